This is an optimization exercise on Yosys and OpenROAD, whose aim is small area and a short achievable clock period, not a production implementation.
Where RTL was checked, it was by simulation tests only, not by an equivalence proof against the original.
The runs stand in the order in which they began. Some may have run side by side, so a run need not build on the results above it, and the first need not be the original design.
The series may have gaps, and a smaller design here may also do less where the tests do not look.
Function not checked in runs 1 to 6, 8, 12 to 15 and 21 to 26: the RTL went through the layout flow alone.

--- flow/design.v ---
`timescale 1ns / 1ps
module eq_streaming #(
	parameter integer C_S_AXI_DATA_WIDTH = 32
)
(
    input aclk,
    input aresetn,
    input [C_S_AXI_DATA_WIDTH-1:0] D_READY,
    input [C_S_AXI_DATA_WIDTH-1:0] FFT_PTNS,
    input [C_S_AXI_DATA_WIDTH-1:0] FFT_BKTS,
    input [C_S_AXI_DATA_WIDTH-1:0] my_reg0,
    input [C_S_AXI_DATA_WIDTH-1:0] my_reg1,
    input [C_S_AXI_DATA_WIDTH-1:0] my_reg2,
    input [C_S_AXI_DATA_WIDTH-1:0] my_reg3,
    input [C_S_AXI_DATA_WIDTH-1:0] my_reg4,
    input [C_S_AXI_DATA_WIDTH-1:0] my_reg5,
    input [C_S_AXI_DATA_WIDTH-1:0] my_reg6,
    input [C_S_AXI_DATA_WIDTH-1:0] my_reg7,
    input [C_S_AXI_DATA_WIDTH-1:0] my_reg8,
    input [C_S_AXI_DATA_WIDTH-1:0] my_reg9,
    input [C_S_AXI_DATA_WIDTH-1:0] my_reg10,
    input [C_S_AXI_DATA_WIDTH-1:0] my_reg11,
    input [C_S_AXI_DATA_WIDTH-1:0] my_reg12,
    input [C_S_AXI_DATA_WIDTH-1:0] s_axis_data,
    output reg s_axis_ready,
    input s_axis_valid,
    output reg [C_S_AXI_DATA_WIDTH-1:0] m_axis_data,
    input m_axis_ready,
    output reg m_axis_valid
);
reg [7:0] j;
reg [31:0] my_bkts;
reg [31:0] bkt_c;
reg [31:0] eq_data;
reg [31:0] count;
reg [31:0] d_count;
reg signed [23:0] my_regA [12:0];
reg r0;
reg v0;
reg r1;
reg v1;
reg signed [47:0] re_result;
reg signed [47:0] img_result;
wire signed [23:0] real_P = {eq_data[15:0],8'd0};
wire signed [23:0] img_P = {eq_data[31:16],8'd0};
always @(posedge aclk )
begin
    if ( aresetn == 1'b0 )
    begin
        my_regA[0] <= 0;
        my_regA[1] <= 0;
        my_regA[2] <= 0;
        my_regA[3] <= 0;
        my_regA[4] <= 0;
        my_regA[5] <= 0;
        my_regA[6] <= 0;
        my_regA[7] <= 0;
        my_regA[8] <= 0;
        my_regA[9] <= 0;
        my_regA[10] <= 0;
        my_regA[11] <= 0;
        my_regA[12] <= 0;
    end
    else begin
        my_regA[0] <= my_reg0[23:0];
        my_regA[1] <= my_reg1[23:0];
        my_regA[2] <= my_reg2[23:0];
        my_regA[3] <= my_reg3[23:0];
        my_regA[4] <= my_reg4[23:0];
        my_regA[5] <= my_reg5[23:0];
        my_regA[6] <= my_reg6[23:0];
        my_regA[7] <= my_reg7[23:0];
        my_regA[8] <= my_reg8[23:0];
        my_regA[9] <= my_reg9[23:0];
        my_regA[10] <= my_reg10[23:0];
        my_regA[11] <= my_reg11[23:0];
        my_regA[12] <= my_reg12[23:0];
    end
end
always @(posedge aclk )
begin
    if ( aresetn == 1'b0 )
    begin
        v0 <= 1'b0;
        v1 <= 1'b0;
        m_axis_valid <= 1'b0;
    end
    else begin
        v0 <= s_axis_valid;
        v1  <= v0;
        m_axis_valid <= v1;
    end
end
always @(posedge aclk )
begin
    if ( aresetn == 1'b0 )
    begin
        r0 <= 1'b0;
        r1 <= 1'b0;
        s_axis_ready <= 1'b0;
    end
    else begin
        r0 <= m_axis_ready;
        r1  <= r0;
        s_axis_ready <= r1;
    end
end
always @(posedge aclk )
begin
    if ( aresetn == 1'b0 )
    begin
        d_count <= 1'b0;
    end
    else begin
        d_count <= count;
    end
end
always @(posedge aclk )
begin
    if ( aresetn == 1'b0 )
    begin
        count <= 32'd0;
        eq_data <= 32'd0;
        m_axis_data <= 32'd0;
        j <= 8'd1;
        my_bkts <= 32'd1;
        bkt_c <= 32'd1;
    end
    else begin
        if(s_axis_valid & m_axis_ready) 
        begin
            if (count == (FFT_PTNS-1))
            begin 
                count <= 32'd0;
            end 
            else begin 
                count <= count + 1'b1;
            end
            eq_data <= s_axis_data;
        end 
		if(v0 & r0)
		begin 
		    if(d_count == 0)
		    begin 
		      re_result <= (real_P*my_regA[0]);
              img_result <= (img_P*my_regA[0]);
		    end 
		    else begin
		      re_result <= (real_P*my_regA[j]);
		      img_result <= (img_P*my_regA[j]);
              if(my_bkts == bkt_c) 
                begin 
                    bkt_c <= 32'd1;
                    if (j == (FFT_BKTS))
                    begin 
                        my_bkts <= 32'd1;
                        j <= 8'd1;
                    end 
                    else begin 
                        j <= j + 8'd1;
                        my_bkts <= (my_bkts) << 1;
                    end 
                end 
                else begin 
                    bkt_c <= bkt_c + 1'b1;
                end
		     end
		end
		if(v1 & r1)
		begin 
		    m_axis_data[15:0] <= re_result[31:16];
            m_axis_data[31:16] <= img_result[31:16];
		end	
    end
end    
endmodule
--- flow/run.sh ---
#!/bin/bash
# synth_recipe.tcl (not shown) runs the flow's synth.tcl, then flattens the netlist and writes it again
# the make line also repeats each setting of config.mk as NAME=value (left out here)
make -C /OpenROAD-flow-scripts/flow DESIGN_CONFIG=/design/flow/config.mk WORK_HOME=/design/flow/orfs CLKGATE_MAP_FILE= SYNTH_SCRIPT=/design/flow/synth_recipe.tcl finish
--- flow/config.mk ---
export PLATFORM = sky130hd
export DESIGN_NAME = eq_streaming
export DESIGN_NICKNAME = eq_streaming
export VERILOG_FILES = /design/flow/design.v
export SDC_FILE = /design/flow/constraint.sdc
export NUM_CORES = 4
export LEC_CHECK = 0
export CAP_MARGIN = 20
export CORE_MARGIN = 2
export CORE_UTILIZATION = 45
export PLACE_DENSITY = 0.6
export SLEW_MARGIN = 20
--- flow/constraint.sdc ---
create_clock -name core_clock -period 10.0 [get_ports {aclk}]
set_input_delay 2.0000 -clock core_clock [delete_from_list [all_inputs] [get_ports {aclk}]]
set_output_delay 2.0000 -clock core_clock [all_outputs]
set_load 0.01 [all_outputs]
==> summary.txt, run 1 <==
Status
  • Status: no timing/DRC/antenna violations

Routing
  • DR WL/cell: 20.5 µm
  • Post-detailed-route count of antenna-violating nets: 0
  • DRC Markers: 0
  • Vias: 39,300
  • Drt via density: 5.12
  • DRT iter0 DRCs: 2,135
  • First-pass iteration count of the detailed router: 5
  • Total routed wirelength: 157,000 µm

Floorplanning
  • Core Footprint: 116,000 µm²
  • Rows: 125
  • Initial Utilization: 45.2%
  • Die Wd: 345 µm
  • Die Ht: 345 µm
  • Die ar.: 119,000 µm²
  • Io pins: 582

Synthesis
  • Syn nets: 7,426
  • Synthesized cell area: 52,400 µm²
  • Synth Register Bits: 550
  • Main synth FF type: dfxtp_1
  • Async set-reset flop share out of synthesis: 0%
  • Post-synth cell types: 78
  • EDFF count, synth: 32
  • Register area share after synthesis: 21.6%
  • Gate Count Post-Synth: 5,815
  • Mapped Avg Cell Area: 9.01 µm²
  • Ys Warns: 2

Worst setup path
  • Worst stage delay on the critical path: 660 ps
  • Setup CP Type: flip-flop to flip-flop
  • FF-to-FF path depth: 27
  • Reg-to-Reg Start: j[0]
  • Crit path DAT: 9450 ps
  • Crit path capture type: flip-flop
  • Slowest CP cell: a211o_1
  • Startpoint type of the worst setup path: flip-flop
  • CP most frequent cell: fa_1
  • WP data required: 10,390 ps
  • CP Max Fanout: 13
  • Flop2flop setup slack: 940 ps
  • RR Endpoint: re_result[31]

Worst hold path
  • Hold Crit Class: flip-flop to flip-flop
  • Hold path start: eq_data[12]
  • Hold path depth: 2
  • Hold Path End: eq_data[12]

Clocking
  • H-tree Lvls: 2
  • # hold bufs at CTS: 0
  • Clock Sinks: 550
  • Root Driver: clkbuf_16
  • CTS tree: built
  • CTS max path bufs: 3
  • Post-CTS sizing: 0
  • Clk latency of the worst-skew pair: 700 ps
  • TritonCTS Buffers: 61
  • Reg clk slew, reported paths: 60 ps
  • Post-CTS Setup Bufs: 0

Global routing
  • Largest net degree at the start of global routing: 125
  • Vias in the first global route: 41,100
  • Grt ovf: 0
  • First-pass GRT wire length: 245,000 µm
  • Initial antenna violation count: 16
  • GRT Total Usage: 26.8%

Placement
  • Post-DP HPWL: 119,000 µm
  • Input/output buffers: 445
  • GP Congestion: 0.867

STA
  • FMAX: 0.110 GHz
  • Actual slew at the worst max-slew pin: 1150 ps
  • Fin Setup TNS: 0 ps
  • Worst rel slew slack: 23.4%
  • Endpoints failing hold: 0
  • Final setup fails: 0
  • Slew Limit Fails: 0
  • Unrepaired setup endpoints after global routing: false
  • Final period util: 90.6%
  • Setup Skew: 49.3 ps
  • Min cycle time layout: 9060 ps

Layout
  • Synth-to-Final Area Change: 15.2%
  • FF/Latch Area: 11,300 µm²
  • Area of the multi-input gates: 36,100 µm²
  • Fill cells: 10,900
  • Final nets: 7,708
  • Ratio of cells with drive above 1 in the final layout: 4.04%

Job
  • Max-Cap Viols: 0
[logic make-up (layout without fill, tap and decap cells)]
family                     Yosys count  count (layout)  synth area share [%]
and+or+nand+nor                   2083            2083                  20.4
buffers and inverters             1337            1663                  9.65
adders and majority gates         1063            1063                  36.3
DFF                                550             550                  21.6
AOI/OAI and AO/OA                  450             450                  6.25
xor gates and xnor gates           306             306                  5.24
muxes                               26              26                 0.525
other                                0               4                     0
[flip-flops by register name (all words and copies together), names as in the netlist]
name          count
v1                1
r0                1
bkt_c            32
j                 8
my_bkts          32
eq_data          32
v0                1
m_axis_data      32
d_count          32
s_axis_ready      1
my_regA         312
r1                1
re_result        16
count            32
img_result       16
m_axis_valid      1
[synth_stat cells (all sizes together) (12+ instances only)]
library cell | count | share of area, %
and2 | 793 | 9.5
nor2 | 136 | 0.98
a21boi | 68 | 0.97
a22o | 61 | 1.0
o21ai | 52 | 0.50
nand4 | 50 | 0.60
a22oi | 52 | 0.74
nor3b | 12 | 0.17
a221oi | 27 | 0.45
or3 | 17 | 0.20
clkbuf | 318 | 2.3
a21oi | 61 | 0.58
nor2b | 36 | 0.43
and3 | 13 | 0.16
xor2 | 92 | 1.5
a21o | 24 | 0.34
mux2 | 12 | 0.26
nand3 | 53 | 0.52
ha | 299 | 7.1
buf | 22 | 0.23
edfxtp | 32 | 1.8
dfxtp | 518 | 20
nand2b | 40 | 0.48
nor3 | 32 | 0.33
fa | 764 | 29
mux2i | 14 | 0.27
nand2 | 821 | 5.9
nor4 | 28 | 0.33
inv | 996 | 7.1
xnor2 | 209 | 3.5
[area by class of cell]
type                            instances  share of cell area (%)
Inverter                              997                    6.20
Tap cell                             1524                    3.16
Antenna cell                            4                  0.0166
Clock buffer                           82                    2.84
Multi-Input combinational cell       3928                    59.7
Clock inverter                         25                   0.423
Timing Repair Buffer                  559                    8.88
Sequential cell                       550                    18.8
[how the worst max path moves through the flow]
stage / from / endpoint / slack (ps) / cells past startpoint
after floorplan: j[0] / re_result[31] / 2310 / 30
after detailed placement: j[0] / re_result[31] / 950 / 27
final: j[0] / re_result[31] / 940 / 27
after global placement: j[0] / re_result[31] / 1080 / 27
after CTS: j[0] / re_result[31] / 900 / 27
after global routing: j[0] / re_result[31] / 650 / 29
[routing by layer]
metal / up-vias / share of wire [%] / track usage, % / wire length, µm
met3: 247 / 6.4 / 4.59 / 10100
met1: 19600 / 43 / 35.3 / 67100
met2: 1161 / 47 / 44.6 / 73600
met4: 24 / 3.9 / 9.00 / 6110
met5: - / 0.097 / 0 / 153
li1: 18300 / - / - / -
[per-stage QoR]
stage | util, % | worst slack, ps | hold slack [ps] | cells | area (µm²)
3_3_place_gp | 50.4 | 1080 | 453 | 7558 | 58400
5_1_grt | 52.1 | 653 | 484 | 7666 | 60400
4_1_cts | 52.1 | 905 | 468 | 7665 | 60400
2_1_floorplan | - | 2310 | 444 | 5815 | 52400
6_report | 52.1 | 940 | 464 | 7669 | 60400
3_5_place_dp | 50.4 | 954 | 457 | 7558 | 58400
[worst max-delay path: cells and delay by family (launching register included)]
kind	cells	cell delay, ps
DFF	1	520
adders and majority gates	7	3270
buffers and inverters	5	840
and+or+nand+nor	4	1150
AOI/OAI and AO/OA	1	660
muxes	1	80
xor gates and xnor gates	9	2190
[cell usage in the layout, fill, tap and decap left out, drive strengths merged, types with 52 or more instances in the layout]
cell type         n
a21boi           68
inv            1002
ha              299
o21ai            52
and2            793
dfxtp           518
nor2            136
xor2             92
xnor2           209
buf             115
a22o             61
fa              764
nand2           821
clkbuf           82
a22oi            52
nand3            53
clkdlybuf4s50   444
a21oi            61
Power of run 1 is not shown: the default activity estimate is doubtful for this run.
==> inputs of run 2 (changes only) <==
==> flow/design.v (replaced) <==
`timescale 1ns / 1ps
module eq_streaming #(
	parameter integer C_S_AXI_DATA_WIDTH = 32
)
(
    input aclk,
    input aresetn,
    input [C_S_AXI_DATA_WIDTH-1:0] D_READY,
    input [C_S_AXI_DATA_WIDTH-1:0] FFT_PTNS,
    input [C_S_AXI_DATA_WIDTH-1:0] FFT_BKTS,
    input [C_S_AXI_DATA_WIDTH-1:0] my_reg0,
    input [C_S_AXI_DATA_WIDTH-1:0] my_reg1,
    input [C_S_AXI_DATA_WIDTH-1:0] my_reg2,
    input [C_S_AXI_DATA_WIDTH-1:0] my_reg3,
    input [C_S_AXI_DATA_WIDTH-1:0] my_reg4,
    input [C_S_AXI_DATA_WIDTH-1:0] my_reg5,
    input [C_S_AXI_DATA_WIDTH-1:0] my_reg6,
    input [C_S_AXI_DATA_WIDTH-1:0] my_reg7,
    input [C_S_AXI_DATA_WIDTH-1:0] my_reg8,
    input [C_S_AXI_DATA_WIDTH-1:0] my_reg9,
    input [C_S_AXI_DATA_WIDTH-1:0] my_reg10,
    input [C_S_AXI_DATA_WIDTH-1:0] my_reg11,
    input [C_S_AXI_DATA_WIDTH-1:0] my_reg12,
    input [C_S_AXI_DATA_WIDTH-1:0] s_axis_data,
    output reg s_axis_ready,
    input s_axis_valid,
    output reg [C_S_AXI_DATA_WIDTH-1:0] m_axis_data,
    input m_axis_ready,
    output reg m_axis_valid
);
wire acc = s_axis_valid & m_axis_ready;
reg v0, v1, r0, r1;
always @(posedge aclk) begin
    if (!aresetn) begin
        v0 <= 1'b0; v1 <= 1'b0; m_axis_valid <= 1'b0;
        r0 <= 1'b0; r1 <= 1'b0; s_axis_ready <= 1'b0;
    end else begin
        v0 <= s_axis_valid; v1 <= v0; m_axis_valid <= v1;
        r0 <= m_axis_ready; r1 <= r0; s_axis_ready <= r1;
    end
end
reg [3:0] nb;
always @(posedge aclk) nb <= FFT_BKTS[3:0];
reg [16:0] rem;
reg z;
reg [11:0] n;
wire [12:0] n1 = {1'b0, n} + 13'd1;
wire wrap = n1[nb];
always @(posedge aclk) begin
    if (!aresetn) begin
        rem <= FFT_PTNS[16:0];
        z <= 1'b1;
        n <= 12'd1;
    end else if (acc) begin
        if (rem == 17'd1) begin
            rem <= FFT_PTNS[16:0];
            z <= 1'b1;
        end else begin
            rem <= rem - 17'd1;
            z <= 1'b0;
        end
        if (!z)
            n <= wrap ? 12'd1 : n1[11:0];
    end
end
wire [11:0] lead;
genvar k;
generate for (k = 0; k < 12; k = k + 1) begin : g_lead
    if (k == 11) begin : g_top
        assign lead[k] = n[k];
    end else begin : g_low
        assign lead[k] = n[k] & ~|n[11:k+1];
    end
end endgenerate
wire [12:0] sel = z ? 13'd1 : {lead, 1'b0};
wire [23:0] gsel =
      ({24{sel[0]}}  & my_reg0[23:0])  | ({24{sel[1]}}  & my_reg1[23:0])
    | ({24{sel[2]}}  & my_reg2[23:0])  | ({24{sel[3]}}  & my_reg3[23:0])
    | ({24{sel[4]}}  & my_reg4[23:0])  | ({24{sel[5]}}  & my_reg5[23:0])
    | ({24{sel[6]}}  & my_reg6[23:0])  | ({24{sel[7]}}  & my_reg7[23:0])
    | ({24{sel[8]}}  & my_reg8[23:0])  | ({24{sel[9]}}  & my_reg9[23:0])
    | ({24{sel[10]}} & my_reg10[23:0]) | ({24{sel[11]}} & my_reg11[23:0])
    | ({24{sel[12]}} & my_reg12[23:0]);
reg [31:0] xd;
reg [23:0] g;
always @(posedge aclk) begin
    xd <= s_axis_data;
    g <= gsel;
end
wire [23:0] pr = {{8{xd[15]}}, xd[15:0]} * g;
wire [23:0] pi = {{8{xd[31]}}, xd[31:16]} * g;
reg [15:0] rr, ri;
always @(posedge aclk) begin
    rr <= pr[23:8];
    ri <= pi[23:8];
end
always @(posedge aclk) begin
    if (!aresetn)
        m_axis_data <= 32'd0;
    else if (v1 & r1)
        m_axis_data <= {ri, rr};
end
endmodule
==> summary.txt, run 2 <==
Status
  • Status: no timing/DRC/antenna violations

Clocking
  • CTS tree: built
  • Reg clk slew, reported paths: 70 ps
  • Post-CTS Setup Bufs: 0
  • Post-CTS sizing: 0
  • TritonCTS Buffers: 17
  • Clock Sinks: 160
  • # hold bufs at CTS: 0
  • CTS max path bufs: 2
  • Root Driver: clkbuf_16
  • Clk latency of the worst-skew pair: 500 ps
  • H-tree Lvls: 4

Layout
  • Final nets: 3,999
  • Ratio of cells with drive above 1 in the final layout: 2.86%
  • Commonest cells after routing, fill and taps aside: inv_1 (523), nand2_1 (475), clkdlybuf4s50_1 (402)
  • Commonest non-fill, non-tap cell in the layout: inv_1
  • Area of the multi-input gates: 16,800 µm²
  • Synth-to-Final Area Change: 22.7%
  • Biggest regs: m_axis_data: 32 flops, xd: 32 flops, g: 24 flops
  • FF/Latch Area: 3380 µm²
  • Fill cells: 4,625

STA
  • Endpoints failing hold: 0
  • Setup Skew: 21.6 ps
  • Final period util: 65.0%
  • Fin Setup TNS: 0 ps
  • Unrepaired setup endpoints after global routing: false
  • Worst rel slew slack: 26.1%
  • Slew Limit Fails: 0
  • Min cycle time layout: 6500 ps
  • Final setup fails: 0
  • FMAX: 0.154 GHz
  • Actual slew at the worst max-slew pin: 1110 ps

Routing
  • Post-Route M1 WL: 31,100 µm
  • Vias: 19,000
  • DR WL/cell: 21.7 µm
  • WL met3: 5780 µm
  • DRC Markers: 0
  • Top layer in use: met5
  • Metal2 WL: 39,300 µm
  • First-pass iteration count of the detailed router: 6
  • Total routed wirelength: 78,300 µm
  • Post-detailed-route count of antenna-violating nets: 0
  • DRT iter0 DRCs: 1,097
  • Drt via density: 5.26

Synthesis
  • Synth top area cells: fa_1 (34%), dfxtp_1 (13%), inv_1 (8.7%)
  • Most frequent cell after synthesis: inv_1
  • EDFF count, synth: 17
  • Post-synth cell types: 68
  • Main synth FF type: dfxtp_1
  • Syn nets: 3,698
  • Gate Count Post-Synth: 2,619
  • Post-synth top area cell: fa_1
  • Synth top area share: 33.7%
  • Register area share after synthesis: 14.9%
  • Synth Register Bits: 160
  • Commonest cells in the synthesized netlist: inv_1 (523), nand2_1 (475), fa_1 (382)
  • Async set-reset flop share out of synthesis: 0%
  • Synthesized cell area: 22,700 µm²
  • Mapped Avg Cell Area: 8.65 µm²
  • Ys Warns: 1

Global routing
  • Initial antenna violation count: 9
  • First-pass GRT wire length: 121,000 µm
  • Grt ovf: 0
  • Vias in the first global route: 20,300
  • GRT Total Usage: 30.9%
  • Largest net degree at the start of global routing: 54

Floorplanning
  • Initial Utilization: 45.4%
  • Rows: 82
  • Core Footprint: 50,000 µm²
  • Die Ht: 228 µm
  • Die ar.: 52,200 µm²
  • Die Wd: 228 µm
  • Io pins: 582

Worst setup path
  • Flop2flop setup slack: 3500 ps
  • WP data required: 10,390 ps
  • CP Max Fanout: 22
  • Startpoint type of the worst setup path: flip-flop
  • Setup CP Type: flip-flop to flip-flop
  • Crit path capture type: flip-flop
  • Crit path DAT: 6890 ps

Placement
  • Input/output buffers: 402
  • Post-DP HPWL: 62,100 µm
  • GP Congestion: 1.05

Worst hold path
  • Hold Crit Class: flip-flop to flip-flop

Job
  • Max-Cap Viols: 0
[run 2: cell type report]
| cell class | instances | area share [%] |
|---|---|---|
| antenna | 6 | 0.0540 |
| multi-input combinational | 1786 | 60.4 |
| clock inverter | 14 | 0.522 |
| inverter | 524 | 7.07 |
| sequential | 160 | 12.2 |
| tap | 672 | 3.02 |
| clock buffer | 18 | 1.54 |
| timing repair buffer | 431 | 15.3 |
[run 2: path summary, 6_finish.rpt]
| kind | startpoint | endpoint | cells past startpoint |
|---|---|---|---|
| max | xd[18] | ri[15] | 19 |
| min | ri[4] | m_axis_data[20] | 2 |
| max reg2reg | xd[18] | ri[15] | 19 |
| min reg2reg | ri[4] | m_axis_data[20] | 2 |
[run 2: stage by stage]
stage	hold WS, ps	setup WS (ps)	instances	util (%)	area, µm²
finish	444	3500	3611	55.6	27800
global route	463	3070	3609	55.6	27800
CTS	449	3450	3605	55.6	27800
detailed placement	434	3490	3573	54.5	27200
global placement	416	3530	3572	54.4	27200
floorplan	412	4330	2619	-	22700
[run 2: per-layer routing]
metal	vias to the layer above	GRT usage, %
met1	9568	37.8
met2	633	54.0
li1	8680	-
met3	97	7.45
met4	4	9.40
met5	-	0
[run 2: cell families after synthesis]
family | after synthesis | synth area share, %
simple gates | 855 | 18.2
compound gates | 294 | 9.52
flops | 160 | 14.9
fa+ha+maj | 531 | 42.0
xor+xnor | 105 | 4.06
mux | 1 | 0.0442
buf+inv | 673 | 11.3
[run 2: worst max-delay path, stage by stage (launching register included)]
cell and delay [ps]:
dfxtp_1 1040, nand2_1 200, fa_1 540, fa_1 480
fa_1 540, inv_1 50, fa_1 490, fa_1 490
inv_1 50, fa_1 470, inv_1 40, ha_1 330
a21o_1 190, a21oi_1 130, nor2b_1 60, a311oi_1 240
nand2_1 180, a41oi_1 380, a21oi_1 220, xnor2_1 260
Power of run 2 is not shown: the default activity estimate is doubtful for this run.
==> inputs of run 3 (changes only) <==
--- a/flow/design.v
+++ b/flow/design.v
@@ -83,15 +83,942 @@
     | ({24{sel[12]}} & my_reg12[23:0]);
-reg [31:0] xd;
 reg [23:0] g;
+always @(posedge aclk) g <= gsel;
+reg [15:0] re_x;
+always @(posedge aclk) re_x <= s_axis_data[15:0];
+wire re_one0 = (re_x[0] ^ 1'b0);
+wire re_two0 = ((re_x[0] & 1'b0 & ~re_x[1]) | (~re_x[0] & ~1'b0 & re_x[1]));
+wire re_neg0 = re_x[1];
+wire re_one1 = (re_x[2] ^ re_x[1]);
+wire re_two1 = ((re_x[2] & re_x[1] & ~re_x[3]) | (~re_x[2] & ~re_x[1] & re_x[3]));
+wire re_neg1 = re_x[3];
+wire re_one2 = (re_x[4] ^ re_x[3]);
+wire re_two2 = ((re_x[4] & re_x[3] & ~re_x[5]) | (~re_x[4] & ~re_x[3] & re_x[5]));
+wire re_neg2 = re_x[5];
+wire re_one3 = (re_x[6] ^ re_x[5]);
+wire re_two3 = ((re_x[6] & re_x[5] & ~re_x[7]) | (~re_x[6] & ~re_x[5] & re_x[7]));
+wire re_neg3 = re_x[7];
+wire re_one4 = (re_x[8] ^ re_x[7]);
+wire re_two4 = ((re_x[8] & re_x[7] & ~re_x[9]) | (~re_x[8] & ~re_x[7] & re_x[9]));
+wire re_neg4 = re_x[9];
+wire re_one5 = (re_x[10] ^ re_x[9]);
+wire re_two5 = ((re_x[10] & re_x[9] & ~re_x[11]) | (~re_x[10] & ~re_x[9] & re_x[11]));
+wire re_neg5 = re_x[11];
+wire re_one6 = (re_x[12] ^ re_x[11]);
+wire re_two6 = ((re_x[12] & re_x[11] & ~re_x[13]) | (~re_x[12] & ~re_x[11] & re_x[13]));
+wire re_neg6 = re_x[13];
+wire re_one7 = (re_x[14] ^ re_x[13]);
+wire re_two7 = ((re_x[14] & re_x[13] & ~re_x[15]) | (~re_x[14] & ~re_x[13] & re_x[15]));
+wire re_neg7 = re_x[15];
+wire re_w0 = ((re_one0 & g[0]) ^ re_neg0);
+wire re_w1 = (((re_one0 & g[1]) | (re_two0 & g[0])) ^ re_neg0);
+wire re_w2 = (((re_one0 & g[2]) | (re_two0 & g[1])) ^ re_neg0);
+wire re_w3 = (((re_one0 & g[3]) | (re_two0 & g[2])) ^ re_neg0);
+wire re_w4 = (((re_one0 & g[4]) | (re_two0 & g[3])) ^ re_neg0);
+wire re_w5 = (((re_one0 & g[5]) | (re_two0 & g[4])) ^ re_neg0);
+wire re_w6 = (((re_one0 & g[6]) | (re_two0 & g[5])) ^ re_neg0);
+wire re_w7 = (((re_one0 & g[7]) | (re_two0 & g[6])) ^ re_neg0);
+wire re_w8 = (((re_one0 & g[8]) | (re_two0 & g[7])) ^ re_neg0);
+wire re_w9 = (((re_one0 & g[9]) | (re_two0 & g[8])) ^ re_neg0);
+wire re_w10 = (((re_one0 & g[10]) | (re_two0 & g[9])) ^ re_neg0);
+wire re_w11 = (((re_one0 & g[11]) | (re_two0 & g[10])) ^ re_neg0);
+wire re_w12 = (((re_one0 & g[12]) | (re_two0 & g[11])) ^ re_neg0);
+wire re_w13 = (((re_one0 & g[13]) | (re_two0 & g[12])) ^ re_neg0);
+wire re_w14 = (((re_one0 & g[14]) | (re_two0 & g[13])) ^ re_neg0);
+wire re_w15 = (((re_one0 & g[15]) | (re_two0 & g[14])) ^ re_neg0);
+wire re_w16 = (((re_one0 & g[16]) | (re_two0 & g[15])) ^ re_neg0);
+wire re_w17 = (((re_one0 & g[17]) | (re_two0 & g[16])) ^ re_neg0);
+wire re_w18 = (((re_one0 & g[18]) | (re_two0 & g[17])) ^ re_neg0);
+wire re_w19 = (((re_one0 & g[19]) | (re_two0 & g[18])) ^ re_neg0);
+wire re_w20 = (((re_one0 & g[20]) | (re_two0 & g[19])) ^ re_neg0);
+wire re_w21 = (((re_one0 & g[21]) | (re_two0 & g[20])) ^ re_neg0);
+wire re_w22 = (((re_one0 & g[22]) | (re_two0 & g[21])) ^ re_neg0);
+wire re_w23 = (((re_one0 & g[23]) | (re_two0 & g[22])) ^ re_neg0);
+wire re_w24 = ((re_one1 & g[0]) ^ re_neg1);
+wire re_w25 = (((re_one1 & g[1]) | (re_two1 & g[0])) ^ re_neg1);
+wire re_w26 = (((re_one1 & g[2]) | (re_two1 & g[1])) ^ re_neg1);
+wire re_w27 = (((re_one1 & g[3]) | (re_two1 & g[2])) ^ re_neg1);
+wire re_w28 = (((re_one1 & g[4]) | (re_two1 & g[3])) ^ re_neg1);
+wire re_w29 = (((re_one1 & g[5]) | (re_two1 & g[4])) ^ re_neg1);
+wire re_w30 = (((re_one1 & g[6]) | (re_two1 & g[5])) ^ re_neg1);
+wire re_w31 = (((re_one1 & g[7]) | (re_two1 & g[6])) ^ re_neg1);
+wire re_w32 = (((re_one1 & g[8]) | (re_two1 & g[7])) ^ re_neg1);
+wire re_w33 = (((re_one1 & g[9]) | (re_two1 & g[8])) ^ re_neg1);
+wire re_w34 = (((re_one1 & g[10]) | (re_two1 & g[9])) ^ re_neg1);
+wire re_w35 = (((re_one1 & g[11]) | (re_two1 & g[10])) ^ re_neg1);
+wire re_w36 = (((re_one1 & g[12]) | (re_two1 & g[11])) ^ re_neg1);
+wire re_w37 = (((re_one1 & g[13]) | (re_two1 & g[12])) ^ re_neg1);
+wire re_w38 = (((re_one1 & g[14]) | (re_two1 & g[13])) ^ re_neg1);
+wire re_w39 = (((re_one1 & g[15]) | (re_two1 & g[14])) ^ re_neg1);
+wire re_w40 = (((re_one1 & g[16]) | (re_two1 & g[15])) ^ re_neg1);
+wire re_w41 = (((re_one1 & g[17]) | (re_two1 & g[16])) ^ re_neg1);
+wire re_w42 = (((re_one1 & g[18]) | (re_two1 & g[17])) ^ re_neg1);
+wire re_w43 = (((re_one1 & g[19]) | (re_two1 & g[18])) ^ re_neg1);
+wire re_w44 = (((re_one1 & g[20]) | (re_two1 & g[19])) ^ re_neg1);
+wire re_w45 = (((re_one1 & g[21]) | (re_two1 & g[20])) ^ re_neg1);
+wire re_w46 = ((re_one2 & g[0]) ^ re_neg2);
+wire re_w47 = (((re_one2 & g[1]) | (re_two2 & g[0])) ^ re_neg2);
+wire re_w48 = (((re_one2 & g[2]) | (re_two2 & g[1])) ^ re_neg2);
+wire re_w49 = (((re_one2 & g[3]) | (re_two2 & g[2])) ^ re_neg2);
+wire re_w50 = (((re_one2 & g[4]) | (re_two2 & g[3])) ^ re_neg2);
+wire re_w51 = (((re_one2 & g[5]) | (re_two2 & g[4])) ^ re_neg2);
+wire re_w52 = (((re_one2 & g[6]) | (re_two2 & g[5])) ^ re_neg2);
+wire re_w53 = (((re_one2 & g[7]) | (re_two2 & g[6])) ^ re_neg2);
+wire re_w54 = (((re_one2 & g[8]) | (re_two2 & g[7])) ^ re_neg2);
+wire re_w55 = (((re_one2 & g[9]) | (re_two2 & g[8])) ^ re_neg2);
+wire re_w56 = (((re_one2 & g[10]) | (re_two2 & g[9])) ^ re_neg2);
+wire re_w57 = (((re_one2 & g[11]) | (re_two2 & g[10])) ^ re_neg2);
+wire re_w58 = (((re_one2 & g[12]) | (re_two2 & g[11])) ^ re_neg2);
+wire re_w59 = (((re_one2 & g[13]) | (re_two2 & g[12])) ^ re_neg2);
+wire re_w60 = (((re_one2 & g[14]) | (re_two2 & g[13])) ^ re_neg2);
+wire re_w61 = (((re_one2 & g[15]) | (re_two2 & g[14])) ^ re_neg2);
+wire re_w62 = (((re_one2 & g[16]) | (re_two2 & g[15])) ^ re_neg2);
+wire re_w63 = (((re_one2 & g[17]) | (re_two2 & g[16])) ^ re_neg2);
+wire re_w64 = (((re_one2 & g[18]) | (re_two2 & g[17])) ^ re_neg2);
+wire re_w65 = (((re_one2 & g[19]) | (re_two2 & g[18])) ^ re_neg2);
+wire re_w66 = ((re_one3 & g[0]) ^ re_neg3);
+wire re_w67 = (((re_one3 & g[1]) | (re_two3 & g[0])) ^ re_neg3);
+wire re_w68 = (((re_one3 & g[2]) | (re_two3 & g[1])) ^ re_neg3);
+wire re_w69 = (((re_one3 & g[3]) | (re_two3 & g[2])) ^ re_neg3);
+wire re_w70 = (((re_one3 & g[4]) | (re_two3 & g[3])) ^ re_neg3);
+wire re_w71 = (((re_one3 & g[5]) | (re_two3 & g[4])) ^ re_neg3);
+wire re_w72 = (((re_one3 & g[6]) | (re_two3 & g[5])) ^ re_neg3);
+wire re_w73 = (((re_one3 & g[7]) | (re_two3 & g[6])) ^ re_neg3);
+wire re_w74 = (((re_one3 & g[8]) | (re_two3 & g[7])) ^ re_neg3);
+wire re_w75 = (((re_one3 & g[9]) | (re_two3 & g[8])) ^ re_neg3);
+wire re_w76 = (((re_one3 & g[10]) | (re_two3 & g[9])) ^ re_neg3);
+wire re_w77 = (((re_one3 & g[11]) | (re_two3 & g[10])) ^ re_neg3);
+wire re_w78 = (((re_one3 & g[12]) | (re_two3 & g[11])) ^ re_neg3);
+wire re_w79 = (((re_one3 & g[13]) | (re_two3 & g[12])) ^ re_neg3);
+wire re_w80 = (((re_one3 & g[14]) | (re_two3 & g[13])) ^ re_neg3);
+wire re_w81 = (((re_one3 & g[15]) | (re_two3 & g[14])) ^ re_neg3);
+wire re_w82 = (((re_one3 & g[16]) | (re_two3 & g[15])) ^ re_neg3);
+wire re_w83 = (((re_one3 & g[17]) | (re_two3 & g[16])) ^ re_neg3);
+wire re_w84 = ((re_one4 & g[0]) ^ re_neg4);
+wire re_w85 = (((re_one4 & g[1]) | (re_two4 & g[0])) ^ re_neg4);
+wire re_w86 = (((re_one4 & g[2]) | (re_two4 & g[1])) ^ re_neg4);
+wire re_w87 = (((re_one4 & g[3]) | (re_two4 & g[2])) ^ re_neg4);
+wire re_w88 = (((re_one4 & g[4]) | (re_two4 & g[3])) ^ re_neg4);
+wire re_w89 = (((re_one4 & g[5]) | (re_two4 & g[4])) ^ re_neg4);
+wire re_w90 = (((re_one4 & g[6]) | (re_two4 & g[5])) ^ re_neg4);
+wire re_w91 = (((re_one4 & g[7]) | (re_two4 & g[6])) ^ re_neg4);
+wire re_w92 = (((re_one4 & g[8]) | (re_two4 & g[7])) ^ re_neg4);
+wire re_w93 = (((re_one4 & g[9]) | (re_two4 & g[8])) ^ re_neg4);
+wire re_w94 = (((re_one4 & g[10]) | (re_two4 & g[9])) ^ re_neg4);
+wire re_w95 = (((re_one4 & g[11]) | (re_two4 & g[10])) ^ re_neg4);
+wire re_w96 = (((re_one4 & g[12]) | (re_two4 & g[11])) ^ re_neg4);
+wire re_w97 = (((re_one4 & g[13]) | (re_two4 & g[12])) ^ re_neg4);
+wire re_w98 = (((re_one4 & g[14]) | (re_two4 & g[13])) ^ re_neg4);
+wire re_w99 = (((re_one4 & g[15]) | (re_two4 & g[14])) ^ re_neg4);
+wire re_w100 = ((re_one5 & g[0]) ^ re_neg5);
+wire re_w101 = (((re_one5 & g[1]) | (re_two5 & g[0])) ^ re_neg5);
+wire re_w102 = (((re_one5 & g[2]) | (re_two5 & g[1])) ^ re_neg5);
+wire re_w103 = (((re_one5 & g[3]) | (re_two5 & g[2])) ^ re_neg5);
+wire re_w104 = (((re_one5 & g[4]) | (re_two5 & g[3])) ^ re_neg5);
+wire re_w105 = (((re_one5 & g[5]) | (re_two5 & g[4])) ^ re_neg5);
+wire re_w106 = (((re_one5 & g[6]) | (re_two5 & g[5])) ^ re_neg5);
+wire re_w107 = (((re_one5 & g[7]) | (re_two5 & g[6])) ^ re_neg5);
+wire re_w108 = (((re_one5 & g[8]) | (re_two5 & g[7])) ^ re_neg5);
+wire re_w109 = (((re_one5 & g[9]) | (re_two5 & g[8])) ^ re_neg5);
+wire re_w110 = (((re_one5 & g[10]) | (re_two5 & g[9])) ^ re_neg5);
+wire re_w111 = (((re_one5 & g[11]) | (re_two5 & g[10])) ^ re_neg5);
+wire re_w112 = (((re_one5 & g[12]) | (re_two5 & g[11])) ^ re_neg5);
+wire re_w113 = (((re_one5 & g[13]) | (re_two5 & g[12])) ^ re_neg5);
+wire re_w114 = ((re_one6 & g[0]) ^ re_neg6);
+wire re_w115 = (((re_one6 & g[1]) | (re_two6 & g[0])) ^ re_neg6);
+wire re_w116 = (((re_one6 & g[2]) | (re_two6 & g[1])) ^ re_neg6);
+wire re_w117 = (((re_one6 & g[3]) | (re_two6 & g[2])) ^ re_neg6);
+wire re_w118 = (((re_one6 & g[4]) | (re_two6 & g[3])) ^ re_neg6);
+wire re_w119 = (((re_one6 & g[5]) | (re_two6 & g[4])) ^ re_neg6);
+wire re_w120 = (((re_one6 & g[6]) | (re_two6 & g[5])) ^ re_neg6);
+wire re_w121 = (((re_one6 & g[7]) | (re_two6 & g[6])) ^ re_neg6);
+wire re_w122 = (((re_one6 & g[8]) | (re_two6 & g[7])) ^ re_neg6);
+wire re_w123 = (((re_one6 & g[9]) | (re_two6 & g[8])) ^ re_neg6);
+wire re_w124 = (((re_one6 & g[10]) | (re_two6 & g[9])) ^ re_neg6);
+wire re_w125 = (((re_one6 & g[11]) | (re_two6 & g[10])) ^ re_neg6);
+wire re_w126 = ((re_one7 & g[0]) ^ re_neg7);
+wire re_w127 = (((re_one7 & g[1]) | (re_two7 & g[0])) ^ re_neg7);
+wire re_w128 = (((re_one7 & g[2]) | (re_two7 & g[1])) ^ re_neg7);
+wire re_w129 = (((re_one7 & g[3]) | (re_two7 & g[2])) ^ re_neg7);
+wire re_w130 = (((re_one7 & g[4]) | (re_two7 & g[3])) ^ re_neg7);
+wire re_w131 = (((re_one7 & g[5]) | (re_two7 & g[4])) ^ re_neg7);
+wire re_w132 = (((re_one7 & g[6]) | (re_two7 & g[5])) ^ re_neg7);
+wire re_w133 = (((re_one7 & g[7]) | (re_two7 & g[6])) ^ re_neg7);
+wire re_w134 = (((re_one7 & g[8]) | (re_two7 & g[7])) ^ re_neg7);
+wire re_w135 = (((re_one7 & g[9]) | (re_two7 & g[8])) ^ re_neg7);
+wire re_w136 = re_neg0 ^ re_w0;
+wire re_w137 = re_neg0 & re_w0;
+wire re_w138 = re_w1 ^ re_w137;
+wire re_w139 = re_w1 & re_w137;
+wire re_w140 = re_neg1 ^ re_w2 ^ re_w24;
+wire re_w141 = (re_neg1 & re_w2) | (re_neg1 & re_w24) | (re_w2 & re_w24);
+wire re_w142 = re_w140 ^ re_w139;
+wire re_w143 = re_w140 & re_w139;
+wire re_w144 = re_w3 ^ re_w25 ^ re_w141;
+wire re_w145 = (re_w3 & re_w25) | (re_w3 & re_w141) | (re_w25 & re_w141);
+wire re_w146 = re_w143 ^ re_w144;
+wire re_w147 = re_w143 & re_w144;
+wire re_w148 = re_neg2 ^ re_w4 ^ re_w26;
+wire re_w149 = (re_neg2 & re_w4) | (re_neg2 & re_w26) | (re_w4 & re_w26);
+wire re_w150 = re_w46 ^ re_w148 ^ re_w145;
+wire re_w151 = (re_w46 & re_w148) | (re_w46 & re_w145) | (re_w148 & re_w145);
+wire re_w152 = re_w147 ^ re_w150;
+wire re_w153 = re_w147 & re_w150;
+wire re_w154 = re_w5 ^ re_w27 ^ re_w47;
+wire re_w155 = (re_w5 & re_w27) | (re_w5 & re_w47) | (re_w27 & re_w47);
+wire re_w156 = re_w149 ^ re_w154 ^ re_w151;
+wire re_w157 = (re_w149 & re_w154) | (re_w149 & re_w151) | (re_w154 & re_w151);
+wire re_w158 = re_w153 ^ re_w156;
+wire re_w159 = re_w153 & re_w156;
+wire re_w160 = re_neg3 ^ re_w6 ^ re_w28;
+wire re_w161 = (re_neg3 & re_w6) | (re_neg3 & re_w28) | (re_w6 & re_w28);
+wire re_w162 = re_w48 ^ re_w66 ^ re_w155;
+wire re_w163 = (re_w48 & re_w66) | (re_w48 & re_w155) | (re_w66 & re_w155);
+wire re_w164 = re_w160 ^ re_w162 ^ re_w157;
+wire re_w165 = (re_w160 & re_w162) | (re_w160 & re_w157) | (re_w162 & re_w157);
+wire re_w166 = re_w159 ^ re_w164;
+wire re_w167 = re_w159 & re_w164;
+wire re_w168 = re_w7 ^ re_w29 ^ re_w49;
+wire re_w169 = (re_w7 & re_w29) | (re_w7 & re_w49) | (re_w29 & re_w49);
+wire re_w170 = re_w67 ^ re_w161 ^ re_w168;
+wire re_w171 = (re_w67 & re_w161) | (re_w67 & re_w168) | (re_w161 & re_w168);
+wire re_w172 = re_w163 ^ re_w170 ^ re_w165;
+wire re_w173 = (re_w163 & re_w170) | (re_w163 & re_w165) | (re_w170 & re_w165);
+wire re_w174 = re_w167 ^ re_w172;
+wire re_w175 = re_w167 & re_w172;
+wire re_w176 = re_neg4 ^ re_w8 ^ re_w30;
+wire re_w177 = (re_neg4 & re_w8) | (re_neg4 & re_w30) | (re_w8 & re_w30);
+wire re_w178 = re_w50 ^ re_w68 ^ re_w84;
+wire re_w179 = (re_w50 & re_w68) | (re_w50 & re_w84) | (re_w68 & re_w84);
+wire re_w180 = re_w169 ^ re_w176 ^ re_w178;
+wire re_w181 = (re_w169 & re_w176) | (re_w169 & re_w178) | (re_w176 & re_w178);
+wire re_w182 = re_w171 ^ re_w180 ^ re_w173;
+wire re_w183 = (re_w171 & re_w180) | (re_w171 & re_w173) | (re_w180 & re_w173);
+wire re_w184 = re_w9 ^ re_w31 ^ re_w51;
+wire re_w185 = (re_w9 & re_w31) | (re_w9 & re_w51) | (re_w31 & re_w51);
+wire re_w186 = re_w69 ^ re_w85 ^ re_w177;
+wire re_w187 = (re_w69 & re_w85) | (re_w69 & re_w177) | (re_w85 & re_w177);
+wire re_w188 = re_w179 ^ re_w184 ^ re_w181;
+wire re_w189 = (re_w179 & re_w184) | (re_w179 & re_w181) | (re_w184 & re_w181);
+wire re_w190 = re_w186 ^ re_w188;
+wire re_w191 = re_w186 & re_w188;
+wire re_w192 = re_neg5 ^ re_w10 ^ re_w32;
+wire re_w193 = (re_neg5 & re_w10) | (re_neg5 & re_w32) | (re_w10 & re_w32);
+wire re_w194 = re_w52 ^ re_w70 ^ re_w86;
+wire re_w195 = (re_w52 & re_w70) | (re_w52 & re_w86) | (re_w70 & re_w86);
+wire re_w196 = re_w100 ^ re_w185 ^ re_w192;
+wire re_w197 = (re_w100 & re_w185) | (re_w100 & re_w192) | (re_w185 & re_w192);
+wire re_w198 = re_w194 ^ re_w187 ^ re_w196;
+wire re_w199 = (re_w194 & re_w187) | (re_w194 & re_w196) | (re_w187 & re_w196);
+wire re_w200 = re_w189 ^ re_w198;
+wire re_w201 = re_w189 & re_w198;
+wire re_w202 = re_w11 ^ re_w33 ^ re_w53;
+wire re_w203 = (re_w11 & re_w33) | (re_w11 & re_w53) | (re_w33 & re_w53);
+wire re_w204 = re_w71 ^ re_w87 ^ re_w101;
+wire re_w205 = (re_w71 & re_w87) | (re_w71 & re_w101) | (re_w87 & re_w101);
+wire re_w206 = re_w193 ^ re_w195 ^ re_w202;
+wire re_w207 = (re_w193 & re_w195) | (re_w193 & re_w202) | (re_w195 & re_w202);
+wire re_w208 = re_w204 ^ re_w197 ^ re_w206;
+wire re_w209 = (re_w204 & re_w197) | (re_w204 & re_w206) | (re_w197 & re_w206);
+wire re_w210 = re_w199 ^ re_w208;
+wire re_w211 = re_w199 & re_w208;
+wire re_w212 = re_neg6 ^ re_w12 ^ re_w34;
+wire re_w213 = (re_neg6 & re_w12) | (re_neg6 & re_w34) | (re_w12 & re_w34);
+wire re_w214 = re_w54 ^ re_w72 ^ re_w88;
+wire re_w215 = (re_w54 & re_w72) | (re_w54 & re_w88) | (re_w72 & re_w88);
+wire re_w216 = re_w102 ^ re_w114 ^ re_w203;
+wire re_w217 = (re_w102 & re_w114) | (re_w102 & re_w203) | (re_w114 & re_w203);
+wire re_w218 = re_w205 ^ re_w212 ^ re_w214;
+wire re_w219 = (re_w205 & re_w212) | (re_w205 & re_w214) | (re_w212 & re_w214);
+wire re_w220 = re_w207 ^ re_w216 ^ re_w218;
+wire re_w221 = (re_w207 & re_w216) | (re_w207 & re_w218) | (re_w216 & re_w218);
+wire re_w222 = re_w209 ^ re_w220;
+wire re_w223 = re_w209 & re_w220;
+wire re_w224 = re_w13 ^ re_w35 ^ re_w55;
+wire re_w225 = (re_w13 & re_w35) | (re_w13 & re_w55) | (re_w35 & re_w55);
+wire re_w226 = re_w73 ^ re_w89 ^ re_w103;
+wire re_w227 = (re_w73 & re_w89) | (re_w73 & re_w103) | (re_w89 & re_w103);
+wire re_w228 = re_w115 ^ re_w213 ^ re_w215;
+wire re_w229 = (re_w115 & re_w213) | (re_w115 & re_w215) | (re_w213 & re_w215);
+wire re_w230 = re_w224 ^ re_w226 ^ re_w217;
+wire re_w231 = (re_w224 & re_w226) | (re_w224 & re_w217) | (re_w226 & re_w217);
+wire re_w232 = re_w219 ^ re_w228 ^ re_w230;
+wire re_w233 = (re_w219 & re_w228) | (re_w219 & re_w230) | (re_w228 & re_w230);
+wire re_w234 = re_w221 ^ re_w223;
+wire re_w235 = re_w221 & re_w223;
+wire re_w236 = re_neg7 ^ re_w14 ^ re_w36;
+wire re_w237 = (re_neg7 & re_w14) | (re_neg7 & re_w36) | (re_w14 & re_w36);
+wire re_w238 = re_w56 ^ re_w74 ^ re_w90;
+wire re_w239 = (re_w56 & re_w74) | (re_w56 & re_w90) | (re_w74 & re_w90);
+wire re_w240 = re_w104 ^ re_w116 ^ re_w126;
+wire re_w241 = (re_w104 & re_w116) | (re_w104 & re_w126) | (re_w116 & re_w126);
+wire re_w242 = re_w225 ^ re_w227 ^ re_w236;
+wire re_w243 = (re_w225 & re_w227) | (re_w225 & re_w236) | (re_w227 & re_w236);
+wire re_w244 = re_w238 ^ re_w240 ^ re_w229;
+wire re_w245 = (re_w238 & re_w240) | (re_w238 & re_w229) | (re_w240 & re_w229);
+wire re_w246 = re_w242 ^ re_w231 ^ re_w244;
+wire re_w247 = (re_w242 & re_w231) | (re_w242 & re_w244) | (re_w231 & re_w244);
+wire re_w248 = re_w233 ^ re_w246;
+wire re_w249 = re_w233 & re_w246;
+wire re_w250 = re_w15 ^ re_w37 ^ re_w57;
+wire re_w251 = (re_w15 & re_w37) | (re_w15 & re_w57) | (re_w37 & re_w57);
+wire re_w252 = re_w75 ^ re_w91 ^ re_w105;
+wire re_w253 = (re_w75 & re_w91) | (re_w75 & re_w105) | (re_w91 & re_w105);
+wire re_w254 = re_w117 ^ re_w127 ^ re_w237;
+wire re_w255 = (re_w117 & re_w127) | (re_w117 & re_w237) | (re_w127 & re_w237);
+wire re_w256 = re_w239 ^ re_w241 ^ re_w250;
+wire re_w257 = (re_w239 & re_w241) | (re_w239 & re_w250) | (re_w241 & re_w250);
+wire re_w258 = re_w252 ^ re_w243 ^ re_w254;
+wire re_w259 = (re_w252 & re_w243) | (re_w252 & re_w254) | (re_w243 & re_w254);
+wire re_w260 = re_w256 ^ re_w245 ^ re_w258;
+wire re_w261 = (re_w256 & re_w245) | (re_w256 & re_w258) | (re_w245 & re_w258);
+wire re_w262 = re_w247 ^ re_w260;
+wire re_w263 = re_w247 & re_w260;
+wire re_w264 = re_w16 ^ re_w38 ^ re_w58;
+wire re_w265 = (re_w16 & re_w38) | (re_w16 & re_w58) | (re_w38 & re_w58);
+wire re_w266 = re_w76 ^ re_w92 ^ re_w106;
+wire re_w267 = (re_w76 & re_w92) | (re_w76 & re_w106) | (re_w92 & re_w106);
+wire re_w268 = re_w118 ^ re_w128 ^ re_w251;
+wire re_w269 = (re_w118 & re_w128) | (re_w118 & re_w251) | (re_w128 & re_w251);
+wire re_w270 = re_w253 ^ re_w264 ^ re_w266;
+wire re_w271 = (re_w253 & re_w264) | (re_w253 & re_w266) | (re_w264 & re_w266);
+wire re_w272 = re_w255 ^ re_w257 ^ re_w268;
+wire re_w273 = (re_w255 & re_w257) | (re_w255 & re_w268) | (re_w257 & re_w268);
+wire re_w274 = re_w270 ^ re_w259 ^ re_w272;
+wire re_w275 = (re_w270 & re_w259) | (re_w270 & re_w272) | (re_w259 & re_w272);
+wire re_w276 = re_w261 ^ re_w274;
+wire re_w277 = re_w261 & re_w274;
+wire re_w278 = re_w17 ^ re_w39 ^ re_w59;
+wire re_w279 = (re_w17 & re_w39) | (re_w17 & re_w59) | (re_w39 & re_w59);
+wire re_w280 = re_w77 ^ re_w93 ^ re_w107;
+wire re_w281 = (re_w77 & re_w93) | (re_w77 & re_w107) | (re_w93 & re_w107);
+wire re_w282 = re_w119 ^ re_w129 ^ re_w265;
+wire re_w283 = (re_w119 & re_w129) | (re_w119 & re_w265) | (re_w129 & re_w265);
+wire re_w284 = re_w267 ^ re_w278 ^ re_w280;
+wire re_w285 = (re_w267 & re_w278) | (re_w267 & re_w280) | (re_w278 & re_w280);
+wire re_w286 = re_w269 ^ re_w271 ^ re_w282;
+wire re_w287 = (re_w269 & re_w271) | (re_w269 & re_w282) | (re_w271 & re_w282);
+wire re_w288 = re_w284 ^ re_w273 ^ re_w286;
+wire re_w289 = (re_w284 & re_w273) | (re_w284 & re_w286) | (re_w273 & re_w286);
+wire re_w290 = re_w275 ^ re_w288;
+wire re_w291 = re_w275 & re_w288;
+wire re_w292 = re_w18 ^ re_w40 ^ re_w60;
+wire re_w293 = (re_w18 & re_w40) | (re_w18 & re_w60) | (re_w40 & re_w60);
+wire re_w294 = re_w78 ^ re_w94 ^ re_w108;
+wire re_w295 = (re_w78 & re_w94) | (re_w78 & re_w108) | (re_w94 & re_w108);
+wire re_w296 = re_w120 ^ re_w130 ^ re_w279;
+wire re_w297 = (re_w120 & re_w130) | (re_w120 & re_w279) | (re_w130 & re_w279);
+wire re_w298 = re_w281 ^ re_w292 ^ re_w294;
+wire re_w299 = (re_w281 & re_w292) | (re_w281 & re_w294) | (re_w292 & re_w294);
+wire re_w300 = re_w283 ^ re_w285 ^ re_w296;
+wire re_w301 = (re_w283 & re_w285) | (re_w283 & re_w296) | (re_w285 & re_w296);
+wire re_w302 = re_w298 ^ re_w287 ^ re_w300;
+wire re_w303 = (re_w298 & re_w287) | (re_w298 & re_w300) | (re_w287 & re_w300);
+wire re_w304 = re_w289 ^ re_w302;
+wire re_w305 = re_w289 & re_w302;
+wire re_w306 = re_w19 ^ re_w41 ^ re_w61;
+wire re_w307 = (re_w19 & re_w41) | (re_w19 & re_w61) | (re_w41 & re_w61);
+wire re_w308 = re_w79 ^ re_w95 ^ re_w109;
+wire re_w309 = (re_w79 & re_w95) | (re_w79 & re_w109) | (re_w95 & re_w109);
+wire re_w310 = re_w121 ^ re_w131 ^ re_w293;
+wire re_w311 = (re_w121 & re_w131) | (re_w121 & re_w293) | (re_w131 & re_w293);
+wire re_w312 = re_w295 ^ re_w306 ^ re_w308;
+wire re_w313 = (re_w295 & re_w306) | (re_w295 & re_w308) | (re_w306 & re_w308);
+wire re_w314 = re_w297 ^ re_w299 ^ re_w310;
+wire re_w315 = (re_w297 & re_w299) | (re_w297 & re_w310) | (re_w299 & re_w310);
+wire re_w316 = re_w312 ^ re_w301 ^ re_w314;
+wire re_w317 = (re_w312 & re_w301) | (re_w312 & re_w314) | (re_w301 & re_w314);
+wire re_w318 = re_w303 ^ re_w316;
+wire re_w319 = re_w303 & re_w316;
+wire re_w320 = re_w20 ^ re_w42 ^ re_w62;
+wire re_w321 = (re_w20 & re_w42) | (re_w20 & re_w62) | (re_w42 & re_w62);
+wire re_w322 = re_w80 ^ re_w96 ^ re_w110;
+wire re_w323 = (re_w80 & re_w96) | (re_w80 & re_w110) | (re_w96 & re_w110);
+wire re_w324 = re_w122 ^ re_w132 ^ re_w307;
+wire re_w325 = (re_w122 & re_w132) | (re_w122 & re_w307) | (re_w132 & re_w307);
+wire re_w326 = re_w309 ^ re_w320 ^ re_w322;
+wire re_w327 = (re_w309 & re_w320) | (re_w309 & re_w322) | (re_w320 & re_w322);
+wire re_w328 = re_w311 ^ re_w313 ^ re_w324;
+wire re_w329 = (re_w311 & re_w313) | (re_w311 & re_w324) | (re_w313 & re_w324);
+wire re_w330 = re_w326 ^ re_w315 ^ re_w328;
+wire re_w331 = (re_w326 & re_w315) | (re_w326 & re_w328) | (re_w315 & re_w328);
+wire re_w332 = re_w317 ^ re_w330;
+wire re_w333 = re_w317 & re_w330;
+wire re_w334 = re_w21 ^ re_w43 ^ re_w63;
+wire re_w335 = (re_w21 & re_w43) | (re_w21 & re_w63) | (re_w43 & re_w63);
+wire re_w336 = re_w81 ^ re_w97 ^ re_w111;
+wire re_w337 = (re_w81 & re_w97) | (re_w81 & re_w111) | (re_w97 & re_w111);
+wire re_w338 = re_w123 ^ re_w133 ^ re_w321;
+wire re_w339 = (re_w123 & re_w133) | (re_w123 & re_w321) | (re_w133 & re_w321);
+wire re_w340 = re_w323 ^ re_w334 ^ re_w336;
+wire re_w341 = (re_w323 & re_w334) | (re_w323 & re_w336) | (re_w334 & re_w336);
+wire re_w342 = re_w325 ^ re_w327 ^ re_w338;
+wire re_w343 = (re_w325 & re_w327) | (re_w325 & re_w338) | (re_w327 & re_w338);
+wire re_w344 = re_w340 ^ re_w329 ^ re_w342;
+wire re_w345 = (re_w340 & re_w329) | (re_w340 & re_w342) | (re_w329 & re_w342);
+wire re_w346 = re_w331 ^ re_w344;
+wire re_w347 = re_w331 & re_w344;
+wire re_w348 = re_w22 ^ re_w44 ^ re_w64;
+wire re_w349 = (re_w22 & re_w44) | (re_w22 & re_w64) | (re_w44 & re_w64);
+wire re_w350 = re_w82 ^ re_w98 ^ re_w112;
+wire re_w351 = (re_w82 & re_w98) | (re_w82 & re_w112) | (re_w98 & re_w112);
+wire re_w352 = re_w124 ^ re_w134 ^ re_w335;
+wire re_w353 = (re_w124 & re_w134) | (re_w124 & re_w335) | (re_w134 & re_w335);
+wire re_w354 = re_w337 ^ re_w348 ^ re_w350;
+wire re_w355 = (re_w337 & re_w348) | (re_w337 & re_w350) | (re_w348 & re_w350);
+wire re_w356 = re_w339 ^ re_w341 ^ re_w352;
+wire re_w357 = (re_w339 & re_w341) | (re_w339 & re_w352) | (re_w341 & re_w352);
+wire re_w358 = re_w354 ^ re_w343 ^ re_w356;
+wire re_w359 = (re_w354 & re_w343) | (re_w354 & re_w356) | (re_w343 & re_w356);
+wire re_w360 = re_w345 ^ re_w358;
+wire re_w361 = re_w345 & re_w358;
+wire re_w362 = re_w23 ^ re_w45 ^ re_w65;
+wire re_w363 = (re_w23 & re_w45) | (re_w23 & re_w65) | (re_w45 & re_w65);
+wire re_w364 = re_w83 ^ re_w99 ^ re_w113;
+wire re_w365 = (re_w83 & re_w99) | (re_w83 & re_w113) | (re_w99 & re_w113);
+wire re_w366 = re_w125 ^ re_w135 ^ re_w349;
+wire re_w367 = (re_w125 & re_w135) | (re_w125 & re_w349) | (re_w135 & re_w349);
+wire re_w368 = re_w351 ^ re_w362 ^ re_w364;
+wire re_w369 = (re_w351 & re_w362) | (re_w351 & re_w364) | (re_w362 & re_w364);
+wire re_w370 = re_w353 ^ re_w355 ^ re_w366;
+wire re_w371 = (re_w353 & re_w355) | (re_w353 & re_w366) | (re_w355 & re_w366);
+wire re_w372 = re_w368 ^ re_w357 ^ re_w370;
+wire re_w373 = (re_w368 & re_w357) | (re_w368 & re_w370) | (re_w357 & re_w370);
+wire re_w374 = re_w359 ^ re_w372;
+wire re_w375 = re_w359 & re_w372;
+reg re_q8_0;
+reg re_q8_1;
+reg re_q9_0;
+reg re_q9_1;
+reg re_q10_0;
+reg re_q10_1;
+reg re_q11_0;
+reg re_q11_1;
+reg re_q12_0;
+reg re_q12_1;
+reg re_q13_0;
+reg re_q13_1;
+reg re_q14_0;
+reg re_q14_1;
+reg re_q15_0;
+reg re_q15_1;
+reg re_q16_0;
+reg re_q16_1;
+reg re_q17_0;
+reg re_q17_1;
+reg re_q18_0;
+reg re_q18_1;
+reg re_q19_0;
+reg re_q19_1;
+reg re_q20_0;
+reg re_q20_1;
+reg re_q21_0;
+reg re_q21_1;
+reg re_q22_0;
+reg re_q22_1;
+reg re_q23_0;
+reg re_q23_1;
 always @(posedge aclk) begin
-    xd <= s_axis_data;
-    g <= gsel;
+    re_q8_0 <= re_w175;
+    re_q8_1 <= re_w182;
+    re_q9_0 <= re_w183;
+    re_q9_1 <= re_w190;
+    re_q10_0 <= re_w191;
+    re_q10_1 <= re_w200;
+    re_q11_0 <= re_w201;
+    re_q11_1 <= re_w210;
+    re_q12_0 <= re_w211;
+    re_q12_1 <= re_w222;
+    re_q13_0 <= re_w232;
+    re_q13_1 <= re_w234;
+    re_q14_0 <= re_w235;
+    re_q14_1 <= re_w248;
+    re_q15_0 <= re_w249;
+    re_q15_1 <= re_w262;
+    re_q16_0 <= re_w263;
+    re_q16_1 <= re_w276;
+    re_q17_0 <= re_w277;
+    re_q17_1 <= re_w290;
+    re_q18_0 <= re_w291;
+    re_q18_1 <= re_w304;
+    re_q19_0 <= re_w305;
+    re_q19_1 <= re_w318;
+    re_q20_0 <= re_w319;
+    re_q20_1 <= re_w332;
+    re_q21_0 <= re_w333;
+    re_q21_1 <= re_w346;
+    re_q22_0 <= re_w347;
+    re_q22_1 <= re_w360;
+    re_q23_0 <= re_w361;
+    re_q23_1 <= re_w374;
 end
-wire [23:0] pr = {{8{xd[15]}}, xd[15:0]} * g;
-wire [23:0] pi = {{8{xd[31]}}, xd[31:16]} * g;
-reg [15:0] rr, ri;
+wire [15:0] re_sum = {re_q23_0, re_q22_0, re_q21_0, re_q20_0, re_q19_0, re_q18_0, re_q17_0, re_q16_0, re_q15_0, re_q14_0, re_q13_0, re_q12_0, re_q11_0, re_q10_0, re_q9_0, re_q8_0} + {re_q23_1, re_q22_1, re_q21_1, re_q20_1, re_q19_1, re_q18_1, re_q17_1, re_q16_1, re_q15_1, re_q14_1, re_q13_1, re_q12_1, re_q11_1, re_q10_1, re_q9_1, re_q8_1};
+reg [15:0] im_x;
+always @(posedge aclk) im_x <= s_axis_data[31:16];
+wire im_one0 = (im_x[0] ^ 1'b0);
+wire im_two0 = ((im_x[0] & 1'b0 & ~im_x[1]) | (~im_x[0] & ~1'b0 & im_x[1]));
+wire im_neg0 = im_x[1];
+wire im_one1 = (im_x[2] ^ im_x[1]);
+wire im_two1 = ((im_x[2] & im_x[1] & ~im_x[3]) | (~im_x[2] & ~im_x[1] & im_x[3]));
+wire im_neg1 = im_x[3];
+wire im_one2 = (im_x[4] ^ im_x[3]);
+wire im_two2 = ((im_x[4] & im_x[3] & ~im_x[5]) | (~im_x[4] & ~im_x[3] & im_x[5]));
+wire im_neg2 = im_x[5];
+wire im_one3 = (im_x[6] ^ im_x[5]);
+wire im_two3 = ((im_x[6] & im_x[5] & ~im_x[7]) | (~im_x[6] & ~im_x[5] & im_x[7]));
+wire im_neg3 = im_x[7];
+wire im_one4 = (im_x[8] ^ im_x[7]);
+wire im_two4 = ((im_x[8] & im_x[7] & ~im_x[9]) | (~im_x[8] & ~im_x[7] & im_x[9]));
+wire im_neg4 = im_x[9];
+wire im_one5 = (im_x[10] ^ im_x[9]);
+wire im_two5 = ((im_x[10] & im_x[9] & ~im_x[11]) | (~im_x[10] & ~im_x[9] & im_x[11]));
+wire im_neg5 = im_x[11];
+wire im_one6 = (im_x[12] ^ im_x[11]);
+wire im_two6 = ((im_x[12] & im_x[11] & ~im_x[13]) | (~im_x[12] & ~im_x[11] & im_x[13]));
+wire im_neg6 = im_x[13];
+wire im_one7 = (im_x[14] ^ im_x[13]);
+wire im_two7 = ((im_x[14] & im_x[13] & ~im_x[15]) | (~im_x[14] & ~im_x[13] & im_x[15]));
+wire im_neg7 = im_x[15];
+wire im_w0 = ((im_one0 & g[0]) ^ im_neg0);
+wire im_w1 = (((im_one0 & g[1]) | (im_two0 & g[0])) ^ im_neg0);
+wire im_w2 = (((im_one0 & g[2]) | (im_two0 & g[1])) ^ im_neg0);
+wire im_w3 = (((im_one0 & g[3]) | (im_two0 & g[2])) ^ im_neg0);
+wire im_w4 = (((im_one0 & g[4]) | (im_two0 & g[3])) ^ im_neg0);
+wire im_w5 = (((im_one0 & g[5]) | (im_two0 & g[4])) ^ im_neg0);
+wire im_w6 = (((im_one0 & g[6]) | (im_two0 & g[5])) ^ im_neg0);
+wire im_w7 = (((im_one0 & g[7]) | (im_two0 & g[6])) ^ im_neg0);
+wire im_w8 = (((im_one0 & g[8]) | (im_two0 & g[7])) ^ im_neg0);
+wire im_w9 = (((im_one0 & g[9]) | (im_two0 & g[8])) ^ im_neg0);
+wire im_w10 = (((im_one0 & g[10]) | (im_two0 & g[9])) ^ im_neg0);
+wire im_w11 = (((im_one0 & g[11]) | (im_two0 & g[10])) ^ im_neg0);
+wire im_w12 = (((im_one0 & g[12]) | (im_two0 & g[11])) ^ im_neg0);
+wire im_w13 = (((im_one0 & g[13]) | (im_two0 & g[12])) ^ im_neg0);
+wire im_w14 = (((im_one0 & g[14]) | (im_two0 & g[13])) ^ im_neg0);
+wire im_w15 = (((im_one0 & g[15]) | (im_two0 & g[14])) ^ im_neg0);
+wire im_w16 = (((im_one0 & g[16]) | (im_two0 & g[15])) ^ im_neg0);
+wire im_w17 = (((im_one0 & g[17]) | (im_two0 & g[16])) ^ im_neg0);
+wire im_w18 = (((im_one0 & g[18]) | (im_two0 & g[17])) ^ im_neg0);
+wire im_w19 = (((im_one0 & g[19]) | (im_two0 & g[18])) ^ im_neg0);
+wire im_w20 = (((im_one0 & g[20]) | (im_two0 & g[19])) ^ im_neg0);
+wire im_w21 = (((im_one0 & g[21]) | (im_two0 & g[20])) ^ im_neg0);
+wire im_w22 = (((im_one0 & g[22]) | (im_two0 & g[21])) ^ im_neg0);
+wire im_w23 = (((im_one0 & g[23]) | (im_two0 & g[22])) ^ im_neg0);
+wire im_w24 = ((im_one1 & g[0]) ^ im_neg1);
+wire im_w25 = (((im_one1 & g[1]) | (im_two1 & g[0])) ^ im_neg1);
+wire im_w26 = (((im_one1 & g[2]) | (im_two1 & g[1])) ^ im_neg1);
+wire im_w27 = (((im_one1 & g[3]) | (im_two1 & g[2])) ^ im_neg1);
+wire im_w28 = (((im_one1 & g[4]) | (im_two1 & g[3])) ^ im_neg1);
+wire im_w29 = (((im_one1 & g[5]) | (im_two1 & g[4])) ^ im_neg1);
+wire im_w30 = (((im_one1 & g[6]) | (im_two1 & g[5])) ^ im_neg1);
+wire im_w31 = (((im_one1 & g[7]) | (im_two1 & g[6])) ^ im_neg1);
+wire im_w32 = (((im_one1 & g[8]) | (im_two1 & g[7])) ^ im_neg1);
+wire im_w33 = (((im_one1 & g[9]) | (im_two1 & g[8])) ^ im_neg1);
+wire im_w34 = (((im_one1 & g[10]) | (im_two1 & g[9])) ^ im_neg1);
+wire im_w35 = (((im_one1 & g[11]) | (im_two1 & g[10])) ^ im_neg1);
+wire im_w36 = (((im_one1 & g[12]) | (im_two1 & g[11])) ^ im_neg1);
+wire im_w37 = (((im_one1 & g[13]) | (im_two1 & g[12])) ^ im_neg1);
+wire im_w38 = (((im_one1 & g[14]) | (im_two1 & g[13])) ^ im_neg1);
+wire im_w39 = (((im_one1 & g[15]) | (im_two1 & g[14])) ^ im_neg1);
+wire im_w40 = (((im_one1 & g[16]) | (im_two1 & g[15])) ^ im_neg1);
+wire im_w41 = (((im_one1 & g[17]) | (im_two1 & g[16])) ^ im_neg1);
+wire im_w42 = (((im_one1 & g[18]) | (im_two1 & g[17])) ^ im_neg1);
+wire im_w43 = (((im_one1 & g[19]) | (im_two1 & g[18])) ^ im_neg1);
+wire im_w44 = (((im_one1 & g[20]) | (im_two1 & g[19])) ^ im_neg1);
+wire im_w45 = (((im_one1 & g[21]) | (im_two1 & g[20])) ^ im_neg1);
+wire im_w46 = ((im_one2 & g[0]) ^ im_neg2);
+wire im_w47 = (((im_one2 & g[1]) | (im_two2 & g[0])) ^ im_neg2);
+wire im_w48 = (((im_one2 & g[2]) | (im_two2 & g[1])) ^ im_neg2);
+wire im_w49 = (((im_one2 & g[3]) | (im_two2 & g[2])) ^ im_neg2);
+wire im_w50 = (((im_one2 & g[4]) | (im_two2 & g[3])) ^ im_neg2);
+wire im_w51 = (((im_one2 & g[5]) | (im_two2 & g[4])) ^ im_neg2);
+wire im_w52 = (((im_one2 & g[6]) | (im_two2 & g[5])) ^ im_neg2);
+wire im_w53 = (((im_one2 & g[7]) | (im_two2 & g[6])) ^ im_neg2);
+wire im_w54 = (((im_one2 & g[8]) | (im_two2 & g[7])) ^ im_neg2);
+wire im_w55 = (((im_one2 & g[9]) | (im_two2 & g[8])) ^ im_neg2);
+wire im_w56 = (((im_one2 & g[10]) | (im_two2 & g[9])) ^ im_neg2);
+wire im_w57 = (((im_one2 & g[11]) | (im_two2 & g[10])) ^ im_neg2);
+wire im_w58 = (((im_one2 & g[12]) | (im_two2 & g[11])) ^ im_neg2);
+wire im_w59 = (((im_one2 & g[13]) | (im_two2 & g[12])) ^ im_neg2);
+wire im_w60 = (((im_one2 & g[14]) | (im_two2 & g[13])) ^ im_neg2);
+wire im_w61 = (((im_one2 & g[15]) | (im_two2 & g[14])) ^ im_neg2);
+wire im_w62 = (((im_one2 & g[16]) | (im_two2 & g[15])) ^ im_neg2);
+wire im_w63 = (((im_one2 & g[17]) | (im_two2 & g[16])) ^ im_neg2);
+wire im_w64 = (((im_one2 & g[18]) | (im_two2 & g[17])) ^ im_neg2);
+wire im_w65 = (((im_one2 & g[19]) | (im_two2 & g[18])) ^ im_neg2);
+wire im_w66 = ((im_one3 & g[0]) ^ im_neg3);
+wire im_w67 = (((im_one3 & g[1]) | (im_two3 & g[0])) ^ im_neg3);
+wire im_w68 = (((im_one3 & g[2]) | (im_two3 & g[1])) ^ im_neg3);
+wire im_w69 = (((im_one3 & g[3]) | (im_two3 & g[2])) ^ im_neg3);
+wire im_w70 = (((im_one3 & g[4]) | (im_two3 & g[3])) ^ im_neg3);
+wire im_w71 = (((im_one3 & g[5]) | (im_two3 & g[4])) ^ im_neg3);
+wire im_w72 = (((im_one3 & g[6]) | (im_two3 & g[5])) ^ im_neg3);
+wire im_w73 = (((im_one3 & g[7]) | (im_two3 & g[6])) ^ im_neg3);
+wire im_w74 = (((im_one3 & g[8]) | (im_two3 & g[7])) ^ im_neg3);
+wire im_w75 = (((im_one3 & g[9]) | (im_two3 & g[8])) ^ im_neg3);
+wire im_w76 = (((im_one3 & g[10]) | (im_two3 & g[9])) ^ im_neg3);
+wire im_w77 = (((im_one3 & g[11]) | (im_two3 & g[10])) ^ im_neg3);
+wire im_w78 = (((im_one3 & g[12]) | (im_two3 & g[11])) ^ im_neg3);
+wire im_w79 = (((im_one3 & g[13]) | (im_two3 & g[12])) ^ im_neg3);
+wire im_w80 = (((im_one3 & g[14]) | (im_two3 & g[13])) ^ im_neg3);
+wire im_w81 = (((im_one3 & g[15]) | (im_two3 & g[14])) ^ im_neg3);
+wire im_w82 = (((im_one3 & g[16]) | (im_two3 & g[15])) ^ im_neg3);
+wire im_w83 = (((im_one3 & g[17]) | (im_two3 & g[16])) ^ im_neg3);
+wire im_w84 = ((im_one4 & g[0]) ^ im_neg4);
+wire im_w85 = (((im_one4 & g[1]) | (im_two4 & g[0])) ^ im_neg4);
+wire im_w86 = (((im_one4 & g[2]) | (im_two4 & g[1])) ^ im_neg4);
+wire im_w87 = (((im_one4 & g[3]) | (im_two4 & g[2])) ^ im_neg4);
+wire im_w88 = (((im_one4 & g[4]) | (im_two4 & g[3])) ^ im_neg4);
+wire im_w89 = (((im_one4 & g[5]) | (im_two4 & g[4])) ^ im_neg4);
+wire im_w90 = (((im_one4 & g[6]) | (im_two4 & g[5])) ^ im_neg4);
+wire im_w91 = (((im_one4 & g[7]) | (im_two4 & g[6])) ^ im_neg4);
+wire im_w92 = (((im_one4 & g[8]) | (im_two4 & g[7])) ^ im_neg4);
+wire im_w93 = (((im_one4 & g[9]) | (im_two4 & g[8])) ^ im_neg4);
+wire im_w94 = (((im_one4 & g[10]) | (im_two4 & g[9])) ^ im_neg4);
+wire im_w95 = (((im_one4 & g[11]) | (im_two4 & g[10])) ^ im_neg4);
+wire im_w96 = (((im_one4 & g[12]) | (im_two4 & g[11])) ^ im_neg4);
+wire im_w97 = (((im_one4 & g[13]) | (im_two4 & g[12])) ^ im_neg4);
+wire im_w98 = (((im_one4 & g[14]) | (im_two4 & g[13])) ^ im_neg4);
+wire im_w99 = (((im_one4 & g[15]) | (im_two4 & g[14])) ^ im_neg4);
+wire im_w100 = ((im_one5 & g[0]) ^ im_neg5);
+wire im_w101 = (((im_one5 & g[1]) | (im_two5 & g[0])) ^ im_neg5);
+wire im_w102 = (((im_one5 & g[2]) | (im_two5 & g[1])) ^ im_neg5);
+wire im_w103 = (((im_one5 & g[3]) | (im_two5 & g[2])) ^ im_neg5);
+wire im_w104 = (((im_one5 & g[4]) | (im_two5 & g[3])) ^ im_neg5);
+wire im_w105 = (((im_one5 & g[5]) | (im_two5 & g[4])) ^ im_neg5);
+wire im_w106 = (((im_one5 & g[6]) | (im_two5 & g[5])) ^ im_neg5);
+wire im_w107 = (((im_one5 & g[7]) | (im_two5 & g[6])) ^ im_neg5);
+wire im_w108 = (((im_one5 & g[8]) | (im_two5 & g[7])) ^ im_neg5);
+wire im_w109 = (((im_one5 & g[9]) | (im_two5 & g[8])) ^ im_neg5);
+wire im_w110 = (((im_one5 & g[10]) | (im_two5 & g[9])) ^ im_neg5);
+wire im_w111 = (((im_one5 & g[11]) | (im_two5 & g[10])) ^ im_neg5);
+wire im_w112 = (((im_one5 & g[12]) | (im_two5 & g[11])) ^ im_neg5);
+wire im_w113 = (((im_one5 & g[13]) | (im_two5 & g[12])) ^ im_neg5);
+wire im_w114 = ((im_one6 & g[0]) ^ im_neg6);
+wire im_w115 = (((im_one6 & g[1]) | (im_two6 & g[0])) ^ im_neg6);
+wire im_w116 = (((im_one6 & g[2]) | (im_two6 & g[1])) ^ im_neg6);
+wire im_w117 = (((im_one6 & g[3]) | (im_two6 & g[2])) ^ im_neg6);
+wire im_w118 = (((im_one6 & g[4]) | (im_two6 & g[3])) ^ im_neg6);
+wire im_w119 = (((im_one6 & g[5]) | (im_two6 & g[4])) ^ im_neg6);
+wire im_w120 = (((im_one6 & g[6]) | (im_two6 & g[5])) ^ im_neg6);
+wire im_w121 = (((im_one6 & g[7]) | (im_two6 & g[6])) ^ im_neg6);
+wire im_w122 = (((im_one6 & g[8]) | (im_two6 & g[7])) ^ im_neg6);
+wire im_w123 = (((im_one6 & g[9]) | (im_two6 & g[8])) ^ im_neg6);
+wire im_w124 = (((im_one6 & g[10]) | (im_two6 & g[9])) ^ im_neg6);
+wire im_w125 = (((im_one6 & g[11]) | (im_two6 & g[10])) ^ im_neg6);
+wire im_w126 = ((im_one7 & g[0]) ^ im_neg7);
+wire im_w127 = (((im_one7 & g[1]) | (im_two7 & g[0])) ^ im_neg7);
+wire im_w128 = (((im_one7 & g[2]) | (im_two7 & g[1])) ^ im_neg7);
+wire im_w129 = (((im_one7 & g[3]) | (im_two7 & g[2])) ^ im_neg7);
+wire im_w130 = (((im_one7 & g[4]) | (im_two7 & g[3])) ^ im_neg7);
+wire im_w131 = (((im_one7 & g[5]) | (im_two7 & g[4])) ^ im_neg7);
+wire im_w132 = (((im_one7 & g[6]) | (im_two7 & g[5])) ^ im_neg7);
+wire im_w133 = (((im_one7 & g[7]) | (im_two7 & g[6])) ^ im_neg7);
+wire im_w134 = (((im_one7 & g[8]) | (im_two7 & g[7])) ^ im_neg7);
+wire im_w135 = (((im_one7 & g[9]) | (im_two7 & g[8])) ^ im_neg7);
+wire im_w136 = im_neg0 ^ im_w0;
+wire im_w137 = im_neg0 & im_w0;
+wire im_w138 = im_w1 ^ im_w137;
+wire im_w139 = im_w1 & im_w137;
+wire im_w140 = im_neg1 ^ im_w2 ^ im_w24;
+wire im_w141 = (im_neg1 & im_w2) | (im_neg1 & im_w24) | (im_w2 & im_w24);
+wire im_w142 = im_w140 ^ im_w139;
+wire im_w143 = im_w140 & im_w139;
+wire im_w144 = im_w3 ^ im_w25 ^ im_w141;
+wire im_w145 = (im_w3 & im_w25) | (im_w3 & im_w141) | (im_w25 & im_w141);
+wire im_w146 = im_w143 ^ im_w144;
+wire im_w147 = im_w143 & im_w144;
+wire im_w148 = im_neg2 ^ im_w4 ^ im_w26;
+wire im_w149 = (im_neg2 & im_w4) | (im_neg2 & im_w26) | (im_w4 & im_w26);
+wire im_w150 = im_w46 ^ im_w148 ^ im_w145;
+wire im_w151 = (im_w46 & im_w148) | (im_w46 & im_w145) | (im_w148 & im_w145);
+wire im_w152 = im_w147 ^ im_w150;
+wire im_w153 = im_w147 & im_w150;
+wire im_w154 = im_w5 ^ im_w27 ^ im_w47;
+wire im_w155 = (im_w5 & im_w27) | (im_w5 & im_w47) | (im_w27 & im_w47);
+wire im_w156 = im_w149 ^ im_w154 ^ im_w151;
+wire im_w157 = (im_w149 & im_w154) | (im_w149 & im_w151) | (im_w154 & im_w151);
+wire im_w158 = im_w153 ^ im_w156;
+wire im_w159 = im_w153 & im_w156;
+wire im_w160 = im_neg3 ^ im_w6 ^ im_w28;
+wire im_w161 = (im_neg3 & im_w6) | (im_neg3 & im_w28) | (im_w6 & im_w28);
+wire im_w162 = im_w48 ^ im_w66 ^ im_w155;
+wire im_w163 = (im_w48 & im_w66) | (im_w48 & im_w155) | (im_w66 & im_w155);
+wire im_w164 = im_w160 ^ im_w162 ^ im_w157;
+wire im_w165 = (im_w160 & im_w162) | (im_w160 & im_w157) | (im_w162 & im_w157);
+wire im_w166 = im_w159 ^ im_w164;
+wire im_w167 = im_w159 & im_w164;
+wire im_w168 = im_w7 ^ im_w29 ^ im_w49;
+wire im_w169 = (im_w7 & im_w29) | (im_w7 & im_w49) | (im_w29 & im_w49);
+wire im_w170 = im_w67 ^ im_w161 ^ im_w168;
+wire im_w171 = (im_w67 & im_w161) | (im_w67 & im_w168) | (im_w161 & im_w168);
+wire im_w172 = im_w163 ^ im_w170 ^ im_w165;
+wire im_w173 = (im_w163 & im_w170) | (im_w163 & im_w165) | (im_w170 & im_w165);
+wire im_w174 = im_w167 ^ im_w172;
+wire im_w175 = im_w167 & im_w172;
+wire im_w176 = im_neg4 ^ im_w8 ^ im_w30;
+wire im_w177 = (im_neg4 & im_w8) | (im_neg4 & im_w30) | (im_w8 & im_w30);
+wire im_w178 = im_w50 ^ im_w68 ^ im_w84;
+wire im_w179 = (im_w50 & im_w68) | (im_w50 & im_w84) | (im_w68 & im_w84);
+wire im_w180 = im_w169 ^ im_w176 ^ im_w178;
+wire im_w181 = (im_w169 & im_w176) | (im_w169 & im_w178) | (im_w176 & im_w178);
+wire im_w182 = im_w171 ^ im_w180 ^ im_w173;
+wire im_w183 = (im_w171 & im_w180) | (im_w171 & im_w173) | (im_w180 & im_w173);
+wire im_w184 = im_w9 ^ im_w31 ^ im_w51;
+wire im_w185 = (im_w9 & im_w31) | (im_w9 & im_w51) | (im_w31 & im_w51);
+wire im_w186 = im_w69 ^ im_w85 ^ im_w177;
+wire im_w187 = (im_w69 & im_w85) | (im_w69 & im_w177) | (im_w85 & im_w177);
+wire im_w188 = im_w179 ^ im_w184 ^ im_w181;
+wire im_w189 = (im_w179 & im_w184) | (im_w179 & im_w181) | (im_w184 & im_w181);
+wire im_w190 = im_w186 ^ im_w188;
+wire im_w191 = im_w186 & im_w188;
+wire im_w192 = im_neg5 ^ im_w10 ^ im_w32;
+wire im_w193 = (im_neg5 & im_w10) | (im_neg5 & im_w32) | (im_w10 & im_w32);
+wire im_w194 = im_w52 ^ im_w70 ^ im_w86;
+wire im_w195 = (im_w52 & im_w70) | (im_w52 & im_w86) | (im_w70 & im_w86);
+wire im_w196 = im_w100 ^ im_w185 ^ im_w192;
+wire im_w197 = (im_w100 & im_w185) | (im_w100 & im_w192) | (im_w185 & im_w192);
+wire im_w198 = im_w194 ^ im_w187 ^ im_w196;
+wire im_w199 = (im_w194 & im_w187) | (im_w194 & im_w196) | (im_w187 & im_w196);
+wire im_w200 = im_w189 ^ im_w198;
+wire im_w201 = im_w189 & im_w198;
+wire im_w202 = im_w11 ^ im_w33 ^ im_w53;
+wire im_w203 = (im_w11 & im_w33) | (im_w11 & im_w53) | (im_w33 & im_w53);
+wire im_w204 = im_w71 ^ im_w87 ^ im_w101;
+wire im_w205 = (im_w71 & im_w87) | (im_w71 & im_w101) | (im_w87 & im_w101);
+wire im_w206 = im_w193 ^ im_w195 ^ im_w202;
+wire im_w207 = (im_w193 & im_w195) | (im_w193 & im_w202) | (im_w195 & im_w202);
+wire im_w208 = im_w204 ^ im_w197 ^ im_w206;
+wire im_w209 = (im_w204 & im_w197) | (im_w204 & im_w206) | (im_w197 & im_w206);
+wire im_w210 = im_w199 ^ im_w208;
+wire im_w211 = im_w199 & im_w208;
+wire im_w212 = im_neg6 ^ im_w12 ^ im_w34;
+wire im_w213 = (im_neg6 & im_w12) | (im_neg6 & im_w34) | (im_w12 & im_w34);
+wire im_w214 = im_w54 ^ im_w72 ^ im_w88;
+wire im_w215 = (im_w54 & im_w72) | (im_w54 & im_w88) | (im_w72 & im_w88);
+wire im_w216 = im_w102 ^ im_w114 ^ im_w203;
+wire im_w217 = (im_w102 & im_w114) | (im_w102 & im_w203) | (im_w114 & im_w203);
+wire im_w218 = im_w205 ^ im_w212 ^ im_w214;
+wire im_w219 = (im_w205 & im_w212) | (im_w205 & im_w214) | (im_w212 & im_w214);
+wire im_w220 = im_w207 ^ im_w216 ^ im_w218;
+wire im_w221 = (im_w207 & im_w216) | (im_w207 & im_w218) | (im_w216 & im_w218);
+wire im_w222 = im_w209 ^ im_w220;
+wire im_w223 = im_w209 & im_w220;
+wire im_w224 = im_w13 ^ im_w35 ^ im_w55;
+wire im_w225 = (im_w13 & im_w35) | (im_w13 & im_w55) | (im_w35 & im_w55);
+wire im_w226 = im_w73 ^ im_w89 ^ im_w103;
+wire im_w227 = (im_w73 & im_w89) | (im_w73 & im_w103) | (im_w89 & im_w103);
+wire im_w228 = im_w115 ^ im_w213 ^ im_w215;
+wire im_w229 = (im_w115 & im_w213) | (im_w115 & im_w215) | (im_w213 & im_w215);
+wire im_w230 = im_w224 ^ im_w226 ^ im_w217;
+wire im_w231 = (im_w224 & im_w226) | (im_w224 & im_w217) | (im_w226 & im_w217);
+wire im_w232 = im_w219 ^ im_w228 ^ im_w230;
+wire im_w233 = (im_w219 & im_w228) | (im_w219 & im_w230) | (im_w228 & im_w230);
+wire im_w234 = im_w221 ^ im_w223;
+wire im_w235 = im_w221 & im_w223;
+wire im_w236 = im_neg7 ^ im_w14 ^ im_w36;
+wire im_w237 = (im_neg7 & im_w14) | (im_neg7 & im_w36) | (im_w14 & im_w36);
+wire im_w238 = im_w56 ^ im_w74 ^ im_w90;
+wire im_w239 = (im_w56 & im_w74) | (im_w56 & im_w90) | (im_w74 & im_w90);
+wire im_w240 = im_w104 ^ im_w116 ^ im_w126;
+wire im_w241 = (im_w104 & im_w116) | (im_w104 & im_w126) | (im_w116 & im_w126);
+wire im_w242 = im_w225 ^ im_w227 ^ im_w236;
+wire im_w243 = (im_w225 & im_w227) | (im_w225 & im_w236) | (im_w227 & im_w236);
+wire im_w244 = im_w238 ^ im_w240 ^ im_w229;
+wire im_w245 = (im_w238 & im_w240) | (im_w238 & im_w229) | (im_w240 & im_w229);
+wire im_w246 = im_w242 ^ im_w231 ^ im_w244;
+wire im_w247 = (im_w242 & im_w231) | (im_w242 & im_w244) | (im_w231 & im_w244);
+wire im_w248 = im_w233 ^ im_w246;
+wire im_w249 = im_w233 & im_w246;
+wire im_w250 = im_w15 ^ im_w37 ^ im_w57;
+wire im_w251 = (im_w15 & im_w37) | (im_w15 & im_w57) | (im_w37 & im_w57);
+wire im_w252 = im_w75 ^ im_w91 ^ im_w105;
+wire im_w253 = (im_w75 & im_w91) | (im_w75 & im_w105) | (im_w91 & im_w105);
+wire im_w254 = im_w117 ^ im_w127 ^ im_w237;
+wire im_w255 = (im_w117 & im_w127) | (im_w117 & im_w237) | (im_w127 & im_w237);
+wire im_w256 = im_w239 ^ im_w241 ^ im_w250;
+wire im_w257 = (im_w239 & im_w241) | (im_w239 & im_w250) | (im_w241 & im_w250);
+wire im_w258 = im_w252 ^ im_w243 ^ im_w254;
+wire im_w259 = (im_w252 & im_w243) | (im_w252 & im_w254) | (im_w243 & im_w254);
+wire im_w260 = im_w256 ^ im_w245 ^ im_w258;
+wire im_w261 = (im_w256 & im_w245) | (im_w256 & im_w258) | (im_w245 & im_w258);
+wire im_w262 = im_w247 ^ im_w260;
+wire im_w263 = im_w247 & im_w260;
+wire im_w264 = im_w16 ^ im_w38 ^ im_w58;
+wire im_w265 = (im_w16 & im_w38) | (im_w16 & im_w58) | (im_w38 & im_w58);
+wire im_w266 = im_w76 ^ im_w92 ^ im_w106;
+wire im_w267 = (im_w76 & im_w92) | (im_w76 & im_w106) | (im_w92 & im_w106);
+wire im_w268 = im_w118 ^ im_w128 ^ im_w251;
+wire im_w269 = (im_w118 & im_w128) | (im_w118 & im_w251) | (im_w128 & im_w251);
+wire im_w270 = im_w253 ^ im_w264 ^ im_w266;
+wire im_w271 = (im_w253 & im_w264) | (im_w253 & im_w266) | (im_w264 & im_w266);
+wire im_w272 = im_w255 ^ im_w257 ^ im_w268;
+wire im_w273 = (im_w255 & im_w257) | (im_w255 & im_w268) | (im_w257 & im_w268);
+wire im_w274 = im_w270 ^ im_w259 ^ im_w272;
+wire im_w275 = (im_w270 & im_w259) | (im_w270 & im_w272) | (im_w259 & im_w272);
+wire im_w276 = im_w261 ^ im_w274;
+wire im_w277 = im_w261 & im_w274;
+wire im_w278 = im_w17 ^ im_w39 ^ im_w59;
+wire im_w279 = (im_w17 & im_w39) | (im_w17 & im_w59) | (im_w39 & im_w59);
+wire im_w280 = im_w77 ^ im_w93 ^ im_w107;
+wire im_w281 = (im_w77 & im_w93) | (im_w77 & im_w107) | (im_w93 & im_w107);
+wire im_w282 = im_w119 ^ im_w129 ^ im_w265;
+wire im_w283 = (im_w119 & im_w129) | (im_w119 & im_w265) | (im_w129 & im_w265);
+wire im_w284 = im_w267 ^ im_w278 ^ im_w280;
+wire im_w285 = (im_w267 & im_w278) | (im_w267 & im_w280) | (im_w278 & im_w280);
+wire im_w286 = im_w269 ^ im_w271 ^ im_w282;
+wire im_w287 = (im_w269 & im_w271) | (im_w269 & im_w282) | (im_w271 & im_w282);
+wire im_w288 = im_w284 ^ im_w273 ^ im_w286;
+wire im_w289 = (im_w284 & im_w273) | (im_w284 & im_w286) | (im_w273 & im_w286);
+wire im_w290 = im_w275 ^ im_w288;
+wire im_w291 = im_w275 & im_w288;
+wire im_w292 = im_w18 ^ im_w40 ^ im_w60;
+wire im_w293 = (im_w18 & im_w40) | (im_w18 & im_w60) | (im_w40 & im_w60);
+wire im_w294 = im_w78 ^ im_w94 ^ im_w108;
+wire im_w295 = (im_w78 & im_w94) | (im_w78 & im_w108) | (im_w94 & im_w108);
+wire im_w296 = im_w120 ^ im_w130 ^ im_w279;
+wire im_w297 = (im_w120 & im_w130) | (im_w120 & im_w279) | (im_w130 & im_w279);
+wire im_w298 = im_w281 ^ im_w292 ^ im_w294;
+wire im_w299 = (im_w281 & im_w292) | (im_w281 & im_w294) | (im_w292 & im_w294);
+wire im_w300 = im_w283 ^ im_w285 ^ im_w296;
+wire im_w301 = (im_w283 & im_w285) | (im_w283 & im_w296) | (im_w285 & im_w296);
+wire im_w302 = im_w298 ^ im_w287 ^ im_w300;
+wire im_w303 = (im_w298 & im_w287) | (im_w298 & im_w300) | (im_w287 & im_w300);
+wire im_w304 = im_w289 ^ im_w302;
+wire im_w305 = im_w289 & im_w302;
+wire im_w306 = im_w19 ^ im_w41 ^ im_w61;
+wire im_w307 = (im_w19 & im_w41) | (im_w19 & im_w61) | (im_w41 & im_w61);
+wire im_w308 = im_w79 ^ im_w95 ^ im_w109;
+wire im_w309 = (im_w79 & im_w95) | (im_w79 & im_w109) | (im_w95 & im_w109);
+wire im_w310 = im_w121 ^ im_w131 ^ im_w293;
+wire im_w311 = (im_w121 & im_w131) | (im_w121 & im_w293) | (im_w131 & im_w293);
+wire im_w312 = im_w295 ^ im_w306 ^ im_w308;
+wire im_w313 = (im_w295 & im_w306) | (im_w295 & im_w308) | (im_w306 & im_w308);
+wire im_w314 = im_w297 ^ im_w299 ^ im_w310;
+wire im_w315 = (im_w297 & im_w299) | (im_w297 & im_w310) | (im_w299 & im_w310);
+wire im_w316 = im_w312 ^ im_w301 ^ im_w314;
+wire im_w317 = (im_w312 & im_w301) | (im_w312 & im_w314) | (im_w301 & im_w314);
+wire im_w318 = im_w303 ^ im_w316;
+wire im_w319 = im_w303 & im_w316;
+wire im_w320 = im_w20 ^ im_w42 ^ im_w62;
+wire im_w321 = (im_w20 & im_w42) | (im_w20 & im_w62) | (im_w42 & im_w62);
+wire im_w322 = im_w80 ^ im_w96 ^ im_w110;
+wire im_w323 = (im_w80 & im_w96) | (im_w80 & im_w110) | (im_w96 & im_w110);
+wire im_w324 = im_w122 ^ im_w132 ^ im_w307;
+wire im_w325 = (im_w122 & im_w132) | (im_w122 & im_w307) | (im_w132 & im_w307);
+wire im_w326 = im_w309 ^ im_w320 ^ im_w322;
+wire im_w327 = (im_w309 & im_w320) | (im_w309 & im_w322) | (im_w320 & im_w322);
+wire im_w328 = im_w311 ^ im_w313 ^ im_w324;
+wire im_w329 = (im_w311 & im_w313) | (im_w311 & im_w324) | (im_w313 & im_w324);
+wire im_w330 = im_w326 ^ im_w315 ^ im_w328;
+wire im_w331 = (im_w326 & im_w315) | (im_w326 & im_w328) | (im_w315 & im_w328);
+wire im_w332 = im_w317 ^ im_w330;
+wire im_w333 = im_w317 & im_w330;
+wire im_w334 = im_w21 ^ im_w43 ^ im_w63;
+wire im_w335 = (im_w21 & im_w43) | (im_w21 & im_w63) | (im_w43 & im_w63);
+wire im_w336 = im_w81 ^ im_w97 ^ im_w111;
+wire im_w337 = (im_w81 & im_w97) | (im_w81 & im_w111) | (im_w97 & im_w111);
+wire im_w338 = im_w123 ^ im_w133 ^ im_w321;
+wire im_w339 = (im_w123 & im_w133) | (im_w123 & im_w321) | (im_w133 & im_w321);
+wire im_w340 = im_w323 ^ im_w334 ^ im_w336;
+wire im_w341 = (im_w323 & im_w334) | (im_w323 & im_w336) | (im_w334 & im_w336);
+wire im_w342 = im_w325 ^ im_w327 ^ im_w338;
+wire im_w343 = (im_w325 & im_w327) | (im_w325 & im_w338) | (im_w327 & im_w338);
+wire im_w344 = im_w340 ^ im_w329 ^ im_w342;
+wire im_w345 = (im_w340 & im_w329) | (im_w340 & im_w342) | (im_w329 & im_w342);
+wire im_w346 = im_w331 ^ im_w344;
+wire im_w347 = im_w331 & im_w344;
+wire im_w348 = im_w22 ^ im_w44 ^ im_w64;
+wire im_w349 = (im_w22 & im_w44) | (im_w22 & im_w64) | (im_w44 & im_w64);
+wire im_w350 = im_w82 ^ im_w98 ^ im_w112;
+wire im_w351 = (im_w82 & im_w98) | (im_w82 & im_w112) | (im_w98 & im_w112);
+wire im_w352 = im_w124 ^ im_w134 ^ im_w335;
+wire im_w353 = (im_w124 & im_w134) | (im_w124 & im_w335) | (im_w134 & im_w335);
+wire im_w354 = im_w337 ^ im_w348 ^ im_w350;
+wire im_w355 = (im_w337 & im_w348) | (im_w337 & im_w350) | (im_w348 & im_w350);
+wire im_w356 = im_w339 ^ im_w341 ^ im_w352;
+wire im_w357 = (im_w339 & im_w341) | (im_w339 & im_w352) | (im_w341 & im_w352);
+wire im_w358 = im_w354 ^ im_w343 ^ im_w356;
+wire im_w359 = (im_w354 & im_w343) | (im_w354 & im_w356) | (im_w343 & im_w356);
+wire im_w360 = im_w345 ^ im_w358;
+wire im_w361 = im_w345 & im_w358;
+wire im_w362 = im_w23 ^ im_w45 ^ im_w65;
+wire im_w363 = (im_w23 & im_w45) | (im_w23 & im_w65) | (im_w45 & im_w65);
+wire im_w364 = im_w83 ^ im_w99 ^ im_w113;
+wire im_w365 = (im_w83 & im_w99) | (im_w83 & im_w113) | (im_w99 & im_w113);
+wire im_w366 = im_w125 ^ im_w135 ^ im_w349;
+wire im_w367 = (im_w125 & im_w135) | (im_w125 & im_w349) | (im_w135 & im_w349);
+wire im_w368 = im_w351 ^ im_w362 ^ im_w364;
+wire im_w369 = (im_w351 & im_w362) | (im_w351 & im_w364) | (im_w362 & im_w364);
+wire im_w370 = im_w353 ^ im_w355 ^ im_w366;
+wire im_w371 = (im_w353 & im_w355) | (im_w353 & im_w366) | (im_w355 & im_w366);
+wire im_w372 = im_w368 ^ im_w357 ^ im_w370;
+wire im_w373 = (im_w368 & im_w357) | (im_w368 & im_w370) | (im_w357 & im_w370);
+wire im_w374 = im_w359 ^ im_w372;
+wire im_w375 = im_w359 & im_w372;
+reg im_q8_0;
+reg im_q8_1;
+reg im_q9_0;
+reg im_q9_1;
+reg im_q10_0;
+reg im_q10_1;
+reg im_q11_0;
+reg im_q11_1;
+reg im_q12_0;
+reg im_q12_1;
+reg im_q13_0;
+reg im_q13_1;
+reg im_q14_0;
+reg im_q14_1;
+reg im_q15_0;
+reg im_q15_1;
+reg im_q16_0;
+reg im_q16_1;
+reg im_q17_0;
+reg im_q17_1;
+reg im_q18_0;
+reg im_q18_1;
+reg im_q19_0;
+reg im_q19_1;
+reg im_q20_0;
+reg im_q20_1;
+reg im_q21_0;
+reg im_q21_1;
+reg im_q22_0;
+reg im_q22_1;
+reg im_q23_0;
+reg im_q23_1;
 always @(posedge aclk) begin
-    rr <= pr[23:8];
-    ri <= pi[23:8];
+    im_q8_0 <= im_w175;
+    im_q8_1 <= im_w182;
+    im_q9_0 <= im_w183;
+    im_q9_1 <= im_w190;
+    im_q10_0 <= im_w191;
+    im_q10_1 <= im_w200;
+    im_q11_0 <= im_w201;
+    im_q11_1 <= im_w210;
+    im_q12_0 <= im_w211;
+    im_q12_1 <= im_w222;
+    im_q13_0 <= im_w232;
+    im_q13_1 <= im_w234;
+    im_q14_0 <= im_w235;
+    im_q14_1 <= im_w248;
+    im_q15_0 <= im_w249;
+    im_q15_1 <= im_w262;
+    im_q16_0 <= im_w263;
+    im_q16_1 <= im_w276;
+    im_q17_0 <= im_w277;
+    im_q17_1 <= im_w290;
+    im_q18_0 <= im_w291;
+    im_q18_1 <= im_w304;
+    im_q19_0 <= im_w305;
+    im_q19_1 <= im_w318;
+    im_q20_0 <= im_w319;
+    im_q20_1 <= im_w332;
+    im_q21_0 <= im_w333;
+    im_q21_1 <= im_w346;
+    im_q22_0 <= im_w347;
+    im_q22_1 <= im_w360;
+    im_q23_0 <= im_w361;
+    im_q23_1 <= im_w374;
 end
+wire [15:0] im_sum = {im_q23_0, im_q22_0, im_q21_0, im_q20_0, im_q19_0, im_q18_0, im_q17_0, im_q16_0, im_q15_0, im_q14_0, im_q13_0, im_q12_0, im_q11_0, im_q10_0, im_q9_0, im_q8_0} + {im_q23_1, im_q22_1, im_q21_1, im_q20_1, im_q19_1, im_q18_1, im_q17_1, im_q16_1, im_q15_1, im_q14_1, im_q13_1, im_q12_1, im_q11_1, im_q10_1, im_q9_1, im_q8_1};
 always @(posedge aclk) begin
@@ -100,3 +1027,3 @@
     else if (v1 & r1)
-        m_axis_data <= {ri, rr};
+        m_axis_data <= {im_sum, re_sum};
 end
==> summary.txt, run 3 <==
Global routing
  • Vias in the first global route: 17,800
  • First-pass GRT wire length: 112,000 µm
  • Grt ovf: 0
  • Initial antenna violation count: 14
  • GRT Total Usage: 33.4%
  • Largest net degree at the start of global routing: 54

Layout
  • Largest register FFs: 32
  • Area of the multi-input gates: 14,100 µm²
  • Reg with most FFs: m_axis_data
  • Biggest regs: m_axis_data: 32 flops, g: 24 flops, rem: 17 flops
  • Ratio of cells with drive above 1 in the final layout: 4.71%
  • FF/Latch Area: 4020 µm²
  • Commonest cells after routing, fill and taps aside: clkdlybuf4s50_1 (401), a22oi_1 (260), xnor2_1 (237)
  • Fill cells: 4,072
  • Final nets: 3,288
  • Synth-to-Final Area Change: 24.3%
  • Commonest non-fill, non-tap cell in the layout: clkdlybuf4s50_1
  • Non-Filler Instances: 3,076
  • Post-layout utilization of the core: 56.7%

Floorplanning
  • Io pins: 582
  • Core Footprint: 43,200 µm²
  • Die ar.: 45,500 µm²
  • Die Ht: 213 µm
  • Rows: 76
  • Initial Utilization: 45.6%
  • Die Wd: 213 µm

Synthesis
  • Most frequent cell after synthesis: a22oi_1
  • Synth top area share: 18.5%
  • Gate Count Post-Synth: 2,213
  • Ys Warns: 1
  • Post-synth cell types: 88
  • Post-synth top area cell: fa_1
  • Synthesized cell area: 19,700 µm²
  • Synth Register Bits: 192
  • Main synth FF type: dfxtp_1
  • Syn nets: 3,032
  • Commonest cells in the synthesized netlist: a22oi_1 (260), xnor2_1 (237), nand2_1 (197)
  • Mapped Avg Cell Area: 8.90 µm²
  • Async set-reset flop share out of synthesis: 0%
  • Synth top area cells: fa_1 (18%), dfxtp_1 (18%), xnor2_1 (11%)
  • Register area share after synthesis: 20.4%
  • EDFF count, synth: 17

Placement
  • GP Congestion: 0.959
  • Placed Cells: 3,034
  • Post-DP HPWL: 58,400 µm
  • Input/output buffers: 402

Clocking
  • H-tree Lvls: 4
  • TritonCTS Buffers: 17
  • Clk latency of the worst-skew pair: 500 ps
  • Post-CTS sizing: 0
  • Reg clk slew, reported paths: 70 ps
  • Root Driver: clkbuf_16
  • CTS tree: built
  • Post-CTS Setup Bufs: 0
  • # hold bufs at CTS: 0
  • Clock Sinks: 192
  • CTS max path bufs: 2

Worst setup path
  • Setup CP Type: flip-flop to flip-flop
  • CP Max Fanout: 20
  • Crit path DAT: 6550 ps
  • Startpoint type of the worst setup path: flip-flop
  • WP data required: 10,390 ps
  • Crit path capture type: flip-flop

STA
  • Min cycle time layout: 6170 ps
  • Worst rel slew slack: 29.0%
  • Endpoints failing hold: 0
  • Final hold slack: 440 ps
  • Fin Setup TNS: 0 ps
  • Final setup fails: 0
  • Slew Limit Fails: 0
  • Final period util: 61.7%
  • Setup Skew: 15.2 ps
  • Unrepaired setup endpoints after global routing: false
  • Actual slew at the worst max-slew pin: 1060 ps
  • FMAX: 0.162 GHz

Routing
  • Drt via density: 5.88
  • First-pass iteration count of the detailed router: 5
  • DRC Markers: 0
  • Vias: 18,100
  • Total routed wirelength: 75,600 µm
  • DRT iter0 DRCs: 1,747
  • DR WL/cell: 24.6 µm
  • Post-detailed-route count of antenna-violating nets: 0

Job
  • Max-Cap Viols: 0

Status
  • Status: no timing/DRC/antenna violations

Worst hold path
  • Hold Crit Class: flip-flop to flip-flop
-- run 3: changes by cell type after synthesis, moves of 60 or more --
cell	before	now
fa_1	382	182
nand2_1	475	197
ha_1	149	89
inv_1	523	196
xnor2_1	77	237
and2_1	226	17
a22oi_1	48	260
-- run 3: through the flow --
step / cell area, µm² / setup slack [ps]
6_report: 24500 / 3830
5_1_grt: 24500 / 3640
4_1_cts: 24400 / 3940
3_5_place_dp: 23900 / 3940
3_3_place_gp: 23900 / 3990
2_1_floorplan: 19700 / 4920
-- run 3: routing by layer --
metal	GRT usage, %	up-vias	wire length [µm]
li1	-	8200	-
met1	43.7	8853	31000
met2	52.3	948	34200
met3	11.4	88	8610
met4	10.1	6	1770
met5	0	-	35
-- run 3: worst max-delay path, stage by stage (launching register included) --
cell      delay [ps]
dfxtp_1          820
clkinv_1         860
ha_1            1060
a22oi_1          240
xnor2_1          190
fa_1             510
inv_1             60
fa_1             370
inv_1             80
fa_1             430
fa_1             390
xor2_1           160
xnor2_1          140
xnor2_1          220
xnor2_1          160
xnor2_1          100
xnor2_1          250
-- run 3: worst paths after layout --
check	from	end	slack [ps]	depth (start not counted)
worst max-delay path	im_x[3]	im_q23_1	3830	16
worst min-delay path	v0	v1	440	1
worst max register to register	im_x[3]	im_q23_1	3830	16
worst min register to register	v0	v1	440	1
-- run 3: kinds of logic (layout without fill, tap and decap cells) --
kind of cell	Yosys count	after routing	synth area share (%)
compound gates	573	573	21.1
xor+xnor	315	315	14.0
fa+ha+maj	271	271	24.1
buf+inv	406	675	8.29
flops	192	192	20.4
mux	18	18	1.00
other cells	0	9	0
simple gates	438	438	11.1
-- run 3: layout make-up --
class / count / share of cell area, %
diodes: 9 / 0.0920
well taps: 585 / 2.99
flip-flops and latches: 192 / 16.4
repair buffers: 435 / 17.5
multi-input cells: 1615 / 57.5
clock inverters: 13 / 0.542
inverters: 208 / 3.19
clock buffers: 19 / 1.85
Power of run 3 is not shown: the default activity estimate is doubtful for this run.
==> inputs of run 4 (changes only) <==
--- a/flow/config.mk
+++ b/flow/config.mk
@@ -11,2 +11,3 @@
 export PLACE_DENSITY = 0.6
+export SETUP_SLACK_MARGIN = 5
 export SLEW_MARGIN = 20
==> summary.txt, run 4 <==
Status
  • Status: no timing/DRC/antenna violations

Global routing
  • Grt ovf: 0
  • First-pass GRT wire length: 110,000 µm
  • GRT Total Usage: 33.1%
  • Largest net degree at the start of global routing: 54
  • Vias in the first global route: 17,600
  • Initial antenna violation count: 9

STA
  • Endpoints failing hold: 0
  • Slew Limit Fails: 0
  • Setup Skew: 11.8 ps
  • Fin Setup TNS: 0 ps
  • Worst rel slew slack: 22.6%
  • Final setup fails: 0
  • Unrepaired setup endpoints after global routing: true
  • Min cycle time layout: 4850 ps
  • Actual slew at the worst max-slew pin: 1160 ps
  • Final period util: 48.5%
  • FMAX: 0.206 GHz

Clocking
  • Root Driver: clkbuf_16
  • Clk latency of the worst-skew pair: 490 ps
  • CTS tree: built
  • Reg clk slew, reported paths: 70 ps
  • # hold bufs at CTS: 0
  • Clock Sinks: 192
  • H-tree Lvls: 4
  • Post-CTS Setup Bufs: 0
  • TritonCTS Buffers: 17
  • CTS max path bufs: 2

Worst setup path
  • Flop2flop setup slack: 5150 ps
  • Worst Path Buf+Inv: 4
  • Startpoint type of the worst setup path: flip-flop
  • Worst-path cell chain: inv_4, ha_1, buf_4, a22oi_1, xnor2_1, fa_1, inv_1, fa_1, inv_1, fa_1, fa_1, xor2_1, xnor2_1, xnor2_1, xnor2_1, xnor2_1, xnor2_1
  • CP Max Fanout: 20
  • Crit path capture type: flip-flop
  • Critical path launch point: re_x[3]
  • WP data required: 10,420 ps
  • Worst stage delay on the critical path: 550 ps
  • Crit path DAT: 5270 ps
  • Setup CP Type: flip-flop to flip-flop
  • Reg-to-Reg Start: re_x[3]
  • Slowest CP cell: fa_1
  • FF-to-FF path depth: 17
  • RR Endpoint: re_q23_1
  • CP delay by family, top: adder cells
  • CP most frequent cell: xnor2_1

Job
  • Max-Cap Viols: 0

Routing
  • First-pass iteration count of the detailed router: 6
  • Drt via density: 5.86
  • DRT iter0 DRCs: 1,774
  • Post-detailed-route count of antenna-violating nets: 0
  • Vias: 18,000
  • Total routed wirelength: 75,700 µm
  • DRC Markers: 0
  • DR WL/cell: 24.6 µm

Worst hold path
  • Hold Path End: v1
  • Hold Crit Class: flip-flop to flip-flop
  • Hold path depth: 1
  • Hold path start: v0

Placement
  • GP Congestion: 0.945
  • Input/output buffers: 402
  • Post-DP HPWL: 58,400 µm

Synthesis
  • Syn nets: 3,032
  • Synth top area share: 18.5%
  • Main synth FF type: dfxtp_1
  • Gate Count Post-Synth: 2,213
  • Post-synth cell types: 88
  • Most frequent cell after synthesis: a22oi_1
  • EDFF count, synth: 17
  • Register area share after synthesis: 20.4%
  • Synth top area cells: fa_1 (18%), dfxtp_1 (18%), xnor2_1 (11%)
  • Async set-reset flop share out of synthesis: 0%
  • Synth Register Bits: 192
  • Post-synth top area cell: fa_1
  • Synthesized cell area: 19,700 µm²
  • Commonest cells in the synthesized netlist: a22oi_1 (260), xnor2_1 (237), nand2_1 (197)
  • Mapped Avg Cell Area: 8.90 µm²
  • Ys Warns: 1

Layout
  • Reg with most FFs: m_axis_data
  • Ratio of cells with drive above 1 in the final layout: 5.27%
  • FF/Latch Area: 4030 µm²
  • Area of the multi-input gates: 14,200 µm²
  • Largest register FFs: 32
  • Biggest regs: m_axis_data: 32 flops, g: 24 flops, rem: 17 flops
  • Fill cells: 4,018
  • Commonest cells after routing, fill and taps aside: clkdlybuf4s50_1 (401), a22oi_1 (259), xnor2_1 (237)
  • Final nets: 3,292
  • Commonest non-fill, non-tap cell in the layout: clkdlybuf4s50_1
  • Synth-to-Final Area Change: 25.1%

Floorplanning
  • Initial Utilization: 45.6%
  • Die Ht: 213 µm
  • Die Wd: 213 µm
  • Core Footprint: 43,200 µm²
  • Die ar.: 45,500 µm²
  • Io pins: 582
  • Rows: 76
==> run 4: cell types whose count changed in the layout (fill, tap and decap cells not counted), sizes merged <==
cell and delta:
clkbuf +7, clkinv -4, diode -3, buf +2
bufinv -1, clkinvlp -1, inv -1
==> run 4: worst max-delay path by stage <==
stage                    end  cells past startpoint
detailed placement  im_q23_1                     16
global placement    im_q23_1                     16
finish              re_q23_1                     17
global route        re_q23_1                     18
CTS                 re_q23_1                     18
floorplan           re_q23_1                     20
==> run 4: area by class of cell <==
type / instances / share of cell area, %
multi-input cells: 1615 / 57.5
clock buffers: 24 / 2.08
well taps: 585 / 2.97
flip-flops and latches: 192 / 16.3
repair buffers: 439 / 17.6
inverters: 208 / 3.23
diodes: 6 / 0.0609
clock inverters: 6 / 0.289
==> run 4: what timing repair did <==
action | 4_1_cts | 5_1_grt
gates cloned | 0 | 0
pin swaps | 0 | 1
resized for setup | 24 | 17
endpoints found under the setup margin | 33 | 4
==> run 4: stage by stage <==
step	setup WS, ps	std cells	instance area (µm²)	hold WS [ps]	util [%]
6_report	5150	3075	24700	434	57.1
5_1_grt	4960	3072	24600	454	57.1
4_1_cts	5020	3067	24600	439	56.9
3_5_place_dp	4010	3037	23900	430	55.3
3_3_place_gp	4050	3037	23900	422	55.3
2_1_floorplan	5030	2213	19700	412	-
==> run 4: cells by family (layout without fill, tap and decap cells) <==
| family | count (synthesis) | count (layout) | synth area share, % |
|---|---|---|---|
| compound gates | 573 | 573 | 21.1 |
| simple gates | 438 | 438 | 11.1 |
| buf+inv | 406 | 677 | 8.29 |
| xor+xnor | 315 | 315 | 14.0 |
| fa+ha+maj | 271 | 271 | 24.1 |
| flops | 192 | 192 | 20.4 |
| mux | 18 | 18 | 1.00 |
| other cells | 0 | 6 | 0 |
==> run 4: per-layer routing <==
metal,up-vias,GRT usage (%),share of wire [%]
met3,104,14.9,13
met4,2,12.0,2.8
met1,8776,41.2,40
met2,959,50.7,45
met5,-,0,0.015
li1,8190,-,-
==> run 4: worst register-to-register path: stages (launching register included) <==
cell and delay, ps:
dfxtp_4 510, inv_4 200, ha_1 330, buf_4 290, a22oi_1 170, xnor2_1 200, fa_1 550, inv_1 70
fa_1 400, inv_1 90, fa_1 450, fa_1 460, xor2_1 170, xnor2_1 200, xnor2_1 170, xnor2_1 120
xnor2_1 270, xnor2_1 150
Power of run 4 is not shown: the default activity estimate is doubtful for this run.
==> run 5: too many edits to list; what changed since run 4 <==
flow/design.v: 1030 -> 1098 lines; modules unchanged: 0
  eq_streaming: edited, 1029 -> 1097 lines, not shown
removed: flow/run.sh
==> flow/flow/run.sh (new file) <==
#!/bin/bash
set -euo pipefail
MARGIN=$(cat flow/margin.txt)
bash standard.sh SETUP_SLACK_MARGIN=$MARGIN finish > make_finish.log 2>&1
==> flow/flow/margin.txt (new file) <==
7
==> flow/standard.sh (new file) <==
#!/bin/bash
# synth_recipe.tcl (not shown) runs the flow's synth.tcl, then flattens the netlist and writes it again
# the make line also repeats each setting of config.mk as NAME=value (left out here)
make -C /OpenROAD-flow-scripts/flow DESIGN_CONFIG=/design/flow/config.mk WORK_HOME=/design/flow/orfs CLKGATE_MAP_FILE= SYNTH_SCRIPT=/design/flow/synth_recipe.tcl "${@:-finish}"
--- a/flow/config.mk
+++ b/flow/config.mk
@@ -11,3 +11,2 @@
 export PLACE_DENSITY = 0.6
-export SETUP_SLACK_MARGIN = 5
 export SLEW_MARGIN = 20
==> summary.txt, run 5 <==
Global routing
  • Grt ovf: 0
  • Grt met1 use: 46.3%
  • GR Util met3: 15.2%
  • Grt peak-use layer: met2
  • GRT Total Usage: 36.7%
  • First-pass GRT wire length: 126,000 µm
  • Met2 usage: 55.8%
  • Largest net degree at the start of global routing: 59
  • Initial antenna violation count: 24
  • Vias in the first global route: 18,900

Floorplanning
  • Initial Utilization: 45.6%
  • Rows: 77
  • Io pins: 582
  • Die ar.: 46,500 µm²
  • Die Ht: 216 µm
  • Die Wd: 216 µm
  • Core Footprint: 44,200 µm²

Placement
  • Cell area after placement: 25,000 µm²
  • GP Congestion: 0.969
  • Post-DP HPWL: 64,700 µm
  • Setup slack after placement: 5180 ps
  • Input/output buffers: 402

Worst setup path
  • Crit path DAT: 4380 ps
  • CP delay by family, top: adder cells
  • Slowest CP cell: fa_1
  • Worst stage delay on the critical path: 530 ps
  • CP most frequent cell: fa_1
  • FF-to-FF path depth: 12
  • Flop2flop setup slack: 6110 ps
  • RR Endpoint: re_q8_1
  • Reg-to-Reg Start: re_x[2]
  • Crit path depth: 12
  • WP data required: 10,490 ps
  • CP Max Fanout: 7
  • Worst-path cell chain: inv_1, ha_4, mux2_4, buf_4, a22oi_1, xnor2_1, fa_1, inv_1, fa_1, fa_1, or4b_4, a2111oi_4
  • Setup CP Type: flip-flop to flip-flop
  • Worst Path Buf+Inv: 3
  • Crit path capture type: flip-flop
  • Startpoint type of the worst setup path: flip-flop

Clocking
  • Clock Sinks: 224
  • Clk latency of the worst-skew pair: 590 ps
  • TritonCTS Buffers: 27
  • Root Driver: clkbuf_16
  • CTS max path bufs: 3
  • # hold bufs at CTS: 0
  • H-tree Lvls: 1
  • Reg clk slew, reported paths: 60 ps
  • CTS tree: built

Synthesis
  • Commonest cells in the synthesized netlist: xnor2_1 (256), a22oi_1 (235), dfxtp_1 (207)
  • Ys Warns: 1
  • Post-synth top area cell: dfxtp_1
  • Register area share after synthesis: 23.1%
  • Main synth FF type: dfxtp_1
  • Post-synth cell types: 66
  • Async set-reset flop share out of synthesis: 0%
  • Syn nets: 3,034
  • Synthesized cell area: 20,100 µm²
  • Synth top area share: 20.6%
  • Most frequent cell after synthesis: xnor2_1
  • Gate Count Post-Synth: 2,213
  • Synth Register Bits: 224
  • EDFF count, synth: 17
  • Synth top area cells: dfxtp_1 (21%), fa_1 (18%), xnor2_1 (11%)
  • Mapped Avg Cell Area: 9.10 µm²

Layout
  • Post-route cell area: 28,500 µm²
  • Area of the multi-input gates: 16,000 µm²
  • Largest register FFs: 32
  • Commonest non-fill, non-tap cell in the layout: clkdlybuf4s50_1
  • FF/Latch Area: 4790 µm²
  • Ratio of cells with drive above 1 in the final layout: 27.8%
  • Commonest cells after routing, fill and taps aside: clkdlybuf4s50_1 (306), xnor2_1 (231), dfxtp_1 (144)
  • Reg with most FFs: m_axis_data
  • Biggest regs: m_axis_data: 32 flops, g: 24 flops, rem: 17 flops
  • Final nets: 3,405
  • Fill cells: 3,655
  • Synth-to-Final Area Change: 41.5%

STA
  • Final period util: 38.9%
  • Endpoints failing hold: 0
  • Min cycle time layout: 3890 ps
  • Unrepaired setup endpoints after global routing: true
  • Setup Skew: 40.9 ps
  • Fin Setup TNS: 0 ps
  • Slack of the critical path: 6110 ps
  • Actual slew at the worst max-slew pin: 1020 ps
  • Slew Limit Fails: 0
  • FMAX: 0.257 GHz
  • Final setup fails: 0
  • Worst rel slew slack: 32.0%

Worst hold path
  • Hold Crit Class: flip-flop to flip-flop
  • Hold Path End: r1
  • Hold path start: r0
  • Hold path depth: 1

Routing
  • First-pass iteration count of the detailed router: 7
  • DRT iter0 DRCs: 1,890
  • Total routed wirelength: 88,500 µm
  • Post-detailed-route count of antenna-violating nets: 0
  • Drt via density: 6.01
  • DRC Markers: 0
  • Vias: 19,300
  • DR WL/cell: 27.6 µm

Status
  • Status: no timing/DRC/antenna violations

Job
  • Max-Cap Viols: 0
## run 5: cell types whose count changed in the layout (fill, tap and decap cells not counted), sizes merged, moves of 25 or more
cell	previous run	this run
a22oi	260	235
a21oi	73	117
nor2b	3	28
nand4	29	4
dlygate4sd2	0	33
nand2	197	108
clkdlybuf4s50	401	306
inv	207	169
a221o	22	48
nor2	54	104
dfxtp	175	207
buf	36	172
## run 5: what timing repair did
| item | 4_1_cts | 5_1_grt |
|---|---|---|
| gates resized for setup | 482 | 149 |
| cloned | 4 | 2 |
| setup buffers | 85 | 27 |
| pin swaps | 171 | 110 |
| setup endpoints to repair | 187 | 145 |
## run 5: layer usage
layer  wire (µm)  vias to the layer above
li1            -                     8493
met1       33200                     9384
met2       37900                     1176
met3       12900                      217
met4        4320                       16
met5         126                        -
## run 5: worst max-delay path by stage
| stage | start | end | slack, ps |
|---|---|---|---|
| after floorplan | re_x[1] | re_q8_1 | 5920 |
| after global placement | im_x[1] | im_q8_1 | 5310 |
| after detailed placement | im_x[1] | im_q8_1 | 5180 |
| after CTS | re_x[1] | re_q8_1 | 6180 |
| after global routing | im_x[1] | im_q8_1 | 6060 |
| final | re_x[2] | re_q8_1 | 6110 |
## run 5: cell families after synthesis
group / synth area share (%)
AOI/OAI and AO/OA: 21.0
xor gates and xnor gates: 14.4
adders and majority gates: 23.7
buffers and inverters: 6.93
DFF: 23.1
muxes: 1.09
and+or+nand+nor: 9.66
## run 5: area by class of cell
| cell class | count | share of cell area (%) |
|---|---|---|
| tap | 592 | 2.60 |
| clock buffer | 36 | 2.63 |
| sequential | 224 | 16.8 |
| antenna | 13 | 0.114 |
| timing repair buffer | 538 | 18.8 |
| multi-input combinational | 1625 | 56.0 |
| inverter | 167 | 2.49 |
| clock inverter | 14 | 0.562 |
| timing repair inverter | 1 | 0.0307 |
## run 5: through the flow
| stage | std cells | hold slack (ps) | util (%) |
|---|---|---|---|
| global placement | 3028 | 421 | 56.4 |
| CTS | 3167 | 440 | 62.6 |
| floorplan | 2213 | 412 | - |
| global route | 3199 | 465 | 64.4 |
| finish | 3210 | 440 | 64.5 |
| detailed placement | 3028 | 419 | 56.4 |
Power of run 5 is not shown: the default activity estimate is doubtful for this run.
--- run 6: outline of the changes from run 5 ---
flow/design.v: 1098 -> 1100 lines; modules unchanged: 0
  eq_streaming: edited, 1097 -> 1099 lines, shown in part
==> module eq_streaming as of run 6, first 56 of 1099 lines <==
module eq_streaming #(
	parameter integer C_S_AXI_DATA_WIDTH = 32
)
(
    input aclk,
    input aresetn,
    input [C_S_AXI_DATA_WIDTH-1:0] D_READY,
    input [C_S_AXI_DATA_WIDTH-1:0] FFT_PTNS,
    input [C_S_AXI_DATA_WIDTH-1:0] FFT_BKTS,
    input [C_S_AXI_DATA_WIDTH-1:0] my_reg0,
    input [C_S_AXI_DATA_WIDTH-1:0] my_reg1,
    input [C_S_AXI_DATA_WIDTH-1:0] my_reg2,
    input [C_S_AXI_DATA_WIDTH-1:0] my_reg3,
    input [C_S_AXI_DATA_WIDTH-1:0] my_reg4,
    input [C_S_AXI_DATA_WIDTH-1:0] my_reg5,
    input [C_S_AXI_DATA_WIDTH-1:0] my_reg6,
    input [C_S_AXI_DATA_WIDTH-1:0] my_reg7,
    input [C_S_AXI_DATA_WIDTH-1:0] my_reg8,
    input [C_S_AXI_DATA_WIDTH-1:0] my_reg9,
    input [C_S_AXI_DATA_WIDTH-1:0] my_reg10,
    input [C_S_AXI_DATA_WIDTH-1:0] my_reg11,
    input [C_S_AXI_DATA_WIDTH-1:0] my_reg12,
    input [C_S_AXI_DATA_WIDTH-1:0] s_axis_data,
    output reg s_axis_ready,
    input s_axis_valid,
    output reg [C_S_AXI_DATA_WIDTH-1:0] m_axis_data,
    input m_axis_ready,
    output reg m_axis_valid
);
wire acc = s_axis_valid & m_axis_ready;
reg v0, v1, r0, r1;
always @(posedge aclk) begin
    if (!aresetn) begin
        v0 <= 1'b0; v1 <= 1'b0; m_axis_valid <= 1'b0;
        r0 <= 1'b0; r1 <= 1'b0; s_axis_ready <= 1'b0;
    end else begin
        v0 <= s_axis_valid; v1 <= v0; m_axis_valid <= v1;
        r0 <= m_axis_ready; r1 <= r0; s_axis_ready <= r1;
    end
end
reg [3:0] nb;
always @(posedge aclk) nb <= FFT_BKTS[3:0];
reg [16:0] rem;
reg z;
reg [11:0] n;
wire [12:0] n1 = {1'b0, n} + 13'd1;
wire wrap = n1[nb];
always @(posedge aclk) begin
    if (!aresetn) begin
        rem <= FFT_PTNS[16:0];
        z <= 1'b1;
        n <= 12'd1;
    end else if (acc) begin
        if (rem == 17'd1) begin
            rem <= FFT_PTNS[16:0];
            z <= 1'b1;
==> summary.txt, run 6 <==
Synthesis
  • Post-synth top area cell: dfxtp_1
  • Main synth FF type: dfxtp_1
  • Most frequent cell after synthesis: a22oi_1
  • Post-synth cell types: 73
  • Async set-reset flop share out of synthesis: 0%
  • Synth Register Bits: 240
  • Syn nets: 2,954
  • Synth top area share: 22.1%
  • Ys Warns: 1
  • Commonest cells in the synthesized netlist: a22oi_1 (294), dfxtp_1 (223), fa_1 (182)
  • Synthesized cell area: 20,200 µm²
  • Mapped Avg Cell Area: 9.47 µm²
  • Register area share after synthesis: 24.6%
  • EDFF count, synth: 17
  • Synth top area cells: dfxtp_1 (22%), fa_1 (18%), a22oi_1 (11%)
  • Gate Count Post-Synth: 2,133

Routing
  • Total routed wirelength: 82,700 µm
  • DRT iter0 DRCs: 1,825
  • DR WL/cell: 26.9 µm
  • Post-detailed-route count of antenna-violating nets: 0
  • DRC Markers: 0
  • First-pass iteration count of the detailed router: 5
  • Drt via density: 5.90
  • Vias: 18,100

Clocking
  • Reg clk slew, reported paths: 60 ps
  • Clock Sinks: 240
  • # hold bufs at CTS: 0
  • TritonCTS Buffers: 29
  • H-tree Lvls: 1
  • CTS max path bufs: 3
  • Root Driver: clkbuf_16
  • Clk latency of the worst-skew pair: 570 ps
  • CTS tree: built

Floorplanning
  • Initial Utilization: 45.7%
  • Io pins: 582
  • Die Wd: 216 µm
  • Rows: 77
  • Core Footprint: 44,200 µm²
  • Die ar.: 46,600 µm²
  • Die Ht: 216 µm

Layout
  • Ratio of cells with drive above 1 in the final layout: 17.0%
  • Largest register FFs: 32
  • Biggest regs: m_axis_data: 32 flops, g: 24 flops, rem: 17 flops
  • Synth-to-Final Area Change: 32.6%
  • Commonest non-fill, non-tap cell in the layout: clkdlybuf4s50_1
  • Final nets: 3,268
  • Reg with most FFs: m_axis_data
  • Commonest cells after routing, fill and taps aside: clkdlybuf4s50_1 (260), a22oi_1 (254), xor2_1 (172)
  • Fill cells: 3,844

Worst hold path
  • Hold path start: v0
  • Hold Crit Class: flip-flop to flip-flop
  • Hold path depth: 1
  • Hold Path End: v1

Worst setup path
  • CP most frequent cell: fa_2
  • Slowest CP cell: fa_2
  • CP delay by family, top: adder cells
  • WP data required: 10,450 ps
  • Startpoint type of the worst setup path: flip-flop
  • Setup CP Type: flip-flop to flip-flop
  • Reg-to-Reg Start: g[2]
  • Flop2flop setup slack: 6610 ps
  • Worst stage delay on the critical path: 410 ps
  • Crit path capture type: flip-flop
  • FF-to-FF path depth: 13
  • CP Max Fanout: 5
  • Worst Path Buf+Inv: 3
  • RR Endpoint: im_q8_1
  • Crit path DAT: 3840 ps
  • Worst-path cell chain: buf_12, buf_4, a22oi_2, xor2_1, fa_2, fa_2, fa_2, fa_2, inv_2, fa_1, nor4b_2, nand2_1, a211oi_2

STA
  • Slew Limit Fails: 0
  • Setup Skew: 13.9 ps
  • Endpoints failing hold: 0
  • Unrepaired setup endpoints after global routing: true
  • Min cycle time layout: 3390 ps
  • Worst rel slew slack: 34.1%
  • FMAX: 0.295 GHz
  • Final setup fails: 0
  • Final period util: 33.9%
  • Actual slew at the worst max-slew pin: 984 ps
  • Fin Setup TNS: 0 ps

Global routing
  • GRT Total Usage: 34.9%
  • Initial antenna violation count: 20
  • Largest net degree at the start of global routing: 54
  • Grt ovf: 0
  • Vias in the first global route: 18,500
  • First-pass GRT wire length: 121,000 µm

Status
  • Status: no timing/DRC/antenna violations

Placement
  • Post-DP HPWL: 61,900 µm
  • GP Congestion: 0.922
  • Input/output buffers: 402

Job
  • Max-Cap Viols: 0
[run 6: cell count changes in the layout (fill, tap and decap cells not counted), moves of 56 or more]
| cell | before | now |
|---|---|---|
| fa_1 | 95 | 171 |
| nor2_1 | 99 | 42 |
| buf_4 | 95 | 39 |
| fa_2 | 87 | 11 |
| inv_1 | 101 | 170 |
| xnor2_1 | 231 | 157 |
| a22oi_2 | 107 | 50 |
| a21oi_1 | 107 | 36 |
| a22oi_1 | 128 | 254 |
| xor2_1 | 75 | 172 |
[run 6: layer usage]
layer	share of wire (%)	track usage [%]
met1	41	46.8
met3	14	14.5
met5	0.028	0
met2	41	50.6
met4	3.5	11.6
[run 6: worst max-delay path by stage]
stage / from / endpoint / slack [ps] / depth (start not counted)
finish: g[2] / im_q8_1 / 6610 / 13
global route: g[2] / im_q8_1 / 6520 / 13
CTS: g[4] / re_q8_1 / 6700 / 13
detailed placement: aresetn / m_axis_data[12] / 5800 / 7
global placement: aresetn / m_axis_data[12] / 5790 / 7
floorplan: g[2] / im_q8_1 / 6750 / 14
[run 6: cell type report]
| type | count | area [µm²] | area share [%] |
|---|---|---|---|
| Antenna cell | 15 | 37.5 | 0.140 |
| Clock buffer | 45 | 866 | 3.23 |
| Clock inverter | 8 | 146 | 0.547 |
| Inverter | 176 | 661 | 2.47 |
| Multi-Input combinational cell | 1528 | 14400 | 53.8 |
| Sequential cell | 240 | 5150 | 19.2 |
| Tap cell | 592 | 741 | 2.77 |
| Timing Repair Buffer | 472 | 4760 | 17.8 |
[run 6: logic make-up (layout without fill, tap and decap cells)]
| logic type | count (synthesis) | count (layout) | share of synthesized area, % |
|---|---|---|---|
| other | 0 | 15 | 0 |
| xor gates and xnor gates | 333 | 333 | 14.4 |
| adders and majority gates | 273 | 273 | 23.7 |
| buffers and inverters | 367 | 701 | 7.08 |
| and+or+nand+nor | 344 | 346 | 8.34 |
| muxes | 24 | 24 | 1.42 |
| AOI/OAI and AO/OA | 552 | 552 | 20.4 |
| DFF | 240 | 240 | 24.6 |
[run 6: repair_timing]
| action | in CTS | in global routing |
|---|---|---|
| cloned | 5 | 3 |
| resized for setup | 431 | 126 |
| setup buffers | 24 | 5 |
| endpoints found under the hold margin | 0 | 0 |
| pin swaps | 93 | 72 |
| setup endpoints to repair | 185 | 90 |
[run 6: stage by stage]
stage	cells	worst slack, ps	cell area, µm²	hold WS (ps)	util, %
floorplan	2133	6750	20600	412	-
global placement	2971	5790	24800	423	56.1
detailed placement	2971	5800	24800	430	56.1
CTS	3053	6700	26300	438	59.5
global route	3076	6520	26800	449	60.5
finish	3076	6610	26800	437	60.5
Power of run 6 is not shown: the default activity estimate is doubtful for this run.
## Run 7: large edit since run 6, in outline
flow/design.v: 1100 -> 1070 lines; modules unchanged: 0
  eq_streaming: edited, 1099 -> 1069 lines, shown in part
==> module eq_streaming as of run 7, first 56 of 1069 lines <==
module eq_streaming #(
	parameter integer C_S_AXI_DATA_WIDTH = 32
)
(
    input aclk,
    input aresetn,
    input [C_S_AXI_DATA_WIDTH-1:0] D_READY,
    input [C_S_AXI_DATA_WIDTH-1:0] FFT_PTNS,
    input [C_S_AXI_DATA_WIDTH-1:0] FFT_BKTS,
    input [C_S_AXI_DATA_WIDTH-1:0] my_reg0,
    input [C_S_AXI_DATA_WIDTH-1:0] my_reg1,
    input [C_S_AXI_DATA_WIDTH-1:0] my_reg2,
    input [C_S_AXI_DATA_WIDTH-1:0] my_reg3,
    input [C_S_AXI_DATA_WIDTH-1:0] my_reg4,
    input [C_S_AXI_DATA_WIDTH-1:0] my_reg5,
    input [C_S_AXI_DATA_WIDTH-1:0] my_reg6,
    input [C_S_AXI_DATA_WIDTH-1:0] my_reg7,
    input [C_S_AXI_DATA_WIDTH-1:0] my_reg8,
    input [C_S_AXI_DATA_WIDTH-1:0] my_reg9,
    input [C_S_AXI_DATA_WIDTH-1:0] my_reg10,
    input [C_S_AXI_DATA_WIDTH-1:0] my_reg11,
    input [C_S_AXI_DATA_WIDTH-1:0] my_reg12,
    input [C_S_AXI_DATA_WIDTH-1:0] s_axis_data,
    output reg s_axis_ready,
    input s_axis_valid,
    output reg [C_S_AXI_DATA_WIDTH-1:0] m_axis_data,
    input m_axis_ready,
    output reg m_axis_valid
);
wire acc = s_axis_valid & m_axis_ready;
reg v0, v1, r0, r1;
always @(posedge aclk) begin
    if (!aresetn) begin
        v0 <= 1'b0; v1 <= 1'b0; m_axis_valid <= 1'b0;
        r0 <= 1'b0; r1 <= 1'b0; s_axis_ready <= 1'b0;
    end else begin
        v0 <= s_axis_valid; v1 <= v0; m_axis_valid <= v1;
        r0 <= m_axis_ready; r1 <= r0; s_axis_ready <= r1;
    end
end
reg [3:0] nb;
always @(posedge aclk) nb <= FFT_BKTS[3:0];
reg [16:0] rem;
reg z;
reg [11:0] n;
wire [12:0] n1 = {1'b0, n} + 13'd1;
wire wrap = n1[nb];
always @(posedge aclk) begin
    if (!aresetn) begin
        rem <= FFT_PTNS[16:0];
        z <= 1'b1;
        n <= 12'd1;
    end else if (acc) begin
        if (rem == 17'd1) begin
            rem <= FFT_PTNS[16:0];
            z <= 1'b1;
==> summary.txt, run 7 <==
STA
  • Final period util: 30.3%
  • Worst rel slew slack: 36.4%
  • Slack of the critical path: 6970 ps
  • FMAX: 0.330 GHz
  • Min cycle time layout: 3030 ps
  • Slew Limit Fails: 0
  • Unrepaired setup endpoints after global routing: true
  • Endpoints failing hold: 0
  • Final hold slack: 446 ps
  • Actual slew at the worst max-slew pin: 953 ps
  • Final setup fails: 0
  • Setup Skew: 17.7 ps
  • Fin Setup TNS: 0 ps

Layout
  • Biggest regs: m_axis_data: 32 flops, g: 24 flops, rem: 17 flops
  • Final nets: 3,348
  • Reg with most FFs: m_axis_data
  • Ratio of cells with drive above 1 in the final layout: 14.0%
  • Commonest cells after routing, fill and taps aside: a22oi_1 (305), clkdlybuf4s50_1 (291), xnor2_1 (171)
  • Synth-to-Final Area Change: 30.5%
  • Largest register FFs: 32
  • Commonest non-fill, non-tap cell in the layout: a22oi_1
  • Post-route cell area: 27,000 µm²

Clocking
  • # hold bufs at CTS: 0
  • Reg clk slew, reported paths: 60 ps
  • Root Driver: clkbuf_16
  • TritonCTS Buffers: 28
  • CTS max path bufs: 3
  • H-tree Lvls: 1
  • Clock Sinks: 242
  • Clk latency of the worst-skew pair: 580 ps
  • CTS tree: built

Global routing
  • GR Util met3: 7.10%
  • Met2 usage: 49.6%
  • Grt peak-use layer: met2
  • Grt met1 use: 43.2%
  • Largest net degree at the start of global routing: 58
  • First-pass GRT wire length: 116,000 µm
  • Initial antenna violation count: 20
  • GRT Total Usage: 32.4%
  • Vias in the first global route: 18,400
  • Grt ovf: 0

Synthesis
  • Synth Register Bits: 242
  • Mapped Avg Cell Area: 9.24 µm²
  • EDFF count, synth: 17
  • Synth top area cells: dfxtp_1 (22%), fa_1 (17%), a22oi_1 (12%)
  • Register area share after synthesis: 24.3%
  • Post-synth cell types: 66
  • Gate Count Post-Synth: 2,238
  • Commonest cells in the synthesized netlist: a22oi_1 (326), dfxtp_1 (225), fa_1 (172)
  • Post-synth top area cell: dfxtp_1
  • Synthesized cell area: 20,700 µm²
  • Async set-reset flop share out of synthesis: 0%
  • Synth top area share: 21.8%
  • Ys Warns: 1
  • Syn nets: 3,071
  • Most frequent cell after synthesis: a22oi_1
  • Main synth FF type: dfxtp_1

Placement
  • Setup slack after placement: 5830 ps
  • Post-DP HPWL: 59,600 µm
  • Cell area after placement: 24,900 µm²
  • GP Congestion: 1.01
  • Input/output buffers: 402

Floorplanning
  • Initial Utilization: 45.6%
  • Rows: 78
  • Io pins: 582
  • Core Footprint: 45,400 µm²
  • Die ar.: 47,700 µm²
  • Die Ht: 218 µm
  • Die Wd: 218 µm

Routing
  • Total routed wirelength: 79,800 µm
  • Vias: 18,600
  • DRT iter0 DRCs: 1,866
  • Post-detailed-route count of antenna-violating nets: 0
  • DR WL/cell: 25.4 µm
  • DRC Markers: 0
  • Drt via density: 5.90
  • First-pass iteration count of the detailed router: 6

Job
  • Max-Cap Viols: 0

Worst setup path
  • Crit path capture type: flip-flop
  • Startpoint type of the worst setup path: input pin
  • FF-to-FF path depth: 7
  • Setup CP Type: input pin to flip-flop
  • Reg-to-Reg Start: g[9]
  • Crit path DAT: 3450 ps
  • CP Max Fanout: 1
  • WP data required: 10,420 ps
  • Flop2flop setup slack: 7120 ps
  • RR Endpoint: re_q18_2

Status
  • Status: no timing/DRC/antenna violations

Worst hold path
  • Hold path start: v0
  • Hold Crit Class: flip-flop to flip-flop
  • Hold path depth: 1
  • Hold Path End: v1
==> run 7: how the worst max path moves through the flow <==
stage                                from               to  depth (start not counted)
final                         my_reg9[11]            g[11]                          5
after global routing      m_axis_data[30]  m_axis_data[30]                          1
after CTS                    my_reg12[14]            g[14]                          7
after detailed placement     my_reg12[18]            g[18]                          7
after global placement       my_reg12[18]            g[18]                          7
after floorplan              s_axis_valid            n[11]                          7
==> run 7: cell type report <==
type	count	area [µm²]
antenna	10	25.0
clock buffer	38	841
clock inverter	14	120
tap	600	751
multi-input combinational	1619	14800
sequential	242	5170
fill	4056	18400
inverter	168	631
timing repair buffer	456	4670
==> run 7: logic make-up after synthesis <==
logic type | after synthesis | share of synthesized area [%]
flip-flops | 242 | 24.3
AND/OR/NAND/NOR | 353 | 8.10
adder cells (fa/ha/maj) | 285 | 23.5
multiplexers | 21 | 1.16
XOR/XNOR | 319 | 13.5
buffers and inverters | 377 | 7.18
AO/OA/AOI/OAI | 641 | 22.3
==> run 7: per-stage QoR <==
stage | std cells | utilization (%)
after floorplan | 2238 | -
after global placement | 3067 | 54.9
after detailed placement | 3067 | 54.9
after CTS | 3123 | 58.1
after global routing | 3137 | 59.4
final | 3147 | 59.4
==> run 7: what timing repair did <==
item,4_1_cts,5_1_grt
endpoints found under the setup margin,149,92
setup buffers,2,13
gates cloned,2,1
hold endpoints to repair,0,0
resized for setup,361,143
pin swaps,40,69
==> run 7: critical path: stages <==
cell	delay, ps
clkdlybuf4s50_1	620
a221oi_2	340
o211ai_1	140
a221oi_2	220
o21ai_1	130
==> run 7: metal layers <==
layer  wire length [µm]  vias to the layer above  part of all wire (%)
met3               8060                      159                    10
met4               4260                       18                   5.3
met1              32100                     9045                    40
li1                   -                     8392                     -
met2              35300                      943                    44
met5                121                        -                  0.15
Power of run 7 is not shown: the default activity estimate is doubtful for this run.
--- run 8: outline of the changes from run 7 ---
flow/design.v: 1070 -> 1070 lines; modules unchanged: 0
  eq_streaming: edited, 1069 -> 1069 lines, shown in part
==> module eq_streaming as of run 8, first 56 of 1069 lines <==
module eq_streaming #(
	parameter integer C_S_AXI_DATA_WIDTH = 32
)
(
    input aclk,
    input aresetn,
    input [C_S_AXI_DATA_WIDTH-1:0] D_READY,
    input [C_S_AXI_DATA_WIDTH-1:0] FFT_PTNS,
    input [C_S_AXI_DATA_WIDTH-1:0] FFT_BKTS,
    input [C_S_AXI_DATA_WIDTH-1:0] my_reg0,
    input [C_S_AXI_DATA_WIDTH-1:0] my_reg1,
    input [C_S_AXI_DATA_WIDTH-1:0] my_reg2,
    input [C_S_AXI_DATA_WIDTH-1:0] my_reg3,
    input [C_S_AXI_DATA_WIDTH-1:0] my_reg4,
    input [C_S_AXI_DATA_WIDTH-1:0] my_reg5,
    input [C_S_AXI_DATA_WIDTH-1:0] my_reg6,
    input [C_S_AXI_DATA_WIDTH-1:0] my_reg7,
    input [C_S_AXI_DATA_WIDTH-1:0] my_reg8,
    input [C_S_AXI_DATA_WIDTH-1:0] my_reg9,
    input [C_S_AXI_DATA_WIDTH-1:0] my_reg10,
    input [C_S_AXI_DATA_WIDTH-1:0] my_reg11,
    input [C_S_AXI_DATA_WIDTH-1:0] my_reg12,
    input [C_S_AXI_DATA_WIDTH-1:0] s_axis_data,
    output reg s_axis_ready,
    input s_axis_valid,
    output reg [C_S_AXI_DATA_WIDTH-1:0] m_axis_data,
    input m_axis_ready,
    output reg m_axis_valid
);
wire acc = s_axis_valid & m_axis_ready;
reg v0, v1, r0, r1;
always @(posedge aclk) begin
    if (!aresetn) begin
        v0 <= 1'b0; v1 <= 1'b0; m_axis_valid <= 1'b0;
        r0 <= 1'b0; r1 <= 1'b0; s_axis_ready <= 1'b0;
    end else begin
        v0 <= s_axis_valid; v1 <= v0; m_axis_valid <= v1;
        r0 <= m_axis_ready; r1 <= r0; s_axis_ready <= r1;
    end
end
reg [3:0] nb;
always @(posedge aclk) nb <= FFT_BKTS[3:0];
reg [16:0] rem;
reg z;
reg [11:0] n;
wire [12:0] n1 = {1'b0, n} + 13'd1;
wire wrap = n1[nb];
always @(posedge aclk) begin
    if (!aresetn) begin
        rem <= FFT_PTNS[16:0];
        z <= 1'b1;
        n <= 12'd1;
    end else if (acc) begin
        if (rem == 17'd1) begin
            rem <= FFT_PTNS[16:0];
            z <= 1'b1;
==> summary.txt, run 8 <==
Clocking
  • H-tree Lvls: 1
  • # hold bufs at CTS: 0
  • Clk latency of the worst-skew pair: 570 ps
  • Clock Sinks: 210
  • Reg clk slew, reported paths: 60 ps
  • CTS tree: built
  • Root Driver: clkbuf_16
  • CTS max path bufs: 3
  • TritonCTS Buffers: 26

Routing
  • DRC Markers: 0
  • First-pass iteration count of the detailed router: 6
  • Total routed wirelength: 86,000 µm
  • DRT iter0 DRCs: 1,720
  • Post-detailed-route count of antenna-violating nets: 0
  • Drt via density: 5.98
  • Vias: 19,200
  • DR WL/cell: 26.8 µm

Synthesis
  • Commonest cells in the synthesized netlist: a22oi_1 (305), inv_1 (196), dfxtp_1 (193)
  • Register area share after synthesis: 21.6%
  • Ys Warns: 1
  • Post-synthesis adder-cell area fraction: 25.8%
  • Synthesized cell area: 20,200 µm²
  • Post-synthesis mux area share: 0.879%
  • Post-synth top area cell: dfxtp_1
  • Synth Register Bits: 210
  • Gate Count Post-Synth: 2,176
  • Most frequent cell after synthesis: a22oi_1
  • Syn nets: 3,039
  • EDFF count, synth: 17
  • Post-synth cell types: 79
  • XOR/XNOR Fraction of Synth Area: 14.4%
  • Synth top area share: 19.1%
  • Post-Synth Simple-Gate Area: 8.74%
  • Async set-reset flop share out of synthesis: 0%
  • Largest family of logic cells by synthesized area: adder cells
  • Synth Area in Compound Gates: 20.7%
  • Synth top area cells: dfxtp_1 (19%), fa_1 (17%), a22oi_1 (11%)
  • Main synth FF type: dfxtp_1
  • Mapped Avg Cell Area: 9.29 µm²

STA
  • Slew Limit Fails: 0
  • Actual slew at the worst max-slew pin: 1100 ps
  • Endpoints failing hold: 0
  • Final period util: 34.6%
  • Unrepaired setup endpoints after global routing: true
  • Setup Skew: 28.6 ps
  • Fin Setup TNS: 0 ps
  • Min cycle time layout: 3460 ps
  • FMAX: 0.289 GHz
  • Worst rel slew slack: 26.9%
  • Final setup fails: 0

Floorplanning
  • Core Footprint: 44,200 µm²
  • Die Wd: 216 µm
  • Die Ht: 216 µm
  • Initial Utilization: 45.7%
  • Io pins: 582
  • Die ar.: 46,600 µm²
  • Rows: 77

Worst setup path
  • Startpoint type of the worst setup path: flip-flop
  • CP Max Fanout: 6
  • WP data required: 10,440 ps
  • Crit path capture type: flip-flop
  • Crit path DAT: 3900 ps
  • Setup CP Type: flip-flop to flip-flop

Global routing
  • Initial antenna violation count: 18
  • Grt ovf: 0
  • GRT Total Usage: 35.5%
  • Largest net degree at the start of global routing: 54
  • Vias in the first global route: 19,300
  • First-pass GRT wire length: 124,000 µm

Placement
  • GP Congestion: 0.931
  • Input/output buffers: 402
  • Post-DP HPWL: 60,100 µm

Job
  • Max-Cap Viols: 0

Layout
  • Commonest non-fill, non-tap cell in the layout: clkdlybuf4s50_1
  • Largest register FFs: 32
  • Final nets: 3,457
  • Reg with most FFs: m_axis_data
  • Commonest cells after routing, fill and taps aside: clkdlybuf4s50_1 (258), a22oi_1 (185), xor2_1 (171)
  • Biggest regs: m_axis_data: 32 flops, g: 24 flops, rem: 17 flops
  • Synth-to-Final Area Change: 42.5%
  • Post-layout utilization of the core: 65.1%
  • Ratio of cells with drive above 1 in the final layout: 29.1%

Status
  • Status: no timing/DRC/antenna violations

Worst hold path
  • Hold Crit Class: flip-flop to flip-flop
run 8: metrics by stage:
| step | area [µm²] | std cells | setup slack [ps] | hold WS, ps |
|---|---|---|---|---|
| floorplan | 21400 | 2176 | 6640 | 412 |
| global placement | 25100 | 3008 | 5860 | 415 |
| detailed placement | 25100 | 3008 | 5810 | 421 |
| CTS | 28000 | 3172 | 6520 | 435 |
| global route | 28800 | 3212 | 6400 | 446 |
| finish | 28800 | 3213 | 6540 | 432 |
run 8: final timing paths:
| kind | startpoint | to | slack [ps] | cells past startpoint |
|---|---|---|---|---|
| worst min-delay path | r0 | r1 | 430 | 1 |
| worst max-delay path | g[12] | re_q15_1 | 6540 | 13 |
| worst min register to register | r0 | r1 | 430 | 1 |
| worst max register to register | g[12] | re_q15_1 | 6540 | 13 |
run 8: metal layers:
metal  GRT usage [%]  vias up  part of all wire, %
met5               0        -               0.0093
met2            52.5     1155                   42
met4            12.2        2                  3.8
met1            47.4     9390                   40
li1                -     8477                    -
met3            13.8      192                   14
run 8: worst max-delay path, cell delays in order, from the launching register on:
cell	delay, ps
dfxtp_4	390
buf_6	130
buf_6	110
buf_6	120
buf_6	100
a22oi_2	170
xnor2_2	100
fa_2	370
inv_2	70
fa_1	440
fa_1	530
fa_1	570
inv_2	50
ha_4	200
run 8: kinds of logic after synthesis:
family / after synthesis
AO/OA/AOI/OAI: 565
buffers and inverters: 394
AND/OR/NAND/NOR: 344
XOR/XNOR: 332
adder cells (fa/ha/maj): 315
flip-flops: 210
multiplexers: 16
run 8: final cells by class:
type	instances	area, µm²
multi-input combinational	1574	15700
fill	3642	15400
tap	592	741
sequential	210	4580
inverter	196	739
timing repair buffer	586	6090
clock buffer	33	728
antenna	8	20.0
clock inverter	14	135
run 8: what timing repair did:
| action | in CTS | in global routing |
|---|---|---|
| pin swaps | 188 | 153 |
| setup endpoints to repair | 174 | 115 |
| cloned | 9 | 3 |
| resized for setup | 608 | 169 |
| buffers inserted | 108 | 30 |
Power of run 8 is not shown: the default activity estimate is doubtful for this run.
==> inputs of run 9 (changes only) <==
==> flow/design.v: back to that of run 7 <==
==> flow/flow/run.sh (replaced) <==
#!/bin/bash
set -euo pipefail
MARGIN=$(cat flow/margin.txt)
bash standard.sh SETUP_SLACK_MARGIN=$MARGIN \
  "BUFFER_PORTS_ARGS=-buffer_cell sky130_fd_sc_hd__buf_1" finish > make_finish.log 2>&1
--- a/flow/config.mk
+++ b/flow/config.mk
@@ -12 +12,2 @@
 export SLEW_MARGIN = 20
+export TNS_END_PERCENT = 10
==> summary.txt, run 9 <==
Worst setup path
  • FF-to-FF path depth: 7
  • CP Max Fanout: 1
  • WP data required: 10,420 ps
  • Crit path capture type: flip-flop
  • Startpoint type of the worst setup path: input pin
  • Crit path DAT: 3590 ps
  • Critical path launch point: my_reg12[8]
  • Setup CP Type: input pin to flip-flop
  • Reg-to-Reg Start: g[5]

Layout
  • Non-Filler Instances: 3,142
  • Commonest non-fill, non-tap cell in the layout: buf_1
  • Reg with most FFs: m_axis_data
  • Ratio of cells with drive above 1 in the final layout: 8.26%
  • Area of the multi-input gates: 14,300 µm²
  • Biggest regs: m_axis_data: 32 flops, g: 24 flops, rem: 17 flops
  • Final nets: 3,340
  • Synth-to-Final Area Change: 15.3%
  • Fill cells: 4,350
  • Commonest cells after routing, fill and taps aside: buf_1 (401), a22oi_1 (326), dfxtp_1 (185)
  • FF/Latch Area: 5120 µm²
  • Largest register FFs: 32

Synthesis
  • Syn nets: 3,071
  • Gate Count Post-Synth: 2,238
  • Async set-reset flop share out of synthesis: 0%
  • EDFF count, synth: 17
  • Mapped Avg Cell Area: 9.24 µm²
  • Synth Register Bits: 242
  • Commonest cells in the synthesized netlist: a22oi_1 (326), dfxtp_1 (225), fa_1 (172)
  • Synthesized cell area: 20,700 µm²
  • Post-synth cell types: 66
  • Register area share after synthesis: 24.3%
  • Post-synth top area cell: dfxtp_1
  • Ys Warns: 1
  • Synth top area share: 21.8%
  • Main synth FF type: dfxtp_1
  • Most frequent cell after synthesis: a22oi_1
  • Synth top area cells: dfxtp_1 (22%), fa_1 (17%), a22oi_1 (12%)

Global routing
  • Grt ovf: 0
  • Initial antenna violation count: 25
  • Vias in the first global route: 18,000
  • GRT Total Usage: 32.0%
  • First-pass GRT wire length: 114,000 µm
  • Largest net degree at the start of global routing: 60

Status
  • Status: no timing/DRC/antenna violations

Floorplanning
  • Die Ht: 218 µm
  • Rows: 78
  • Initial Utilization: 45.6%
  • Die Wd: 218 µm
  • Die ar.: 47,700 µm²
  • Core Footprint: 45,400 µm²
  • Io pins: 582

Clocking
  • CTS max path bufs: 3
  • Root Driver: clkbuf_16
  • Reg clk slew, reported paths: 60 ps
  • H-tree Lvls: 1
  • Clock Sinks: 242
  • TritonCTS Buffers: 28
  • # hold bufs at CTS: 0
  • Clk latency of the worst-skew pair: 570 ps
  • CTS tree: built

Routing
  • Drt via density: 5.87
  • DRT iter0 DRCs: 1,885
  • Total routed wirelength: 78,900 µm
  • Post-detailed-route count of antenna-violating nets: 0
  • Vias: 18,400
  • DR WL/cell: 25.1 µm
  • First-pass iteration count of the detailed router: 6
  • DRC Markers: 0

STA
  • Worst rel slew slack: 37.4%
  • Slew Limit Fails: 0
  • Final setup fails: 0
  • Actual slew at the worst max-slew pin: 937 ps
  • Final period util: 31.7%
  • FMAX: 0.316 GHz
  • Setup Skew: 19.4 ps
  • Min cycle time layout: 3170 ps
  • Unrepaired setup endpoints after global routing: true
  • Endpoints failing hold: 0
  • Fin Setup TNS: 0 ps

Placement
  • Post-DP HPWL: 59,200 µm
  • Input/output buffers: 402
  • Placed Cells: 3,067
  • GP Congestion: 1.06

Worst hold path
  • Hold path start: r0
  • Hold path depth: 1
  • Hold Crit Class: flip-flop to flip-flop

Job
  • Max-Cap Viols: 0
run 9: cell count changes in the layout (fill, tap and decap cells not counted), sizes merged, moves of 35 or more:
cell,delta
o21ai,+37
xor2,-35
a221o,-48
dlygate4sd2,-51
buf,+226
clkdlybuf4s50,-258
run 9: logic make-up (layout without fill, tap and decap cells):
logic type	count (synthesis)	in the layout	synth area share, %
xor+xnor	319	319	13.5
buf+inv	377	668	7.18
fa+ha+maj	285	285	23.5
flops	242	242	24.3
compound gates	641	641	22.3
mux	21	21	1.16
simple gates	353	353	8.10
other cells	0	13	0
run 9: worst max-delay path: stages:
cell	delay (ps)
buf_1	80
a22oi_1	160
o21ai_0	100
a221oi_1	560
o211ai_1	330
a221oi_2	250
o21ai_1	110
run 9: through the flow:
step / util [%] / hold WS [ps] / area (µm²) / setup WS [ps]
after floorplan: - / 412 / 20700 / 6800
after global placement: 49.3 / 415 / 22400 / 6050
after detailed placement: 49.3 / 426 / 22400 / 5990
after CTS: 51.5 / 440 / 23400 / 6720
after global routing: 52.5 / 471 / 23800 / 6830
final: 52.5 / 435 / 23800 / 6830
run 9: layout make-up:
class | count | area share [%]
Timing Repair Buffer | 448 | 8.47
Antenna cell | 13 | 0.136
Multi-Input combinational cell | 1619 | 60.1
Inverter | 168 | 2.65
Clock buffer | 44 | 3.57
Clock inverter | 8 | 0.436
Tap cell | 600 | 3.15
Sequential cell | 242 | 21.5
run 9: layer usage:
layer,part of all wire (%),GRT usage (%),up-vias,wire (µm)
li1,-,-,8374,-
met1,40,41.1,8926,31200
met2,44,49.3,1017,34600
met3,11,9.41,115,8770
met4,5.3,15.4,12,4200
met5,0.098,0,-,77
run 9: timing repair:
item,4_1_cts,5_1_grt
gates cloned,0,4
buffers inserted,0,6
endpoints found under the setup margin,144,161
pin swaps,2,10
gates resized for setup,10,101
run 9: final timing paths:
path / to / slack (ps)
setup / recovery: g[8] / 6830
hold / removal: r1 / 440
setup reg to reg: im_c8 / 6940
hold reg to reg: r1 / 440
Power of run 9 is not shown: the default activity estimate is doubtful for this run.
==> inputs of run 10 (changes only) <==
--- a/flow/config.mk
+++ b/flow/config.mk
@@ -12,2 +12 @@
 export SLEW_MARGIN = 20
-export TNS_END_PERCENT = 10
==> summary.txt, run 10 <==
Clocking
  • # hold bufs at CTS: 0
  • Reg clk slew, reported paths: 60 ps
  • CTS max path bufs: 3
  • Clk latency of the worst-skew pair: 580 ps
  • Root Driver: clkbuf_16
  • Clock Sinks: 242
  • CTS tree: built
  • H-tree Lvls: 1
  • TritonCTS Buffers: 28

Worst setup path
  • Crit path DAT: 3440 ps
  • WP data required: 10,400 ps
  • Startpoint type of the worst setup path: input pin
  • Setup CP Type: input pin to flip-flop
  • Crit path capture type: flip-flop
  • RR Endpoint: im_c8
  • Flop2flop setup slack: 7000 ps
  • FF-to-FF path depth: 10
  • CP Max Fanout: 1
  • Reg-to-Reg Start: g[2]

Routing
  • DRT iter0 DRCs: 1,740
  • Drt via density: 5.87
  • Post-detailed-route count of antenna-violating nets: 0
  • DRC Markers: 0
  • Vias: 18,500
  • DR WL/cell: 24.9 µm
  • Total routed wirelength: 78,300 µm
  • First-pass iteration count of the detailed router: 6

Floorplanning
  • Core Footprint: 45,400 µm²
  • Rows: 78
  • Die Ht: 218 µm
  • Initial Utilization: 45.6%
  • Io pins: 582
  • Die Wd: 218 µm
  • Die ar.: 47,700 µm²

Status
  • Status: no timing/DRC/antenna violations

Layout
  • Commonest non-fill, non-tap cell in the layout: buf_1
  • Ratio of cells with drive above 1 in the final layout: 11.6%
  • Final nets: 3,349
  • Reg with most FFs: m_axis_data
  • Commonest cells after routing, fill and taps aside: buf_1 (366), a22oi_1 (324), xnor2_1 (171)
  • Area of the multi-input gates: 14,400 µm²
  • Biggest regs: m_axis_data: 32 flops, g: 24 flops, rem: 17 flops
  • Post-layout utilization of the core: 53.3%
  • Synth-to-Final Area Change: 17.1%
  • FF/Latch Area: 5140 µm²
  • Largest register FFs: 32
  • Non-Filler Instances: 3,144
  • Fill cells: 4,258

Global routing
  • GRT Total Usage: 32.3%
  • Grt ovf: 0
  • Largest net degree at the start of global routing: 60
  • Initial antenna violation count: 16
  • First-pass GRT wire length: 115,000 µm
  • Vias in the first global route: 18,400

Job
  • Max-Cap Viols: 0

Synthesis
  • Ys Warns: 1
  • Async set-reset flop share out of synthesis: 0%
  • Syn nets: 3,071
  • Most frequent cell after synthesis: a22oi_1
  • Synth Register Bits: 242
  • Synthesized cell area: 20,700 µm²
  • Synth top area cells: dfxtp_1 (22%), fa_1 (17%), a22oi_1 (12%)
  • Commonest cells in the synthesized netlist: a22oi_1 (326), dfxtp_1 (225), fa_1 (172)
  • Main synth FF type: dfxtp_1
  • Post-synth top area cell: dfxtp_1
  • Register area share after synthesis: 24.3%
  • Mapped Avg Cell Area: 9.24 µm²
  • Gate Count Post-Synth: 2,238
  • Post-synth cell types: 66
  • Synth top area share: 21.8%
  • EDFF count, synth: 17

Placement
  • Post-DP HPWL: 59,000 µm
  • Setup slack after placement: 5780 ps
  • GP Congestion: 1.02
  • Input/output buffers: 402
  • Placed Cells: 3,071

STA
  • Slew Limit Fails: 0
  • Fin Setup TNS: 0 ps
  • Setup Skew: 31.8 ps
  • Worst rel slew slack: 35.8%
  • Endpoints failing hold: 0
  • Final period util: 30.4%
  • Min cycle time layout: 3040 ps
  • Actual slew at the worst max-slew pin: 959 ps
  • Final setup fails: 0
  • Unrepaired setup endpoints after global routing: true
  • Slack of the critical path: 6960 ps
  • FMAX: 0.329 GHz

Worst hold path
  • Hold Path End: r1
  • Hold path start: r0
  • Hold Crit Class: flip-flop to flip-flop
  • Hold path depth: 1
-- run 10: cell counts after synthesis --
Identical to the previous run, type by type.
-- run 10: final cells by class --
class | instances | area share (%)
Multi-Input combinational cell | 1619 | 59.5
Sequential cell | 242 | 21.2
Tap cell | 600 | 3.10
Inverter | 168 | 2.60
Timing Repair Buffer | 457 | 9.60
Clock inverter | 14 | 0.599
Antenna cell | 6 | 0.0620
Clock buffer | 38 | 3.30
-- run 10: repair_timing --
item                                   in CTS  in global routing
pin swaps                                   9                 22
resized for setup                         150                 69
gates cloned                                2                  0
setup endpoints to repair                 140                 93
endpoints found under the hold margin       0                  0
setup buffers                               2                 11
-- run 10: worst max-delay path, cell delays in order --
cell and delay (ps):
buf_1 70, a22oi_1 160, o21ai_1 90, a221oi_2 210, o211ai_1 430, a221oi_2 340, o21ai_1 140
-- run 10: logic make-up (layout without fill, tap and decap cells) --
group / Yosys count / in the layout / synth area share (%)
AOI/OAI and AO/OA: 641 / 641 / 22.3
buffers and inverters: 377 / 677 / 7.18
and+or+nand+nor: 353 / 353 / 8.10
xor gates and xnor gates: 319 / 319 / 13.5
adders and majority gates: 285 / 285 / 23.5
DFF: 242 / 242 / 24.3
muxes: 21 / 21 / 1.16
other: 0 / 6 / 0
-- run 10: worst max-delay path by stage --
stage | from | end | slack [ps] | depth (start not counted)
3_5_place_dp | my_reg12[8] | g[8] | 5780 | 7
2_1_floorplan | s_axis_valid | n[11] | 6830 | 7
6_report | my_reg12[1] | g[1] | 6960 | 7
5_1_grt | my_reg12[2] | g[2] | 6930 | 7
3_3_place_gp | my_reg12[8] | g[8] | 5790 | 7
4_1_cts | g[3] | re_c8 | 6750 | 9
-- run 10: per-layer routing --
| layer | vias up | part of all wire [%] | track usage, % |
|---|---|---|---|
| met5 | - | 0.092 | 0 |
| met4 | 12 | 5.9 | 17.3 |
| met3 | 127 | 10 | 8.43 |
| met2 | 1018 | 43 | 48.9 |
| met1 | 8911 | 41 | 42.2 |
| li1 | 8394 | - | - |
-- run 10: through the flow --
stage          area, µm²  hold slack [ps]
2_1_floorplan      20700              412
3_3_place_gp       22400              413
6_report           24200              435
4_1_cts            23900              435
5_1_grt            24200              459
3_5_place_dp       22400              420
Power of run 10 is not shown: the default activity estimate is doubtful for this run.
==> inputs of run 11 (changes only) <==
==> flow/flow/margin.txt (replaced) <==
7.4
==> summary.txt, run 11 <==
Status
  • Status: no timing/DRC/antenna violations

Synthesis
  • Largest family of logic cells by synthesized area: adder cells
  • Post-Synth Simple-Gate Area: 8.10%
  • Synth top area cells: dfxtp_1 (22%), fa_1 (17%), a22oi_1 (12%)
  • Post-synthesis mux area share: 1.16%
  • Synth Register Bits: 242
  • Async set-reset flop share out of synthesis: 0%
  • Mapped Avg Cell Area: 9.24 µm²
  • Main synth FF type: dfxtp_1
  • Synth top area share: 21.8%
  • Post-synth top area cell: dfxtp_1
  • Post-synth cell types: 66
  • Register area share after synthesis: 24.3%
  • Gate Count Post-Synth: 2,238
  • Syn nets: 3,071
  • Synthesized cell area: 20,700 µm²
  • Synth Area in Compound Gates: 22.3%
  • Most frequent cell after synthesis: a22oi_1
  • Post-synthesis adder-cell area fraction: 23.5%
  • Ys Warns: 1
  • Commonest cells in the synthesized netlist: a22oi_1 (326), dfxtp_1 (225), fa_1 (172)
  • XOR/XNOR Fraction of Synth Area: 13.5%
  • EDFF count, synth: 17

Placement
  • Input/output buffers: 402
  • Placed Cells: 3,071
  • Post-DP HPWL: 59,000 µm
  • GP Congestion: 1.03

Layout
  • Ratio of cells with drive above 1 in the final layout: 29.9%
  • Fill cells: 3,747
  • Largest register FFs: 32
  • Reg with most FFs: m_axis_data
  • Commonest non-fill, non-tap cell in the layout: buf_1
  • Post-layout utilization of the core: 62.0%
  • Final nets: 3,502
  • FF/Latch Area: 5250 µm²
  • Non-Filler Instances: 3,296
  • Synth-to-Final Area Change: 36.1%
  • Area of the multi-input gates: 16,200 µm²
  • Biggest regs: m_axis_data: 32 flops, g: 24 flops, rem: 17 flops
  • Commonest cells after routing, fill and taps aside: buf_1 (358), a22oi_1 (203), inv_1 (146)

Global routing
  • Grt ovf: 0
  • Vias in the first global route: 19,700
  • Largest net degree at the start of global routing: 60
  • Initial antenna violation count: 12
  • First-pass GRT wire length: 125,000 µm
  • GRT Total Usage: 35.5%

STA
  • Worst rel slew slack: 55.3%
  • Endpoints failing hold: 0
  • Unrepaired setup endpoints after global routing: true
  • Final period util: 30.3%
  • FMAX: 0.330 GHz
  • Actual slew at the worst max-slew pin: 667 ps
  • Setup Skew: 18.3 ps
  • Fin Setup TNS: 0 ps
  • Final setup fails: 0
  • Slew Limit Fails: 0
  • Min cycle time layout: 3030 ps

Routing
  • Post-detailed-route count of antenna-violating nets: 0
  • First-pass iteration count of the detailed router: 8
  • DR WL/cell: 26.8 µm
  • DRC Markers: 0
  • Vias: 19,900
  • DRT iter0 DRCs: 2,119
  • Drt via density: 6.04
  • Total routed wirelength: 88,200 µm

Clocking
  • Root Driver: clkbuf_16
  • Clock Sinks: 242
  • CTS max path bufs: 3
  • # hold bufs at CTS: 0
  • Clk latency of the worst-skew pair: 580 ps
  • TritonCTS Buffers: 28
  • H-tree Lvls: 1
  • Reg clk slew, reported paths: 60 ps
  • CTS tree: built

Worst setup path
  • WP data required: 10,440 ps
  • Crit path DAT: 3470 ps
  • Setup CP Type: input pin to flip-flop
  • Startpoint type of the worst setup path: input pin
  • Crit path capture type: flip-flop
  • CP Max Fanout: 1

Job
  • Max-Cap Viols: 0

Floorplanning
  • Rows: 78
  • Core Footprint: 45,400 µm²
  • Die Wd: 218 µm
  • Die ar.: 47,700 µm²
  • Die Ht: 218 µm
  • Io pins: 582
  • Initial Utilization: 45.6%

Worst hold path
  • Hold Crit Class: flip-flop to flip-flop
run 11: cell counts after synthesis:
No cell type changed its count.
run 11: timing repair:
| item | CTS | global route |
|---|---|---|
| pin swaps | 120 | 193 |
| cloned | 13 | 3 |
| setup endpoints to repair | 213 | 134 |
| resized for setup | 457 | 227 |
| setup buffers | 104 | 48 |
| hold endpoints to repair | 0 | 0 |
run 11: cell type report:
class	count	share of cell area, %
multi-input cells	1620	57.6
flip-flops and latches	242	18.7
repair buffers	609	15.5
clock buffers	37	2.83
well taps	600	2.67
inverters	168	2.27
clock inverters	12	0.423
diodes	8	0.0712
run 11: critical path: stages:
cell      delay, ps
buf_1           250
a221oi_4        530
o211ai_1        280
a221oi_2        280
o21ai_1         110
run 11: metal layers:
| metal | vias up | track usage [%] | share of wire [%] |
|---|---|---|---|
| met1 | 9595 | 44.1 | 38 |
| met4 | 4 | 19.0 | 6.3 |
| li1 | 8722 | - | - |
| met3 | 253 | 12.2 | 12 |
| met2 | 1324 | 54.3 | 44 |
| met5 | - | 0 | 0.025 |
run 11: stage by stage:
stage                     instance area [µm²]  setup WS, ps  hold WS [ps]
final                                   28100          6970           437
after global routing                    28100          6950           449
after CTS                               26600          6960           435
after detailed placement                22700          5960           420
after global placement                  22700          5920           413
after floorplan                         21400          6830           412
run 11: worst paths after layout:
check / to / from / cells past startpoint / slack, ps
worst min-delay path: r1 / r0 / 1 / 440
worst min register to register: r1 / r0 / 1 / 440
worst max register to register: m_axis_data[28] / im_q8_2 / 11 / 7270
worst max-delay path: g[7] / my_reg9[7] / 5 / 6970
run 11: kinds of logic after synthesis:
kind of cell / after synthesis
simple gates: 353
compound gates: 641
flops: 242
mux: 21
fa+ha+maj: 285
xor+xnor: 319
buf+inv: 377
Power of run 11 is not shown: the default activity estimate is doubtful for this run.
==> inputs of run 12 (changes only) <==
--- a/flow/design.v
+++ b/flow/design.v
@@ -43,3 +43,3 @@
 always @(posedge aclk) nb <= FFT_BKTS[3:0];
-reg [16:0] rem;
+reg [15:0] rem;
 reg z;
@@ -50,3 +50,3 @@
     if (!aresetn) begin
-        rem <= FFT_PTNS[16:0];
+        rem <= FFT_PTNS[15:0];
         z <= 1'b1;
@@ -54,7 +54,7 @@
     end else if (acc) begin
-        if (rem == 17'd1) begin
-            rem <= FFT_PTNS[16:0];
+        if (rem == 16'd1) begin
+            rem <= FFT_PTNS[15:0];
             z <= 1'b1;
         end else begin
-            rem <= rem - 17'd1;
+            rem <= rem - 16'd1;
             z <= 1'b0;
==> flow/flow/margin.txt (replaced) <==
7
--- a/flow/config.mk
+++ b/flow/config.mk
@@ -9,4 +9,6 @@
 export CORE_MARGIN = 2
-export CORE_UTILIZATION = 45
-export PLACE_DENSITY = 0.6
+export CORE_UTILIZATION = 65
+export CTS_CLUSTER_DIAMETER = 120
+export CTS_CLUSTER_SIZE = 30
+export PLACE_DENSITY = 0.75
 export SLEW_MARGIN = 20
==> summary.txt, run 12 <==
Status
  • Status: no timing/DRC/antenna violations

Synthesis
  • Gate Count Post-Synth: 2,146
  • Commonest cells in the synthesized netlist: a22oi_1 (278), dfxtp_1 (225), xnor2_1 (175)
  • Synth top area cells: dfxtp_1 (22%), fa_1 (17%), a22oi_1 (10%)
  • Post-synthesis mux area share: 1.08%
  • Post-synth cell types: 67
  • Mapped Avg Cell Area: 9.45 µm²
  • Synth top area share: 22.2%
  • EDFF count, synth: 16
  • Async set-reset flop share out of synthesis: 0%
  • Post-Synth Simple-Gate Area: 8.67%
  • Most frequent cell after synthesis: a22oi_1
  • Synth Register Bits: 241
  • Register area share after synthesis: 24.6%
  • Main synth FF type: dfxtp_1
  • XOR/XNOR Fraction of Synth Area: 13.9%
  • Ys Warns: 1
  • Post-synth top area cell: dfxtp_1
  • Largest family of logic cells by synthesized area: adder cells
  • Syn nets: 2,979
  • Synth Area in Compound Gates: 21.0%
  • Post-synthesis adder-cell area fraction: 23.9%
  • Synthesized cell area: 20,300 µm²

Routing
  • Vias: 18,700
  • DRC Markers: 0
  • DR WL/cell: 27.5 µm
  • Total routed wirelength: 77,900 µm
  • DRT iter0 DRCs: 2,419
  • Drt via density: 6.62
  • First-pass iteration count of the detailed router: 8
  • Post-detailed-route count of antenna-violating nets: 0

STA
  • Fin Setup TNS: 0 ps
  • Slew Limit Fails: 0
  • Actual slew at the worst max-slew pin: 945 ps
  • Final setup fails: 0
  • Setup Skew: 45.1 ps
  • Final period util: 32.9%
  • Unrepaired setup endpoints after global routing: true
  • FMAX: 0.304 GHz
  • Worst rel slew slack: 37.0%
  • Min cycle time layout: 3290 ps
  • Endpoints failing hold: 0

Global routing
  • Vias in the first global route: 18,100
  • Largest net degree at the start of global routing: 56
  • First-pass GRT wire length: 113,000 µm
  • Initial antenna violation count: 15
  • GRT Total Usage: 46.0%
  • Grt peak-use layer: met2
  • Grt ovf: 0
  • GR Util met3: 13.5%
  • Grt met1 use: 56.3%
  • Met2 usage: 68.5%

Placement
  • GP Congestion: 1.12
  • Placed Cells: 2,782
  • Cell area after placement: 22,000 µm²
  • Post-DP HPWL: 59,500 µm
  • Input/output buffers: 401

Floorplanning
  • Io pins: 582
  • Die Wd: 181 µm
  • Die Ht: 181 µm
  • Rows: 64
  • Initial Utilization: 66.2%
  • Core Footprint: 30,700 µm²
  • Die ar.: 32,600 µm²

Worst hold path
  • Hold Path End: r1
  • Hold path depth: 1
  • Hold path start: r0
  • Hold Crit Class: flip-flop to flip-flop

Worst setup path
  • Setup CP Type: input pin to flip-flop
  • Startpoint type of the worst setup path: input pin
  • CP Max Fanout: 1
  • Worst-path cell chain: buf_1, nand3b_1, a21oi_2, a221o_1, a221o_1, a221o_1, a221oi_2, nand3_1
  • WP data required: 10,380 ps
  • RR Endpoint: im_q23_2
  • Worst stage delay on the critical path: 420 ps
  • FF-to-FF path depth: 9
  • Reg-to-Reg Start: g[19]
  • Crit path capture type: flip-flop
  • Crit path DAT: 3670 ps
  • Flop2flop setup slack: 6920 ps
  • Slowest CP cell: a221o_1
  • CP most frequent cell: a221o_1

Clocking
  • CTS tree: built
  • Clk latency of the worst-skew pair: 510 ps
  • H-tree Lvls: 1
  • Reg clk slew, reported paths: 120 ps
  • CTS max path bufs: 3
  • # hold bufs at CTS: 0
  • Clock Sinks: 241
  • Root Driver: clkbuf_16
  • TritonCTS Buffers: 12

Layout
  • Largest register FFs: 32
  • Fill cells: 2,280
  • Commonest cells after routing, fill and taps aside: buf_1 (367), a22oi_1 (278), xnor2_1 (175)
  • Post-layout utilization of the core: 74.7%
  • Synth-to-Final Area Change: 12.9%
  • Non-Filler Instances: 2,830
  • Commonest non-fill, non-tap cell in the layout: buf_1
  • Biggest regs: m_axis_data: 32 flops, g: 24 flops, rem: 16 flops
  • Post-route cell area: 22,900 µm²
  • Reg with most FFs: m_axis_data
  • Ratio of cells with drive above 1 in the final layout: 9.87%
  • Final nets: 3,251

Job
  • Max-Cap Viols: 0
## run 12: worst max path at each step
stage                 start    end  slack [ps]  cells after the start
3_5_place_dp   s_axis_valid   n[2]        6070                      6
6_report       my_reg11[16]  g[16]        6710                      8
3_3_place_gp   s_axis_valid   n[2]        6030                      6
4_1_cts        my_reg11[16]  g[16]        6760                      8
2_1_floorplan  my_reg11[10]  g[10]        6760                      7
5_1_grt        my_reg11[23]  g[23]        6710                      8
## run 12: logic make-up (layout without fill, tap and decap cells)
family / after synthesis / in the layout
xor gates and xnor gates: 321 / 321
buffers and inverters: 364 / 636
and+or+nand+nor: 341 / 343
DFF: 241 / 241
adders and majority gates: 285 / 285
muxes: 20 / 20
AOI/OAI and AO/OA: 574 / 575
other: 0 / 13
## run 12: worst max-delay path: cells and delay by family
kind / cells / cell delay [ps]
simple gates: 2 / 220
buf+inv: 1 / 80
compound gates: 5 / 1380
## run 12: through the flow
step	worst slack, ps	hold slack, ps
finish	6710	454
global route	6710	468
CTS	6760	456
detailed placement	6070	426
global placement	6030	418
floorplan	6760	412
## run 12: cell type report
type / instances / area (µm²) / area share [%]
Clock buffer: 16 / 337 / 1.47
Timing Repair Buffer: 450 / 2100 / 9.15
Antenna cell: 13 / 32.5 / 0.142
Inverter: 169 / 634 / 2.77
Sequential cell: 241 / 5080 / 22.2
Clock inverter: 1 / 30.0 / 0.131
Tap cell: 396 / 495 / 2.16
Multi-Input combinational cell: 1544 / 14200 / 62.0
## run 12: timing repair
item,4_1_cts,5_1_grt
endpoints found under the setup margin,128,98
gates cloned,3,2
pin swaps,3,9
resized for setup,89,70
setup buffers,5,8
## run 12: layer usage
layer / up-vias / part of all wire, %
met5: - / 0.014
met1: 8976 / 34
met4: 2 / 9.8
li1: 8112 / -
met3: 311 / 13
met2: 1332 / 43
Power of run 12 is not shown: the default activity estimate is doubtful for this run.
==> inputs of run 13 (changes only) <==
--- a/flow/design.v
+++ b/flow/design.v
@@ -30,3 +30,2 @@
 );
-wire acc = s_axis_valid & m_axis_ready;
 reg v0, v1, r0, r1;
@@ -43,4 +42,7 @@
 always @(posedge aclk) nb <= FFT_BKTS[3:0];
+wire a0 = v0 & r0;
 reg [15:0] rem;
 reg z;
+wire last = (rem == 16'd1);
+wire z_e = a0 ? last : z;
 reg [11:0] n;
@@ -48,2 +50,3 @@
 wire wrap = n1[nb];
+wire [11:0] n_e = (a0 & ~z) ? (wrap ? 12'd1 : n1[11:0]) : n;
 always @(posedge aclk) begin
@@ -53,12 +56,7 @@
         n <= 12'd1;
-    end else if (acc) begin
-        if (rem == 16'd1) begin
-            rem <= FFT_PTNS[15:0];
-            z <= 1'b1;
-        end else begin
-            rem <= rem - 16'd1;
-            z <= 1'b0;
-        end
-        if (!z)
-            n <= wrap ? 12'd1 : n1[11:0];
+    end else begin
+        if (a0)
+            rem <= last ? FFT_PTNS[15:0] : rem - 16'd1;
+        z <= z_e;
+        n <= n_e;
     end
@@ -69,8 +67,8 @@
     if (k == 11) begin : g_top
-        assign lead[k] = n[k];
+        assign lead[k] = n_e[k];
     end else begin : g_low
-        assign lead[k] = n[k] & ~|n[11:k+1];
+        assign lead[k] = n_e[k] & ~|n_e[11:k+1];
     end
 end endgenerate
-wire [12:0] sel = z ? 13'd1 : {lead, 1'b0};
+wire [12:0] sel = z_e ? 13'd1 : {lead, 1'b0};
 wire [23:0] gsel =
--- a/flow/config.mk
+++ b/flow/config.mk
@@ -9,6 +9,4 @@
 export CORE_MARGIN = 2
-export CORE_UTILIZATION = 65
-export CTS_CLUSTER_DIAMETER = 120
-export CTS_CLUSTER_SIZE = 30
-export PLACE_DENSITY = 0.75
+export CORE_UTILIZATION = 45
+export PLACE_DENSITY = 0.6
 export SLEW_MARGIN = 20
==> summary.txt, run 13 <==
Clocking
  • Clock Sinks: 241
  • H-tree Lvls: 1
  • Root Driver: clkbuf_16
  • CTS tree: built
  • Clk latency of the worst-skew pair: 590 ps
  • CTS max path bufs: 3
  • TritonCTS Buffers: 30
  • Reg clk slew, reported paths: 60 ps

Routing
  • Total routed wirelength: 83,600 µm
  • DR WL/cell: 25.6 µm
  • Post-detailed-route count of antenna-violating nets: 0
  • DRC Markers: 0
  • First-pass iteration count of the detailed router: 8
  • Drt via density: 5.91
  • Vias: 19,300
  • DRT iter0 DRCs: 1,775

Synthesis
  • Synth top area cells: dfxtp_1 (22%), fa_1 (17%), a22oi_1 (9.5%)
  • Ys Warns: 1
  • EDFF count, synth: 16
  • Most frequent cell after synthesis: a22oi_1
  • Synth Register Bits: 241
  • Synthesized cell area: 20,800 µm²
  • Post-synth top area cell: dfxtp_1
  • Async set-reset flop share out of synthesis: 0%
  • Commonest cells in the synthesized netlist: a22oi_1 (262), dfxtp_1 (225), inv_1 (177)
  • Syn nets: 3,075
  • Mapped Avg Cell Area: 9.26 µm²
  • Main synth FF type: dfxtp_1
  • Post-synth cell types: 75
  • Register area share after synthesis: 24.0%
  • Gate Count Post-Synth: 2,242
  • Synth top area share: 21.7%

Layout
  • Synth-to-Final Area Change: 26.5%
  • Final nets: 3,463
  • Commonest cells after routing, fill and taps aside: buf_1 (366), a22oi_1 (254), inv_1 (175)
  • Commonest non-fill, non-tap cell in the layout: buf_1
  • Post-layout utilization of the core: 57.7%
  • Non-Filler Instances: 3,268
  • Ratio of cells with drive above 1 in the final layout: 18.8%
  • Biggest regs: m_axis_data: 32 flops, g: 24 flops, rem: 16 flops
  • Largest register FFs: 32
  • Reg with most FFs: m_axis_data

Placement
  • Input/output buffers: 401
  • Placed Cells: 3,075
  • Post-DP HPWL: 60,000 µm
  • GP Congestion: 0.996

STA
  • Unrepaired setup endpoints after global routing: true
  • FMAX: 0.279 GHz
  • Setup Skew: 15.9 ps
  • Slew Limit Fails: 0
  • Fin Setup TNS: 0 ps
  • Min cycle time layout: 3590 ps
  • Worst rel slew slack: 29.5%
  • Final setup fails: 0
  • Endpoints failing hold: 0
  • Final period util: 35.9%
  • Actual slew at the worst max-slew pin: 1060 ps

Floorplanning
  • Core Footprint: 45,500 µm²
  • Die Wd: 219 µm
  • Initial Utilization: 45.6%
  • Die Ht: 219 µm
  • Rows: 78
  • Die ar.: 47,900 µm²
  • Io pins: 582

Worst setup path
  • CP delay by family, top: simple AND/OR/NAND/NOR gates
  • Reg-to-Reg Start: n[0]
  • Worst stage delay on the critical path: 630 ps
  • CP Max Fanout: 9
  • Slowest CP cell: or4b_4
  • WP data required: 10,450 ps
  • Critical path launch point: n[0]
  • Worst-path cell chain: ha_4, nand2b_4, nand2_1, mux4_2, o211a_4, or4b_4, o221a_4, and2_2, a22o_1, a211oi_4, nand4_1
  • Startpoint type of the worst setup path: flip-flop
  • Worst Path Buf+Inv: 0
  • Setup CP Type: flip-flop to flip-flop
  • Crit path DAT: 4030 ps
  • Crit path capture type: flip-flop

Global routing
  • Grt met1 use: 43.8%
  • Grt ovf: 0
  • Initial antenna violation count: 19
  • Met2 usage: 52.7%
  • Vias in the first global route: 19,400
  • Largest net degree at the start of global routing: 58
  • Grt peak-use layer: met2
  • GRT Total Usage: 34.4%
  • First-pass GRT wire length: 123,000 µm
  • GR Util met3: 9.98%

Status
  • Status: no timing/DRC/antenna violations

Worst hold path
  • Hold Crit Class: flip-flop to flip-flop
  • Hold path start: m_axis_data[0]

Job
  • Max-Cap Viols: 0
==> run 13: cell count changes after synthesis, moves of 16 or more <==
| cell | change |
|---|---|
| and2_1 | +27 |
| a21oi_1 | -51 |
| o21ai_0 | +29 |
| a22oi_1 | -16 |
| nor2_1 | +43 |
| a221o_1 | -43 |
| a22o_1 | +28 |
| nor3_1 | +26 |
| nand2_1 | +25 |
| nand3_1 | -21 |
| nand3b_1 | -22 |
| nand4_1 | +16 |
==> run 13: what timing repair did <==
action / 4_1_cts / 5_1_grt
gates cloned: 12 / 4
endpoints found under the setup margin: 151 / 87
pin swaps: 98 / 52
hold endpoints to repair: 0 / 0
hold buffers: 0 / 0
buffers inserted: 79 / 28
resized for setup: 323 / 80
==> run 13: final timing paths <==
path | end | slack [ps] | depth (start not counted)
min | m_axis_data[0] | 470 | 2
max | g[5] | 6410 | 11
min reg2reg | m_axis_data[0] | 470 | 2
max reg2reg | g[5] | 6410 | 11
==> run 13: final cells by class <==
class	instances	area (µm²)
inverters	179	672
clock buffers	40	881
clock inverters	16	135
multi-input cells	1638	15600
fillers	4173	19200
diodes	14	35.0
repair buffers	540	3000
flip-flops and latches	241	5160
well taps	600	751
==> run 13: worst reg2reg max path: stages, from the launching register on <==
cell and delay, ps:
dfxtp_4 380, ha_4 210, nand2b_4 140, nand2_1 40, mux4_2 480, o211a_4 280
or4b_4 630, o221a_4 330, and2_2 300, a22o_1 250, a211oi_4 270, nand4_1 130
==> run 13: kinds of logic (layout without fill, tap and decap cells) <==
logic type                 Yosys count  in the layout  synth area share, %
xor gates and xnor gates           334            334                 14.1
AOI/OAI and AO/OA                  547            549                 19.9
and+or+nand+nor                    444            454                 10.4
adders and majority gates          285            285                 23.4
buffers and inverters              375            775                 7.17
DFF                                241            241                 24.0
muxes                               16             16                0.922
other                                0             14                    0
==> run 13: routing by layer <==
| layer | share of wire (%) | up-vias |
|---|---|---|
| met3 | 10 | 227 |
| met5 | 0.24 | - |
| met4 | 6.0 | 14 |
| met2 | 44 | 1039 |
| met1 | 39 | 9399 |
| li1 | - | 8624 |
==> run 13: stage by stage <==
stage,instance area [µm²],worst slack [ps],hold slack [ps]
final,26200,6410,471
after global routing,26200,6390,506
after CTS,25600,6460,471
after detailed placement,22500,5260,458
after global placement,22500,5240,453
after floorplan,20900,6640,448
Power of run 13 is not shown: the default activity estimate is doubtful for this run.
==> inputs of run 14 (changes only) <==
--- a/flow/design.v
+++ b/flow/design.v
@@ -30,2 +30,3 @@
 );
+wire acc = s_axis_valid & m_axis_ready;
 reg v0, v1, r0, r1;
@@ -42,7 +43,4 @@
 always @(posedge aclk) nb <= FFT_BKTS[3:0];
-wire a0 = v0 & r0;
 reg [15:0] rem;
 reg z;
-wire last = (rem == 16'd1);
-wire z_e = a0 ? last : z;
 reg [11:0] n;
@@ -50,3 +48,2 @@
 wire wrap = n1[nb];
-wire [11:0] n_e = (a0 & ~z) ? (wrap ? 12'd1 : n1[11:0]) : n;
 always @(posedge aclk) begin
@@ -56,7 +53,12 @@
         n <= 12'd1;
-    end else begin
-        if (a0)
-            rem <= last ? FFT_PTNS[15:0] : rem - 16'd1;
-        z <= z_e;
-        n <= n_e;
+    end else if (acc) begin
+        if (rem == 16'd1) begin
+            rem <= FFT_PTNS[15:0];
+            z <= 1'b1;
+        end else begin
+            rem <= rem - 16'd1;
+            z <= 1'b0;
+        end
+        if (!z)
+            n <= wrap ? 12'd1 : n1[11:0];
     end
@@ -67,8 +69,8 @@
     if (k == 11) begin : g_top
-        assign lead[k] = n_e[k];
+        assign lead[k] = n[k];
     end else begin : g_low
-        assign lead[k] = n_e[k] & ~|n_e[11:k+1];
+        assign lead[k] = n[k] & ~|n[11:k+1];
     end
 end endgenerate
-wire [12:0] sel = z_e ? 13'd1 : {lead, 1'b0};
+wire [12:0] sel = z ? 13'd1 : {lead, 1'b0};
 wire [23:0] gsel =
--- a/flow/config.mk
+++ b/flow/config.mk
@@ -9,4 +9,4 @@
 export CORE_MARGIN = 2
-export CORE_UTILIZATION = 45
-export PLACE_DENSITY = 0.6
+export CORE_UTILIZATION = 65
+export PLACE_DENSITY = 0.75
 export SLEW_MARGIN = 20
==> summary.txt, run 14 <==
Floorplanning
  • Die Wd: 181 µm
  • Io pins: 582
  • Initial Utilization: 66.2%
  • Die Ht: 181 µm
  • Die ar.: 32,600 µm²
  • Rows: 64
  • Core Footprint: 30,700 µm²

Worst hold path
  • Hold Path End: v1
  • Hold path start: v0
  • Hold Crit Class: flip-flop to flip-flop
  • Hold path depth: 1

Global routing
  • Vias in the first global route: 18,700
  • Initial antenna violation count: 18
  • GRT Total Usage: 47.0%
  • Grt ovf: 0
  • First-pass GRT wire length: 115,000 µm
  • Largest net degree at the start of global routing: 56

Synthesis
  • Synth top area cells: dfxtp_1 (22%), fa_1 (17%), a22oi_1 (10%)
  • Async set-reset flop share out of synthesis: 0%
  • Synthesized cell area: 20,300 µm²
  • Synth Register Bits: 241
  • Post-synth top area cell: dfxtp_1
  • Commonest cells in the synthesized netlist: a22oi_1 (278), dfxtp_1 (225), xnor2_1 (175)
  • Gate Count Post-Synth: 2,146
  • EDFF count, synth: 16
  • Syn nets: 2,979
  • Post-synth cell types: 67
  • Most frequent cell after synthesis: a22oi_1
  • Synth top area share: 22.2%
  • Ys Warns: 1
  • Main synth FF type: dfxtp_1
  • Mapped Avg Cell Area: 9.45 µm²
  • Register area share after synthesis: 24.6%

Clocking
  • Reg clk slew, reported paths: 70 ps
  • CTS max path bufs: 3
  • H-tree Lvls: 1
  • Clk latency of the worst-skew pair: 570 ps
  • Clock Sinks: 241
  • Root Driver: clkbuf_16
  • TritonCTS Buffers: 26
  • CTS tree: built

Layout
  • Synth-to-Final Area Change: 17.2%
  • Final nets: 3,277
  • Commonest non-fill, non-tap cell in the layout: buf_1
  • Biggest regs: m_axis_data: 32 flops, g: 24 flops, rem: 16 flops
  • Ratio of cells with drive above 1 in the final layout: 12.3%
  • Commonest cells after routing, fill and taps aside: buf_1 (366), a22oi_1 (278), xnor2_1 (175)
  • Largest register FFs: 32
  • Reg with most FFs: m_axis_data

STA
  • Slew Limit Fails: 0
  • Endpoints failing hold: 0
  • Min cycle time layout: 3260 ps
  • Unrepaired setup endpoints after global routing: true
  • Final setup fails: 0
  • Actual slew at the worst max-slew pin: 877 ps
  • FMAX: 0.307 GHz
  • Fin Setup TNS: 0 ps
  • Final period util: 32.6%
  • Worst rel slew slack: 41.4%
  • Setup Skew: 27.2 ps

Worst setup path
  • CP Max Fanout: 1
  • Crit path DAT: 3670 ps
  • Startpoint type of the worst setup path: input pin
  • Worst stage delay on the critical path: 420 ps
  • RR Endpoint: im_q23_2
  • Setup CP Type: input pin to flip-flop
  • FF-to-FF path depth: 9
  • Reg-to-Reg Start: im_two[0]
  • Flop2flop setup slack: 6960 ps
  • Worst-path cell chain: buf_1, nand3b_1, a21oi_2, a221o_1, a221o_1, a221o_1, a221oi_2, nand3_1
  • WP data required: 10,420 ps
  • Slowest CP cell: a221o_1
  • Critical path launch point: my_reg11[16]
  • CP most frequent cell: a221o_1
  • Crit path capture type: flip-flop

Routing
  • First-pass iteration count of the detailed router: 7
  • DRC Markers: 0
  • Post-detailed-route count of antenna-violating nets: 0
  • Vias: 19,200
  • DRT iter0 DRCs: 2,495
  • WL met3: 10,800 µm
  • Drt via density: 6.69
  • Metal2 WL: 33,600 µm
  • Post-Route M1 WL: 26,800 µm
  • Top layer in use: met5
  • Total routed wirelength: 80,000 µm
  • DR WL/cell: 27.8 µm

Placement
  • GP Congestion: 1.12
  • Post-DP HPWL: 59,500 µm
  • Input/output buffers: 401

Job
  • Max-Cap Viols: 0

Status
  • Status: no timing/DRC/antenna violations
-- run 14: timing repair --
item / in CTS / in global routing
hold endpoints to repair: 0 / 0
pin swaps: 3 / 9
gates resized for setup: 160 / 56
setup endpoints to repair: 140 / 84
setup buffers: 10 / 15
hold buffers: 0 / 0
cloned: 3 / 2
-- run 14: per-layer routing --
layer  global-route usage [%]  vias up
met5                        0        -
met4                     40.4        8
met3                     16.0      361
met2                     69.1     1419
met1                     54.9     9273
li1                         -     8179
-- run 14: metrics by stage --
step                setup slack, ps  std cells  hold WS (ps)  util (%)  area (µm²)
floorplan                      6760       2146           412         -       20500
global placement               6030       2782           418      71.6       22000
detailed placement             6070       2782           426      71.6       22000
CTS                            6790       2843           443      76.4       23400
global route                   6750       2871           453      77.5       23800
finish                         6740       2875           443      77.6       23800
-- run 14: logic make-up (layout without fill, tap and decap cells) --
logic type      count (synthesis)  count (layout)  share of synthesized area (%)
compound gates                574             575                           21.0
xor+xnor                      321             321                           13.9
fa+ha+maj                     285             285                           23.9
buf+inv                       364             679                           6.92
flops                         241             241                           24.6
mux                            20              20                           1.08
other cells                     0              15                              0
simple gates                  341             343                           8.67
-- run 14: worst max path at each step --
| stage | endpoint | slack (ps) | cells after the start |
|---|---|---|---|
| 5_1_grt | g[18] | 6750 | 8 |
| 6_report | g[16] | 6740 | 8 |
| 4_1_cts | g[16] | 6790 | 8 |
| 3_5_place_dp | n[2] | 6070 | 6 |
| 2_1_floorplan | g[10] | 6760 | 7 |
| 3_3_place_gp | n[2] | 6030 | 6 |
-- run 14: layout make-up --
type                    instances  area, µm²
multi-input cells            1544      14200
fillers                      2100       6880
flip-flops and latches        241       5100
repair buffers                462       2340
clock buffers                  37        793
inverters                     169        634
well taps                     396        495
clock inverters                11        154
diodes                         15       37.5
-- run 14: critical path: cells and delay by family --
kind / cells / cell delay [ps]
AO/OA/AOI/OAI: 5 / 1380
AND/OR/NAND/NOR: 2 / 220
buffers and inverters: 1 / 80
Power of run 14 is not shown: the default activity estimate is doubtful for this run.
==> inputs of run 15 (changes only) <==
--- a/flow/config.mk
+++ b/flow/config.mk
@@ -10,2 +10,4 @@
 export CORE_UTILIZATION = 65
+export CTS_CLUSTER_DIAMETER = 100
+export CTS_CLUSTER_SIZE = 25
 export PLACE_DENSITY = 0.75
==> summary.txt, run 15 <==
Floorplanning
  • Die Wd: 181 µm
  • Rows: 64
  • Initial Utilization: 66.2%
  • Io pins: 582
  • Die ar.: 32,600 µm²
  • Die Ht: 181 µm
  • Core Footprint: 30,700 µm²

Synthesis
  • Ys Warns: 1
  • Syn nets: 2,979
  • Post-synth top area cell: dfxtp_1
  • Synth top area share: 22.2%
  • Gate Count Post-Synth: 2,146
  • Most frequent cell after synthesis: a22oi_1
  • EDFF count, synth: 16
  • Main synth FF type: dfxtp_1
  • Synth Register Bits: 241
  • Commonest cells in the synthesized netlist: a22oi_1 (278), dfxtp_1 (225), xnor2_1 (175)
  • Async set-reset flop share out of synthesis: 0%
  • Mapped Avg Cell Area: 9.45 µm²
  • Register area share after synthesis: 24.6%
  • Synthesized cell area: 20,300 µm²
  • Post-synth cell types: 67
  • Synth top area cells: dfxtp_1 (22%), fa_1 (17%), a22oi_1 (10%)

STA
  • Unrepaired setup endpoints after global routing: true
  • FMAX: 0.302 GHz
  • Setup Skew: 15.3 ps
  • Endpoints failing hold: 0
  • Worst rel slew slack: 37.9%
  • Fin Setup TNS: 0 ps
  • Min cycle time layout: 3310 ps
  • Final period util: 33.1%
  • Final setup fails: 0
  • Slew Limit Fails: 0
  • Actual slew at the worst max-slew pin: 932 ps

Clocking
  • Root Driver: clkbuf_16
  • CTS tree: built
  • # hold bufs at CTS: 0
  • Clock Sinks: 241
  • H-tree Lvls: 1
  • Clk latency of the worst-skew pair: 500 ps
  • TritonCTS Buffers: 13
  • CTS max path bufs: 3
  • Reg clk slew, reported paths: 100 ps

Worst setup path
  • Crit path capture type: flip-flop
  • Setup CP Type: input pin to flip-flop
  • Worst stage delay on the critical path: 410 ps
  • Critical path launch point: my_reg11[16]
  • Crit path DAT: 3670 ps
  • RR Endpoint: im_q23_2
  • WP data required: 10,370 ps
  • FF-to-FF path depth: 9
  • CP Max Fanout: 1
  • Worst Setup EP: g[16]
  • Flop2flop setup slack: 6810 ps
  • Slowest CP cell: a221o_1
  • Worst-path cell chain: buf_1, nand3b_1, a21oi_2, a221o_1, a221o_1, a221o_1, a221oi_2, nand3_1
  • Startpoint type of the worst setup path: input pin
  • CP most frequent cell: a221o_1
  • Reg-to-Reg Start: g[16]

Global routing
  • Largest net degree at the start of global routing: 56
  • Initial antenna violation count: 11
  • First-pass GRT wire length: 112,000 µm
  • Vias in the first global route: 18,200
  • GRT Total Usage: 45.9%
  • Grt ovf: 0

Layout
  • Final nets: 3,249
  • Commonest non-fill, non-tap cell in the layout: buf_1
  • Reg with most FFs: m_axis_data
  • Ratio of cells with drive above 1 in the final layout: 8.81%
  • Synth-to-Final Area Change: 12.1%
  • Non-Filler Instances: 2,824
  • Largest register FFs: 32
  • Commonest cells after routing, fill and taps aside: buf_1 (376), a22oi_1 (278), dfxtp_1 (182)
  • Biggest regs: m_axis_data: 32 flops, g: 24 flops, rem: 16 flops

Placement
  • Input/output buffers: 401
  • Placed Cells: 2,782
  • Post-DP HPWL: 59,500 µm
  • GP Congestion: 1.12

Routing
  • Total routed wirelength: 77,700 µm
  • Drt via density: 6.68
  • DRT iter0 DRCs: 2,611
  • DRC Markers: 0
  • DR WL/cell: 27.5 µm
  • First-pass iteration count of the detailed router: 7
  • Vias: 18,900
  • Post-detailed-route count of antenna-violating nets: 0

Status
  • Status: no timing/DRC/antenna violations

Job
  • Max-Cap Viols: 0

Worst hold path
  • Hold Crit Class: flip-flop to flip-flop
-- run 15: cell count changes in the layout (fill, tap and decap cells not counted), moves of 5 or more --
cell       change
buf_1         +10
buf_2          +7
buf_4         -12
buf_6         -34
clkbuf_16     -14
clkbuf_2      +15
clkbuf_8       -9
dfxtp_1       +29
dfxtp_2       -18
dfxtp_4       -11
diode_2        -5
-- run 15: area by class of cell --
cell class	instances	area, µm²
fillers	2310	7920
well taps	396	495
diodes	10	25.0
inverters	169	634
repair buffers	447	2010
clock inverters	1	8.76
multi-input cells	1544	14200
flip-flops and latches	241	5040
clock buffers	16	337
-- run 15: repair_timing --
action	in CTS	in global routing
gates cloned	3	2
endpoints found under the hold margin	0	0
setup endpoints to repair	109	90
pin swaps	3	7
gates resized for setup	66	50
setup buffers	4	6
-- run 15: how the worst min path moves through the flow --
stage	to	slack, ps	cells after the start	startpoint
finish	r1	450	1	r0
global route	v1	460	1	v0
CTS	r1	450	1	r0
detailed placement	r1	430	1	r0
global placement	v1	420	1	v0
floorplan	r1	410	1	r0
-- run 15: cell families (layout without fill, tap and decap cells) --
| family | Yosys count | count (layout) | share of synthesized area, % |
|---|---|---|---|
| flops | 241 | 241 | 24.6 |
| mux | 20 | 20 | 1.08 |
| simple gates | 341 | 343 | 8.67 |
| other cells | 0 | 10 | 0 |
| buf+inv | 364 | 633 | 6.92 |
| compound gates | 574 | 575 | 21.0 |
| fa+ha+maj | 285 | 285 | 23.9 |
| xor+xnor | 321 | 321 | 13.9 |
-- run 15: critical path, delay by kind of cell --
family | cells | cell delay (ps)
AOI/OAI and AO/OA | 5 | 1380
and+or+nand+nor | 2 | 230
buffers and inverters | 1 | 80
-- run 15: metrics by stage --
step / util, % / instance area [µm²] / hold slack [ps] / setup slack, ps
after CTS: 73.4 / 22500 / 450 / 6740
after global routing: 74.2 / 22700 / 462 / 6700
after detailed placement: 71.6 / 22000 / 426 / 6070
final: 74.2 / 22700 / 446 / 6690
after global placement: 71.6 / 22000 / 418 / 6030
after floorplan: - / 20500 / 412 / 6760
-- run 15: per-layer routing --
layer	routed length [µm]	part of all wire (%)	vias up	global-route usage [%]
li1	-	-	8085	-
met1	26000	33	9037	54.0
met2	32500	42	1426	66.3
met3	10900	14	303	16.0
met4	8290	11	2	40.1
met5	18	0.023	-	0
Power of run 15 is not shown: the default activity estimate is doubtful for this run.
==> inputs of run 16 (changes only) <==
--- a/flow/design.v
+++ b/flow/design.v
@@ -75,10 +75,10 @@
 wire [12:0] sel = z ? 13'd1 : {lead, 1'b0};
-wire [23:0] gsel =
-      ({24{sel[0]}}  & my_reg0[23:0])  | ({24{sel[1]}}  & my_reg1[23:0])
-    | ({24{sel[2]}}  & my_reg2[23:0])  | ({24{sel[3]}}  & my_reg3[23:0])
-    | ({24{sel[4]}}  & my_reg4[23:0])  | ({24{sel[5]}}  & my_reg5[23:0])
-    | ({24{sel[6]}}  & my_reg6[23:0])  | ({24{sel[7]}}  & my_reg7[23:0])
-    | ({24{sel[8]}}  & my_reg8[23:0])  | ({24{sel[9]}}  & my_reg9[23:0])
-    | ({24{sel[10]}} & my_reg10[23:0]) | ({24{sel[11]}} & my_reg11[23:0])
-    | ({24{sel[12]}} & my_reg12[23:0]);
+wire [23:0] gsel;
+eq_gmux13 u_gmux (
+    .sel(sel),
+    .d0(my_reg0[23:0]), .d1(my_reg1[23:0]), .d2(my_reg2[23:0]), .d3(my_reg3[23:0]),
+    .d4(my_reg4[23:0]), .d5(my_reg5[23:0]), .d6(my_reg6[23:0]), .d7(my_reg7[23:0]),
+    .d8(my_reg8[23:0]), .d9(my_reg9[23:0]), .d10(my_reg10[23:0]), .d11(my_reg11[23:0]),
+    .d12(my_reg12[23:0]),
+    .y(gsel));
 reg [23:0] g;
@@ -1070 +1070,13 @@
 endmodule
+module eq_gmux13 (
+    input [12:0] sel,
+    input [23:0] d0, d1, d2, d3, d4, d5, d6, d7, d8, d9, d10, d11, d12,
+    output [23:0] y
+);
+assign y =
+      ({24{sel[0]}}  & d0)  | ({24{sel[1]}}  & d1)  | ({24{sel[2]}}  & d2)
+    | ({24{sel[3]}}  & d3)  | ({24{sel[4]}}  & d4)  | ({24{sel[5]}}  & d5)
+    | ({24{sel[6]}}  & d6)  | ({24{sel[7]}}  & d7)  | ({24{sel[8]}}  & d8)
+    | ({24{sel[9]}}  & d9)  | ({24{sel[10]}} & d10) | ({24{sel[11]}} & d11)
+    | ({24{sel[12]}} & d12);
+endmodule
--- a/flow/config.mk
+++ b/flow/config.mk
@@ -9,6 +9,5 @@
 export CORE_MARGIN = 2
-export CORE_UTILIZATION = 65
-export CTS_CLUSTER_DIAMETER = 100
-export CTS_CLUSTER_SIZE = 25
-export PLACE_DENSITY = 0.75
+export CORE_UTILIZATION = 60
+export PLACE_DENSITY = 0.7
 export SLEW_MARGIN = 20
+export SYNTH_HIERARCHICAL = 1
==> summary.txt, run 16 <==
Synthesis
  • Gate Count Post-Synth: 2,129
  • Commonest cells in the synthesized netlist: a22oi_1 (372), dfxtp_1 (225), xnor2_1 (223)
  • Synth Register Bits: 241
  • Ys Warns: 7
  • Syn nets: 2,962
  • Mapped Avg Cell Area: 9.54 µm²
  • Register area share after synthesis: 24.6%
  • EDFF count, synth: 16
  • Synthesized cell area: 20,300 µm²
  • Synth top area cells: dfxtp_1 (22%), fa_1 (17%), a22oi_1 (14%)
  • Post-synth cell types: 76
  • Most frequent cell after synthesis: a22oi_1
  • Synth top area share: 22.2%
  • Post-synth top area cell: dfxtp_1
  • Main synth FF type: dfxtp_1
  • Async set-reset flop share out of synthesis: 0%

Floorplanning
  • Initial Utilization: 60.7%
  • Rows: 67
  • Die Ht: 188 µm
  • Die Wd: 188 µm
  • Die ar.: 35,300 µm²
  • Io pins: 582
  • Core Footprint: 33,400 µm²

Layout
  • Commonest cells after routing, fill and taps aside: a22oi_1 (372), buf_1 (366), xnor2_1 (223)
  • Post-route cell area: 23,500 µm²
  • Non-Filler Instances: 2,902
  • Ratio of cells with drive above 1 in the final layout: 11.7%
  • Commonest non-fill, non-tap cell in the layout: a22oi_1
  • Final nets: 3,252
  • Reg with most FFs: m_axis_data
  • Biggest regs: m_axis_data: 32 flops, g: 24 flops, rem: 16 flops
  • Synth-to-Final Area Change: 15.7%
  • Largest register FFs: 32

STA
  • Worst rel slew slack: 37.0%
  • FMAX: 0.327 GHz
  • Endpoints failing hold: 0
  • Slew Limit Fails: 0
  • Actual slew at the worst max-slew pin: 936 ps
  • Fin Setup TNS: 0 ps
  • Final period util: 30.6%
  • Final setup fails: 0
  • Final hold slack: 441 ps
  • Min cycle time layout: 3060 ps
  • Unrepaired setup endpoints after global routing: true
  • Setup Skew: 23.5 ps

Job
  • Max-Cap Viols: 0

Worst hold path
  • Hold Crit Class: flip-flop to flip-flop
  • Hold Path End: r1
  • Hold path depth: 1
  • Hold path start: r0

Worst setup path
  • Reg-to-Reg Start: re_two[0]
  • Setup CP Type: flip-flop to flip-flop
  • Flop2flop setup slack: 6940 ps
  • WP data required: 10,480 ps
  • RR Endpoint: re_q23_2
  • Crit path capture type: flip-flop
  • CP Max Fanout: 23
  • Startpoint type of the worst setup path: flip-flop
  • Crit path DAT: 3540 ps
  • FF-to-FF path depth: 10

Clocking
  • Clk latency of the worst-skew pair: 580 ps
  • H-tree Lvls: 1
  • CTS tree: built
  • TritonCTS Buffers: 28
  • # hold bufs at CTS: 0
  • Clock Sinks: 241
  • CTS max path bufs: 3
  • Root Driver: clkbuf_16
  • Reg clk slew, reported paths: 70 ps

Routing
  • First-pass iteration count of the detailed router: 12
  • Vias: 19,300
  • Total routed wirelength: 87,100 µm
  • Post-detailed-route count of antenna-violating nets: 0
  • DR WL/cell: 30.0 µm
  • Drt via density: 6.66
  • DRC Markers: 0
  • DRT iter0 DRCs: 3,180

Global routing
  • Initial antenna violation count: 17
  • Vias in the first global route: 18,400
  • First-pass GRT wire length: 123,000 µm
  • Grt ovf: 0
  • GRT Total Usage: 48.4%
  • Largest net degree at the start of global routing: 42

Placement
  • Post-DP HPWL: 64,900 µm
  • Placed Cells: 2,821
  • Cell area after placement: 21,800 µm²
  • GP Congestion: 1.05
  • Input/output buffers: 401

Status
  • Status: no timing/DRC/antenna violations
-- run 16: final cells by class --
| type | count | area (µm²) |
|---|---|---|
| multi-input combinational | 1511 | 13900 |
| clock inverter | 19 | 240 |
| clock buffer | 33 | 749 |
| timing repair buffer | 448 | 2150 |
| sequential | 241 | 5090 |
| tap | 448 | 561 |
| fill | 2635 | 9960 |
| antenna | 13 | 32.5 |
| inverter | 189 | 719 |
-- run 16: kinds of logic after synthesis --
kind of cell	count (synthesis)	synth area share, %
adders and majority gates	285	23.9
xor gates and xnor gates	322	13.9
DFF	241	24.6
buffers and inverters	380	7.68
muxes	16	0.875
and+or+nand+nor	311	7.96
AOI/OAI and AO/OA	574	21.1
-- run 16: worst max path at each step --
stage | from | slack [ps] | cells past startpoint | endpoint
2_1_floorplan | s_axis_valid | 6960 | 6 | n[10]
3_3_place_gp | aresetn | 5900 | 7 | rem[7]
3_5_place_dp | aresetn | 5860 | 7 | rem[7]
4_1_cts | im_one[4] | 6800 | 9 | im_q23_2
5_1_grt | im_one[5] | 6830 | 9 | im_q23_2
6_report | re_two[0] | 6940 | 10 | re_q23_2
-- run 16: stage by stage --
step           worst slack, ps  util [%]
3_3_place_gp              5900      65.2
3_5_place_dp              5860      65.2
2_1_floorplan             6960         -
4_1_cts                   6800      69.4
5_1_grt                   6830      70.2
6_report                  6940      70.2
-- run 16: worst max-delay path, stage by stage (launching register included) --
cell and delay (ps):
dfxtp_2 630, a22oi_1 190, xnor2_1 180, fa_1 560, inv_1 80, fa_1 420, xnor2_1 160, xnor2_1 210
xnor2_1 170, xnor2_1 120, xnor2_1 250
-- run 16: timing repair --
item,in CTS,in global routing
setup endpoints to repair,161,103
setup buffers,4,9
gates resized for setup,146,46
cloned,0,3
pin swaps,0,6
-- run 16: per-module statistics from Yosys, one instance, submodules excluded --
| module | cells inside | cell area [µm²] | times used |
|---|---|---|---|
| eq_streaming | 1911 | 18700 | 1 |
| eq_gmux13 | 218 | 1600 | 1 |
-- run 16: metal layers --
metal | wire length, µm | up-vias | global-route usage, %
met5 | 122 | - | 0
li1 | - | 8098 | -
met1 | 28300 | 9213 | 55.9
met4 | 9650 | 6 | 41.1
met2 | 35900 | 1633 | 69.8
met3 | 13200 | 385 | 19.7
Power of run 16 is not shown: the default activity estimate is doubtful for this run.
==> inputs of run 17 (changes only) <==
--- a/flow/config.mk
+++ b/flow/config.mk
@@ -9,4 +9,4 @@
 export CORE_MARGIN = 2
-export CORE_UTILIZATION = 60
-export PLACE_DENSITY = 0.7
+export CORE_UTILIZATION = 45
+export PLACE_DENSITY = 0.6
 export SLEW_MARGIN = 20
==> summary.txt, run 17 <==
Clocking
  • Clock Sinks: 241
  • TritonCTS Buffers: 29
  • CTS max path bufs: 3
  • CTS tree: built
  • Reg clk slew, reported paths: 60 ps
  • # hold bufs at CTS: 0
  • H-tree Lvls: 1
  • Clk latency of the worst-skew pair: 580 ps
  • Root Driver: clkbuf_16

Synthesis
  • Post-synth top area cell: dfxtp_1
  • Post-synth cell types: 76
  • Gate Count Post-Synth: 2,129
  • Async set-reset flop share out of synthesis: 0%
  • Synthesized cell area: 20,300 µm²
  • Main synth FF type: dfxtp_1
  • Mapped Avg Cell Area: 9.54 µm²
  • Synth top area cells: dfxtp_1 (22%), fa_1 (17%), a22oi_1 (14%)
  • Syn nets: 2,962
  • Synth Register Bits: 241
  • Ys Warns: 7
  • Commonest cells in the synthesized netlist: a22oi_1 (372), dfxtp_1 (225), xnor2_1 (223)
  • EDFF count, synth: 16
  • Synth top area share: 22.2%
  • Most frequent cell after synthesis: a22oi_1
  • Register area share after synthesis: 24.6%

Global routing
  • GR Util met3: 10.8%
  • Largest net degree at the start of global routing: 42
  • Grt met1 use: 47.0%
  • Grt ovf: 0
  • GRT Total Usage: 36.7%
  • First-pass GRT wire length: 125,000 µm
  • Grt peak-use layer: met2
  • Met2 usage: 53.5%
  • Initial antenna violation count: 14
  • Vias in the first global route: 18,100

Floorplanning
  • Die Ht: 216 µm
  • Io pins: 582
  • Rows: 77
  • Die ar.: 46,800 µm²
  • Core Footprint: 44,400 µm²
  • Die Wd: 216 µm
  • Initial Utilization: 45.7%

STA
  • Slew Limit Fails: 0
  • Fin Setup TNS: 0 ps
  • Min cycle time layout: 3020 ps
  • Endpoints failing hold: 0
  • FMAX: 0.331 GHz
  • Actual slew at the worst max-slew pin: 1200 ps
  • Final setup fails: 0
  • Final period util: 30.2%
  • Unrepaired setup endpoints after global routing: true
  • Setup Skew: 28.8 ps
  • Worst rel slew slack: 19.7%

Routing
  • DRT iter0 DRCs: 2,313
  • DR WL/cell: 28.9 µm
  • Post-detailed-route count of antenna-violating nets: 0
  • First-pass iteration count of the detailed router: 10
  • DRC Markers: 0
  • Total routed wirelength: 87,900 µm
  • Vias: 18,300
  • Drt via density: 6.02

Layout
  • Largest register FFs: 32
  • Biggest regs: m_axis_data: 32 flops, g: 24 flops, rem: 16 flops
  • Post-route cell area: 23,700 µm²
  • Post-layout utilization of the core: 53.3%
  • Commonest non-fill, non-tap cell in the layout: a22oi_1
  • Reg with most FFs: m_axis_data
  • Final nets: 3,252
  • Commonest cells after routing, fill and taps aside: a22oi_1 (372), buf_1 (366), xnor2_1 (223)
  • Synth-to-Final Area Change: 16.7%
  • Ratio of cells with drive above 1 in the final layout: 11.7%

Placement
  • GP Congestion: 1.10
  • Post-DP HPWL: 68,200 µm
  • Cell area after placement: 22,000 µm²
  • Input/output buffers: 401

Worst setup path
  • Worst Path Buf+Inv: 1
  • Startpoint type of the worst setup path: flip-flop
  • Crit path DAT: 1020 ps
  • WP data required: 8000 ps
  • FF-to-FF path depth: 10
  • RR Endpoint: g[8]
  • Flop2flop setup slack: 7050 ps
  • Worst stage delay on the critical path: 330 ps
  • Setup CP Type: flip-flop to primary output
  • Slowest CP cell: dfxtp_2
  • CP Max Fanout: 2
  • CP delay by family, top: flip-flops
  • Worst-path cell chain: buf_6
  • Reg-to-Reg Start: z
  • Crit path capture type: primary output

Job
  • Max-Cap Viols: 0

Worst hold path
  • Hold Crit Class: flip-flop to flip-flop
  • Hold path depth: 1
  • Hold Path End: v1
  • Hold path start: v0

Status
  • Status: no timing/DRC/antenna violations
-- run 17: changes by cell type in the layout (fill, tap and decap cells not counted), sizes merged, moves of 2 or more --
cell	before	now
clkbuf	34	39
diode	13	6
clkinvlp	3	1
bufinv	4	2
and3b	3	1
-- run 17: per-module statistics from Yosys, one instance, submodules excluded --
module / cell area, µm² / cells inside / copies in the design
eq_streaming: 18700 / 1911 / 1
eq_gmux13: 1600 / 218 / 1
-- run 17: area by class of cell --
cell class / instances / area, µm²
antenna: 6 / 15.0
clock buffer: 38 / 841
clock inverter: 15 / 153
fill: 4157 / 20700
inverter: 189 / 719
multi-input combinational: 1509 / 13900
sequential: 241 / 5120
tap: 592 / 741
timing repair buffer: 449 / 2220
-- run 17: routing by layer --
metal / vias to the layer above / share of wire [%] / wire length (µm)
met2: 1062 / 42 / 37000
met1: 8920 / 38 / 33800
met5: - / 0.081 / 71
met3: 204 / 11 / 9960
met4: 10 / 8.0 / 7040
li1: 8091 / - / -
-- run 17: through the flow --
stage / instances / hold WS (ps) / setup slack, ps
after global placement: 2969 / 414 / 5770
after floorplan: 2129 / 412 / 6960
final: 3039 / 440 / 6980
after global routing: 3036 / 472 / 6900
after detailed placement: 2969 / 426 / 5720
after CTS: 3025 / 441 / 6940
-- run 17: worst max-delay path by stage --
stage | start | endpoint | slack, ps | cells past startpoint
2_1_floorplan | s_axis_valid | n[10] | 6960 | 6
3_3_place_gp | aresetn | rem[4] | 5770 | 6
3_5_place_dp | aresetn | rem[4] | 5720 | 6
4_1_cts | im_one[5] | im_q23_2 | 6940 | 9
5_1_grt | im_neg[2] | im_q23_2 | 6900 | 9
6_report | m_axis_data[31] | m_axis_data[31] | 6980 | 1
-- run 17: logic make-up after synthesis --
kind of cell / Yosys count / share of synthesized area [%]
compound gates: 574 / 21.1
xor+xnor: 322 / 13.9
fa+ha+maj: 285 / 23.9
buf+inv: 380 / 7.68
flops: 241 / 24.6
mux: 16 / 0.875
simple gates: 311 / 7.96
-- run 17: timing repair --
action / 4_1_cts / 5_1_grt
endpoints found under the setup margin: 163 / 85
pin swaps: 0 / 7
buffers inserted: 3 / 7
cloned: 0 / 1
gates resized for setup: 157 / 43
Power of run 17 is not shown: the default activity estimate is doubtful for this run.
==> inputs of run 18 (changes only) <==
==> flow/flow/margin.txt (replaced) <==
6.85
==> summary.txt, run 18 <==
Status
  • Status: no timing/DRC/antenna violations

Synthesis
  • Synth Register Bits: 241
  • Main synth FF type: dfxtp_1
  • Syn nets: 2,962
  • Mapped Avg Cell Area: 9.54 µm²
  • Most frequent cell after synthesis: a22oi_1
  • Ys Warns: 7
  • Synthesized cell area: 20,300 µm²
  • Register area share after synthesis: 24.6%
  • Commonest cells in the synthesized netlist: a22oi_1 (372), dfxtp_1 (225), xnor2_1 (223)
  • Async set-reset flop share out of synthesis: 0%
  • EDFF count, synth: 16
  • Post-synth top area cell: dfxtp_1
  • Gate Count Post-Synth: 2,129
  • Synth top area cells: dfxtp_1 (22%), fa_1 (17%), a22oi_1 (14%)
  • Post-synth cell types: 76
  • Synth top area share: 22.2%

STA
  • Final period util: 31.2%
  • Unrepaired setup endpoints after global routing: true
  • Endpoints failing hold: 0
  • Worst rel slew slack: 35.8%
  • Final setup fails: 0
  • Setup Skew: 19.6 ps
  • Slew Limit Fails: 0
  • Fin Setup TNS: 0 ps
  • Actual slew at the worst max-slew pin: 963 ps
  • Min cycle time layout: 3120 ps
  • FMAX: 0.320 GHz

Routing
  • Total routed wirelength: 86,500 µm
  • Post-detailed-route count of antenna-violating nets: 0
  • DRC Markers: 0
  • DRT iter0 DRCs: 1,988
  • Drt via density: 6.05
  • First-pass iteration count of the detailed router: 6
  • Vias: 18,400
  • DR WL/cell: 28.5 µm

Layout
  • Biggest regs: m_axis_data: 32 flops, g: 24 flops, rem: 16 flops
  • Commonest non-fill, non-tap cell in the layout: buf_1
  • Synth-to-Final Area Change: 14.3%
  • Fill cells: 4,284
  • Commonest cells after routing, fill and taps aside: buf_1 (400), a22oi_1 (372), xnor2_1 (223)
  • Largest register FFs: 32
  • Reg with most FFs: m_axis_data
  • Ratio of cells with drive above 1 in the final layout: 8.02%
  • Final nets: 3,242

Worst setup path
  • Crit path DAT: 1120 ps
  • Crit path capture type: primary output
  • Worst Setup EP: m_axis_data[15]
  • Worst-path cell chain: buf_1
  • Flop2flop setup slack: 6930 ps
  • Startpoint type of the worst setup path: flip-flop
  • FF-to-FF path depth: 9
  • Setup CP Type: flip-flop to primary output
  • RR Endpoint: im_c8
  • Critical path launch point: m_axis_data[15]
  • Crit path depth: 1
  • Reg-to-Reg Start: g[5]
  • Worst Path Buf+Inv: 1
  • Worst stage delay on the critical path: 340 ps
  • CP Max Fanout: 2
  • WP data required: 8000 ps
  • Slowest CP cell: dfxtp_1
  • CP delay by family, top: flip-flops

Floorplanning
  • Initial Utilization: 45.7%
  • Io pins: 582
  • Die Ht: 216 µm
  • Die ar.: 46,800 µm²
  • Core Footprint: 44,400 µm²
  • Die Wd: 216 µm
  • Rows: 77

Clocking
  • Clk latency of the worst-skew pair: 580 ps
  • CTS max path bufs: 3
  • Clock Sinks: 241
  • Reg clk slew, reported paths: 60 ps
  • H-tree Lvls: 1
  • TritonCTS Buffers: 28
  • CTS tree: built
  • Root Driver: clkbuf_16

Global routing
  • Largest net degree at the start of global routing: 42
  • First-pass GRT wire length: 124,000 µm
  • Grt ovf: 0
  • GRT Total Usage: 36.3%
  • Initial antenna violation count: 17
  • Vias in the first global route: 18,200

Job
  • Max-Cap Viols: 0

Worst hold path
  • Hold path start: v0
  • Hold Crit Class: flip-flop to flip-flop

Placement
  • GP Congestion: 1.13
  • Input/output buffers: 401
  • Post-DP HPWL: 67,700 µm
[run 18: cell count changes in the layout (fill, tap and decap cells not counted), sizes merged]
cell	previous run	this run
diode	6	11
clkinvlp	1	2
bufinv	2	5
clkinv	11	9
a41o	2	1
clkbuf	39	37
buf	448	439
inv	190	189
[run 18: worst min-delay path by stage]
stage	endpoint	slack [ps]	cells past startpoint
finish	v1	430	1
global placement	v1	420	1
detailed placement	v1	420	1
global route	r1	460	1
floorplan	r1	410	1
CTS	v1	430	1
[run 18: kinds of logic (layout without fill, tap and decap cells)]
logic type | count (synthesis) | count (layout) | share of synthesized area, %
buf+inv | 380 | 681 | 7.68
other cells | 0 | 11 | 0
xor+xnor | 322 | 322 | 13.9
flops | 241 | 241 | 24.6
compound gates | 574 | 574 | 21.1
fa+ha+maj | 285 | 285 | 23.9
simple gates | 311 | 311 | 7.96
mux | 16 | 16 | 0.875
[run 18: layer usage]
layer	track usage, %	routed length [µm]	vias up	part of all wire [%]
li1	-	-	8076	-
met1	45.9	32800	8946	38
met2	52.5	36000	1149	42
met3	11.6	10700	185	12
met4	25.1	7010	6	8.1
met5	0	35	-	0.040
[run 18: per-stage QoR]
stage / cells / cell area, µm² / hold slack (ps) / worst slack, ps / utilization [%]
floorplan: 2129 / 20300 / 412 / 6960 / -
global placement: 2970 / 22000 / 417 / 5780 / 49.6
detailed placement: 2970 / 22000 / 419 / 5770 / 49.6
CTS: 3021 / 23100 / 434 / 6810 / 52.0
global route: 3029 / 23200 / 460 / 6790 / 52.2
finish: 3033 / 23200 / 434 / 6880 / 52.2
[run 18: final cells by class]
type / count / area [µm²] / share of cell area, %
Antenna cell: 11 / 27.5 / 0.119
Clock inverter: 16 / 213 / 0.917
Sequential cell: 241 / 5040 / 21.7
Inverter: 189 / 719 / 3.10
Tap cell: 592 / 741 / 3.19
Clock buffer: 35 / 788 / 3.40
Multi-Input combinational cell: 1508 / 13800 / 59.6
Timing Repair Buffer: 441 / 1850 / 7.98
[run 18: per-module statistics from Yosys, one instance, submodules excluded]
module	cells	cell area (µm²)
eq_gmux13	218	1600
eq_streaming	1911	18700
[run 18: repair_timing]
item / 4_1_cts / 5_1_grt
hold buffers: 0 / 0
endpoints found under the hold margin: 0 / 0
setup buffers: 0 / 1
endpoints found under the setup margin: 84 / 38
resized for setup: 33 / 23
Power of run 18 is not shown: the default activity estimate is doubtful for this run.
==> inputs of run 19 (changes only) <==
==> flow/flow/margin.txt (replaced) <==
7
--- a/flow/config.mk
+++ b/flow/config.mk
@@ -10,2 +10,4 @@
 export CORE_UTILIZATION = 45
+export CTS_CLUSTER_DIAMETER = 80
+export CTS_CLUSTER_SIZE = 20
 export PLACE_DENSITY = 0.6
==> summary.txt, run 19 <==
Worst setup path
  • Crit path DAT: 990 ps
  • CP Max Fanout: 2
  • CP delay by family, top: flip-flops
  • Worst stage delay on the critical path: 340 ps
  • Crit path capture type: primary output
  • Worst-path cell chain: buf_6
  • WP data required: 8000 ps
  • Slowest CP cell: dfxtp_2
  • Worst Path Buf+Inv: 1
  • Setup CP Type: flip-flop to primary output
  • Startpoint type of the worst setup path: flip-flop

Routing
  • DRC Markers: 0
  • Vias: 18,300
  • Drt via density: 6.08
  • DR WL/cell: 29.1 µm
  • Total routed wirelength: 87,600 µm
  • First-pass iteration count of the detailed router: 8
  • DRT iter0 DRCs: 2,329
  • Post-detailed-route count of antenna-violating nets: 0

Layout
  • Biggest regs: m_axis_data: 32 flops, g: 24 flops, rem: 16 flops
  • Post-layout utilization of the core: 52.4%
  • Synth-to-Final Area Change: 14.6%
  • Commonest non-fill, non-tap cell in the layout: a22oi_1
  • Final nets: 3,238
  • Post-route cell area: 23,300 µm²
  • Ratio of cells with drive above 1 in the final layout: 10.8%
  • Largest register FFs: 32
  • Commonest cells after routing, fill and taps aside: a22oi_1 (372), buf_1 (366), xnor2_1 (223)
  • Reg with most FFs: m_axis_data

Synthesis
  • Async set-reset flop share out of synthesis: 0%
  • Synth top area cells: dfxtp_1 (22%), fa_1 (17%), a22oi_1 (14%)
  • Synth Register Bits: 241
  • Ys Warns: 7
  • Main synth FF type: dfxtp_1
  • EDFF count, synth: 16
  • Syn nets: 2,962
  • Post-synth cell types: 76
  • Register area share after synthesis: 24.6%
  • Commonest cells in the synthesized netlist: a22oi_1 (372), dfxtp_1 (225), xnor2_1 (223)
  • Synth top area share: 22.2%
  • Most frequent cell after synthesis: a22oi_1
  • Post-synth top area cell: dfxtp_1
  • Mapped Avg Cell Area: 9.54 µm²
  • Synthesized cell area: 20,300 µm²
  • Gate Count Post-Synth: 2,129

Clocking
  • Clock Sinks: 241
  • Clk latency of the worst-skew pair: 550 ps
  • CTS max path bufs: 3
  • Reg clk slew, reported paths: 80 ps
  • # hold bufs at CTS: 0
  • CTS tree: built
  • TritonCTS Buffers: 18
  • Root Driver: clkbuf_16
  • H-tree Lvls: 1

Floorplanning
  • Die ar.: 46,800 µm²
  • Io pins: 582
  • Rows: 77
  • Core Footprint: 44,400 µm²
  • Initial Utilization: 45.7%
  • Die Wd: 216 µm
  • Die Ht: 216 µm

Worst hold path
  • Hold Crit Class: flip-flop to flip-flop

Placement
  • Post-DP HPWL: 68,200 µm
  • GP Congestion: 1.10
  • Input/output buffers: 401
  • Cell area after placement: 22,000 µm²
  • Setup slack after placement: 5720 ps

Job
  • Max-Cap Viols: 0

STA
  • Slew Limit Fails: 0
  • FMAX: 0.335 GHz
  • Setup Skew: 29.2 ps
  • Fin Setup TNS: 0 ps
  • Worst rel slew slack: 21.7%
  • Min cycle time layout: 2990 ps
  • Final setup fails: 0
  • Endpoints failing hold: 0
  • Slack of the critical path: 7010 ps
  • Actual slew at the worst max-slew pin: 1170 ps
  • Unrepaired setup endpoints after global routing: true
  • Final period util: 29.9%

Global routing
  • Largest net degree at the start of global routing: 42
  • First-pass GRT wire length: 124,000 µm
  • Initial antenna violation count: 13
  • GRT Total Usage: 36.6%
  • Grt ovf: 0
  • Met2 usage: 52.9%
  • Grt met1 use: 47.1%
  • Grt peak-use layer: met2
  • GR Util met3: 10.6%
  • Vias in the first global route: 18,000

Status
  • Status: no timing/DRC/antenna violations
## run 19: cell counts after synthesis
Identical to the previous run, type by type.
## run 19: final cells by class
cell class                 instances  area [µm²]
fill                            4191       21100
multi-input combinational       1509       13900
sequential                       241        5120
timing repair buffer             446        2190
tap                              592         741
inverter                         189         719
clock buffer                      22         475
clock inverter                     9         114
antenna                            5        12.5
## run 19: repair_timing
action	4_1_cts	5_1_grt
endpoints found under the setup margin	162	88
pin swaps	0	8
gates resized for setup	149	55
buffers inserted	2	5
gates cloned	0	1
endpoints found under the hold margin	0	0
## run 19: Yosys stat by module, one instance, submodules excluded
module        times used  area, µm²  flip-flops and latches
eq_gmux13              1       1600                       0
eq_streaming           1      18700                     241
## run 19: worst paths after layout
check	from	to	slack (ps)	cells after the start
worst max register to register	im_neg[2]	im_q23_2	7090	9
worst min-delay path	v0	v1	450	1
worst min register to register	v0	v1	450	1
worst max-delay path	m_axis_data[25]	m_axis_data[25]	7010	1
## run 19: cell families (layout without fill, tap and decap cells)
kind of cell    after synthesis  count (layout)  share of synthesized area [%]
buf+inv                     380             666                           7.68
fa+ha+maj                   285             285                           23.9
flops                       241             241                           24.6
mux                          16              16                          0.875
other cells                   0               5                              0
compound gates              574             575                           21.1
simple gates                311             311                           7.96
xor+xnor                    322             322                           13.9
## run 19: per-layer routing
layer | vias up | part of all wire, %
met5 | - | 0.079
met4 | 10 | 8.1
met3 | 206 | 11
met2 | 1066 | 42
met1 | 8980 | 39
li1 | 8043 | -
## run 19: metrics by stage
stage / std cells / hold WS, ps
floorplan: 2129 / 412
global placement: 2969 / 414
detailed placement: 2969 / 426
CTS: 3002 / 445
global route: 3011 / 478
finish: 3013 / 446
Power of run 19 is not shown: the default activity estimate is doubtful for this run.
==> inputs of run 20 (changes only) <==
--- a/flow/config.mk
+++ b/flow/config.mk
@@ -10,4 +10,4 @@
 export CORE_UTILIZATION = 45
-export CTS_CLUSTER_DIAMETER = 80
-export CTS_CLUSTER_SIZE = 20
+export CTS_CLUSTER_DIAMETER = 100
+export CTS_CLUSTER_SIZE = 30
 export PLACE_DENSITY = 0.6
==> summary.txt, run 20 <==
Floorplanning
  • Die ar.: 46,800 µm²
  • Initial Utilization: 45.7%
  • Rows: 77
  • Io pins: 582
  • Die Ht: 216 µm
  • Die Wd: 216 µm
  • Core Footprint: 44,400 µm²

Status
  • Status: no timing/DRC/antenna violations

Synthesis
  • Most frequent cell after synthesis: a22oi_1
  • Mapped Avg Cell Area: 9.54 µm²
  • Post-synth cell types: 76
  • Register area share after synthesis: 24.6%
  • Synth Register Bits: 241
  • Commonest cells in the synthesized netlist: a22oi_1 (372), dfxtp_1 (225), xnor2_1 (223)
  • EDFF count, synth: 16
  • Gate Count Post-Synth: 2,129
  • Synth top area share: 22.2%
  • Ys Warns: 7
  • Synthesized cell area: 20,300 µm²
  • Async set-reset flop share out of synthesis: 0%
  • Syn nets: 2,962
  • Synth top area cells: dfxtp_1 (22%), fa_1 (17%), a22oi_1 (14%)
  • Main synth FF type: dfxtp_1
  • Post-synth top area cell: dfxtp_1

Worst setup path
  • Crit path capture type: primary output
  • Worst stage delay on the critical path: 350 ps
  • Startpoint type of the worst setup path: flip-flop
  • Worst Path Buf+Inv: 1
  • CP Max Fanout: 1
  • WP data required: 8000 ps
  • Setup CP Type: flip-flop to primary output
  • Crit path DAT: 980 ps
  • Slowest CP cell: dfxtp_2
  • CP delay by family, top: flip-flops
  • Worst-path cell chain: buf_6

Routing
  • Vias: 18,200
  • First-pass iteration count of the detailed router: 7
  • Total routed wirelength: 87,600 µm
  • Post-detailed-route count of antenna-violating nets: 0
  • DR WL/cell: 29.1 µm
  • DRC Markers: 0
  • DRT iter0 DRCs: 2,131
  • Drt via density: 6.05

Global routing
  • GRT Total Usage: 36.5%
  • First-pass GRT wire length: 124,000 µm
  • Grt ovf: 0
  • Initial antenna violation count: 12
  • Vias in the first global route: 18,000
  • Largest net degree at the start of global routing: 43

Clocking
  • Root Driver: clkbuf_16
  • H-tree Lvls: 1
  • Clock Sinks: 241
  • # hold bufs at CTS: 0
  • Reg clk slew, reported paths: 120 ps
  • CTS max path bufs: 3
  • CTS tree: built
  • TritonCTS Buffers: 13
  • Clk latency of the worst-skew pair: 510 ps

STA
  • Worst rel slew slack: 20.0%
  • Fin Setup TNS: 0 ps
  • Endpoints failing hold: 0
  • Final period util: 29.8%
  • Setup Skew: 20.4 ps
  • FMAX: 0.335 GHz
  • Unrepaired setup endpoints after global routing: true
  • Slew Limit Fails: 0
  • Final setup fails: 0
  • Actual slew at the worst max-slew pin: 1200 ps
  • Min cycle time layout: 2980 ps

Layout
  • Synth-to-Final Area Change: 13.7%
  • Final nets: 3,239
  • Largest register FFs: 32
  • Reg with most FFs: m_axis_data
  • Commonest non-fill, non-tap cell in the layout: a22oi_1
  • Post-layout utilization of the core: 52.0%
  • Ratio of cells with drive above 1 in the final layout: 10.6%
  • Biggest regs: m_axis_data: 32 flops, g: 24 flops, rem: 16 flops
  • Commonest cells after routing, fill and taps aside: a22oi_1 (372), buf_1 (366), xnor2_1 (223)

Job
  • Max-Cap Viols: 0

Worst hold path
  • Hold Crit Class: flip-flop to flip-flop

Placement
  • Input/output buffers: 401
  • Post-DP HPWL: 68,200 µm
  • GP Congestion: 1.10
## run 20: cell counts after synthesis
Identical to the previous run, type by type.
## run 20: cell type report
class | count | area [µm²]
Fill cell | 4212 | 21300
Multi-Input combinational cell | 1509 | 13900
Sequential cell | 241 | 5120
Timing Repair Buffer | 452 | 2140
Tap cell | 592 | 741
Inverter | 189 | 719
Clock buffer | 16 | 347
Clock inverter | 5 | 93.8
Antenna cell | 7 | 17.5
## run 20: path summary, 6_finish.rpt
path	cells after the start	start	endpoint	slack, ps
setup reg to reg	9	g[3]	re_c8	7050
hold / removal	1	v0	v1	450
setup / recovery	1	m_axis_valid	m_axis_valid	7020
hold reg to reg	1	v0	v1	450
## run 20: stage by stage
step	std cells	setup slack [ps]	hold slack, ps	instance area, µm²
global route	3008	6870	477	23100
floorplan	2129	6960	412	20300
finish	3011	7020	451	23100
CTS	2993	6970	453	22700
global placement	2969	5770	414	22000
detailed placement	2969	5720	426	22000
## run 20: kinds of logic after synthesis
family	count (synthesis)	synth area share, %
xor gates and xnor gates	322	13.9
AOI/OAI and AO/OA	574	21.1
buffers and inverters	380	7.68
DFF	241	24.6
adders and majority gates	285	23.9
and+or+nand+nor	311	7.96
muxes	16	0.875
## run 20: Yosys stat by module, one instance, submodules excluded
module | times used | area (µm²) | cells inside | flip-flops and latches
eq_streaming | 1 | 18700 | 1911 | 241
eq_gmux13 | 1 | 1600 | 218 | 0
## run 20: timing repair
| action | CTS | global route |
|---|---|---|
| buffers inserted | 2 | 11 |
| cloned | 1 | 0 |
| setup endpoints to repair | 166 | 89 |
| pin swaps | 0 | 8 |
| hold endpoints to repair | 0 | 0 |
| gates resized for setup | 112 | 79 |
## run 20: routing by layer
layer / vias to the layer above / share of wire (%) / track usage (%)
li1: 8038 / - / -
met1: 8933 / 39 / 47.1
met2: 1035 / 42 / 52.7
met3: 202 / 11 / 10.4
met4: 8 / 8.1 / 25.1
met5: - / 0.063 / 0
Power of run 20 is not shown: the default activity estimate is doubtful for this run.
--- run 21: outline of the changes from run 20 ---
flow/design.v: 1082 -> 1092 lines; modules unchanged: 1
  eq_streaming: edited, 1069 -> 1071 lines, not shown
  eq_fa: new, 4 lines
  eq_ha: new, 4 lines
==> module eq_fa as of run 21 <==
module eq_fa (input a, input b, input c, output s, output co);
assign s = a ^ b ^ c;
assign co = (a & b) | (a & c) | (b & c);
endmodule
==> module eq_ha as of run 21 <==
module eq_ha (input a, input b, output s, output co);
assign s = a ^ b;
assign co = a & b;
endmodule
--- a/flow/config.mk
+++ b/flow/config.mk
@@ -10,4 +10,4 @@
 export CORE_UTILIZATION = 45
-export CTS_CLUSTER_DIAMETER = 100
-export CTS_CLUSTER_SIZE = 30
+export CTS_CLUSTER_DIAMETER = 80
+export CTS_CLUSTER_SIZE = 20
 export PLACE_DENSITY = 0.6
==> summary.txt, run 21 <==
Routing
  • Total routed wirelength: 83,300 µm
  • Post-detailed-route count of antenna-violating nets: 0
  • Drt via density: 6.22
  • Vias: 17,800
  • DRT iter0 DRCs: 1,934
  • DRC Markers: 0
  • First-pass iteration count of the detailed router: 8
  • DR WL/cell: 29.1 µm

Layout
  • Largest register FFs: 32
  • Area of the multi-input gates: 13,900 µm²
  • Post-layout utilization of the core: 53.2%
  • Final nets: 3,101
  • Commonest non-fill, non-tap cell in the layout: a22oi_1
  • Synth-to-Final Area Change: 16.6%
  • Fill cells: 3,974
  • FF/Latch Area: 5130 µm²
  • Biggest regs: m_axis_data: 32 flops, g: 24 flops, rem: 16 flops
  • Ratio of cells with drive above 1 in the final layout: 10.4%
  • Commonest cells after routing, fill and taps aside: a22oi_1 (373), buf_1 (365), xnor2_1 (294)
  • Reg with most FFs: m_axis_data
  • Non-Filler Instances: 2,862

Clocking
  • TritonCTS Buffers: 20
  • Clk latency of the worst-skew pair: 540 ps
  • CTS max path bufs: 3
  • # hold bufs at CTS: 0
  • H-tree Lvls: 1
  • Reg clk slew, reported paths: 80 ps
  • Clock Sinks: 241
  • CTS tree: built
  • Root Driver: clkbuf_16

Synthesis
  • Register area share after synthesis: 25.4%
  • Async set-reset flop share out of synthesis: 0%
  • Main synth FF type: dfxtp_1
  • Post-synth top area cell: dfxtp_1
  • Commonest cells in the synthesized netlist: a22oi_1 (373), xnor2_1 (294), dfxtp_1 (225)
  • Post-synth cell types: 66
  • Mapped Avg Cell Area: 9.99 µm²
  • Syn nets: 2,813
  • Synth top area cells: dfxtp_1 (23%), fa_1 (19%), a22oi_1 (14%)
  • Gate Count Post-Synth: 1,968
  • Most frequent cell after synthesis: a22oi_1
  • Synthesized cell area: 19,700 µm²
  • Ys Warns: 7
  • Synth top area share: 22.9%
  • Synth Register Bits: 241
  • EDFF count, synth: 16

Status
  • Status: no timing/DRC/antenna violations

Placement
  • GP Congestion: 0.995
  • Placed Cells: 2,803
  • Post-DP HPWL: 64,600 µm
  • Input/output buffers: 401

Worst setup path
  • Worst stage delay on the critical path: 540 ps
  • Worst-path cell chain: fa_1, ha_2, a21o_1, a2111oi_1, o21ai_1, a41o_1, a2111oi_4, o21ai_0, a31oi_1
  • Crit path DAT: 3470 ps
  • WP data required: 10,460 ps
  • Setup CP Type: flip-flop to flip-flop
  • Slowest CP cell: fa_1
  • Crit path capture type: flip-flop
  • Startpoint type of the worst setup path: flip-flop
  • CP Max Fanout: 6

Floorplanning
  • Core Footprint: 43,100 µm²
  • Io pins: 582
  • Die Ht: 213 µm
  • Initial Utilization: 45.6%
  • Die Wd: 213 µm
  • Rows: 76
  • Die ar.: 45,400 µm²

Global routing
  • First-pass GRT wire length: 119,000 µm
  • Vias in the first global route: 17,400
  • Grt ovf: 0
  • Initial antenna violation count: 13
  • GRT Total Usage: 36.3%
  • Largest net degree at the start of global routing: 48

STA
  • Final setup fails: 0
  • Fin Setup TNS: 0 ps
  • Unrepaired setup endpoints after global routing: true
  • Setup Skew: 15.9 ps
  • FMAX: 0.333 GHz
  • Actual slew at the worst max-slew pin: 926 ps
  • Final period util: 30.1%
  • Endpoints failing hold: 0
  • Slew Limit Fails: 0
  • Worst rel slew slack: 38.3%
  • Min cycle time layout: 3010 ps

Worst hold path
  • Hold Crit Class: flip-flop to flip-flop

Job
  • Max-Cap Viols: 0
==> run 21: what timing repair did <==
| item | 4_1_cts | 5_1_grt |
|---|---|---|
| buffers inserted | 7 | 7 |
| cloned | 0 | 2 |
| endpoints found under the setup margin | 132 | 59 |
| pin swaps | 2 | 6 |
| gates resized for setup | 150 | 51 |
==> run 21: worst max-delay path, delay by kind of cell (launching register included) <==
family	cells	cell delay, ps
flops	1	320
compound gates	7	1760
fa+ha+maj	2	840
==> run 21: worst paths after layout <==
| path | start | to | slack (ps) | cells after the start |
|---|---|---|---|---|
| setup / recovery | re_q14_0 | m_axis_data[15] | 6990 | 9 |
| hold reg to reg | v0 | v1 | 440 | 1 |
| hold / removal | v0 | v1 | 440 | 1 |
| setup reg to reg | re_q14_0 | m_axis_data[15] | 6990 | 9 |
==> run 21: logic make-up after synthesis <==
logic type,after synthesis,synth area share (%)
AO/OA/AOI/OAI,580,21.5
XOR/XNOR,306,13.6
adder cells (fa/ha/maj),297,25.9
buffers and inverters,230,4.83
flip-flops,241,25.4
multiplexers,16,0.904
AND/OR/NAND/NOR,298,7.95
==> run 21: cell type report <==
type,count,share of cell area (%)
multi-input combinational,1497,60.6
clock inverter,11,0.857
timing repair buffer,456,9.93
clock buffer,22,2.31
antenna,10,0.109
sequential,241,22.4
tap,585,3.19
inverter,40,0.655
==> run 21: metrics by stage <==
stage / hold slack (ps) / area (µm²) / setup WS (ps)
after floorplan: 412 / 19700 / 7000
after CTS: 439 / 22600 / 6990
after detailed placement: 421 / 21400 / 6050
after global placement: 419 / 21400 / 6220
final: 441 / 22900 / 6990
after global routing: 447 / 22900 / 6770
==> run 21: Yosys stat by module, one instance, submodules excluded <==
module	cell area, µm²	cells inside	flip-flops and latches
eq_streaming	13900	1526	241
eq_gmux13	1600	218	0
eq_fa	20.0	1	0
eq_ha	12.5	1	0
==> run 21: per-layer routing <==
layer  vias to the layer above  global-route usage, %  part of all wire (%)
li1                       7728                      -                     -
met1                      8806                   45.5                    37
met2                      1063                   53.5                    43
met3                       197                   10.7                    11
met4                         8                   25.9                   8.3
met5                         -                      0                 0.071
Power of run 21 is not shown: the default activity estimate is doubtful for this run.
==> inputs of run 22 (changes only) <==
--- a/flow/config.mk
+++ b/flow/config.mk
@@ -10,4 +10,4 @@
 export CORE_UTILIZATION = 45
-export CTS_CLUSTER_DIAMETER = 80
-export CTS_CLUSTER_SIZE = 20
+export CTS_CLUSTER_DIAMETER = 90
+export CTS_CLUSTER_SIZE = 25
 export PLACE_DENSITY = 0.6
==> summary.txt, run 22 <==
Status
  • Status: no timing/DRC/antenna violations

Global routing
  • Largest net degree at the start of global routing: 37
  • Grt ovf: 0
  • Initial antenna violation count: 13
  • GRT Total Usage: 36.5%
  • Vias in the first global route: 17,500
  • First-pass GRT wire length: 119,000 µm

Routing
  • DR WL/cell: 29.2 µm
  • DRC Markers: 0
  • DRT iter0 DRCs: 1,862
  • Post-detailed-route count of antenna-violating nets: 0
  • Total routed wirelength: 83,300 µm
  • Vias: 17,600
  • First-pass iteration count of the detailed router: 6
  • Drt via density: 6.17

Worst setup path
  • Startpoint type of the worst setup path: flip-flop
  • CP delay by family, top: simple AND/OR/NAND/NOR gates
  • Worst-path cell chain: buf_4, or4_4, nor4_4, and2_1, buf_4, a222oi_1, and3_1, nand4_1
  • Flop2flop setup slack: 6880 ps
  • CP Max Fanout: 32
  • RR Endpoint: g[13]
  • CP most frequent cell: buf_4
  • Crit path DAT: 3480 ps
  • FF-to-FF path depth: 8
  • Crit path capture type: flip-flop
  • Slowest CP cell: a222oi_1
  • WP data required: 10,370 ps
  • Setup CP Type: flip-flop to flip-flop
  • Reg-to-Reg Start: z
  • Worst Path Buf+Inv: 2
  • Worst stage delay on the critical path: 850 ps

Clocking
  • Clk latency of the worst-skew pair: 530 ps
  • H-tree Lvls: 1
  • Root Driver: clkbuf_16
  • TritonCTS Buffers: 16
  • CTS max path bufs: 3
  • Clock Sinks: 241
  • Reg clk slew, reported paths: 110 ps
  • # hold bufs at CTS: 0
  • CTS tree: built

STA
  • Actual slew at the worst max-slew pin: 929 ps
  • Min cycle time layout: 3120 ps
  • Fin Setup TNS: 0 ps
  • Setup Skew: 22.7 ps
  • Endpoints failing hold: 0
  • FMAX: 0.321 GHz
  • Slew Limit Fails: 0
  • Final period util: 31.2%
  • Unrepaired setup endpoints after global routing: true
  • Final setup fails: 0
  • Worst rel slew slack: 38.1%

Synthesis
  • Post-synth cell types: 66
  • Mapped Avg Cell Area: 9.99 µm²
  • Async set-reset flop share out of synthesis: 0%
  • Post-synth top area cell: dfxtp_1
  • Synth top area cells: dfxtp_1 (23%), fa_1 (19%), a22oi_1 (14%)
  • Synth Register Bits: 241
  • Syn nets: 2,813
  • Gate Count Post-Synth: 1,968
  • Synth top area share: 22.9%
  • EDFF count, synth: 16
  • Register area share after synthesis: 25.4%
  • Main synth FF type: dfxtp_1
  • Ys Warns: 7
  • Commonest cells in the synthesized netlist: a22oi_1 (373), xnor2_1 (294), dfxtp_1 (225)
  • Synthesized cell area: 19,700 µm²
  • Most frequent cell after synthesis: a22oi_1

Worst hold path
  • Hold path depth: 1
  • Hold path start: v0
  • Hold Path End: v1
  • Hold Crit Class: flip-flop to flip-flop

Layout
  • Ratio of cells with drive above 1 in the final layout: 9.88%
  • Commonest cells after routing, fill and taps aside: a22oi_1 (373), buf_1 (366), xnor2_1 (294)
  • Largest register FFs: 32
  • Final nets: 3,093
  • Reg with most FFs: m_axis_data
  • Commonest non-fill, non-tap cell in the layout: a22oi_1
  • Biggest regs: m_axis_data: 32 flops, g: 24 flops, rem: 16 flops
  • Synth-to-Final Area Change: 15.6%

Job
  • Max-Cap Viols: 0

Floorplanning
  • Initial Utilization: 45.6%
  • Io pins: 582
  • Die Wd: 213 µm
  • Rows: 76
  • Die ar.: 45,400 µm²
  • Die Ht: 213 µm
  • Core Footprint: 43,100 µm²

Placement
  • Input/output buffers: 401
  • GP Congestion: 0.995
  • Post-DP HPWL: 64,600 µm
run 22: cell families (layout without fill, tap and decap cells):
| logic type | count (synthesis) | in the layout | share of synthesized area, % |
|---|---|---|---|
| xor gates and xnor gates | 306 | 306 | 13.6 |
| buffers and inverters | 230 | 519 | 4.83 |
| other | 0 | 9 | 0 |
| DFF | 241 | 241 | 25.4 |
| AOI/OAI and AO/OA | 580 | 580 | 21.5 |
| adders and majority gates | 297 | 297 | 25.9 |
| and+or+nand+nor | 298 | 298 | 7.95 |
| muxes | 16 | 16 | 0.904 |
run 22: through the flow:
step | setup slack (ps) | hold slack, ps | instances | utilization (%) | cell area (µm²)
floorplan | 7000 | 412 | 1968 | - | 19700
global placement | 6220 | 419 | 2803 | 49.7 | 21400
detailed placement | 6050 | 421 | 2803 | 49.7 | 21400
CTS | 6990 | 432 | 2836 | 51.9 | 22400
global route | 6860 | 444 | 2844 | 52.7 | 22700
finish | 6880 | 423 | 2851 | 52.7 | 22700
run 22: worst max-delay path by stage:
stage | from | end | slack [ps] | depth (start not counted)
after global placement | s_axis_valid | n[3] | 6220 | 7
after global routing | re_q15_0 | m_axis_data[14] | 6860 | 9
after detailed placement | s_axis_valid | n[3] | 6050 | 7
final | z | g[13] | 6880 | 8
after CTS | m_axis_data[31] | m_axis_data[31] | 6990 | 1
after floorplan | aresetn | m_axis_data[10] | 7000 | 5
run 22: layout make-up:
cell class / count / area, µm²
Fill cell: 3997 / 20400
Sequential cell: 241 / 5130
Multi-Input combinational cell: 1497 / 13900
Clock inverter: 8 / 133
Antenna cell: 9 / 22.5
Timing Repair Buffer: 452 / 2230
Inverter: 40 / 150
Clock buffer: 19 / 443
Tap cell: 585 / 732
run 22: metal layers:
| layer | up-vias | wire length [µm] | GRT usage [%] |
|---|---|---|---|
| met5 | - | 63 | 0 |
| met4 | 10 | 6890 | 26.8 |
| met3 | 185 | 8810 | 10.5 |
| met2 | 1030 | 35800 | 54.0 |
| met1 | 8674 | 31700 | 45.4 |
| li1 | 7695 | - | - |
run 22: Yosys stat by module, one instance, submodules excluded:
module / area, µm² / flip-flops and latches / times used / cells
eq_streaming: 13900 / 241 / 1 / 1526
eq_gmux13: 1600 / 0 / 1 / 218
eq_fa: 20.0 / 0 / 182 / 1
eq_ha: 12.5 / 0 / 42 / 1
run 22: repair_timing:
| item | CTS | global route |
|---|---|---|
| endpoints found under the setup margin | 130 | 60 |
| pin swaps | 2 | 3 |
| setup buffers | 4 | 6 |
| gates cloned | 2 | 0 |
| gates resized for setup | 127 | 65 |
Power of run 22 is not shown: the default activity estimate is doubtful for this run.
==> inputs of run 23 (changes only) <==
--- a/flow/design.v
+++ b/flow/design.v
@@ -573,4 +573,149 @@
 eq_fa re_fa360 (.a(re_q23_0), .b(re_q23_1), .c(re_q23_2), .s(re_w358), .co(re_w359));
-wire [16:0] re_sum_x = {re_w357, re_w355, re_w353, re_w351, re_w349, re_w347, re_w345, re_w343, re_w341, re_w339, re_w337, re_w335, re_w333, re_w331, re_w329, re_w328, re_c8} + {re_w358, re_w356, re_w354, re_w352, re_w350, re_w348, re_w346, re_w344, re_w342, re_w340, re_w338, re_w336, re_w334, re_w332, re_w330, 1'b0, re_c8};
-wire [15:0] re_sum = re_sum_x[16:1];
+wire re_w360, re_w361;
+eq_ha re_ha362 (.a(re_w329), .b(re_w330), .s(re_w360), .co(re_w361));
+wire re_w362, re_w363;
+eq_ha re_ha364 (.a(re_w331), .b(re_w332), .s(re_w362), .co(re_w363));
+wire re_w364, re_w365;
+eq_ha re_ha366 (.a(re_w333), .b(re_w334), .s(re_w364), .co(re_w365));
+wire re_w366, re_w367;
+eq_ha re_ha368 (.a(re_w335), .b(re_w336), .s(re_w366), .co(re_w367));
+wire re_w368, re_w369;
+eq_ha re_ha370 (.a(re_w337), .b(re_w338), .s(re_w368), .co(re_w369));
+wire re_w370, re_w371;
+eq_ha re_ha372 (.a(re_w339), .b(re_w340), .s(re_w370), .co(re_w371));
+wire re_w372, re_w373;
+eq_ha re_ha374 (.a(re_w341), .b(re_w342), .s(re_w372), .co(re_w373));
+wire re_w374, re_w375;
+eq_ha re_ha376 (.a(re_w343), .b(re_w344), .s(re_w374), .co(re_w375));
+wire re_w376, re_w377;
+eq_ha re_ha378 (.a(re_w345), .b(re_w346), .s(re_w376), .co(re_w377));
+wire re_w378, re_w379;
+eq_ha re_ha380 (.a(re_w347), .b(re_w348), .s(re_w378), .co(re_w379));
+wire re_w380, re_w381;
+eq_ha re_ha382 (.a(re_w349), .b(re_w350), .s(re_w380), .co(re_w381));
+wire re_w382, re_w383;
+eq_ha re_ha384 (.a(re_w351), .b(re_w352), .s(re_w382), .co(re_w383));
+wire re_w384, re_w385;
+eq_ha re_ha386 (.a(re_w353), .b(re_w354), .s(re_w384), .co(re_w385));
+wire re_w386, re_w387;
+eq_ha re_ha388 (.a(re_w355), .b(re_w356), .s(re_w386), .co(re_w387));
+wire re_w388, re_w389;
+eq_ha re_ha390 (.a(re_w357), .b(re_w358), .s(re_w388), .co(re_w389));
+wire re_w390;
+eq_and re_c391 (.a(re_w328), .b(re_c8), .y(re_w390));
+wire re_w391;
+eq_gc re_gc392 (.gh(re_w363), .ph(re_w362), .gl(re_w361), .g(re_w391));
+wire re_w392;
+eq_and re_c393 (.a(re_w362), .b(re_w360), .y(re_w392));
+wire re_w393;
+eq_gc re_gc394 (.gh(re_w367), .ph(re_w366), .gl(re_w365), .g(re_w393));
+wire re_w394;
+eq_and re_c395 (.a(re_w366), .b(re_w364), .y(re_w394));
+wire re_w395;
+eq_gc re_gc396 (.gh(re_w371), .ph(re_w370), .gl(re_w369), .g(re_w395));
+wire re_w396;
+eq_and re_c397 (.a(re_w370), .b(re_w368), .y(re_w396));
+wire re_w397;
+eq_gc re_gc398 (.gh(re_w375), .ph(re_w374), .gl(re_w373), .g(re_w397));
+wire re_w398;
+eq_and re_c399 (.a(re_w374), .b(re_w372), .y(re_w398));
+wire re_w399;
+eq_gc re_gc400 (.gh(re_w379), .ph(re_w378), .gl(re_w377), .g(re_w399));
+wire re_w400;
+eq_and re_c401 (.a(re_w378), .b(re_w376), .y(re_w400));
+wire re_w401;
+eq_gc re_gc402 (.gh(re_w383), .ph(re_w382), .gl(re_w381), .g(re_w401));
+wire re_w402;
+eq_and re_c403 (.a(re_w382), .b(re_w380), .y(re_w402));
+wire re_w403;
+eq_gc re_gc404 (.gh(re_w387), .ph(re_w386), .gl(re_w385), .g(re_w403));
+wire re_w404;
+eq_and re_c405 (.a(re_w386), .b(re_w384), .y(re_w404));
+wire re_w405;
+eq_gc re_gc406 (.gh(re_w361), .ph(re_w360), .gl(re_w390), .g(re_w405));
+wire re_w406;
+eq_gc re_gc407 (.gh(re_w391), .ph(re_w392), .gl(re_w390), .g(re_w406));
+wire re_w407;
+eq_gc re_gc408 (.gh(re_w369), .ph(re_w368), .gl(re_w393), .g(re_w407));
+wire re_w408;
+eq_and re_c409 (.a(re_w368), .b(re_w394), .y(re_w408));
+wire re_w409;
+eq_gc re_gc410 (.gh(re_w395), .ph(re_w396), .gl(re_w393), .g(re_w409));
+wire re_w410;
+eq_and re_c411 (.a(re_w396), .b(re_w394), .y(re_w410));
+wire re_w411;
+eq_gc re_gc412 (.gh(re_w377), .ph(re_w376), .gl(re_w397), .g(re_w411));
+wire re_w412;
+eq_and re_c413 (.a(re_w376), .b(re_w398), .y(re_w412));
+wire re_w413;
+eq_gc re_gc414 (.gh(re_w399), .ph(re_w400), .gl(re_w397), .g(re_w413));
+wire re_w414;
+eq_and re_c415 (.a(re_w400), .b(re_w398), .y(re_w414));
+wire re_w415;
+eq_gc re_gc416 (.gh(re_w385), .ph(re_w384), .gl(re_w401), .g(re_w415));
+wire re_w416;
+eq_and re_c417 (.a(re_w384), .b(re_w402), .y(re_w416));
+wire re_w417;
+eq_gc re_gc418 (.gh(re_w403), .ph(re_w404), .gl(re_w401), .g(re_w417));
+wire re_w418;
+eq_and re_c419 (.a(re_w404), .b(re_w402), .y(re_w418));
+wire re_w419;
+eq_gc re_gc420 (.gh(re_w365), .ph(re_w364), .gl(re_w406), .g(re_w419));
+wire re_w420;
+eq_gc re_gc421 (.gh(re_w393), .ph(re_w394), .gl(re_w406), .g(re_w420));
+wire re_w421;
+eq_gc re_gc422 (.gh(re_w407), .ph(re_w408), .gl(re_w406), .g(re_w421));
+wire re_w422;
+eq_gc re_gc423 (.gh(re_w409), .ph(re_w410), .gl(re_w406), .g(re_w422));
+wire re_w423;
+eq_gc re_gc424 (.gh(re_w381), .ph(re_w380), .gl(re_w413), .g(re_w423));
+wire re_w424;
+eq_and re_c425 (.a(re_w380), .b(re_w414), .y(re_w424));
+wire re_w425;
+eq_gc re_gc426 (.gh(re_w401), .ph(re_w402), .gl(re_w413), .g(re_w425));
+wire re_w426;
+eq_and re_c427 (.a(re_w402), .b(re_w414), .y(re_w426));
+wire re_w427;
+eq_gc re_gc428 (.gh(re_w415), .ph(re_w416), .gl(re_w413), .g(re_w427));
+wire re_w428;
+eq_and re_c429 (.a(re_w416), .b(re_w414), .y(re_w428));
+wire re_w429;
+eq_gc re_gc430 (.gh(re_w417), .ph(re_w418), .gl(re_w413), .g(re_w429));
+wire re_w430;
+eq_and re_c431 (.a(re_w418), .b(re_w414), .y(re_w430));
+wire re_w431;
+eq_gc re_gc432 (.gh(re_w373), .ph(re_w372), .gl(re_w422), .g(re_w431));
+wire re_w432;
+eq_gc re_gc433 (.gh(re_w397), .ph(re_w398), .gl(re_w422), .g(re_w432));
+wire re_w433;
+eq_gc re_gc434 (.gh(re_w411), .ph(re_w412), .gl(re_w422), .g(re_w433));
+wire re_w434;
+eq_gc re_gc435 (.gh(re_w413), .ph(re_w414), .gl(re_w422), .g(re_w434));
+wire re_w435;
+eq_gc re_gc436 (.gh(re_w423), .ph(re_w424), .gl(re_w422), .g(re_w435));
+wire re_w436;
+eq_gc re_gc437 (.gh(re_w425), .ph(re_w426), .gl(re_w422), .g(re_w436));
+wire re_w437;
+eq_gc re_gc438 (.gh(re_w427), .ph(re_w428), .gl(re_w422), .g(re_w437));
+wire re_w438;
+eq_gc re_gc439 (.gh(re_w429), .ph(re_w430), .gl(re_w422), .g(re_w438));
+wire re_w439;
+eq_gc re_gc440 (.gh(re_w389), .ph(re_w388), .gl(re_w438), .g(re_w439));
+wire re_w440 = re_w328 ^ re_c8;
+wire re_w441 = re_w360 ^ re_w390;
+wire re_w442 = re_w362 ^ re_w405;
+wire re_w443 = re_w364 ^ re_w406;
+wire re_w444 = re_w366 ^ re_w419;
+wire re_w445 = re_w368 ^ re_w420;
+wire re_w446 = re_w370 ^ re_w421;
+wire re_w447 = re_w372 ^ re_w422;
+wire re_w448 = re_w374 ^ re_w431;
+wire re_w449 = re_w376 ^ re_w432;
+wire re_w450 = re_w378 ^ re_w433;
+wire re_w451 = re_w380 ^ re_w434;
+wire re_w452 = re_w382 ^ re_w435;
+wire re_w453 = re_w384 ^ re_w436;
+wire re_w454 = re_w386 ^ re_w437;
+wire re_w455 = re_w388 ^ re_w438;
+wire [15:0] re_sum = {re_w455, re_w454, re_w453, re_w452, re_w451, re_w450, re_w449, re_w448, re_w447, re_w446, re_w445, re_w444, re_w443, re_w442, re_w441, re_w440};
 reg [7:0] im_one, im_two, im_neg;
@@ -1063,4 +1208,149 @@
 eq_fa im_fa360 (.a(im_q23_0), .b(im_q23_1), .c(im_q23_2), .s(im_w358), .co(im_w359));
-wire [16:0] im_sum_x = {im_w357, im_w355, im_w353, im_w351, im_w349, im_w347, im_w345, im_w343, im_w341, im_w339, im_w337, im_w335, im_w333, im_w331, im_w329, im_w328, im_c8} + {im_w358, im_w356, im_w354, im_w352, im_w350, im_w348, im_w346, im_w344, im_w342, im_w340, im_w338, im_w336, im_w334, im_w332, im_w330, 1'b0, im_c8};
-wire [15:0] im_sum = im_sum_x[16:1];
+wire im_w360, im_w361;
+eq_ha im_ha362 (.a(im_w329), .b(im_w330), .s(im_w360), .co(im_w361));
+wire im_w362, im_w363;
+eq_ha im_ha364 (.a(im_w331), .b(im_w332), .s(im_w362), .co(im_w363));
+wire im_w364, im_w365;
+eq_ha im_ha366 (.a(im_w333), .b(im_w334), .s(im_w364), .co(im_w365));
+wire im_w366, im_w367;
+eq_ha im_ha368 (.a(im_w335), .b(im_w336), .s(im_w366), .co(im_w367));
+wire im_w368, im_w369;
+eq_ha im_ha370 (.a(im_w337), .b(im_w338), .s(im_w368), .co(im_w369));
+wire im_w370, im_w371;
+eq_ha im_ha372 (.a(im_w339), .b(im_w340), .s(im_w370), .co(im_w371));
+wire im_w372, im_w373;
+eq_ha im_ha374 (.a(im_w341), .b(im_w342), .s(im_w372), .co(im_w373));
+wire im_w374, im_w375;
+eq_ha im_ha376 (.a(im_w343), .b(im_w344), .s(im_w374), .co(im_w375));
+wire im_w376, im_w377;
+eq_ha im_ha378 (.a(im_w345), .b(im_w346), .s(im_w376), .co(im_w377));
+wire im_w378, im_w379;
+eq_ha im_ha380 (.a(im_w347), .b(im_w348), .s(im_w378), .co(im_w379));
+wire im_w380, im_w381;
+eq_ha im_ha382 (.a(im_w349), .b(im_w350), .s(im_w380), .co(im_w381));
+wire im_w382, im_w383;
+eq_ha im_ha384 (.a(im_w351), .b(im_w352), .s(im_w382), .co(im_w383));
+wire im_w384, im_w385;
+eq_ha im_ha386 (.a(im_w353), .b(im_w354), .s(im_w384), .co(im_w385));
+wire im_w386, im_w387;
+eq_ha im_ha388 (.a(im_w355), .b(im_w356), .s(im_w386), .co(im_w387));
+wire im_w388, im_w389;
+eq_ha im_ha390 (.a(im_w357), .b(im_w358), .s(im_w388), .co(im_w389));
+wire im_w390;
+eq_and im_c391 (.a(im_w328), .b(im_c8), .y(im_w390));
+wire im_w391;
+eq_gc im_gc392 (.gh(im_w363), .ph(im_w362), .gl(im_w361), .g(im_w391));
+wire im_w392;
+eq_and im_c393 (.a(im_w362), .b(im_w360), .y(im_w392));
+wire im_w393;
+eq_gc im_gc394 (.gh(im_w367), .ph(im_w366), .gl(im_w365), .g(im_w393));
+wire im_w394;
+eq_and im_c395 (.a(im_w366), .b(im_w364), .y(im_w394));
+wire im_w395;
+eq_gc im_gc396 (.gh(im_w371), .ph(im_w370), .gl(im_w369), .g(im_w395));
+wire im_w396;
+eq_and im_c397 (.a(im_w370), .b(im_w368), .y(im_w396));
+wire im_w397;
+eq_gc im_gc398 (.gh(im_w375), .ph(im_w374), .gl(im_w373), .g(im_w397));
+wire im_w398;
+eq_and im_c399 (.a(im_w374), .b(im_w372), .y(im_w398));
+wire im_w399;
+eq_gc im_gc400 (.gh(im_w379), .ph(im_w378), .gl(im_w377), .g(im_w399));
+wire im_w400;
+eq_and im_c401 (.a(im_w378), .b(im_w376), .y(im_w400));
+wire im_w401;
+eq_gc im_gc402 (.gh(im_w383), .ph(im_w382), .gl(im_w381), .g(im_w401));
+wire im_w402;
+eq_and im_c403 (.a(im_w382), .b(im_w380), .y(im_w402));
+wire im_w403;
+eq_gc im_gc404 (.gh(im_w387), .ph(im_w386), .gl(im_w385), .g(im_w403));
+wire im_w404;
+eq_and im_c405 (.a(im_w386), .b(im_w384), .y(im_w404));
+wire im_w405;
+eq_gc im_gc406 (.gh(im_w361), .ph(im_w360), .gl(im_w390), .g(im_w405));
+wire im_w406;
+eq_gc im_gc407 (.gh(im_w391), .ph(im_w392), .gl(im_w390), .g(im_w406));
+wire im_w407;
+eq_gc im_gc408 (.gh(im_w369), .ph(im_w368), .gl(im_w393), .g(im_w407));
+wire im_w408;
+eq_and im_c409 (.a(im_w368), .b(im_w394), .y(im_w408));
+wire im_w409;
+eq_gc im_gc410 (.gh(im_w395), .ph(im_w396), .gl(im_w393), .g(im_w409));
+wire im_w410;
+eq_and im_c411 (.a(im_w396), .b(im_w394), .y(im_w410));
+wire im_w411;
+eq_gc im_gc412 (.gh(im_w377), .ph(im_w376), .gl(im_w397), .g(im_w411));
+wire im_w412;
+eq_and im_c413 (.a(im_w376), .b(im_w398), .y(im_w412));
+wire im_w413;
+eq_gc im_gc414 (.gh(im_w399), .ph(im_w400), .gl(im_w397), .g(im_w413));
+wire im_w414;
+eq_and im_c415 (.a(im_w400), .b(im_w398), .y(im_w414));
+wire im_w415;
+eq_gc im_gc416 (.gh(im_w385), .ph(im_w384), .gl(im_w401), .g(im_w415));
+wire im_w416;
+eq_and im_c417 (.a(im_w384), .b(im_w402), .y(im_w416));
+wire im_w417;
+eq_gc im_gc418 (.gh(im_w403), .ph(im_w404), .gl(im_w401), .g(im_w417));
+wire im_w418;
+eq_and im_c419 (.a(im_w404), .b(im_w402), .y(im_w418));
+wire im_w419;
+eq_gc im_gc420 (.gh(im_w365), .ph(im_w364), .gl(im_w406), .g(im_w419));
+wire im_w420;
+eq_gc im_gc421 (.gh(im_w393), .ph(im_w394), .gl(im_w406), .g(im_w420));
+wire im_w421;
+eq_gc im_gc422 (.gh(im_w407), .ph(im_w408), .gl(im_w406), .g(im_w421));
+wire im_w422;
+eq_gc im_gc423 (.gh(im_w409), .ph(im_w410), .gl(im_w406), .g(im_w422));
+wire im_w423;
+eq_gc im_gc424 (.gh(im_w381), .ph(im_w380), .gl(im_w413), .g(im_w423));
+wire im_w424;
+eq_and im_c425 (.a(im_w380), .b(im_w414), .y(im_w424));
+wire im_w425;
+eq_gc im_gc426 (.gh(im_w401), .ph(im_w402), .gl(im_w413), .g(im_w425));
+wire im_w426;
+eq_and im_c427 (.a(im_w402), .b(im_w414), .y(im_w426));
+wire im_w427;
+eq_gc im_gc428 (.gh(im_w415), .ph(im_w416), .gl(im_w413), .g(im_w427));
+wire im_w428;
+eq_and im_c429 (.a(im_w416), .b(im_w414), .y(im_w428));
+wire im_w429;
+eq_gc im_gc430 (.gh(im_w417), .ph(im_w418), .gl(im_w413), .g(im_w429));
+wire im_w430;
+eq_and im_c431 (.a(im_w418), .b(im_w414), .y(im_w430));
+wire im_w431;
+eq_gc im_gc432 (.gh(im_w373), .ph(im_w372), .gl(im_w422), .g(im_w431));
+wire im_w432;
+eq_gc im_gc433 (.gh(im_w397), .ph(im_w398), .gl(im_w422), .g(im_w432));
+wire im_w433;
+eq_gc im_gc434 (.gh(im_w411), .ph(im_w412), .gl(im_w422), .g(im_w433));
+wire im_w434;
+eq_gc im_gc435 (.gh(im_w413), .ph(im_w414), .gl(im_w422), .g(im_w434));
+wire im_w435;
+eq_gc im_gc436 (.gh(im_w423), .ph(im_w424), .gl(im_w422), .g(im_w435));
+wire im_w436;
+eq_gc im_gc437 (.gh(im_w425), .ph(im_w426), .gl(im_w422), .g(im_w436));
+wire im_w437;
+eq_gc im_gc438 (.gh(im_w427), .ph(im_w428), .gl(im_w422), .g(im_w437));
+wire im_w438;
+eq_gc im_gc439 (.gh(im_w429), .ph(im_w430), .gl(im_w422), .g(im_w438));
+wire im_w439;
+eq_gc im_gc440 (.gh(im_w389), .ph(im_w388), .gl(im_w438), .g(im_w439));
+wire im_w440 = im_w328 ^ im_c8;
+wire im_w441 = im_w360 ^ im_w390;
+wire im_w442 = im_w362 ^ im_w405;
+wire im_w443 = im_w364 ^ im_w406;
+wire im_w444 = im_w366 ^ im_w419;
+wire im_w445 = im_w368 ^ im_w420;
+wire im_w446 = im_w370 ^ im_w421;
+wire im_w447 = im_w372 ^ im_w422;
+wire im_w448 = im_w374 ^ im_w431;
+wire im_w449 = im_w376 ^ im_w432;
+wire im_w450 = im_w378 ^ im_w433;
+wire im_w451 = im_w380 ^ im_w434;
+wire im_w452 = im_w382 ^ im_w435;
+wire im_w453 = im_w384 ^ im_w436;
+wire im_w454 = im_w386 ^ im_w437;
+wire im_w455 = im_w388 ^ im_w438;
+wire [15:0] im_sum = {im_w455, im_w454, im_w453, im_w452, im_w451, im_w450, im_w449, im_w448, im_w447, im_w446, im_w445, im_w444, im_w443, im_w442, im_w441, im_w440};
 always @(posedge aclk) begin
@@ -1077,8 +1367,15 @@
 );
-assign y =
-      ({24{sel[0]}}  & d0)  | ({24{sel[1]}}  & d1)  | ({24{sel[2]}}  & d2)
-    | ({24{sel[3]}}  & d3)  | ({24{sel[4]}}  & d4)  | ({24{sel[5]}}  & d5)
-    | ({24{sel[6]}}  & d6)  | ({24{sel[7]}}  & d7)  | ({24{sel[8]}}  & d8)
-    | ({24{sel[9]}}  & d9)  | ({24{sel[10]}} & d10) | ({24{sel[11]}} & d11)
-    | ({24{sel[12]}} & d12);
+genvar i;
+generate for (i = 0; i < 24; i = i + 1) begin : g_bit
+    wire na, nb, nc, nd, ne;
+    eq_aoi222 u_a (.a1(sel[0]), .a2(d0[i]), .b1(sel[1]), .b2(d1[i]), .c1(sel[2]), .c2(d2[i]), .y(na));
+    eq_aoi222 u_b (.a1(sel[3]), .a2(d3[i]), .b1(sel[4]), .b2(d4[i]), .c1(sel[5]), .c2(d5[i]), .y(nb));
+    eq_aoi222 u_c (.a1(sel[6]), .a2(d6[i]), .b1(sel[7]), .b2(d7[i]), .c1(sel[8]), .c2(d8[i]), .y(nc));
+    eq_aoi222 u_d (.a1(sel[9]), .a2(d9[i]), .b1(sel[10]), .b2(d10[i]), .c1(sel[11]), .c2(d11[i]), .y(nd));
+    assign ne = ~(sel[12] & d12[i]);
+    assign y[i] = ~(na & nb & nc & nd & ne);
+end endgenerate
+endmodule
+module eq_aoi222 (input a1, input a2, input b1, input b2, input c1, input c2, output y);
+assign y = ~((a1 & a2) | (b1 & b2) | (c1 & c2));
 endmodule
@@ -1092 +1389,7 @@
 endmodule
+module eq_gc (input gh, input ph, input gl, output g);
+assign g = gh | (ph & gl);
+endmodule
+module eq_and (input a, input b, output y);
+assign y = a & b;
+endmodule
--- a/flow/config.mk
+++ b/flow/config.mk
@@ -10,4 +10,4 @@
 export CORE_UTILIZATION = 45
-export CTS_CLUSTER_DIAMETER = 90
-export CTS_CLUSTER_SIZE = 25
+export CTS_CLUSTER_DIAMETER = 80
+export CTS_CLUSTER_SIZE = 20
 export PLACE_DENSITY = 0.6
==> summary.txt, run 23 <==
Synthesis
  • Register area share after synthesis: 25.7%
  • Synth Register Bits: 241
  • Synth top area share: 23.2%
  • EDFF count, synth: 16
  • Async set-reset flop share out of synthesis: 0%
  • Main synth FF type: dfxtp_1
  • Post-synth cell types: 55
  • Post-synth top area cell: dfxtp_1
  • Synth top area cells: dfxtp_1 (23%), fa_1 (19%), xnor2_1 (14%)
  • Gate Count Post-Synth: 1,838
  • Commonest cells in the synthesized netlist: xnor2_1 (311), a22oi_1 (254), dfxtp_1 (225)
  • Synthesized cell area: 19,400 µm²
  • Most frequent cell after synthesis: xnor2_1
  • Syn nets: 2,683
  • Mapped Avg Cell Area: 10.5 µm²
  • Ys Warns: 7

Job
  • Max-Cap Viols: 0

Global routing
  • GRT Total Usage: 35.3%
  • Vias in the first global route: 17,100
  • Largest net degree at the start of global routing: 65
  • Grt ovf: 0
  • Initial antenna violation count: 10
  • First-pass GRT wire length: 114,000 µm

Routing
  • Post-detailed-route count of antenna-violating nets: 0
  • DRC Markers: 0
  • First-pass iteration count of the detailed router: 9
  • Total routed wirelength: 79,200 µm
  • Drt via density: 6.27
  • DRT iter0 DRCs: 2,299
  • DR WL/cell: 29.2 µm
  • Vias: 17,000

Worst setup path
  • WP data required: 10,440 ps
  • CP Max Fanout: 1
  • Crit path capture type: flip-flop
  • Startpoint type of the worst setup path: input pin
  • Worst-path cell chain: buf_1, a222oi_1, nand4_1, a21o_1
  • Slowest CP cell: a222oi_1
  • Setup CP Type: input pin to flip-flop
  • Worst stage delay on the critical path: 1020 ps
  • Crit path DAT: 3470 ps

Layout
  • Largest register FFs: 32
  • Ratio of cells with drive above 1 in the final layout: 11.7%
  • Commonest cells after routing, fill and taps aside: buf_1 (363), xnor2_1 (311), a22oi_1 (254)
  • Commonest non-fill, non-tap cell in the layout: buf_1
  • Fill cells: 3,924
  • Synth-to-Final Area Change: 16.5%
  • Area of the multi-input gates: 13,800 µm²
  • Biggest regs: m_axis_data: 32 flops, g: 24 flops, rem: 16 flops
  • Reg with most FFs: m_axis_data
  • Final nets: 2,999
  • FF/Latch Area: 5140 µm²

STA
  • Final period util: 30.3%
  • Fin Setup TNS: 0 ps
  • Min cycle time layout: 3030 ps
  • Unrepaired setup endpoints after global routing: true
  • Slew Limit Fails: 0
  • Actual slew at the worst max-slew pin: 1200 ps
  • Endpoints failing hold: 0
  • FMAX: 0.330 GHz
  • Final setup fails: 0
  • Setup Skew: 21.3 ps
  • Worst rel slew slack: 19.9%

Clocking
  • Reg clk slew, reported paths: 80 ps
  • Clock Sinks: 241
  • Root Driver: clkbuf_16
  • CTS tree: built
  • TritonCTS Buffers: 19
  • H-tree Lvls: 1
  • CTS max path bufs: 3
  • Clk latency of the worst-skew pair: 550 ps

Worst hold path
  • Hold Crit Class: flip-flop to flip-flop

Floorplanning
  • Die ar.: 44,700 µm²
  • Rows: 76
  • Die Ht: 212 µm
  • Io pins: 582
  • Die Wd: 212 µm
  • Core Footprint: 42,800 µm²
  • Initial Utilization: 45.3%

Placement
  • Post-DP HPWL: 61,400 µm
  • GP Congestion: 0.986
  • Input/output buffers: 401

Status
  • Status: no timing/DRC/antenna violations
==> run 23: cell count changes after synthesis, moves of 14 or more <==
cell      previous run  this run
o211a_1              1        32
a21oi_1             36         9
a22oi_1            373       254
a21o_1              16        85
a222oi_1            24        96
and3_1              29         4
o21ai_0             59        11
o21ai_2              1        15
and2_1              16        47
nor2_1              35        18
xnor2_1            294       311
nand3_1             23         8
==> run 23: per-module statistics from Yosys, one instance, submodules excluded <==
module / cells / cell area (µm²)
eq_aoi222: 1 / 10.0
eq_streaming: 1340 / 12800
eq_fa: 1 / 20.0
eq_and: 1 / 6.26
eq_ha: 1 / 12.5
eq_gmux13: 50 / 358
eq_gc: 1 / 7.51
==> run 23: worst max-delay path, delay by kind of cell <==
family	cells	cell delay (ps)
compound gates	2	1220
buf+inv	1	80
simple gates	1	160
==> run 23: kinds of logic (layout without fill, tap and decap cells) <==
logic type                 count (synthesis)  in the layout  synth area share, %
muxes                                     14             14                0.813
buffers and inverters                    199            524                 4.10
other                                      0              5                    0
AOI/OAI and AO/OA                        538            538                 22.6
xor gates and xnor gates                 315            315                 14.2
adders and majority gates                297            297                 26.2
DFF                                      241            241                 25.7
and+or+nand+nor                          234            235                 6.26
==> run 23: metrics by stage <==
step | std cells | util, % | setup WS, ps | area, µm² | hold WS, ps
finish | 2715 | 52.8 | 6970 | 22600 | 443
CTS | 2703 | 52.2 | 6960 | 22300 | 442
global placement | 2657 | 49.7 | 6260 | 21300 | 415
floorplan | 1838 | - | 6920 | 19500 | 412
detailed placement | 2657 | 49.7 | 6240 | 21300 | 421
global route | 2713 | 52.7 | 6950 | 22600 | 471
==> run 23: repair_timing <==
item,in CTS,in global routing
hold buffers,0,0
resized for setup,146,43
setup buffers,14,6
cloned,1,1
pin swaps,6,3
endpoints found under the setup margin,130,77
==> run 23: final timing paths <==
| check | start | end | slack, ps | cells past startpoint |
|---|---|---|---|---|
| setup reg to reg | z | g[10] | 7020 | 8 |
| hold / removal | v0 | v1 | 440 | 1 |
| hold reg to reg | v0 | v1 | 440 | 1 |
| setup / recovery | my_reg3[9] | g[9] | 6970 | 4 |
==> run 23: final cells by class <==
| type | count | area share [%] |
|---|---|---|
| Timing Repair Buffer | 457 | 9.95 |
| Inverter | 36 | 0.599 |
| Sequential cell | 241 | 22.8 |
| Multi-Input combinational cell | 1399 | 61.0 |
| Antenna cell | 5 | 0.0554 |
| Tap cell | 546 | 3.03 |
| Clock inverter | 9 | 0.443 |
| Clock buffer | 22 | 2.20 |
==> run 23: metal layers <==
metal / GRT usage (%) / up-vias / part of all wire (%)
li1: - / 7387 / -
met1: 45.8 / 8452 / 38
met2: 52.6 / 1035 / 43
met3: 9.06 / 136 / 12
met4: 21.6 / 0 / 6.9
met5: 0 / - / 0
Power of run 23 is not shown: the default activity estimate is doubtful for this run.
==> inputs of run 24 (changes only) <==
--- a/flow/design.v
+++ b/flow/design.v
@@ -573,149 +573,4 @@
 eq_fa re_fa360 (.a(re_q23_0), .b(re_q23_1), .c(re_q23_2), .s(re_w358), .co(re_w359));
-wire re_w360, re_w361;
-eq_ha re_ha362 (.a(re_w329), .b(re_w330), .s(re_w360), .co(re_w361));
-wire re_w362, re_w363;
-eq_ha re_ha364 (.a(re_w331), .b(re_w332), .s(re_w362), .co(re_w363));
-wire re_w364, re_w365;
-eq_ha re_ha366 (.a(re_w333), .b(re_w334), .s(re_w364), .co(re_w365));
-wire re_w366, re_w367;
-eq_ha re_ha368 (.a(re_w335), .b(re_w336), .s(re_w366), .co(re_w367));
-wire re_w368, re_w369;
-eq_ha re_ha370 (.a(re_w337), .b(re_w338), .s(re_w368), .co(re_w369));
-wire re_w370, re_w371;
-eq_ha re_ha372 (.a(re_w339), .b(re_w340), .s(re_w370), .co(re_w371));
-wire re_w372, re_w373;
-eq_ha re_ha374 (.a(re_w341), .b(re_w342), .s(re_w372), .co(re_w373));
-wire re_w374, re_w375;
-eq_ha re_ha376 (.a(re_w343), .b(re_w344), .s(re_w374), .co(re_w375));
-wire re_w376, re_w377;
-eq_ha re_ha378 (.a(re_w345), .b(re_w346), .s(re_w376), .co(re_w377));
-wire re_w378, re_w379;
-eq_ha re_ha380 (.a(re_w347), .b(re_w348), .s(re_w378), .co(re_w379));
-wire re_w380, re_w381;
-eq_ha re_ha382 (.a(re_w349), .b(re_w350), .s(re_w380), .co(re_w381));
-wire re_w382, re_w383;
-eq_ha re_ha384 (.a(re_w351), .b(re_w352), .s(re_w382), .co(re_w383));
-wire re_w384, re_w385;
-eq_ha re_ha386 (.a(re_w353), .b(re_w354), .s(re_w384), .co(re_w385));
-wire re_w386, re_w387;
-eq_ha re_ha388 (.a(re_w355), .b(re_w356), .s(re_w386), .co(re_w387));
-wire re_w388, re_w389;
-eq_ha re_ha390 (.a(re_w357), .b(re_w358), .s(re_w388), .co(re_w389));
-wire re_w390;
-eq_and re_c391 (.a(re_w328), .b(re_c8), .y(re_w390));
-wire re_w391;
-eq_gc re_gc392 (.gh(re_w363), .ph(re_w362), .gl(re_w361), .g(re_w391));
-wire re_w392;
-eq_and re_c393 (.a(re_w362), .b(re_w360), .y(re_w392));
-wire re_w393;
-eq_gc re_gc394 (.gh(re_w367), .ph(re_w366), .gl(re_w365), .g(re_w393));
-wire re_w394;
-eq_and re_c395 (.a(re_w366), .b(re_w364), .y(re_w394));
-wire re_w395;
-eq_gc re_gc396 (.gh(re_w371), .ph(re_w370), .gl(re_w369), .g(re_w395));
-wire re_w396;
-eq_and re_c397 (.a(re_w370), .b(re_w368), .y(re_w396));
-wire re_w397;
-eq_gc re_gc398 (.gh(re_w375), .ph(re_w374), .gl(re_w373), .g(re_w397));
-wire re_w398;
-eq_and re_c399 (.a(re_w374), .b(re_w372), .y(re_w398));
-wire re_w399;
-eq_gc re_gc400 (.gh(re_w379), .ph(re_w378), .gl(re_w377), .g(re_w399));
-wire re_w400;
-eq_and re_c401 (.a(re_w378), .b(re_w376), .y(re_w400));
-wire re_w401;
-eq_gc re_gc402 (.gh(re_w383), .ph(re_w382), .gl(re_w381), .g(re_w401));
-wire re_w402;
-eq_and re_c403 (.a(re_w382), .b(re_w380), .y(re_w402));
-wire re_w403;
-eq_gc re_gc404 (.gh(re_w387), .ph(re_w386), .gl(re_w385), .g(re_w403));
-wire re_w404;
-eq_and re_c405 (.a(re_w386), .b(re_w384), .y(re_w404));
-wire re_w405;
-eq_gc re_gc406 (.gh(re_w361), .ph(re_w360), .gl(re_w390), .g(re_w405));
-wire re_w406;
-eq_gc re_gc407 (.gh(re_w391), .ph(re_w392), .gl(re_w390), .g(re_w406));
-wire re_w407;
-eq_gc re_gc408 (.gh(re_w369), .ph(re_w368), .gl(re_w393), .g(re_w407));
-wire re_w408;
-eq_and re_c409 (.a(re_w368), .b(re_w394), .y(re_w408));
-wire re_w409;
-eq_gc re_gc410 (.gh(re_w395), .ph(re_w396), .gl(re_w393), .g(re_w409));
-wire re_w410;
-eq_and re_c411 (.a(re_w396), .b(re_w394), .y(re_w410));
-wire re_w411;
-eq_gc re_gc412 (.gh(re_w377), .ph(re_w376), .gl(re_w397), .g(re_w411));
-wire re_w412;
-eq_and re_c413 (.a(re_w376), .b(re_w398), .y(re_w412));
-wire re_w413;
-eq_gc re_gc414 (.gh(re_w399), .ph(re_w400), .gl(re_w397), .g(re_w413));
-wire re_w414;
-eq_and re_c415 (.a(re_w400), .b(re_w398), .y(re_w414));
-wire re_w415;
-eq_gc re_gc416 (.gh(re_w385), .ph(re_w384), .gl(re_w401), .g(re_w415));
-wire re_w416;
-eq_and re_c417 (.a(re_w384), .b(re_w402), .y(re_w416));
-wire re_w417;
-eq_gc re_gc418 (.gh(re_w403), .ph(re_w404), .gl(re_w401), .g(re_w417));
-wire re_w418;
-eq_and re_c419 (.a(re_w404), .b(re_w402), .y(re_w418));
-wire re_w419;
-eq_gc re_gc420 (.gh(re_w365), .ph(re_w364), .gl(re_w406), .g(re_w419));
-wire re_w420;
-eq_gc re_gc421 (.gh(re_w393), .ph(re_w394), .gl(re_w406), .g(re_w420));
-wire re_w421;
-eq_gc re_gc422 (.gh(re_w407), .ph(re_w408), .gl(re_w406), .g(re_w421));
-wire re_w422;
-eq_gc re_gc423 (.gh(re_w409), .ph(re_w410), .gl(re_w406), .g(re_w422));
-wire re_w423;
-eq_gc re_gc424 (.gh(re_w381), .ph(re_w380), .gl(re_w413), .g(re_w423));
-wire re_w424;
-eq_and re_c425 (.a(re_w380), .b(re_w414), .y(re_w424));
-wire re_w425;
-eq_gc re_gc426 (.gh(re_w401), .ph(re_w402), .gl(re_w413), .g(re_w425));
-wire re_w426;
-eq_and re_c427 (.a(re_w402), .b(re_w414), .y(re_w426));
-wire re_w427;
-eq_gc re_gc428 (.gh(re_w415), .ph(re_w416), .gl(re_w413), .g(re_w427));
-wire re_w428;
-eq_and re_c429 (.a(re_w416), .b(re_w414), .y(re_w428));
-wire re_w429;
-eq_gc re_gc430 (.gh(re_w417), .ph(re_w418), .gl(re_w413), .g(re_w429));
-wire re_w430;
-eq_and re_c431 (.a(re_w418), .b(re_w414), .y(re_w430));
-wire re_w431;
-eq_gc re_gc432 (.gh(re_w373), .ph(re_w372), .gl(re_w422), .g(re_w431));
-wire re_w432;
-eq_gc re_gc433 (.gh(re_w397), .ph(re_w398), .gl(re_w422), .g(re_w432));
-wire re_w433;
-eq_gc re_gc434 (.gh(re_w411), .ph(re_w412), .gl(re_w422), .g(re_w433));
-wire re_w434;
-eq_gc re_gc435 (.gh(re_w413), .ph(re_w414), .gl(re_w422), .g(re_w434));
-wire re_w435;
-eq_gc re_gc436 (.gh(re_w423), .ph(re_w424), .gl(re_w422), .g(re_w435));
-wire re_w436;
-eq_gc re_gc437 (.gh(re_w425), .ph(re_w426), .gl(re_w422), .g(re_w436));
-wire re_w437;
-eq_gc re_gc438 (.gh(re_w427), .ph(re_w428), .gl(re_w422), .g(re_w437));
-wire re_w438;
-eq_gc re_gc439 (.gh(re_w429), .ph(re_w430), .gl(re_w422), .g(re_w438));
-wire re_w439;
-eq_gc re_gc440 (.gh(re_w389), .ph(re_w388), .gl(re_w438), .g(re_w439));
-wire re_w440 = re_w328 ^ re_c8;
-wire re_w441 = re_w360 ^ re_w390;
-wire re_w442 = re_w362 ^ re_w405;
-wire re_w443 = re_w364 ^ re_w406;
-wire re_w444 = re_w366 ^ re_w419;
-wire re_w445 = re_w368 ^ re_w420;
-wire re_w446 = re_w370 ^ re_w421;
-wire re_w447 = re_w372 ^ re_w422;
-wire re_w448 = re_w374 ^ re_w431;
-wire re_w449 = re_w376 ^ re_w432;
-wire re_w450 = re_w378 ^ re_w433;
-wire re_w451 = re_w380 ^ re_w434;
-wire re_w452 = re_w382 ^ re_w435;
-wire re_w453 = re_w384 ^ re_w436;
-wire re_w454 = re_w386 ^ re_w437;
-wire re_w455 = re_w388 ^ re_w438;
-wire [15:0] re_sum = {re_w455, re_w454, re_w453, re_w452, re_w451, re_w450, re_w449, re_w448, re_w447, re_w446, re_w445, re_w444, re_w443, re_w442, re_w441, re_w440};
+wire [16:0] re_sum_x = {re_w357, re_w355, re_w353, re_w351, re_w349, re_w347, re_w345, re_w343, re_w341, re_w339, re_w337, re_w335, re_w333, re_w331, re_w329, re_w328, re_c8} + {re_w358, re_w356, re_w354, re_w352, re_w350, re_w348, re_w346, re_w344, re_w342, re_w340, re_w338, re_w336, re_w334, re_w332, re_w330, 1'b0, re_c8};
+wire [15:0] re_sum = re_sum_x[16:1];
 reg [7:0] im_one, im_two, im_neg;
@@ -1208,149 +1063,4 @@
 eq_fa im_fa360 (.a(im_q23_0), .b(im_q23_1), .c(im_q23_2), .s(im_w358), .co(im_w359));
-wire im_w360, im_w361;
-eq_ha im_ha362 (.a(im_w329), .b(im_w330), .s(im_w360), .co(im_w361));
-wire im_w362, im_w363;
-eq_ha im_ha364 (.a(im_w331), .b(im_w332), .s(im_w362), .co(im_w363));
-wire im_w364, im_w365;
-eq_ha im_ha366 (.a(im_w333), .b(im_w334), .s(im_w364), .co(im_w365));
-wire im_w366, im_w367;
-eq_ha im_ha368 (.a(im_w335), .b(im_w336), .s(im_w366), .co(im_w367));
-wire im_w368, im_w369;
-eq_ha im_ha370 (.a(im_w337), .b(im_w338), .s(im_w368), .co(im_w369));
-wire im_w370, im_w371;
-eq_ha im_ha372 (.a(im_w339), .b(im_w340), .s(im_w370), .co(im_w371));
-wire im_w372, im_w373;
-eq_ha im_ha374 (.a(im_w341), .b(im_w342), .s(im_w372), .co(im_w373));
-wire im_w374, im_w375;
-eq_ha im_ha376 (.a(im_w343), .b(im_w344), .s(im_w374), .co(im_w375));
-wire im_w376, im_w377;
-eq_ha im_ha378 (.a(im_w345), .b(im_w346), .s(im_w376), .co(im_w377));
-wire im_w378, im_w379;
-eq_ha im_ha380 (.a(im_w347), .b(im_w348), .s(im_w378), .co(im_w379));
-wire im_w380, im_w381;
-eq_ha im_ha382 (.a(im_w349), .b(im_w350), .s(im_w380), .co(im_w381));
-wire im_w382, im_w383;
-eq_ha im_ha384 (.a(im_w351), .b(im_w352), .s(im_w382), .co(im_w383));
-wire im_w384, im_w385;
-eq_ha im_ha386 (.a(im_w353), .b(im_w354), .s(im_w384), .co(im_w385));
-wire im_w386, im_w387;
-eq_ha im_ha388 (.a(im_w355), .b(im_w356), .s(im_w386), .co(im_w387));
-wire im_w388, im_w389;
-eq_ha im_ha390 (.a(im_w357), .b(im_w358), .s(im_w388), .co(im_w389));
-wire im_w390;
-eq_and im_c391 (.a(im_w328), .b(im_c8), .y(im_w390));
-wire im_w391;
-eq_gc im_gc392 (.gh(im_w363), .ph(im_w362), .gl(im_w361), .g(im_w391));
-wire im_w392;
-eq_and im_c393 (.a(im_w362), .b(im_w360), .y(im_w392));
-wire im_w393;
-eq_gc im_gc394 (.gh(im_w367), .ph(im_w366), .gl(im_w365), .g(im_w393));
-wire im_w394;
-eq_and im_c395 (.a(im_w366), .b(im_w364), .y(im_w394));
-wire im_w395;
-eq_gc im_gc396 (.gh(im_w371), .ph(im_w370), .gl(im_w369), .g(im_w395));
-wire im_w396;
-eq_and im_c397 (.a(im_w370), .b(im_w368), .y(im_w396));
-wire im_w397;
-eq_gc im_gc398 (.gh(im_w375), .ph(im_w374), .gl(im_w373), .g(im_w397));
-wire im_w398;
-eq_and im_c399 (.a(im_w374), .b(im_w372), .y(im_w398));
-wire im_w399;
-eq_gc im_gc400 (.gh(im_w379), .ph(im_w378), .gl(im_w377), .g(im_w399));
-wire im_w400;
-eq_and im_c401 (.a(im_w378), .b(im_w376), .y(im_w400));
-wire im_w401;
-eq_gc im_gc402 (.gh(im_w383), .ph(im_w382), .gl(im_w381), .g(im_w401));
-wire im_w402;
-eq_and im_c403 (.a(im_w382), .b(im_w380), .y(im_w402));
-wire im_w403;
-eq_gc im_gc404 (.gh(im_w387), .ph(im_w386), .gl(im_w385), .g(im_w403));
-wire im_w404;
-eq_and im_c405 (.a(im_w386), .b(im_w384), .y(im_w404));
-wire im_w405;
-eq_gc im_gc406 (.gh(im_w361), .ph(im_w360), .gl(im_w390), .g(im_w405));
-wire im_w406;
-eq_gc im_gc407 (.gh(im_w391), .ph(im_w392), .gl(im_w390), .g(im_w406));
-wire im_w407;
-eq_gc im_gc408 (.gh(im_w369), .ph(im_w368), .gl(im_w393), .g(im_w407));
-wire im_w408;
-eq_and im_c409 (.a(im_w368), .b(im_w394), .y(im_w408));
-wire im_w409;
-eq_gc im_gc410 (.gh(im_w395), .ph(im_w396), .gl(im_w393), .g(im_w409));
-wire im_w410;
-eq_and im_c411 (.a(im_w396), .b(im_w394), .y(im_w410));
-wire im_w411;
-eq_gc im_gc412 (.gh(im_w377), .ph(im_w376), .gl(im_w397), .g(im_w411));
-wire im_w412;
-eq_and im_c413 (.a(im_w376), .b(im_w398), .y(im_w412));
-wire im_w413;
-eq_gc im_gc414 (.gh(im_w399), .ph(im_w400), .gl(im_w397), .g(im_w413));
-wire im_w414;
-eq_and im_c415 (.a(im_w400), .b(im_w398), .y(im_w414));
-wire im_w415;
-eq_gc im_gc416 (.gh(im_w385), .ph(im_w384), .gl(im_w401), .g(im_w415));
-wire im_w416;
-eq_and im_c417 (.a(im_w384), .b(im_w402), .y(im_w416));
-wire im_w417;
-eq_gc im_gc418 (.gh(im_w403), .ph(im_w404), .gl(im_w401), .g(im_w417));
-wire im_w418;
-eq_and im_c419 (.a(im_w404), .b(im_w402), .y(im_w418));
-wire im_w419;
-eq_gc im_gc420 (.gh(im_w365), .ph(im_w364), .gl(im_w406), .g(im_w419));
-wire im_w420;
-eq_gc im_gc421 (.gh(im_w393), .ph(im_w394), .gl(im_w406), .g(im_w420));
-wire im_w421;
-eq_gc im_gc422 (.gh(im_w407), .ph(im_w408), .gl(im_w406), .g(im_w421));
-wire im_w422;
-eq_gc im_gc423 (.gh(im_w409), .ph(im_w410), .gl(im_w406), .g(im_w422));
-wire im_w423;
-eq_gc im_gc424 (.gh(im_w381), .ph(im_w380), .gl(im_w413), .g(im_w423));
-wire im_w424;
-eq_and im_c425 (.a(im_w380), .b(im_w414), .y(im_w424));
-wire im_w425;
-eq_gc im_gc426 (.gh(im_w401), .ph(im_w402), .gl(im_w413), .g(im_w425));
-wire im_w426;
-eq_and im_c427 (.a(im_w402), .b(im_w414), .y(im_w426));
-wire im_w427;
-eq_gc im_gc428 (.gh(im_w415), .ph(im_w416), .gl(im_w413), .g(im_w427));
-wire im_w428;
-eq_and im_c429 (.a(im_w416), .b(im_w414), .y(im_w428));
-wire im_w429;
-eq_gc im_gc430 (.gh(im_w417), .ph(im_w418), .gl(im_w413), .g(im_w429));
-wire im_w430;
-eq_and im_c431 (.a(im_w418), .b(im_w414), .y(im_w430));
-wire im_w431;
-eq_gc im_gc432 (.gh(im_w373), .ph(im_w372), .gl(im_w422), .g(im_w431));
-wire im_w432;
-eq_gc im_gc433 (.gh(im_w397), .ph(im_w398), .gl(im_w422), .g(im_w432));
-wire im_w433;
-eq_gc im_gc434 (.gh(im_w411), .ph(im_w412), .gl(im_w422), .g(im_w433));
-wire im_w434;
-eq_gc im_gc435 (.gh(im_w413), .ph(im_w414), .gl(im_w422), .g(im_w434));
-wire im_w435;
-eq_gc im_gc436 (.gh(im_w423), .ph(im_w424), .gl(im_w422), .g(im_w435));
-wire im_w436;
-eq_gc im_gc437 (.gh(im_w425), .ph(im_w426), .gl(im_w422), .g(im_w436));
-wire im_w437;
-eq_gc im_gc438 (.gh(im_w427), .ph(im_w428), .gl(im_w422), .g(im_w437));
-wire im_w438;
-eq_gc im_gc439 (.gh(im_w429), .ph(im_w430), .gl(im_w422), .g(im_w438));
-wire im_w439;
-eq_gc im_gc440 (.gh(im_w389), .ph(im_w388), .gl(im_w438), .g(im_w439));
-wire im_w440 = im_w328 ^ im_c8;
-wire im_w441 = im_w360 ^ im_w390;
-wire im_w442 = im_w362 ^ im_w405;
-wire im_w443 = im_w364 ^ im_w406;
-wire im_w444 = im_w366 ^ im_w419;
-wire im_w445 = im_w368 ^ im_w420;
-wire im_w446 = im_w370 ^ im_w421;
-wire im_w447 = im_w372 ^ im_w422;
-wire im_w448 = im_w374 ^ im_w431;
-wire im_w449 = im_w376 ^ im_w432;
-wire im_w450 = im_w378 ^ im_w433;
-wire im_w451 = im_w380 ^ im_w434;
-wire im_w452 = im_w382 ^ im_w435;
-wire im_w453 = im_w384 ^ im_w436;
-wire im_w454 = im_w386 ^ im_w437;
-wire im_w455 = im_w388 ^ im_w438;
-wire [15:0] im_sum = {im_w455, im_w454, im_w453, im_w452, im_w451, im_w450, im_w449, im_w448, im_w447, im_w446, im_w445, im_w444, im_w443, im_w442, im_w441, im_w440};
+wire [16:0] im_sum_x = {im_w357, im_w355, im_w353, im_w351, im_w349, im_w347, im_w345, im_w343, im_w341, im_w339, im_w337, im_w335, im_w333, im_w331, im_w329, im_w328, im_c8} + {im_w358, im_w356, im_w354, im_w352, im_w350, im_w348, im_w346, im_w344, im_w342, im_w340, im_w338, im_w336, im_w334, im_w332, im_w330, 1'b0, im_c8};
+wire [15:0] im_sum = im_sum_x[16:1];
 always @(posedge aclk) begin
@@ -1389,7 +1099 @@
 endmodule
-module eq_gc (input gh, input ph, input gl, output g);
-assign g = gh | (ph & gl);
-endmodule
-module eq_and (input a, input b, output y);
-assign y = a & b;
-endmodule
==> summary.txt, run 24 <==
Synthesis
  • Most frequent cell after synthesis: xnor2_1
  • EDFF count, synth: 16
  • Synth top area cells: dfxtp_1 (23%), fa_1 (19%), xnor2_1 (13%)
  • Ys Warns: 7
  • Commonest cells in the synthesized netlist: xnor2_1 (294), a22oi_1 (255), dfxtp_1 (225)
  • Register area share after synthesis: 25.7%
  • Post-synth cell types: 67
  • Synthesized cell area: 19,400 µm²
  • Post-synth top area cell: dfxtp_1
  • Syn nets: 2,741
  • Async set-reset flop share out of synthesis: 0%
  • Synth top area share: 23.3%
  • Mapped Avg Cell Area: 10.2 µm²
  • Main synth FF type: dfxtp_1
  • Gate Count Post-Synth: 1,896
  • Synth Register Bits: 241

Clocking
  • Clk latency of the worst-skew pair: 540 ps
  • H-tree Lvls: 1
  • Clock Sinks: 241
  • CTS max path bufs: 3
  • Reg clk slew, reported paths: 70 ps
  • TritonCTS Buffers: 20
  • CTS tree: built
  • Root Driver: clkbuf_16

Worst setup path
  • RR Endpoint: g[17]
  • Reg-to-Reg Start: z
  • Crit path DAT: 3560 ps
  • Worst stage delay on the critical path: 670 ps
  • Flop2flop setup slack: 6940 ps
  • Startpoint type of the worst setup path: input pin
  • Crit path capture type: flip-flop
  • Slowest CP cell: a222oi_1
  • CP Max Fanout: 1
  • Worst Setup EP: g[3]
  • Critical path launch point: my_reg9[3]
  • WP data required: 10,420 ps
  • FF-to-FF path depth: 8
  • Worst-path cell chain: buf_8, a222oi_1, buf_4, nand4_1, a21o_1
  • Setup CP Type: input pin to flip-flop

Floorplanning
  • Die Wd: 211 µm
  • Die Ht: 211 µm
  • Rows: 76
  • Io pins: 582
  • Initial Utilization: 45.3%
  • Die ar.: 44,700 µm²
  • Core Footprint: 42,800 µm²

Routing
  • DRT iter0 DRCs: 2,096
  • Drt via density: 6.30
  • Post-detailed-route count of antenna-violating nets: 0
  • First-pass iteration count of the detailed router: 9
  • Vias: 17,500
  • Total routed wirelength: 82,000 µm
  • DRC Markers: 0
  • DR WL/cell: 29.5 µm

Layout
  • Largest register FFs: 32
  • Reg with most FFs: m_axis_data
  • Synth-to-Final Area Change: 17.6%
  • Final nets: 3,054
  • Commonest non-fill, non-tap cell in the layout: buf_1
  • Ratio of cells with drive above 1 in the final layout: 11.4%
  • Biggest regs: m_axis_data: 32 flops, g: 24 flops, rem: 16 flops
  • Commonest cells after routing, fill and taps aside: buf_1 (362), xnor2_1 (294), a22oi_1 (255)

Status
  • Status: no timing/DRC/antenna violations

Job
  • Max-Cap Viols: 0

STA
  • Final period util: 31.4%
  • Slack of the critical path: 6860 ps
  • Endpoints failing hold: 0
  • Fin Setup TNS: 0 ps
  • FMAX: 0.318 GHz
  • Worst rel slew slack: 32.0%
  • Slew Limit Fails: 0
  • Unrepaired setup endpoints after global routing: true
  • Actual slew at the worst max-slew pin: 1020 ps
  • Setup Skew: 21.8 ps
  • Min cycle time layout: 3140 ps
  • Final setup fails: 0

Global routing
  • GRT Total Usage: 36.4%
  • First-pass GRT wire length: 118,000 µm
  • Grt ovf: 0
  • Vias in the first global route: 17,200
  • Largest net degree at the start of global routing: 37
  • Initial antenna violation count: 22

Placement
  • Post-DP HPWL: 63,700 µm
  • Setup slack after placement: 5940 ps
  • GP Congestion: 1.07
  • Input/output buffers: 401

Worst hold path
  • Hold Crit Class: flip-flop to flip-flop
## run 24: cell types whose count changed in the layout (fill, tap and decap cells not counted), moves of 9 or more
cell	previous run	this run
a21o_1	85	36
a21oi_1	9	36
and2_1	46	16
diode_2	5	14
nand3_1	8	22
nor2_1	16	33
nor3_1	8	17
o211a_1	32	1
o21ai_0	9	55
o21ai_2	15	3
xnor2_1	311	294
## run 24: cells by family after synthesis
family | after synthesis | synth area share (%)
AO/OA/AOI/OAI | 556 | 21.8
XOR/XNOR | 306 | 13.8
adder cells (fa/ha/maj) | 297 | 26.2
buffers and inverters | 206 | 4.19
flip-flops | 241 | 25.7
multiplexers | 16 | 0.917
AND/OR/NAND/NOR | 274 | 7.29
## run 24: worst max-delay path: cells and delay by family
family	cells	cell delay [ps]
AOI/OAI and AO/OA	2	920
buffers and inverters	2	380
and+or+nand+nor	1	260
## run 24: layer usage
metal | track usage (%) | vias up | routed length (µm)
met4 | 20.5 | 10 | 5350
li1 | - | 7640 | -
met3 | 9.35 | 151 | 8940
met2 | 55.2 | 1033 | 35500
met1 | 47.2 | 8681 | 32100
met5 | 0 | - | 67
## run 24: worst min path at each step
stage	to	slack [ps]	from	depth (start not counted)
floorplan	r1	410	r0	1
global placement	v1	420	v0	1
detailed placement	r1	420	r0	1
CTS	r1	440	r0	1
global route	v1	450	v0	1
finish	v1	440	v0	1
## run 24: Yosys stat by module, one instance, submodules excluded
module	copies in the design	cells inside	flops+latches	cell area, µm²
eq_aoi222	96	1	0	10.0
eq_streaming	1	1526	241	13900
eq_fa	182	1	0	20.0
eq_ha	42	1	0	12.5
eq_gmux13	1	50	0	358
## run 24: repair_timing
action,in CTS,in global routing
buffers inserted,11,2
gates cloned,2,0
pin swaps,11,4
endpoints found under the setup margin,138,73
hold buffers,0,0
gates resized for setup,163,58
## run 24: layout make-up
cell class,count,area [µm²]
Antenna cell,14,35.0
Clock buffer,23,543
Clock inverter,10,111
Fill cell,3893,20000
Inverter,40,154
Multi-Input combinational cell,1449,13800
Sequential cell,241,5120
Tap cell,546,683
Timing Repair Buffer,457,2330
## run 24: metrics by stage
step	instance area (µm²)	hold slack (ps)	util, %	std cells
6_report	22800	440	53.2	2780
5_1_grt	22800	450	53.2	2767
4_1_cts	22500	440	52.6	2764
3_5_place_dp	21300	421	49.7	2718
3_3_place_gp	21300	416	49.7	2718
2_1_floorplan	19400	412	-	1896
Power of run 24 is not shown: the default activity estimate is doubtful for this run.
==> inputs of run 25 (changes only) <==
--- a/flow/design.v
+++ b/flow/design.v
@@ -573,4 +573,149 @@
 eq_fa re_fa360 (.a(re_q23_0), .b(re_q23_1), .c(re_q23_2), .s(re_w358), .co(re_w359));
-wire [16:0] re_sum_x = {re_w357, re_w355, re_w353, re_w351, re_w349, re_w347, re_w345, re_w343, re_w341, re_w339, re_w337, re_w335, re_w333, re_w331, re_w329, re_w328, re_c8} + {re_w358, re_w356, re_w354, re_w352, re_w350, re_w348, re_w346, re_w344, re_w342, re_w340, re_w338, re_w336, re_w334, re_w332, re_w330, 1'b0, re_c8};
-wire [15:0] re_sum = re_sum_x[16:1];
+wire re_w360, re_w361;
+eq_ha re_ha362 (.a(re_w329), .b(re_w330), .s(re_w360), .co(re_w361));
+wire re_w362, re_w363;
+eq_ha re_ha364 (.a(re_w331), .b(re_w332), .s(re_w362), .co(re_w363));
+wire re_w364, re_w365;
+eq_ha re_ha366 (.a(re_w333), .b(re_w334), .s(re_w364), .co(re_w365));
+wire re_w366, re_w367;
+eq_ha re_ha368 (.a(re_w335), .b(re_w336), .s(re_w366), .co(re_w367));
+wire re_w368, re_w369;
+eq_ha re_ha370 (.a(re_w337), .b(re_w338), .s(re_w368), .co(re_w369));
+wire re_w370, re_w371;
+eq_ha re_ha372 (.a(re_w339), .b(re_w340), .s(re_w370), .co(re_w371));
+wire re_w372, re_w373;
+eq_ha re_ha374 (.a(re_w341), .b(re_w342), .s(re_w372), .co(re_w373));
+wire re_w374, re_w375;
+eq_ha re_ha376 (.a(re_w343), .b(re_w344), .s(re_w374), .co(re_w375));
+wire re_w376, re_w377;
+eq_ha re_ha378 (.a(re_w345), .b(re_w346), .s(re_w376), .co(re_w377));
+wire re_w378, re_w379;
+eq_ha re_ha380 (.a(re_w347), .b(re_w348), .s(re_w378), .co(re_w379));
+wire re_w380, re_w381;
+eq_ha re_ha382 (.a(re_w349), .b(re_w350), .s(re_w380), .co(re_w381));
+wire re_w382, re_w383;
+eq_ha re_ha384 (.a(re_w351), .b(re_w352), .s(re_w382), .co(re_w383));
+wire re_w384, re_w385;
+eq_ha re_ha386 (.a(re_w353), .b(re_w354), .s(re_w384), .co(re_w385));
+wire re_w386, re_w387;
+eq_ha re_ha388 (.a(re_w355), .b(re_w356), .s(re_w386), .co(re_w387));
+wire re_w388, re_w389;
+eq_ha re_ha390 (.a(re_w357), .b(re_w358), .s(re_w388), .co(re_w389));
+wire re_w390;
+eq_and re_c391 (.a(re_w328), .b(re_c8), .y(re_w390));
+wire re_w391;
+eq_gc re_gc392 (.gh(re_w363), .ph(re_w362), .gl(re_w361), .g(re_w391));
+wire re_w392;
+eq_and re_c393 (.a(re_w362), .b(re_w360), .y(re_w392));
+wire re_w393;
+eq_gc re_gc394 (.gh(re_w367), .ph(re_w366), .gl(re_w365), .g(re_w393));
+wire re_w394;
+eq_and re_c395 (.a(re_w366), .b(re_w364), .y(re_w394));
+wire re_w395;
+eq_gc re_gc396 (.gh(re_w371), .ph(re_w370), .gl(re_w369), .g(re_w395));
+wire re_w396;
+eq_and re_c397 (.a(re_w370), .b(re_w368), .y(re_w396));
+wire re_w397;
+eq_gc re_gc398 (.gh(re_w375), .ph(re_w374), .gl(re_w373), .g(re_w397));
+wire re_w398;
+eq_and re_c399 (.a(re_w374), .b(re_w372), .y(re_w398));
+wire re_w399;
+eq_gc re_gc400 (.gh(re_w379), .ph(re_w378), .gl(re_w377), .g(re_w399));
+wire re_w400;
+eq_and re_c401 (.a(re_w378), .b(re_w376), .y(re_w400));
+wire re_w401;
+eq_gc re_gc402 (.gh(re_w383), .ph(re_w382), .gl(re_w381), .g(re_w401));
+wire re_w402;
+eq_and re_c403 (.a(re_w382), .b(re_w380), .y(re_w402));
+wire re_w403;
+eq_gc re_gc404 (.gh(re_w387), .ph(re_w386), .gl(re_w385), .g(re_w403));
+wire re_w404;
+eq_and re_c405 (.a(re_w386), .b(re_w384), .y(re_w404));
+wire re_w405;
+eq_gc re_gc406 (.gh(re_w361), .ph(re_w360), .gl(re_w390), .g(re_w405));
+wire re_w406;
+eq_gc re_gc407 (.gh(re_w391), .ph(re_w392), .gl(re_w390), .g(re_w406));
+wire re_w407;
+eq_gc re_gc408 (.gh(re_w369), .ph(re_w368), .gl(re_w393), .g(re_w407));
+wire re_w408;
+eq_and re_c409 (.a(re_w368), .b(re_w394), .y(re_w408));
+wire re_w409;
+eq_gc re_gc410 (.gh(re_w395), .ph(re_w396), .gl(re_w393), .g(re_w409));
+wire re_w410;
+eq_and re_c411 (.a(re_w396), .b(re_w394), .y(re_w410));
+wire re_w411;
+eq_gc re_gc412 (.gh(re_w377), .ph(re_w376), .gl(re_w397), .g(re_w411));
+wire re_w412;
+eq_and re_c413 (.a(re_w376), .b(re_w398), .y(re_w412));
+wire re_w413;
+eq_gc re_gc414 (.gh(re_w399), .ph(re_w400), .gl(re_w397), .g(re_w413));
+wire re_w414;
+eq_and re_c415 (.a(re_w400), .b(re_w398), .y(re_w414));
+wire re_w415;
+eq_gc re_gc416 (.gh(re_w385), .ph(re_w384), .gl(re_w401), .g(re_w415));
+wire re_w416;
+eq_and re_c417 (.a(re_w384), .b(re_w402), .y(re_w416));
+wire re_w417;
+eq_gc re_gc418 (.gh(re_w403), .ph(re_w404), .gl(re_w401), .g(re_w417));
+wire re_w418;
+eq_and re_c419 (.a(re_w404), .b(re_w402), .y(re_w418));
+wire re_w419;
+eq_gc re_gc420 (.gh(re_w365), .ph(re_w364), .gl(re_w406), .g(re_w419));
+wire re_w420;
+eq_gc re_gc421 (.gh(re_w393), .ph(re_w394), .gl(re_w406), .g(re_w420));
+wire re_w421;
+eq_gc re_gc422 (.gh(re_w407), .ph(re_w408), .gl(re_w406), .g(re_w421));
+wire re_w422;
+eq_gc re_gc423 (.gh(re_w409), .ph(re_w410), .gl(re_w406), .g(re_w422));
+wire re_w423;
+eq_gc re_gc424 (.gh(re_w381), .ph(re_w380), .gl(re_w413), .g(re_w423));
+wire re_w424;
+eq_and re_c425 (.a(re_w380), .b(re_w414), .y(re_w424));
+wire re_w425;
+eq_gc re_gc426 (.gh(re_w401), .ph(re_w402), .gl(re_w413), .g(re_w425));
+wire re_w426;
+eq_and re_c427 (.a(re_w402), .b(re_w414), .y(re_w426));
+wire re_w427;
+eq_gc re_gc428 (.gh(re_w415), .ph(re_w416), .gl(re_w413), .g(re_w427));
+wire re_w428;
+eq_and re_c429 (.a(re_w416), .b(re_w414), .y(re_w428));
+wire re_w429;
+eq_gc re_gc430 (.gh(re_w417), .ph(re_w418), .gl(re_w413), .g(re_w429));
+wire re_w430;
+eq_and re_c431 (.a(re_w418), .b(re_w414), .y(re_w430));
+wire re_w431;
+eq_gc re_gc432 (.gh(re_w373), .ph(re_w372), .gl(re_w422), .g(re_w431));
+wire re_w432;
+eq_gc re_gc433 (.gh(re_w397), .ph(re_w398), .gl(re_w422), .g(re_w432));
+wire re_w433;
+eq_gc re_gc434 (.gh(re_w411), .ph(re_w412), .gl(re_w422), .g(re_w433));
+wire re_w434;
+eq_gc re_gc435 (.gh(re_w413), .ph(re_w414), .gl(re_w422), .g(re_w434));
+wire re_w435;
+eq_gc re_gc436 (.gh(re_w423), .ph(re_w424), .gl(re_w422), .g(re_w435));
+wire re_w436;
+eq_gc re_gc437 (.gh(re_w425), .ph(re_w426), .gl(re_w422), .g(re_w436));
+wire re_w437;
+eq_gc re_gc438 (.gh(re_w427), .ph(re_w428), .gl(re_w422), .g(re_w437));
+wire re_w438;
+eq_gc re_gc439 (.gh(re_w429), .ph(re_w430), .gl(re_w422), .g(re_w438));
+wire re_w439;
+eq_gc re_gc440 (.gh(re_w389), .ph(re_w388), .gl(re_w438), .g(re_w439));
+wire re_w440 = re_w328 ^ re_c8;
+wire re_w441 = re_w360 ^ re_w390;
+wire re_w442 = re_w362 ^ re_w405;
+wire re_w443 = re_w364 ^ re_w406;
+wire re_w444 = re_w366 ^ re_w419;
+wire re_w445 = re_w368 ^ re_w420;
+wire re_w446 = re_w370 ^ re_w421;
+wire re_w447 = re_w372 ^ re_w422;
+wire re_w448 = re_w374 ^ re_w431;
+wire re_w449 = re_w376 ^ re_w432;
+wire re_w450 = re_w378 ^ re_w433;
+wire re_w451 = re_w380 ^ re_w434;
+wire re_w452 = re_w382 ^ re_w435;
+wire re_w453 = re_w384 ^ re_w436;
+wire re_w454 = re_w386 ^ re_w437;
+wire re_w455 = re_w388 ^ re_w438;
+wire [15:0] re_sum = {re_w455, re_w454, re_w453, re_w452, re_w451, re_w450, re_w449, re_w448, re_w447, re_w446, re_w445, re_w444, re_w443, re_w442, re_w441, re_w440};
 reg [7:0] im_one, im_two, im_neg;
@@ -1063,4 +1208,149 @@
 eq_fa im_fa360 (.a(im_q23_0), .b(im_q23_1), .c(im_q23_2), .s(im_w358), .co(im_w359));
-wire [16:0] im_sum_x = {im_w357, im_w355, im_w353, im_w351, im_w349, im_w347, im_w345, im_w343, im_w341, im_w339, im_w337, im_w335, im_w333, im_w331, im_w329, im_w328, im_c8} + {im_w358, im_w356, im_w354, im_w352, im_w350, im_w348, im_w346, im_w344, im_w342, im_w340, im_w338, im_w336, im_w334, im_w332, im_w330, 1'b0, im_c8};
-wire [15:0] im_sum = im_sum_x[16:1];
+wire im_w360, im_w361;
+eq_ha im_ha362 (.a(im_w329), .b(im_w330), .s(im_w360), .co(im_w361));
+wire im_w362, im_w363;
+eq_ha im_ha364 (.a(im_w331), .b(im_w332), .s(im_w362), .co(im_w363));
+wire im_w364, im_w365;
+eq_ha im_ha366 (.a(im_w333), .b(im_w334), .s(im_w364), .co(im_w365));
+wire im_w366, im_w367;
+eq_ha im_ha368 (.a(im_w335), .b(im_w336), .s(im_w366), .co(im_w367));
+wire im_w368, im_w369;
+eq_ha im_ha370 (.a(im_w337), .b(im_w338), .s(im_w368), .co(im_w369));
+wire im_w370, im_w371;
+eq_ha im_ha372 (.a(im_w339), .b(im_w340), .s(im_w370), .co(im_w371));
+wire im_w372, im_w373;
+eq_ha im_ha374 (.a(im_w341), .b(im_w342), .s(im_w372), .co(im_w373));
+wire im_w374, im_w375;
+eq_ha im_ha376 (.a(im_w343), .b(im_w344), .s(im_w374), .co(im_w375));
+wire im_w376, im_w377;
+eq_ha im_ha378 (.a(im_w345), .b(im_w346), .s(im_w376), .co(im_w377));
+wire im_w378, im_w379;
+eq_ha im_ha380 (.a(im_w347), .b(im_w348), .s(im_w378), .co(im_w379));
+wire im_w380, im_w381;
+eq_ha im_ha382 (.a(im_w349), .b(im_w350), .s(im_w380), .co(im_w381));
+wire im_w382, im_w383;
+eq_ha im_ha384 (.a(im_w351), .b(im_w352), .s(im_w382), .co(im_w383));
+wire im_w384, im_w385;
+eq_ha im_ha386 (.a(im_w353), .b(im_w354), .s(im_w384), .co(im_w385));
+wire im_w386, im_w387;
+eq_ha im_ha388 (.a(im_w355), .b(im_w356), .s(im_w386), .co(im_w387));
+wire im_w388, im_w389;
+eq_ha im_ha390 (.a(im_w357), .b(im_w358), .s(im_w388), .co(im_w389));
+wire im_w390;
+eq_and im_c391 (.a(im_w328), .b(im_c8), .y(im_w390));
+wire im_w391;
+eq_gc im_gc392 (.gh(im_w363), .ph(im_w362), .gl(im_w361), .g(im_w391));
+wire im_w392;
+eq_and im_c393 (.a(im_w362), .b(im_w360), .y(im_w392));
+wire im_w393;
+eq_gc im_gc394 (.gh(im_w367), .ph(im_w366), .gl(im_w365), .g(im_w393));
+wire im_w394;
+eq_and im_c395 (.a(im_w366), .b(im_w364), .y(im_w394));
+wire im_w395;
+eq_gc im_gc396 (.gh(im_w371), .ph(im_w370), .gl(im_w369), .g(im_w395));
+wire im_w396;
+eq_and im_c397 (.a(im_w370), .b(im_w368), .y(im_w396));
+wire im_w397;
+eq_gc im_gc398 (.gh(im_w375), .ph(im_w374), .gl(im_w373), .g(im_w397));
+wire im_w398;
+eq_and im_c399 (.a(im_w374), .b(im_w372), .y(im_w398));
+wire im_w399;
+eq_gc im_gc400 (.gh(im_w379), .ph(im_w378), .gl(im_w377), .g(im_w399));
+wire im_w400;
+eq_and im_c401 (.a(im_w378), .b(im_w376), .y(im_w400));
+wire im_w401;
+eq_gc im_gc402 (.gh(im_w383), .ph(im_w382), .gl(im_w381), .g(im_w401));
+wire im_w402;
+eq_and im_c403 (.a(im_w382), .b(im_w380), .y(im_w402));
+wire im_w403;
+eq_gc im_gc404 (.gh(im_w387), .ph(im_w386), .gl(im_w385), .g(im_w403));
+wire im_w404;
+eq_and im_c405 (.a(im_w386), .b(im_w384), .y(im_w404));
+wire im_w405;
+eq_gc im_gc406 (.gh(im_w361), .ph(im_w360), .gl(im_w390), .g(im_w405));
+wire im_w406;
+eq_gc im_gc407 (.gh(im_w391), .ph(im_w392), .gl(im_w390), .g(im_w406));
+wire im_w407;
+eq_gc im_gc408 (.gh(im_w369), .ph(im_w368), .gl(im_w393), .g(im_w407));
+wire im_w408;
+eq_and im_c409 (.a(im_w368), .b(im_w394), .y(im_w408));
+wire im_w409;
+eq_gc im_gc410 (.gh(im_w395), .ph(im_w396), .gl(im_w393), .g(im_w409));
+wire im_w410;
+eq_and im_c411 (.a(im_w396), .b(im_w394), .y(im_w410));
+wire im_w411;
+eq_gc im_gc412 (.gh(im_w377), .ph(im_w376), .gl(im_w397), .g(im_w411));
+wire im_w412;
+eq_and im_c413 (.a(im_w376), .b(im_w398), .y(im_w412));
+wire im_w413;
+eq_gc im_gc414 (.gh(im_w399), .ph(im_w400), .gl(im_w397), .g(im_w413));
+wire im_w414;
+eq_and im_c415 (.a(im_w400), .b(im_w398), .y(im_w414));
+wire im_w415;
+eq_gc im_gc416 (.gh(im_w385), .ph(im_w384), .gl(im_w401), .g(im_w415));
+wire im_w416;
+eq_and im_c417 (.a(im_w384), .b(im_w402), .y(im_w416));
+wire im_w417;
+eq_gc im_gc418 (.gh(im_w403), .ph(im_w404), .gl(im_w401), .g(im_w417));
+wire im_w418;
+eq_and im_c419 (.a(im_w404), .b(im_w402), .y(im_w418));
+wire im_w419;
+eq_gc im_gc420 (.gh(im_w365), .ph(im_w364), .gl(im_w406), .g(im_w419));
+wire im_w420;
+eq_gc im_gc421 (.gh(im_w393), .ph(im_w394), .gl(im_w406), .g(im_w420));
+wire im_w421;
+eq_gc im_gc422 (.gh(im_w407), .ph(im_w408), .gl(im_w406), .g(im_w421));
+wire im_w422;
+eq_gc im_gc423 (.gh(im_w409), .ph(im_w410), .gl(im_w406), .g(im_w422));
+wire im_w423;
+eq_gc im_gc424 (.gh(im_w381), .ph(im_w380), .gl(im_w413), .g(im_w423));
+wire im_w424;
+eq_and im_c425 (.a(im_w380), .b(im_w414), .y(im_w424));
+wire im_w425;
+eq_gc im_gc426 (.gh(im_w401), .ph(im_w402), .gl(im_w413), .g(im_w425));
+wire im_w426;
+eq_and im_c427 (.a(im_w402), .b(im_w414), .y(im_w426));
+wire im_w427;
+eq_gc im_gc428 (.gh(im_w415), .ph(im_w416), .gl(im_w413), .g(im_w427));
+wire im_w428;
+eq_and im_c429 (.a(im_w416), .b(im_w414), .y(im_w428));
+wire im_w429;
+eq_gc im_gc430 (.gh(im_w417), .ph(im_w418), .gl(im_w413), .g(im_w429));
+wire im_w430;
+eq_and im_c431 (.a(im_w418), .b(im_w414), .y(im_w430));
+wire im_w431;
+eq_gc im_gc432 (.gh(im_w373), .ph(im_w372), .gl(im_w422), .g(im_w431));
+wire im_w432;
+eq_gc im_gc433 (.gh(im_w397), .ph(im_w398), .gl(im_w422), .g(im_w432));
+wire im_w433;
+eq_gc im_gc434 (.gh(im_w411), .ph(im_w412), .gl(im_w422), .g(im_w433));
+wire im_w434;
+eq_gc im_gc435 (.gh(im_w413), .ph(im_w414), .gl(im_w422), .g(im_w434));
+wire im_w435;
+eq_gc im_gc436 (.gh(im_w423), .ph(im_w424), .gl(im_w422), .g(im_w435));
+wire im_w436;
+eq_gc im_gc437 (.gh(im_w425), .ph(im_w426), .gl(im_w422), .g(im_w436));
+wire im_w437;
+eq_gc im_gc438 (.gh(im_w427), .ph(im_w428), .gl(im_w422), .g(im_w437));
+wire im_w438;
+eq_gc im_gc439 (.gh(im_w429), .ph(im_w430), .gl(im_w422), .g(im_w438));
+wire im_w439;
+eq_gc im_gc440 (.gh(im_w389), .ph(im_w388), .gl(im_w438), .g(im_w439));
+wire im_w440 = im_w328 ^ im_c8;
+wire im_w441 = im_w360 ^ im_w390;
+wire im_w442 = im_w362 ^ im_w405;
+wire im_w443 = im_w364 ^ im_w406;
+wire im_w444 = im_w366 ^ im_w419;
+wire im_w445 = im_w368 ^ im_w420;
+wire im_w446 = im_w370 ^ im_w421;
+wire im_w447 = im_w372 ^ im_w422;
+wire im_w448 = im_w374 ^ im_w431;
+wire im_w449 = im_w376 ^ im_w432;
+wire im_w450 = im_w378 ^ im_w433;
+wire im_w451 = im_w380 ^ im_w434;
+wire im_w452 = im_w382 ^ im_w435;
+wire im_w453 = im_w384 ^ im_w436;
+wire im_w454 = im_w386 ^ im_w437;
+wire im_w455 = im_w388 ^ im_w438;
+wire [15:0] im_sum = {im_w455, im_w454, im_w453, im_w452, im_w451, im_w450, im_w449, im_w448, im_w447, im_w446, im_w445, im_w444, im_w443, im_w442, im_w441, im_w440};
 always @(posedge aclk) begin
@@ -1077,15 +1367,8 @@
 );
-genvar i;
-generate for (i = 0; i < 24; i = i + 1) begin : g_bit
-    wire na, nb, nc, nd, ne;
-    eq_aoi222 u_a (.a1(sel[0]), .a2(d0[i]), .b1(sel[1]), .b2(d1[i]), .c1(sel[2]), .c2(d2[i]), .y(na));
-    eq_aoi222 u_b (.a1(sel[3]), .a2(d3[i]), .b1(sel[4]), .b2(d4[i]), .c1(sel[5]), .c2(d5[i]), .y(nb));
-    eq_aoi222 u_c (.a1(sel[6]), .a2(d6[i]), .b1(sel[7]), .b2(d7[i]), .c1(sel[8]), .c2(d8[i]), .y(nc));
-    eq_aoi222 u_d (.a1(sel[9]), .a2(d9[i]), .b1(sel[10]), .b2(d10[i]), .c1(sel[11]), .c2(d11[i]), .y(nd));
-    assign ne = ~(sel[12] & d12[i]);
-    assign y[i] = ~(na & nb & nc & nd & ne);
-end endgenerate
-endmodule
-module eq_aoi222 (input a1, input a2, input b1, input b2, input c1, input c2, output y);
-assign y = ~((a1 & a2) | (b1 & b2) | (c1 & c2));
+assign y =
+      ({24{sel[0]}}  & d0)  | ({24{sel[1]}}  & d1)  | ({24{sel[2]}}  & d2)
+    | ({24{sel[3]}}  & d3)  | ({24{sel[4]}}  & d4)  | ({24{sel[5]}}  & d5)
+    | ({24{sel[6]}}  & d6)  | ({24{sel[7]}}  & d7)  | ({24{sel[8]}}  & d8)
+    | ({24{sel[9]}}  & d9)  | ({24{sel[10]}} & d10) | ({24{sel[11]}} & d11)
+    | ({24{sel[12]}} & d12);
 endmodule
@@ -1099 +1382,7 @@
 endmodule
+module eq_gc (input gh, input ph, input gl, output g);
+assign g = gh | (ph & gl);
+endmodule
+module eq_and (input a, input b, output y);
+assign y = a & b;
+endmodule
==> summary.txt, run 25 <==
Synthesis
  • Post-synth cell types: 56
  • Synthesized cell area: 19,700 µm²
  • Async set-reset flop share out of synthesis: 0%
  • Register area share after synthesis: 25.3%
  • Ys Warns: 7
  • EDFF count, synth: 16
  • Main synth FF type: dfxtp_1
  • Commonest cells in the synthesized netlist: a22oi_1 (372), xnor2_1 (311), dfxtp_1 (225)
  • Synth top area share: 22.9%
  • Most frequent cell after synthesis: a22oi_1
  • Syn nets: 2,755
  • Post-synth top area cell: dfxtp_1
  • Synth top area cells: dfxtp_1 (23%), fa_1 (19%), a22oi_1 (14%)
  • Gate Count Post-Synth: 1,910
  • Mapped Avg Cell Area: 10.3 µm²
  • Synth Register Bits: 241

Worst setup path
  • FF-to-FF path depth: 6
  • Crit path capture type: flip-flop
  • Flop2flop setup slack: 6990 ps
  • Reg-to-Reg Start: re_two[1]
  • CP Max Fanout: 21
  • Crit path DAT: 3410 ps
  • Startpoint type of the worst setup path: flip-flop
  • WP data required: 10,400 ps
  • RR Endpoint: re_q23_2
  • Setup CP Type: flip-flop to flip-flop

Routing
  • DRC Markers: 0
  • Post-detailed-route count of antenna-violating nets: 0
  • DR WL/cell: 25.8 µm
  • Vias: 17,000
  • DRT iter0 DRCs: 2,046
  • Total routed wirelength: 72,200 µm
  • First-pass iteration count of the detailed router: 7
  • Drt via density: 6.09

STA
  • Actual slew at the worst max-slew pin: 902 ps
  • Final hold slack: 443 ps
  • Setup Skew: 20.0 ps
  • Slew Limit Fails: 0
  • Endpoints failing hold: 0
  • Final period util: 30.1%
  • Unrepaired setup endpoints after global routing: true
  • Worst rel slew slack: 39.8%
  • FMAX: 0.333 GHz
  • Slack of the critical path: 6990 ps
  • Fin Setup TNS: 0 ps
  • Min cycle time layout: 3010 ps
  • Final setup fails: 0

Clocking
  • CTS max path bufs: 3
  • TritonCTS Buffers: 17
  • H-tree Lvls: 1
  • Root Driver: clkbuf_16
  • Reg clk slew, reported paths: 80 ps
  • Clock Sinks: 241
  • CTS tree: built
  • Clk latency of the worst-skew pair: 520 ps
  • # hold bufs at CTS: 0

Layout
  • Reg with most FFs: m_axis_data
  • Largest register FFs: 32
  • Commonest non-fill, non-tap cell in the layout: a22oi_1
  • Ratio of cells with drive above 1 in the final layout: 10.6%
  • Biggest regs: m_axis_data: 32 flops, g: 24 flops, rem: 16 flops
  • Post-route cell area: 22,400 µm²
  • Synth-to-Final Area Change: 14.0%
  • Final nets: 3,033
  • Commonest cells after routing, fill and taps aside: a22oi_1 (372), buf_1 (364), xnor2_1 (311)

Worst hold path
  • Hold Crit Class: flip-flop to flip-flop
  • Hold Path End: r1
  • Hold path start: r0
  • Hold path depth: 1

Global routing
  • GRT Total Usage: 31.4%
  • First-pass GRT wire length: 106,000 µm
  • Initial antenna violation count: 19
  • Grt ovf: 0
  • Largest net degree at the start of global routing: 65
  • Vias in the first global route: 16,800

Floorplanning
  • Die Ht: 213 µm
  • Initial Utilization: 45.6%
  • Rows: 76
  • Io pins: 582
  • Die Wd: 213 µm
  • Core Footprint: 43,100 µm²
  • Die ar.: 45,400 µm²

Status
  • Status: no timing/DRC/antenna violations

Job
  • Max-Cap Viols: 0

Placement
  • Input/output buffers: 401
  • GP Congestion: 0.916
  • Post-DP HPWL: 55,500 µm
  • Setup slack after placement: 6190 ps
  • Cell area after placement: 21,400 µm²
## run 25: kinds of logic after synthesis
group	after synthesis	synth area share (%)
mux	14	0.802
simple gates	258	6.92
fa+ha+maj	297	25.8
compound gates	562	22.3
xor+xnor	315	14.0
flops	241	25.3
buf+inv	223	4.74
## run 25: modules after synthesis, one instance, submodules excluded
module	times used	area (µm²)	cells
eq_and	36	6.26	1
eq_fa	182	20.0	1
eq_gc	62	7.51	1
eq_gmux13	1	1600	218
eq_ha	72	12.5	1
eq_streaming	1	12800	1340
## run 25: final cells by class
class | count | area [µm²]
clock inverter | 5 | 42.5
tap | 585 | 732
multi-input combinational | 1450 | 13900
sequential | 241 | 5120
inverter | 36 | 135
timing repair buffer | 442 | 2020
fill | 4057 | 20700
clock buffer | 20 | 447
antenna | 14 | 35.0
## run 25: what timing repair did
action / in CTS / in global routing
setup buffers: 3 / 7
resized for setup: 110 / 50
cloned: 1 / 3
pin swaps: 3 / 2
hold endpoints to repair: 0 / 0
setup endpoints to repair: 124 / 61
## run 25: worst max-delay path by stage
stage                         start               to  depth (start not counted)  slack, ps
CTS                 m_axis_data[11]  m_axis_data[11]                          1       7000
finish                    re_two[1]         re_q23_2                          6       6990
global route              re_neg[3]         re_q23_2                          5       6950
detailed placement          aresetn           rem[3]                          5       6190
global placement            aresetn           rem[3]                          5       6220
floorplan              s_axis_valid             n[0]                          7       6900
## run 25: routing by layer
| metal | GRT usage (%) | vias up | share of wire, % |
|---|---|---|---|
| li1 | - | 7460 | - |
| met1 | 43.8 | 8450 | 41 |
| met2 | 46.0 | 991 | 43 |
| met3 | 10.1 | 114 | 12 |
| met4 | 10.0 | 2 | 3.4 |
| met5 | 0 | - | 0.018 |
## run 25: worst max-delay path, stage by stage (launching register included)
cell     delay, ps
dfxtp_2        650
a22oi_1        160
xnor2_1        180
fa_1           580
fa_1           470
fa_1           510
ha_1           320
## run 25: through the flow
step	cells	util (%)
2_1_floorplan	1910	-
3_3_place_gp	2739	49.7
3_5_place_dp	2740	49.7
4_1_cts	2769	51.4
5_1_grt	2785	52.0
6_report	2793	52.1
Power of run 25 is not shown: the default activity estimate is doubtful for this run.
## Run 26: large edit since run 25, in outline
flow/design.v: 1388 -> 1364 lines; modules unchanged: 5
  eq_streaming: edited, 1361 -> 1337 lines, shown in part
==> module eq_streaming, changes in run 26, first 30 of 1292 lines <==
@@ -278,163 +278,161 @@
 wire re_w166, re_w167;
-eq_fa re_fa168 (.a(re_w9), .b(re_w31), .c(re_w51), .s(re_w166), .co(re_w167));
+eq_ha re_ha168 (.a(re_w157), .b(re_w164), .s(re_w166), .co(re_w167));
 wire re_w168, re_w169;
-eq_fa re_fa170 (.a(re_w69), .b(re_w85), .c(re_w161), .s(re_w168), .co(re_w169));
+eq_fa re_fa170 (.a(re_w9), .b(re_w31), .c(re_w51), .s(re_w168), .co(re_w169));
 wire re_w170, re_w171;
-eq_ha re_ha172 (.a(re_w163), .b(re_w166), .s(re_w170), .co(re_w171));
+eq_fa re_fa172 (.a(re_w69), .b(re_w85), .c(re_w161), .s(re_w170), .co(re_w171));
 wire re_w172, re_w173;
-eq_fa re_fa174 (.a(re_neg[5]), .b(re_w10), .c(re_w32), .s(re_w172), .co(re_w173));
+eq_fa re_fa174 (.a(re_w163), .b(re_w168), .c(re_w165), .s(re_w172), .co(re_w173));
 wire re_w174, re_w175;
-eq_fa re_fa176 (.a(re_w52), .b(re_w70), .c(re_w86), .s(re_w174), .co(re_w175));
+eq_ha re_ha176 (.a(re_w170), .b(re_w167), .s(re_w174), .co(re_w175));
 wire re_w176, re_w177;
-eq_fa re_fa178 (.a(re_w100), .b(re_w167), .c(re_w172), .s(re_w176), .co(re_w177));
+eq_fa re_fa178 (.a(re_neg[5]), .b(re_w10), .c(re_w32), .s(re_w176), .co(re_w177));
 wire re_w178, re_w179;
-eq_ha re_ha180 (.a(re_w174), .b(re_w171), .s(re_w178), .co(re_w179));
+eq_fa re_fa180 (.a(re_w52), .b(re_w70), .c(re_w86), .s(re_w178), .co(re_w179));
 wire re_w180, re_w181;
-eq_fa re_fa182 (.a(re_w11), .b(re_w33), .c(re_w53), .s(re_w180), .co(re_w181));
+eq_fa re_fa182 (.a(re_w100), .b(re_w169), .c(re_w176), .s(re_w180), .co(re_w181));
 wire re_w182, re_w183;
-eq_fa re_fa184 (.a(re_w71), .b(re_w87), .c(re_w101), .s(re_w182), .co(re_w183));
+eq_fa re_fa184 (.a(re_w178), .b(re_w171), .c(re_w180), .s(re_w182), .co(re_w183));
 wire re_w184, re_w185;
-eq_fa re_fa186 (.a(re_w173), .b(re_w175), .c(re_w180), .s(re_w184), .co(re_w185));
==> summary.txt, run 26 <==
Clocking
  • # hold bufs at CTS: 0
  • TritonCTS Buffers: 18
  • Root Driver: clkbuf_16
  • Clk latency of the worst-skew pair: 520 ps
  • CTS tree: built
  • Reg clk slew, reported paths: 80 ps
  • CTS max path bufs: 3
  • Clock Sinks: 237
  • H-tree Lvls: 1

Floorplanning
  • Io pins: 582
  • Die Wd: 212 µm
  • Initial Utilization: 45.3%
  • Die ar.: 44,900 µm²
  • Rows: 76
  • Core Footprint: 42,900 µm²
  • Die Ht: 212 µm

Global routing
  • Grt ovf: 0
  • Grt peak-use layer: met2
  • Initial antenna violation count: 13
  • Vias in the first global route: 16,500
  • GRT Total Usage: 32.4%
  • Grt met1 use: 45.4%
  • First-pass GRT wire length: 108,000 µm
  • GR Util met3: 5.34%
  • Met2 usage: 51.2%
  • Largest net degree at the start of global routing: 62

Routing
  • DRT iter0 DRCs: 2,165
  • DR WL/cell: 26.5 µm
  • Drt via density: 6.09
  • DRC Markers: 0
  • Vias: 17,000
  • Post-detailed-route count of antenna-violating nets: 0
  • Total routed wirelength: 74,100 µm
  • First-pass iteration count of the detailed router: 9

Layout
  • FF/Latch Area: 5020 µm²
  • Non-Filler Instances: 2,792
  • Reg with most FFs: m_axis_data
  • Ratio of cells with drive above 1 in the final layout: 10.6%
  • Area of the multi-input gates: 13,700 µm²
  • Final nets: 3,021
  • Fill cells: 4,021
  • Largest register FFs: 32
  • Commonest cells after routing, fill and taps aside: a22oi_1 (373), buf_1 (364), xnor2_1 (331)
  • Commonest non-fill, non-tap cell in the layout: a22oi_1
  • Biggest regs: m_axis_data: 32 flops, g: 24 flops, rem: 16 flops
  • Synth-to-Final Area Change: 14.9%

STA
  • Min cycle time layout: 3100 ps
  • Worst rel slew slack: 46.1%
  • Setup Skew: 16.5 ps
  • Endpoints failing hold: 0
  • Actual slew at the worst max-slew pin: 808 ps
  • Fin Setup TNS: 0 ps
  • Unrepaired setup endpoints after global routing: true
  • FMAX: 0.323 GHz
  • Slew Limit Fails: 0
  • Final period util: 31.0%
  • Final setup fails: 0

Synthesis
  • Synth Register Bits: 237
  • Ys Warns: 7
  • Synth top area cells: dfxtp_1 (23%), fa_1 (18%), xnor2_1 (15%)
  • EDFF count, synth: 16
  • Syn nets: 2,745
  • Mapped Avg Cell Area: 10.1 µm²
  • Main synth FF type: dfxtp_1
  • Register area share after synthesis: 25.2%
  • Synth top area share: 22.8%
  • Synthesized cell area: 19,400 µm²
  • Commonest cells in the synthesized netlist: a22oi_1 (373), xnor2_1 (332), dfxtp_1 (221)
  • Gate Count Post-Synth: 1,916
  • Most frequent cell after synthesis: a22oi_1
  • Post-synth top area cell: dfxtp_1
  • Post-synth cell types: 66
  • Async set-reset flop share out of synthesis: 0%

Placement
  • Placed Cells: 2,743
  • GP Congestion: 1.04
  • Post-DP HPWL: 56,800 µm
  • Input/output buffers: 401

Worst hold path
  • Hold Crit Class: flip-flop to flip-flop

Worst setup path
  • Setup CP Type: input pin to flip-flop
  • WP data required: 10,460 ps
  • Crit path DAT: 3560 ps
  • CP Max Fanout: 6
  • Flop2flop setup slack: 6970 ps
  • Startpoint type of the worst setup path: input pin
  • Crit path capture type: flip-flop

Status
  • Status: no timing/DRC/antenna violations

Job
  • Max-Cap Viols: 0
-- run 26: logic make-up after synthesis --
group	count (synthesis)	share of synthesized area, %
buf+inv	223	4.75
compound gates	556	21.7
fa+ha+maj	281	24.6
mux	19	1.07
flops	237	25.2
simple gates	255	7.12
xor+xnor	345	15.5
-- run 26: area by class of cell --
cell class                      instances  share of cell area, %
Clock buffer                           20                   2.19
Clock inverter                          7                  0.442
Inverter                               34                  0.571
Multi-Input combinational cell       1456                   61.5
Antenna cell                            8                 0.0896
Tap cell                              585                   3.27
Sequential cell                       237                   22.5
Timing Repair Buffer                  445                   9.48
-- run 26: worst paths after layout --
kind                startpoint    end  cells after the start
setup / recovery  m_axis_ready  n[10]                     10
setup reg to reg          n[4]  n[10]                     10
hold reg to reg             r0     r1                      1
hold / removal              r0     r1                      1
-- run 26: critical path: stages --
cell and delay, ps:
buf_8 80, nand2_4 40, or2_4 260, a2111oi_4 250, o32ai_4 160, nor3_4 240, buf_4 140, buf_6 110
and3_4 170, a221o_1 90
-- run 26: stage by stage --
| step | utilization (%) | hold slack (ps) | setup WS, ps | area (µm²) |
|---|---|---|---|---|
| floorplan | - | 412 | 6550 | 19500 |
| global placement | 49.4 | 414 | 5930 | 21200 |
| detailed placement | 49.4 | 420 | 5930 | 21200 |
| CTS | 51.4 | 441 | 6980 | 22000 |
| global route | 52.1 | 453 | 6850 | 22400 |
| finish | 52.1 | 439 | 6900 | 22400 |
-- run 26: repair_timing --
item / in CTS / in global routing
pin swaps: 5 / 5
endpoints found under the setup margin: 151 / 68
setup buffers: 8 / 6
gates resized for setup: 106 / 65
hold endpoints to repair: 0 / 0
-- run 26: Yosys stat by module, one instance, submodules excluded --
module        times used  cell area, µm²
eq_and                36            6.26
eq_fa                170            20.0
eq_gc                 62            7.51
eq_gmux13              1            1600
eq_ha                 68            12.5
eq_streaming           1           12900
-- run 26: per-layer routing --
layer | part of all wire (%) | vias to the layer above | wire length, µm
met5 | 0.055 | - | 41
met4 | 3.4 | 6 | 2550
met3 | 9.0 | 124 | 6660
met2 | 46 | 919 | 33900
met1 | 42 | 8480 | 30900
li1 | - | 7476 | -
Power of run 26 is not shown: the default activity estimate is doubtful for this run.
==> inputs of run 27 (changes only) <==
--- a/flow/design.v
+++ b/flow/design.v
@@ -279,161 +279,157 @@
 wire re_w166, re_w167;
-eq_ha re_ha168 (.a(re_w157), .b(re_w164), .s(re_w166), .co(re_w167));
+eq_fa re_fa168 (.a(re_w9), .b(re_w31), .c(re_w51), .s(re_w166), .co(re_w167));
 wire re_w168, re_w169;
-eq_fa re_fa170 (.a(re_w9), .b(re_w31), .c(re_w51), .s(re_w168), .co(re_w169));
+eq_fa re_fa170 (.a(re_w69), .b(re_w85), .c(re_w161), .s(re_w168), .co(re_w169));
 wire re_w170, re_w171;
-eq_fa re_fa172 (.a(re_w69), .b(re_w85), .c(re_w161), .s(re_w170), .co(re_w171));
+eq_ha re_ha172 (.a(re_w163), .b(re_w166), .s(re_w170), .co(re_w171));
 wire re_w172, re_w173;
-eq_fa re_fa174 (.a(re_w163), .b(re_w168), .c(re_w165), .s(re_w172), .co(re_w173));
+eq_fa re_fa174 (.a(re_neg[5]), .b(re_w10), .c(re_w32), .s(re_w172), .co(re_w173));
 wire re_w174, re_w175;
-eq_ha re_ha176 (.a(re_w170), .b(re_w167), .s(re_w174), .co(re_w175));
+eq_fa re_fa176 (.a(re_w52), .b(re_w70), .c(re_w86), .s(re_w174), .co(re_w175));
 wire re_w176, re_w177;
-eq_fa re_fa178 (.a(re_neg[5]), .b(re_w10), .c(re_w32), .s(re_w176), .co(re_w177));
+eq_fa re_fa178 (.a(re_w100), .b(re_w167), .c(re_w172), .s(re_w176), .co(re_w177));
 wire re_w178, re_w179;
-eq_fa re_fa180 (.a(re_w52), .b(re_w70), .c(re_w86), .s(re_w178), .co(re_w179));
+eq_ha re_ha180 (.a(re_w174), .b(re_w171), .s(re_w178), .co(re_w179));
 wire re_w180, re_w181;
-eq_fa re_fa182 (.a(re_w100), .b(re_w169), .c(re_w176), .s(re_w180), .co(re_w181));
+eq_fa re_fa182 (.a(re_w11), .b(re_w33), .c(re_w53), .s(re_w180), .co(re_w181));
 wire re_w182, re_w183;
-eq_fa re_fa184 (.a(re_w178), .b(re_w171), .c(re_w180), .s(re_w182), .co(re_w183));
+eq_fa re_fa184 (.a(re_w71), .b(re_w87), .c(re_w101), .s(re_w182), .co(re_w183));
 wire re_w184, re_w185;
-eq_fa re_fa186 (.a(re_w11), .b(re_w33), .c(re_w53), .s(re_w184), .co(re_w185));
+eq_fa re_fa186 (.a(re_w173), .b(re_w175), .c(re_w180), .s(re_w184), .co(re_w185));
 wire re_w186, re_w187;
-eq_fa re_fa188 (.a(re_w71), .b(re_w87), .c(re_w101), .s(re_w186), .co(re_w187));
+eq_ha re_ha188 (.a(re_w182), .b(re_w177), .s(re_w186), .co(re_w187));
 wire re_w188, re_w189;
-eq_fa re_fa190 (.a(re_w177), .b(re_w179), .c(re_w184), .s(re_w188), .co(re_w189));
+eq_fa re_fa190 (.a(re_neg[6]), .b(re_w12), .c(re_w34), .s(re_w188), .co(re_w189));
 wire re_w190, re_w191;
-eq_ha re_ha192 (.a(re_w186), .b(re_w181), .s(re_w190), .co(re_w191));
+eq_fa re_fa192 (.a(re_w54), .b(re_w72), .c(re_w88), .s(re_w190), .co(re_w191));
 wire re_w192, re_w193;
-eq_fa re_fa194 (.a(re_neg[6]), .b(re_w12), .c(re_w34), .s(re_w192), .co(re_w193));
+eq_fa re_fa194 (.a(re_w102), .b(re_w114), .c(re_w181), .s(re_w192), .co(re_w193));
 wire re_w194, re_w195;
-eq_fa re_fa196 (.a(re_w54), .b(re_w72), .c(re_w88), .s(re_w194), .co(re_w195));
+eq_fa re_fa196 (.a(re_w183), .b(re_w188), .c(re_w190), .s(re_w194), .co(re_w195));
 wire re_w196, re_w197;
-eq_fa re_fa198 (.a(re_w102), .b(re_w114), .c(re_w185), .s(re_w196), .co(re_w197));
+eq_ha re_ha198 (.a(re_w185), .b(re_w192), .s(re_w196), .co(re_w197));
 wire re_w198, re_w199;
-eq_fa re_fa200 (.a(re_w187), .b(re_w192), .c(re_w194), .s(re_w198), .co(re_w199));
+eq_fa re_fa200 (.a(re_w13), .b(re_w35), .c(re_w55), .s(re_w198), .co(re_w199));
 wire re_w200, re_w201;
-eq_ha re_ha202 (.a(re_w189), .b(re_w196), .s(re_w200), .co(re_w201));
+eq_fa re_fa202 (.a(re_w73), .b(re_w89), .c(re_w103), .s(re_w200), .co(re_w201));
 wire re_w202, re_w203;
-eq_fa re_fa204 (.a(re_w13), .b(re_w35), .c(re_w55), .s(re_w202), .co(re_w203));
+eq_fa re_fa204 (.a(re_w115), .b(re_w189), .c(re_w191), .s(re_w202), .co(re_w203));
 wire re_w204, re_w205;
-eq_fa re_fa206 (.a(re_w73), .b(re_w89), .c(re_w103), .s(re_w204), .co(re_w205));
+eq_fa re_fa206 (.a(re_w198), .b(re_w200), .c(re_w193), .s(re_w204), .co(re_w205));
 wire re_w206, re_w207;
-eq_fa re_fa208 (.a(re_w115), .b(re_w193), .c(re_w195), .s(re_w206), .co(re_w207));
+eq_ha re_ha208 (.a(re_w195), .b(re_w202), .s(re_w206), .co(re_w207));
 wire re_w208, re_w209;
-eq_fa re_fa210 (.a(re_w202), .b(re_w204), .c(re_w197), .s(re_w208), .co(re_w209));
+eq_fa re_fa210 (.a(re_neg[7]), .b(re_w14), .c(re_w36), .s(re_w208), .co(re_w209));
 wire re_w210, re_w211;
-eq_ha re_ha212 (.a(re_w199), .b(re_w206), .s(re_w210), .co(re_w211));
+eq_fa re_fa212 (.a(re_w56), .b(re_w74), .c(re_w90), .s(re_w210), .co(re_w211));
 wire re_w212, re_w213;
-eq_fa re_fa214 (.a(re_neg[7]), .b(re_w14), .c(re_w36), .s(re_w212), .co(re_w213));
+eq_fa re_fa214 (.a(re_w104), .b(re_w116), .c(re_w126), .s(re_w212), .co(re_w213));
 wire re_w214, re_w215;
-eq_fa re_fa216 (.a(re_w56), .b(re_w74), .c(re_w90), .s(re_w214), .co(re_w215));
+eq_fa re_fa216 (.a(re_w199), .b(re_w201), .c(re_w208), .s(re_w214), .co(re_w215));
 wire re_w216, re_w217;
-eq_fa re_fa218 (.a(re_w104), .b(re_w116), .c(re_w126), .s(re_w216), .co(re_w217));
+eq_fa re_fa218 (.a(re_w210), .b(re_w212), .c(re_w203), .s(re_w216), .co(re_w217));
 wire re_w218, re_w219;
-eq_fa re_fa220 (.a(re_w203), .b(re_w205), .c(re_w212), .s(re_w218), .co(re_w219));
+eq_ha re_ha220 (.a(re_w214), .b(re_w207), .s(re_w218), .co(re_w219));
 wire re_w220, re_w221;
-eq_fa re_fa222 (.a(re_w214), .b(re_w216), .c(re_w207), .s(re_w220), .co(re_w221));
+eq_fa re_fa222 (.a(re_w15), .b(re_w37), .c(re_w57), .s(re_w220), .co(re_w221));
 wire re_w222, re_w223;
-eq_ha re_ha224 (.a(re_w218), .b(re_w211), .s(re_w222), .co(re_w223));
+eq_fa re_fa224 (.a(re_w75), .b(re_w91), .c(re_w105), .s(re_w222), .co(re_w223));
 wire re_w224, re_w225;
-eq_fa re_fa226 (.a(re_w15), .b(re_w37), .c(re_w57), .s(re_w224), .co(re_w225));
+eq_fa re_fa226 (.a(re_w117), .b(re_w127), .c(re_w209), .s(re_w224), .co(re_w225));
 wire re_w226, re_w227;
-eq_fa re_fa228 (.a(re_w75), .b(re_w91), .c(re_w105), .s(re_w226), .co(re_w227));
+eq_fa re_fa228 (.a(re_w211), .b(re_w213), .c(re_w220), .s(re_w226), .co(re_w227));
 wire re_w228, re_w229;
-eq_fa re_fa230 (.a(re_w117), .b(re_w127), .c(re_w213), .s(re_w228), .co(re_w229));
+eq_fa re_fa230 (.a(re_w222), .b(re_w215), .c(re_w224), .s(re_w228), .co(re_w229));
 wire re_w230, re_w231;
-eq_fa re_fa232 (.a(re_w215), .b(re_w217), .c(re_w224), .s(re_w230), .co(re_w231));
+eq_ha re_ha232 (.a(re_w226), .b(re_w217), .s(re_w230), .co(re_w231));
 wire re_w232, re_w233;
-eq_fa re_fa234 (.a(re_w226), .b(re_w219), .c(re_w228), .s(re_w232), .co(re_w233));
+eq_fa re_fa234 (.a(re_w16), .b(re_w38), .c(re_w58), .s(re_w232), .co(re_w233));
 wire re_w234, re_w235;
-eq_ha re_ha236 (.a(re_w230), .b(re_w221), .s(re_w234), .co(re_w235));
+eq_fa re_fa236 (.a(re_w76), .b(re_w92), .c(re_w106), .s(re_w234), .co(re_w235));
 wire re_w236, re_w237;
-eq_fa re_fa238 (.a(re_w16), .b(re_w38), .c(re_w58), .s(re_w236), .co(re_w237));
+eq_fa re_fa238 (.a(re_w118), .b(re_w128), .c(re_w221), .s(re_w236), .co(re_w237));
 wire re_w238, re_w239;
-eq_fa re_fa240 (.a(re_w76), .b(re_w92), .c(re_w106), .s(re_w238), .co(re_w239));
+eq_fa re_fa240 (.a(re_w223), .b(re_w232), .c(re_w234), .s(re_w238), .co(re_w239));
 wire re_w240, re_w241;
-eq_fa re_fa242 (.a(re_w118), .b(re_w128), .c(re_w225), .s(re_w240), .co(re_w241));
+eq_fa re_fa242 (.a(re_w225), .b(re_w227), .c(re_w236), .s(re_w240), .co(re_w241));
 wire re_w242, re_w243;
-eq_fa re_fa244 (.a(re_w227), .b(re_w236), .c(re_w238), .s(re_w242), .co(re_w243));
+eq_ha re_ha244 (.a(re_w238), .b(re_w229), .s(re_w242), .co(re_w243));
 wire re_w244, re_w245;
-eq_fa re_fa246 (.a(re_w229), .b(re_w231), .c(re_w240), .s(re_w244), .co(re_w245));
+eq_fa re_fa246 (.a(re_w17), .b(re_w39), .c(re_w59), .s(re_w244), .co(re_w245));
 wire re_w246, re_w247;
-eq_ha re_ha248 (.a(re_w242), .b(re_w233), .s(re_w246), .co(re_w247));
+eq_fa re_fa248 (.a(re_w77), .b(re_w93), .c(re_w107), .s(re_w246), .co(re_w247));
 wire re_w248, re_w249;
-eq_fa re_fa250 (.a(re_w17), .b(re_w39), .c(re_w59), .s(re_w248), .co(re_w249));
+eq_fa re_fa250 (.a(re_w119), .b(re_w129), .c(re_w233), .s(re_w248), .co(re_w249));
 wire re_w250, re_w251;
-eq_fa re_fa252 (.a(re_w77), .b(re_w93), .c(re_w107), .s(re_w250), .co(re_w251));
+eq_fa re_fa252 (.a(re_w235), .b(re_w244), .c(re_w246), .s(re_w250), .co(re_w251));
 wire re_w252, re_w253;
-eq_fa re_fa254 (.a(re_w119), .b(re_w129), .c(re_w237), .s(re_w252), .co(re_w253));
+eq_fa re_fa254 (.a(re_w237), .b(re_w239), .c(re_w248), .s(re_w252), .co(re_w253));
 wire re_w254, re_w255;
-eq_fa re_fa256 (.a(re_w239), .b(re_w248), .c(re_w250), .s(re_w254), .co(re_w255));
+eq_ha re_ha256 (.a(re_w250), .b(re_w241), .s(re_w254), .co(re_w255));
 wire re_w256, re_w257;
-eq_fa re_fa258 (.a(re_w241), .b(re_w243), .c(re_w252), .s(re_w256), .co(re_w257));
+eq_fa re_fa258 (.a(re_w18), .b(re_w40), .c(re_w60), .s(re_w256), .co(re_w257));
 wire re_w258, re_w259;
-eq_ha re_ha260 (.a(re_w254), .b(re_w245), .s(re_w258), .co(re_w259));
+eq_fa re_fa260 (.a(re_w78), .b(re_w94), .c(re_w108), .s(re_w258), .co(re_w259));
 wire re_w260, re_w261;
-eq_fa re_fa262 (.a(re_w18), .b(re_w40), .c(re_w60), .s(re_w260), .co(re_w261));
+eq_fa re_fa262 (.a(re_w120), .b(re_w130), .c(re_w245), .s(re_w260), .co(re_w261));
 wire re_w262, re_w263;
-eq_fa re_fa264 (.a(re_w78), .b(re_w94), .c(re_w108), .s(re_w262), .co(re_w263));
+eq_fa re_fa264 (.a(re_w247), .b(re_w256), .c(re_w258), .s(re_w262), .co(re_w263));
 wire re_w264, re_w265;
-eq_fa re_fa266 (.a(re_w120), .b(re_w130), .c(re_w249), .s(re_w264), .co(re_w265));
+eq_fa re_fa266 (.a(re_w249), .b(re_w251), .c(re_w260), .s(re_w264), .co(re_w265));
 wire re_w266, re_w267;
-eq_fa re_fa268 (.a(re_w251), .b(re_w260), .c(re_w262), .s(re_w266), .co(re_w267));
+eq_ha re_ha268 (.a(re_w262), .b(re_w253), .s(re_w266), .co(re_w267));
 wire re_w268, re_w269;
-eq_fa re_fa270 (.a(re_w253), .b(re_w255), .c(re_w264), .s(re_w268), .co(re_w269));
+eq_fa re_fa270 (.a(re_w19), .b(re_w41), .c(re_w61), .s(re_w268), .co(re_w269));
 wire re_w270, re_w271;
-eq_ha re_ha272 (.a(re_w266), .b(re_w257), .s(re_w270), .co(re_w271));
+eq_fa re_fa272 (.a(re_w79), .b(re_w95), .c(re_w109), .s(re_w270), .co(re_w271));
 wire re_w272, re_w273;
-eq_fa re_fa274 (.a(re_w19), .b(re_w41), .c(re_w61), .s(re_w272), .co(re_w273));
+eq_fa re_fa274 (.a(re_w121), .b(re_w131), .c(re_w257), .s(re_w272), .co(re_w273));
 wire re_w274, re_w275;
-eq_fa re_fa276 (.a(re_w79), .b(re_w95), .c(re_w109), .s(re_w274), .co(re_w275));
+eq_fa re_fa276 (.a(re_w259), .b(re_w268), .c(re_w270), .s(re_w274), .co(re_w275));
 wire re_w276, re_w277;
-eq_fa re_fa278 (.a(re_w121), .b(re_w131), .c(re_w261), .s(re_w276), .co(re_w277));
+eq_fa re_fa278 (.a(re_w261), .b(re_w263), .c(re_w272), .s(re_w276), .co(re_w277));
 wire re_w278, re_w279;
-eq_fa re_fa280 (.a(re_w263), .b(re_w272), .c(re_w274), .s(re_w278), .co(re_w279));
+eq_ha re_ha280 (.a(re_w274), .b(re_w265), .s(re_w278), .co(re_w279));
 wire re_w280, re_w281;
-eq_fa re_fa282 (.a(re_w265), .b(re_w267), .c(re_w276), .s(re_w280), .co(re_w281));
+eq_fa re_fa282 (.a(re_w20), .b(re_w42), .c(re_w62), .s(re_w280), .co(re_w281));
 wire re_w282, re_w283;
-eq_ha re_ha284 (.a(re_w278), .b(re_w269), .s(re_w282), .co(re_w283));
+eq_fa re_fa284 (.a(re_w80), .b(re_w96), .c(re_w110), .s(re_w282), .co(re_w283));
 wire re_w284, re_w285;
-eq_fa re_fa286 (.a(re_w20), .b(re_w42), .c(re_w62), .s(re_w284), .co(re_w285));
+eq_fa re_fa286 (.a(re_w122), .b(re_w132), .c(re_w269), .s(re_w284), .co(re_w285));
 wire re_w286, re_w287;
-eq_fa re_fa288 (.a(re_w80), .b(re_w96), .c(re_w110), .s(re_w286), .co(re_w287));
+eq_fa re_fa288 (.a(re_w271), .b(re_w280), .c(re_w282), .s(re_w286), .co(re_w287));
 wire re_w288, re_w289;
-eq_fa re_fa290 (.a(re_w122), .b(re_w132), .c(re_w273), .s(re_w288), .co(re_w289));
+eq_fa re_fa290 (.a(re_w273), .b(re_w275), .c(re_w284), .s(re_w288), .co(re_w289));
 wire re_w290, re_w291;
-eq_fa re_fa292 (.a(re_w275), .b(re_w284), .c(re_w286), .s(re_w290), .co(re_w291));
+eq_ha re_ha292 (.a(re_w286), .b(re_w277), .s(re_w290), .co(re_w291));
 wire re_w292, re_w293;
-eq_fa re_fa294 (.a(re_w277), .b(re_w279), .c(re_w288), .s(re_w292), .co(re_w293));
+eq_fa re_fa294 (.a(re_w21), .b(re_w43), .c(re_w63), .s(re_w292), .co(re_w293));
 wire re_w294, re_w295;
-eq_ha re_ha296 (.a(re_w290), .b(re_w281), .s(re_w294), .co(re_w295));
+eq_fa re_fa296 (.a(re_w81), .b(re_w97), .c(re_w111), .s(re_w294), .co(re_w295));
 wire re_w296, re_w297;
-eq_fa re_fa298 (.a(re_w21), .b(re_w43), .c(re_w63), .s(re_w296), .co(re_w297));
+eq_fa re_fa298 (.a(re_w123), .b(re_w133), .c(re_w281), .s(re_w296), .co(re_w297));
 wire re_w298, re_w299;
-eq_fa re_fa300 (.a(re_w81), .b(re_w97), .c(re_w111), .s(re_w298), .co(re_w299));
+eq_fa re_fa300 (.a(re_w283), .b(re_w292), .c(re_w294), .s(re_w298), .co(re_w299));
 wire re_w300, re_w301;
-eq_fa re_fa302 (.a(re_w123), .b(re_w133), .c(re_w285), .s(re_w300), .co(re_w301));
+eq_fa re_fa302 (.a(re_w285), .b(re_w287), .c(re_w296), .s(re_w300), .co(re_w301));
 wire re_w302, re_w303;
-eq_fa re_fa304 (.a(re_w287), .b(re_w296), .c(re_w298), .s(re_w302), .co(re_w303));
+eq_ha re_ha304 (.a(re_w298), .b(re_w289), .s(re_w302), .co(re_w303));
 wire re_w304, re_w305;
-eq_fa re_fa306 (.a(re_w289), .b(re_w291), .c(re_w300), .s(re_w304), .co(re_w305));
+eq_fa re_fa306 (.a(re_w22), .b(re_w44), .c(re_w64), .s(re_w304), .co(re_w305));
 wire re_w306, re_w307;
-eq_ha re_ha308 (.a(re_w302), .b(re_w293), .s(re_w306), .co(re_w307));
+eq_fa re_fa308 (.a(re_w82), .b(re_w98), .c(re_w112), .s(re_w306), .co(re_w307));
 wire re_w308, re_w309;
-eq_fa re_fa310 (.a(re_w22), .b(re_w44), .c(re_w64), .s(re_w308), .co(re_w309));
+eq_fa re_fa310 (.a(re_w124), .b(re_w134), .c(re_w293), .s(re_w308), .co(re_w309));
 wire re_w310, re_w311;
-eq_fa re_fa312 (.a(re_w82), .b(re_w98), .c(re_w112), .s(re_w310), .co(re_w311));
+eq_fa re_fa312 (.a(re_w295), .b(re_w304), .c(re_w306), .s(re_w310), .co(re_w311));
 wire re_w312, re_w313;
-eq_fa re_fa314 (.a(re_w124), .b(re_w134), .c(re_w297), .s(re_w312), .co(re_w313));
+eq_fa re_fa314 (.a(re_w297), .b(re_w299), .c(re_w308), .s(re_w312), .co(re_w313));
 wire re_w314, re_w315;
-eq_fa re_fa316 (.a(re_w299), .b(re_w308), .c(re_w310), .s(re_w314), .co(re_w315));
-wire re_w316, re_w317;
-eq_fa re_fa318 (.a(re_w301), .b(re_w303), .c(re_w312), .s(re_w316), .co(re_w317));
-wire re_w318, re_w319;
-eq_ha re_ha320 (.a(re_w314), .b(re_w305), .s(re_w318), .co(re_w319));
-wire re_w320 = re_w23 ^ re_w45 ^ re_w65;
-wire re_w321 = re_w83 ^ re_w99 ^ re_w113;
-wire re_w322 = re_w125 ^ re_w135 ^ re_w320;
-wire re_w323 = re_w321 ^ re_w309 ^ re_w311;
-wire re_w324 = re_w322 ^ re_w323 ^ re_w313;
-wire re_w325 = re_w315 ^ re_w324;
+eq_ha re_ha316 (.a(re_w310), .b(re_w301), .s(re_w314), .co(re_w315));
+wire re_w316 = re_w23 ^ re_w45 ^ re_w65;
+wire re_w317 = re_w83 ^ re_w99 ^ re_w113;
+wire re_w318 = re_w125 ^ re_w135 ^ re_w316;
+wire re_w319 = re_w317 ^ re_w305 ^ re_w307;
+wire re_w320 = re_w318 ^ re_w319 ^ re_w309;
+wire re_w321 = re_w311 ^ re_w320;
 wire [8:0] re_lo = {1'b0, re_w156, re_w150, re_w144, re_w140, re_w137, re_w24, re_w1, re_w0} + {1'b0, re_w158, re_w152, re_w146, re_w142, re_w138, re_w136, 1'b0, re_neg[0]};
@@ -442,4 +438,6 @@
 reg re_q8_1;
+reg re_q8_2;
 reg re_q9_0;
 reg re_q9_1;
+reg re_q9_2;
 reg re_q10_0;
@@ -488,49 +486,55 @@
     re_c8 <= re_lo[8];
-    re_q8_0 <= re_w159;
-    re_q8_1 <= re_w166;
-    re_q9_0 <= re_w172;
-    re_q9_1 <= re_w174;
-    re_q10_0 <= re_w173;
-    re_q10_1 <= re_w175;
-    re_q10_2 <= re_w182;
-    re_q11_0 <= re_w188;
-    re_q11_1 <= re_w183;
-    re_q11_2 <= re_w190;
-    re_q12_0 <= re_w198;
-    re_q12_1 <= re_w191;
-    re_q12_2 <= re_w200;
-    re_q13_0 <= re_w201;
-    re_q13_1 <= re_w208;
-    re_q13_2 <= re_w210;
-    re_q14_0 <= re_w209;
-    re_q14_1 <= re_w220;
-    re_q14_2 <= re_w222;
-    re_q15_0 <= re_w223;
-    re_q15_1 <= re_w232;
-    re_q15_2 <= re_w234;
-    re_q16_0 <= re_w244;
-    re_q16_1 <= re_w235;
-    re_q16_2 <= re_w246;
-    re_q17_0 <= re_w256;
-    re_q17_1 <= re_w247;
-    re_q17_2 <= re_w258;
-    re_q18_0 <= re_w268;
-    re_q18_1 <= re_w259;
-    re_q18_2 <= re_w270;
-    re_q19_0 <= re_w280;
-    re_q19_1 <= re_w271;
-    re_q19_2 <= re_w282;
-    re_q20_0 <= re_w292;
-    re_q20_1 <= re_w283;
-    re_q20_2 <= re_w294;
-    re_q21_0 <= re_w304;
-    re_q21_1 <= re_w295;
-    re_q21_2 <= re_w306;
-    re_q22_0 <= re_w316;
-    re_q22_1 <= re_w307;
-    re_q22_2 <= re_w318;
-    re_q23_0 <= re_w317;
-    re_q23_1 <= re_w319;
-    re_q23_2 <= re_w325;
+    re_q8_0 <= re_w157;
+    re_q8_1 <= re_w159;
+    re_q8_2 <= re_w164;
+    re_q9_0 <= re_w165;
+    re_q9_1 <= re_w168;
+    re_q9_2 <= re_w170;
+    re_q10_0 <= re_w169;
+    re_q10_1 <= re_w176;
+    re_q10_2 <= re_w178;
+    re_q11_0 <= re_w179;
+    re_q11_1 <= re_w184;
+    re_q11_2 <= re_w186;
+    re_q12_0 <= re_w194;
+    re_q12_1 <= re_w187;
+    re_q12_2 <= re_w196;
+    re_q13_0 <= re_w197;
+    re_q13_1 <= re_w204;
+    re_q13_2 <= re_w206;
+    re_q14_0 <= re_w205;
+    re_q14_1 <= re_w216;
+    re_q14_2 <= re_w218;
+    re_q15_0 <= re_w219;
+    re_q15_1 <= re_w228;
+    re_q15_2 <= re_w230;
+    re_q16_0 <= re_w240;
+    re_q16_1 <= re_w231;
+    re_q16_2 <= re_w242;
+    re_q17_0 <= re_w252;
+    re_q17_1 <= re_w243;
+    re_q17_2 <= re_w254;
+    re_q18_0 <= re_w264;
+    re_q18_1 <= re_w255;
+    re_q18_2 <= re_w266;
+    re_q19_0 <= re_w276;
+    re_q19_1 <= re_w267;
+    re_q19_2 <= re_w278;
+    re_q20_0 <= re_w288;
+    re_q20_1 <= re_w279;
+    re_q20_2 <= re_w290;
+    re_q21_0 <= re_w300;
+    re_q21_1 <= re_w291;
+    re_q21_2 <= re_w302;
+    re_q22_0 <= re_w312;
+    re_q22_1 <= re_w303;
+    re_q22_2 <= re_w314;
+    re_q23_0 <= re_w313;
+    re_q23_1 <= re_w315;
+    re_q23_2 <= re_w321;
 end
+wire re_w322, re_w323;
+eq_fa re_fa324 (.a(re_q8_0), .b(re_q8_1), .c(re_q8_2), .s(re_w322), .co(re_w323));
+wire re_w324, re_w325;
+eq_fa re_fa326 (.a(re_q9_0), .b(re_q9_1), .c(re_q9_2), .s(re_w324), .co(re_w325));
 wire re_w326, re_w327;
@@ -563,5 +567,5 @@
 wire re_w353, re_w354;
-eq_ha re_ha355 (.a(re_q8_0), .b(re_q8_1), .s(re_w353), .co(re_w354));
+eq_ha re_ha355 (.a(re_w323), .b(re_w324), .s(re_w353), .co(re_w354));
 wire re_w355, re_w356;
-eq_ha re_ha357 (.a(re_q9_0), .b(re_q9_1), .s(re_w355), .co(re_w356));
+eq_ha re_ha357 (.a(re_w325), .b(re_w326), .s(re_w355), .co(re_w356));
 wire re_w357, re_w358;
@@ -592,7 +596,7 @@
 wire re_w382;
-eq_gc re_gc383 (.gh(re_w354), .ph(re_w353), .gl(re_c8), .g(re_w382));
+eq_and re_c383 (.a(re_w322), .b(re_c8), .y(re_w382));
 wire re_w383;
-eq_and re_c384 (.a(re_w326), .b(re_w356), .y(re_w383));
+eq_gc re_gc384 (.gh(re_w356), .ph(re_w355), .gl(re_w354), .g(re_w383));
 wire re_w384;
-eq_and re_c385 (.a(re_w326), .b(re_w355), .y(re_w384));
+eq_and re_c385 (.a(re_w355), .b(re_w353), .y(re_w384));
 wire re_w385;
@@ -622,3 +626,3 @@
 wire re_w397;
-eq_gc re_gc398 (.gh(re_w356), .ph(re_w355), .gl(re_w382), .g(re_w397));
+eq_gc re_gc398 (.gh(re_w354), .ph(re_w353), .gl(re_w382), .g(re_w397));
 wire re_w398;
@@ -691,5 +695,5 @@
 eq_and re_c432 (.a(re_w381), .b(re_w430), .y(re_w431));
-wire re_w432 = re_w353 ^ re_c8;
-wire re_w433 = re_w355 ^ re_w382;
-wire re_w434 = re_w326 ^ re_w397;
+wire re_w432 = re_w322 ^ re_c8;
+wire re_w433 = re_w353 ^ re_w382;
+wire re_w434 = re_w355 ^ re_w397;
 wire re_w435 = re_w357 ^ re_w398;
@@ -902,161 +906,157 @@
 wire im_w166, im_w167;
-eq_ha im_ha168 (.a(im_w157), .b(im_w164), .s(im_w166), .co(im_w167));
+eq_fa im_fa168 (.a(im_w9), .b(im_w31), .c(im_w51), .s(im_w166), .co(im_w167));
 wire im_w168, im_w169;
-eq_fa im_fa170 (.a(im_w9), .b(im_w31), .c(im_w51), .s(im_w168), .co(im_w169));
+eq_fa im_fa170 (.a(im_w69), .b(im_w85), .c(im_w161), .s(im_w168), .co(im_w169));
 wire im_w170, im_w171;
-eq_fa im_fa172 (.a(im_w69), .b(im_w85), .c(im_w161), .s(im_w170), .co(im_w171));
+eq_ha im_ha172 (.a(im_w163), .b(im_w166), .s(im_w170), .co(im_w171));
 wire im_w172, im_w173;
-eq_fa im_fa174 (.a(im_w163), .b(im_w168), .c(im_w165), .s(im_w172), .co(im_w173));
+eq_fa im_fa174 (.a(im_neg[5]), .b(im_w10), .c(im_w32), .s(im_w172), .co(im_w173));
 wire im_w174, im_w175;
-eq_ha im_ha176 (.a(im_w170), .b(im_w167), .s(im_w174), .co(im_w175));
+eq_fa im_fa176 (.a(im_w52), .b(im_w70), .c(im_w86), .s(im_w174), .co(im_w175));
 wire im_w176, im_w177;
-eq_fa im_fa178 (.a(im_neg[5]), .b(im_w10), .c(im_w32), .s(im_w176), .co(im_w177));
+eq_fa im_fa178 (.a(im_w100), .b(im_w167), .c(im_w172), .s(im_w176), .co(im_w177));
 wire im_w178, im_w179;
-eq_fa im_fa180 (.a(im_w52), .b(im_w70), .c(im_w86), .s(im_w178), .co(im_w179));
+eq_ha im_ha180 (.a(im_w174), .b(im_w171), .s(im_w178), .co(im_w179));
 wire im_w180, im_w181;
-eq_fa im_fa182 (.a(im_w100), .b(im_w169), .c(im_w176), .s(im_w180), .co(im_w181));
+eq_fa im_fa182 (.a(im_w11), .b(im_w33), .c(im_w53), .s(im_w180), .co(im_w181));
 wire im_w182, im_w183;
-eq_fa im_fa184 (.a(im_w178), .b(im_w171), .c(im_w180), .s(im_w182), .co(im_w183));
+eq_fa im_fa184 (.a(im_w71), .b(im_w87), .c(im_w101), .s(im_w182), .co(im_w183));
 wire im_w184, im_w185;
-eq_fa im_fa186 (.a(im_w11), .b(im_w33), .c(im_w53), .s(im_w184), .co(im_w185));
+eq_fa im_fa186 (.a(im_w173), .b(im_w175), .c(im_w180), .s(im_w184), .co(im_w185));
 wire im_w186, im_w187;
-eq_fa im_fa188 (.a(im_w71), .b(im_w87), .c(im_w101), .s(im_w186), .co(im_w187));
+eq_ha im_ha188 (.a(im_w182), .b(im_w177), .s(im_w186), .co(im_w187));
 wire im_w188, im_w189;
-eq_fa im_fa190 (.a(im_w177), .b(im_w179), .c(im_w184), .s(im_w188), .co(im_w189));
+eq_fa im_fa190 (.a(im_neg[6]), .b(im_w12), .c(im_w34), .s(im_w188), .co(im_w189));
 wire im_w190, im_w191;
-eq_ha im_ha192 (.a(im_w186), .b(im_w181), .s(im_w190), .co(im_w191));
+eq_fa im_fa192 (.a(im_w54), .b(im_w72), .c(im_w88), .s(im_w190), .co(im_w191));
 wire im_w192, im_w193;
-eq_fa im_fa194 (.a(im_neg[6]), .b(im_w12), .c(im_w34), .s(im_w192), .co(im_w193));
+eq_fa im_fa194 (.a(im_w102), .b(im_w114), .c(im_w181), .s(im_w192), .co(im_w193));
 wire im_w194, im_w195;
-eq_fa im_fa196 (.a(im_w54), .b(im_w72), .c(im_w88), .s(im_w194), .co(im_w195));
+eq_fa im_fa196 (.a(im_w183), .b(im_w188), .c(im_w190), .s(im_w194), .co(im_w195));
 wire im_w196, im_w197;
-eq_fa im_fa198 (.a(im_w102), .b(im_w114), .c(im_w185), .s(im_w196), .co(im_w197));
+eq_ha im_ha198 (.a(im_w185), .b(im_w192), .s(im_w196), .co(im_w197));
 wire im_w198, im_w199;
-eq_fa im_fa200 (.a(im_w187), .b(im_w192), .c(im_w194), .s(im_w198), .co(im_w199));
+eq_fa im_fa200 (.a(im_w13), .b(im_w35), .c(im_w55), .s(im_w198), .co(im_w199));
 wire im_w200, im_w201;
-eq_ha im_ha202 (.a(im_w189), .b(im_w196), .s(im_w200), .co(im_w201));
+eq_fa im_fa202 (.a(im_w73), .b(im_w89), .c(im_w103), .s(im_w200), .co(im_w201));
 wire im_w202, im_w203;
-eq_fa im_fa204 (.a(im_w13), .b(im_w35), .c(im_w55), .s(im_w202), .co(im_w203));
+eq_fa im_fa204 (.a(im_w115), .b(im_w189), .c(im_w191), .s(im_w202), .co(im_w203));
 wire im_w204, im_w205;
-eq_fa im_fa206 (.a(im_w73), .b(im_w89), .c(im_w103), .s(im_w204), .co(im_w205));
+eq_fa im_fa206 (.a(im_w198), .b(im_w200), .c(im_w193), .s(im_w204), .co(im_w205));
 wire im_w206, im_w207;
-eq_fa im_fa208 (.a(im_w115), .b(im_w193), .c(im_w195), .s(im_w206), .co(im_w207));
+eq_ha im_ha208 (.a(im_w195), .b(im_w202), .s(im_w206), .co(im_w207));
 wire im_w208, im_w209;
-eq_fa im_fa210 (.a(im_w202), .b(im_w204), .c(im_w197), .s(im_w208), .co(im_w209));
+eq_fa im_fa210 (.a(im_neg[7]), .b(im_w14), .c(im_w36), .s(im_w208), .co(im_w209));
 wire im_w210, im_w211;
-eq_ha im_ha212 (.a(im_w199), .b(im_w206), .s(im_w210), .co(im_w211));
+eq_fa im_fa212 (.a(im_w56), .b(im_w74), .c(im_w90), .s(im_w210), .co(im_w211));
 wire im_w212, im_w213;
-eq_fa im_fa214 (.a(im_neg[7]), .b(im_w14), .c(im_w36), .s(im_w212), .co(im_w213));
+eq_fa im_fa214 (.a(im_w104), .b(im_w116), .c(im_w126), .s(im_w212), .co(im_w213));
 wire im_w214, im_w215;
-eq_fa im_fa216 (.a(im_w56), .b(im_w74), .c(im_w90), .s(im_w214), .co(im_w215));
+eq_fa im_fa216 (.a(im_w199), .b(im_w201), .c(im_w208), .s(im_w214), .co(im_w215));
 wire im_w216, im_w217;
-eq_fa im_fa218 (.a(im_w104), .b(im_w116), .c(im_w126), .s(im_w216), .co(im_w217));
+eq_fa im_fa218 (.a(im_w210), .b(im_w212), .c(im_w203), .s(im_w216), .co(im_w217));
 wire im_w218, im_w219;
-eq_fa im_fa220 (.a(im_w203), .b(im_w205), .c(im_w212), .s(im_w218), .co(im_w219));
+eq_ha im_ha220 (.a(im_w214), .b(im_w207), .s(im_w218), .co(im_w219));
 wire im_w220, im_w221;
-eq_fa im_fa222 (.a(im_w214), .b(im_w216), .c(im_w207), .s(im_w220), .co(im_w221));
+eq_fa im_fa222 (.a(im_w15), .b(im_w37), .c(im_w57), .s(im_w220), .co(im_w221));
 wire im_w222, im_w223;
-eq_ha im_ha224 (.a(im_w218), .b(im_w211), .s(im_w222), .co(im_w223));
+eq_fa im_fa224 (.a(im_w75), .b(im_w91), .c(im_w105), .s(im_w222), .co(im_w223));
 wire im_w224, im_w225;
-eq_fa im_fa226 (.a(im_w15), .b(im_w37), .c(im_w57), .s(im_w224), .co(im_w225));
+eq_fa im_fa226 (.a(im_w117), .b(im_w127), .c(im_w209), .s(im_w224), .co(im_w225));
 wire im_w226, im_w227;
-eq_fa im_fa228 (.a(im_w75), .b(im_w91), .c(im_w105), .s(im_w226), .co(im_w227));
+eq_fa im_fa228 (.a(im_w211), .b(im_w213), .c(im_w220), .s(im_w226), .co(im_w227));
 wire im_w228, im_w229;
-eq_fa im_fa230 (.a(im_w117), .b(im_w127), .c(im_w213), .s(im_w228), .co(im_w229));
+eq_fa im_fa230 (.a(im_w222), .b(im_w215), .c(im_w224), .s(im_w228), .co(im_w229));
 wire im_w230, im_w231;
-eq_fa im_fa232 (.a(im_w215), .b(im_w217), .c(im_w224), .s(im_w230), .co(im_w231));
+eq_ha im_ha232 (.a(im_w226), .b(im_w217), .s(im_w230), .co(im_w231));
 wire im_w232, im_w233;
-eq_fa im_fa234 (.a(im_w226), .b(im_w219), .c(im_w228), .s(im_w232), .co(im_w233));
+eq_fa im_fa234 (.a(im_w16), .b(im_w38), .c(im_w58), .s(im_w232), .co(im_w233));
 wire im_w234, im_w235;
-eq_ha im_ha236 (.a(im_w230), .b(im_w221), .s(im_w234), .co(im_w235));
+eq_fa im_fa236 (.a(im_w76), .b(im_w92), .c(im_w106), .s(im_w234), .co(im_w235));
 wire im_w236, im_w237;
-eq_fa im_fa238 (.a(im_w16), .b(im_w38), .c(im_w58), .s(im_w236), .co(im_w237));
+eq_fa im_fa238 (.a(im_w118), .b(im_w128), .c(im_w221), .s(im_w236), .co(im_w237));
 wire im_w238, im_w239;
-eq_fa im_fa240 (.a(im_w76), .b(im_w92), .c(im_w106), .s(im_w238), .co(im_w239));
+eq_fa im_fa240 (.a(im_w223), .b(im_w232), .c(im_w234), .s(im_w238), .co(im_w239));
 wire im_w240, im_w241;
-eq_fa im_fa242 (.a(im_w118), .b(im_w128), .c(im_w225), .s(im_w240), .co(im_w241));
+eq_fa im_fa242 (.a(im_w225), .b(im_w227), .c(im_w236), .s(im_w240), .co(im_w241));
 wire im_w242, im_w243;
-eq_fa im_fa244 (.a(im_w227), .b(im_w236), .c(im_w238), .s(im_w242), .co(im_w243));
+eq_ha im_ha244 (.a(im_w238), .b(im_w229), .s(im_w242), .co(im_w243));
 wire im_w244, im_w245;
-eq_fa im_fa246 (.a(im_w229), .b(im_w231), .c(im_w240), .s(im_w244), .co(im_w245));
+eq_fa im_fa246 (.a(im_w17), .b(im_w39), .c(im_w59), .s(im_w244), .co(im_w245));
 wire im_w246, im_w247;
-eq_ha im_ha248 (.a(im_w242), .b(im_w233), .s(im_w246), .co(im_w247));
+eq_fa im_fa248 (.a(im_w77), .b(im_w93), .c(im_w107), .s(im_w246), .co(im_w247));
 wire im_w248, im_w249;
-eq_fa im_fa250 (.a(im_w17), .b(im_w39), .c(im_w59), .s(im_w248), .co(im_w249));
+eq_fa im_fa250 (.a(im_w119), .b(im_w129), .c(im_w233), .s(im_w248), .co(im_w249));
 wire im_w250, im_w251;
-eq_fa im_fa252 (.a(im_w77), .b(im_w93), .c(im_w107), .s(im_w250), .co(im_w251));
+eq_fa im_fa252 (.a(im_w235), .b(im_w244), .c(im_w246), .s(im_w250), .co(im_w251));
 wire im_w252, im_w253;
-eq_fa im_fa254 (.a(im_w119), .b(im_w129), .c(im_w237), .s(im_w252), .co(im_w253));
+eq_fa im_fa254 (.a(im_w237), .b(im_w239), .c(im_w248), .s(im_w252), .co(im_w253));
 wire im_w254, im_w255;
-eq_fa im_fa256 (.a(im_w239), .b(im_w248), .c(im_w250), .s(im_w254), .co(im_w255));
+eq_ha im_ha256 (.a(im_w250), .b(im_w241), .s(im_w254), .co(im_w255));
 wire im_w256, im_w257;
-eq_fa im_fa258 (.a(im_w241), .b(im_w243), .c(im_w252), .s(im_w256), .co(im_w257));
+eq_fa im_fa258 (.a(im_w18), .b(im_w40), .c(im_w60), .s(im_w256), .co(im_w257));
 wire im_w258, im_w259;
-eq_ha im_ha260 (.a(im_w254), .b(im_w245), .s(im_w258), .co(im_w259));
+eq_fa im_fa260 (.a(im_w78), .b(im_w94), .c(im_w108), .s(im_w258), .co(im_w259));
 wire im_w260, im_w261;
-eq_fa im_fa262 (.a(im_w18), .b(im_w40), .c(im_w60), .s(im_w260), .co(im_w261));
+eq_fa im_fa262 (.a(im_w120), .b(im_w130), .c(im_w245), .s(im_w260), .co(im_w261));
 wire im_w262, im_w263;
-eq_fa im_fa264 (.a(im_w78), .b(im_w94), .c(im_w108), .s(im_w262), .co(im_w263));
+eq_fa im_fa264 (.a(im_w247), .b(im_w256), .c(im_w258), .s(im_w262), .co(im_w263));
 wire im_w264, im_w265;
-eq_fa im_fa266 (.a(im_w120), .b(im_w130), .c(im_w249), .s(im_w264), .co(im_w265));
+eq_fa im_fa266 (.a(im_w249), .b(im_w251), .c(im_w260), .s(im_w264), .co(im_w265));
 wire im_w266, im_w267;
-eq_fa im_fa268 (.a(im_w251), .b(im_w260), .c(im_w262), .s(im_w266), .co(im_w267));
+eq_ha im_ha268 (.a(im_w262), .b(im_w253), .s(im_w266), .co(im_w267));
 wire im_w268, im_w269;
-eq_fa im_fa270 (.a(im_w253), .b(im_w255), .c(im_w264), .s(im_w268), .co(im_w269));
+eq_fa im_fa270 (.a(im_w19), .b(im_w41), .c(im_w61), .s(im_w268), .co(im_w269));
 wire im_w270, im_w271;
-eq_ha im_ha272 (.a(im_w266), .b(im_w257), .s(im_w270), .co(im_w271));
+eq_fa im_fa272 (.a(im_w79), .b(im_w95), .c(im_w109), .s(im_w270), .co(im_w271));
 wire im_w272, im_w273;
-eq_fa im_fa274 (.a(im_w19), .b(im_w41), .c(im_w61), .s(im_w272), .co(im_w273));
+eq_fa im_fa274 (.a(im_w121), .b(im_w131), .c(im_w257), .s(im_w272), .co(im_w273));
 wire im_w274, im_w275;
-eq_fa im_fa276 (.a(im_w79), .b(im_w95), .c(im_w109), .s(im_w274), .co(im_w275));
+eq_fa im_fa276 (.a(im_w259), .b(im_w268), .c(im_w270), .s(im_w274), .co(im_w275));
 wire im_w276, im_w277;
-eq_fa im_fa278 (.a(im_w121), .b(im_w131), .c(im_w261), .s(im_w276), .co(im_w277));
+eq_fa im_fa278 (.a(im_w261), .b(im_w263), .c(im_w272), .s(im_w276), .co(im_w277));
 wire im_w278, im_w279;
-eq_fa im_fa280 (.a(im_w263), .b(im_w272), .c(im_w274), .s(im_w278), .co(im_w279));
+eq_ha im_ha280 (.a(im_w274), .b(im_w265), .s(im_w278), .co(im_w279));
 wire im_w280, im_w281;
-eq_fa im_fa282 (.a(im_w265), .b(im_w267), .c(im_w276), .s(im_w280), .co(im_w281));
+eq_fa im_fa282 (.a(im_w20), .b(im_w42), .c(im_w62), .s(im_w280), .co(im_w281));
 wire im_w282, im_w283;
-eq_ha im_ha284 (.a(im_w278), .b(im_w269), .s(im_w282), .co(im_w283));
+eq_fa im_fa284 (.a(im_w80), .b(im_w96), .c(im_w110), .s(im_w282), .co(im_w283));
 wire im_w284, im_w285;
-eq_fa im_fa286 (.a(im_w20), .b(im_w42), .c(im_w62), .s(im_w284), .co(im_w285));
+eq_fa im_fa286 (.a(im_w122), .b(im_w132), .c(im_w269), .s(im_w284), .co(im_w285));
 wire im_w286, im_w287;
-eq_fa im_fa288 (.a(im_w80), .b(im_w96), .c(im_w110), .s(im_w286), .co(im_w287));
+eq_fa im_fa288 (.a(im_w271), .b(im_w280), .c(im_w282), .s(im_w286), .co(im_w287));
 wire im_w288, im_w289;
-eq_fa im_fa290 (.a(im_w122), .b(im_w132), .c(im_w273), .s(im_w288), .co(im_w289));
+eq_fa im_fa290 (.a(im_w273), .b(im_w275), .c(im_w284), .s(im_w288), .co(im_w289));
 wire im_w290, im_w291;
-eq_fa im_fa292 (.a(im_w275), .b(im_w284), .c(im_w286), .s(im_w290), .co(im_w291));
+eq_ha im_ha292 (.a(im_w286), .b(im_w277), .s(im_w290), .co(im_w291));
 wire im_w292, im_w293;
-eq_fa im_fa294 (.a(im_w277), .b(im_w279), .c(im_w288), .s(im_w292), .co(im_w293));
+eq_fa im_fa294 (.a(im_w21), .b(im_w43), .c(im_w63), .s(im_w292), .co(im_w293));
 wire im_w294, im_w295;
-eq_ha im_ha296 (.a(im_w290), .b(im_w281), .s(im_w294), .co(im_w295));
+eq_fa im_fa296 (.a(im_w81), .b(im_w97), .c(im_w111), .s(im_w294), .co(im_w295));
 wire im_w296, im_w297;
-eq_fa im_fa298 (.a(im_w21), .b(im_w43), .c(im_w63), .s(im_w296), .co(im_w297));
+eq_fa im_fa298 (.a(im_w123), .b(im_w133), .c(im_w281), .s(im_w296), .co(im_w297));
 wire im_w298, im_w299;
-eq_fa im_fa300 (.a(im_w81), .b(im_w97), .c(im_w111), .s(im_w298), .co(im_w299));
+eq_fa im_fa300 (.a(im_w283), .b(im_w292), .c(im_w294), .s(im_w298), .co(im_w299));
 wire im_w300, im_w301;
-eq_fa im_fa302 (.a(im_w123), .b(im_w133), .c(im_w285), .s(im_w300), .co(im_w301));
+eq_fa im_fa302 (.a(im_w285), .b(im_w287), .c(im_w296), .s(im_w300), .co(im_w301));
 wire im_w302, im_w303;
-eq_fa im_fa304 (.a(im_w287), .b(im_w296), .c(im_w298), .s(im_w302), .co(im_w303));
+eq_ha im_ha304 (.a(im_w298), .b(im_w289), .s(im_w302), .co(im_w303));
 wire im_w304, im_w305;
-eq_fa im_fa306 (.a(im_w289), .b(im_w291), .c(im_w300), .s(im_w304), .co(im_w305));
+eq_fa im_fa306 (.a(im_w22), .b(im_w44), .c(im_w64), .s(im_w304), .co(im_w305));
 wire im_w306, im_w307;
-eq_ha im_ha308 (.a(im_w302), .b(im_w293), .s(im_w306), .co(im_w307));
+eq_fa im_fa308 (.a(im_w82), .b(im_w98), .c(im_w112), .s(im_w306), .co(im_w307));
 wire im_w308, im_w309;
-eq_fa im_fa310 (.a(im_w22), .b(im_w44), .c(im_w64), .s(im_w308), .co(im_w309));
+eq_fa im_fa310 (.a(im_w124), .b(im_w134), .c(im_w293), .s(im_w308), .co(im_w309));
 wire im_w310, im_w311;
-eq_fa im_fa312 (.a(im_w82), .b(im_w98), .c(im_w112), .s(im_w310), .co(im_w311));
+eq_fa im_fa312 (.a(im_w295), .b(im_w304), .c(im_w306), .s(im_w310), .co(im_w311));
 wire im_w312, im_w313;
-eq_fa im_fa314 (.a(im_w124), .b(im_w134), .c(im_w297), .s(im_w312), .co(im_w313));
+eq_fa im_fa314 (.a(im_w297), .b(im_w299), .c(im_w308), .s(im_w312), .co(im_w313));
 wire im_w314, im_w315;
-eq_fa im_fa316 (.a(im_w299), .b(im_w308), .c(im_w310), .s(im_w314), .co(im_w315));
-wire im_w316, im_w317;
-eq_fa im_fa318 (.a(im_w301), .b(im_w303), .c(im_w312), .s(im_w316), .co(im_w317));
-wire im_w318, im_w319;
-eq_ha im_ha320 (.a(im_w314), .b(im_w305), .s(im_w318), .co(im_w319));
-wire im_w320 = im_w23 ^ im_w45 ^ im_w65;
-wire im_w321 = im_w83 ^ im_w99 ^ im_w113;
-wire im_w322 = im_w125 ^ im_w135 ^ im_w320;
-wire im_w323 = im_w321 ^ im_w309 ^ im_w311;
-wire im_w324 = im_w322 ^ im_w323 ^ im_w313;
-wire im_w325 = im_w315 ^ im_w324;
+eq_ha im_ha316 (.a(im_w310), .b(im_w301), .s(im_w314), .co(im_w315));
+wire im_w316 = im_w23 ^ im_w45 ^ im_w65;
+wire im_w317 = im_w83 ^ im_w99 ^ im_w113;
+wire im_w318 = im_w125 ^ im_w135 ^ im_w316;
+wire im_w319 = im_w317 ^ im_w305 ^ im_w307;
+wire im_w320 = im_w318 ^ im_w319 ^ im_w309;
+wire im_w321 = im_w311 ^ im_w320;
 wire [8:0] im_lo = {1'b0, im_w156, im_w150, im_w144, im_w140, im_w137, im_w24, im_w1, im_w0} + {1'b0, im_w158, im_w152, im_w146, im_w142, im_w138, im_w136, 1'b0, im_neg[0]};
@@ -1065,4 +1065,6 @@
 reg im_q8_1;
+reg im_q8_2;
 reg im_q9_0;
 reg im_q9_1;
+reg im_q9_2;
 reg im_q10_0;
@@ -1111,49 +1113,55 @@
     im_c8 <= im_lo[8];
-    im_q8_0 <= im_w159;
-    im_q8_1 <= im_w166;
-    im_q9_0 <= im_w172;
-    im_q9_1 <= im_w174;
-    im_q10_0 <= im_w173;
-    im_q10_1 <= im_w175;
-    im_q10_2 <= im_w182;
-    im_q11_0 <= im_w188;
-    im_q11_1 <= im_w183;
-    im_q11_2 <= im_w190;
-    im_q12_0 <= im_w198;
-    im_q12_1 <= im_w191;
-    im_q12_2 <= im_w200;
-    im_q13_0 <= im_w201;
-    im_q13_1 <= im_w208;
-    im_q13_2 <= im_w210;
-    im_q14_0 <= im_w209;
-    im_q14_1 <= im_w220;
-    im_q14_2 <= im_w222;
-    im_q15_0 <= im_w223;
-    im_q15_1 <= im_w232;
-    im_q15_2 <= im_w234;
-    im_q16_0 <= im_w244;
-    im_q16_1 <= im_w235;
-    im_q16_2 <= im_w246;
-    im_q17_0 <= im_w256;
-    im_q17_1 <= im_w247;
-    im_q17_2 <= im_w258;
-    im_q18_0 <= im_w268;
-    im_q18_1 <= im_w259;
-    im_q18_2 <= im_w270;
-    im_q19_0 <= im_w280;
-    im_q19_1 <= im_w271;
-    im_q19_2 <= im_w282;
-    im_q20_0 <= im_w292;
-    im_q20_1 <= im_w283;
-    im_q20_2 <= im_w294;
-    im_q21_0 <= im_w304;
-    im_q21_1 <= im_w295;
-    im_q21_2 <= im_w306;
-    im_q22_0 <= im_w316;
-    im_q22_1 <= im_w307;
-    im_q22_2 <= im_w318;
-    im_q23_0 <= im_w317;
-    im_q23_1 <= im_w319;
-    im_q23_2 <= im_w325;
+    im_q8_0 <= im_w157;
+    im_q8_1 <= im_w159;
+    im_q8_2 <= im_w164;
+    im_q9_0 <= im_w165;
+    im_q9_1 <= im_w168;
+    im_q9_2 <= im_w170;
+    im_q10_0 <= im_w169;
+    im_q10_1 <= im_w176;
+    im_q10_2 <= im_w178;
+    im_q11_0 <= im_w179;
+    im_q11_1 <= im_w184;
+    im_q11_2 <= im_w186;
+    im_q12_0 <= im_w194;
+    im_q12_1 <= im_w187;
+    im_q12_2 <= im_w196;
+    im_q13_0 <= im_w197;
+    im_q13_1 <= im_w204;
+    im_q13_2 <= im_w206;
+    im_q14_0 <= im_w205;
+    im_q14_1 <= im_w216;
+    im_q14_2 <= im_w218;
+    im_q15_0 <= im_w219;
+    im_q15_1 <= im_w228;
+    im_q15_2 <= im_w230;
+    im_q16_0 <= im_w240;
+    im_q16_1 <= im_w231;
+    im_q16_2 <= im_w242;
+    im_q17_0 <= im_w252;
+    im_q17_1 <= im_w243;
+    im_q17_2 <= im_w254;
+    im_q18_0 <= im_w264;
+    im_q18_1 <= im_w255;
+    im_q18_2 <= im_w266;
+    im_q19_0 <= im_w276;
+    im_q19_1 <= im_w267;
+    im_q19_2 <= im_w278;
+    im_q20_0 <= im_w288;
+    im_q20_1 <= im_w279;
+    im_q20_2 <= im_w290;
+    im_q21_0 <= im_w300;
+    im_q21_1 <= im_w291;
+    im_q21_2 <= im_w302;
+    im_q22_0 <= im_w312;
+    im_q22_1 <= im_w303;
+    im_q22_2 <= im_w314;
+    im_q23_0 <= im_w313;
+    im_q23_1 <= im_w315;
+    im_q23_2 <= im_w321;
 end
+wire im_w322, im_w323;
+eq_fa im_fa324 (.a(im_q8_0), .b(im_q8_1), .c(im_q8_2), .s(im_w322), .co(im_w323));
+wire im_w324, im_w325;
+eq_fa im_fa326 (.a(im_q9_0), .b(im_q9_1), .c(im_q9_2), .s(im_w324), .co(im_w325));
 wire im_w326, im_w327;
@@ -1186,5 +1194,5 @@
 wire im_w353, im_w354;
-eq_ha im_ha355 (.a(im_q8_0), .b(im_q8_1), .s(im_w353), .co(im_w354));
+eq_ha im_ha355 (.a(im_w323), .b(im_w324), .s(im_w353), .co(im_w354));
 wire im_w355, im_w356;
-eq_ha im_ha357 (.a(im_q9_0), .b(im_q9_1), .s(im_w355), .co(im_w356));
+eq_ha im_ha357 (.a(im_w325), .b(im_w326), .s(im_w355), .co(im_w356));
 wire im_w357, im_w358;
@@ -1215,7 +1223,7 @@
 wire im_w382;
-eq_gc im_gc383 (.gh(im_w354), .ph(im_w353), .gl(im_c8), .g(im_w382));
+eq_and im_c383 (.a(im_w322), .b(im_c8), .y(im_w382));
 wire im_w383;
-eq_and im_c384 (.a(im_w326), .b(im_w356), .y(im_w383));
+eq_gc im_gc384 (.gh(im_w356), .ph(im_w355), .gl(im_w354), .g(im_w383));
 wire im_w384;
-eq_and im_c385 (.a(im_w326), .b(im_w355), .y(im_w384));
+eq_and im_c385 (.a(im_w355), .b(im_w353), .y(im_w384));
 wire im_w385;
@@ -1245,3 +1253,3 @@
 wire im_w397;
-eq_gc im_gc398 (.gh(im_w356), .ph(im_w355), .gl(im_w382), .g(im_w397));
+eq_gc im_gc398 (.gh(im_w354), .ph(im_w353), .gl(im_w382), .g(im_w397));
 wire im_w398;
@@ -1314,5 +1322,5 @@
 eq_and im_c432 (.a(im_w381), .b(im_w430), .y(im_w431));
-wire im_w432 = im_w353 ^ im_c8;
-wire im_w433 = im_w355 ^ im_w382;
-wire im_w434 = im_w326 ^ im_w397;
+wire im_w432 = im_w322 ^ im_c8;
+wire im_w433 = im_w353 ^ im_w382;
+wire im_w434 = im_w355 ^ im_w397;
 wire im_w435 = im_w357 ^ im_w398;
==> summary.txt, run 27 <==
Synthesis
  • Most frequent cell after synthesis: a22oi_1
  • Mapped Avg Cell Area: 10.2 µm²
  • Gate Count Post-Synth: 1,920
  • Synth top area cells: dfxtp_1 (23%), fa_1 (17%), xnor2_1 (15%)
  • Commonest cells in the synthesized netlist: a22oi_1 (373), xnor2_1 (332), dfxtp_1 (225)
  • Synth Register Bits: 241
  • Synthesized cell area: 19,500 µm²
  • EDFF count, synth: 16
  • Main synth FF type: dfxtp_1
  • Synth top area share: 23.1%
  • Async set-reset flop share out of synthesis: 0%
  • Ys Warns: 7
  • Register area share after synthesis: 25.5%
  • Post-synth top area cell: dfxtp_1
  • Post-synth cell types: 66
  • Syn nets: 2,749

Layout
  • Ratio of cells with drive above 1 in the final layout: 10.8%
  • Commonest non-fill, non-tap cell in the layout: a22oi_1
  • Final nets: 3,027
  • Commonest cells after routing, fill and taps aside: a22oi_1 (373), buf_1 (364), xnor2_1 (332)
  • Biggest regs: m_axis_data: 32 flops, g: 24 flops, rem: 16 flops
  • Reg with most FFs: m_axis_data
  • Largest register FFs: 32
  • Synth-to-Final Area Change: 15.6%

Clocking
  • TritonCTS Buffers: 20
  • Reg clk slew, reported paths: 80 ps
  • Root Driver: clkbuf_16
  • Clk latency of the worst-skew pair: 550 ps
  • Clock Sinks: 241
  • H-tree Lvls: 1
  • CTS tree: built
  • CTS max path bufs: 3
  • # hold bufs at CTS: 0

Worst setup path
  • Crit path DAT: 990 ps
  • Setup CP Type: flip-flop to primary output
  • Worst Setup EP: m_axis_data[24]
  • Reg-to-Reg Start: re_q10_0
  • Crit path depth: 1
  • Slowest CP cell: dfxtp_2
  • Flop2flop setup slack: 7100 ps
  • Startpoint type of the worst setup path: flip-flop
  • Worst-path cell chain: buf_6
  • CP delay by family, top: flip-flops
  • FF-to-FF path depth: 10
  • WP data required: 8000 ps
  • Worst Path Buf+Inv: 1
  • CP Max Fanout: 2
  • Worst stage delay on the critical path: 330 ps
  • Crit path capture type: primary output
  • RR Endpoint: m_axis_data[15]
  • Critical path launch point: m_axis_data[24]

STA
  • Actual slew at the worst max-slew pin: 822 ps
  • Worst rel slew slack: 45.2%
  • Slew Limit Fails: 0
  • Endpoints failing hold: 0
  • FMAX: 0.334 GHz
  • Final period util: 29.9%
  • Setup Skew: 30.7 ps
  • Unrepaired setup endpoints after global routing: true
  • Final setup fails: 0
  • Slack of the critical path: 7010 ps
  • Fin Setup TNS: 0 ps
  • Min cycle time layout: 2990 ps

Routing
  • Drt via density: 6.06
  • First-pass iteration count of the detailed router: 9
  • Post-detailed-route count of antenna-violating nets: 0
  • Vias: 17,000
  • DRT iter0 DRCs: 2,045
  • DR WL/cell: 26.4 µm
  • DRC Markers: 0
  • Total routed wirelength: 74,200 µm

Placement
  • Setup slack after placement: 5970 ps
  • GP Congestion: 1.04
  • Input/output buffers: 401
  • Post-DP HPWL: 56,500 µm

Floorplanning
  • Core Footprint: 43,000 µm²
  • Die Wd: 212 µm
  • Die Ht: 212 µm
  • Io pins: 582
  • Rows: 76
  • Initial Utilization: 45.4%
  • Die ar.: 45,100 µm²

Global routing
  • GR Util met3: 5.86%
  • Initial antenna violation count: 26
  • Grt ovf: 0
  • Grt met1 use: 45.2%
  • First-pass GRT wire length: 108,000 µm
  • Grt peak-use layer: met2
  • Met2 usage: 49.9%
  • GRT Total Usage: 32.3%
  • Vias in the first global route: 16,600
  • Largest net degree at the start of global routing: 63

Worst hold path
  • Hold Crit Class: flip-flop to flip-flop

Job
  • Max-Cap Viols: 0

Status
  • Status: no timing/DRC/antenna violations
[run 27: cells by family (layout without fill, tap and decap cells)]
| family | Yosys count | in the layout | share of synthesized area (%) |
|---|---|---|---|
| other | 0 | 15 | 0 |
| buffers and inverters | 223 | 512 | 4.74 |
| and+or+nand+nor | 255 | 255 | 7.09 |
| DFF | 241 | 241 | 25.5 |
| muxes | 19 | 19 | 1.06 |
| xor gates and xnor gates | 345 | 345 | 15.5 |
| adders and majority gates | 281 | 281 | 24.5 |
| AOI/OAI and AO/OA | 556 | 556 | 21.6 |
[run 27: stage by stage]
| stage | hold slack (ps) | utilization [%] | instances | instance area (µm²) |
|---|---|---|---|---|
| after global placement | 415 | 49.5 | 2749 | 21300 |
| after CTS | 438 | 51.9 | 2785 | 22300 |
| final | 435 | 52.5 | 2809 | 22600 |
| after global routing | 460 | 52.5 | 2807 | 22600 |
| after floorplan | 412 | - | 1920 | 19600 |
| after detailed placement | 420 | 49.5 | 2749 | 21300 |
[run 27: worst min path at each step]
stage	end	slack (ps)	startpoint	depth (start not counted)
2_1_floorplan	r1	410	r0	1
3_3_place_gp	v1	420	v0	1
3_5_place_dp	r1	420	r0	1
4_1_cts	r1	440	r0	1
5_1_grt	r1	460	r0	1
6_report	r1	440	r0	1
[run 27: area by class of cell]
cell class                 instances  area (µm²)
clock inverter                    12         145
tap                              585         732
clock buffer                      21         504
timing repair buffer             445        2160
antenna                           15        37.5
multi-input combinational       1456       13700
inverter                          34         128
fill                            4073       20400
sequential                       241        5120
[run 27: modules after synthesis, one instance, submodules excluded]
module | cell area [µm²] | times used | cells inside | flops+latches
eq_streaming | 13000 | 1 | 1366 | 241
eq_gmux13 | 1600 | 1 | 218 | 0
eq_fa | 20.0 | 170 | 1 | 0
eq_ha | 12.5 | 68 | 1 | 0
eq_gc | 7.51 | 62 | 1 | 0
eq_and | 6.26 | 36 | 1 | 0
[run 27: timing repair]
item / in CTS / in global routing
pin swaps: 4 / 3
setup buffers: 3 / 9
endpoints found under the hold margin: 0 / 0
resized for setup: 147 / 43
endpoints found under the setup margin: 159 / 61
[run 27: metal layers]
layer	part of all wire (%)	routed length, µm	vias up
met5	0.084	62	-
met4	3.7	2760	10
met3	9.3	6920	135
met2	45	33500	936
met1	42	30900	8432
li1	-	-	7501
Power of run 27 is not shown: the default activity estimate is doubtful for this run.
==> inputs of run 28 (changes only) <==
==> flow/flow/margin.txt (replaced) <==
7.04
==> summary.txt, run 28 <==
Synthesis
  • Register area share after synthesis: 25.5%
  • Ys Warns: 7
  • Commonest cells in the synthesized netlist: a22oi_1 (373), xnor2_1 (332), dfxtp_1 (225)
  • Mapped Avg Cell Area: 10.2 µm²
  • Synthesized cell area: 19,500 µm²
  • EDFF count, synth: 16
  • Synth top area share: 23.1%
  • Syn nets: 2,749
  • Main synth FF type: dfxtp_1
  • Post-synth top area cell: dfxtp_1
  • Synth top area cells: dfxtp_1 (23%), fa_1 (17%), xnor2_1 (15%)
  • Most frequent cell after synthesis: a22oi_1
  • Gate Count Post-Synth: 1,920
  • Synth Register Bits: 241
  • Post-synth cell types: 66
  • Async set-reset flop share out of synthesis: 0%

Layout
  • Final nets: 3,032
  • Ratio of cells with drive above 1 in the final layout: 11.2%
  • Biggest regs: m_axis_data: 32 flops, g: 24 flops, rem: 16 flops
  • Largest register FFs: 32
  • Commonest non-fill, non-tap cell in the layout: a22oi_1
  • Commonest cells after routing, fill and taps aside: a22oi_1 (373), buf_1 (364), xnor2_1 (332)
  • Reg with most FFs: m_axis_data
  • Synth-to-Final Area Change: 16.0%

Job
  • Max-Cap Viols: 0

Floorplanning
  • Io pins: 582
  • Die ar.: 45,100 µm²
  • Die Wd: 212 µm
  • Rows: 76
  • Initial Utilization: 45.4%
  • Die Ht: 212 µm
  • Core Footprint: 43,000 µm²

Status
  • Status: no timing/DRC/antenna violations

Routing
  • DRT iter0 DRCs: 2,144
  • Post-detailed-route count of antenna-violating nets: 0
  • First-pass iteration count of the detailed router: 7
  • Vias: 17,200
  • DR WL/cell: 26.4 µm
  • Drt via density: 6.10
  • DRC Markers: 0
  • Total routed wirelength: 74,300 µm

Worst setup path
  • Crit path DAT: 990 ps
  • Crit path capture type: primary output
  • CP delay by family, top: flip-flops
  • Startpoint type of the worst setup path: flip-flop
  • Worst Path Buf+Inv: 1
  • CP Max Fanout: 2
  • Worst-path cell chain: buf_6
  • Worst stage delay on the critical path: 330 ps
  • Setup CP Type: flip-flop to primary output
  • Slowest CP cell: dfxtp_2
  • WP data required: 8000 ps

STA
  • FMAX: 0.334 GHz
  • Min cycle time layout: 2990 ps
  • Final setup fails: 0
  • Endpoints failing hold: 0
  • Final period util: 29.9%
  • Actual slew at the worst max-slew pin: 820 ps
  • Unrepaired setup endpoints after global routing: true
  • Slew Limit Fails: 0
  • Worst rel slew slack: 45.2%
  • Fin Setup TNS: 0 ps
  • Setup Skew: 31.6 ps

Clocking
  • CTS tree: built
  • Clock Sinks: 241
  • # hold bufs at CTS: 0
  • CTS max path bufs: 3
  • Reg clk slew, reported paths: 80 ps
  • TritonCTS Buffers: 20
  • Clk latency of the worst-skew pair: 550 ps
  • Root Driver: clkbuf_16
  • H-tree Lvls: 1

Global routing
  • Largest net degree at the start of global routing: 63
  • Grt ovf: 0
  • GRT Total Usage: 32.3%
  • Initial antenna violation count: 24
  • First-pass GRT wire length: 108,000 µm
  • Vias in the first global route: 16,600

Worst hold path
  • Hold Crit Class: flip-flop to flip-flop

Placement
  • Input/output buffers: 401
  • GP Congestion: 1.04
  • Post-DP HPWL: 56,500 µm
run 28: cell count changes in the layout (fill, tap and decap cells not counted), moves of 2 or more:
cell     previous run  this run
dfxtp_2            61        55
dfxtp_4            15        21
buf_8               1         4
buf_2               3         1
buf_4              34        36
buf_6              40        42
run 28: per-layer routing:
layer / up-vias / wire length, µm / track usage (%) / share of wire [%]
met5: - / 80 / 0 / 0.11
met4: 12 / 2780 / 11.6 / 3.7
met3: 142 / 7150 / 6.14 / 9.6
met2: 960 / 33500 / 50.1 / 45
met1: 8535 / 30800 / 45.0 / 41
li1: 7511 / - / - / -
run 28: cell families after synthesis:
family / after synthesis / share of synthesized area (%)
XOR/XNOR: 345 / 15.5
flip-flops: 241 / 25.5
AO/OA/AOI/OAI: 556 / 21.6
AND/OR/NAND/NOR: 255 / 7.09
multiplexers: 19 / 1.06
buffers and inverters: 223 / 4.74
adder cells (fa/ha/maj): 281 / 24.5
run 28: cell type report:
type,count,area (µm²)
Fill cell,4067,20300
Multi-Input combinational cell,1456,13700
Sequential cell,241,5130
Timing Repair Buffer,450,2230
Tap cell,585,732
Clock buffer,21,504
Clock inverter,12,145
Inverter,34,128
Antenna cell,14,35.0
run 28: what timing repair did:
item,in CTS,in global routing
buffers inserted,4,13
resized for setup,166,41
setup endpoints to repair,164,65
pin swaps,5,7
run 28: through the flow:
| stage | hold slack [ps] | util [%] | std cells | area [µm²] | setup WS (ps) |
|---|---|---|---|---|---|
| after floorplan | 412 | - | 1920 | 19600 | 6550 |
| after global placement | 415 | 49.5 | 2749 | 21300 | 5990 |
| after detailed placement | 420 | 49.5 | 2749 | 21300 | 5970 |
| after CTS | 438 | 52.1 | 2786 | 22400 | 6980 |
| after global routing | 460 | 52.7 | 2811 | 22700 | 6940 |
| final | 435 | 52.7 | 2813 | 22700 | 7010 |
run 28: Yosys stat by module (local to each module, per instance):
module	cells	times used	cell area [µm²]
eq_and	1	36	6.26
eq_fa	1	170	20.0
eq_gc	1	62	7.51
eq_gmux13	218	1	1600
eq_ha	1	68	12.5
eq_streaming	1366	1	13000
run 28: final timing paths:
| kind | end | depth (start not counted) | slack [ps] | startpoint |
|---|---|---|---|---|
| worst max-delay path | m_axis_data[24] | 1 | 7010 | m_axis_data[24] |
| worst min-delay path | r1 | 1 | 440 | r0 |
| worst max register to register | m_axis_data[15] | 10 | 7140 | re_q10_0 |
| worst min register to register | r1 | 1 | 440 | r0 |
Power of run 28 is not shown: the default activity estimate is doubtful for this run.
==> inputs of run 29 (changes only) <==
==> flow/flow/margin.txt (replaced) <==
6.97
==> summary.txt, run 29 <==
Layout
  • Non-Filler Instances: 2,803
  • Post-layout utilization of the core: 52.1%
  • FF/Latch Area: 5100 µm²
  • Largest register FFs: 32
  • Area of the multi-input gates: 13,700 µm²
  • Synth-to-Final Area Change: 14.7%
  • Ratio of cells with drive above 1 in the final layout: 10.2%
  • Commonest non-fill, non-tap cell in the layout: a22oi_1
  • Reg with most FFs: m_axis_data
  • Fill cells: 4,091
  • Biggest regs: m_axis_data: 32 flops, g: 24 flops, rem: 16 flops
  • Final nets: 3,024
  • Commonest cells after routing, fill and taps aside: a22oi_1 (373), buf_1 (364), xnor2_1 (332)

Worst setup path
  • Startpoint type of the worst setup path: input pin
  • WP data required: 10,480 ps
  • Worst-path cell chain: buf_8, nand2_4, or2_4, a2111oi_4, o32ai_4, nor3_4, buf_6, and3_4, a221o_1
  • CP Max Fanout: 8
  • CP delay by family, top: simple AND/OR/NAND/NOR gates
  • Worst stage delay on the critical path: 340 ps
  • Crit path DAT: 3580 ps
  • Slowest CP cell: a2111oi_4
  • Worst Path Buf+Inv: 2
  • Crit path capture type: flip-flop
  • Setup CP Type: input pin to flip-flop

Routing
  • Post-detailed-route count of antenna-violating nets: 0
  • Vias: 17,000
  • DR WL/cell: 26.3 µm
  • Total routed wirelength: 73,800 µm
  • DRC Markers: 0
  • DRT iter0 DRCs: 2,125
  • First-pass iteration count of the detailed router: 9
  • Drt via density: 6.08

Synthesis
  • Main synth FF type: dfxtp_1
  • Ys Warns: 7
  • Commonest cells in the synthesized netlist: a22oi_1 (373), xnor2_1 (332), dfxtp_1 (225)
  • Mapped Avg Cell Area: 10.2 µm²
  • Post-synth cell types: 66
  • Synth top area cells: dfxtp_1 (23%), fa_1 (17%), xnor2_1 (15%)
  • Register area share after synthesis: 25.5%
  • Synth top area share: 23.1%
  • Gate Count Post-Synth: 1,920
  • Syn nets: 2,749
  • Async set-reset flop share out of synthesis: 0%
  • Post-synth top area cell: dfxtp_1
  • EDFF count, synth: 16
  • Synth Register Bits: 241
  • Synthesized cell area: 19,500 µm²
  • Most frequent cell after synthesis: a22oi_1

Clocking
  • TritonCTS Buffers: 20
  • H-tree Lvls: 1
  • Clk latency of the worst-skew pair: 550 ps
  • CTS max path bufs: 3
  • Reg clk slew, reported paths: 80 ps
  • Root Driver: clkbuf_16
  • Clock Sinks: 241
  • CTS tree: built

Floorplanning
  • Initial Utilization: 45.4%
  • Die ar.: 45,100 µm²
  • Die Ht: 212 µm
  • Io pins: 582
  • Rows: 76
  • Core Footprint: 43,000 µm²
  • Die Wd: 212 µm

STA
  • Final period util: 31.0%
  • Fin Setup TNS: 0 ps
  • Endpoints failing hold: 0
  • FMAX: 0.323 GHz
  • Slew Limit Fails: 0
  • Actual slew at the worst max-slew pin: 814 ps
  • Worst rel slew slack: 45.7%
  • Final setup fails: 0
  • Min cycle time layout: 3100 ps
  • Unrepaired setup endpoints after global routing: true
  • Setup Skew: 29.2 ps

Global routing
  • GRT Total Usage: 32.3%
  • Largest net degree at the start of global routing: 63
  • First-pass GRT wire length: 108,000 µm
  • Vias in the first global route: 16,600
  • Grt ovf: 0
  • Initial antenna violation count: 25

Placement
  • Post-DP HPWL: 56,500 µm
  • Input/output buffers: 401
  • Placed Cells: 2,749
  • GP Congestion: 1.04

Worst hold path
  • Hold Crit Class: flip-flop to flip-flop

Status
  • Status: no timing/DRC/antenna violations

Job
  • Max-Cap Viols: 0
[run 29: cell counts after synthesis]
No cell type changed its count.
[run 29: repair_timing]
action,in CTS,in global routing
gates resized for setup,90,73
setup endpoints to repair,157,55
pin swaps,1,8
buffers inserted,2,7
hold buffers,0,0
gates cloned,0,0
[run 29: area by class of cell]
class / instances / area share [%]
Sequential cell: 241 / 22.8
Multi-Input combinational cell: 1456 / 61.4
Clock inverter: 12 / 0.648
Inverter: 34 / 0.570
Timing Repair Buffer: 442 / 8.99
Clock buffer: 21 / 2.25
Tap cell: 585 / 3.27
Antenna cell: 12 / 0.134
[run 29: metal layers]
layer	part of all wire, %	track usage (%)	vias up	wire length, µm
met1	42	45.3	8496	30900
li1	-	-	7495	-
met5	0.12	0	-	90
met4	3.7	11.9	14	2710
met3	9.3	5.82	129	6850
met2	45	49.7	908	33200
[run 29: final timing paths]
check / from / endpoint / slack [ps] / cells after the start
worst min-delay path: r0 / r1 / 440 / 1
worst min register to register: r0 / r1 / 440 / 1
worst max register to register: re_two[0] / re_c8 / 7020 / 8
worst max-delay path: m_axis_ready / n[10] / 6900 / 9
[run 29: per-module statistics from Yosys (local to each module, per instance)]
| module | area, µm² | times used | flip-flops and latches | cells |
|---|---|---|---|---|
| eq_gc | 7.51 | 62 | 0 | 1 |
| eq_gmux13 | 1600 | 1 | 0 | 218 |
| eq_and | 6.26 | 36 | 0 | 1 |
| eq_ha | 12.5 | 68 | 0 | 1 |
| eq_fa | 20.0 | 170 | 0 | 1 |
| eq_streaming | 13000 | 1 | 241 | 1366 |
[run 29: metrics by stage]
stage	hold slack [ps]	setup slack [ps]	instance area (µm²)
floorplan	412	6550	19600
global placement	415	5990	21300
detailed placement	420	5970	21300
CTS	438	6960	22100
global route	460	6850	22400
finish	436	6900	22400
[run 29: logic make-up (layout without fill, tap and decap cells)]
kind of cell | count (synthesis) | after routing | share of synthesized area, %
other | 0 | 12 | 0
adder cells (fa/ha/maj) | 281 | 281 | 24.5
AND/OR/NAND/NOR | 255 | 255 | 7.09
flip-flops | 241 | 241 | 25.5
multiplexers | 19 | 19 | 1.06
AO/OA/AOI/OAI | 556 | 556 | 21.6
XOR/XNOR | 345 | 345 | 15.5
buffers and inverters | 223 | 509 | 4.74
Power of run 29 is not shown: the default activity estimate is doubtful for this run.
==> inputs of run 30 (changes only) <==
==> flow/flow/margin.txt (replaced) <==
7
--- a/flow/config.mk
+++ b/flow/config.mk
@@ -9,6 +9,6 @@
 export CORE_MARGIN = 2
-export CORE_UTILIZATION = 45
+export CORE_UTILIZATION = 52
 export CTS_CLUSTER_DIAMETER = 80
 export CTS_CLUSTER_SIZE = 20
-export PLACE_DENSITY = 0.6
+export PLACE_DENSITY = 0.65
 export SLEW_MARGIN = 20
==> summary.txt, run 30 <==
Synthesis
  • Synthesized cell area: 19,500 µm²
  • Post-synth top area cell: dfxtp_1
  • Post-synth cell types: 66
  • Ys Warns: 7
  • Commonest cells in the synthesized netlist: a22oi_1 (373), xnor2_1 (332), dfxtp_1 (225)
  • Register area share after synthesis: 25.5%
  • Syn nets: 2,749
  • Most frequent cell after synthesis: a22oi_1
  • Main synth FF type: dfxtp_1
  • Mapped Avg Cell Area: 10.2 µm²
  • Synth Register Bits: 241
  • Gate Count Post-Synth: 1,920
  • Async set-reset flop share out of synthesis: 0%
  • Synth top area cells: dfxtp_1 (23%), fa_1 (17%), xnor2_1 (15%)
  • EDFF count, synth: 16
  • Synth top area share: 23.1%

Worst setup path
  • Flop2flop setup slack: 7040 ps
  • Worst stage delay on the critical path: 870 ps
  • Startpoint type of the worst setup path: input pin
  • Crit path capture type: flip-flop
  • Crit path DAT: 3430 ps
  • Setup CP Type: input pin to flip-flop
  • Worst-path cell chain: buf_1, a222oi_1, and3_1, nand4_1
  • CP Max Fanout: 1
  • WP data required: 10,370 ps
  • Slowest CP cell: a222oi_1

Clocking
  • CTS tree: built
  • Clock Sinks: 241
  • Root Driver: clkbuf_16
  • H-tree Lvls: 1
  • CTS max path bufs: 3
  • Clk latency of the worst-skew pair: 520 ps
  • TritonCTS Buffers: 19
  • Reg clk slew, reported paths: 80 ps

Floorplanning
  • Die Ht: 198 µm
  • Core Footprint: 36,800 µm²
  • Die ar.: 39,100 µm²
  • Io pins: 582
  • Rows: 70
  • Die Wd: 198 µm
  • Initial Utilization: 53.1%

STA
  • Slew Limit Fails: 0
  • Fin Setup TNS: 0 ps
  • Final setup fails: 0
  • FMAX: 0.327 GHz
  • Min cycle time layout: 3060 ps
  • Setup Skew: 21.9 ps
  • Endpoints failing hold: 0
  • Actual slew at the worst max-slew pin: 939 ps
  • Final period util: 30.6%
  • Worst rel slew slack: 37.4%
  • Unrepaired setup endpoints after global routing: true
  • Slack of the critical path: 6940 ps

Global routing
  • First-pass GRT wire length: 111,000 µm
  • Initial antenna violation count: 22
  • Vias in the first global route: 16,900
  • GRT Total Usage: 38.8%
  • Largest net degree at the start of global routing: 63
  • Grt ovf: 0

Layout
  • Reg with most FFs: m_axis_data
  • Fill cells: 3,144
  • Biggest regs: m_axis_data: 32 flops, g: 24 flops, rem: 16 flops
  • Area of the multi-input gates: 13,700 µm²
  • Commonest cells after routing, fill and taps aside: a22oi_1 (373), buf_1 (364), xnor2_1 (330)
  • Final nets: 3,022
  • FF/Latch Area: 5100 µm²
  • Largest register FFs: 32
  • Commonest non-fill, non-tap cell in the layout: a22oi_1
  • Ratio of cells with drive above 1 in the final layout: 10.4%
  • Synth-to-Final Area Change: 14.6%

Routing
  • Drt via density: 6.49
  • Metal2 WL: 34,300 µm
  • Total routed wirelength: 77,400 µm
  • Top layer in use: met5
  • DRC Markers: 0
  • First-pass iteration count of the detailed router: 8
  • DRT iter0 DRCs: 2,617
  • DR WL/cell: 28.8 µm
  • WL met3: 8090 µm
  • Vias: 17,500
  • Post-detailed-route count of antenna-violating nets: 0
  • Post-Route M1 WL: 30,700 µm

Placement
  • Post-DP HPWL: 59,200 µm
  • GP Congestion: 1.09
  • Setup slack after placement: 6000 ps
  • Input/output buffers: 401

Status
  • Status: no timing/DRC/antenna violations

Worst hold path
  • Hold Crit Class: flip-flop to flip-flop

Job
  • Max-Cap Viols: 0
-- run 30: logic make-up (layout without fill, tap and decap cells) --
group                      after synthesis  in the layout  synth area share [%]
adders and majority gates              281            281                  24.5
and+or+nand+nor                        255            255                  7.09
muxes                                   19             19                  1.06
DFF                                    241            241                  25.5
buffers and inverters                  223            507                  4.74
AOI/OAI and AO/OA                      556            556                  21.6
xor gates and xnor gates               345            345                  15.5
other                                    0             15                     0
-- run 30: timing repair --
action	4_1_cts	5_1_grt
pin swaps	4	1
cloned	1	0
gates resized for setup	118	66
endpoints found under the setup margin	157	79
hold buffers	0	0
buffers inserted	5	2
-- run 30: worst paths after layout --
| check | from | to | depth (start not counted) |
|---|---|---|---|
| hold reg to reg | v0 | v1 | 1 |
| hold / removal | v0 | v1 | 1 |
| setup reg to reg | z | g[9] | 10 |
| setup / recovery | my_reg3[12] | g[12] | 4 |
-- run 30: Yosys stat by module, one instance, submodules excluded --
module | cells | flops+latches | cell area [µm²]
eq_and | 1 | 0 | 6.26
eq_fa | 1 | 0 | 20.0
eq_gc | 1 | 0 | 7.51
eq_gmux13 | 218 | 0 | 1600
eq_ha | 1 | 0 | 12.5
eq_streaming | 1366 | 241 | 13000
-- run 30: metrics by stage --
| stage | util (%) | hold WS (ps) | instances | cell area, µm² |
|---|---|---|---|---|
| 6_report | 60.8 | 458 | 2687 | 22400 |
| 5_1_grt | 60.8 | 469 | 2685 | 22400 |
| 4_1_cts | 59.9 | 456 | 2670 | 22100 |
| 3_5_place_dp | 57.4 | 437 | 2632 | 21100 |
| 3_3_place_gp | 57.4 | 416 | 2632 | 21100 |
| 2_1_floorplan | - | 412 | 1920 | 19600 |
-- run 30: area by class of cell --
class                      count  area share, %
tap                          468           2.62
sequential                   241           22.8
timing repair buffer         441           9.67
multi-input combinational   1456           61.4
inverter                      34          0.570
clock buffer                  26           2.38
antenna                       15          0.168
clock inverter                 6          0.369
-- run 30: worst max-delay path: cells and delay by family --
family | cells | cell delay [ps]
AO/OA/AOI/OAI | 1 | 870
buffers and inverters | 1 | 160
AND/OR/NAND/NOR | 2 | 380
-- run 30: per-layer routing --
metal  GRT usage [%]  vias up
li1                -     7497
met1            52.1     8627
met2            58.7     1122
met3            9.66      197
met4            18.5        8
met5               0        -
Power of run 30 is not shown: the default activity estimate is doubtful for this run.
==> inputs of run 31 (changes only) <==
--- a/flow/config.mk
+++ b/flow/config.mk
@@ -9,6 +9,6 @@
 export CORE_MARGIN = 2
-export CORE_UTILIZATION = 52
+export CORE_UTILIZATION = 40
 export CTS_CLUSTER_DIAMETER = 80
 export CTS_CLUSTER_SIZE = 20
-export PLACE_DENSITY = 0.65
+export PLACE_DENSITY = 0.55
 export SLEW_MARGIN = 20
==> summary.txt, run 31 <==
Status
  • Status: no timing/DRC/antenna violations

Synthesis
  • Post-synth top area cell: dfxtp_1
  • EDFF count, synth: 16
  • Main synth FF type: dfxtp_1
  • Syn nets: 2,749
  • Mapped Avg Cell Area: 10.2 µm²
  • Register area share after synthesis: 25.5%
  • Async set-reset flop share out of synthesis: 0%
  • Synth top area cells: dfxtp_1 (23%), fa_1 (17%), xnor2_1 (15%)
  • Synth Register Bits: 241
  • Ys Warns: 7
  • Gate Count Post-Synth: 1,920
  • Post-synth cell types: 66
  • Commonest cells in the synthesized netlist: a22oi_1 (373), xnor2_1 (332), dfxtp_1 (225)
  • Most frequent cell after synthesis: a22oi_1
  • Synth top area share: 23.1%
  • Synthesized cell area: 19,500 µm²

Routing
  • DRC Markers: 0
  • Vias: 17,100
  • DR WL/cell: 26.9 µm
  • Total routed wirelength: 76,300 µm
  • First-pass iteration count of the detailed router: 8
  • Post-detailed-route count of antenna-violating nets: 0
  • Drt via density: 6.02
  • DRT iter0 DRCs: 2,039

Floorplanning
  • Initial Utilization: 40.7%
  • Die Wd: 225 µm
  • Io pins: 582
  • Core Footprint: 47,900 µm²
  • Die ar.: 50,600 µm²
  • Rows: 80
  • Die Ht: 225 µm

STA
  • Fin Setup TNS: 0 ps
  • Final setup fails: 0
  • Unrepaired setup endpoints after global routing: true
  • Final hold slack: 442 ps
  • FMAX: 0.329 GHz
  • Worst rel slew slack: 41.4%
  • Slew Limit Fails: 0
  • Actual slew at the worst max-slew pin: 878 ps
  • Endpoints failing hold: 0
  • Min cycle time layout: 3040 ps
  • Setup Skew: 16.9 ps
  • Final period util: 30.4%

Layout
  • Commonest non-fill, non-tap cell in the layout: a22oi_1
  • Fill cells: 4,554
  • Ratio of cells with drive above 1 in the final layout: 11.0%
  • Reg with most FFs: m_axis_data
  • Commonest cells after routing, fill and taps aside: a22oi_1 (373), buf_1 (364), xnor2_1 (331)
  • Synth-to-Final Area Change: 15.6%
  • Biggest regs: m_axis_data: 32 flops, g: 24 flops, rem: 16 flops
  • Post-route cell area: 22,600 µm²
  • Final nets: 3,031
  • Largest register FFs: 32

Clocking
  • Clock Sinks: 241
  • Reg clk slew, reported paths: 80 ps
  • TritonCTS Buffers: 19
  • Root Driver: clkbuf_16
  • CTS max path bufs: 3
  • # hold bufs at CTS: 0
  • H-tree Lvls: 1
  • Clk latency of the worst-skew pair: 520 ps
  • CTS tree: built

Worst setup path
  • WP data required: 10,450 ps
  • Slowest CP cell: or2_4
  • Worst stage delay on the critical path: 270 ps
  • CP Max Fanout: 7
  • Startpoint type of the worst setup path: input pin
  • Worst-path cell chain: buf_8, nand2_4, or2_4, a2111oi_4, o32ai_4, nor3_4, buf_6, buf_16, nand2_2, a31oi_1
  • Crit path DAT: 3490 ps
  • Setup CP Type: input pin to flip-flop
  • Crit path capture type: flip-flop

Global routing
  • Largest net degree at the start of global routing: 63
  • Initial antenna violation count: 17
  • Vias in the first global route: 16,900
  • First-pass GRT wire length: 111,000 µm
  • GRT Total Usage: 29.4%
  • Grt ovf: 0

Placement
  • Post-DP HPWL: 57,500 µm
  • GP Congestion: 1.01
  • Input/output buffers: 401
  • Cell area after placement: 21,300 µm²

Job
  • Max-Cap Viols: 0

Worst hold path
  • Hold Crit Class: flip-flop to flip-flop
run 31: cell types whose count changed in the layout (fill, tap and decap cells not counted), sizes merged:
cell / previous run / this run
diode: 15 / 11
clkbuf: 27 / 20
and2: 47 / 48
clkinv: 3 / 5
buf: 440 / 447
and3b: 1 / 3
inv: 37 / 38
run 31: final timing paths:
check / from / endpoint / slack, ps / cells past startpoint
setup reg to reg: re_two[0] / re_c8 / 6980 / 8
hold / removal: r0 / r1 / 440 / 1
setup / recovery: s_axis_valid / n[6] / 6960 / 10
hold reg to reg: r0 / r1 / 440 / 1
run 31: cell type report:
class,instances,area (µm²),share of cell area (%)
clock inverters,9,98.8,0.438
inverters,34,128,0.566
well taps,615,769,3.41
flip-flops and latches,241,5100,22.6
repair buffers,447,2170,9.62
clock buffers,20,479,2.12
multi-input cells,1459,13800,61.1
diodes,11,27.5,0.122
run 31: timing repair:
| item | in CTS | in global routing |
|---|---|---|
| cloned | 3 | 1 |
| pin swaps | 4 | 4 |
| buffers inserted | 6 | 9 |
| setup endpoints to repair | 155 | 91 |
| gates resized for setup | 135 | 49 |
run 31: logic make-up after synthesis:
group                      after synthesis  synth area share [%]
adders and majority gates              281                  24.5
AOI/OAI and AO/OA                      556                  21.6
DFF                                    241                  25.5
xor gates and xnor gates               345                  15.5
muxes                                   19                  1.06
and+or+nand+nor                        255                  7.09
buffers and inverters                  223                  4.74
run 31: per-module statistics from Yosys, one instance, submodules excluded:
| module | copies in the design | cell area (µm²) | cells | flip-flops and latches |
|---|---|---|---|---|
| eq_streaming | 1 | 13000 | 1366 | 241 |
| eq_gmux13 | 1 | 1600 | 218 | 0 |
| eq_fa | 170 | 20.0 | 1 | 0 |
| eq_ha | 68 | 12.5 | 1 | 0 |
| eq_gc | 62 | 7.51 | 1 | 0 |
| eq_and | 36 | 6.26 | 1 | 0 |
run 31: routing by layer:
metal | GRT usage [%] | wire, µm
met5 | 0 | 23
met4 | 10.8 | 3040
met3 | 5.33 | 6550
met2 | 46.7 | 35500
met1 | 40.2 | 31200
run 31: through the flow:
step / std cells / util [%] / setup slack [ps]
final: 2836 / 47.1 / 6960
after global routing: 2830 / 47.0 / 6900
after CTS: 2815 / 46.4 / 7000
after detailed placement: 2777 / 44.4 / 6020
after global placement: 2777 / 44.4 / 6040
after floorplan: 1920 / - / 6550
run 31: critical path: cells and delay by family:
kind | cells | cell delay (ps)
buf+inv | 3 | 350
compound gates | 3 | 570
simple gates | 4 | 570
Power of run 31 is not shown: the default activity estimate is doubtful for this run.
==> inputs of run 32 (changes only) <==
--- a/flow/config.mk
+++ b/flow/config.mk
@@ -9,6 +9,6 @@
 export CORE_MARGIN = 2
-export CORE_UTILIZATION = 40
-export CTS_CLUSTER_DIAMETER = 80
-export CTS_CLUSTER_SIZE = 20
-export PLACE_DENSITY = 0.55
+export CORE_UTILIZATION = 45
+export CTS_CLUSTER_DIAMETER = 100
+export CTS_CLUSTER_SIZE = 30
+export PLACE_DENSITY = 0.6
 export SLEW_MARGIN = 20
==> summary.txt, run 32 <==
Routing
  • Total routed wirelength: 73,700 µm
  • DRT iter0 DRCs: 2,047
  • Post-Route M1 WL: 30,500 µm
  • Top layer in use: met5
  • DRC Markers: 0
  • Metal2 WL: 33,400 µm
  • DR WL/cell: 26.3 µm
  • First-pass iteration count of the detailed router: 8
  • Post-detailed-route count of antenna-violating nets: 0
  • Vias: 17,000
  • WL met3: 7180 µm
  • Drt via density: 6.08

STA
  • Slack of the critical path: 7020 ps
  • Slew Limit Fails: 0
  • FMAX: 0.335 GHz
  • Min cycle time layout: 2980 ps
  • Fin Setup TNS: 0 ps
  • Worst rel slew slack: 45.3%
  • Setup Skew: 27.8 ps
  • Endpoints failing hold: 0
  • Actual slew at the worst max-slew pin: 819 ps
  • Final setup fails: 0
  • Unrepaired setup endpoints after global routing: true
  • Final period util: 29.8%

Worst setup path
  • CP Max Fanout: 1
  • Startpoint type of the worst setup path: flip-flop
  • Worst-path cell chain: buf_6
  • Setup CP Type: flip-flop to primary output
  • WP data required: 8000 ps
  • Worst Path Buf+Inv: 1
  • Crit path depth: 1
  • Worst Setup EP: m_axis_valid
  • Slowest CP cell: dfxtp_2
  • FF-to-FF path depth: 10
  • CP delay by family, top: flip-flops
  • Worst stage delay on the critical path: 350 ps
  • Crit path DAT: 980 ps
  • RR Endpoint: m_axis_data[15]
  • Reg-to-Reg Start: re_q10_0
  • Critical path launch point: m_axis_valid
  • Crit path capture type: primary output
  • Flop2flop setup slack: 7100 ps

Clocking
  • Clk latency of the worst-skew pair: 520 ps
  • H-tree Lvls: 1
  • Root Driver: clkbuf_16
  • Clock Sinks: 241
  • TritonCTS Buffers: 14
  • CTS max path bufs: 3
  • Reg clk slew, reported paths: 110 ps
  • CTS tree: built

Global routing
  • Largest net degree at the start of global routing: 63
  • Grt ovf: 0
  • Initial antenna violation count: 26
  • GRT Total Usage: 32.1%
  • First-pass GRT wire length: 108,000 µm
  • Vias in the first global route: 16,600

Synthesis
  • Ys Warns: 7
  • Gate Count Post-Synth: 1,920
  • Post-synth top area cell: dfxtp_1
  • Synthesized cell area: 19,500 µm²
  • Post-synth cell types: 66
  • Syn nets: 2,749
  • Commonest cells in the synthesized netlist: a22oi_1 (373), xnor2_1 (332), dfxtp_1 (225)
  • Async set-reset flop share out of synthesis: 0%
  • Register area share after synthesis: 25.5%
  • Main synth FF type: dfxtp_1
  • Most frequent cell after synthesis: a22oi_1
  • EDFF count, synth: 16
  • Mapped Avg Cell Area: 10.2 µm²
  • Synth top area share: 23.1%
  • Synth top area cells: dfxtp_1 (23%), fa_1 (17%), xnor2_1 (15%)
  • Synth Register Bits: 241

Layout
  • Largest register FFs: 32
  • Ratio of cells with drive above 1 in the final layout: 10.6%
  • Reg with most FFs: m_axis_data
  • Commonest non-fill, non-tap cell in the layout: a22oi_1
  • Synth-to-Final Area Change: 14.6%
  • Final nets: 3,026
  • Biggest regs: m_axis_data: 32 flops, g: 24 flops, rem: 16 flops
  • Commonest cells after routing, fill and taps aside: a22oi_1 (373), buf_1 (364), xnor2_1 (332)

Floorplanning
  • Rows: 76
  • Die Ht: 212 µm
  • Die Wd: 212 µm
  • Initial Utilization: 45.4%
  • Io pins: 582
  • Core Footprint: 43,000 µm²
  • Die ar.: 45,100 µm²

Placement
  • Post-DP HPWL: 56,500 µm
  • Setup slack after placement: 5970 ps
  • Input/output buffers: 401
  • GP Congestion: 1.04

Job
  • Max-Cap Viols: 0

Status
  • Status: no timing/DRC/antenna violations

Worst hold path
  • Hold Crit Class: flip-flop to flip-flop
## run 32: cell counts after synthesis
Identical to the previous run, type by type.
## run 32: what timing repair did
action / CTS / global route
resized for setup: 120 / 67
setup buffers: 6 / 11
hold buffers: 0 / 0
setup endpoints to repair: 157 / 64
pin swaps: 5 / 4
## run 32: final cells by class
class | instances | area (µm²)
multi-input cells | 1456 | 13700
diodes | 14 | 35.0
flip-flops and latches | 241 | 5130
fillers | 4107 | 20600
repair buffers | 450 | 2120
clock buffers | 18 | 397
inverters | 34 | 128
clock inverters | 6 | 96.3
well taps | 585 | 732
## run 32: how the worst min path moves through the flow
stage,start,end,slack (ps),cells after the start
6_report,r0,r1,440,1
5_1_grt,r0,r1,460,1
4_1_cts,r0,r1,440,1
3_5_place_dp,r0,r1,420,1
3_3_place_gp,v0,v1,420,1
2_1_floorplan,r0,r1,410,1
## run 32: logic make-up after synthesis
family / Yosys count / synth area share [%]
XOR/XNOR: 345 / 15.5
AO/OA/AOI/OAI: 556 / 21.6
multiplexers: 19 / 1.06
AND/OR/NAND/NOR: 255 / 7.09
adder cells (fa/ha/maj): 281 / 24.5
buffers and inverters: 223 / 4.74
flip-flops: 241 / 25.5
## run 32: through the flow
stage	hold WS (ps)	instance area (µm²)	cells	util [%]
finish	443	22400	2804	52.1
global route	460	22400	2801	52.1
CTS	442	22100	2779	51.4
detailed placement	420	21300	2749	49.5
global placement	415	21300	2749	49.5
floorplan	412	19600	1920	-
## run 32: routing by layer
metal	track usage, %	up-vias
li1	-	7497
met1	43.8	8465
met2	49.9	930
met3	7.55	134
met4	11.2	14
met5	0	-
## run 32: per-module statistics from Yosys, one instance, submodules excluded
| module | times used | cells inside | flops+latches | area, µm² |
|---|---|---|---|---|
| eq_streaming | 1 | 1366 | 241 | 13000 |
| eq_and | 36 | 1 | 0 | 6.26 |
| eq_gmux13 | 1 | 218 | 0 | 1600 |
| eq_fa | 170 | 1 | 0 | 20.0 |
| eq_ha | 68 | 1 | 0 | 12.5 |
| eq_gc | 62 | 1 | 0 | 7.51 |
Power of run 32 is not shown: the default activity estimate is doubtful for this run.
==> inputs of run 33 (changes only) <==
--- a/flow/config.mk
+++ b/flow/config.mk
@@ -10,4 +10,4 @@
 export CORE_UTILIZATION = 45
-export CTS_CLUSTER_DIAMETER = 100
-export CTS_CLUSTER_SIZE = 30
+export CTS_CLUSTER_DIAMETER = 60
+export CTS_CLUSTER_SIZE = 16
 export PLACE_DENSITY = 0.6
==> summary.txt, run 33 <==
Layout
  • Ratio of cells with drive above 1 in the final layout: 11.5%
  • Commonest cells after routing, fill and taps aside: a22oi_1 (373), buf_1 (364), xnor2_1 (332)
  • Commonest non-fill, non-tap cell in the layout: a22oi_1
  • Largest register FFs: 32
  • Fill cells: 4,036
  • Biggest regs: m_axis_data: 32 flops, g: 24 flops, rem: 16 flops
  • Final nets: 3,037
  • Synth-to-Final Area Change: 17.6%
  • Reg with most FFs: m_axis_data

Synthesis
  • EDFF count, synth: 16
  • Post-synth cell types: 66
  • Synth top area cells: dfxtp_1 (23%), fa_1 (17%), xnor2_1 (15%)
  • Synthesized cell area: 19,500 µm²
  • Syn nets: 2,749
  • Synth top area share: 23.1%
  • Gate Count Post-Synth: 1,920
  • Async set-reset flop share out of synthesis: 0%
  • Main synth FF type: dfxtp_1
  • Synth Register Bits: 241
  • Register area share after synthesis: 25.5%
  • Commonest cells in the synthesized netlist: a22oi_1 (373), xnor2_1 (332), dfxtp_1 (225)
  • Most frequent cell after synthesis: a22oi_1
  • Ys Warns: 7
  • Post-synth top area cell: dfxtp_1
  • Mapped Avg Cell Area: 10.2 µm²

Clocking
  • Clk latency of the worst-skew pair: 580 ps
  • CTS max path bufs: 3
  • Clock Sinks: 241
  • H-tree Lvls: 1
  • # hold bufs at CTS: 0
  • TritonCTS Buffers: 27
  • Root Driver: clkbuf_16
  • CTS tree: built
  • Reg clk slew, reported paths: 70 ps

Global routing
  • Vias in the first global route: 16,800
  • GRT Total Usage: 32.4%
  • GR Util met3: 7.70%
  • Grt met1 use: 44.3%
  • Initial antenna violation count: 29
  • First-pass GRT wire length: 109,000 µm
  • Largest net degree at the start of global routing: 63
  • Grt peak-use layer: met2
  • Met2 usage: 49.9%
  • Grt ovf: 0

Floorplanning
  • Die Ht: 212 µm
  • Core Footprint: 43,000 µm²
  • Die ar.: 45,100 µm²
  • Die Wd: 212 µm
  • Initial Utilization: 45.4%
  • Rows: 76
  • Io pins: 582

Routing
  • First-pass iteration count of the detailed router: 9
  • Drt via density: 6.10
  • Total routed wirelength: 74,500 µm
  • Vias: 17,200
  • DRC Markers: 0
  • Post-detailed-route count of antenna-violating nets: 0
  • DR WL/cell: 26.3 µm
  • DRT iter0 DRCs: 2,012

Placement
  • GP Congestion: 1.04
  • Post-DP HPWL: 56,500 µm
  • Input/output buffers: 401

Worst setup path
  • Crit path DAT: 3510 ps
  • CP Max Fanout: 5
  • Startpoint type of the worst setup path: input pin
  • Crit path capture type: flip-flop
  • WP data required: 10,430 ps
  • Setup CP Type: input pin to flip-flop

STA
  • FMAX: 0.325 GHz
  • Final setup fails: 0
  • Fin Setup TNS: 0 ps
  • Setup Skew: 16.7 ps
  • Actual slew at the worst max-slew pin: 813 ps
  • Min cycle time layout: 3080 ps
  • Unrepaired setup endpoints after global routing: true
  • Slew Limit Fails: 0
  • Final period util: 30.8%
  • Endpoints failing hold: 0
  • Worst rel slew slack: 45.7%

Worst hold path
  • Hold Crit Class: flip-flop to flip-flop

Job
  • Max-Cap Viols: 0

Status
  • Status: no timing/DRC/antenna violations
## run 33: kinds of logic (layout without fill, tap and decap cells)
kind of cell	Yosys count	count (layout)	synth area share [%]
compound gates	556	556	21.6
xor+xnor	345	345	15.5
fa+ha+maj	281	281	24.5
buf+inv	223	532	4.74
flops	241	241	25.5
mux	19	19	1.06
other cells	0	14	0
simple gates	255	255	7.09
## run 33: worst max-delay path, cell delays in order
cell and delay, ps:
buf_8 70, nand2_4 40, or2_4 270, a2111oi_4 340, o32ai_4 170, buf_4 170, buf_4 120, o21ai_0 180
o211ai_1 130
## run 33: per-stage QoR
stage               hold WS, ps  util [%]  worst slack (ps)  std cells  cell area (µm²)
global route                445      53.4              6870       2826            23000
global placement            415      49.5              5990       2749            21300
finish                      426      53.4              6920       2828            23000
CTS                         426      52.7              6940       2801            22600
detailed placement          420      49.5              5970       2749            21300
floorplan                   412         -              6550       1920            19600
## run 33: path summary, 6_finish.rpt
check	from	to	slack (ps)	depth (start not counted)
max	m_axis_ready	n[0]	6920	9
min	r0	r1	430	1
max reg2reg	g[4]	re_c8	7050	9
min reg2reg	r0	r1	430	1
## run 33: final cells by class
cell class	instances	area (µm²)	area share, %
Sequential cell	241	5130	22.3
Inverter	34	128	0.556
Multi-Input combinational cell	1456	13700	59.9
Clock inverter	17	245	1.07
Timing Repair Buffer	448	2210	9.64
Clock buffer	33	728	3.17
Tap cell	585	732	3.19
Antenna cell	14	35.0	0.153
## run 33: per-module statistics from Yosys (local to each module, per instance)
module	cell area, µm²	copies in the design	flip-flops and latches	cells
eq_ha	12.5	68	0	1
eq_streaming	13000	1	241	1366
eq_and	6.26	36	0	1
eq_gc	7.51	62	0	1
eq_fa	20.0	170	0	1
eq_gmux13	1600	1	0	218
## run 33: what timing repair did
item / 4_1_cts / 5_1_grt
endpoints found under the setup margin: 159 / 64
pin swaps: 1 / 8
resized for setup: 145 / 60
hold endpoints to repair: 0 / 0
buffers inserted: 2 / 13
gates cloned: 0 / 0
## run 33: metal layers
metal / up-vias / part of all wire [%]
li1: 7538 / -
met1: 8593 / 41
met3: 153 / 10
met4: 16 / 3.7
met2: 949 / 45
met5: - / 0.14
Power of run 33 is not shown: the default activity estimate is doubtful for this run.
==> inputs of run 34 (changes only) <==
--- a/flow/config.mk
+++ b/flow/config.mk
@@ -10,4 +10,4 @@
 export CORE_UTILIZATION = 45
-export CTS_CLUSTER_DIAMETER = 60
-export CTS_CLUSTER_SIZE = 16
+export CTS_CLUSTER_DIAMETER = 150
+export CTS_CLUSTER_SIZE = 24
 export PLACE_DENSITY = 0.6
==> summary.txt, run 34 <==
Status
  • Status: no timing/DRC/antenna violations

Floorplanning
  • Die ar.: 45,100 µm²
  • Rows: 76
  • Initial Utilization: 45.4%
  • Core Footprint: 43,000 µm²
  • Io pins: 582
  • Die Ht: 212 µm
  • Die Wd: 212 µm

Worst setup path
  • CP Max Fanout: 8
  • Crit path DAT: 3470 ps
  • Startpoint type of the worst setup path: input pin
  • Crit path capture type: flip-flop
  • WP data required: 10,470 ps
  • Setup CP Type: input pin to flip-flop

Placement
  • Post-DP HPWL: 56,500 µm
  • Setup slack after placement: 5970 ps
  • Cell area after placement: 21,300 µm²
  • GP Congestion: 1.04
  • Input/output buffers: 401

Clocking
  • CTS max path bufs: 3
  • Clock Sinks: 241
  • Reg clk slew, reported paths: 110 ps
  • Root Driver: clkbuf_16
  • TritonCTS Buffers: 14
  • CTS tree: built
  • Clk latency of the worst-skew pair: 520 ps
  • H-tree Lvls: 1

STA
  • Min cycle time layout: 3000 ps
  • Setup Skew: 32.6 ps
  • Final period util: 30.0%
  • Final setup fails: 0
  • Endpoints failing hold: 0
  • FMAX: 0.333 GHz
  • Unrepaired setup endpoints after global routing: true
  • Slack of the critical path: 7000 ps
  • Slew Limit Fails: 0
  • Worst rel slew slack: 45.5%
  • Actual slew at the worst max-slew pin: 816 ps
  • Fin Setup TNS: 0 ps

Global routing
  • Largest net degree at the start of global routing: 63
  • GRT Total Usage: 32.2%
  • Initial antenna violation count: 25
  • Grt ovf: 0
  • First-pass GRT wire length: 108,000 µm
  • Vias in the first global route: 16,600

Synthesis
  • Synth Register Bits: 241
  • Post-synth top area cell: dfxtp_1
  • Commonest cells in the synthesized netlist: a22oi_1 (373), xnor2_1 (332), dfxtp_1 (225)
  • Mapped Avg Cell Area: 10.2 µm²
  • Register area share after synthesis: 25.5%
  • Synth top area share: 23.1%
  • Most frequent cell after synthesis: a22oi_1
  • Async set-reset flop share out of synthesis: 0%
  • Synthesized cell area: 19,500 µm²
  • Main synth FF type: dfxtp_1
  • Syn nets: 2,749
  • Ys Warns: 7
  • Synth top area cells: dfxtp_1 (23%), fa_1 (17%), xnor2_1 (15%)
  • Gate Count Post-Synth: 1,920
  • Post-synth cell types: 66
  • EDFF count, synth: 16

Routing
  • Total routed wirelength: 74,000 µm
  • Post-detailed-route count of antenna-violating nets: 0
  • Vias: 17,000
  • Drt via density: 6.10
  • First-pass iteration count of the detailed router: 7
  • DRC Markers: 0
  • DRT iter0 DRCs: 2,046
  • DR WL/cell: 26.5 µm

Layout
  • Final nets: 3,020
  • Commonest non-fill, non-tap cell in the layout: a22oi_1
  • Fill cells: 4,110
  • Biggest regs: m_axis_data: 32 flops, g: 24 flops, rem: 16 flops
  • Synth-to-Final Area Change: 13.6%
  • Largest register FFs: 32
  • Ratio of cells with drive above 1 in the final layout: 9.89%
  • Reg with most FFs: m_axis_data
  • Post-layout utilization of the core: 51.6%
  • Commonest cells after routing, fill and taps aside: a22oi_1 (373), buf_1 (364), xnor2_1 (332)
  • Post-route cell area: 22,200 µm²

Job
  • Max-Cap Viols: 0

Worst hold path
  • Hold Crit Class: flip-flop to flip-flop
## run 34: cell type report
type                            instances  area [µm²]  area share (%)
Sequential cell                       241        5110            23.1
Clock buffer                           18         387            1.74
Inverter                               34         128           0.575
Multi-Input combinational cell       1456       13700            61.9
Tap cell                              585         732            3.30
Clock inverter                          1        30.0           0.135
Timing Repair Buffer                  444        2020            9.10
Antenna cell                           13        32.5           0.147
## run 34: stage by stage
stage,hold WS (ps),cells
2_1_floorplan,412,1920
3_3_place_gp,415,2749
3_5_place_dp,420,2749
4_1_cts,444,2771
5_1_grt,469,2792
6_report,444,2792
## run 34: cells by family (layout without fill, tap and decap cells)
| family | Yosys count | in the layout | share of synthesized area (%) |
|---|---|---|---|
| xor gates and xnor gates | 345 | 345 | 15.5 |
| other | 0 | 13 | 0 |
| muxes | 19 | 19 | 1.06 |
| and+or+nand+nor | 255 | 255 | 7.09 |
| adders and majority gates | 281 | 281 | 24.5 |
| AOI/OAI and AO/OA | 556 | 556 | 21.6 |
| DFF | 241 | 241 | 25.5 |
| buffers and inverters | 223 | 497 | 4.74 |
## run 34: final timing paths
check                           depth (start not counted)  slack (ps)         endpoint    startpoint
worst max-delay path                                    9        7000            n[10]  m_axis_ready
worst min-delay path                                    1         440               r1            r0
worst max register to register                         10        7100  m_axis_data[15]      re_q10_0
worst min register to register                          1         440               r1            r0
## run 34: worst max-delay path, cell delays in order
cell       delay (ps)
buf_8              70
nand2_4            40
or2_4             270
a2111oi_4         250
o32ai_4           150
nor3_4            240
buf_6             160
and3_4            180
a221o_1           100
## run 34: layer usage
layer	routed length, µm	global-route usage (%)	up-vias
li1	-	-	7466
met1	31100	44.9	8523
met2	33700	49.9	910
met3	6710	6.51	130
met4	2490	10.8	10
met5	63	0	-
## run 34: modules after synthesis, one instance, submodules excluded
module	flops+latches	copies in the design
eq_and	0	36
eq_fa	0	170
eq_gc	0	62
eq_gmux13	0	1
eq_ha	0	68
eq_streaming	241	1
## run 34: timing repair
item                       4_1_cts  5_1_grt
hold buffers                     0        0
setup endpoints to repair      159       61
gates resized for setup         95       72
pin swaps                        4        7
setup buffers                    3        8
Power of run 34 is not shown: the default activity estimate is doubtful for this run.

-- what the ideal ports hide --
How much do the figures lean on ideal ports? The routed layouts below were timed once more, with nothing changed but the port constraints.
Step 1 assumes that a clkbuf_16 drives the clock port and a buf_2 every other input.
Step 2 adds t to the input delays and takes it off the output delays; t is the mean of the earliest and latest rising clock arrival at the registers after step 1. Input paths then give back, and output paths get back, about the clock's delay inside the block.
Slacks: ideal ports / drivers / drivers and shift; pairs: ideal ports / drivers.
run | shift t [ns] | slack for setup (ns) | worst hold slack (ns) | latest minus earliest clock arrival (ns)
run 1 | 0.754 | 0.940 / 0.940 / 0.940 | 0.464 / 0.464 / 0.464 | 0.050 / 0.050
run 2 | 0.554 | 3.502 / 3.502 / 3.502 | 0.444 / 0.444 / 0.444 | 0.023 / 0.023
run 3 | 0.554 | 3.832 / 3.832 / 3.832 | 0.440 / 0.440 / 0.440 | 0.016 / 0.016
run 4 | 0.544 | 5.146 / 5.146 / 5.146 | 0.434 / 0.434 / 0.434 | 0.015 / 0.015
run 5 | 0.625 | 6.112 / 6.112 / 6.112 | 0.440 / 0.440 / 0.440 | 0.041 / 0.041
run 6 | 0.611 | 6.608 / 6.608 / 6.383 | 0.437 / 0.437 / 0.437 | 0.015 / 0.015
run 7 | 0.618 | 6.967 / 6.932 / 6.368 | 0.446 / 0.446 / 0.446 | 0.018 / 0.018
run 8 | 0.604 | 6.540 / 6.540 / 6.299 | 0.432 / 0.432 / 0.432 | 0.032 / 0.032
run 9 | 0.605 | 6.833 / 6.850 / 6.244 | 0.435 / 0.435 / 0.435 | 0.019 / 0.019
run 10 | 0.613 | 6.959 / 6.920 / 6.366 | 0.435 / 0.435 / 0.435 | 0.033 / 0.033
run 11 | 0.621 | 6.968 / 6.921 / 6.369 | 0.437 / 0.437 / 0.437 | 0.021 / 0.021
run 12 | 0.550 | 6.711 / 6.750 / 6.200 | 0.454 / 0.454 / 0.454 | 0.045 / 0.045
run 13 | 0.635 | 6.413 / 6.413 / 6.413 | 0.471 / 0.471 / 0.471 | 0.019 / 0.018
run 14 | 0.607 | 6.744 / 6.777 / 6.170 | 0.443 / 0.443 / 0.443 | 0.028 / 0.027
run 15 | 0.548 | 6.694 / 6.729 / 6.181 | 0.446 / 0.446 / 0.446 | 0.019 / 0.019
run 16 | 0.622 | 6.945 / 6.932 / 6.417 | 0.441 / 0.441 / 0.441 | 0.023 / 0.024
run 17 | 0.624 | 6.980 / 6.923 / 6.495 | 0.440 / 0.440 / 0.440 | 0.029 / 0.028
run 18 | 0.626 | 6.876 / 6.817 / 6.373 | 0.434 / 0.434 / 0.434 | 0.023 / 0.022
run 19 | 0.595 | 7.011 / 6.952 / 6.512 | 0.446 / 0.446 / 0.446 | 0.029 / 0.029
run 20 | 0.561 | 7.018 / 6.959 / 6.523 | 0.451 / 0.451 / 0.451 | 0.022 / 0.023
run 21 | 0.586 | 6.994 / 6.951 / 6.508 | 0.441 / 0.441 / 0.441 | 0.017 / 0.018
run 22 | 0.579 | 6.885 / 6.885 / 6.451 | 0.423 / 0.423 / 0.423 | 0.028 / 0.027
run 23 | 0.590 | 6.972 / 6.929 / 6.347 | 0.443 / 0.443 / 0.443 | 0.024 / 0.024
run 24 | 0.584 | 6.859 / 6.870 / 6.286 | 0.440 / 0.440 / 0.440 | 0.022 / 0.022
run 25 | 0.566 | 6.995 / 6.971 / 6.588 | 0.443 / 0.443 / 0.443 | 0.022 / 0.022
run 26 | 0.568 | 6.900 / 6.814 / 6.246 | 0.439 / 0.439 / 0.439 | 0.019 / 0.020
run 27 | 0.586 | 7.008 / 6.954 / 6.382 | 0.435 / 0.435 / 0.435 | 0.031 / 0.032
run 28 | 0.585 | 7.008 / 6.919 / 6.334 | 0.435 / 0.435 / 0.435 | 0.032 / 0.033
run 29 | 0.583 | 6.900 / 6.773 / 6.190 | 0.436 / 0.436 / 0.436 | 0.030 / 0.030
run 30 | 0.567 | 6.940 / 6.829 / 6.262 | 0.458 / 0.458 / 0.458 | 0.022 / 0.022
run 31 | 0.572 | 6.956 / 6.895 / 6.324 | 0.442 / 0.442 / 0.442 | 0.022 / 0.021
run 32 | 0.567 | 7.015 / 6.924 / 6.357 | 0.443 / 0.443 / 0.443 | 0.028 / 0.028
run 33 | 0.624 | 6.924 / 6.803 / 6.179 | 0.426 / 0.426 / 0.426 | 0.018 / 0.018
run 34 | 0.554 | 6.999 / 6.886 / 6.332 | 0.444 / 0.444 / 0.444 | 0.034 / 0.034
After both steps setup and hold are still met in every run listed. The setup slack of run 33, which loses most, moves by -0.121 ns with the drivers and by -0.745 ns with both steps.
